Context: an optimization exercise on an open-source flow, tuned for small area, a short achievable clock period and few clock cycles per item. The choices shown serve that exercise and are no tape-out recipe.
RTL that was checked went through simulation tests only; none was proved equivalent to the original.
Order is by start time. A run may have started before the one above it ended, and the first run may already hold edits.
Some runs may be left out. An edit can pass the tests and still lose a function that they never use.
Only the layout flow was run in runs 2, 7, 11, 16, 22 to 30, 35, 36, 38, 39, 42, 43, 50, 53, 54, 57, 58 and 60; the RTL was not checked for function there.
No driver is modelled on the clock port, so clock power and skew are understated where the tree is cut down; a real chip needs a root buffer or a tree.

`run.sh`:
```
#!/bin/bash
# synth_recipe.tcl (not shown) runs the flow's synth.tcl, then flattens the netlist and writes it again
# the make line also repeats each setting of config.mk as NAME=value (left out here)
make -C /OpenROAD-flow-scripts/flow DESIGN_CONFIG=/design/flow/config.mk WORK_HOME=/design/flow/orfs CLKGATE_MAP_FILE= SYNTH_SCRIPT=/design/flow/synth_recipe.tcl finish
```
`config.mk`:
```
export PLATFORM = sky130hd
export DESIGN_NAME = Reconstructor
export DESIGN_NICKNAME = Reconstructor
export VERILOG_FILES = /design/flow/design.v
export SDC_FILE = /design/flow/constraint.sdc
export NUM_CORES = 4
export LEC_CHECK = 0
export CAP_MARGIN = 20
export CORE_MARGIN = 2
export CORE_UTILIZATION = 40
export PLACE_DENSITY = 0.6
export SLEW_MARGIN = 20
```
`constraint.sdc`:
```
create_clock -name core_clock -period 11.0 [get_ports {CLK}]
set_input_delay 2.2000 -clock core_clock [delete_from_list [all_inputs] [get_ports {CLK}]]
set_output_delay 2.2000 -clock core_clock [all_outputs]
set_load 0.01 [all_outputs]
```
`design.v`:
```
`timescale 1ns / 1ps
module Reconstructor(
    input enable,
    input CLK,
    input reset,
    input [7:0]height,
    input [7:0]width,
    input Vector_sig,
    input [7:0]mv_x,
    input [7:0]addr_x,
    input [7:0]mv_y,
    input [7:0]addr_y,
    output Nxt_block_sig,
	 input [1:0]data_type,
	 output [15:0]Tindex,
	 input [5:0]pdi,
	 output [15:0]index,
	 output we,
	 output [8:0]datax_out,
	 output [8:0]datay_out,
	 output [5:0]pdo
    );
reg [2:0] state;
reg [2:0] next_state;
assign Nxt_block_sig = (state == waiting);
parameter idle = 3'd0;
parameter waiting = 3'd1;
parameter bgen = 3'd2;
parameter ogen = 3'd3;
parameter comset = 3'd4;
reg Blo_fin;
reg OA_fin;
reg Com_fin;
reg Type_fin;
always @(posedge CLK or posedge reset)
	begin
		if (reset)
			state <= idle;
		else
			state <= next_state;
	end
always @(*)
	begin
		case (state)
			idle :
				begin 
					if (enable)
						next_state <= waiting;
					else	
						next_state <= idle;
				end
			waiting :
				if (Vector_sig)
					begin
						next_state <= bgen;
					end
				else
					begin
						next_state <= waiting;
					end
			bgen :
				begin 
					if (Blo_fin)
						next_state <= ogen;
					else	
						next_state <= bgen;
				end
			ogen :
				begin 
					if (OA_fin)
						next_state <= comset;
					else	
						next_state <= ogen;
				end
			comset :
				begin 
					if (Com_fin)
						next_state <= waiting;
					else	if (Com_fin)
						next_state <= idle;
					else
						next_state <= comset;
				end
			default :
				next_state <= idle;
		endcase
	end
reg [7:0]Raddr_x[0:3];
reg [7:0]Raddr_y[0:3];
wire [7:0]lookup;
assign lookup = Raddr_x[0];
reg c0;
always @(posedge CLK)
	begin
		if (state == idle)
			begin
				Blo_fin <= 0;
				c0 <= 1'b0;
				Raddr_x[0] <= 0; Raddr_x[1] <= 0; Raddr_x[2] <= 0; Raddr_x[3] <= 0;
				Raddr_y[0] <= 0; Raddr_y[1] <= 0; Raddr_y[2] <= 0; Raddr_y[3] <= 0;
			end
		else if (state == bgen)
			case (c0)
				1'b0 :
					begin
						c0 <= 1'b1;
						Blo_fin <= 1;
						Raddr_x[0] <= baddr1 (mv_x, addr_x);  
						Raddr_y[0] <= baddr1 (mv_y, addr_y);
						Raddr_x[1] <= baddr4 (mv_x, addr_x);  
						Raddr_y[1] <= baddr1 (mv_y, addr_y);
						Raddr_x[2] <= baddr1 (mv_x, addr_x);  
						Raddr_y[2] <= baddr4 (mv_y, addr_y);
						Raddr_x[3] <= baddr4 (mv_x, addr_x);  
						Raddr_y[3] <= baddr4 (mv_y, addr_y);
					end
				1'b1 :
					begin
						Blo_fin <= 0;
						c0 <= 1'b0;
					end
			endcase
	end
function [7:0] baddr1;
  input [7:0] mv, addr;
  begin
    baddr1 = ((mv + (addr-1)*4 ) >> 2) + 1;
  end
endfunction
function [7:0] baddr2;
  input [7:0] mv, addr;
  begin
    baddr2 = ((mv + 1 + (addr-1)*4 ) >> 2) + 1;
  end
endfunction
function [7:0] baddr3;
  input [7:0] mv, addr;
  begin
    baddr3 = ((mv + 2 + (addr-1)*4 ) >> 2) + 1;
  end
endfunction
function [7:0] baddr4;
  input [7:0] mv, addr;
  begin
    baddr4 = ((mv + addr*4 - 1) >> 2)+ 1;
  end
endfunction
reg c1;
reg [4:0]OAvalue[0:3];
always @(posedge CLK)
	begin
		if (state == idle)
			begin
				c1 <= 0;
				OA_fin <= 1'b0;
			end
		else if (state == ogen)
			case (c1)
				1'b0 :
					begin
						OA_fin <= 1'b1;
						c1 <= 1'b1;
						OAvalue[0] = inBlock(baddr1(mv_x,addr_x),baddr1(mv_y,addr_y),Raddr_x[0],Raddr_y[0])
										+	inBlock(baddr1(mv_x,addr_x),baddr2(mv_y,addr_y),Raddr_x[0],Raddr_y[0])
										+	inBlock(baddr1(mv_x,addr_x),baddr3(mv_y,addr_y),Raddr_x[0],Raddr_y[0])
										+	inBlock(baddr1(mv_x,addr_x),baddr4(mv_y,addr_y),Raddr_x[0],Raddr_y[0])
										+	inBlock(baddr2(mv_x,addr_x),baddr1(mv_y,addr_y),Raddr_x[0],Raddr_y[0])
										+	inBlock(baddr2(mv_x,addr_x),baddr2(mv_y,addr_y),Raddr_x[0],Raddr_y[0])
										+	inBlock(baddr2(mv_x,addr_x),baddr3(mv_y,addr_y),Raddr_x[0],Raddr_y[0])
										+	inBlock(baddr2(mv_x,addr_x),baddr4(mv_y,addr_y),Raddr_x[0],Raddr_y[0])
										+	inBlock(baddr3(mv_x,addr_x),baddr1(mv_y,addr_y),Raddr_x[0],Raddr_y[0])
										+	inBlock(baddr3(mv_x,addr_x),baddr2(mv_y,addr_y),Raddr_x[0],Raddr_y[0])
										+	inBlock(baddr3(mv_x,addr_x),baddr3(mv_y,addr_y),Raddr_x[0],Raddr_y[0])
										+	inBlock(baddr3(mv_x,addr_x),baddr4(mv_y,addr_y),Raddr_x[0],Raddr_y[0])
										+	inBlock(baddr4(mv_x,addr_x),baddr1(mv_y,addr_y),Raddr_x[0],Raddr_y[0])
										+	inBlock(baddr4(mv_x,addr_x),baddr2(mv_y,addr_y),Raddr_x[0],Raddr_y[0])
										+	inBlock(baddr4(mv_x,addr_x),baddr3(mv_y,addr_y),Raddr_x[0],Raddr_y[0])
										+	inBlock(baddr4(mv_x,addr_x),baddr4(mv_y,addr_y),Raddr_x[0],Raddr_y[0]);
						OAvalue[1] = inBlock(baddr1(mv_x,addr_x),baddr1(mv_y,addr_y),Raddr_x[1],Raddr_y[1])
										+	inBlock(baddr1(mv_x,addr_x),baddr2(mv_y,addr_y),Raddr_x[1],Raddr_y[1])
										+	inBlock(baddr1(mv_x,addr_x),baddr3(mv_y,addr_y),Raddr_x[1],Raddr_y[1])
										+	inBlock(baddr1(mv_x,addr_x),baddr4(mv_y,addr_y),Raddr_x[1],Raddr_y[1])
										+	inBlock(baddr2(mv_x,addr_x),baddr1(mv_y,addr_y),Raddr_x[1],Raddr_y[1])
										+	inBlock(baddr2(mv_x,addr_x),baddr2(mv_y,addr_y),Raddr_x[1],Raddr_y[1])
										+	inBlock(baddr2(mv_x,addr_x),baddr3(mv_y,addr_y),Raddr_x[1],Raddr_y[1])
										+	inBlock(baddr2(mv_x,addr_x),baddr4(mv_y,addr_y),Raddr_x[1],Raddr_y[1])
										+	inBlock(baddr3(mv_x,addr_x),baddr1(mv_y,addr_y),Raddr_x[1],Raddr_y[1])
										+	inBlock(baddr3(mv_x,addr_x),baddr2(mv_y,addr_y),Raddr_x[1],Raddr_y[1])
										+	inBlock(baddr3(mv_x,addr_x),baddr3(mv_y,addr_y),Raddr_x[1],Raddr_y[1])
										+	inBlock(baddr3(mv_x,addr_x),baddr4(mv_y,addr_y),Raddr_x[1],Raddr_y[1])
										+	inBlock(baddr4(mv_x,addr_x),baddr1(mv_y,addr_y),Raddr_x[1],Raddr_y[1])
										+	inBlock(baddr4(mv_x,addr_x),baddr2(mv_y,addr_y),Raddr_x[1],Raddr_y[1])
										+	inBlock(baddr4(mv_x,addr_x),baddr3(mv_y,addr_y),Raddr_x[1],Raddr_y[1])
										+	inBlock(baddr4(mv_x,addr_x),baddr4(mv_y,addr_y),Raddr_x[1],Raddr_y[1]);
						OAvalue[2] = inBlock(baddr1(mv_x,addr_x),baddr1(mv_y,addr_y),Raddr_x[2],Raddr_y[2])
										+	inBlock(baddr1(mv_x,addr_x),baddr2(mv_y,addr_y),Raddr_x[2],Raddr_y[2])
										+	inBlock(baddr1(mv_x,addr_x),baddr3(mv_y,addr_y),Raddr_x[2],Raddr_y[2])
										+	inBlock(baddr1(mv_x,addr_x),baddr4(mv_y,addr_y),Raddr_x[2],Raddr_y[2])
										+	inBlock(baddr2(mv_x,addr_x),baddr1(mv_y,addr_y),Raddr_x[2],Raddr_y[2])
										+	inBlock(baddr2(mv_x,addr_x),baddr2(mv_y,addr_y),Raddr_x[2],Raddr_y[2])
										+	inBlock(baddr2(mv_x,addr_x),baddr3(mv_y,addr_y),Raddr_x[2],Raddr_y[2])
										+	inBlock(baddr2(mv_x,addr_x),baddr4(mv_y,addr_y),Raddr_x[2],Raddr_y[2])
										+	inBlock(baddr3(mv_x,addr_x),baddr1(mv_y,addr_y),Raddr_x[2],Raddr_y[2])
										+	inBlock(baddr3(mv_x,addr_x),baddr2(mv_y,addr_y),Raddr_x[2],Raddr_y[2])
										+	inBlock(baddr3(mv_x,addr_x),baddr3(mv_y,addr_y),Raddr_x[2],Raddr_y[2])
										+	inBlock(baddr3(mv_x,addr_x),baddr4(mv_y,addr_y),Raddr_x[2],Raddr_y[2])
										+	inBlock(baddr4(mv_x,addr_x),baddr1(mv_y,addr_y),Raddr_x[2],Raddr_y[2])
										+	inBlock(baddr4(mv_x,addr_x),baddr2(mv_y,addr_y),Raddr_x[2],Raddr_y[2])
										+	inBlock(baddr4(mv_x,addr_x),baddr3(mv_y,addr_y),Raddr_x[2],Raddr_y[2])
										+	inBlock(baddr4(mv_x,addr_x),baddr4(mv_y,addr_y),Raddr_x[2],Raddr_y[2]);
						OAvalue[3] = inBlock(baddr1(mv_x,addr_x),baddr1(mv_y,addr_y),Raddr_x[3],Raddr_y[3])
										+	inBlock(baddr1(mv_x,addr_x),baddr2(mv_y,addr_y),Raddr_x[3],Raddr_y[3])
										+	inBlock(baddr1(mv_x,addr_x),baddr3(mv_y,addr_y),Raddr_x[3],Raddr_y[3])
										+	inBlock(baddr1(mv_x,addr_x),baddr4(mv_y,addr_y),Raddr_x[3],Raddr_y[3])
										+	inBlock(baddr2(mv_x,addr_x),baddr1(mv_y,addr_y),Raddr_x[3],Raddr_y[3])
										+	inBlock(baddr2(mv_x,addr_x),baddr2(mv_y,addr_y),Raddr_x[3],Raddr_y[3])
										+	inBlock(baddr2(mv_x,addr_x),baddr3(mv_y,addr_y),Raddr_x[3],Raddr_y[3])
										+	inBlock(baddr2(mv_x,addr_x),baddr4(mv_y,addr_y),Raddr_x[3],Raddr_y[3])
										+	inBlock(baddr3(mv_x,addr_x),baddr1(mv_y,addr_y),Raddr_x[3],Raddr_y[3])
										+	inBlock(baddr3(mv_x,addr_x),baddr2(mv_y,addr_y),Raddr_x[3],Raddr_y[3])
										+	inBlock(baddr3(mv_x,addr_x),baddr3(mv_y,addr_y),Raddr_x[3],Raddr_y[3])
										+	inBlock(baddr3(mv_x,addr_x),baddr4(mv_y,addr_y),Raddr_x[3],Raddr_y[3])
										+	inBlock(baddr4(mv_x,addr_x),baddr1(mv_y,addr_y),Raddr_x[3],Raddr_y[3])
										+	inBlock(baddr4(mv_x,addr_x),baddr2(mv_y,addr_y),Raddr_x[3],Raddr_y[3])
										+	inBlock(baddr4(mv_x,addr_x),baddr3(mv_y,addr_y),Raddr_x[3],Raddr_y[3])
										+	inBlock(baddr4(mv_x,addr_x),baddr4(mv_y,addr_y),Raddr_x[3],Raddr_y[3]);
					end
				1'b1 :
					begin
						OA_fin <= 1'b0;
						c1 <= 1'b0;
					end
			endcase
	end
function  inBlock;
  input [7:0] addrx, addry, blockx, blocky;
  begin
    inBlock = (addrx == blockx) && (addry == blocky);
  end
endfunction
reg [1:0]ct;
reg [1:0]btype;
assign Tindex = (addr_y-1)*width + addr_x-1;
always @(posedge CLK)
	btype <= data_type;
reg [4:0]c2;
reg [5:0]p_out;
reg wlf;
reg [2:0]reg_index;
assign we = wlf;
assign index = Raddr_x[reg_index]-1 + (Raddr_y[reg_index]-1)*width ;
assign pdo = p_out;
assign datax_out = {1'b0,mv_x};
assign datay_out = {1'b0,mv_y};
always @(posedge CLK)
	begin
		if (state != comset)
			begin
				c2 <= 0;
				Com_fin <= 0;
				reg_index <= 0;
				wlf <= 0;
			end
		else if (state == comset)
			case (c2)
				4'd0	:
					begin
						c2 <= c2+1;
						wlf <= 0; 
						p_out <= OAvalue[reg_index] + btype*4;
						reg_index <= 0;
					end
				4'd1	:
					begin
						if ( p_out > pdi ) begin wlf <= 1; c2 <= c2+1; end
						else begin c2 <= c2+2; reg_index <= 1; end
					end
				4'd2	:
					begin
						c2 <= c2+1;
						wlf <= 0;
						reg_index <= 1;
					end
				4'd3	:
					begin
						c2 <= c2+1;
						wlf <= 0; 
						p_out <= OAvalue[reg_index] + btype*4;
					end
				4'd4	:
					begin
						if ( p_out > pdi ) begin wlf <= 1; c2 <= c2+1; end
						else begin c2 <= c2+2; reg_index <= 2; end
					end
				4'd5	:
					begin
						c2 <= c2+1;
						wlf <= 0;
						reg_index <= 2;
					end
				4'd6	:
					begin
						c2 <= c2+1;
						wlf <= 0; 
						p_out <= OAvalue[reg_index] + btype*4;
					end
				4'd7	:
					begin
						if ( p_out > pdi ) begin wlf <= 1; c2 <= c2+1; end
						else begin c2 <= c2+2; reg_index <= 3; end
					end
				4'd8	:
					begin
						c2 <= c2+1;
						wlf <= 0;
						reg_index <= 3;
					end
				4'd9	:
					begin
						c2 <= c2+1;
						wlf <= 0; 
						p_out <= OAvalue[reg_index] + btype*4;
					end
				4'd10	:
					begin
						if ( p_out > pdi ) begin wlf <= 1; c2 <= c2+1; end
						else begin c2 <= c2+2; reg_index <= 0; end
					end
				4'd11	:
					begin
						c2 <= c2+1;
						wlf <= 0;
						reg_index <= 0;
					end
				4'd12 :
					begin
						c2 <= c2+1;
						Com_fin <= 1;
					end
				4'd13 :
					begin
						c2 <= 0;
						Com_fin <= 0;
					end
			endcase
	end
endmodule
```
==> results by group, run 1 <==
Clock network
  • CTS root buf: clkbuf_16
  • Post-CTS setup buffer count: 0
  • Clock tree buffer depth: 2
  • Worst-skew pair later-pin latency: roughly 0.35 ns
  • Total CTS buffers: 9
  • TritonCTS Sinks: 74
  • CTS tree: yes
  • H-Tree Depth: 3
  • Clk pin slew, worst setup/hold paths: 0.06 ns

Timing
  • Final Cycle Share: 0.974
  • Setup tns final: 0 ns
  • Slew margin rel.: 0.346
  • Clk_skew: 0.0117 ns
  • Fin. max-slew vios: 0
  • RSZ-0062 raised after global routing: no
  • Max Fclk: 93.3 MHz
  • Tightest Pin Transition: 0.981 ns
  • Minimum clock period after layout: ~11 ns
  • Final hold violations: 0
  • Setup Viol. Count Final: 0

Placed design
  • Post-DP HPWL: 35.0 mm
  • Placement Cell Area: 19000 sq um
  • Gpl congestion: ~0.86
  • IO buf count: roughly 110

Drt
  • DRT Pass-1 Iters: 5
  • DR vias: around 14000
  • Routed length per placed instance: 15.6 um
  • Final ANT Viol Nets: 0
  • Drt drc: 0
  • Initial DRC Count: 713
  • Vias per cell: a little over 5
  • Final WL: just over 40 mm

Critical path
  • CP max stage cell: or4_4
  • Worst setup EP type: output pin
  • Worst R2R Start: Raddr_y[2][0]$_SDFFE_PP0P_
  • Critical path data required time: between 8 and 9 ns
  • CP Max Fanout: 5
  • Max incr delay on CP: between 0.5 and 0.6 ns
  • Crit start category: input port
  • Crit path kind: input port to output pin
  • Critical-path cell list: clkdlybuf4s50_1, or4_4, nor2_4, nand3_2, xnor2_2, and2_1, fa_1, fa_1, fa_1, inv_1, fa_1, inv_1, fa_1, ha_1, a21o_1, a31oi_1, o211ai_1, a31o_2, a21oi_1, xnor2_1, clkdlybuf4s50_1
  • CP startpoint: addr_y[0]
  • Critical path data arrival time: 8.52 ns
  • Critical Path Most Common Cell: fa_1

Yosys
  • Post-synth cell types: 89
  • Synth top area share: 0.208
  • Post-synthesis compound-gate area fraction: 0.0935
  • Post-synth ARST share: 0.0405
  • #FFs+latches synth: 74
  • Largest family of logic cells by synthesized area: adder cells
  • Yosys warning count: 4
  • Avg Synthesized Cell Area: 8.66 sq um
  • Simple-gate share of the synthesized area: 0.190
  • Adder-cell area share of the yosys netlist: 0.339
  • Post-synthesis mux area share: 0.0186
  • Xor-xnor portion of the synthesized cell area: 0.171
  • Post-synth EDFFs: 26
  • Top_reg_cell synth: dfxtp_1
  • Synthesized cell area: 17400 sq um
  • Synth area leaders: fa_1 21%, ha_1 13%, xnor2_1 8.9%
  • Sequential area share after synthesis: 0.101
  • Gate Count Post-Synth: 2009
  • Post-synth top area cell: fa_1

Global routing
  • Vias in the first global route: 13500
  • GRT Residual Overflow: 0
  • First-pass GRT wire length: 68.3 mm
  • Initial antenna violation count: 0
  • Tot GR Track Use: 0.189
  • Largest net degree at the start of global routing: 44

Hold path
  • Hold wc startpoint: wlf$_SDFFE_PN0P_
  • Worst hold path class: flip-flop to flip-flop

Layout
  • Share of cells above drive strength 1: 0.0459
  • Area growth from synthesis to layout: 11.3%
  • Nets@finish: between 2000 and 2500
  • Most common cell after layout, fill and taps aside: inv_1
  • Register Area: approximately 1800 sq um
  • Final Cell Area: 19400 sq um
  • Multi-input gate area: 14200 sq um
  • Filler cell count: 4290
  • Ant diodes: 0
  • Commonest cells after routing, fill and taps aside: 291 x inv_1, 199 x nand2_1, 182 x ha_1

Floorplanning
  • Starting Density: 0.405
  • Die X: 213 um
  • Die Y: between 200 and 250 um
  • Core ar.: 43000 sq um
  • Die ar.: 45200 sq um
  • FP Rows: 76
  • I/O Pins: 118

Run
  • Maxcap violations: 0

Status
  • Outcome: timing/DRC/antenna clean
[cell usage after synthesis (all sizes together), types with 4 or more instances]
master and n:
a211oi 27, a21o 25, a21oi 84, a221oi 4, a31oi 7, and2 72
and3 17, and4 12, buf 28, clkbuf 62, dfxtp 45, edfxtp 26
fa 181, ha 182, inv 291, mux2i 20, mux4 5, nand2 199
nand2b 15, nand3 45, nand3b 6, nand4 11, nand4b 5, nor2 96
nor2b 39, nor3 50, nor3b 11, nor4 6, nor4b 5, nor4bb 5
o211ai 4, o21a 15, o21ai 39, o21bai 10, o31ai 6, or2 13
or3 6, xnor2 179, xnor3 22, xor2 90, xor3 4
[through the flow]
step / instances / setup WS [ns] / hold WS (ns) / utilization
final: 2655 / 0.284 / 0.473 / 0.451
after detailed placement: 2639 / 0.123 / 0.474 / 0.442
after global placement: 2639 / 0.214 / 0.461 / 0.442
after global routing: 2655 / 0.0276 / 0.510 / 0.451
after floorplan: 2010 / 1.37 / 0.445 / -
after CTS: 2655 / 0.102 / 0.485 / 0.450
[worst max-delay path: cells and delay by family]
kind | cells | cell delay [ns]
simple gates | 4 | 0.98
fa+ha+maj | 6 | 2.80
buf+inv | 4 | 1.09
xor+xnor | 2 | 0.37
compound gates | 5 | 1.08
[layer usage]
layer / GRT usage / share of wire / vias to the layer above
met4: 0.0449 / 0.020 / 0
met2: 0.326 / 0.48 / 264
met5: 0 / 0 / -
met1: 0.256 / 0.47 / 6674
li1: - / - / 6634
met3: 0.0174 / 0.032 / 50
[cell type report]
type                       instances  area share
sequential                        74      0.0907
timing repair buffer             134      0.0657
clock buffer                      10      0.0118
inverter                         291      0.0564
tap                              585      0.0378
clock inverter                     6     0.00594
multi-input combinational       1555       0.732
[flip-flops by register name, indices dropped and copies added (netlist names)]
register and flops:
reg_index 2, Com_fin 1, OA_fin 1, Blo_fin 1
OAvalue 20, btype 2, state 3, p_out 6
wlf 1, c2 5, Raddr_x 16, Raddr_y 16
[worst paths after layout]
check	slack [ns]	depth (start not counted)	to
worst max-delay path	0.28	21	Tindex[15]
worst min-delay path	0.47	2	wlf$_SDFFE_PN0P_
worst max register to register	5.81	16	OAvalue[2][2]$_DFFE_PP_
worst min register to register	0.47	2	wlf$_SDFFE_PN0P_
max in group asynchronous	8.85	2	state[2]$_DFF_PP0_
min in group asynchronous	2.02	2	state[1]$_DFF_PP0_
[what timing repair did]
action,4_1_cts,5_1_grt
gates resized for setup,0,3
endpoints found under the setup margin,0,2
hold buffers,0,0
[cells by family after synthesis]
logic type               Yosys count
other                              1
XOR/XNOR                         295
AND/OR/NAND/NOR                  621
adder cells (fa/ha/maj)          363
flip-flops                        74
buffers and inverters            381
multiplexers                      26
AO/OA/AOI/OAI                    248
Testbench counts, summed over its fixed seeds: cycles 90,520, vectors 5,350.
Power of run 1 is not shown: default switching activity piles up to over one toggle a cycle in this logic, so the estimate is an artifact.
==> inputs of run 2 (changes only) <==
==> design.v (replaced) <==
module Reconstructor(
    input enable,
    input CLK,
    input reset,
    input [7:0]height,
    input [7:0]width,
    input Vector_sig,
    input [7:0]mv_x,
    input [7:0]addr_x,
    input [7:0]mv_y,
    input [7:0]addr_y,
    output Nxt_block_sig,
    input [1:0]data_type,
    output [15:0]Tindex,
    input [5:0]pdi,
    output [15:0]index,
    output we,
    output [8:0]datax_out,
    output [8:0]datay_out,
    output [5:0]pdo
    );
localparam IDLE = 3'd0, WAIT = 3'd1, S1 = 3'd2, RD0 = 3'd3, CMP = 3'd4, RD = 3'd5;
reg [2:0] state;
reg [15:0] I, N;          
reg jxN, jyN, nval;       
reg [4:0] preg;           
reg [1:0] btype;
wire [1:0] rx = mv_x[1:0], ry = mv_y[1:0];
wire hasx = |rx, hasy = |ry;
function [4:0] oa;
  input jx, jy;
  input [1:0] rx, ry;
  reg [2:0] cx, cy;
  begin
    cx = jx ? {1'b0, rx} : (rx == 2'd0 ? 3'd4 : {1'b0, 2'd0 - rx});
    cy = jy ? {1'b0, ry} : (ry == 2'd0 ? 3'd4 : {1'b0, 2'd0 - ry});
    oa = cx * cy;
  end
endfunction
wire s_cmp = (state == CMP);
wire wr = s_cmp & ({1'b0, preg} > pdi);
wire last = ~nval;
wire bx = (state == RD0) ? 1'b0 : jxN;
wire by = (state == RD0) ? 1'b0 : jyN;
wire nx_v  = (~bx & hasx) | (~by & hasy);
wire nx_x  = ~bx & hasx;
wire nx_y  = (~bx & hasx) ? by : 1'b1;
wire tgt_x = (state == S1) ? 1'b0 : nx_x;
wire tgt_y = (state == S1) ? 1'b0 : nx_y;
wire tmode = (state == IDLE) | (state == WAIT) | (s_cmp & last);
wire [7:0] op = tmode ? addr_y : addr_y + mv_y[7:2] + {7'd0, tgt_y};
wire [7:0] ax = tmode ? addr_x : addr_x + mv_x[7:2] + {7'd0, tgt_x};
wire [15:0] M = op * width + {8'd0, ax} + {8'hFF, ~width};
assign Nxt_block_sig = (state == WAIT) | (s_cmp & last & ~wr);
assign Tindex = I;
assign index = (s_cmp & ~wr) ? N : I;
assign we = wr;
assign pdo = {1'b0, preg};
assign datax_out = {1'b0, mv_x};
assign datay_out = {1'b0, mv_y};
always @(posedge CLK or posedge reset)
  if (reset)
    state <= IDLE;
  else
    case (state)
      IDLE: if (enable) state <= WAIT;
      WAIT: if (Vector_sig) state <= S1;
      S1:   state <= RD0;
      RD0:  state <= CMP;
      CMP:  if (last) state <= (~wr & Vector_sig) ? S1 : WAIT;
            else if (wr) state <= RD;
      RD:   state <= CMP;
      default: state <= IDLE;
    endcase
always @(posedge CLK) begin
  case (state)
    IDLE, WAIT, S1: I <= M;
    RD0: begin
      N <= M; nval <= nx_v; jxN <= nx_x; jyN <= nx_y;
      btype <= data_type;
      preg <= oa(1'b0, 1'b0, rx, ry) + {data_type, 2'b00};
    end
    CMP: if (last) I <= M;
         else begin
           I <= N;
           preg <= oa(jxN, jyN, rx, ry) + {btype, 2'b00};
           N <= M; nval <= nx_v; jxN <= nx_x; jyN <= nx_y;
         end
    default: ;
  endcase
end
endmodule
==> run 2 against run 1 <==
  * Still clean
  * Cell area down 62%
  * Via count down 66%
  * Synthesized cell count down 68%
  * Utilization up 4.3 points
  * Non-clock buffer count down 26
  * Clock skew down 0.0040 ns
  * Sequential cell count down 29
  * Register-to-register slack worse by 2.5 ns
  * Worst setup slack better by 0.88 ns
  * Synthesized area down 65%
  * Wire length down 69%
  * Largest cell class unchanged
==> results by group, run 2 <==
Yosys
  • Synthesized cell area: 6150 sq um (was 17400 sq um)
  • Synth area leaders: edfxtp_1 21%, fa_1 19%, ha_1 15% (was fa_1 21%, ha_1 13%, xnor2_1 8.9%)
  • Post-synth top area cell: edfxtp_1 (was fa_1)
  • Post-synth ARST share: 0.0667 (was 0.0405)
  • Avg Synthesized Cell Area: 9.43 sq um (was 8.66 sq um)
  • Post-synth top cells: 94 x inv_1, 80 x nand2_1, 76 x ha_1 (was 291 x inv_1, 199 x nand2_1, 182 x ha_1)
  • Gate Count Post-Synth: 652 (was 2009)
  • Post-synth EDFFs: 42 (was 26)
  • Synth top area share: 0.205 (was 0.208)

Floorplanning
  • Core ar.: 15100 sq um (was 43000 sq um)
  • Die ar.: 16400 sq um (was 45200 sq um)
  • Die X: 128 um (was 213 um)
  • Starting Density: 0.407 (was 0.405)

Clock network
  • Post-CTS Resized: 0 (unchanged)
  • TritonCTS Sinks: 45 (was 74)
  • Clk pin slew, worst setup/hold paths: 0.06 ns (about the same)
  • CTS root buf: clkbuf_16 (unchanged)
  • Clock tree buffer depth: 2 (unchanged)
  • CTS Hold Bufs: 0 (unchanged)

Global routing
  • Largest net degree at the start of global routing: 24 (was 44)
  • Tot GR Track Use: 0.163 (was 0.189)

Critical path
  • Crit start category: input port (unchanged)
  • Crit path kind: input port to flip-flop (was input port to output pin)
  • R2R Setup Slk: 3.31 ns (was 5.81 ns)
  • Critical path data required time: 11.03 ns (was 8.80 ns)
  • Max incr delay on CP: 0.62 ns (was 0.56 ns)
  • Worst R2R Start: state[1]$_DFFE_PP0P_ (was Raddr_y[2][0]$_SDFFE_PP0P_)
  • CP max stage cell: xor2_1 (was or4_4)
  • Critical path data arrival time: 9.86 ns (was 8.52 ns)
  • Worst R2R End: I[15]$_DFFE_PP_ (was OAvalue[2][2]$_DFFE_PP_)

Hold path
  • Hold Path End: I[2]$_DFFE_PP_ (was wlf$_SDFFE_PN0P_)
  • Hold path cells: 2 (unchanged)

Layout
  • Ant diodes: 0 (unchanged)
  • Filler cell count: 1420 (was 4290)
  • Commonest cells after routing, fill and taps aside: 106 x clkdlybuf4s50_1, 94 x inv_1, 80 x nand2_1 (was 291 x inv_1, 199 x nand2_1, 182 x ha_1)
  • Area growth from synthesis to layout: 21.2% (was 11.3%)
  • Nets@finish: 931 (was 2488)
  • Register Area: 1340 sq um (was 1760 sq um)
  • Most common cell after layout, fill and taps aside: clkdlybuf4s50_1 (was inv_1)

Timing
  • Clk_skew: 0.00766 ns (was 0.0117 ns)
  • Final hold violations: 0 (unchanged)
  • Minimum clock period after layout: 9.83 ns (was 10.72 ns)
  • Tightest Pin Transition: 1.05 ns (was 0.981 ns)
  • Setup tns final: 0 ns (unchanged)
  • Fin. max-slew vios: 0 (unchanged)
  • Final Cycle Share: 0.894 (was 0.974)

Status
  • Outcome: timing/DRC/antenna clean (unchanged)

Placed design
  • Post-DP HPWL: 10.9 mm (was 35.0 mm)

Drt
  • Vias per cell: 4.94 (was 5.13)
[run 2: metrics by stage]
stage / utilization / hold WS [ns] / worst slack [ns] / cell area (sq um) / instances
CTS: 0.494 / 0.556 / 1.15 / 7450 / 926
global placement: 0.481 / 0.538 / 0.940 / 7260 / 918
global route: 0.494 / 0.581 / 0.619 / 7450 / 926
floorplan: - / 0.504 / 2.06 / 6150 / 654
detailed placement: 0.481 / 0.539 / 0.861 / 7260 / 918
finish: 0.494 / 0.553 / 1.17 / 7450 / 926
[run 2: worst max path at each step]
stage | start | endpoint
2_1_floorplan | mv_x[0] | I[15]$_DFFE_PP_
3_3_place_gp | mv_x[0] | I[14]$_DFFE_PP_
3_5_place_dp | mv_x[0] | I[15]$_DFFE_PP_
4_1_cts | mv_x[0] | I[15]$_DFFE_PP_
5_1_grt | mv_x[0] | I[15]$_DFFE_PP_
6_report | mv_x[0] | I[15]$_DFFE_PP_
[run 2: cell families after synthesis]
group	synth area share
AOI/OAI and AO/OA	0.103
xor gates and xnor gates	0.0385
adders and majority gates	0.344
buffers and inverters	0.0920
DFF	0.217
muxes	0.0544
other	0.000610
and+or+nand+nor	0.150
[run 2: worst max-delay path, delay by kind of cell]
kind | cells | cell delay [ns]
adder cells (fa/ha/maj) | 9 | 4.14
AO/OA/AOI/OAI | 7 | 1.13
XOR/XNOR | 2 | 0.76
buffers and inverters | 5 | 0.74
AND/OR/NAND/NOR | 5 | 0.60
multiplexers | 1 | 0.28
[run 2: per-layer routing]
layer	wire length [um]	GRT usage
met1	6340	0.220
met2	5990	0.285
met3	472	0.0179
met4	65	0.0297
met5	0	0
[run 2: area by class of cell]
type | count | share of cell area
clock buffer | 5 | 0.0168
clock inverter | 3 | 0.00924
inverter | 95 | 0.0479
multi-input combinational | 482 | 0.571
sequential | 45 | 0.179
tap | 188 | 0.0316
timing repair buffer | 108 | 0.144
Power of run 2 is left out for the same reason.
==> inputs of run 3 (changes only) <==
--- a/design.v
+++ b/design.v
@@ -27,5 +27,9 @@
 reg [1:0] btype;
 wire [1:0] rx = mv_x[1:0], ry = mv_y[1:0];
-wire hasx = |rx, hasy = |ry;
+reg hasx, hasy;
+always @(posedge CLK) begin
+  hasx <= |rx;
+  hasy <= |ry;
+end
 function [4:0] oa;
   input jx, jy;
@@ -49,6 +53,11 @@
 wire tgt_y = (state == S1) ? 1'b0 : nx_y;
 wire tmode = (state == IDLE) | (state == WAIT) | (s_cmp & last);
-wire [7:0] op = tmode ? addr_y : addr_y + mv_y[7:2] + {7'd0, tgt_y};
-wire [7:0] ax = tmode ? addr_x : addr_x + mv_x[7:2] + {7'd0, tgt_x};
+reg [7:0] ry0, rx0;
+always @(posedge CLK) begin
+  ry0 <= addr_y + mv_y[7:2];
+  rx0 <= addr_x + mv_x[7:2];
+end
+wire [7:0] op = tmode ? addr_y : ry0 + {7'd0, tgt_y};
+wire [7:0] ax = tmode ? addr_x : rx0 + {7'd0, tgt_x};
 wire [15:0] M = op * width + {8'd0, ax} + {8'hFF, ~width};
 assign Nxt_block_sig = (state == WAIT) | (s_cmp & last & ~wr);
--- a/config.mk
+++ b/config.mk
@@ -6,7 +6,9 @@
 export NUM_CORES = 4
 export LEC_CHECK = 0
+export ABC_CLOCK_PERIOD_IN_PS = 6000
 export CAP_MARGIN = 20
 export CORE_MARGIN = 2
 export CORE_UTILIZATION = 40
 export PLACE_DENSITY = 0.6
+export SETUP_SLACK_MARGIN = 4.5
 export SLEW_MARGIN = 20
==> run 3 against run 2 <==
  * Clock skew increased by 0.0038 ns
  * Non-clock buffer count rose by 45
  * Synthesized area rose by 13%
  * Critical path depth is 9 lower
  * Via count is 19% higher
  * Utilization rose by 5.4 points
  * Maximum frequency rose by 50%
  * Global-route usage up 1.9 points
  * Sequential cell count grew 18
  * Still clean
  * Hold slack lost 0.012 ns
==> results by group, run 3 <==
Status
  • Outcome: timing/DRC/antenna clean (unchanged)

Floorplanning
  • Die ar.: 18400 sq um (was 16400 sq um)
  • I/O Pins: 118 (unchanged)
  • Die Y: 136 um (was 128 um)
  • FP Rows: 48 (was 45)
  • Die X: 136 um (was 128 um)

Timing
  • Final hold violations: 0 (unchanged)
  • Minimum clock period after layout: 6.57 ns (was 9.83 ns)
  • Post-route setup slack: 4.43 ns (was 1.17 ns)
  • Max Fclk: 152 MHz (was 102 MHz)
  • Worst Hold Slack: 0.541 ns (was 0.553 ns)
  • Fin. max-slew vios: 0 (unchanged)
  • RSZ-0062 raised after global routing: yes (was no)
  • Tightest Pin Transition: 0.997 ns (was 1.05 ns)
  • Clk_skew: 0.0114 ns (was 0.00766 ns)

Global routing
  • GRT Residual Overflow: 0 (unchanged)
  • Vias in the first global route: 5566 (was 4777)
  • GR Util met3: 0.0343 (was 0.0179)
  • Tot GR Track Use: 0.181 (was 0.163)
  • Largest net degree at the start of global routing: 29 (was 24)
  • GRT met1 Usage: 0.240 (was 0.220)
  • First-pass GRT wire length: 26.7 mm (was 22.0 mm)

Hold path
  • Hold Path End: I[2]$_DFFE_PP_ (unchanged)
  • Hold wc startpoint: N[2]$_DFFE_PP_ (unchanged)
  • Hold path cells: 2 (unchanged)

Drt
  • Initial DRC Count: 292 (was 144)
  • Drt drc: 0 (unchanged)
  • DRT Pass-1 Iters: 4 (unchanged)
  • DR vias: 5459 (was 4579)
  • Final WL: 16.4 mm (was 12.9 mm)

Layout
  • Final Cell Area: 9370 sq um (was 7450 sq um)
  • Fin cells: 1101 (was 926)
  • Most common cell after layout, fill and taps aside: inv_1 (was clkdlybuf4s50_1)
  • Share of cells above drive strength 1: 0.253 (was 0.0501)
  • Filler cell count: 1498 (was 1420)
  • Area growth from synthesis to layout: 34.8% (was 21.2%)
  • Nets@finish: 1069 (was 931)
  • Ant diodes: 0 (unchanged)

Clock network
  • CTS Hold Bufs: 0 (unchanged)
  • CTS tree: yes (unchanged)
  • Worst-skew pair later-pin latency: 0.34 ns (was 0.29 ns)
  • TritonCTS Sinks: 63 (was 45)
  • Total CTS buffers: 9 (was 5)

Yosys
  • Synth top area share: 0.181 (was 0.205)
  • Post-synth top cells: 101 x nand2_1, 97 x inv_1, 82 x ha_1 (was 94 x inv_1, 80 x nand2_1, 76 x ha_1)
  • Gate Count Post-Synth: 737 (was 652)
  • #FFs+latches synth: 63 (was 45)
  • Count leader, synth: nand2_1 (was inv_1)
  • Avg Synthesized Cell Area: 9.43 sq um (about the same)
  • Sequential area share after synthesis: 0.244 (was 0.217)
  • Post-synth top area cell: edfxtp_1 (unchanged)
  • Post-synth EDFFs: 42 (unchanged)
  • Post-synth ARST share: 0.0476 (was 0.0667)
  • Top_reg_cell synth: edfxtp_1 (unchanged)
  • Synthesized cell area: 6950 sq um (was 6150 sq um)
  • Post-synth cell types: 61 (was 57)
  • Yosys warning count: 1 (unchanged)

Critical path
  • Critical path's top delay family: adder cells (unchanged)
  • Max incr delay on CP: 0.54 ns (was 0.62 ns)
  • CP max stage cell: fa_1 (was xor2_1)
  • Crit start category: input port (unchanged)
  • Critical path buffers and inverters: 6 (was 5)
  • Worst setup EP type: flip-flop (unchanged)
  • R2R cell count: 28 (was 26)
  • Worst R2R Start: state[1]$_DFFE_PP0P_ (unchanged)
  • Critical path data arrival time: 6.65 ns (was 9.86 ns)

Run
  • Maxcap violations: 0 (unchanged)

Placed design
  • IO buf count: 106 (unchanged)
  • Gpl congestion: 0.805 (was 0.830)
  • # placed instances: 1038 (was 918)
  • Post-DP HPWL: 12.4 mm (was 10.9 mm)
-- run 3: changes by cell type in the layout (fill, tap and decap cells not counted), sizes merged, moves of 9 or more --
cell           previous run  this run
buf                       2        64
clkdlybuf4s50           106        64
nand2                    81       101
dfxtp                     0        18
clkdlybuf4s15             0        14
clkbuf                    5        15
nand3                     4        14
xnor2                    17        26
-- run 3: worst max path at each step --
stage | to | slack [ns] | startpoint
6_report | N[15]$_DFFE_PP_ | 4.43 | addr_y[4]
4_1_cts | I[13]$_DFFE_PP_ | 4.37 | addr_y[4]
5_1_grt | N[15]$_DFFE_PP_ | 4.25 | addr_y[4]
3_3_place_gp | N[15]$_DFFE_PP_ | 3.55 | addr_y[5]
3_5_place_dp | N[15]$_DFFE_PP_ | 3.53 | addr_y[5]
2_1_floorplan | N[15]$_DFFE_PP_ | 4.35 | addr_y[1]
-- run 3: logic make-up (layout without fill, tap and decap cells) --
| family | Yosys count | count (layout) | share of synthesized area |
|---|---|---|---|
| multiplexers | 31 | 31 | 0.0542 |
| adder cells (fa/ha/maj) | 138 | 138 | 0.309 |
| buffers and inverters | 129 | 266 | 0.0832 |
| XOR/XNOR | 35 | 35 | 0.0441 |
| AO/OA/AOI/OAI | 92 | 92 | 0.0886 |
| flip-flops | 63 | 63 | 0.244 |
| AND/OR/NAND/NOR | 248 | 248 | 0.176 |
| other | 1 | 3 | 0.000540 |
-- run 3: what timing repair did --
item                       CTS  global route
setup endpoints to repair   38            36
resized for setup          191            57
pin swaps                   28            31
setup buffers               29            16
cloned                       1             0
-- run 3: area by class of cell --
class	count	area, sq um	area share
clock buffers	12	246	0.0263
multi-input cells	547	5290	0.564
well taps	225	282	0.0301
repair buffers	153	1440	0.154
inverters	97	364	0.0389
clock inverters	4	45.0	0.00481
flip-flops and latches	63	1700	0.182
-- run 3: metal layers --
| metal | vias to the layer above | part of all wire |
|---|---|---|
| li1 | 2722 | - |
| met1 | 2610 | 0.47 |
| met2 | 116 | 0.47 |
| met3 | 11 | 0.048 |
| met4 | 0 | 0.014 |
| met5 | - | 0 |
Testbench counts for the RTL of run 3, summed over its fixed seeds: cycles 37,029, vectors 5,350.
Power of run 3 is left out for the same reason.
==> inputs of run 4 (changes only) <==
--- a/config.mk
+++ b/config.mk
@@ -6,9 +6,7 @@
 export NUM_CORES = 4
 export LEC_CHECK = 0
-export ABC_CLOCK_PERIOD_IN_PS = 6000
 export CAP_MARGIN = 20
 export CORE_MARGIN = 2
 export CORE_UTILIZATION = 40
 export PLACE_DENSITY = 0.6
-export SETUP_SLACK_MARGIN = 4.5
 export SLEW_MARGIN = 20
==> run 4 against run 3 <==
  * Worst setup slack worse by 1.1 ns
  * Cell count fell by 4.3%
  * Highest routed layer unchanged
  * Critical endpoint unchanged
  * First-iteration DRC count down 21%
  * Critical path type unchanged
==> results by group, run 4 <==
Floorplanning
  • Die Y: 136 um (unchanged)
  • FP Rows: 48 (unchanged)
  • Die X: 136 um (unchanged)
  • Starting Density: 0.406 (unchanged)
  • I/O Pins: 118 (unchanged)

Timing
  • Clk_skew: 0.0109 ns (was 0.0114 ns)
  • Final hold violations: 0 (unchanged)
  • Max Fclk: 131 MHz (was 152 MHz)
  • RSZ-0062 raised after global routing: no (was yes)
  • Minimum clock period after layout: 7.63 ns (was 6.57 ns)
  • Fin. max-slew vios: 0 (unchanged)
  • Slew margin rel.: 0.298 (was 0.334)
  • Setup tns final: 0 ns (unchanged)
  • Tightest Pin Transition: 1.05 ns (was 0.997 ns)

Clock network
  • CTS root buf: clkbuf_16 (unchanged)
  • H-Tree Depth: 3 (unchanged)
  • CTS Hold Bufs: 0 (unchanged)
  • TritonCTS Sinks: 63 (unchanged)
  • Total CTS buffers: 9 (unchanged)
  • Clock tree buffer depth: 2 (unchanged)
  • Post-CTS setup buffer count: 0 (was 29)
  • Worst-skew pair later-pin latency: 0.33 ns (was 0.34 ns)
  • CTS tree: yes (unchanged)

Layout
  • Nets@finish: 1022 (was 1069)
  • Most common cell after layout, fill and taps aside: clkdlybuf4s50_1 (was inv_1)
  • Commonest cells after routing, fill and taps aside: 106 x clkdlybuf4s50_1, 101 x nand2_1, 97 x inv_1 (was 88 x inv_1, 86 x nand2_1, 64 x ha_1, 64 x clkdlybuf4s50_1, 52 x fa_1)
  • Share of cells above drive strength 1: 0.0603 (was 0.253)
  • Filler cell count: 1558 (was 1498)

Yosys
  • Post-synth top cells: 101 x nand2_1, 97 x inv_1, 82 x ha_1 (unchanged)
  • Avg Synthesized Cell Area: 9.43 sq um (unchanged)
  • Yosys warning count: 1 (unchanged)
  • Post-synth cell types: 61 (unchanged)
  • Post-synth ARST share: 0.0476 (unchanged)
  • Sequential area share after synthesis: 0.244 (unchanged)
  • Count leader, synth: nand2_1 (unchanged)
  • Synth area leaders: edfxtp_1 18%, fa_1 16%, ha_1 15% (unchanged)
  • #FFs+latches synth: 63 (unchanged)
  • Top_reg_cell synth: edfxtp_1 (unchanged)
  • Synth top area share: 0.181 (unchanged)
  • Post-synth top area cell: edfxtp_1 (unchanged)
  • Post-synth EDFFs: 42 (unchanged)
  • Synthesized cell area: 6950 sq um (unchanged)

Global routing
  • Vias in the first global route: 5222 (was 5566)
  • First-pass GRT wire length: 24.2 mm (was 26.7 mm)
  • GR Util met3: 0.0268 (was 0.0343)
  • GR met2 Demand/Resource: 0.270 (was 0.308)
  • Global routing's busiest layer: met2 (unchanged)
  • Largest net degree at the start of global routing: 29 (unchanged)
  • Initial antenna violation count: 0 (unchanged)
  • Tot GR Track Use: 0.163 (was 0.181)

Critical path
  • Crit path kind: input port to flip-flop (unchanged)
  • Crit start category: input port (unchanged)
  • R2R cell count: 27 (was 28)
  • Worst setup EP type: flip-flop (unchanged)
  • CP Max Fanout: 8 (was 5)
  • Worst R2R End: N[15]$_DFFE_PP_ (was I[13]$_DFFE_PP_)
  • Critical path data required time: 11.08 ns (about the same)
  • Setup crit end: N[15]$_DFFE_PP_ (unchanged)

Status
  • Outcome: timing/DRC/antenna clean (unchanged)

Drt
  • Initial DRC Count: 232 (was 292)
  • Final WL: 14.1 mm (was 16.4 mm)
  • Final ANT Viol Nets: 0 (unchanged)
  • Vias per cell: 4.90 (was 4.96)
  • DR vias: 5168 (was 5459)
  • Routed length per placed instance: 13.4 um (was 14.9 um)
  • DRT Pass-1 Iters: 4 (unchanged)

Placed design
  • IO buf count: 106 (unchanged)
  • Post-DP HPWL: 11.8 mm (was 12.4 mm)

Hold path
  • Worst hold path class: flip-flop to flip-flop (unchanged)
  • Hold wc startpoint: N[2]$_DFFE_PP_ (unchanged)

Run
  • Maxcap violations: 0 (unchanged)
## run 4: cell counts after synthesis
No cell type changed its count.
## run 4: routing by layer
layer	part of all wire	wire length, um	up-vias
met1	0.48	6740	2409
met3	0.051	713	11
met2	0.46	6460	122
met5	0	0	-
li1	-	-	2626
met4	0.012	169	0
## run 4: cell type report
cell class                 count  area [sq um]  area share
multi-input combinational    547          4680       0.559
sequential                    63          1700       0.202
timing repair buffer         106          1060       0.127
inverter                      97           364      0.0435
tap                          225           282      0.0336
clock buffer                  13           250      0.0299
clock inverter                 3          42.5     0.00508
## run 4: kinds of logic after synthesis
logic type	Yosys count	share of synthesized area
AOI/OAI and AO/OA	92	0.0886
xor gates and xnor gates	35	0.0441
and+or+nand+nor	248	0.176
DFF	63	0.244
buffers and inverters	129	0.0832
adders and majority gates	138	0.309
other	1	0.000540
muxes	31	0.0542
## run 4: worst min-delay path by stage
stage	to	slack, ns	depth (start not counted)
after floorplan	I[0]$_DFFE_PP_	0.50	2
after global placement	I[0]$_DFFE_PP_	0.53	2
after detailed placement	I[2]$_DFFE_PP_	0.54	2
after CTS	I[0]$_DFFE_PP_	0.55	2
after global routing	I[2]$_DFFE_PP_	0.59	2
final	I[2]$_DFFE_PP_	0.55	2
## run 4: through the flow
step / std cells / instance area [sq um] / worst slack, ns / util
after detailed placement: 1038 / 8090 / 2.96 / 0.472
final: 1054 / 8380 / 3.37 / 0.490
after global routing: 1054 / 8380 / 2.89 / 0.490
after global placement: 1038 / 8090 / 3.00 / 0.472
after CTS: 1054 / 8380 / 3.30 / 0.490
after floorplan: 739 / 6960 / 3.90 / -
## run 4: critical path: stages
cell             delay, ns
clkdlybuf4s50_1       0.49
nand2_1               0.05
o21ai_1               0.35
nand2_1               0.16
fa_1                  0.55
inv_1                 0.05
fa_1                  0.51
inv_1                 0.05
fa_1                  0.47
inv_1                 0.05
fa_1                  0.53
inv_1                 0.05
fa_1                  0.52
inv_1                 0.04
ha_1                  0.35
and3_1                0.24
a221oi_4              0.34
o21ai_2               0.17
a2111oi_2             0.30
and4b_1               0.22
Power of run 4 is left out for the same reason.
==> inputs of run 5 (changes only) <==
--- a/config.mk
+++ b/config.mk
@@ -6,7 +6,9 @@
 export NUM_CORES = 4
 export LEC_CHECK = 0
+export ABC_CLOCK_PERIOD_IN_PS = 6000
 export CAP_MARGIN = 20
 export CORE_MARGIN = 2
 export CORE_UTILIZATION = 40
 export PLACE_DENSITY = 0.6
+export SETUP_SLACK_MARGIN = 3.5
 export SLEW_MARGIN = 20
==> run 5 against run 4 <==
  * Global-route usage about the same
  * Cell count grew 0.57%
  * Register-to-register slack better by 0.56 ns
  * Maximum frequency increased by 5.5%
  * Sequential share of layout area decreased by 0.41 points
  * Via count increased by 0.62%
  * Utilization increased by 1.1 points
  * Critical path type unchanged
  * Synthesized area is the same
  * Die area did not move
==> results by group, run 5 <==
Layout
  • Ant diodes: 0 (unchanged)
  • Nets@finish: 1028 (was 1022)
  • Clock network share of area: 0.0342 (was 0.0349)
  • Sequential cells: 63 (unchanged)
  • Seq area share: 0.198 (was 0.202)
  • Multi-In Gates: 547 (unchanged)

Status
  • Outcome: timing/DRC/antenna clean (unchanged)

Critical path
  • Critical path data required time: 11.08 ns (about the same)
  • CP max stage cell: fa_1 (unchanged)
  • Worst R2R Start: state[1]$_DFFE_PP0P_ (unchanged)
  • R2R Setup Slk: 4.02 ns (was 3.46 ns)
  • Critical path data arrival time: 7.32 ns (was 7.72 ns)
  • Worst setup EP type: flip-flop (unchanged)

Yosys
  • Post-synth cell types: 61 (unchanged)
  • Synthesized cell area: 6950 sq um (unchanged)
  • Sequential area share after synthesis: 0.244 (unchanged)
  • Synth area leaders: edfxtp_1 18%, fa_1 16%, ha_1 15% (unchanged)
  • Count leader, synth: nand2_1 (unchanged)
  • Yosys warning count: 1 (unchanged)
  • Avg Synthesized Cell Area: 9.43 sq um (unchanged)

Clock network
  • Clock tree buffer depth: 2 (unchanged)
  • CTS tree: yes (unchanged)
  • H-Tree Depth: 3 (unchanged)
  • CTS root buf: clkbuf_16 (unchanged)

Timing
  • Tightest Pin Transition: 1.04 ns (was 1.05 ns)
  • Max Fclk: 138 MHz (was 131 MHz)
  • Setup tns final: 0 ns (unchanged)
  • Minimum clock period after layout: 7.23 ns (was 7.63 ns)
  • Final hold violations: 0 (unchanged)
  • Post-route setup slack: 3.77 ns (was 3.37 ns)
  • Fin. max-slew vios: 0 (unchanged)
  • Final Cycle Share: 0.657 (was 0.694)
  • Slew margin rel.: 0.303 (was 0.298)
  • RSZ-0062 raised after global routing: yes (was no)

Global routing
  • Tot GR Track Use: 0.163 (about the same)
  • GRT Residual Overflow: 0 (unchanged)
  • Initial antenna violation count: 0 (unchanged)

Hold path
  • Worst hold path class: flip-flop to flip-flop (unchanged)

Placed design
  • Post-DP HPWL: 11.8 mm (unchanged)
  • IO buf count: 106 (unchanged)

Floorplanning
  • I/O Pins: 118 (unchanged)
  • Die ar.: 18400 sq um (unchanged)
  • Starting Density: 0.406 (unchanged)
  • Die X: 136 um (unchanged)

Drt
  • Final ANT Viol Nets: 0 (unchanged)
  • DR WL met2: 6.61 mm (was 6.46 mm)
  • Metal3 WL: 638 um (was 713 um)
  • Final WL: 14.3 mm (was 14.1 mm)

Run
  • Maxcap violations: 0 (unchanged)
run 5: cell counts after synthesis:
Identical to the previous run, type by type.
run 5: repair_timing:
item | in CTS | in global routing
gates resized for setup | 3 | 30
endpoints found under the setup margin | 3 | 15
pin swaps | 1 | 4
setup buffers | 2 | 4
run 5: how the worst min path moves through the flow:
stage / startpoint / to / slack, ns / depth (start not counted)
finish: N[2]$_DFFE_PP_ / I[2]$_DFFE_PP_ / 0.55 / 2
global route: N[2]$_DFFE_PP_ / I[2]$_DFFE_PP_ / 0.59 / 2
CTS: N[0]$_DFFE_PP_ / I[0]$_DFFE_PP_ / 0.55 / 2
detailed placement: N[2]$_DFFE_PP_ / I[2]$_DFFE_PP_ / 0.54 / 2
global placement: N[0]$_DFFE_PP_ / I[0]$_DFFE_PP_ / 0.53 / 2
floorplan: N[0]$_DFFE_PP_ / I[0]$_DFFE_PP_ / 0.50 / 2
run 5: kinds of logic after synthesis:
family,Yosys count,synth area share
AND/OR/NAND/NOR,248,0.176
adder cells (fa/ha/maj),138,0.309
buffers and inverters,129,0.0832
AO/OA/AOI/OAI,92,0.0886
flip-flops,63,0.244
XOR/XNOR,35,0.0441
multiplexers,31,0.0542
other,1,0.000540
run 5: through the flow:
| step | instances | area (sq um) | hold WS [ns] | utilization |
|---|---|---|---|---|
| 6_report | 1060 | 8560 | 0.552 | 0.500 |
| 3_3_place_gp | 1038 | 8090 | 0.532 | 0.472 |
| 5_1_grt | 1060 | 8560 | 0.588 | 0.500 |
| 2_1_floorplan | 739 | 6960 | 0.503 | - |
| 4_1_cts | 1056 | 8400 | 0.551 | 0.491 |
| 3_5_place_dp | 1038 | 8090 | 0.537 | 0.472 |
run 5: metal layers:
metal / vias to the layer above / track usage
met5: - / 0
met4: 0 / 0.0440
met3: 11 / 0.0268
met2: 118 / 0.271
met1: 2429 / 0.221
li1: 2642 / -
run 5: critical path, delay by kind of cell:
kind	cells	cell delay [ns]
and+or+nand+nor	4	0.77
buffers and inverters	5	0.67
adders and majority gates	6	2.72
AOI/OAI and AO/OA	4	0.94
Power of run 5 is left out for the same reason.
==> inputs of run 6 (changes only) <==
--- a/config.mk
+++ b/config.mk
@@ -10,5 +10,7 @@
 export CORE_MARGIN = 2
 export CORE_UTILIZATION = 40
+export CTS_BUF_LIST = sky130_fd_sc_hd__clkbuf_8
+export CTS_CLUSTER_SIZE = 30
 export PLACE_DENSITY = 0.6
-export SETUP_SLACK_MARGIN = 3.5
+export SETUP_SLACK_MARGIN = 4.5
 export SLEW_MARGIN = 20
==> run 6 against run 5 <==
  * Cell count increased by 4.1%
  * Die area is the same
  * Maximum frequency increased by 11%
  * First-iteration DRC count is 9.2% higher
  * Critical path depth stayed put
  * Wire length rose by 15%
  * Synthesized cell count did not move
  * Via count up 6.1%
  * Count of clock-buffer cells in the layout fell by 3
  * Non-clock buffer count rose by 43
  * Critical path type unchanged
  * Critical endpoint unchanged
==> results by group, run 6 <==
Yosys
  • Synthesized cell area: 6950 sq um (unchanged)
  • #FFs+latches synth: 63 (unchanged)
  • Post-synth cell types: 61 (unchanged)
  • Post-synthesis compound-gate area fraction: 0.0886 (unchanged)
  • Post-synth ARST share: 0.0476 (unchanged)
  • Largest family of logic cells by synthesized area: adder cells (unchanged)
  • Top_reg_cell synth: edfxtp_1 (unchanged)
  • Synth top area share: 0.181 (unchanged)
  • Gate Count Post-Synth: 737 (unchanged)
  • Yosys warning count: 1 (unchanged)
  • Sequential area share after synthesis: 0.244 (unchanged)
  • Post-synth top area cell: edfxtp_1 (unchanged)

Clock network
  • H-Tree Depth: 3 (unchanged)
  • Clock tree buffer depth: 2 (unchanged)
  • Clk pin slew, worst setup/hold paths: 0.07 ns (was 0.05 ns)

Critical path
  • Critical path data arrival time: 6.63 ns (was 7.32 ns)
  • R2R cell count: 26 (was 27)
  • Crit start category: input port (unchanged)
  • Worst setup EP type: flip-flop (unchanged)

Hold path
  • Hold Path End: I[2]$_DFFE_PP_ (unchanged)
  • Hold wc startpoint: N[2]$_DFFE_PP_ (unchanged)
  • Worst hold path class: flip-flop to flip-flop (unchanged)

Timing
  • RSZ-0062 raised after global routing: yes (unchanged)
  • Setup Viol. Count Final: 0 (unchanged)
  • Clk_skew: 0.0203 ns (was 0.0130 ns)
  • Slew margin rel.: 0.330 (was 0.303)
  • Setup tns final: 0 ns (unchanged)
  • Final Cycle Share: 0.592 (was 0.657)

Drt
  • Final ANT Viol Nets: 0 (unchanged)
  • Vias per cell: 5.00 (was 4.91)
  • DR vias: 5518 (was 5200)
  • DRT Pass-1 Iters: 5 (was 4)
  • Routed length per placed instance: 14.9 um (was 13.5 um)

Floorplanning
  • Core ar.: 17100 sq um (unchanged)
  • Starting Density: 0.406 (unchanged)
  • Die ar.: 18400 sq um (unchanged)
  • FP Rows: 48 (unchanged)
  • Die X: 136 um (unchanged)
  • I/O Pins: 118 (unchanged)

Layout
  • Commonest cells after routing, fill and taps aside: 89 x inv_1, 87 x nand2_1, 64 x ha_1, 64 x clkdlybuf4s50_1, 53 x fa_1 (was 102 x clkdlybuf4s50_1, 98 x nand2_1, 97 x inv_1)
  • Layout Utilization: 0.544 (was 0.500)
  • Fin cells: 1103 (was 1060)
  • Area growth from synthesis to layout: 33.9% (was 23.2%)

Global routing
  • Largest net degree at the start of global routing: 29 (unchanged)
  • Initial antenna violation count: 0 (unchanged)
  • Tot GR Track Use: 0.183 (was 0.163)

Run
  • Maxcap violations: 0 (unchanged)

Placed design
  • IO buf count: 106 (unchanged)

Status
  • Outcome: timing/DRC/antenna clean (unchanged)
==> run 6: cell counts after synthesis <==
No cell type changed its count.
==> run 6: per-stage QoR <==
step	worst slack [ns]	hold slack, ns	area [sq um]
finish	4.49	0.545	9310
global route	4.28	0.580	9310
CTS	4.40	0.546	8970
detailed placement	3.53	0.528	8240
global placement	3.55	0.514	8240
floorplan	4.35	0.503	7110
==> run 6: cell type report <==
cell class	instances	area (sq um)	share of cell area
clock buffers	10	138	0.0148
repair buffers	155	1480	0.159
flip-flops and latches	63	1700	0.183
multi-input cells	547	5290	0.569
inverters	97	364	0.0391
well taps	225	282	0.0302
clock inverters	6	52.6	0.00565
==> run 6: worst max-delay path: stages <==
cell,delay [ns]
buf_8,0.10
nand2_4,0.05
o21ai_4,0.08
and2_4,0.16
fa_1,0.54
inv_2,0.05
fa_1,0.52
inv_2,0.04
fa_1,0.46
fa_1,0.54
inv_1,0.05
fa_2,0.53
inv_2,0.04
ha_4,0.15
a211o_1,0.28
a21oi_2,0.19
o21ai_4,0.11
a2111oi_4,0.29
and4b_1,0.23
==> run 6: routing by layer <==
layer  global-route usage  share of wire  wire length [um]  up-vias
met5                    0              0                 0        -
met4               0.0475          0.012               194        0
met3               0.0339          0.045               744       15
met2                0.308           0.47              7800      127
met1                0.242           0.47              7680     2655
li1                     -              -                 -     2721
==> run 6: worst max-delay path by stage <==
stage                    startpoint         endpoint  cells past startpoint
6_report                  addr_y[5]  N[15]$_DFFE_PP_                     19
2_1_floorplan             addr_y[1]  N[15]$_DFFE_PP_                     17
4_1_cts                   addr_y[5]  I[13]$_DFFE_PP_                     19
3_3_place_gp              addr_y[5]  N[15]$_DFFE_PP_                     20
5_1_grt        state[1]$_DFFE_PP0P_  N[15]$_DFFE_PP_                     27
3_5_place_dp              addr_y[5]  N[15]$_DFFE_PP_                     20
==> run 6: cells by family after synthesis <==
family,count (synthesis)
adders and majority gates,138
other,1
AOI/OAI and AO/OA,92
and+or+nand+nor,248
xor gates and xnor gates,35
muxes,31
DFF,63
buffers and inverters,129
Power of run 6 is left out for the same reason.
==> inputs of run 7 (changes only) <==
--- a/design.v
+++ b/design.v
@@ -60,5 +60,7 @@
 wire [7:0] op = tmode ? addr_y : ry0 + {7'd0, tgt_y};
 wire [7:0] ax = tmode ? addr_x : rx0 + {7'd0, tgt_x};
-wire [15:0] M = op * width + {8'd0, ax} + {8'hFF, ~width};
+wire [15:0] r0 = {8'hFF, ~(width & {8{~op[0]}})};
+wire [14:0] pr = op[7:1] * width;
+wire [15:0] M = r0 + {pr, 1'b0} + {8'd0, ax};
 assign Nxt_block_sig = (state == WAIT) | (s_cmp & last & ~wr);
 assign Tindex = I;
==> run 7 against run 6 <==
  * Cell area down 4.1%
  * Die area down 4.9%
  * Global-route usage down 1.6 points
  * Count of clock-buffer cells in the layout down 1
  * Synthesized cell count down 5.3%
  * Sequential share of layout area up 0.78 points
  * Sequential cell count unchanged
  * Still clean
  * Utilization up 1.4 points
  * Cell count down 4.4%
  * Clock skew down 0.011 ns
  * Critical path depth up 6
  * Wire length down 11%
==> results by group, run 7 <==
Critical path
  • CP Max Fanout: 4 (unchanged)
  • Critical Path Most Common Cell: fa_1 (unchanged)
  • Max incr delay on CP: 0.55 ns (was 0.54 ns)
  • Critical path data required time: 11.11 ns (was 11.12 ns)
  • CP max stage cell: fa_1 (unchanged)
  • Critical path's top delay family: adder cells (unchanged)
  • Critical path buffers and inverters: 5 (unchanged)
  • Crit path kind: input port to flip-flop (unchanged)
  • Worst setup EP type: flip-flop (unchanged)
  • Crit start category: input port (unchanged)

Run
  • Maxcap violations: 0 (unchanged)

Placed design
  • IO buf count: 106 (unchanged)
  • # placed instances: 996 (was 1038)
  • Post-DP HPWL: 11.3 mm (was 12.4 mm)
  • Placement Cell Area: 7940 sq um (was 8240 sq um)
  • Gpl congestion: 0.794 (was 0.805)
  • Dpl ws: 2.62 ns (was 3.53 ns)

Clock network
  • TritonCTS Sinks: 63 (unchanged)
  • H-Tree Depth: 3 (unchanged)
  • CTS root buf: clkbuf_8 (unchanged)
  • CTS tree: yes (unchanged)
  • CTS Hold Bufs: 0 (unchanged)
  • Clock tree buffer depth: 2 (unchanged)
  • Worst-skew pair later-pin latency: 0.35 ns (was 0.37 ns)

Yosys
  • Post-synth ARST share: 0.0476 (unchanged)
  • #FFs+latches synth: 63 (unchanged)
  • Yosys warning count: 1 (unchanged)
  • Top_reg_cell synth: edfxtp_1 (unchanged)
  • Count leader, synth: inv_1 (was nand2_1)
  • Sequential area share after synthesis: 0.257 (was 0.244)
  • Post-synth top area cell: edfxtp_1 (unchanged)
  • Avg Synthesized Cell Area: 9.45 sq um (was 9.43 sq um)
  • Post-synth EDFFs: 42 (unchanged)
  • Gate Count Post-Synth: 698 (was 737)
  • Post-synth top cells: 86 x inv_1, 76 x ha_1, 66 x nand2_1 (was 101 x nand2_1, 97 x inv_1, 82 x ha_1)
  • Synth area leaders: edfxtp_1 19%, ha_1 14%, fa_1 14% (was edfxtp_1 18%, fa_1 16%, ha_1 15%)
  • Synth top area share: 0.191 (was 0.181)

Layout
  • Area growth from synthesis to layout: 35.3% (was 33.9%)
  • Layout Utilization: 0.558 (was 0.544)
  • Filler cell count: 1426 (was 1510)
  • Nets@finish: 1015 (was 1071)

Drt
  • Final ANT Viol Nets: 0 (unchanged)
  • Initial DRC Count: 184 (was 274)
  • Drt drc: 0 (unchanged)
  • Routed length per placed instance: 13.9 um (was 14.9 um)
  • Vias per cell: 4.84 (was 5.00)

Timing
  • Post-route setup slack: 3.58 ns (was 4.49 ns)
  • Worst Hold Slack: 0.556 ns (was 0.545 ns)
  • RSZ-0062 raised after global routing: yes (unchanged)
  • Final Cycle Share: 0.675 (was 0.592)
  • Fin. max-slew vios: 0 (unchanged)
  • Tightest Pin Transition: 1.02 ns (was 1.00 ns)
  • Final hold violations: 0 (unchanged)
  • Setup Viol. Count Final: 0 (unchanged)
  • Slew margin rel.: 0.319 (was 0.330)
  • Max Fclk: 135 MHz (was 154 MHz)
  • Clk_skew: 0.00948 ns (was 0.0203 ns)

Floorplanning
  • Starting Density: 0.412 (was 0.406)
  • Die Y: 132 um (was 136 um)
  • I/O Pins: 118 (unchanged)
  • Die ar.: 17500 sq um (was 18400 sq um)
  • FP Rows: 46 (was 48)

Global routing
  • Initial antenna violation count: 0 (unchanged)
  • GRT Residual Overflow: 0 (unchanged)
  • GR met2 Demand/Resource: 0.294 (was 0.308)
  • GR Util met3: 0.0280 (was 0.0339)
  • Vias in the first global route: 5294 (was 5589)
  • Largest net degree at the start of global routing: 29 (unchanged)
  • GRT met1 Usage: 0.209 (was 0.242)

Status
  • Outcome: timing/DRC/antenna clean (unchanged)

Hold path
  • Worst hold path class: flip-flop to flip-flop (unchanged)
## run 7: cell type report
cell class | count | area [sq um] | share of cell area
clock buffers | 9 | 124 | 0.0139
clock inverters | 7 | 121 | 0.0136
inverters | 87 | 329 | 0.0369
multi-input cells | 521 | 4930 | 0.552
flip-flops and latches | 63 | 1700 | 0.190
well taps | 216 | 270 | 0.0303
repair buffers | 152 | 1450 | 0.163
## run 7: repair_timing
item	4_1_cts	5_1_grt
resized for setup	118	46
buffers inserted	29	14
pin swaps	41	35
endpoints found under the setup margin	38	37
## run 7: final timing paths
| path | depth (start not counted) | endpoint | start | slack (ns) |
|---|---|---|---|---|
| max | 25 | I[15]$_DFFE_PP_ | addr_y[3] | 3.58 |
| min in group asynchronous | 2 | state[1]$_DFFE_PP0P_ | reset | 2.04 |
| min | 2 | I[4]$_DFFE_PP_ | N[4]$_DFFE_PP_ | 0.56 |
| max reg2reg | 32 | I[15]$_DFFE_PP_ | state[1]$_DFFE_PP0P_ | 3.78 |
| max in group asynchronous | 2 | state[2]$_DFFE_PP0P_ | reset | 8.80 |
| min reg2reg | 2 | I[4]$_DFFE_PP_ | N[4]$_DFFE_PP_ | 0.56 |
## run 7: metal layers
metal / up-vias / routed length (um)
met5: - / 0
met2: 97 / 7190
met4: 0 / 206
met1: 2416 / 6680
li1: 2584 / -
met3: 14 / 578
## run 7: kinds of logic (layout without fill, tap and decap cells)
group | after synthesis | in the layout | share of synthesized area
fa+ha+maj | 122 | 122 | 0.282
compound gates | 101 | 101 | 0.0990
flops | 63 | 63 | 0.257
mux | 32 | 32 | 0.0540
xor+xnor | 55 | 55 | 0.0730
buf+inv | 116 | 255 | 0.0770
other cells | 1 | 3 | 0.000568
simple gates | 208 | 208 | 0.157
## run 7: worst register-to-register path, delay by kind of cell (launching register included)
family	cells	cell delay, ns
compound gates	9	1.65
xor+xnor	2	0.27
fa+ha+maj	9	3.36
buf+inv	3	0.14
flops	1	0.42
mux	1	0.26
simple gates	8	0.90
Power of run 7 is left out for the same reason.
==> inputs of run 8 (changes only) <==
--- a/design.v
+++ b/design.v
@@ -60,7 +60,5 @@
 wire [7:0] op = tmode ? addr_y : ry0 + {7'd0, tgt_y};
 wire [7:0] ax = tmode ? addr_x : rx0 + {7'd0, tgt_x};
-wire [15:0] r0 = {8'hFF, ~(width & {8{~op[0]}})};
-wire [14:0] pr = op[7:1] * width;
-wire [15:0] M = r0 + {pr, 1'b0} + {8'd0, ax};
+wire [15:0] M = op * width + {8'd0, ax} + {8'hFF, ~width};
 assign Nxt_block_sig = (state == WAIT) | (s_cmp & last & ~wr);
 assign Tindex = I;
==> flow/run.sh (new file) <==
#!/bin/bash
# Standard layout, with every port buffered by sky130_fd_sc_hd__buf_2.
set -euo pipefail
export BUFFER_PORTS_ARGS="-buffer_cell sky130_fd_sc_hd__buf_2"
bash standard.sh > standard.log 2>&1
==> standard.sh (new file) <==
#!/bin/bash
# synth_recipe.tcl (not shown) runs the flow's synth.tcl, then flattens the netlist and writes it again
# the make line also repeats each setting of config.mk as NAME=value (left out here)
make -C /OpenROAD-flow-scripts/flow DESIGN_CONFIG=/design/flow/config.mk WORK_HOME=/design/flow/orfs CLKGATE_MAP_FILE= SYNTH_SCRIPT=/design/flow/synth_recipe.tcl "${@:-finish}"
removed: run.sh
==> run 8 against run 7 <==
  * Still clean
  * Non-clock buffer count shrank 17
  * Via count rose by 4.5%
  * Largest cell class unchanged
  * Die area increased by 5.2%
  * Maximum frequency grew 15%
  * Hold slack worse by 0.015 ns
  * Critical path depth fell by 8
==> results by group, run 8 <==
Drt
  • DRT Pass-1 Iters: 4 (unchanged)
  • Vias per cell: 4.93 (was 4.84)
  • Routed length per placed instance: 13.7 um (was 13.9 um)
  • Final WL: 14.8 mm (was 14.7 mm)

Yosys
  • Post-synth EDFFs: 42 (unchanged)
  • Top_reg_cell synth: edfxtp_1 (unchanged)
  • Yosys warning count: 1 (unchanged)
  • Synth area leaders: edfxtp_1 18%, fa_1 16%, ha_1 15% (was edfxtp_1 19%, ha_1 14%, fa_1 14%)
  • Post-synth top area cell: edfxtp_1 (unchanged)
  • Avg Synthesized Cell Area: 9.43 sq um (was 9.45 sq um)
  • Post-synthesis compound-gate area fraction: 0.0886 (was 0.0990)
  • Post-synth top cells: 101 x nand2_1, 97 x inv_1, 82 x ha_1 (was 86 x inv_1, 76 x ha_1, 66 x nand2_1)
  • Gate Count Post-Synth: 737 (was 698)
  • Synthesized cell area: 6950 sq um (was 6600 sq um)
  • Xor-xnor portion of the synthesized cell area: 0.0441 (was 0.0730)
  • Largest family of logic cells by synthesized area: adder cells (unchanged)

Clock network
  • Worst-skew pair later-pin latency: 0.36 ns (was 0.35 ns)
  • TritonCTS Sinks: 63 (unchanged)
  • CTS tree: yes (unchanged)
  • Clock tree buffer depth: 2 (unchanged)
  • Clk pin slew, worst setup/hold paths: 0.08 ns (about the same)
  • Total CTS buffers: 9 (unchanged)

Layout
  • Buffers excl. clock: 135 (was 152)
  • Register Area: 1700 sq um (unchanged)
  • Layout Utilization: 0.497 (was 0.558)
  • Clock network share of area: 0.0222 (was 0.0275)
  • Nets@finish: 1052 (was 1015)
  • Fin cells: 1084 (was 1055)
  • Largest class: multi-input combinational cells (unchanged)
  • Most common cell after layout, fill and taps aside: buf_2 (was clkdlybuf4s50_1)

Global routing
  • Initial antenna violation count: 1 (was 0)
  • GR met2 Demand/Resource: 0.260 (was 0.294)
  • Tot GR Track Use: 0.165 (was 0.167)
  • GRT Residual Overflow: 0 (unchanged)
  • Largest net degree at the start of global routing: 29 (unchanged)
  • First-pass GRT wire length: 24.2 mm (was 24.3 mm)

Timing
  • Setup tns final: 0 ns (unchanged)
  • Setup Viol. Count Final: 0 (unchanged)
  • Max Fclk: 154 MHz (was 135 MHz)
  • RSZ-0062 raised after global routing: yes (unchanged)
  • Final hold violations: 0 (unchanged)

Critical path
  • Critical Path Most Common Cell: fa_1 (unchanged)
  • Max incr delay on CP: 0.55 ns (about the same)
  • CP Max Fanout: 6 (was 4)
  • Critical path data required time: 11.12 ns (was 11.11 ns)

Run
  • Maxcap violations: 0 (unchanged)

Status
  • Outcome: timing/DRC/antenna clean (unchanged)

Hold path
  • Worst hold path class: flip-flop to flip-flop (unchanged)

Floorplanning
  • FP Rows: 48 (was 46)
[run 8: cell types whose count changed in the layout (fill, tap and decap cells not counted), moves of 6 or more]
| cell | change |
|---|---|
| buf_2 | +97 |
| clkdlybuf4s50_1 | -85 |
| nand2_1 | +36 |
| nor2b_1 | -21 |
| inv_1 | +16 |
| mux2_2 | -14 |
| buf_6 | -10 |
| fa_1 | +9 |
| mux2_4 | +8 |
| xnor2_1 | -8 |
| o21a_1 | -7 |
| buf_4 | -6 |
[run 8: metrics by stage]
step	worst slack (ns)	hold slack (ns)	instance area, sq um
floorplan	4.35	0.503	7110
detailed placement	3.58	0.527	7700
CTS	4.46	0.546	8180
finish	4.52	0.540	8510
global placement	3.61	0.517	7700
global route	4.33	0.561	8510
[run 8: cells by family (layout without fill, tap and decap cells)]
group | Yosys count | in the layout
other cells | 1 | 3
compound gates | 92 | 92
buf+inv | 129 | 248
fa+ha+maj | 138 | 138
flops | 63 | 63
mux | 31 | 31
simple gates | 248 | 249
xor+xnor | 35 | 35
[run 8: metal layers]
metal / part of all wire / wire length, um / up-vias
li1: - / - / 2685
met5: 0 / 0 / -
met4: 0.012 / 176 / 0
met3: 0.050 / 742 / 13
met1: 0.49 / 7300 / 2512
met2: 0.45 / 6630 / 130
[run 8: worst paths after layout]
path,end,slack (ns),cells after the start,startpoint
setup / recovery,N[15]$_DFFE_PP_,4.52,17,addr_y[0]
hold / removal,I[1]$_DFFE_PP_,0.54,2,N[1]$_DFFE_PP_
setup reg to reg,N[15]$_DFFE_PP_,4.65,27,state[1]$_DFFE_PP0P_
hold reg to reg,I[1]$_DFFE_PP_,0.54,2,N[1]$_DFFE_PP_
max in group asynchronous,state[1]$_DFFE_PP0P_,9.14,2,reset
min in group asynchronous,state[0]$_DFFE_PP0P_,1.71,2,reset
[run 8: timing repair]
| action | in CTS | in global routing |
|---|---|---|
| setup endpoints to repair | 20 | 17 |
| gates resized for setup | 38 | 50 |
| setup buffers | 17 | 12 |
| cloned | 0 | 1 |
| pin swaps | 16 | 28 |
Testbench counts for the RTL of run 8, summed over its fixed seeds: cycles 37,029, vectors 5,350.
Power of run 8 is left out for the same reason.
==> inputs of run 9 (changes only) <==
==> flow/run.sh (replaced) <==
#!/bin/bash
# Standard layout, with every port buffered by sky130_fd_sc_hd__buf_1.
set -euo pipefail
export BUFFER_PORTS_ARGS="-buffer_cell sky130_fd_sc_hd__buf_1"
bash standard.sh > standard.log 2>&1
==> run 9 against run 8 <==
  * Die area unchanged
  * Clock skew increased by 0.0055 ns
  * Count of clock-buffer cells in the layout did not move
  * Critical endpoint is now I[11]$_DFFE_PP_
  * Sequential cell count is the same
  * Still clean on timing, DRC and antenna
==> results by group, run 9 <==
Layout
  • Clkbuf count: 9 (unchanged)
  • Fin cells: 1086 (was 1084)
  • Multi-input gate share of total cell area: 0.615 (was 0.610)
  • Commonest cells after routing, fill and taps aside: 99 x inv_1, 93 x buf_1, 86 x nand2_1 (was 101 x buf_2, 94 x inv_1, 91 x nand2_1)
  • Ant diodes: 1 (was 0)
  • Area growth from synthesis to layout: 19.0% (was 22.5%)
  • Sequential cells: 63 (unchanged)
  • Non-clock inverters: 97 (unchanged)
  • Buffers excl. clock: 136 (was 135)
  • Multi-input gate area: 5090 sq um (was 5200 sq um)
  • Filler cell count: 1658 (was 1610)
  • Multi-In Gates: 548 (unchanged)
  • Most common cell after layout, fill and taps aside: inv_1 (was buf_2)
  • Register Area: 1700 sq um (unchanged)
  • Seq area share: 0.206 (was 0.200)
  • Final Cell Area: 8270 sq um (was 8510 sq um)

Placed design
  • IO buf count: 106 (unchanged)
  • Dpl ws: 3.57 ns (was 3.58 ns)
  • Post-DP HPWL: 11.7 mm (was 11.5 mm)
  • Placement Cell Area: 7570 sq um (was 7700 sq um)
  • Gpl congestion: 0.775 (was 0.778)

Critical path
  • Critical path data arrival time: 6.67 ns (was 6.60 ns)
  • Worst setup EP type: flip-flop (unchanged)
  • CP Max Fanout: 7 (was 6)
  • Worst R2R Start: state[0]$_DFFE_PP0P_ (was state[1]$_DFFE_PP0P_)
  • Worst R2R End: I[11]$_DFFE_PP_ (was N[15]$_DFFE_PP_)
  • CP startpoint: addr_y[0] (unchanged)

Run
  • Maxcap violations: 0 (unchanged)

Timing
  • Worst Hold Slack: 0.546 ns (was 0.540 ns)
  • Fin. max-slew vios: 0 (unchanged)
  • Max Fclk: 152 MHz (was 154 MHz)
  • Slew margin rel.: 0.313 (was 0.314)
  • Setup Viol. Count Final: 0 (unchanged)
  • Setup tns final: 0 ns (unchanged)
  • Minimum clock period after layout: 6.57 ns (was 6.48 ns)
  • Tightest Pin Transition: 1.03 ns (about the same)
  • Final Cycle Share: 0.597 (was 0.589)

Global routing
  • GRT Residual Overflow: 0 (unchanged)
  • Tot GR Track Use: 0.164 (was 0.165)
  • First-pass GRT wire length: 24.0 mm (was 24.2 mm)
  • Largest net degree at the start of global routing: 29 (unchanged)
  • Vias in the first global route: 4964 (was 5035)
  • Initial antenna violation count: 1 (unchanged)

Drt
  • Final ANT Viol Nets: 0 (unchanged)
  • DRT Pass-1 Iters: 4 (unchanged)
  • Drt drc: 0 (unchanged)
  • Final WL: 14.9 mm (was 14.8 mm)
  • Vias per cell: 4.85 (was 4.93)
  • Routed length per placed instance: 13.7 um (about the same)

Yosys
  • Synth top area share: 0.181 (unchanged)
  • Synth area leaders: edfxtp_1 18%, fa_1 16%, ha_1 15% (unchanged)
  • Post-synth EDFFs: 42 (unchanged)
  • Post-synth ARST share: 0.0476 (unchanged)
  • Avg Synthesized Cell Area: 9.43 sq um (unchanged)
  • Post-synth top cells: 101 x nand2_1, 97 x inv_1, 82 x ha_1 (unchanged)
  • Top_reg_cell synth: edfxtp_1 (unchanged)
  • Post-synth top area cell: edfxtp_1 (unchanged)
  • Gate Count Post-Synth: 737 (unchanged)
  • Yosys warning count: 1 (unchanged)
  • Synthesized cell area: 6950 sq um (unchanged)

Clock network
  • Clock tree buffer depth: 2 (unchanged)
  • Worst-skew pair later-pin latency: 0.36 ns (about the same)
  • H-Tree Depth: 3 (unchanged)
  • Clk pin slew, worst setup/hold paths: 0.07 ns (was 0.08 ns)

Floorplanning
  • Die X: 136 um (unchanged)
  • Die ar.: 18400 sq um (unchanged)
  • FP Rows: 48 (unchanged)
  • Die Y: 136 um (unchanged)
  • Starting Density: 0.406 (unchanged)
  • Tap cells: 225 (unchanged)

Status
  • Outcome: timing/DRC/antenna clean (unchanged)
[run 9: cell families (layout without fill, tap and decap cells)]
group	count (synthesis)	in the layout	share of synthesized area
other	1	4	0.000540
xor gates and xnor gates	35	35	0.0441
DFF	63	63	0.244
AOI/OAI and AO/OA	92	92	0.0886
adders and majority gates	138	138	0.309
and+or+nand+nor	248	249	0.176
buffers and inverters	129	249	0.0832
muxes	31	31	0.0542
[run 9: worst max-delay path: stages]
cell,delay (ns)
buf_8,0.10
mux2i_4,0.25
nand2b_4,0.20
fa_1,0.43
fa_1,0.51
inv_1,0.05
fa_1,0.48
fa_1,0.54
inv_1,0.05
fa_1,0.49
inv_2,0.04
ha_4,0.17
a211o_1,0.31
a21oi_2,0.19
o21ai_4,0.09
buf_4,0.15
xor2_2,0.15
mux2_4,0.26
[run 9: worst min-delay path by stage]
| stage | startpoint | end | slack, ns | cells after the start |
|---|---|---|---|---|
| after floorplan | N[0]$_DFFE_PP_ | I[0]$_DFFE_PP_ | 0.50 | 2 |
| after global placement | N[0]$_DFFE_PP_ | I[0]$_DFFE_PP_ | 0.51 | 2 |
| after detailed placement | N[0]$_DFFE_PP_ | I[0]$_DFFE_PP_ | 0.52 | 2 |
| after CTS | hasy$_DFF_P_ | nval$_DFFE_PP_ | 0.56 | 2 |
| after global routing | N[0]$_DFFE_PP_ | I[0]$_DFFE_PP_ | 0.58 | 2 |
| final | N[4]$_DFFE_PP_ | I[4]$_DFFE_PP_ | 0.55 | 2 |
[run 9: what timing repair did]
item                                    4_1_cts  5_1_grt
gates resized for setup                      38       46
endpoints found under the setup margin       20       24
setup buffers                                16       14
pin swaps                                     8       23
cloned                                        0        1
[run 9: per-layer routing]
layer  track usage  wire length (um)  vias to the layer above
met1         0.230              7340                     2442
met2         0.262              6510                      127
met3        0.0336               831                       12
li1              -                 -                     2688
met4        0.0382               190                        0
met5             0                 0                        -
Power of run 9 is left out for the same reason.
==> inputs of run 10 (changes only) <==
--- a/design.v
+++ b/design.v
@@ -26,9 +26,11 @@
 reg [4:0] preg;           
 reg [1:0] btype;
-wire [1:0] rx = mv_x[1:0], ry = mv_y[1:0];
+reg [7:0] ry0, rx0;
 reg hasx, hasy;
 always @(posedge CLK) begin
-  hasx <= |rx;
-  hasy <= |ry;
+  ry0 <= addr_y + mv_y[7:2];
+  rx0 <= addr_x + mv_x[7:2];
+  hasx <= |mv_x[1:0];
+  hasy <= |mv_y[1:0];
 end
 function [4:0] oa;
@@ -43,25 +45,20 @@
 endfunction
 wire s_cmp = (state == CMP);
+wire s_rd0 = (state == RD0);
 wire wr = s_cmp & ({1'b0, preg} > pdi);
 wire last = ~nval;
-wire bx = (state == RD0) ? 1'b0 : jxN;
-wire by = (state == RD0) ? 1'b0 : jyN;
-wire nx_v  = (~bx & hasx) | (~by & hasy);
-wire nx_x  = ~bx & hasx;
-wire nx_y  = (~bx & hasx) ? by : 1'b1;
-wire tgt_x = (state == S1) ? 1'b0 : nx_x;
-wire tgt_y = (state == S1) ? 1'b0 : nx_y;
+wire adv = s_rd0 | (s_cmp & ~last);    
+wire nx_v = (~jxN & hasx) | (~jyN & hasy);
+wire nx_x = ~jxN & hasx;
+wire nx_y = (~jxN & hasx) ? jyN : 1'b1;
 wire tmode = (state == IDLE) | (state == WAIT) | (s_cmp & last);
-reg [7:0] ry0, rx0;
-always @(posedge CLK) begin
-  ry0 <= addr_y + mv_y[7:2];
-  rx0 <= addr_x + mv_x[7:2];
-end
+wire tgt_x = (state == S1) ? 1'b0 : (state == RD) ? jxN : nx_x;
+wire tgt_y = (state == S1) ? 1'b0 : (state == RD) ? jyN : nx_y;
 wire [7:0] op = tmode ? addr_y : ry0 + {7'd0, tgt_y};
 wire [7:0] ax = tmode ? addr_x : rx0 + {7'd0, tgt_x};
 wire [15:0] M = op * width + {8'd0, ax} + {8'hFF, ~width};
 assign Nxt_block_sig = (state == WAIT) | (s_cmp & last & ~wr);
-assign Tindex = I;
-assign index = (s_cmp & ~wr) ? N : I;
+assign Tindex = N;
+assign index = (s_rd0 | (s_cmp & ~wr)) ? N : I;
 assign we = wr;
 assign pdo = {1'b0, preg};
@@ -83,19 +80,15 @@
     endcase
 always @(posedge CLK) begin
-  case (state)
-    IDLE, WAIT, S1: I <= M;
-    RD0: begin
-      N <= M; nval <= nx_v; jxN <= nx_x; jyN <= nx_y;
-      btype <= data_type;
-      preg <= oa(1'b0, 1'b0, rx, ry) + {data_type, 2'b00};
-    end
-    CMP: if (last) I <= M;
-         else begin
-           I <= N;
-           preg <= oa(jxN, jyN, rx, ry) + {btype, 2'b00};
-           N <= M; nval <= nx_v; jxN <= nx_x; jyN <= nx_y;
-         end
-    default: ;
-  endcase
+  N <= M;
+  if (state == S1) begin
+    jxN <= 1'b0; jyN <= 1'b0; nval <= 1'b1;
+  end
+  if (s_rd0)
+    btype <= data_type;
+  if (adv) begin
+    I <= N;
+    preg <= oa(jxN, jyN, mv_x[1:0], mv_y[1:0]) + {(s_rd0 ? data_type : btype), 2'b00};
+    nval <= nx_v; jxN <= nx_x; jyN <= nx_y;
+  end
 end
 endmodule
==> run 10 against run 9 <==
  * Synthesized cell count down 11%
  * Maximum frequency grew 3.8%
  * Synthesized area down 10%
  * Count of clock-buffer cells in the layout grew 1
  * Largest cell class unchanged
  * Sequential share of layout area grew 0.96 points
  * Non-clock buffer count down 23
  * Critical endpoint is now N[15]$_DFF_P_
  * Still clean on timing, DRC and antenna
  * Clock skew increased by 0.0013 ns
  * Global-route usage fell by 0.82 points
  * Wire length shrank 17%
  * Sequential cell count unchanged
  * Critical path depth down 2
  * Highest routed layer unchanged
  * Via count is 12% lower
==> results by group, run 10 <==
Timing
  • Final Cycle Share: 0.575 (was 0.597)
  • Tightest Pin Transition: 0.891 ns (was 1.03 ns)
  • Minimum clock period after layout: 6.33 ns (was 6.57 ns)
  • Slew margin rel.: 0.404 (was 0.313)

Global routing
  • GR Util met3: 0.0291 (was 0.0336)
  • Global routing's busiest layer: met2 (unchanged)
  • GR met2 Demand/Resource: 0.273 (was 0.262)
  • Initial antenna violation count: 0 (was 1)
  • Tot GR Track Use: 0.156 (was 0.164)
  • GRT met1 Usage: 0.196 (was 0.230)
  • Vias in the first global route: 4741 (was 4964)

Layout
  • Commonest cells after routing, fill and taps aside: 101 x buf_1, 100 x inv_1, 78 x ha_1 (was 99 x inv_1, 93 x buf_1, 86 x nand2_1)
  • Area growth from synthesis to layout: 13.3% (was 19.0%)
  • Filler cell count: 1463 (was 1658)
  • Ant diodes: 0 (was 1)
  • Most common cell after layout, fill and taps aside: buf_1 (was inv_1)
  • Nets@finish: 944 (was 1053)

Placed design
  • Post-DP HPWL: 10.4 mm (was 11.7 mm)
  • Gpl congestion: 0.845 (was 0.775)
  • IO buf count: 106 (unchanged)

Critical path
  • Worst setup EP type: flip-flop (unchanged)
  • Critical path data arrival time: 6.56 ns (was 6.67 ns)
  • Worst R2R End: N[15]$_DFF_P_ (was I[11]$_DFFE_PP_)
  • Critical Path Most Common Cell: fa_1 (unchanged)
  • CP Max Fanout: 9 (was 7)
  • R2R Setup Slk: 4.83 ns (was 4.62 ns)
  • Crit path kind: input port to flip-flop (unchanged)

Yosys
  • Largest family of logic cells by synthesized area: adder cells (unchanged)
  • Post-synth top area cell: fa_1 (was edfxtp_1)
  • Simple-gate share of the synthesized area: 0.142 (was 0.176)
  • Sequential area share after synthesis: 0.243 (was 0.244)
  • Synthesized cell area: 6240 sq um (was 6950 sq um)
  • Top_reg_cell synth: dfxtp_1 (was edfxtp_1)
  • Yosys warning count: 1 (unchanged)
  • Adder-cell area share of the yosys netlist: 0.329 (was 0.309)

Hold path
  • Worst hold path class: flip-flop to flip-flop (unchanged)
  • Hold wc startpoint: N[1]$_DFF_P_ (was N[4]$_DFFE_PP_)

Drt
  • Final WL: 12.3 mm (was 14.9 mm)
  • DR vias: 4643 (was 5269)
  • Metal3 WL: 563 um (was 831 um)
  • Metal-1 WL: 5.78 mm (was 7.34 mm)

Floorplanning
  • Die X: 129 um (was 136 um)
  • Starting Density: 0.410 (was 0.406)
  • Core ar.: 15200 sq um (was 17100 sq um)

Clock network
  • CTS tree: yes (unchanged)
  • TritonCTS Sinks: 63 (unchanged)
  • Post-CTS setup buffer count: 0 (was 16)
  • Post-CTS Resized: 5 (was 38)

Status
  • Outcome: timing/DRC/antenna clean (unchanged)
run 10: cell count changes after synthesis, sizes merged, moves of 4 or more:
cell / previous run / this run
and2: 30 / 23
nor4: 4 / 0
nor3: 10 / 5
or2: 7 / 0
clkbuf: 3 / 7
dfxtp: 18 / 36
mux2i: 8 / 4
or3: 5 / 1
nand2: 101 / 70
o21ai: 25 / 29
edfxtp: 42 / 24
run 10: kinds of logic (layout without fill, tap and decap cells):
group                      after synthesis  count (layout)
AOI/OAI and AO/OA                       87              87
xor gates and xnor gates                36              36
adders and majority gates              132             132
buffers and inverters                  132             228
DFF                                     63              63
muxes                                   25              25
other                                    1               3
and+or+nand+nor                        183             183
run 10: layout make-up:
| cell class | count | area [sq um] | share of cell area |
|---|---|---|---|
| Multi-Input combinational cell | 466 | 4250 | 0.601 |
| Sequential cell | 63 | 1520 | 0.215 |
| Timing Repair Buffer | 113 | 469 | 0.0664 |
| Inverter | 99 | 372 | 0.0526 |
| Tap cell | 188 | 235 | 0.0333 |
| Clock buffer | 10 | 138 | 0.0195 |
| Clock inverter | 6 | 85.1 | 0.0120 |
run 10: worst min-delay path by stage:
| stage | endpoint | slack (ns) | cells past startpoint |
|---|---|---|---|
| after CTS | I[1]$_DFFE_PP_ | 0.47 | 0 |
| final | I[1]$_DFFE_PP_ | 0.46 | 0 |
| after global routing | I[1]$_DFFE_PP_ | 0.48 | 0 |
| after global placement | I[15]$_DFFE_PP_ | 0.44 | 0 |
| after floorplan | btype[0]$_DFF_P_ | 0.47 | 1 |
| after detailed placement | I[1]$_DFFE_PP_ | 0.45 | 0 |
run 10: metrics by stage:
step | utilization | instance area, sq um | setup slack (ns) | std cells | hold WS (ns)
finish | 0.465 | 7070 | 4.67 | 945 | 0.456
global route | 0.465 | 7070 | 4.45 | 945 | 0.480
CTS | 0.457 | 6940 | 4.54 | 939 | 0.466
detailed placement | 0.440 | 6690 | 3.85 | 923 | 0.447
global placement | 0.440 | 6690 | 3.96 | 923 | 0.442
floorplan | - | 6260 | 4.51 | 661 | 0.474
Testbench counts for the RTL of run 10, summed over its fixed seeds: cycles 37,029, vectors 5,350.
Power of run 10 is left out for the same reason.
==> inputs of run 11 (changes only) <==
--- a/design.v
+++ b/design.v
@@ -57,5 +57,5 @@
 wire [7:0] op = tmode ? addr_y : ry0 + {7'd0, tgt_y};
 wire [7:0] ax = tmode ? addr_x : rx0 + {7'd0, tgt_x};
-wire [15:0] M = op * width + {8'd0, ax} + {8'hFF, ~width};
+wire [15:0] M = op[7:1] * {width, 1'b0} + {8'hFF, ~(width & {8{~op[0]}})} + {8'd0, ax};
 assign Nxt_block_sig = (state == WAIT) | (s_cmp & last & ~wr);
 assign Tindex = N;
==> run 11 against run 10 <==
  * Synthesized area down 0.44%
  * Sequential cell count did not move
  * Cell count increased by 4.8%
  * Via count grew 6.3%
  * Register-to-register slack worse by 0.77 ns
  * Sequential share of layout area down 2.0 points
  * Critical path depth is 7 higher
  * Non-clock buffer count grew 40
  * Synthesized cell count is the same
  * Worst setup slack got worse by 0.77 ns
  * Highest routed layer unchanged
==> results by group, run 11 <==
Status
  • Outcome: timing/DRC/antenna clean (unchanged)

Drt
  • DR vias: 4937 (was 4643)
  • Drt drc: 0 (unchanged)
  • Final ANT Viol Nets: 0 (unchanged)
  • DRT Pass-1 Iters: 4 (was 6)
  • Initial DRC Count: 217 (was 202)
  • Final WL: 13.2 mm (was 12.3 mm)

Floorplanning
  • Core ar.: 15200 sq um (unchanged)
  • Die X: 129 um (about the same)
  • FP Rows: 45 (unchanged)
  • Starting Density: 0.409 (was 0.410)
  • Tap cells: 188 (unchanged)
  • Die ar.: 16500 sq um (was 16600 sq um)
  • I/O Pins: 118 (unchanged)
  • Die Y: 129 um (about the same)

Layout
  • Most common cell after layout, fill and taps aside: buf_1 (unchanged)
  • Multi-In Gates: 484 (was 466)
  • Register Area: 1520 sq um (unchanged)
  • Clock network share of area: 0.0233 (was 0.0315)
  • Nets@finish: 973 (was 944)
  • Non-clock inverters: 86 (was 99)
  • Seq area share: 0.195 (was 0.215)
  • Sequential cells: 63 (unchanged)
  • Area growth from synthesis to layout: 25.3% (was 13.3%)
  • Buffering overhead: 0.110 (was 0.0664)
  • Final Cell Area: 7780 sq um (was 7070 sq um)
  • Share of cells above drive strength 1: 0.223 (was 0.0898)
  • Largest class: multi-input combinational cells (unchanged)
  • Buffers excl. clock: 153 (was 113)
  • Commonest cells after routing, fill and taps aside: 93 x buf_1, 86 x inv_1, 60 x ha_1 (was 101 x buf_1, 100 x inv_1, 78 x ha_1)

Hold path
  • Hold Path End: I[13]$_DFFE_PP_ (was I[1]$_DFFE_PP_)
  • Hold wc startpoint: N[13]$_DFF_P_ (was N[1]$_DFF_P_)
  • Hold path cells: 0 (unchanged)
  • Worst hold path class: flip-flop to flip-flop (unchanged)

Timing
  • Final Cycle Share: 0.646 (was 0.575)
  • Final hold violations: 0 (unchanged)
  • Setup Viol. Count Final: 0 (unchanged)
  • Fin. max-slew vios: 0 (unchanged)
  • Setup tns final: 0 ns (unchanged)
  • Max Fclk: 141 MHz (was 158 MHz)
  • Tightest Pin Transition: 0.904 ns (was 0.891 ns)
  • Slew margin rel.: 0.396 (was 0.404)

Yosys
  • Gate Count Post-Synth: 659 (unchanged)
  • Synthesized cell area: 6210 sq um (was 6240 sq um)
  • Post-synth top cells: 86 x inv_1, 74 x ha_1, 53 x nand2_1 (was 99 x inv_1, 79 x ha_1, 70 x nand2_1)
  • Post-synth ARST share: 0.0476 (unchanged)
  • Avg Synthesized Cell Area: 9.42 sq um (was 9.47 sq um)
  • Count leader, synth: inv_1 (unchanged)
  • Synth top area share: 0.149 (was 0.170)
  • Post-synth top area cell: ha_1 (was fa_1)
  • Yosys warning count: 1 (unchanged)

Clock network
  • Total CTS buffers: 9 (unchanged)
  • Post-CTS setup buffer count: 32 (was 0)
  • Clk pin slew, worst setup/hold paths: 0.06 ns (was 0.07 ns)
  • CTS Hold Bufs: 0 (unchanged)
  • CTS tree: yes (unchanged)
  • TritonCTS Sinks: 63 (unchanged)
  • Post-CTS Resized: 62 (was 5)

Placed design
  • Post-DP HPWL: 10.2 mm (was 10.4 mm)
  • Placement Cell Area: 6740 sq um (was 6690 sq um)
  • Gpl congestion: 0.861 (was 0.845)

Critical path
  • R2R cell count: 30 (was 25)
  • Worst R2R End: N[15]$_DFF_P_ (unchanged)
  • Critical path's top delay family: adder cells (unchanged)
  • Max incr delay on CP: 0.51 ns (was 0.55 ns)
  • Crit path kind: input port to flip-flop (unchanged)
  • Critical path data required time: 11.23 ns (about the same)
  • Worst R2R Start: state[1]$_DFFE_PP0P_ (was state[2]$_DFFE_PP0P_)
  • Critical path buffers and inverters: 5 (was 4)
  • CP max stage cell: fa_1 (unchanged)

Global routing
  • First-pass GRT wire length: 22.4 mm (was 20.9 mm)
[run 11: cell types whose count changed in the layout (fill, tap and decap cells not counted), sizes merged, moves of 6 or more]
cell | before | now
a21oi | 24 | 34
nor2b | 10 | 27
o21ai | 29 | 22
nand2 | 70 | 53
inv | 100 | 88
o21bai | 1 | 10
a21o | 7 | 14
fa | 53 | 42
xnor2 | 25 | 31
or2 | 0 | 7
buf | 109 | 151
[run 11: kinds of logic after synthesis]
| family | count (synthesis) | share of synthesized area |
|---|---|---|
| AOI/OAI and AO/OA | 112 | 0.119 |
| xor gates and xnor gates | 45 | 0.0657 |
| adders and majority gates | 116 | 0.284 |
| buffers and inverters | 114 | 0.0868 |
| DFF | 63 | 0.244 |
| muxes | 26 | 0.0520 |
| other | 1 | 0.000604 |
| and+or+nand+nor | 182 | 0.147 |
[run 11: per-stage QoR]
step	hold slack, ns	util	worst slack (ns)	instances
2_1_floorplan	0.474	-	3.76	661
3_3_place_gp	0.453	0.443	3.24	928
3_5_place_dp	0.459	0.443	3.15	928
4_1_cts	0.473	0.489	3.94	976
5_1_grt	0.471	0.512	3.70	990
6_report	0.465	0.512	3.90	990
[run 11: per-layer routing]
metal | track usage | routed length (um) | vias up | share of wire
li1 | - | - | 2468 | -
met1 | 0.203 | 5960 | 2352 | 0.45
met2 | 0.300 | 6560 | 101 | 0.50
met3 | 0.0341 | 477 | 16 | 0.036
met4 | 0.0492 | 212 | 0 | 0.016
met5 | 0 | 0 | - | 0
[run 11: worst max-delay path by stage]
stage	startpoint	to	slack, ns	depth (start not counted)
global route	addr_y[2]	N[15]$_DFF_P_	3.70	27
detailed placement	addr_y[6]	N[13]$_DFF_P_	3.15	23
finish	addr_y[2]	N[15]$_DFF_P_	3.90	23
global placement	addr_y[6]	N[15]$_DFF_P_	3.24	23
CTS	addr_y[4]	N[15]$_DFF_P_	3.94	21
floorplan	addr_y[2]	N[13]$_DFF_P_	3.76	22
Power of run 11 is left out for the same reason.
==> inputs of run 12 (changes only) <==
--- a/design.v
+++ b/design.v
@@ -57,5 +57,5 @@
 wire [7:0] op = tmode ? addr_y : ry0 + {7'd0, tgt_y};
 wire [7:0] ax = tmode ? addr_x : rx0 + {7'd0, tgt_x};
-wire [15:0] M = op[7:1] * {width, 1'b0} + {8'hFF, ~(width & {8{~op[0]}})} + {8'd0, ax};
+wire [15:0] M = op * width + {8'd0, ax} + {8'hFF, ~width};
 assign Nxt_block_sig = (state == WAIT) | (s_cmp & last & ~wr);
 assign Tindex = N;
--- a/config.mk
+++ b/config.mk
@@ -13,4 +13,4 @@
 export CTS_CLUSTER_SIZE = 30
 export PLACE_DENSITY = 0.6
-export SETUP_SLACK_MARGIN = 4.5
+export SETUP_SLACK_MARGIN = 5
 export SLEW_MARGIN = 20
==> run 12 against run 11 <==
  * Still clean
  * Clock skew decreased by 0.0044 ns
  * Via count fell by 0.81%
  * Utilization is 2.1 points higher
  * Sequential cell count stayed put
  * Critical path type is now input port to output pin
  * Largest cell class unchanged
==> results by group, run 12 <==
Floorplanning
  • Die X: 129 um (about the same)
  • Starting Density: 0.410 (was 0.409)
  • Core ar.: 15200 sq um (unchanged)
  • Die ar.: 16600 sq um (was 16500 sq um)
  • FP Rows: 45 (unchanged)

Drt
  • DR vias: 4897 (was 4937)
  • Final ANT Viol Nets: 0 (unchanged)
  • Initial DRC Count: 210 (was 217)
  • Vias per cell: 4.94 (was 4.99)
  • DRT Pass-1 Iters: 4 (unchanged)
  • Routed length per placed instance: 13.9 um (was 13.3 um)
  • Final WL: 13.8 mm (was 13.2 mm)

Timing
  • Fin. max-slew vios: 0 (unchanged)
  • RSZ-0062 raised after global routing: yes (unchanged)
  • Max Fclk: 164 MHz (was 141 MHz)
  • Setup tns final: 0 ns (unchanged)
  • Minimum clock period after layout: 6.08 ns (was 7.10 ns)
  • Worst Hold Slack: 0.463 ns (was 0.465 ns)
  • Post-route setup slack: 4.92 ns (was 3.90 ns)
  • Final hold violations: 0 (unchanged)
  • Slew margin rel.: 0.382 (was 0.396)
  • Final Cycle Share: 0.553 (was 0.646)
  • Clk_skew: 0.0105 ns (was 0.0149 ns)
  • Setup Viol. Count Final: 0 (unchanged)

Layout
  • Commonest cells after routing, fill and taps aside: 95 x inv_1, 73 x buf_1, 61 x ha_1 (was 93 x buf_1, 86 x inv_1, 60 x ha_1)
  • Share of cells above drive strength 1: 0.274 (was 0.223)
  • Fin cells: 991 (was 990)
  • Final Cell Area: 8110 sq um (was 7780 sq um)
  • Area growth from synthesis to layout: 30.0% (was 25.3%)
  • Ant diodes: 0 (unchanged)
  • Filler cell count: 1353 (was 1406)

Yosys
  • #FFs+latches synth: 63 (unchanged)
  • Synthesized cell area: 6240 sq um (was 6210 sq um)
  • Post-synth ARST share: 0.0476 (unchanged)
  • Post-synth cell types: 61 (was 64)
  • Post-synth top area cell: fa_1 (was ha_1)
  • Avg Synthesized Cell Area: 9.47 sq um (was 9.42 sq um)
  • Sequential area share after synthesis: 0.243 (was 0.244)
  • Post-synth EDFFs: 24 (unchanged)
  • Post-synth top cells: 99 x inv_1, 79 x ha_1, 70 x nand2_1 (was 86 x inv_1, 74 x ha_1, 53 x nand2_1)
  • Gate Count Post-Synth: 659 (unchanged)

Critical path
  • Crit path kind: input port to output pin (was input port to flip-flop)
  • Worst setup EP type: output pin (was flip-flop)
  • Critical path data arrival time: 3.88 ns (was 7.33 ns)
  • Critical path data required time: 8.80 ns (was 11.23 ns)

Global routing
  • GR met2 Demand/Resource: 0.291 (was 0.300)
  • Vias in the first global route: 4829 (was 5015)
  • Initial antenna violation count: 0 (unchanged)
  • GRT Residual Overflow: 0 (unchanged)
  • GRT met1 Usage: 0.207 (was 0.203)
  • Global routing's busiest layer: met2 (unchanged)
  • GR Util met3: 0.0328 (was 0.0341)

Placed design
  • Post-DP HPWL: 10.2 mm (about the same)
  • IO buf count: 106 (unchanged)
  • Dpl ws: 4.31 ns (was 3.15 ns)
  • # placed instances: 923 (was 928)
  • Gpl congestion: 0.830 (was 0.861)
  • Placement Cell Area: 6820 sq um (was 6740 sq um)

Clock network
  • Worst-skew pair later-pin latency: 0.36 ns (about the same)
  • CTS tree: yes (unchanged)
  • Clock tree buffer depth: 2 (unchanged)
  • CTS root buf: clkbuf_8 (unchanged)
  • Post-CTS setup buffer count: 27 (was 32)
  • TritonCTS Sinks: 63 (unchanged)
  • Post-CTS Resized: 81 (was 62)
  • CTS Hold Bufs: 0 (unchanged)
  • Total CTS buffers: 9 (unchanged)
  • H-Tree Depth: 3 (unchanged)

Run
  • Maxcap violations: 0 (unchanged)

Status
  • Outcome: timing/DRC/antenna clean (unchanged)

Hold path
  • Worst hold path class: flip-flop to flip-flop (unchanged)
run 12: cell count changes in the layout (fill, tap and decap cells not counted), sizes merged, moves of 7 or more:
cell / change
a21o: -7
a21oi: -10
fa: +11
o21bai: -9
o21ai: +7
or2: -7
nand2: +17
nor2b: -17
inv: +11
run 12: kinds of logic (layout without fill, tap and decap cells):
kind of cell | Yosys count | count (layout) | share of synthesized area
adder cells (fa/ha/maj) | 132 | 132 | 0.329
AND/OR/NAND/NOR | 183 | 183 | 0.142
AO/OA/AOI/OAI | 87 | 87 | 0.0919
flip-flops | 63 | 63 | 0.243
buffers and inverters | 132 | 274 | 0.0935
other | 1 | 3 | 0.000601
multiplexers | 25 | 25 | 0.0503
XOR/XNOR | 36 | 36 | 0.0505
run 12: final cells by class:
class	instances	area (sq um)	share of cell area
repair buffers	159	1030	0.126
inverters	99	372	0.0458
clock buffers	9	124	0.0153
flip-flops and latches	63	1520	0.187
clock inverters	7	97.6	0.0120
multi-input cells	466	4740	0.584
well taps	188	235	0.0290
run 12: metal layers:
metal	share of wire	up-vias
met1	0.45	2344
met2	0.50	108
li1	-	2427
met4	0.015	0
met5	0	-
met3	0.041	18
run 12: worst paths after layout:
kind / end / startpoint / slack [ns] / cells after the start
hold / removal: I[10]$_DFFE_PP_ / N[10]$_DFF_P_ / 0.46 / 0
hold reg to reg: I[10]$_DFFE_PP_ / N[10]$_DFF_P_ / 0.46 / 0
setup reg to reg: N[11]$_DFF_P_ / state[2]$_DFFE_PP0P_ / 5.06 / 25
setup / recovery: index[12] / pdi[4] / 4.92 / 11
min in group asynchronous: state[1]$_DFFE_PP0P_ / reset / 1.67 / 2
max in group asynchronous: state[2]$_DFFE_PP0P_ / reset / 9.19 / 2
run 12: worst max-delay path, stage by stage:
cell,delay [ns]
buf_1,0.09
inv_2,0.05
ha_4,0.21
and3_4,0.19
a31o_4,0.23
a21oi_4,0.15
o21ai_4,0.08
buf_6,0.14
buf_16,0.14
mux2_4,0.30
buf_6,0.12
Testbench counts for the RTL of run 12, summed over its fixed seeds: cycles 37,029, vectors 5,350.
Power of run 12 is left out for the same reason.
==> inputs of run 13 (changes only) <==
--- a/config.mk
+++ b/config.mk
@@ -6,5 +6,5 @@
 export NUM_CORES = 4
 export LEC_CHECK = 0
-export ABC_CLOCK_PERIOD_IN_PS = 6000
+export ABC_CLOCK_PERIOD_IN_PS = 4500
 export CAP_MARGIN = 20
 export CORE_MARGIN = 2
==> run 13 against run 12 <==
  * Die area did not move
  * Count of clock-buffer cells in the layout did not move
  * Cell area did not move
  * First-iteration DRC count did not move
  * Synthesized area did not move
  * Global-route usage did not move
  * Sequential cell count did not move
  * Worst setup slack did not move
  * Hold slack did not move
==> results by group, run 13 <==
Status
  • Outcome: timing/DRC/antenna clean (unchanged)

Yosys
  • Post-synth cell types: 61 (unchanged)
  • Sequential area share after synthesis: 0.243 (unchanged)
  • Avg Synthesized Cell Area: 9.47 sq um (unchanged)
  • Gate Count Post-Synth: 659 (unchanged)
  • Post-synth top cells: 99 x inv_1, 79 x ha_1, 70 x nand2_1 (unchanged)
  • Top_reg_cell synth: dfxtp_1 (unchanged)
  • Yosys warning count: 1 (unchanged)
  • Post-synth ARST share: 0.0476 (unchanged)
  • Synth top area share: 0.170 (unchanged)

Critical path
  • Crit start category: input port (unchanged)
  • Critical path buffers and inverters: 5 (unchanged)
  • Critical path's top delay family: buffers and inverters (unchanged)
  • Critical Path Most Common Cell: buf_6 (unchanged)
  • Max incr delay on CP: 0.30 ns (about the same)
  • Worst setup EP type: output pin (unchanged)
  • Critical-path cell list: buf_1, inv_2, ha_4, and3_4, a31o_4, a21oi_4, o21ai_4, buf_6, buf_16, mux2_4, buf_6 (unchanged)
  • CP max stage cell: mux2_4 (unchanged)
  • Critical path data arrival time: 3.88 ns (about the same)
  • Critical path data required time: 8.80 ns (about the same)
  • Crit path kind: input port to output pin (unchanged)

Drt
  • Routed length per placed instance: 13.9 um (unchanged)
  • Final ANT Viol Nets: 0 (unchanged)
  • DR vias: 4897 (unchanged)
  • Vias per cell: 4.94 (unchanged)
  • Initial DRC Count: 210 (unchanged)
  • Final WL: 13.8 mm (unchanged)
  • Drt drc: 0 (unchanged)
  • DRT Pass-1 Iters: 4 (unchanged)

Global routing
  • Global routing's busiest layer: met2 (unchanged)
  • Tot GR Track Use: 0.166 (unchanged)
  • Vias in the first global route: 4829 (unchanged)
  • GR met2 Demand/Resource: 0.291 (unchanged)
  • GRT Residual Overflow: 0 (unchanged)
  • Largest net degree at the start of global routing: 30 (unchanged)
  • First-pass GRT wire length: 22.2 mm (unchanged)
  • GR Util met3: 0.0328 (unchanged)
  • GRT met1 Usage: 0.207 (unchanged)

Clock network
  • H-Tree Depth: 3 (unchanged)
  • Total CTS buffers: 9 (unchanged)
  • CTS Hold Bufs: 0 (unchanged)
  • TritonCTS Sinks: 63 (unchanged)
  • CTS tree: yes (unchanged)
  • CTS root buf: clkbuf_8 (unchanged)
  • Clock tree buffer depth: 2 (unchanged)
  • Worst-skew pair later-pin latency: 0.36 ns (about the same)

Layout
  • Nets@finish: 990 (unchanged)
  • Ant diodes: 0 (unchanged)
  • Commonest cells after routing, fill and taps aside: 95 x inv_1, 73 x buf_1, 61 x ha_1 (unchanged)
  • Share of cells above drive strength 1: 0.274 (unchanged)
  • Area growth from synthesis to layout: 30.0% (unchanged)
  • Most common cell after layout, fill and taps aside: inv_1 (unchanged)

Hold path
  • Worst hold path class: flip-flop to flip-flop (unchanged)

Placed design
  • IO buf count: 106 (unchanged)
  • Gpl congestion: 0.830 (unchanged)
  • Post-DP HPWL: 10.2 mm (unchanged)

Timing
  • Tightest Pin Transition: 0.924 ns (unchanged)
  • Max Fclk: 164 MHz (unchanged)
  • Setup tns final: 0 ns (unchanged)
  • Setup Viol. Count Final: 0 (unchanged)
  • RSZ-0062 raised after global routing: yes (unchanged)
  • Clk_skew: 0.0105 ns (unchanged)
  • Final hold violations: 0 (unchanged)
  • Minimum clock period after layout: 6.08 ns (unchanged)
  • Fin. max-slew vios: 0 (unchanged)

Floorplanning
  • Die Y: 129 um (unchanged)
  • I/O Pins: 118 (unchanged)
  • Starting Density: 0.410 (unchanged)
  • FP Rows: 45 (unchanged)
  • Die X: 129 um (unchanged)
  • Die ar.: 16600 sq um (unchanged)
run 13: cell counts after synthesis:
No cell type changed its count.
run 13: what timing repair did:
action	4_1_cts	5_1_grt
setup buffers	27	24
cloned	1	0
endpoints found under the setup margin	25	27
resized for setup	81	80
pin swaps	21	39
run 13: layout make-up:
cell class / count / area (sq um)
clock buffers: 9 / 124
clock inverters: 7 / 97.6
fillers: 1353 / 7090
inverters: 99 / 372
multi-input cells: 466 / 4740
flip-flops and latches: 63 / 1520
well taps: 188 / 235
repair buffers: 159 / 1030
run 13: per-layer routing:
layer,share of wire,vias up
li1,-,2427
met1,0.45,2344
met2,0.50,108
met3,0.041,18
met4,0.015,0
met5,0,-
run 13: through the flow:
step	hold slack [ns]	setup WS [ns]	utilization	instance area (sq um)	cells
3_5_place_dp	0.453	4.31	0.449	6820	923
5_1_grt	0.481	4.83	0.534	8110	991
6_report	0.463	4.92	0.534	8110	991
3_3_place_gp	0.445	4.37	0.449	6820	923
2_1_floorplan	0.474	4.87	-	6400	661
4_1_cts	0.470	4.89	0.501	7620	967
run 13: path summary, 6_finish.rpt:
kind	startpoint	endpoint	slack [ns]	cells after the start
max	pdi[4]	index[12]	4.92	11
min	N[10]$_DFF_P_	I[10]$_DFFE_PP_	0.46	0
max reg2reg	state[2]$_DFFE_PP0P_	N[11]$_DFF_P_	5.06	25
min reg2reg	N[10]$_DFF_P_	I[10]$_DFFE_PP_	0.46	0
max in group asynchronous	reset	state[2]$_DFFE_PP0P_	9.19	2
min in group asynchronous	reset	state[1]$_DFFE_PP0P_	1.67	2
run 13: cell families after synthesis:
logic type                 Yosys count  synth area share
DFF                                 63             0.243
and+or+nand+nor                    183             0.142
AOI/OAI and AO/OA                   87            0.0919
xor gates and xnor gates            36            0.0505
adders and majority gates          132             0.329
buffers and inverters              132            0.0935
other                                1          0.000601
muxes                               25            0.0503
Power of run 13 is left out for the same reason.
==> inputs of run 14 (changes only) <==
--- a/config.mk
+++ b/config.mk
@@ -6,5 +6,5 @@
 export NUM_CORES = 4
 export LEC_CHECK = 0
-export ABC_CLOCK_PERIOD_IN_PS = 4500
+export ABC_CLOCK_PERIOD_IN_PS = 6000
 export CAP_MARGIN = 20
 export CORE_MARGIN = 2
@@ -13,4 +13,4 @@
 export CTS_CLUSTER_SIZE = 30
 export PLACE_DENSITY = 0.6
-export SETUP_SLACK_MARGIN = 5
+export SETUP_SLACK_MARGIN = 4
 export SLEW_MARGIN = 20
==> run 14 against run 13 <==
  * Still clean
  * Sequential share of layout area up 3.3 points
  * Synthesized area is the same
  * Synthesized cell count unchanged
  * Cell area fell by 15%
  * Die area unchanged
  * Hold slack better by 0.0028 ns
  * Cell count shrank 5.2%
  * Global-route usage shrank 1.2 points
  * Critical path type is now input port to flip-flop
  * Largest cell class unchanged
==> results by group, run 14 <==
Status
  • Outcome: timing/DRC/antenna clean (unchanged)

Drt
  • DRT Pass-1 Iters: 4 (unchanged)
  • Initial DRC Count: 186 (was 210)
  • DR vias: 4589 (was 4897)
  • Final ANT Viol Nets: 0 (unchanged)
  • Final WL: 12.1 mm (was 13.8 mm)

Layout
  • Share of cells above drive strength 1: 0.0639 (was 0.274)
  • Ant diodes: 0 (unchanged)
  • Commonest cells after routing, fill and taps aside: 106 x buf_1, 99 x inv_1, 79 x ha_1 (was 95 x inv_1, 73 x buf_1, 61 x ha_1)
  • Most common cell after layout, fill and taps aside: buf_1 (was inv_1)
  • Final Cell Area: 6890 sq um (was 8110 sq um)
  • Nets@finish: 938 (was 990)

Clock network
  • TritonCTS Sinks: 63 (unchanged)
  • Total CTS buffers: 9 (unchanged)
  • Worst-skew pair later-pin latency: 0.35 ns (was 0.36 ns)
  • CTS root buf: clkbuf_8 (unchanged)
  • CTS Hold Bufs: 0 (unchanged)
  • H-Tree Depth: 3 (unchanged)
  • Clk pin slew, worst setup/hold paths: 0.08 ns (was 0.07 ns)
  • CTS tree: yes (unchanged)

Timing
  • Final hold violations: 0 (unchanged)
  • RSZ-0062 raised after global routing: no (was yes)
  • Worst Hold Slack: 0.466 ns (was 0.463 ns)
  • Setup Viol. Count Final: 0 (unchanged)
  • Setup tns final: 0 ns (unchanged)
  • Slew margin rel.: 0.388 (was 0.382)
  • Tightest Pin Transition: 0.915 ns (was 0.924 ns)
  • Clk_skew: 0.0110 ns (was 0.0105 ns)
  • Fin. max-slew vios: 0 (unchanged)
  • Final Cycle Share: 0.606 (was 0.553)

Hold path
  • Hold Path End: I[1]$_DFFE_PP_ (was I[10]$_DFFE_PP_)
  • Worst hold path class: flip-flop to flip-flop (unchanged)
  • Hold path cells: 0 (unchanged)
  • Hold wc startpoint: N[1]$_DFF_P_ (was N[10]$_DFF_P_)

Critical path
  • CP startpoint: addr_y[7] (was pdi[4])
  • Worst R2R End: N[15]$_DFF_P_ (was N[11]$_DFF_P_)
  • Worst R2R Start: state[2]$_DFFE_PP0P_ (unchanged)
  • Critical path data required time: 11.23 ns (was 8.80 ns)
  • R2R Setup Slk: 4.50 ns (was 5.06 ns)
  • Worst setup EP type: flip-flop (was output pin)
  • R2R cell count: 25 (unchanged)
  • Setup crit end: N[15]$_DFF_P_ (was index[12])
  • CP Max Fanout: 8 (unchanged)

Floorplanning
  • I/O Pins: 118 (unchanged)
  • Core ar.: 15200 sq um (unchanged)
  • Die Y: 129 um (unchanged)
  • Die ar.: 16600 sq um (unchanged)
  • Starting Density: 0.410 (unchanged)
  • FP Rows: 45 (unchanged)
  • Die X: 129 um (unchanged)

Yosys
  • Post-synth cell types: 61 (unchanged)
  • Sequential area share after synthesis: 0.243 (unchanged)
  • Synth top area share: 0.170 (unchanged)
  • Gate Count Post-Synth: 659 (unchanged)
  • Synth area leaders: fa_1 17%, ha_1 16%, dfxtp_1 12% (unchanged)
  • Count leader, synth: inv_1 (unchanged)
  • Avg Synthesized Cell Area: 9.47 sq um (unchanged)
  • Yosys warning count: 1 (unchanged)
  • Synthesized cell area: 6240 sq um (unchanged)
  • Post-synth top area cell: fa_1 (unchanged)
  • Post-synth ARST share: 0.0476 (unchanged)

Global routing
  • First-pass GRT wire length: 20.8 mm (was 22.2 mm)
  • GRT Residual Overflow: 0 (unchanged)
  • Largest net degree at the start of global routing: 30 (unchanged)
  • Initial antenna violation count: 0 (unchanged)
  • Vias in the first global route: 4609 (was 4829)

Placed design
  • Placement Cell Area: 6680 sq um (was 6820 sq um)
  • IO buf count: 106 (unchanged)
  • Gpl congestion: 0.821 (was 0.830)
  • Post-DP HPWL: 10.3 mm (was 10.2 mm)

Run
  • Maxcap violations: 0 (unchanged)
==> run 14: cell counts after synthesis <==
No cell type changed its count.
==> run 14: metal layers <==
| layer | global-route usage | up-vias | part of all wire |
|---|---|---|---|
| met1 | 0.199 | 2150 | 0.48 |
| li1 | - | 2321 | - |
| met5 | 0 | - | 0 |
| met3 | 0.0274 | 15 | 0.040 |
| met2 | 0.263 | 103 | 0.47 |
| met4 | 0.0448 | 0 | 0.011 |
==> run 14: through the flow <==
| step | instances | util | setup slack [ns] |
|---|---|---|---|
| after floorplan | 661 | - | 4.45 |
| after global placement | 923 | 0.439 | 3.84 |
| after detailed placement | 923 | 0.439 | 3.77 |
| after CTS | 939 | 0.452 | 4.11 |
| after global routing | 939 | 0.453 | 3.99 |
| final | 939 | 0.453 | 4.33 |
==> run 14: area by class of cell <==
cell class,count,area (sq um)
multi-input combinational,466,4160
timing repair buffer,107,405
tap,188,235
fill,1506,8310
sequential,63,1520
inverter,99,372
clock buffer,9,124
clock inverter,7,72.6
==> run 14: logic make-up (layout without fill, tap and decap cells) <==
group | after synthesis | after routing | synth area share
adders and majority gates | 132 | 132 | 0.329
other | 1 | 3 | 0.000601
DFF | 63 | 63 | 0.243
and+or+nand+nor | 183 | 183 | 0.142
xor gates and xnor gates | 36 | 36 | 0.0505
muxes | 25 | 25 | 0.0503
buffers and inverters | 132 | 222 | 0.0935
AOI/OAI and AO/OA | 87 | 87 | 0.0919
==> run 14: repair_timing <==
| action | CTS | global route |
|---|---|---|
| setup buffers | 0 | 0 |
| setup endpoints to repair | 0 | 7 |
| gates resized for setup | 0 | 3 |
==> run 14: worst max-delay path, stage by stage <==
cell     delay [ns]
buf_1          0.19
nand2_1        0.10
o21ai_2        0.18
nand2_1        0.14
fa_1           0.51
inv_1          0.05
fa_1           0.54
fa_1           0.44
fa_1           0.54
inv_1          0.05
fa_1           0.49
inv_1          0.04
ha_1           0.36
a21oi_1        0.27
nand2_1        0.09
a31oi_1        0.38
o21ai_1        0.18
xnor2_1        0.15
Power of run 14 is left out for the same reason.
==> inputs of run 15 (changes only) <==
--- a/config.mk
+++ b/config.mk
@@ -6,5 +6,4 @@
 export NUM_CORES = 4
 export LEC_CHECK = 0
-export ABC_CLOCK_PERIOD_IN_PS = 6000
 export CAP_MARGIN = 20
 export CORE_MARGIN = 2
@@ -13,4 +12,4 @@
 export CTS_CLUSTER_SIZE = 30
 export PLACE_DENSITY = 0.6
-export SETUP_SLACK_MARGIN = 4
+export SETUP_SLACK_MARGIN = 4.5
 export SLEW_MARGIN = 20
==> run 15 against run 14 <==
  * Synthesized cell count stayed put
  * Critical endpoint unchanged
  * Die area stayed put
  * Wire length increased by 1.7%
  * Via count grew 1.2%
  * Non-clock buffer count is 6 higher
  * Global-route usage is 0.22 points higher
  * Hold slack worse by 0.0094 ns
  * Still clean
  * Cell count grew 0.64%
  * Cell area rose by 2.6%
  * Clock skew rose by 0.0050 ns
  * Synthesized area is the same
==> results by group, run 15 <==
Floorplanning
  • Core ar.: 15200 sq um (unchanged)
  • Starting Density: 0.410 (unchanged)
  • Die ar.: 16600 sq um (unchanged)
  • Die X: 129 um (unchanged)
  • Die Y: 129 um (unchanged)

Yosys
  • #FFs+latches synth: 63 (unchanged)
  • Post-synth EDFFs: 24 (unchanged)
  • Synth top area share: 0.170 (unchanged)
  • Yosys warning count: 1 (unchanged)
  • Post-synth ARST share: 0.0476 (unchanged)
  • Sequential area share after synthesis: 0.243 (unchanged)
  • Synth area leaders: fa_1 17%, ha_1 16%, dfxtp_1 12% (unchanged)
  • Synthesized cell area: 6240 sq um (unchanged)
  • Post-synth top cells: 99 x inv_1, 79 x ha_1, 70 x nand2_1 (unchanged)
  • Post-synth cell types: 61 (unchanged)

Critical path
  • CP Max Fanout: 9 (was 8)
  • CP max stage cell: fa_1 (unchanged)
  • Crit start category: input port (unchanged)
  • Critical-path cell list: buf_1, nand2_1, fa_1, fa_1, inv_1, fa_1, fa_1, inv_1, fa_1, inv_1, ha_4, a21oi_2, nand2_1, a31oi_4, o21ai_1, xnor2_1 (was buf_1, nand2_1, o21ai_2, nand2_1, fa_1, inv_1, fa_1, fa_1, fa_1, inv_1, fa_1, inv_1, ha_1, a21oi_1, nand2_1, a31oi_1, o21ai_1, xnor2_1)
  • Critical path data required time: 11.23 ns (about the same)
  • Critical Path Most Common Cell: fa_1 (unchanged)
  • Max incr delay on CP: 0.55 ns (was 0.54 ns)
  • Crit path kind: input port to flip-flop (unchanged)
  • Critical path data arrival time: 6.56 ns (was 6.90 ns)
  • Critical path buffers and inverters: 4 (unchanged)
  • Worst setup EP type: flip-flop (unchanged)

Timing
  • Setup tns final: 0 ns (unchanged)
  • Setup Viol. Count Final: 0 (unchanged)
  • Fin. max-slew vios: 0 (unchanged)
  • Slew margin rel.: 0.404 (was 0.388)
  • Final Cycle Share: 0.575 (was 0.606)
  • Final hold violations: 0 (unchanged)

Layout
  • Nets@finish: 944 (was 938)
  • Most common cell after layout, fill and taps aside: buf_1 (unchanged)

Placed design
  • Gpl congestion: 0.845 (was 0.821)
  • Post-DP HPWL: 10.4 mm (was 10.3 mm)

Drt
  • Drt drc: 0 (unchanged)
  • Initial DRC Count: 202 (was 186)
  • Final ANT Viol Nets: 0 (unchanged)
  • Final WL: 12.3 mm (was 12.1 mm)
  • Routed length per placed instance: 13.0 um (was 12.9 um)

Global routing
  • GRT Residual Overflow: 0 (unchanged)
  • Largest net degree at the start of global routing: 30 (unchanged)
  • Initial antenna violation count: 0 (unchanged)

Clock network
  • Worst-skew pair later-pin latency: 0.35 ns (about the same)
  • CTS root buf: clkbuf_8 (unchanged)
  • Total CTS buffers: 9 (unchanged)

Hold path
  • Worst hold path class: flip-flop to flip-flop (unchanged)

Status
  • Outcome: timing/DRC/antenna clean (unchanged)
-- run 15: final timing paths --
kind | start | to | depth (start not counted)
worst max-delay path | width[5] | N[15]$_DFF_P_ | 16
worst min-delay path | N[1]$_DFF_P_ | I[1]$_DFFE_PP_ | 0
worst max register to register | state[2]$_DFFE_PP0P_ | N[15]$_DFF_P_ | 25
worst min register to register | N[1]$_DFF_P_ | I[1]$_DFFE_PP_ | 0
max in group asynchronous | reset | state[1]$_DFFE_PP0P_ | 2
min in group asynchronous | reset | state[0]$_DFFE_PP0P_ | 2
-- run 15: logic make-up after synthesis --
| logic type | count (synthesis) | share of synthesized area |
|---|---|---|
| xor gates and xnor gates | 36 | 0.0505 |
| AOI/OAI and AO/OA | 87 | 0.0919 |
| DFF | 63 | 0.243 |
| other | 1 | 0.000601 |
| and+or+nand+nor | 183 | 0.142 |
| buffers and inverters | 132 | 0.0935 |
| muxes | 25 | 0.0503 |
| adders and majority gates | 132 | 0.329 |
-- run 15: metrics by stage --
| stage | hold slack, ns | util | instances |
|---|---|---|---|
| floorplan | 0.474 | - | 661 |
| global placement | 0.442 | 0.440 | 923 |
| detailed placement | 0.447 | 0.440 | 923 |
| CTS | 0.466 | 0.457 | 939 |
| global route | 0.480 | 0.465 | 945 |
| finish | 0.456 | 0.465 | 945 |
-- run 15: layout make-up --
class / count / area [sq um]
clock inverters: 6 / 85.1
repair buffers: 113 / 469
clock buffers: 10 / 138
fillers: 1463 / 8140
flip-flops and latches: 63 / 1520
well taps: 188 / 235
multi-input cells: 466 / 4250
inverters: 99 / 372
-- run 15: repair_timing --
| item | 4_1_cts | 5_1_grt |
|---|---|---|
| gates cloned | 0 | 0 |
| pin swaps | 0 | 6 |
| buffers inserted | 0 | 6 |
| resized for setup | 5 | 18 |
| setup endpoints to repair | 8 | 25 |
-- run 15: routing by layer --
metal | GRT usage | routed length (um) | part of all wire
met1 | 0.196 | 5780 | 0.47
met2 | 0.273 | 5800 | 0.47
met3 | 0.0291 | 563 | 0.046
met4 | 0.0480 | 156 | 0.013
met5 | 0 | 0 | 0
Power of run 15 is left out for the same reason.
==> inputs of run 16 (changes only) <==
--- a/design.v
+++ b/design.v
@@ -57,5 +57,22 @@
 wire [7:0] op = tmode ? addr_y : ry0 + {7'd0, tgt_y};
 wire [7:0] ax = tmode ? addr_x : rx0 + {7'd0, tgt_x};
-wire [15:0] M = op * width + {8'd0, ax} + {8'hFF, ~width};
+function [8:0] bpp;              
+  input b2, b1, b0;
+  input [7:0] w;
+  reg one, two;
+  begin
+    one = b1 ^ b0;
+    two = (b2 & ~b1 & ~b0) | (~b2 & b1 & b0);
+    bpp = ({9{one}} & {1'b0, w} | {9{two}} & {w, 1'b0}) ^ {9{b2}};
+  end
+endfunction
+wire [8:0] pp0 = bpp(op[1], op[0], 1'b0, width);
+wire [8:0] pp1 = bpp(op[3], op[2], op[1], width);
+wire [8:0] pp2 = bpp(op[5], op[4], op[3], width);
+wire [8:0] pp3 = bpp(op[7], op[6], op[5], width);
+wire [15:0] ex = {~op[7], 1'b1, ~op[5], 1'b1, ~op[3], 1'b1, ~op[1], 1'b1,
+                  1'b0, op[7], 1'b0, op[5], 1'b0, op[3], 1'b0, op[1]};
+wire [15:0] M = {7'd0, pp0} + {5'd0, pp1, 2'd0} + {3'd0, pp2, 4'd0} + {1'd0, pp3, 6'd0}
+              + {op[7] ? width : 8'd0, 8'd0} + ex + {8'd0, ax} + {8'd0, ~width};
 assign Nxt_block_sig = (state == WAIT) | (s_cmp & last & ~wr);
 assign Tindex = N;
--- a/config.mk
+++ b/config.mk
@@ -6,4 +6,5 @@
 export NUM_CORES = 4
 export LEC_CHECK = 0
+export ABC_CLOCK_PERIOD_IN_PS = 6000
 export CAP_MARGIN = 20
 export CORE_MARGIN = 2
==> run 16 against run 15 <==
  * Still clean on timing, DRC and antenna
  * Critical path depth up 3
  * Hold slack better by 0.027 ns
  * Cell area up 12%
  * Maximum frequency down 2.1%
  * Sequential share of layout area down 2.4 points
  * Synthesized cell count up 16%
  * Critical endpoint is now N[14]$_DFF_P_
  * Largest cell class unchanged
  * Highest routed layer unchanged
==> results by group, run 16 <==
Clock network
  • H-Tree Depth: 3 (unchanged)
  • CTS root buf: clkbuf_8 (unchanged)
  • Total CTS buffers: 9 (unchanged)
  • TritonCTS Sinks: 63 (unchanged)
  • Worst-skew pair later-pin latency: 0.34 ns (was 0.35 ns)
  • Clk pin slew, worst setup/hold paths: 0.07 ns (about the same)

Floorplanning
  • Die ar.: 17700 sq um (was 16600 sq um)
  • Starting Density: 0.405 (was 0.410)
  • FP Rows: 47 (was 45)
  • I/O Pins: 118 (unchanged)

Yosys
  • Synth area leaders: ha_1 13%, fa_1 12%, dfxtp_1 11% (was fa_1 17%, ha_1 16%, dfxtp_1 12%)
  • Count leader, synth: inv_1 (unchanged)
  • Synth top area share: 0.128 (was 0.170)
  • #FFs+latches synth: 63 (unchanged)
  • Post-synth cell types: 69 (was 61)
  • Yosys warning count: 1 (unchanged)
  • Post-synthesis mux area share: 0.0219 (was 0.0503)
  • Top_reg_cell synth: dfxtp_1 (unchanged)
  • Post-synthesis compound-gate area fraction: 0.192 (was 0.0919)
  • Xor-xnor portion of the synthesized cell area: 0.0668 (was 0.0505)
  • Gate Count Post-Synth: 764 (was 659)
  • Post-synth ARST share: 0.0476 (unchanged)

Drt
  • DRT Pass-1 Iters: 5 (was 6)
  • Vias per cell: 5.47 (was 4.91)
  • DR vias: 5965 (was 4643)
  • Initial DRC Count: 484 (was 202)

Global routing
  • Tot GR Track Use: 0.197 (was 0.156)
  • Largest net degree at the start of global routing: 24 (was 30)
  • First-pass GRT wire length: 28.4 mm (was 20.9 mm)

Critical path
  • CP max stage cell: or4_4 (was fa_1)
  • CP Max Fanout: 5 (was 9)
  • Crit start category: input port (unchanged)
  • Max incr delay on CP: 0.53 ns (was 0.55 ns)
  • Critical path data arrival time: 6.69 ns (was 6.56 ns)
  • Crit path kind: input port to flip-flop (unchanged)
  • Critical-path cell list: buf_2, or3_4, o31a_4, and3_4, or4_4, fa_1, inv_1, fa_1, inv_2, fa_1, inv_2, ha_4, ha_4, o21ai_2, a21bo_2, nor2_2, nand2_2, o2111ai_2, or3b_4 (was buf_1, nand2_1, fa_1, fa_1, inv_1, fa_1, fa_1, inv_1, fa_1, inv_1, ha_4, a21oi_2, nand2_1, a31oi_4, o21ai_1, xnor2_1)

Status
  • Outcome: timing/DRC/antenna clean (unchanged)

Placed design
  • Placement Cell Area: 7230 sq um (was 6690 sq um)
  • Post-DP HPWL: 12.5 mm (was 10.4 mm)
  • Gpl congestion: 0.891 (was 0.845)

Timing
  • Setup Viol. Count Final: 0 (unchanged)
  • Fin. max-slew vios: 0 (unchanged)

Layout
  • Share of cells above drive strength 1: 0.163 (was 0.0898)
  • Final Cell Area: 7930 sq um (was 7070 sq um)
  • Most common cell after layout, fill and taps aside: buf_1 (unchanged)
  • Nets@finish: 1033 (was 944)
  • Filler cell count: 1605 (was 1463)
  • Ant diodes: 0 (unchanged)

Hold path
  • Worst hold path class: flip-flop to flip-flop (unchanged)
## run 16: cell types whose count changed after synthesis, sizes merged, moves of 10 or more
cell    previous run  this run
fa                53        40
a22oi              0        17
nand4              2        18
mux2              21         5
nand2             70        35
ha                79        68
a32oi              0        10
a21oi             24        52
xnor2             25        38
and2              23         3
clkbuf             7        31
o211ai             3        17
nand3             14        35
## run 16: repair_timing
| action | CTS | global route |
|---|---|---|
| endpoints found under the hold margin | 0 | 0 |
| pin swaps | 7 | 24 |
| gates resized for setup | 41 | 38 |
| endpoints found under the setup margin | 8 | 6 |
| setup buffers | 21 | 7 |
| gates cloned | 3 | 0 |
## run 16: final timing paths
kind,depth (start not counted),start,endpoint
max,19,addr_y[7],N[14]$_DFF_P_
min,2,btype[1]$_DFF_P_,btype[1]$_DFF_P_
min in group asynchronous,2,reset,state[0]$_DFFE_PP0P_
min reg2reg,2,btype[1]$_DFF_P_,btype[1]$_DFF_P_
max reg2reg,27,state[1]$_DFFE_PP0P_,N[14]$_DFF_P_
max in group asynchronous,2,reset,state[1]$_DFFE_PP0P_
## run 16: layout make-up
cell class,instances,area [sq um],area share
Clock inverter,5,20.0,0.00253
Timing Repair Buffer,140,698,0.0881
Sequential cell,63,1520,0.191
Tap cell,220,275,0.0347
Multi-Input combinational cell,558,4900,0.618
Inverter,93,364,0.0459
Clock buffer,11,151,0.0191
## run 16: routing by layer
| layer | vias up | wire length, um | track usage |
|---|---|---|---|
| met3 | 22 | 918 | 0.0377 |
| met4 | 0 | 301 | 0.0561 |
| met1 | 2858 | 7710 | 0.262 |
| met5 | - | 0 | 0 |
| met2 | 179 | 8100 | 0.330 |
| li1 | 2906 | - | - |
## run 16: per-stage QoR
stage,hold WS (ns),utilization,setup slack [ns],cells
global placement,0.471,0.439,3.61,1043
finish,0.483,0.481,4.53,1090
global route,0.526,0.481,4.41,1090
CTS,0.490,0.470,4.50,1083
detailed placement,0.476,0.439,3.56,1043
floorplan,0.455,-,4.44,766
Power of run 16 is left out for the same reason.
==> inputs of run 17 (changes only) <==
--- a/design.v
+++ b/design.v
@@ -57,22 +57,10 @@
 wire [7:0] op = tmode ? addr_y : ry0 + {7'd0, tgt_y};
 wire [7:0] ax = tmode ? addr_x : rx0 + {7'd0, tgt_x};
-function [8:0] bpp;              
-  input b2, b1, b0;
-  input [7:0] w;
-  reg one, two;
-  begin
-    one = b1 ^ b0;
-    two = (b2 & ~b1 & ~b0) | (~b2 & b1 & b0);
-    bpp = ({9{one}} & {1'b0, w} | {9{two}} & {w, 1'b0}) ^ {9{b2}};
-  end
-endfunction
-wire [8:0] pp0 = bpp(op[1], op[0], 1'b0, width);
-wire [8:0] pp1 = bpp(op[3], op[2], op[1], width);
-wire [8:0] pp2 = bpp(op[5], op[4], op[3], width);
-wire [8:0] pp3 = bpp(op[7], op[6], op[5], width);
-wire [15:0] ex = {~op[7], 1'b1, ~op[5], 1'b1, ~op[3], 1'b1, ~op[1], 1'b1,
-                  1'b0, op[7], 1'b0, op[5], 1'b0, op[3], 1'b0, op[1]};
-wire [15:0] M = {7'd0, pp0} + {5'd0, pp1, 2'd0} + {3'd0, pp2, 4'd0} + {1'd0, pp3, 6'd0}
-              + {op[7] ? width : 8'd0, 8'd0} + ex + {8'd0, ax} + {8'd0, ~width};
+wire [15:0] W16 = {8'd0, width};
+wire [15:0] M = {8'hFF, ~(width & {8{~op[0]}})}
+              + (op[1] ? W16 << 1 : 16'd0) + (op[2] ? W16 << 2 : 16'd0)
+              + (op[3] ? W16 << 3 : 16'd0) + (op[4] ? W16 << 4 : 16'd0)
+              + (op[5] ? W16 << 5 : 16'd0) + (op[6] ? W16 << 6 : 16'd0)
+              + (op[7] ? W16 << 7 : 16'd0) + {8'd0, ax};
 assign Nxt_block_sig = (state == WAIT) | (s_cmp & last & ~wr);
 assign Tindex = N;
==> run 17 against run 16 <==
  * Via count down 30%
  * Synthesized area down 14%
  * Global-route usage down 4.8 points
  * Wire length down 35%
  * Critical endpoint is now index[11]
  * Highest routed layer unchanged
  * Hold slack worse by 0.022 ns
==> results by group, run 17 <==
Critical path
  • Worst setup EP type: output pin (was flip-flop)
  • Critical path data arrival time: 4.14 ns (was 6.69 ns)
  • Critical-path cell list: buf_1, inv_1, ha_1, and3_4, and3_4, a211o_1, a21bo_4, mux2_4, buf_1 (was buf_2, or3_4, o31a_4, and3_4, or4_4, fa_1, inv_1, fa_1, inv_2, fa_1, inv_2, ha_4, ha_4, o21ai_2, a21bo_2, nor2_2, nand2_2, o2111ai_2, or3b_4)
  • Crit path kind: input port to output pin (was input port to flip-flop)
  • Max incr delay on CP: 0.37 ns (was 0.53 ns)
  • Crit start category: input port (unchanged)
  • CP max stage cell: a211o_1 (was or4_4)
  • Critical path buffers and inverters: 3 (was 4)

Drt
  • Routed length per placed instance: 13.0 um (was 15.6 um)
  • Vias per cell: 4.89 (was 5.47)
  • DR vias: 4199 (was 5965)
  • Drt drc: 0 (unchanged)
  • DRT Pass-1 Iters: 7 (was 5)

Layout
  • Share of cells above drive strength 1: 0.0692 (was 0.163)
  • Ant diodes: 0 (unchanged)
  • Most common cell after layout, fill and taps aside: buf_1 (unchanged)
  • Area growth from synthesis to layout: 12.0% (was 18.8%)
  • Nets@finish: 847 (was 1033)

Clock network
  • CTS root buf: clkbuf_8 (unchanged)
  • TritonCTS Sinks: 63 (unchanged)
  • Clk pin slew, worst setup/hold paths: 0.07 ns (about the same)
  • CTS tree: yes (unchanged)
  • H-Tree Depth: 3 (unchanged)
  • CTS Hold Bufs: 0 (unchanged)
  • Worst-skew pair later-pin latency: 0.34 ns (about the same)

Global routing
  • First-pass GRT wire length: 18.0 mm (was 28.4 mm)
  • Initial antenna violation count: 0 (unchanged)

Timing
  • Max Fclk: 158 MHz (was 155 MHz)
  • Final Cycle Share: 0.576 (was 0.588)
  • Clk_skew: 0.0122 ns (was 0.0127 ns)
  • Fin. max-slew vios: 0 (unchanged)
  • Setup Viol. Count Final: 0 (unchanged)
  • Minimum clock period after layout: 6.34 ns (was 6.47 ns)
  • Tightest Pin Transition: 0.877 ns (was 1.00 ns)
  • Final hold violations: 0 (unchanged)
  • RSZ-0062 raised after global routing: no (was yes)
  • Slew margin rel.: 0.414 (was 0.330)

Hold path
  • Worst hold path class: flip-flop to flip-flop (unchanged)

Run
  • Maxcap violations: 0 (unchanged)

Yosys
  • Post-synth top cells: 75 x inv_1, 64 x ha_1, 53 x nand2_1 (was 91 x inv_1, 68 x ha_1, 52 x a21oi_1)
  • Synth area leaders: fa_1 17%, ha_1 14%, dfxtp_1 13% (was ha_1 13%, fa_1 12%, dfxtp_1 11%)
  • Yosys warning count: 1 (unchanged)
  • Adder-cell area share of the yosys netlist: 0.312 (was 0.248)
  • Simple-gate share of the synthesized area: 0.152 (was 0.150)
  • Largest family of logic cells by synthesized area: adder cells (unchanged)

Floorplanning
  • Die X: 123 um (was 133 um)
  • Starting Density: 0.410 (was 0.405)

Status
  • Outcome: timing/DRC/antenna clean (unchanged)

Placed design
  • IO buf count: 106 (unchanged)
## run 17: changes by cell type after synthesis, sizes merged, moves of 14 or more
| cell | delta |
|---|---|
| a22oi | -17 |
| nand2 | +18 |
| nor2 | -16 |
| nor2b | +24 |
| inv | -18 |
| clkbuf | -28 |
| and2 | +14 |
| nand4 | -17 |
| nand3 | -20 |
| xnor2 | -17 |
| a21oi | -34 |
## run 17: cell type report
type,instances,area (sq um)
fillers,1360,7540
multi-input cells,418,3750
flip-flops and latches,63,1520
repair buffers,107,405
inverters,75,282
well taps,180,225
clock buffers,9,124
clock inverters,7,87.6
## run 17: routing by layer
| metal | up-vias | global-route usage | wire length (um) |
|---|---|---|---|
| met1 | 1971 | 0.201 | 5430 |
| met4 | 0 | 0.0433 | 134 |
| met3 | 12 | 0.0295 | 596 |
| met5 | - | 0 | 0 |
| li1 | 2089 | - | - |
| met2 | 127 | 0.244 | 4980 |
## run 17: logic make-up (layout without fill, tap and decap cells)
kind of cell	after synthesis	count (layout)
AO/OA/AOI/OAI	71	71
AND/OR/NAND/NOR	173	173
multiplexers	24	24
adder cells (fa/ha/maj)	113	113
buffers and inverters	103	198
flip-flops	63	63
other	1	3
XOR/XNOR	34	34
## run 17: metrics by stage
step	instances	util	instance area, sq um	hold WS [ns]	setup slack, ns
floorplan	584	-	5720	0.471	4.81
global placement	843	0.441	6140	0.437	4.10
detailed placement	843	0.441	6140	0.449	4.05
CTS	859	0.457	6360	0.465	4.61
global route	859	0.459	6390	0.476	4.52
finish	859	0.459	6390	0.461	4.66
## run 17: final timing paths
kind	depth (start not counted)	endpoint	from	slack, ns
max	9	index[11]	pdi[3]	4.66
min	0	I[15]$_DFFE_PP_	N[15]$_DFF_P_	0.46
max reg2reg	22	N[13]$_DFF_P_	jxN$_SDFFCE_PN0P_	5.08
min reg2reg	0	I[15]$_DFFE_PP_	N[15]$_DFF_P_	0.46
max in group asynchronous	2	state[2]$_DFFE_PP0P_	reset	9.17
min in group asynchronous	2	state[1]$_DFFE_PP0P_	reset	1.69
Testbench counts for the RTL of run 17, summed over its fixed seeds: cycles 37,029, vectors 5,350.
Power of run 17 is left out for the same reason.
==> inputs of run 18 (changes only) <==
==> flow/run.sh (replaced) <==
#!/bin/bash
# Standard layout, with every port buffered by sky130_fd_sc_hd__buf_1 and a
# clock tree of clkbuf_8 without dummy loads.
set -euo pipefail
export BUFFER_PORTS_ARGS="-buffer_cell sky130_fd_sc_hd__buf_1"
export CTS_ARGS="-sink_clustering_enable -repair_clock_nets -dont_use_dummy_load -buf_list sky130_fd_sc_hd__clkbuf_8 -sink_clustering_size 30 -sink_clustering_max_diameter 150"
bash standard.sh > standard.log 2>&1
==> run 18 against run 17 <==
  * Still clean on timing, DRC and antenna
  * Global-route usage down 0.078 points
  * Synthesized cell count unchanged
  * Utilization down 0.63 points
  * Cell count down 0.81%
  * Non-clock buffer count unchanged
  * First-iteration DRC count down 31%
  * Cell area down 1.4%
  * Die area unchanged
  * Critical path type unchanged
==> results by group, run 18 <==
Status
  • Outcome: timing/DRC/antenna clean (unchanged)

Placed design
  • IO buf count: 106 (unchanged)
  • Gpl congestion: 0.792 (unchanged)
  • # placed instances: 843 (unchanged)
  • Placement Cell Area: 6140 sq um (unchanged)

Drt
  • Final ANT Viol Nets: 0 (unchanged)
  • DR vias: 4175 (was 4199)
  • DRT Pass-1 Iters: 5 (was 7)
  • Initial DRC Count: 133 (was 194)
  • Final WL: 11.1 mm (about the same)
  • Drt drc: 0 (unchanged)
  • Routed length per placed instance: 13.0 um (about the same)

Timing
  • Max Fclk: 158 MHz (about the same)
  • Fin. max-slew vios: 0 (unchanged)
  • Clk_skew: 0.0107 ns (was 0.0122 ns)
  • Setup Viol. Count Final: 0 (unchanged)
  • RSZ-0062 raised after global routing: no (unchanged)
  • Slew margin rel.: 0.415 (was 0.414)
  • Final hold violations: 0 (unchanged)
  • Final Cycle Share: 0.576 (about the same)
  • Minimum clock period after layout: 6.34 ns (about the same)
  • Setup tns final: 0 ns (unchanged)
  • Tightest Pin Transition: 0.875 ns (was 0.877 ns)

Yosys
  • Yosys warning count: 1 (unchanged)
  • Post-synth top cells: 75 x inv_1, 64 x ha_1, 53 x nand2_1 (unchanged)
  • Synth top area share: 0.172 (unchanged)
  • Sequential area share after synthesis: 0.266 (unchanged)
  • Gate Count Post-Synth: 582 (unchanged)
  • Synth area leaders: fa_1 17%, ha_1 14%, dfxtp_1 13% (unchanged)
  • Count leader, synth: inv_1 (unchanged)
  • Synthesized cell area: 5710 sq um (unchanged)
  • Avg Synthesized Cell Area: 9.81 sq um (unchanged)
  • Post-synth EDFFs: 24 (unchanged)
  • Top_reg_cell synth: dfxtp_1 (unchanged)
  • Post-synth ARST share: 0.0476 (unchanged)

Critical path
  • CP Max Fanout: 16 (unchanged)
  • Crit path kind: input port to output pin (unchanged)
  • Critical path data arrival time: 4.14 ns (about the same)
  • CP startpoint: pdi[3] (unchanged)
  • Critical-path cell list: buf_1, inv_1, ha_1, and3_4, and3_4, a211o_1, a21bo_4, mux2_4, buf_1 (unchanged)
  • Crit start category: input port (unchanged)
  • Max incr delay on CP: 0.37 ns (about the same)
  • Critical path data required time: 8.80 ns (about the same)
  • Worst R2R Start: jxN$_SDFFCE_PN0P_ (unchanged)
  • CP max stage cell: a211o_1 (unchanged)

Clock network
  • TritonCTS Sinks: 63 (unchanged)
  • Worst-skew pair later-pin latency: 0.33 ns (was 0.34 ns)
  • Clock tree buffer depth: 2 (unchanged)
  • Total CTS buffers: 9 (unchanged)
  • CTS tree: yes (unchanged)
  • Clk pin slew, worst setup/hold paths: 0.06 ns (was 0.07 ns)
  • Post-CTS setup buffer count: 0 (unchanged)
  • CTS root buf: clkbuf_8 (unchanged)

Run
  • Maxcap violations: 0 (unchanged)

Layout
  • Area growth from synthesis to layout: 10.5% (was 12.0%)
  • Final Cell Area: 6310 sq um (was 6390 sq um)
  • Share of cells above drive strength 1: 0.0625 (was 0.0692)
  • Nets@finish: 847 (unchanged)
  • Commonest cells after routing, fill and taps aside: 106 x buf_1, 75 x inv_1, 64 x ha_1 (unchanged)

Hold path
  • Worst hold path class: flip-flop to flip-flop (unchanged)
  • Hold wc startpoint: N[15]$_DFF_P_ (unchanged)

Floorplanning
  • Die X: 123 um (unchanged)
  • Die ar.: 15200 sq um (unchanged)
  • FP Rows: 43 (unchanged)
  • I/O Pins: 118 (unchanged)
  • Core ar.: 13900 sq um (unchanged)
  • Die Y: 123 um (unchanged)

Global routing
  • Initial antenna violation count: 0 (unchanged)
  • First-pass GRT wire length: 17.9 mm (was 18.0 mm)
  • Tot GR Track Use: 0.149 (about the same)
  • Vias in the first global route: 3967 (was 3955)
==> run 18: cell counts after synthesis <==
No cell type changed its count.
==> run 18: final timing paths <==
path,end,slack [ns],depth (start not counted)
setup / recovery,index[11],4.66,9
hold / removal,I[15]$_DFFE_PP_,0.46,0
setup reg to reg,N[13]$_DFF_P_,5.07,22
hold reg to reg,I[15]$_DFFE_PP_,0.46,0
max in group asynchronous,state[2]$_DFFE_PP0P_,9.16,2
min in group asynchronous,state[1]$_DFFE_PP0P_,1.71,2
==> run 18: worst max-delay path, delay by kind of cell <==
family | cells | cell delay [ns]
multiplexers | 1 | 0.32
AND/OR/NAND/NOR | 2 | 0.36
AO/OA/AOI/OAI | 2 | 0.71
adder cells (fa/ha/maj) | 1 | 0.30
buffers and inverters | 3 | 0.23
==> run 18: logic make-up after synthesis <==
kind of cell,after synthesis,synth area share
xor+xnor,34,0.0522
other cells,1,0.000657
simple gates,173,0.152
compound gates,71,0.0794
flops,63,0.266
mux,24,0.0526
buf+inv,103,0.0850
fa+ha+maj,113,0.312
==> run 18: metal layers <==
metal  global-route usage  up-vias  wire length, um
met4               0.0433        0              108
met2                0.243      119             4980
met3               0.0295        8              544
li1                     -     2081                -
met5                    0        -                0
met1                0.199     1967             5460
==> run 18: final cells by class <==
| type | instances | area [sq um] |
|---|---|---|
| Inverter | 75 | 282 |
| Sequential cell | 63 | 1520 |
| Timing Repair Buffer | 107 | 405 |
| Multi-Input combinational cell | 418 | 3750 |
| Fill cell | 1365 | 7630 |
| Tap cell | 180 | 225 |
| Clock buffer | 9 | 124 |
==> run 18: metrics by stage <==
step           hold slack, ns  worst slack, ns  utilization
4_1_cts                 0.464             4.60        0.450
3_5_place_dp            0.449             4.05        0.441
3_3_place_gp            0.437             4.10        0.441
6_report                0.459             4.66        0.453
5_1_grt                 0.474             4.51        0.453
2_1_floorplan           0.471             4.81            -
==> run 18: what timing repair did <==
action	4_1_cts	5_1_grt
gates resized for setup	3	8
setup endpoints to repair	18	3
hold buffers	0	0
Power of run 18 is left out for the same reason.
==> inputs of run 19 (changes only) <==
--- a/design.v
+++ b/design.v
@@ -26,9 +26,6 @@
 reg [4:0] preg;           
 reg [1:0] btype;
-reg [7:0] ry0, rx0;
 reg hasx, hasy;
 always @(posedge CLK) begin
-  ry0 <= addr_y + mv_y[7:2];
-  rx0 <= addr_x + mv_x[7:2];
   hasx <= |mv_x[1:0];
   hasy <= |mv_y[1:0];
@@ -52,9 +49,29 @@
 wire nx_x = ~jxN & hasx;
 wire nx_y = (~jxN & hasx) ? jyN : 1'b1;
+reg [2:0] ns;
+always @(*)
+  case (state)
+    IDLE: ns = enable ? WAIT : IDLE;
+    WAIT: ns = Vector_sig ? S1 : WAIT;
+    S1:   ns = RD0;
+    RD0:  ns = CMP;
+    CMP:  ns = last ? ((~wr & Vector_sig) ? S1 : WAIT) : (wr ? RD : CMP);
+    RD:   ns = CMP;
+    default: ns = IDLE;
+  endcase
+wire kx = (state == S1) ? 1'b0 : adv ? nx_x : jxN;
+wire ky = (state == S1) ? 1'b0 : adv ? nx_y : jyN;
+wire kx_nx = ~kx & hasx;
+wire ky_nx = (~kx & hasx) ? ky : 1'b1;
+wire tx = (ns == S1) ? 1'b0 : (ns == RD) ? kx : kx_nx;
+wire ty = (ns == S1) ? 1'b0 : (ns == RD) ? ky : ky_nx;
+reg [7:0] ryc, rxc;
+always @(posedge CLK) begin
+  ryc <= addr_y + mv_y[7:2] + {7'd0, ty};
+  rxc <= addr_x + mv_x[7:2] + {7'd0, tx};
+end
 wire tmode = (state == IDLE) | (state == WAIT) | (s_cmp & last);
-wire tgt_x = (state == S1) ? 1'b0 : (state == RD) ? jxN : nx_x;
-wire tgt_y = (state == S1) ? 1'b0 : (state == RD) ? jyN : nx_y;
-wire [7:0] op = tmode ? addr_y : ry0 + {7'd0, tgt_y};
-wire [7:0] ax = tmode ? addr_x : rx0 + {7'd0, tgt_x};
+wire [7:0] op = tmode ? addr_y : ryc;
+wire [7:0] ax = tmode ? addr_x : rxc;
 wire [15:0] W16 = {8'd0, width};
 wire [15:0] M = {8'hFF, ~(width & {8{~op[0]}})}
@@ -74,14 +91,5 @@
     state <= IDLE;
   else
-    case (state)
-      IDLE: if (enable) state <= WAIT;
-      WAIT: if (Vector_sig) state <= S1;
-      S1:   state <= RD0;
-      RD0:  state <= CMP;
-      CMP:  if (last) state <= (~wr & Vector_sig) ? S1 : WAIT;
-            else if (wr) state <= RD;
-      RD:   state <= CMP;
-      default: state <= IDLE;
-    endcase
+    state <= ns;
 always @(posedge CLK) begin
   N <= M;
==> flow/run.sh (replaced) <==
#!/bin/bash
# Standard layout, with every port buffered by sky130_fd_sc_hd__buf_1.
set -euo pipefail
export BUFFER_PORTS_ARGS="-buffer_cell sky130_fd_sc_hd__buf_1"
bash standard.sh > standard.log 2>&1
==> run 19 against run 18 <==
  * Clock skew increased by 0.0030 ns
  * Non-clock buffer count up 2
  * Utilization rose by 1.4 points
  * Worst setup slack worse by 0.011 ns
  * Synthesized area decreased by 3.4%
  * Cell area is 1.3% lower
  * First-iteration DRC count up 92%
  * Count of clock-buffer cells in the layout grew 1
  * Global-route usage is 0.77 points higher
  * Cell count decreased by 4.5%
  * Largest cell class unchanged
  * Register-to-register slack better by 0.41 ns
  * Synthesized cell count decreased by 7.9%
==> results by group, run 19 <==
Drt
  • Vias per cell: 4.90 (about the same)
  • Final WL: 10.8 mm (was 11.1 mm)
  • Metal3 WL: 502 um (was 544 um)
  • Final ANT Viol Nets: 0 (unchanged)

Yosys
  • Synthesized cell area: 5510 sq um (was 5710 sq um)
  • Simple-gate share of the synthesized area: 0.128 (was 0.152)
  • Post-synthesis mux area share: 0.0788 (was 0.0526)
  • #FFs+latches synth: 63 (unchanged)
  • Sequential area share after synthesis: 0.275 (was 0.266)
  • Adder-cell area share of the yosys netlist: 0.317 (was 0.312)
  • Post-synth top cells: 71 x inv_1, 58 x ha_1, 51 x fa_1, 51 x nand2_1, 36 x dfxtp_1 (was 75 x inv_1, 64 x ha_1, 53 x nand2_1)
  • Synth area leaders: fa_1 19%, ha_1 13%, dfxtp_1 13% (was fa_1 17%, ha_1 14%, dfxtp_1 13%)
  • Gate Count Post-Synth: 536 (was 582)
  • Post-synth EDFFs: 24 (unchanged)
  • Top_reg_cell synth: dfxtp_1 (unchanged)
  • Xor-xnor portion of the synthesized cell area: 0.0365 (was 0.0522)
  • Largest family of logic cells by synthesized area: adder cells (unchanged)
  • Yosys warning count: 1 (unchanged)

Placed design
  • Gpl congestion: 0.826 (was 0.792)
  • Dpl ws: 3.95 ns (was 4.05 ns)
  • IO buf count: 106 (unchanged)

Floorplanning
  • Die ar.: 14700 sq um (was 15200 sq um)
  • I/O Pins: 118 (unchanged)
  • Die X: 121 um (was 123 um)
  • Core ar.: 13300 sq um (was 13900 sq um)
  • Die Y: 121 um (was 123 um)

Run
  • Maxcap violations: 0 (unchanged)

Timing
  • Minimum clock period after layout: 6.35 ns (was 6.34 ns)
  • Setup tns final: 0 ns (unchanged)
  • Final Cycle Share: 0.577 (was 0.576)
  • Clk_skew: 0.0136 ns (was 0.0107 ns)
  • Slew margin rel.: 0.401 (was 0.415)
  • Tightest Pin Transition: 0.896 ns (was 0.875 ns)

Critical path
  • CP Max Fanout: 16 (unchanged)
  • CP startpoint: pdi[3] (unchanged)
  • Worst setup EP type: output pin (unchanged)
  • Critical path data required time: 8.80 ns (about the same)

Hold path
  • Hold wc startpoint: N[15]$_DFF_P_ (unchanged)
  • Worst hold path class: flip-flop to flip-flop (unchanged)

Layout
  • Share of cells above drive strength 1: 0.0878 (was 0.0625)
  • Fin cells: 814 (was 852)
  • Filler cell count: 1275 (was 1365)
  • Most common cell after layout, fill and taps aside: buf_1 (unchanged)

Clock network
  • Worst-skew pair later-pin latency: 0.35 ns (was 0.33 ns)
  • Total CTS buffers: 9 (unchanged)
  • CTS root buf: clkbuf_8 (unchanged)

Global routing
  • Vias in the first global route: 4071 (was 3967)
  • GRT Residual Overflow: 0 (unchanged)

Status
  • Outcome: timing/DRC/antenna clean (unchanged)
run 19: cell types whose count changed after synthesis, moves of 6 or more:
cell and change:
nor2b_1 -17, ha_1 -6, nand3_1 -9, xor2_1 -6, and2_1 +8, mux2_2 +11
run 19: cell families (layout without fill, tap and decap cells):
| logic type | Yosys count | count (layout) |
|---|---|---|
| and+or+nand+nor | 142 | 142 |
| adders and majority gates | 109 | 109 |
| buffers and inverters | 96 | 196 |
| AOI/OAI and AO/OA | 66 | 66 |
| DFF | 63 | 63 |
| muxes | 36 | 36 |
| xor gates and xnor gates | 23 | 23 |
| other | 1 | 3 |
run 19: critical path, cell delays in order:
cell and delay [ns]:
buf_1 0.07, inv_1 0.04, ha_1 0.30, and3_4 0.18, a31o_1 0.22, a21o_4 0.22, a32o_4 0.42, mux2_4 0.34
buf_1 0.13
run 19: stage by stage:
| step | hold WS (ns) | cell area, sq um |
|---|---|---|
| floorplan | 0.474 | 5520 |
| detailed placement | 0.450 | 5960 |
| global route | 0.487 | 6220 |
| CTS | 0.466 | 6190 |
| global placement | 0.443 | 5960 |
| finish | 0.464 | 6220 |
run 19: final cells by class:
| cell class | count | area (sq um) | area share |
|---|---|---|---|
| Clock buffer | 10 | 138 | 0.0221 |
| Clock inverter | 6 | 77.6 | 0.0125 |
| Inverter | 71 | 267 | 0.0428 |
| Multi-Input combinational cell | 379 | 3580 | 0.576 |
| Sequential cell | 63 | 1520 | 0.244 |
| Tap cell | 176 | 220 | 0.0354 |
| Timing Repair Buffer | 109 | 420 | 0.0676 |
run 19: worst paths after layout:
check | to | cells past startpoint | slack (ns)
max in group asynchronous | state[0]$_DFF_PP0_ | 2 | 9.21
min in group asynchronous | state[1]$_DFF_PP0_ | 2 | 1.67
hold / removal | I[15]$_DFFE_PN_ | 0 | 0.46
setup / recovery | index[12] | 9 | 4.65
setup reg to reg | N[13]$_DFF_P_ | 17 | 5.48
hold reg to reg | I[15]$_DFFE_PN_ | 0 | 0.46
Testbench counts for the RTL of run 19, summed over its fixed seeds: cycles 37,029, vectors 5,350.
Power of run 19 is left out for the same reason.
==> inputs of run 20 (changes only) <==
==> flow/run.sh (replaced) <==
#!/bin/bash
# Standard layout, with every port buffered by sky130_fd_sc_hd__buf_1 and a
# clock tree of clkbuf_8 without dummy loads.
set -euo pipefail
export BUFFER_PORTS_ARGS="-buffer_cell sky130_fd_sc_hd__buf_1"
export CTS_ARGS="-sink_clustering_enable -repair_clock_nets -dont_use_dummy_load -buf_list sky130_fd_sc_hd__clkbuf_8 -sink_clustering_size 30 -sink_clustering_max_diameter 150"
bash standard.sh > standard.log 2>&1
--- a/config.mk
+++ b/config.mk
@@ -6,11 +6,10 @@
 export NUM_CORES = 4
 export LEC_CHECK = 0
-export ABC_CLOCK_PERIOD_IN_PS = 6000
 export CAP_MARGIN = 20
 export CORE_MARGIN = 2
-export CORE_UTILIZATION = 40
+export CORE_UTILIZATION = 60
 export CTS_BUF_LIST = sky130_fd_sc_hd__clkbuf_8
 export CTS_CLUSTER_SIZE = 30
-export PLACE_DENSITY = 0.6
+export PLACE_DENSITY = 0.75
 export SETUP_SLACK_MARGIN = 4.5
 export SLEW_MARGIN = 20
==> run 20 against run 19 <==
  * Wire length shrank 2.6%
  * Synthesized cell count is the same
  * Utilization grew 22 points
  * Hold slack lost 0.038 ns
  * Sequential cell count is the same
  * Count of clock-buffer cells in the layout shrank 1
  * Via count is essentially flat
  * Die area shrank 32%
  * Non-clock buffer count shrank 3
  * First-iteration DRC count shrank 47%
  * Global-route usage grew 7.1 points
==> results by group, run 20 <==
Clock network
  • Clk pin slew, worst setup/hold paths: 0.08 ns (was 0.06 ns)
  • Clock tree buffer depth: 2 (unchanged)
  • CTS tree: yes (unchanged)
  • TritonCTS Sinks: 63 (unchanged)
  • Total CTS buffers: 9 (unchanged)
  • H-Tree Depth: 3 (unchanged)
  • CTS root buf: clkbuf_8 (unchanged)
  • Post-CTS setup buffer count: 0 (unchanged)

Layout
  • Area growth from synthesis to layout: 9.19% (was 12.9%)
  • Share of cells above drive strength 1: 0.0764 (was 0.0878)
  • Commonest cells after routing, fill and taps aside: 106 x buf_1, 71 x inv_1, 57 x ha_1 (was 106 x buf_1, 73 x inv_1, 57 x ha_1)
  • Nets@finish: 799 (was 802)
  • Final Cell Area: 6020 sq um (was 6220 sq um)
  • Ant diodes: 0 (unchanged)
  • Most common cell after layout, fill and taps aside: buf_1 (unchanged)
  • Fin cells: 736 (was 814)

Yosys
  • Post-synth EDFFs: 24 (unchanged)
  • Sequential area share after synthesis: 0.275 (unchanged)
  • Gate Count Post-Synth: 536 (unchanged)
  • Avg Synthesized Cell Area: 10.3 sq um (unchanged)
  • Synth area leaders: fa_1 19%, ha_1 13%, dfxtp_1 13% (unchanged)
  • Post-synth ARST share: 0.0476 (unchanged)
  • Synth top area share: 0.185 (unchanged)
  • Post-synth cell types: 57 (unchanged)
  • Count leader, synth: inv_1 (unchanged)
  • #FFs+latches synth: 63 (unchanged)
  • Top_reg_cell synth: dfxtp_1 (unchanged)
  • Synthesized cell area: 5510 sq um (unchanged)
  • Post-synth top cells: 71 x inv_1, 58 x ha_1, 51 x fa_1, 51 x nand2_1, 36 x dfxtp_1 (unchanged)
  • Yosys warning count: 1 (unchanged)

Drt
  • Drt drc: 0 (unchanged)
  • DRT Pass-1 Iters: 4 (unchanged)
  • Final ANT Viol Nets: 0 (unchanged)
  • DR vias: 3984 (was 3985)
  • Final WL: 10.5 mm (was 10.8 mm)
  • Initial DRC Count: 136 (was 256)

Global routing
  • Initial antenna violation count: 0 (unchanged)
  • Tot GR Track Use: 0.228 (was 0.156)
  • Vias in the first global route: 4006 (was 4071)
  • Largest net degree at the start of global routing: 22 (unchanged)
  • GRT Residual Overflow: 0 (unchanged)
  • First-pass GRT wire length: 18.0 mm (was 18.3 mm)

Critical path
  • Crit start category: input port (unchanged)
  • Worst setup EP type: flip-flop (was output pin)
  • Worst R2R Start: state[2]$_DFF_PP0_ (unchanged)
  • Critical path data required time: 11.29 ns (was 8.80 ns)
  • CP startpoint: addr_y[0] (was pdi[3])
  • Critical path data arrival time: 6.63 ns (was 4.15 ns)
  • CP Max Fanout: 8 (was 16)

Timing
  • Setup tns final: 0 ns (unchanged)
  • Fin. max-slew vios: 0 (unchanged)
  • Clk_skew: 0.0290 ns (was 0.0136 ns)
  • Final Cycle Share: 0.577 (about the same)
  • Setup Viol. Count Final: 0 (unchanged)
  • RSZ-0062 raised after global routing: yes (was no)
  • Max Fclk: 158 MHz (about the same)
  • Worst Hold Slack: 0.426 ns (was 0.464 ns)
  • Minimum clock period after layout: 6.34 ns (was 6.35 ns)

Floorplanning
  • Die Y: 99.8 um (was 121 um)
  • Core ar.: 8810 sq um (was 13300 sq um)
  • Starting Density: 0.626 (was 0.413)
  • Die X: 99.8 um (was 121 um)
  • Die ar.: 9970 sq um (was 14700 sq um)

Status
  • Outcome: timing/DRC/antenna clean (unchanged)

Hold path
  • Worst hold path class: flip-flop to flip-flop (unchanged)
  • Hold path cells: 0 (unchanged)

Run
  • Maxcap violations: 0 (unchanged)

Placed design
  • Post-DP HPWL: 8.67 mm (was 9.00 mm)
  • # placed instances: 727 (was 797)
  • Placement Cell Area: 5860 sq um (was 5960 sq um)
  • IO buf count: 106 (unchanged)
[run 20: repair_timing]
action	in CTS	in global routing
hold buffers	0	0
cloned	0	0
resized for setup	4	4
pin swaps	0	1
endpoints found under the setup margin	17	17
[run 20: final cells by class]
cell class                      count  area (sq um)
Inverter                           71           267
Clock buffer                        9           124
Multi-Input combinational cell    379          3580
Fill cell                         742          2790
Sequential cell                    63          1520
Timing Repair Buffer              106           398
Tap cell                          108           135
[run 20: worst paths after layout]
kind	slack, ns	end
setup / recovery	4.66	N[13]$_DFF_P_
hold / removal	0.43	I[11]$_DFFE_PN_
setup reg to reg	4.99	N[13]$_DFF_P_
hold reg to reg	0.43	I[11]$_DFFE_PN_
max in group asynchronous	9.17	state[1]$_DFF_PP0_
min in group asynchronous	1.70	state[2]$_DFF_PP0_
[run 20: cell families after synthesis]
| group | share of synthesized area |
|---|---|
| AOI/OAI and AO/OA | 0.0813 |
| xor gates and xnor gates | 0.0365 |
| adders and majority gates | 0.317 |
| buffers and inverters | 0.0831 |
| DFF | 0.275 |
| muxes | 0.0788 |
| other | 0.000680 |
| and+or+nand+nor | 0.128 |
[run 20: per-layer routing]
layer  track usage  wire (um)
met5             0          0
met4        0.0738        175
met3        0.0453        552
met2         0.390       4960
met1         0.291       4850
[run 20: through the flow]
stage / worst slack [ns] / utilization
after global placement: 4.07 / 0.666
after detailed placement: 3.97 / 0.666
after floorplan: 4.58 / -
after CTS: 4.57 / 0.681
final: 4.66 / 0.683
after global routing: 4.42 / 0.683
[run 20: critical path, cell delays in order]
cell and delay, ns:
buf_1 0.11, mux2i_2 0.42, and2_1 0.21, fa_1 0.44
fa_1 0.52, inv_1 0.05, fa_1 0.47, inv_1 0.05
fa_1 0.52, inv_1 0.04, ha_2 0.36, o21ai_0 0.12
o21ai_1 0.23, a21boi_0 0.17, or4b_2 0.63, nand3_1 0.08
Power of run 20 is left out for the same reason.
==> inputs of run 21 (changes only) <==
--- a/config.mk
+++ b/config.mk
@@ -6,10 +6,11 @@
 export NUM_CORES = 4
 export LEC_CHECK = 0
+export ABC_CLOCK_PERIOD_IN_PS = 6000
 export CAP_MARGIN = 20
 export CORE_MARGIN = 2
-export CORE_UTILIZATION = 60
+export CORE_UTILIZATION = 40
 export CTS_BUF_LIST = sky130_fd_sc_hd__clkbuf_8
 export CTS_CLUSTER_SIZE = 30
-export PLACE_DENSITY = 0.75
+export PLACE_DENSITY = 0.6
 export SETUP_SLACK_MARGIN = 4.5
 export SLEW_MARGIN = 20
==> run 21 against run 20 <==
  * Hold slack improved by 0.035 ns
  * Cell area rose by 1.9%
  * Wire length rose by 2.7%
  * Synthesized cell count did not move
  * Largest cell class unchanged
==> results by group, run 21 <==
Yosys
  • Yosys warning count: 1 (unchanged)
  • Gate Count Post-Synth: 536 (unchanged)
  • Post-synth top cells: 71 x inv_1, 58 x ha_1, 51 x fa_1, 51 x nand2_1, 36 x dfxtp_1 (unchanged)
  • Post-synth ARST share: 0.0476 (unchanged)
  • Synth area leaders: fa_1 19%, ha_1 13%, dfxtp_1 13% (unchanged)
  • Post-synthesis compound-gate area fraction: 0.0813 (unchanged)
  • Sequential area share after synthesis: 0.275 (unchanged)
  • Adder-cell area share of the yosys netlist: 0.317 (unchanged)
  • Count leader, synth: inv_1 (unchanged)
  • #FFs+latches synth: 63 (unchanged)
  • Largest family of logic cells by synthesized area: adder cells (unchanged)
  • Post-synthesis mux area share: 0.0788 (unchanged)
  • Synthesized cell area: 5510 sq um (unchanged)
  • Avg Synthesized Cell Area: 10.3 sq um (unchanged)
  • Post-synth top area cell: fa_1 (unchanged)
  • Post-synth cell types: 57 (unchanged)

Floorplanning
  • Core ar.: 13300 sq um (was 8810 sq um)
  • Starting Density: 0.413 (was 0.626)
  • I/O Pins: 118 (unchanged)
  • Die ar.: 14700 sq um (was 9970 sq um)
  • Die X: 121 um (was 99.8 um)

Timing
  • Fin. max-slew vios: 0 (unchanged)
  • Clk_skew: 0.0203 ns (was 0.0290 ns)
  • Final hold violations: 0 (unchanged)
  • Post-route setup slack: 4.65 ns (was 4.66 ns)
  • Minimum clock period after layout: 6.35 ns (was 6.34 ns)
  • Slew margin rel.: 0.403 (was 0.320)
  • Max Fclk: 157 MHz (was 158 MHz)
  • Setup Viol. Count Final: 0 (unchanged)
  • RSZ-0062 raised after global routing: no (was yes)
  • Setup tns final: 0 ns (unchanged)
  • Final Cycle Share: 0.577 (about the same)

Layout
  • Commonest cells after routing, fill and taps aside: 106 x buf_1, 71 x inv_1, 57 x ha_1 (unchanged)
  • Final Cell Area: 6130 sq um (was 6020 sq um)
  • Layout Utilization: 0.459 (was 0.683)
  • Share of cells above drive strength 1: 0.0808 (was 0.0764)
  • Area growth from synthesis to layout: 11.2% (was 9.19%)
  • Nets@finish: 802 (was 799)

Placed design
  • Gpl congestion: 0.826 (was 0.852)
  • Placement Cell Area: 5960 sq um (was 5860 sq um)
  • Dpl ws: 3.95 ns (was 3.97 ns)
  • IO buf count: 106 (unchanged)

Critical path
  • Max incr delay on CP: 0.43 ns (was 0.63 ns)
  • Worst R2R End: N[13]$_DFF_P_ (unchanged)
  • Crit start category: input port (unchanged)
  • Critical Path Most Common Cell: buf_1 (was fa_1)
  • Setup crit end: index[12] (was N[13]$_DFF_P_)
  • Critical-path cell list: buf_1, inv_1, ha_1, and3_4, a31o_1, a21o_4, a32o_4, mux2_4, buf_1 (was buf_1, mux2i_2, and2_1, fa_1, fa_1, inv_1, fa_1, inv_1, fa_1, inv_1, ha_2, o21ai_0, o21ai_1, a21boi_0, or4b_2, nand3_1)
  • R2R cell count: 17 (was 16)
  • Critical path data required time: 8.80 ns (was 11.29 ns)
  • R2R Setup Slk: 5.47 ns (was 4.99 ns)
  • Worst R2R Start: state[2]$_DFF_PP0_ (unchanged)
  • CP max stage cell: a32o_4 (was or4b_2)

Drt
  • Initial DRC Count: 257 (was 136)
  • DR vias: 3967 (was 3984)
  • Drt drc: 0 (unchanged)
  • DRT Pass-1 Iters: 4 (unchanged)
  • Vias per cell: 4.92 (was 5.41)
  • Final WL: 10.8 mm (was 10.5 mm)

Global routing
  • GRT Residual Overflow: 0 (unchanged)
  • Vias in the first global route: 4058 (was 4006)
  • First-pass GRT wire length: 18.4 mm (was 18.0 mm)

Clock network
  • Worst-skew pair later-pin latency: 0.35 ns (was 0.34 ns)
  • Total CTS buffers: 9 (unchanged)
  • TritonCTS Sinks: 63 (unchanged)
  • Clk pin slew, worst setup/hold paths: 0.07 ns (was 0.08 ns)
  • CTS root buf: clkbuf_8 (unchanged)
  • H-Tree Depth: 3 (unchanged)
  • CTS Hold Bufs: 0 (unchanged)

Run
  • Maxcap violations: 0 (unchanged)

Status
  • Outcome: timing/DRC/antenna clean (unchanged)
## run 21: cell counts after synthesis
No cell type changed its count.
## run 21: repair_timing
action                     in CTS  in global routing
setup buffers                   0                  1
setup endpoints to repair      17                  1
resized for setup               4                  6
pin swaps                       0                  1
## run 21: worst min-delay path by stage
stage                           startpoint          endpoint  slack (ns)  cells past startpoint
after floorplan           btype[0]$_DFF_P_  btype[0]$_DFF_P_        0.47                      1
after global placement       N[15]$_DFF_P_   I[15]$_DFFE_PN_        0.44                      0
after detailed placement     N[15]$_DFF_P_   I[15]$_DFFE_PN_        0.45                      0
after CTS                    N[15]$_DFF_P_   I[15]$_DFFE_PN_        0.47                      0
after global routing          N[1]$_DFF_P_    I[1]$_DFFE_PN_        0.49                      0
final                         N[2]$_DFF_P_    I[2]$_DFFE_PN_        0.46                      0
## run 21: worst max-delay path: cells and delay by family
kind                       cells  cell delay (ns)
and+or+nand+nor                1             0.18
adders and majority gates      1             0.30
AOI/OAI and AO/OA              3             0.87
muxes                          1             0.34
buffers and inverters          3             0.24
## run 21: per-layer routing
metal | track usage | wire length, um | vias to the layer above
met5 | 0 | 0 | -
met1 | 0.191 | 4860 | 1903
li1 | - | - | 1950
met2 | 0.270 | 5260 | 101
met4 | 0.0496 | 180 | 0
met3 | 0.0456 | 522 | 13
## run 21: final cells by class
cell class | count | area (sq um)
timing repair buffer | 109 | 420
fill | 1282 | 7220
inverter | 71 | 267
sequential | 63 | 1520
clock buffer | 9 | 124
tap | 176 | 220
multi-input combinational | 379 | 3580
## run 21: metrics by stage
stage	cells	hold slack, ns
2_1_floorplan	538	0.474
3_3_place_gp	797	0.443
3_5_place_dp	797	0.450
4_1_cts	806	0.466
5_1_grt	807	0.487
6_report	807	0.461
Power of run 21 is left out for the same reason.
==> inputs of run 22 (changes only) <==
==> design.v (replaced) <==
module Reconstructor(
    input enable,
    input CLK,
    input reset,
    input [7:0]height,
    input [7:0]width,
    input Vector_sig,
    input [7:0]mv_x,
    input [7:0]addr_x,
    input [7:0]mv_y,
    input [7:0]addr_y,
    output Nxt_block_sig,
    input [1:0]data_type,
    output [15:0]Tindex,
    input [5:0]pdi,
    output [15:0]index,
    output we,
    output [8:0]datax_out,
    output [8:0]datay_out,
    output [5:0]pdo
    );
localparam IDLE = 3'd0, WAIT = 3'd1, S1 = 3'd2, RD = 3'd3, TL = 3'd4, WR = 3'd5;
reg [2:0] state;
reg [15:0] N;             
reg [1:0] kN;             
reg [1:0] kP;             
reg pv;                   
reg tv;                   
reg [3:0] f;              
reg [4:0] preg;           
reg [1:0] btype;
reg [7:0] ry0, rx0;
reg [1:0] rx, ry;
reg ser;                  
always @(posedge CLK) begin
  ry0 <= addr_y + mv_y[7:2];
  rx0 <= addr_x + mv_x[7:2];
  rx <= mv_x[1:0];
  ry <= mv_y[1:0];
  ser <= (width == 8'd0) | (width == 8'd1) | (width == 8'd255);
end
wire hasx = |rx, hasy = |ry;
function [4:0] oa;
  input [1:0] k;
  input [1:0] rx, ry;
  reg [2:0] cx, cy;
  begin
    cx = k[0] ? {1'b0, rx} : (rx == 2'd0 ? 3'd4 : {1'b0, 2'd0 - rx});
    cy = k[1] ? {1'b0, ry} : (ry == 2'd0 ? 3'd4 : {1'b0, 2'd0 - ry});
    oa = cx * cy;
  end
endfunction
wire [1:0] tsel = tv ? btype : data_type;
wire [4:0] pN = oa(kN, rx, ry) + {tsel, 2'b00};    
wire s_rd = (state == RD), s_tl = (state == TL), s_wr = (state == WR);
wire gt = {1'b0, preg} > pdi;
wire nv = (~kN[0] & hasx) | (~kN[1] & hasy);
wire [1:0] nxt = (~kN[0] & hasx) ? {kN[1], 1'b1} : 2'b10;
wire [3:0] fr = s_wr ? f & ~(4'b0001 << kN) : f;
wire [1:0] ff = fr[0] ? 2'd0 : fr[1] ? 2'd1 : fr[2] ? 2'd2 : 2'd3;
wire fany = |fr;
reg [1:0] tgt;
reg tmode;
always @(*) begin
  tgt = kN; tmode = 1'b0;
  case (state)
    S1: tgt = 2'd0;
    RD: if (nv & ~ser) tgt = nxt;
    TL: if (fany) tgt = ff;
        else if (ser & nv) tgt = nxt;
        else tmode = 1'b1;
    WR: if (fany) tgt = ff; else tmode = 1'b1;
    default: tmode = 1'b1;
  endcase
end
wire [7:0] op = tmode ? addr_y : ry0 + {7'd0, tgt[1]};
wire [7:0] ax = tmode ? addr_x : rx0 + {7'd0, tgt[0]};
wire [15:0] W16 = {8'd0, width};
wire [15:0] M = {8'hFF, ~(width & {8{~op[0]}})}
              + (op[1] ? W16 << 1 : 16'd0) + (op[2] ? W16 << 2 : 16'd0)
              + (op[3] ? W16 << 3 : 16'd0) + (op[4] ? W16 << 4 : 16'd0)
              + (op[5] ? W16 << 5 : 16'd0) + (op[6] ? W16 << 6 : 16'd0)
              + (op[7] ? W16 << 7 : 16'd0) + {8'd0, ax};
wire tl_done = s_tl & ~fany & ~(ser & nv);    
assign Nxt_block_sig = (state == WAIT) | (tl_done & ~gt);
assign Tindex = N;
assign index = N;
assign we = (s_tl & gt) | s_wr;
assign pdo = {1'b0, pN};
assign datax_out = {1'b0, mv_x};
assign datay_out = {1'b0, mv_y};
always @(posedge CLK or posedge reset)
  if (reset)
    state <= IDLE;
  else
    case (state)
      IDLE: if (enable) state <= WAIT;
      WAIT: if (Vector_sig) state <= S1;
      S1:   state <= RD;
      RD:   if (~nv | ser) state <= TL;
      TL:   if (fany) state <= WR;
            else if (ser & nv) state <= RD;
            else state <= (~gt & Vector_sig) ? S1 : WAIT;
      WR:   if (~fany) state <= WAIT;
      default: state <= IDLE;
    endcase
always @(posedge CLK) begin
  N <= M;
  kN <= tgt;
  case (state)
    S1: begin pv <= 1'b0; tv <= 1'b0; f <= 4'd0; end
    RD: begin
      if (pv) f[kP] <= gt;
      kP <= kN; pv <= 1'b1;
      preg <= pN;
      if (~tv) btype <= data_type;
      tv <= 1'b1;
    end
    TL: pv <= 1'b0;
    WR: f <= fr;
    default: ;
  endcase
end
endmodule
==> run 22 against run 21 <==
  * Still clean on timing, DRC and antenna
  * Critical path depth increased by 15
  * Sequential share of layout area down 6.7 points
  * Via count up 27%
  * Synthesized cell count increased by 30%
  * Synthesized area rose by 16%
  * Critical path type is now flip-flop to flip-flop
  * Largest cell class unchanged
==> results by group, run 22 <==
Timing
  • Setup Viol. Count Final: 0 (unchanged)
  • Max Fclk: 159 MHz (was 157 MHz)
  • RSZ-0062 raised after global routing: yes (was no)
  • Minimum clock period after layout: 6.28 ns (was 6.35 ns)

Layout
  • Commonest cells after routing, fill and taps aside: 106 x buf_1, 94 x inv_1, 64 x ha_1 (was 106 x buf_1, 71 x inv_1, 57 x ha_1)
  • Filler cell count: 1608 (was 1282)
  • Area growth from synthesis to layout: 14.2% (was 11.2%)
  • Nets@finish: 972 (was 802)
  • Max FFs per register: 16
  • Share of cells above drive strength 1: 0.141 (was 0.0808)
  • Most common cell after layout, fill and taps aside: buf_1 (unchanged)

Yosys
  • Post-synth cell types: 77 (was 57)
  • Synth area leaders: fa_1 15%, ha_1 14%, dfxtp_1 12% (was fa_1 19%, ha_1 13%, dfxtp_1 13%)
  • Top_reg_cell synth: dfxtp_1 (unchanged)
  • Synth top area share: 0.154 (was 0.185)
  • Count leader, synth: inv_1 (unchanged)

Global routing
  • Vias in the first global route: 4781 (was 4058)
  • GRT Residual Overflow: 0 (unchanged)
  • Largest net degree at the start of global routing: 18 (was 22)
  • Tot GR Track Use: 0.173 (was 0.158)

Hold path
  • Worst hold path class: flip-flop to flip-flop (unchanged)
  • Hold wc startpoint: kN[1]$_DFF_P_ (was N[2]$_DFF_P_)

Placed design
  • Dpl ws: 2.89 ns (was 3.95 ns)
  • IO buf count: 106 (unchanged)
  • Gpl congestion: 0.795 (was 0.826)
  • Placement Cell Area: 6690 sq um (was 5960 sq um)

Drt
  • Routed length per placed instance: 14.1 um (was 13.4 um)
  • DRT Pass-1 Iters: 4 (unchanged)
  • Vias per cell: 5.01 (was 4.92)
  • Final ANT Viol Nets: 0 (unchanged)
  • Final WL: 14.2 mm (was 10.8 mm)

Clock network
  • CTS root buf: clkbuf_8 (unchanged)
  • Clock tree buffer depth: 2 (unchanged)
  • CTS tree: yes (unchanged)
  • TritonCTS Sinks: 57 (was 63)
  • H-Tree Depth: 3 (unchanged)

Critical path
  • Crit start category: flip-flop (was input port)
  • Worst setup EP type: flip-flop (was output pin)
  • CP max stage cell: fa_2 (was a32o_4)
  • Crit path kind: flip-flop to flip-flop (was input port to output pin)
  • R2R cell count: 24 (was 17)
  • Critical path buffers and inverters: 3 (unchanged)
  • Worst R2R Start: state[0]$_DFFE_PP0P_ (was state[2]$_DFF_PP0_)
  • Critical path data required time: 11.23 ns (was 8.80 ns)
  • Critical path data arrival time: 6.52 ns (was 4.15 ns)

Floorplanning
  • I/O Pins: 118 (unchanged)
  • Core ar.: 15800 sq um (was 13300 sq um)
  • Starting Density: 0.405 (was 0.413)

Status
  • Outcome: timing/DRC/antenna clean (unchanged)
run 22: timing repair:
item                                    in CTS  in global routing
endpoints found under the hold margin        0                  0
pin swaps                                    6                 31
endpoints found under the setup margin      11                  7
resized for setup                           18                 40
buffers inserted                             8                 24
run 22: layer usage:
layer,track usage,share of wire,vias up
met5,0,0,-
met4,0.0488,0.014,0
li1,-,-,2553
met2,0.294,0.50,93
met1,0.225,0.45,2374
met3,0.0334,0.034,16
run 22: worst max path at each step:
stage	slack [ns]	from	end	cells past startpoint
finish	4.72	state[0]$_DFFE_PP0P_	N[14]$_DFF_P_	24
global route	4.47	state[0]$_DFFE_PP0P_	N[14]$_DFF_P_	27
CTS	4.52	kN[0]$_DFF_P_	N[14]$_DFF_P_	24
global placement	2.91	state[2]$_DFFE_PP0P_	N[15]$_DFF_P_	24
detailed placement	2.89	state[2]$_DFFE_PP0P_	N[15]$_DFF_P_	24
floorplan	4.55	addr_y[2]	N[15]$_DFF_P_	16
run 22: cell type report:
class	count	area, sq um	share of cell area
multi-input cells	489	4570	0.627
well taps	216	270	0.0370
inverters	97	373	0.0511
clock buffers	9	124	0.0170
flip-flops and latches	57	1320	0.181
repair buffers	138	636	0.0871
run 22: cells by family (layout without fill, tap and decap cells):
| family | count (synthesis) | after routing | synth area share |
|---|---|---|---|
| compound gates | 111 | 111 | 0.126 |
| xor+xnor | 30 | 30 | 0.0411 |
| fa+ha+maj | 120 | 120 | 0.293 |
| buf+inv | 155 | 244 | 0.115 |
| flops | 57 | 57 | 0.204 |
| mux | 13 | 13 | 0.0213 |
| other cells | 1 | 3 | 0.000587 |
| simple gates | 212 | 212 | 0.199 |
run 22: tightest hold or removal path, cell delays in order (launching register included):
cell     delay [ns]
dfxtp_4        0.37
a21oi_1        0.11
a31oi_1        0.06
run 22: through the flow:
stage           util  hold WS [ns]
2_1_floorplan      -         0.445
3_3_place_gp   0.424         0.583
3_5_place_dp   0.424         0.595
4_1_cts        0.440         0.574
5_1_grt        0.463         0.620
6_report       0.463         0.591
Power of run 22 is left out for the same reason.
==> inputs of run 23 (changes only) <==
--- a/design.v
+++ b/design.v
@@ -30,10 +30,7 @@
 reg [4:0] preg;           
 reg [1:0] btype;
-reg [7:0] ry0, rx0;
 reg [1:0] rx, ry;
 reg ser;                  
 always @(posedge CLK) begin
-  ry0 <= addr_y + mv_y[7:2];
-  rx0 <= addr_x + mv_x[7:2];
   rx <= mv_x[1:0];
   ry <= mv_y[1:0];
@@ -51,29 +48,79 @@
   end
 endfunction
-wire [1:0] tsel = tv ? btype : data_type;
-wire [4:0] pN = oa(kN, rx, ry) + {tsel, 2'b00};    
+wire [4:0] oaN = oa(kN, rx, ry);
+wire [4:0] pN = oaN + {btype, 2'b00};                           
+wire [4:0] pN0 = oaN + {(tv ? btype : data_type), 2'b00};      
 wire s_rd = (state == RD), s_tl = (state == TL), s_wr = (state == WR);
 wire gt = {1'b0, preg} > pdi;
-wire nv = (~kN[0] & hasx) | (~kN[1] & hasy);
-wire [1:0] nxt = (~kN[0] & hasx) ? {kN[1], 1'b1} : 2'b10;
-wire [3:0] fr = s_wr ? f & ~(4'b0001 << kN) : f;
-wire [1:0] ff = fr[0] ? 2'd0 : fr[1] ? 2'd1 : fr[2] ? 2'd2 : 2'd3;
+function [2:0] nextk;             
+  input [1:0] k;
+  input hx, hy;
+  begin
+    nextk[2] = (~k[0] & hx) | (~k[1] & hy);
+    nextk[1:0] = (~k[0] & hx) ? {k[1], 1'b1} : 2'b10;
+  end
+endfunction
+function [1:0] first;
+  input [3:0] fl;
+  first = fl[0] ? 2'd0 : fl[1] ? 2'd1 : fl[2] ? 2'd2 : 2'd3;
+endfunction
+function [2:0] target;
+  input [2:0] st;
+  input [1:0] k;
+  input [3:0] fl;
+  input sr, hx, hy;
+  reg [2:0] n;
+  begin
+    n = nextk(k, hx, hy);
+    target = {1'b0, k};
+    case (st)
+      S1: target = 3'd0;
+      RD: if (n[2] & ~sr) target = {1'b0, n[1:0]};
+      TL: if (|fl) target = {1'b0, first(fl)};
+          else if (sr & n[2]) target = {1'b0, n[1:0]};
+          else target = 3'b100;
+      WR: if (|fl) target = {1'b0, first(fl)}; else target = 3'b100;
+      default: target = 3'b100;
+    endcase
+  end
+endfunction
+wire [2:0] nk = nextk(kN, hasx, hasy);
+wire nv = nk[2];
+wire [3:0] fr = s_wr ? f & ~(4'b0001 << kN) : f;    
 wire fany = |fr;
+reg [2:0] ns;
+always @(*)
+  case (state)
+    IDLE: ns = enable ? WAIT : IDLE;
+    WAIT: ns = Vector_sig ? S1 : WAIT;
+    S1:   ns = RD;
+    RD:   ns = (~nv | ser) ? TL : RD;
+    TL:   ns = fany ? WR : (ser & nv) ? RD : (~gt & Vector_sig) ? S1 : WAIT;
+    WR:   ns = fany ? WR : WAIT;
+    default: ns = IDLE;
+  endcase
+reg [3:0] fn;
+always @(*) begin
+  fn = f;
+  case (state)
+    S1: fn = 4'd0;
+    RD: if (pv) fn[kP] = gt;
+    WR: fn = fr;
+    default: ;
+  endcase
+end
 reg [1:0] tgt;
 reg tmode;
-always @(*) begin
-  tgt = kN; tmode = 1'b0;
-  case (state)
-    S1: tgt = 2'd0;
-    RD: if (nv & ~ser) tgt = nxt;
-    TL: if (fany) tgt = ff;
-        else if (ser & nv) tgt = nxt;
-        else tmode = 1'b1;
-    WR: if (fany) tgt = ff; else tmode = 1'b1;
-    default: tmode = 1'b1;
-  endcase
+wire [3:0] fnr = (ns == WR) ? fn & ~(4'b0001 << tgt) : fn;
+wire [2:0] tn = target(ns, tgt, fnr, ser, hasx, hasy);
+reg [7:0] ryc, rxc;
+always @(posedge CLK) begin
+  tgt <= tn[1:0];
+  tmode <= tn[2];
+  ryc <= addr_y + mv_y[7:2] + {7'd0, tn[1]};
+  rxc <= addr_x + mv_x[7:2] + {7'd0, tn[0]};
 end
-wire [7:0] op = tmode ? addr_y : ry0 + {7'd0, tgt[1]};
-wire [7:0] ax = tmode ? addr_x : rx0 + {7'd0, tgt[0]};
+wire [7:0] op = tmode ? addr_y : ryc;
+wire [7:0] ax = tmode ? addr_x : rxc;
 wire [15:0] W16 = {8'd0, width};
 wire [15:0] M = {8'hFF, ~(width & {8{~op[0]}})}
@@ -94,29 +141,18 @@
     state <= IDLE;
   else
-    case (state)
-      IDLE: if (enable) state <= WAIT;
-      WAIT: if (Vector_sig) state <= S1;
-      S1:   state <= RD;
-      RD:   if (~nv | ser) state <= TL;
-      TL:   if (fany) state <= WR;
-            else if (ser & nv) state <= RD;
-            else state <= (~gt & Vector_sig) ? S1 : WAIT;
-      WR:   if (~fany) state <= WAIT;
-      default: state <= IDLE;
-    endcase
+    state <= ns;
 always @(posedge CLK) begin
   N <= M;
   kN <= tgt;
+  f <= fn;
   case (state)
-    S1: begin pv <= 1'b0; tv <= 1'b0; f <= 4'd0; end
+    S1: begin pv <= 1'b0; tv <= 1'b0; end
     RD: begin
-      if (pv) f[kP] <= gt;
       kP <= kN; pv <= 1'b1;
-      preg <= pN;
+      preg <= pN0;
       if (~tv) btype <= data_type;
       tv <= 1'b1;
     end
     TL: pv <= 1'b0;
-    WR: f <= fr;
     default: ;
   endcase
==> run 23 against run 22 <==
  * Still clean on timing, DRC and antenna
  * Wire length is 16% lower
  * Sequential cell count is 3 higher
  * Sequential share of layout area is 3.7 points higher
  * Register-to-register slack better by 0.85 ns
  * Clock skew is 0.0012 ns higher
  * Synthesized area is 12% lower
  * Largest cell class unchanged
==> results by group, run 23 <==
Yosys
  • Yosys warning count: 1 (unchanged)
  • Post-synth cell types: 60 (was 77)
  • Avg Synthesized Cell Area: 9.45 sq um (was 9.14 sq um)
  • Sequential area share after synthesis: 0.237 (was 0.204)
  • Synthesized cell area: 5590 sq um (was 6390 sq um)
  • Gate Count Post-Synth: 592 (was 699)

Floorplanning
  • Starting Density: 0.406 (was 0.405)
  • FP Rows: 43 (was 46)
  • I/O Pins: 118 (unchanged)
  • Core ar.: 13800 sq um (was 15800 sq um)
  • Die X: 122 um (was 130 um)
  • Die Y: 122 um (was 130 um)
  • Die ar.: 14900 sq um (was 17000 sq um)

Clock network
  • H-Tree Depth: 3 (unchanged)
  • Clk pin slew, worst setup/hold paths: 0.07 ns (about the same)

Global routing
  • First-pass GRT wire length: 19.9 mm (was 23.0 mm)
  • GRT Residual Overflow: 0 (unchanged)
  • Largest net degree at the start of global routing: 17 (was 18)
  • Vias in the first global route: 4297 (was 4781)
  • Initial antenna violation count: 0 (unchanged)

Hold path
  • Worst hold path class: flip-flop to flip-flop (unchanged)
  • Hold path cells: 0 (was 2)

Critical path
  • Worst setup EP type: flip-flop (unchanged)
  • Crit path kind: input port to flip-flop (was flip-flop to flip-flop)
  • CP max stage cell: fa_1 (was fa_2)
  • Critical-path cell list: buf_1, mux2_4, and2_1, fa_1, fa_1, fa_1, ha_1, ha_1, fa_1, a21o_1, a21oi_2, o21bai_1, a21oi_2, o21ai_1, a21o_1, a21oi_1, xnor2_1 (was or3b_4, a21oi_4, a31o_2, a21oi_1, a31oi_1, ha_2, ha_4, xor2_2, nor2_2, a221oi_4, buf_4, nand4_1, fa_2, fa_1, fa_1, inv_1, fa_1, ha_4, nor2b_2, o31a_1, o211ai_1, buf_4, a211o_1, nand4_1)
  • R2R cell count: 15 (was 24)
  • Critical Path Most Common Cell: fa_1 (unchanged)

Layout
  • Filler cell count: 1388 (was 1608)
  • Fin cells: 843 (was 1006)
  • Area growth from synthesis to layout: 8.72% (was 14.2%)
  • Commonest cells after routing, fill and taps aside: 105 x buf_1, 74 x inv_1, 73 x nand2_1 (was 106 x buf_1, 94 x inv_1, 64 x ha_1)

Timing
  • Setup tns final: 0 ns (unchanged)
  • Worst Hold Slack: 0.488 ns (was 0.591 ns)
  • Slew margin rel.: 0.327 (was 0.390)
  • Max Fclk: 160 MHz (was 159 MHz)
  • Setup Viol. Count Final: 0 (unchanged)
  • Minimum clock period after layout: 6.26 ns (was 6.28 ns)

Placed design
  • IO buf count: 106 (unchanged)
  • Post-DP HPWL: 9.71 mm (was 10.8 mm)

Status
  • Outcome: timing/DRC/antenna clean (unchanged)

Drt
  • Final WL: 11.8 mm (was 14.2 mm)
  • Metal3 WL: 687 um (was 483 um)
  • Final ANT Viol Nets: 0 (unchanged)
  • DR WL met2: 6.19 mm (was 7.04 mm)
  • Highest metal layer with signal wires: met4 (unchanged)
  • Drt drc: 0 (unchanged)
  • Vias per cell: 4.93 (was 5.01)

Run
  • Maxcap violations: 0 (unchanged)
-- run 23: changes by cell type after synthesis, sizes merged, moves of 8 or more --
cell / previous run / this run
or3b: 13 / 0
nor3b: 27 / 1
nor2b: 16 / 6
nand3: 25 / 2
and2: 0 / 17
inv: 96 / 76
mux2: 5 / 14
a31oi: 8 / 0
nand2: 36 / 74
-- run 23: final timing paths --
check	start	end	slack, ns
min in group asynchronous	reset	state[1]$_DFF_PP0_	1.67
min	tgt[1]$_DFF_P_	kN[1]$_DFF_P_	0.49
max	addr_y[4]	N[14]$_DFF_P_	4.74
max in group asynchronous	reset	state[0]$_DFF_PP0_	9.20
max reg2reg	tmode$_DFF_P_	N[14]$_DFF_P_	5.57
min reg2reg	tgt[1]$_DFF_P_	kN[1]$_DFF_P_	0.49
-- run 23: layer usage --
metal,up-vias,global-route usage
met2,99,0.312
met5,-,0
li1,2046,-
met1,1999,0.195
met3,12,0.0534
met4,0,0.0489
-- run 23: critical path, delay by kind of cell --
family	cells	cell delay [ns]
compound gates	7	1.13
xor+xnor	1	0.13
fa+ha+maj	6	2.45
buf+inv	1	0.10
mux	1	0.30
simple gates	1	0.19
-- run 23: kinds of logic (layout without fill, tap and decap cells) --
family,count (synthesis),count (layout),synth area share
flops,60,60,0.237
simple gates,162,162,0.141
mux,22,22,0.0432
fa+ha+maj,116,116,0.329
compound gates,77,77,0.0960
buf+inv,128,196,0.112
other cells,1,4,0.000670
xor+xnor,26,26,0.0407
-- run 23: timing repair --
action / 4_1_cts / 5_1_grt
hold buffers: 0 / 0
gates resized for setup: 5 / 4
endpoints found under the setup margin: 1 / 1
buffers inserted: 0 / 5
pin swaps: 0 / 1
-- run 23: final cells by class --
type                            count  area [sq um]  area share
Multi-Input combinational cell    406          3680       0.605
Tap cell                          180           225      0.0370
Clock buffer                        9           124      0.0204
Antenna cell                        1          2.50    0.000412
Inverter                           76           285      0.0469
Timing Repair Buffer              111           437      0.0718
Sequential cell                    60          1330       0.218
Power of run 23 is left out for the same reason.
==> inputs of run 24 (changes only) <==
--- a/design.v
+++ b/design.v
@@ -28,5 +28,4 @@
 reg tv;                   
 reg [3:0] f;              
-reg [4:0] preg;           
 reg [1:0] btype;
 reg [1:0] rx, ry;
@@ -48,9 +47,8 @@
   end
 endfunction
-wire [4:0] oaN = oa(kN, rx, ry);
-wire [4:0] pN = oaN + {btype, 2'b00};                           
-wire [4:0] pN0 = oaN + {(tv ? btype : data_type), 2'b00};      
+wire [1:0] kQ = (state == RD) ? kP : kN;
+wire [4:0] pQ = oa(kQ, rx, ry) + {btype, 2'b00};
 wire s_rd = (state == RD), s_tl = (state == TL), s_wr = (state == WR);
-wire gt = {1'b0, preg} > pdi;
+wire gt = {1'b0, pQ} > pdi;
 function [2:0] nextk;             
   input [1:0] k;
@@ -134,5 +132,5 @@
 assign index = N;
 assign we = (s_tl & gt) | s_wr;
-assign pdo = {1'b0, pN};
+assign pdo = {1'b0, pQ};
 assign datax_out = {1'b0, mv_x};
 assign datay_out = {1'b0, mv_y};
@@ -150,5 +148,4 @@
     RD: begin
       kP <= kN; pv <= 1'b1;
-      preg <= pN0;
       if (~tv) btype <= data_type;
       tv <= 1'b1;
==> run 24 against run 23 <==
  * Still clean on timing, DRC and antenna
  * Clock skew is 0.0021 ns lower
  * Hold slack better by 0.025 ns
  * Cell count is 1.9% higher
  * Sequential cell count is 5 lower
  * Utilization is 2.5 points higher
  * Register-to-register slack worse by 0.94 ns
  * Worst setup slack worse by 0.33 ns
==> results by group, run 24 <==
Yosys
  • Post-synth top cells: 78 x inv_1, 73 x nand2_1, 62 x ha_1 (was 74 x inv_1, 73 x nand2_1, 64 x ha_1)
  • Post-synth ARST share: 0.0545 (was 0.0500)
  • Count leader, synth: inv_1 (unchanged)
  • Post-synth cell types: 67 (was 60)
  • Synth area leaders: fa_1 19%, dfxtp_1 17%, ha_1 14% (was fa_1 19%, dfxtp_1 16%, ha_1 14%)
  • Top_reg_cell synth: dfxtp_1 (unchanged)
  • Gate Count Post-Synth: 602 (was 592)
  • Post-synth top area cell: fa_1 (unchanged)
  • Post-synth EDFFs: 6 (was 11)
  • #FFs+latches synth: 55 (was 60)
  • Sequential area share after synthesis: 0.215 (was 0.237)

Drt
  • DR vias: 4264 (was 4156)
  • Metal3 WL: 609 um (was 687 um)
  • DR WL met2: 6.08 mm (was 6.19 mm)
  • DRT Pass-1 Iters: 4 (unchanged)
  • Vias per cell: 4.96 (was 4.93)
  • Metal-1 WL: 5.25 mm (was 4.84 mm)
  • Initial DRC Count: 165 (was 209)
  • Drt drc: 0 (unchanged)
  • Final WL: 12.1 mm (was 11.8 mm)

Timing
  • RSZ-0062 raised after global routing: yes (was no)
  • Minimum clock period after layout: 6.58 ns (was 6.26 ns)
  • Tightest Pin Transition: 0.921 ns (was 1.01 ns)
  • Final hold violations: 0 (unchanged)
  • Max Fclk: 152 MHz (was 160 MHz)

Global routing
  • Vias in the first global route: 4299 (was 4297)
  • GRT Residual Overflow: 0 (unchanged)

Clock network
  • Post-CTS setup buffer count: 15 (was 0)
  • Worst-skew pair later-pin latency: 0.33 ns (was 0.35 ns)
  • Total CTS buffers: 5 (was 9)
  • CTS tree: yes (unchanged)
  • CTS Hold Bufs: 0 (unchanged)

Hold path
  • Hold Path End: kN[0]$_DFF_P_ (was kN[1]$_DFF_P_)
  • Hold path cells: 0 (unchanged)
  • Worst hold path class: flip-flop to flip-flop (unchanged)

Floorplanning
  • Die ar.: 14600 sq um (was 14900 sq um)
  • I/O Pins: 118 (unchanged)
  • Die Y: 121 um (was 122 um)

Critical path
  • Worst setup EP type: output pin (was flip-flop)
  • Crit path kind: flip-flop to output pin (was input port to flip-flop)
  • CP max stage cell: dfrtp_2 (was fa_1)
  • R2R cell count: 35 (was 15)

Run
  • Maxcap violations: 0 (unchanged)

Layout
  • Most common cell after layout, fill and taps aside: buf_1 (unchanged)
  • Max FFs per register: 16 (unchanged)
  • Commonest cells after routing, fill and taps aside: 104 x buf_1, 77 x inv_1, 71 x nand2_1 (was 105 x buf_1, 74 x inv_1, 73 x nand2_1)

Placed design
  • Post-DP HPWL: 9.37 mm (was 9.71 mm)
  • Dpl ws: 3.78 ns (was 3.95 ns)

Status
  • Outcome: timing/DRC/antenna clean (unchanged)
run 24: through the flow:
step,util,instance area [sq um],cells
2_1_floorplan,-,5480,604
3_3_place_gp,0.432,5740,833
3_5_place_dp,0.432,5740,833
4_1_cts,0.457,6070,853
5_1_grt,0.466,6200,859
6_report,0.466,6200,859
run 24: worst max-delay path by stage:
| stage | cells after the start | to | slack [ns] | from |
|---|---|---|---|---|
| 5_1_grt | 23 | Nxt_block_sig | 4.22 | state[2]$_DFF_PP0_ |
| 3_5_place_dp | 22 | Nxt_block_sig | 3.78 | state[2]$_DFF_PP0_ |
| 6_report | 23 | Nxt_block_sig | 4.42 | state[2]$_DFF_PP0_ |
| 3_3_place_gp | 22 | Nxt_block_sig | 3.86 | state[2]$_DFF_PP0_ |
| 2_1_floorplan | 23 | Nxt_block_sig | 4.50 | state[1]$_DFF_PP0_ |
| 4_1_cts | 23 | Nxt_block_sig | 4.39 | state[2]$_DFF_PP0_ |
run 24: cell families (layout without fill, tap and decap cells):
kind of cell,Yosys count,after routing,synth area share
muxes,17,17,0.0339
buffers and inverters,133,212,0.121
adders and majority gates,113,113,0.328
and+or+nand+nor,175,175,0.159
AOI/OAI and AO/OA,83,83,0.102
DFF,55,55,0.215
xor gates and xnor gates,25,25,0.0400
other,1,3,0.000686
run 24: final cells by class:
| class | count | area [sq um] |
|---|---|---|
| clock buffer | 5 | 68.8 |
| fill | 1277 | 7100 |
| inverter | 80 | 310 |
| multi-input combinational | 416 | 3850 |
| sequential | 55 | 1180 |
| tap | 176 | 220 |
| timing repair buffer | 127 | 571 |
run 24: worst max-delay path, delay by kind of cell, from the launching register on:
family,cells,cell delay (ns)
AOI/OAI and AO/OA,4,0.41
xor gates and xnor gates,2,0.32
adders and majority gates,4,1.24
buffers and inverters,4,0.36
DFF,1,0.42
and+or+nand+nor,9,1.29
run 24: per-layer routing:
layer	track usage	vias to the layer above
met5	0	-
met4	0.0443	0
met1	0.225	2040
met2	0.304	122
met3	0.0343	10
li1	-	2092
Power of run 24 is left out for the same reason.
==> inputs of run 25 (changes only) <==
--- a/design.v
+++ b/design.v
@@ -22,5 +22,5 @@
 localparam IDLE = 3'd0, WAIT = 3'd1, S1 = 3'd2, RD = 3'd3, TL = 3'd4, WR = 3'd5;
 reg [2:0] state;
-reg [15:0] N;             
+reg [15:0] NS, NC;        
 reg [1:0] kN;             
 reg [1:0] kP;             
@@ -121,12 +121,31 @@
 wire [7:0] op = tmode ? addr_y : ryc;
 wire [7:0] ax = tmode ? addr_x : rxc;
+function [31:0] csa;               
+  input [15:0] a, b, c;
+  begin
+    csa[15:0] = a ^ b ^ c;
+    csa[31:16] = {(a[14:0] & b[14:0]) | (a[14:0] & c[14:0]) | (b[14:0] & c[14:0]), 1'b0};
+  end
+endfunction
 wire [15:0] W16 = {8'd0, width};
-wire [15:0] M = {8'hFF, ~(width & {8{~op[0]}})}
-              + (op[1] ? W16 << 1 : 16'd0) + (op[2] ? W16 << 2 : 16'd0)
-              + (op[3] ? W16 << 3 : 16'd0) + (op[4] ? W16 << 4 : 16'd0)
-              + (op[5] ? W16 << 5 : 16'd0) + (op[6] ? W16 << 6 : 16'd0)
-              + (op[7] ? W16 << 7 : 16'd0) + {8'd0, ax};
+wire [15:0] r0 = {8'hFF, ~(width & {8{~op[0]}})};
+wire [15:0] r1 = op[1] ? W16 << 1 : 16'd0;
+wire [15:0] r2 = op[2] ? W16 << 2 : 16'd0;
+wire [15:0] r3 = op[3] ? W16 << 3 : 16'd0;
+wire [15:0] r4 = op[4] ? W16 << 4 : 16'd0;
+wire [15:0] r5 = op[5] ? W16 << 5 : 16'd0;
+wire [15:0] r6 = op[6] ? W16 << 6 : 16'd0;
+wire [15:0] r7 = op[7] ? W16 << 7 : 16'd0;
+wire [15:0] r8 = {8'd0, ax};
+wire [31:0] a1 = csa(r0, r1, r2);
+wire [31:0] a2 = csa(r3, r4, r5);
+wire [31:0] a3 = csa(r6, r7, r8);
+wire [31:0] b1 = csa(a1[15:0], a1[31:16], a2[15:0]);
+wire [31:0] b2 = csa(a2[31:16], a3[15:0], a3[31:16]);
+wire [31:0] c1 = csa(b1[15:0], b1[31:16], b2[15:0]);
+wire [31:0] d1 = csa(c1[15:0], c1[31:16], b2[31:16]);
 wire tl_done = s_tl & ~fany & ~(ser & nv);    
 assign Nxt_block_sig = (state == WAIT) | (tl_done & ~gt);
+wire [15:0] N = NS + NC;
 assign Tindex = N;
 assign index = N;
@@ -141,5 +160,6 @@
     state <= ns;
 always @(posedge CLK) begin
-  N <= M;
+  NS <= d1[15:0];
+  NC <= d1[31:16];
   kN <= tgt;
   f <= fn;
==> run 25 against run 24 <==
  * Cell area rose by 9.7%
  * Non-clock buffer count fell by 7
  * Global-route usage fell by 0.84 points
  * Utilization fell by 1.6 points
  * Register-to-register slack improved by 0.27 ns
  * Hold slack got worse by 0.016 ns
  * Count of clock-buffer cells in the layout rose by 4
  * Sequential share of layout area rose by 2.5 points
  * Synthesized cell count rose by 8.0%
  * Critical path type unchanged
==> results by group, run 25 <==
Critical path
  • Worst setup EP type: output pin (unchanged)
  • Critical path data arrival time: 4.56 ns (was 4.38 ns)
  • CP Max Fanout: 5 (unchanged)
  • CP max stage cell: fa_1 (was dfrtp_2)
  • Max incr delay on CP: 0.42 ns (about the same)

Timing
  • Slew margin rel.: 0.408 (was 0.385)
  • RSZ-0062 raised after global routing: yes (unchanged)
  • Post-route setup slack: 4.24 ns (was 4.42 ns)
  • Tightest Pin Transition: 0.887 ns (was 0.921 ns)
  • Setup Viol. Count Final: 0 (unchanged)
  • Worst Hold Slack: 0.498 ns (was 0.513 ns)
  • Setup tns final: 0 ns (unchanged)
  • Minimum clock period after layout: 6.76 ns (was 6.58 ns)
  • Clk_skew: 0.0283 ns (was 0.0138 ns)

Drt
  • Drt drc: 0 (unchanged)
  • DR vias: 4595 (was 4264)
  • Metal-1 WL: 5.79 mm (was 5.25 mm)
  • Vias per cell: 5.02 (was 4.96)
  • DRT Pass-1 Iters: 4 (unchanged)

Yosys
  • Simple-gate share of the synthesized area: 0.165 (was 0.159)
  • Xor-xnor portion of the synthesized cell area: 0.0356 (was 0.0400)
  • Post-synthesis compound-gate area fraction: 0.112 (was 0.102)
  • Adder-cell area share of the yosys netlist: 0.301 (was 0.328)
  • Count leader, synth: inv_1 (unchanged)
  • Largest family of logic cells by synthesized area: adder cells (unchanged)
  • Post-synth top cells: 87 x inv_1, 63 x ha_1, 60 x dfxtp_1 (was 78 x inv_1, 73 x nand2_1, 62 x ha_1)
  • Post-synth top area cell: dfxtp_1 (was fa_1)

Global routing
  • Largest net degree at the start of global routing: 17 (unchanged)
  • Initial antenna violation count: 0 (unchanged)
  • GRT Residual Overflow: 0 (unchanged)

Layout
  • Multi-input gate area: 4140 sq um (was 3850 sq um)
  • Fin cells: 915 (was 859)
  • Ant diodes: 0 (unchanged)
  • Commonest cells after routing, fill and taps aside: 104 x buf_1, 85 x inv_1, 62 x ha_1 (was 104 x buf_1, 77 x inv_1, 71 x nand2_1)
  • Filler cell count: 1452 (was 1277)
  • Layout Utilization: 0.450 (was 0.466)

Hold path
  • Worst hold path class: flip-flop to flip-flop (unchanged)
  • Hold path cells: 0 (unchanged)

Placed design
  • Dpl ws: 3.81 ns (was 3.78 ns)
  • # placed instances: 892 (was 833)
  • Post-DP HPWL: 9.95 mm (was 9.37 mm)
  • Gpl congestion: 0.817 (was 0.847)

Status
  • Outcome: timing/DRC/antenna clean (unchanged)

Clock network
  • Total CTS buffers: 9 (was 5)
  • CTS root buf: clkbuf_8 (unchanged)
  • TritonCTS Sinks: 69 (was 55)

Run
  • Maxcap violations: 0 (unchanged)

Floorplanning
  • I/O Pins: 118 (unchanged)
  • Core ar.: 15100 sq um (was 13300 sq um)
run 25: cell types whose count changed after synthesis, sizes merged, moves of 4 or more:
cell / change
a21oi: +5
and2: -13
dfxtp: +14
inv: +8
mux2i: +4
nand2: -30
nor2: +7
nor2b: +35
o211ai: +7
run 25: cell type report:
cell class / count / area share
Clock buffer: 9 / 0.0182
Tap cell: 188 / 0.0346
Sequential cell: 69 / 0.215
Multi-Input combinational cell: 441 / 0.608
Inverter: 88 / 0.0486
Timing Repair Buffer: 120 / 0.0749
run 25: what timing repair did:
action | CTS | global route
resized for setup | 15 | 11
pin swaps | 15 | 8
hold buffers | 0 | 0
setup endpoints to repair | 7 | 6
buffers inserted | 12 | 2
run 25: final timing paths:
kind / startpoint / endpoint / slack (ns)
worst max-delay path: state[2]$_DFF_PP0_ / Nxt_block_sig / 4.24
worst min-delay path: tgt[1]$_DFF_P_ / kN[1]$_DFF_P_ / 0.50
worst max register to register: state[2]$_DFF_PP0_ / ryc[6]$_DFF_P_ / 4.90
worst min register to register: tgt[1]$_DFF_P_ / kN[1]$_DFF_P_ / 0.50
max in group asynchronous: reset / state[0]$_DFF_PP0_ / 9.18
min in group asynchronous: reset / state[0]$_DFF_PP0_ / 1.68
run 25: logic make-up (layout without fill, tap and decap cells):
| logic type | Yosys count | after routing |
|---|---|---|
| and+or+nand+nor | 183 | 183 |
| buffers and inverters | 142 | 217 |
| adders and majority gates | 116 | 116 |
| AOI/OAI and AO/OA | 94 | 94 |
| DFF | 69 | 69 |
| xor gates and xnor gates | 25 | 25 |
| muxes | 20 | 20 |
| other | 1 | 3 |
run 25: critical path, delay by kind of cell (launching register included):
kind / cells / cell delay (ns)
adder cells (fa/ha/maj): 4 / 1.25
AND/OR/NAND/NOR: 7 / 1.22
multiplexers: 2 / 0.46
AO/OA/AOI/OAI: 3 / 0.42
flip-flops: 1 / 0.41
XOR/XNOR: 2 / 0.29
buffers and inverters: 2 / 0.17
Power of run 25 is not shown: the default activity estimate is doubtful for this run.
==> inputs of run 26 (changes only) <==
--- a/design.v
+++ b/design.v
@@ -28,4 +28,5 @@
 reg tv;                   
 reg [3:0] f;              
+reg [4:0] preg;           
 reg [1:0] btype;
 reg [1:0] rx, ry;
@@ -47,8 +48,9 @@
   end
 endfunction
-wire [1:0] kQ = (state == RD) ? kP : kN;
-wire [4:0] pQ = oa(kQ, rx, ry) + {btype, 2'b00};
+wire [4:0] oaN = oa(kN, rx, ry);
+wire [4:0] pN = oaN + {btype, 2'b00};                           
+wire [4:0] pN0 = oaN + {(tv ? btype : data_type), 2'b00};      
 wire s_rd = (state == RD), s_tl = (state == TL), s_wr = (state == WR);
-wire gt = {1'b0, pQ} > pdi;
+wire gt = {1'b0, preg} > pdi;
 function [2:0] nextk;             
   input [1:0] k;
@@ -151,5 +153,5 @@
 assign index = N;
 assign we = (s_tl & gt) | s_wr;
-assign pdo = {1'b0, pQ};
+assign pdo = {1'b0, pN};
 assign datax_out = {1'b0, mv_x};
 assign datay_out = {1'b0, mv_y};
@@ -168,4 +170,5 @@
     RD: begin
       kP <= kN; pv <= 1'b1;
+      preg <= pN0;
       if (~tv) btype <= data_type;
       tv <= 1'b1;
==> run 26 against run 25 <==
  * Cell count grew 2.0%
  * Via count shrank 0.11%
  * Count of clock-buffer cells in the layout is the same
  * Maximum frequency grew 13%
  * Worst setup slack gained 0.80 ns
  * Sequential share of layout area grew 2.5 points
  * Sequential cell count grew 5
==> results by group, run 26 <==
Run
  • Maxcap violations: 0 (unchanged)

Floorplanning
  • Core ar.: 15300 sq um (was 15100 sq um)
  • Die Y: 129 um (was 128 um)
  • Die ar.: 16700 sq um (was 16400 sq um)
  • FP Rows: 45 (unchanged)
  • Starting Density: 0.410 (was 0.408)

Critical path
  • Critical path buffers and inverters: 3 (was 2)
  • Critical Path Most Common Cell: a21oi_1
  • Max incr delay on CP: 0.34 ns (was 0.42 ns)
  • Worst setup EP type: output pin (unchanged)
  • Critical path data arrival time: 3.76 ns (was 4.56 ns)
  • Critical path data required time: 8.80 ns (about the same)
  • Critical path depth in cells: 9 (was 20)
  • Crit start category: input port (was flip-flop)

Clock network
  • CTS tree: yes (unchanged)
  • Clock tree buffer depth: 2 (unchanged)

Layout
  • Most common cell after layout, fill and taps aside: buf_1 (unchanged)
  • Area growth from synthesis to layout: 7.02% (was 10.5%)

Drt
  • DR WL met2: 5.92 mm (was 6.03 mm)
  • Initial DRC Count: 202 (was 140)
  • Vias per cell: 4.92 (was 5.02)
  • Metal3 WL: 543 um (was 521 um)
  • Metal-1 WL: 5.69 mm (was 5.79 mm)
  • Final ANT Viol Nets: 0 (unchanged)
  • Highest metal layer with signal wires: met4 (unchanged)
  • Final WL: 12.3 mm (was 12.5 mm)
  • DR vias: 4590 (was 4595)

Timing
  • Minimum clock period after layout: 5.96 ns (was 6.76 ns)
  • Clk_skew: 0.0282 ns (was 0.0283 ns)
  • Final hold violations: 0 (unchanged)
  • RSZ-0062 raised after global routing: no (was yes)

Global routing
  • Initial antenna violation count: 0 (unchanged)
  • GR met2 Demand/Resource: 0.274 (was 0.284)
  • GRT met1 Usage: 0.198 (was 0.213)
  • First-pass GRT wire length: 20.8 mm (was 21.8 mm)
  • Global routing's busiest layer: met2 (unchanged)

Yosys
  • Synth area leaders: dfxtp_1 19%, fa_1 17%, ha_1 13% (was dfxtp_1 20%, fa_1 17%, ha_1 13%)
  • Count leader, synth: inv_1 (unchanged)
  • Simple-gate share of the synthesized area: 0.161 (was 0.165)
  • Sequential area share after synthesis: 0.257 (was 0.237)
  • Post-synthesis compound-gate area fraction: 0.103 (was 0.112)
  • Avg Synthesized Cell Area: 9.52 sq um (was 9.47 sq um)
  • Post-synthesis mux area share: 0.0342 (was 0.0348)
  • Post-synth top cells: 85 x inv_1, 65 x ha_1, 60 x dfxtp_1 (was 87 x inv_1, 63 x ha_1, 60 x dfxtp_1)

Placed design
  • IO buf count: 106 (unchanged)
  • Post-DP HPWL: 10.4 mm (was 9.95 mm)

Hold path
  • Worst hold path class: flip-flop to flip-flop (unchanged)
  • Hold path cells: 0 (unchanged)

Status
  • Outcome: timing/DRC/antenna clean (unchanged)
run 26: cell types whose count changed after synthesis, sizes merged, moves of 3 or more:
cell    previous run  this run
edfxtp             6        11
o211ai             9         6
o21bai             3         0
nor2              35        41
run 26: stage by stage:
step | cells | instance area [sq um] | hold WS [ns] | util | setup slack [ns]
CTS | 933 | 6700 | 0.462 | 0.439 | 5.03
detailed placement | 924 | 6570 | 0.463 | 0.431 | 4.80
floorplan | 659 | 6260 | 0.329 | - | 5.38
global placement | 924 | 6570 | 0.460 | 0.431 | 4.96
finish | 933 | 6700 | 0.462 | 0.439 | 5.04
global route | 933 | 6700 | 0.477 | 0.439 | 4.80
run 26: cell type report:
cell class                      count  area [sq um]
Fill cell                        1521          8560
Multi-Input combinational cell    445          3970
Sequential cell                    74          1610
Timing Repair Buffer              106           398
Inverter                           88           330
Tap cell                          211           264
Clock buffer                        9           124
run 26: path summary, 6_finish.rpt:
check | startpoint | endpoint | slack (ns)
max | pdi[2] | Nxt_block_sig | 5.04
min | tgt[0]$_DFF_P_ | kN[0]$_DFF_P_ | 0.46
max reg2reg | state[0]$_DFF_PP0_ | rxc[7]$_DFF_P_ | 6.76
min reg2reg | tgt[0]$_DFF_P_ | kN[0]$_DFF_P_ | 0.46
max in group asynchronous | reset | state[2]$_DFF_PP0_ | 9.20
min in group asynchronous | reset | state[0]$_DFF_PP0_ | 1.68
run 26: logic make-up (layout without fill, tap and decap cells):
family,count (synthesis),count (layout)
buffers and inverters,140,203
AO/OA/AOI/OAI,91,91
XOR/XNOR,23,23
other,1,3
adder cells (fa/ha/maj),119,119
flip-flops,74,74
AND/OR/NAND/NOR,189,189
multiplexers,20,20
run 26: worst register-to-register path: cells and delay by family, from the launching register on:
family	cells	cell delay (ns)
adders and majority gates	1	0.43
AOI/OAI and AO/OA	10	2.37
xor gates and xnor gates	1	0.14
DFF	1	0.63
and+or+nand+nor	3	0.56
Power of run 26 is not shown: the default activity estimate is doubtful for this run.
==> inputs of run 27 (changes only) <==
--- a/design.v
+++ b/design.v
@@ -22,5 +22,5 @@
 localparam IDLE = 3'd0, WAIT = 3'd1, S1 = 3'd2, RD = 3'd3, TL = 3'd4, WR = 3'd5;
 reg [2:0] state;
-reg [15:0] NS, NC;        
+reg [15:0] N;             
 reg [1:0] kN;             
 reg [1:0] kP;             
@@ -123,31 +123,12 @@
 wire [7:0] op = tmode ? addr_y : ryc;
 wire [7:0] ax = tmode ? addr_x : rxc;
-function [31:0] csa;               
-  input [15:0] a, b, c;
-  begin
-    csa[15:0] = a ^ b ^ c;
-    csa[31:16] = {(a[14:0] & b[14:0]) | (a[14:0] & c[14:0]) | (b[14:0] & c[14:0]), 1'b0};
-  end
-endfunction
 wire [15:0] W16 = {8'd0, width};
-wire [15:0] r0 = {8'hFF, ~(width & {8{~op[0]}})};
-wire [15:0] r1 = op[1] ? W16 << 1 : 16'd0;
-wire [15:0] r2 = op[2] ? W16 << 2 : 16'd0;
-wire [15:0] r3 = op[3] ? W16 << 3 : 16'd0;
-wire [15:0] r4 = op[4] ? W16 << 4 : 16'd0;
-wire [15:0] r5 = op[5] ? W16 << 5 : 16'd0;
-wire [15:0] r6 = op[6] ? W16 << 6 : 16'd0;
-wire [15:0] r7 = op[7] ? W16 << 7 : 16'd0;
-wire [15:0] r8 = {8'd0, ax};
-wire [31:0] a1 = csa(r0, r1, r2);
-wire [31:0] a2 = csa(r3, r4, r5);
-wire [31:0] a3 = csa(r6, r7, r8);
-wire [31:0] b1 = csa(a1[15:0], a1[31:16], a2[15:0]);
-wire [31:0] b2 = csa(a2[31:16], a3[15:0], a3[31:16]);
-wire [31:0] c1 = csa(b1[15:0], b1[31:16], b2[15:0]);
-wire [31:0] d1 = csa(c1[15:0], c1[31:16], b2[31:16]);
+wire [15:0] M = {8'hFF, ~(width & {8{~op[0]}})}
+              + (op[1] ? W16 << 1 : 16'd0) + (op[2] ? W16 << 2 : 16'd0)
+              + (op[3] ? W16 << 3 : 16'd0) + (op[4] ? W16 << 4 : 16'd0)
+              + (op[5] ? W16 << 5 : 16'd0) + (op[6] ? W16 << 6 : 16'd0)
+              + (op[7] ? W16 << 7 : 16'd0) + {8'd0, ax};
 wire tl_done = s_tl & ~fany & ~(ser & nv);    
 assign Nxt_block_sig = (state == WAIT) | (tl_done & ~gt);
-wire [15:0] N = NS + NC;
 assign Tindex = N;
 assign index = N;
@@ -162,6 +143,5 @@
     state <= ns;
 always @(posedge CLK) begin
-  NS <= d1[15:0];
-  NC <= d1[31:16];
+  N <= M;
   kN <= tgt;
   f <= fn;
==> flow/run.sh (replaced) <==
#!/bin/bash
# Standard layout, with every port buffered by sky130_fd_sc_hd__buf_1 and a
# clock tree of clkbuf_8 without dummy loads.
set -euo pipefail
export BUFFER_PORTS_ARGS="-buffer_cell sky130_fd_sc_hd__buf_1"
export CTS_ARGS="-sink_clustering_enable -repair_clock_nets -dont_use_dummy_load -buf_list sky130_fd_sc_hd__clkbuf_16 -sink_clustering_size 64 -sink_clustering_max_diameter 500 -distance_between_buffers 200"
bash standard.sh > standard.log 2>&1
==> run 27 against run 26 <==
  * Die area fell by 10%
  * Cell count fell by 9.6%
  * Wire length fell by 3.9%
  * First-iteration DRC count rose by 5.4%
  * Critical path depth rose by 8
  * Synthesized cell count fell by 9.9%
  * Cell area fell by 7.6%
==> results by group, run 27 <==
Clock network
  • CTS Hold Bufs: 0 (unchanged)
  • CTS root buf: clkbuf_16 (was clkbuf_8)
  • Total CTS buffers: 9 (unchanged)
  • TritonCTS Sinks: 60 (was 74)
  • Worst-skew pair later-pin latency: 0.33 ns (was 0.37 ns)

Global routing
  • Largest net degree at the start of global routing: 17 (unchanged)
  • Initial antenna violation count: 0 (unchanged)
  • Vias in the first global route: 4284 (was 4628)
  • First-pass GRT wire length: 19.9 mm (was 20.8 mm)

Timing
  • Tightest Pin Transition: 1.02 ns (was 0.895 ns)
  • Minimum clock period after layout: 6.28 ns (was 5.96 ns)
  • Clk_skew: 0.0122 ns (was 0.0282 ns)
  • Setup tns final: 0 ns (unchanged)
  • Slew margin rel.: 0.317 (was 0.403)
  • Final Cycle Share: 0.571 (was 0.542)

Placed design
  • Post-DP HPWL: 9.71 mm (was 10.4 mm)
  • Placement Cell Area: 5880 sq um (was 6570 sq um)
  • IO buf count: 106 (unchanged)

Layout
  • Filler cell count: 1376 (was 1521)
  • Nets@finish: 840 (was 903)
  • Commonest cells after routing, fill and taps aside: 103 x buf_1, 74 x inv_1, 73 x nand2_1 (was 106 x buf_1, 85 x inv_1, 65 x ha_1)
  • Max FFs per register: 16 (unchanged)
  • Register Area: 1330 sq um (was 1610 sq um)
  • Share of cells above drive strength 1: 0.0740 (was 0.0499)

Floorplanning
  • Die ar.: 14900 sq um (was 16700 sq um)
  • FP Rows: 43 (was 45)
  • Die Y: 122 um (was 129 um)

Critical path
  • Critical path data arrival time: 6.53 ns (was 3.76 ns)
  • CP max stage cell: fa_1 (was o21ai_1)
  • Worst setup EP type: flip-flop (was output pin)
  • Crit start category: input port (unchanged)
  • Critical path's top delay family: adder cells (was compound AO/OA/AOI/OAI gates)
  • CP Max Fanout: 5 (was 6)
  • Critical path data required time: 11.25 ns (was 8.80 ns)

Drt
  • Final WL: 11.9 mm (was 12.3 mm)
  • DR vias: 4166 (was 4590)
  • Drt drc: 0 (unchanged)
  • DR WL met2: 6.21 mm (was 5.92 mm)
  • Metal3 WL: 662 um (was 543 um)
  • Initial DRC Count: 213 (was 202)
  • DRT Pass-1 Iters: 4 (unchanged)

Yosys
  • #FFs+latches synth: 60 (was 74)
  • Gate Count Post-Synth: 592 (was 657)
  • Yosys warning count: 1 (unchanged)
  • Post-synth EDFFs: 11 (unchanged)
  • Avg Synthesized Cell Area: 9.45 sq um (was 9.52 sq um)
  • Post-synth top area cell: fa_1 (was dfxtp_1)

Status
  • Outcome: timing/DRC/antenna clean (unchanged)

Hold path
  • Worst hold path class: flip-flop to flip-flop (unchanged)
[run 27: cell types whose count changed after synthesis, sizes merged, moves of 5 or more]
cell    previous run  this run
and2               9        17
clkbuf             5        10
or3                0         5
dfxtp             60        46
nand3              7         2
nand2             45        74
nor2              41        25
o21a               5         0
buf               47        42
inv               88        76
nor2b             42         6
[run 27: cells by family (layout without fill, tap and decap cells)]
| logic type | count (synthesis) | count (layout) | share of synthesized area |
|---|---|---|---|
| and+or+nand+nor | 162 | 162 | 0.141 |
| buffers and inverters | 128 | 196 | 0.112 |
| adders and majority gates | 116 | 116 | 0.329 |
| AOI/OAI and AO/OA | 77 | 77 | 0.0960 |
| DFF | 60 | 60 | 0.237 |
| xor gates and xnor gates | 26 | 26 | 0.0407 |
| muxes | 22 | 22 | 0.0432 |
| other | 1 | 4 | 0.000670 |
[run 27: per-layer routing]
| layer | GRT usage | vias up |
|---|---|---|
| li1 | - | 2045 |
| met1 | 0.195 | 2017 |
| met2 | 0.311 | 93 |
| met3 | 0.0525 | 11 |
| met4 | 0.0553 | 0 |
| met5 | 0 | - |
[run 27: worst paths after layout]
kind	slack, ns	end	from	cells past startpoint
min reg2reg	0.48	kN[1]$_DFF_P_	tgt[1]$_DFF_P_	0
min in group asynchronous	1.70	state[1]$_DFF_PP0_	reset	2
max in group asynchronous	9.17	state[0]$_DFF_PP0_	reset	2
max reg2reg	5.58	N[14]$_DFF_P_	tmode$_DFF_P_	15
max	4.72	N[14]$_DFF_P_	addr_y[4]	17
min	0.48	kN[1]$_DFF_P_	tgt[1]$_DFF_P_	0
[run 27: timing repair]
action,4_1_cts,5_1_grt
cloned,0,0
pin swaps,0,1
endpoints found under the setup margin,1,1
setup buffers,0,5
gates resized for setup,5,6
[run 27: area by class of cell]
cell class,count,share of cell area
antenna,1,0.000405
multi-input combinational,406,0.595
sequential,60,0.214
tap,180,0.0364
timing repair buffer,111,0.0710
clock buffer,9,0.0364
inverter,76,0.0461
Power of run 27 is not shown: default switching activity piles up to over one toggle a cycle in this logic, so the estimate is an artifact.
==> inputs of run 28 (changes only) <==
==> flow/run.sh (replaced) <==
#!/bin/bash
# Standard layout, with every port buffered by sky130_fd_sc_hd__buf_1 and a
# clock tree of clkbuf_8 without dummy loads.
set -euo pipefail
export BUFFER_PORTS_ARGS="-buffer_cell sky130_fd_sc_hd__buf_1"
export CTS_ARGS="-sink_clustering_enable -repair_clock_nets -dont_use_dummy_load -buf_list sky130_fd_sc_hd__clkbuf_8 -sink_clustering_size 64 -sink_clustering_max_diameter 500"
bash standard.sh > standard.log 2>&1
==> run 28 against run 27 <==
  * Cell area is 1.7% lower
  * Cell count stayed put
  * Via count is 0.24% lower
  * Synthesized area stayed put
  * Die area stayed put
  * First-iteration DRC count is 1.9% lower
  * Utilization is 0.75 points lower
  * Sequential cell count stayed put
  * Wire length hardly changed
  * Highest routed layer unchanged
  * Non-clock buffer count stayed put
  * Sequential share of layout area is 0.37 points higher
==> results by group, run 28 <==
Clock network
  • CTS root buf: clkbuf_8 (was clkbuf_16)
  • CTS Hold Bufs: 0 (unchanged)
  • TritonCTS Sinks: 60 (unchanged)
  • Worst-skew pair later-pin latency: 0.35 ns (was 0.33 ns)

Floorplanning
  • Starting Density: 0.406 (unchanged)
  • Core ar.: 13800 sq um (unchanged)
  • Die ar.: 14900 sq um (unchanged)
  • FP Rows: 43 (unchanged)

Placed design
  • Placement Cell Area: 5880 sq um (unchanged)
  • # placed instances: 828 (unchanged)
  • Gpl congestion: 0.846 (unchanged)
  • IO buf count: 106 (unchanged)

Yosys
  • Top_reg_cell synth: dfxtp_1 (unchanged)
  • Post-synth top area cell: fa_1 (unchanged)
  • Count leader, synth: inv_1 (unchanged)
  • Post-synth cell types: 60 (unchanged)
  • Avg Synthesized Cell Area: 9.45 sq um (unchanged)
  • Yosys warning count: 1 (unchanged)
  • Post-synth ARST share: 0.0500 (unchanged)
  • Post-synth EDFFs: 11 (unchanged)
  • Gate Count Post-Synth: 592 (unchanged)

Drt
  • Final WL: 11.8 mm (was 11.9 mm)
  • DR vias: 4156 (was 4166)
  • Highest metal layer with signal wires: met4 (unchanged)
  • Metal-1 WL: 4.84 mm (unchanged)
  • Drt drc: 0 (unchanged)

Status
  • Outcome: timing/DRC/antenna clean (unchanged)

Timing
  • Final Cycle Share: 0.569 (was 0.571)
  • Minimum clock period after layout: 6.26 ns (was 6.28 ns)
  • Fin. max-slew vios: 0 (unchanged)
  • Clk_skew: 0.0159 ns (was 0.0122 ns)
  • Setup tns final: 0 ns (unchanged)
  • Worst Hold Slack: 0.488 ns (was 0.480 ns)

Run
  • Maxcap violations: 0 (unchanged)

Layout
  • Fin cells: 843 (unchanged)
  • Share of cells above drive strength 1: 0.0710 (was 0.0740)
  • Nets@finish: 840 (unchanged)
  • Area growth from synthesis to layout: 8.72% (was 10.6%)
  • Final Cell Area: 6080 sq um (was 6180 sq um)
  • Max FFs per register: 16 (unchanged)
  • Commonest cells after routing, fill and taps aside: 105 x buf_1, 74 x inv_1, 73 x nand2_1 (was 103 x buf_1, 74 x inv_1, 73 x nand2_1)

Critical path
  • CP max stage cell: fa_1 (unchanged)
  • Worst setup EP type: flip-flop (unchanged)
  • CP Max Fanout: 5 (unchanged)
  • Critical path data arrival time: 6.52 ns (was 6.53 ns)

Global routing
  • Global routing's busiest layer: met2 (unchanged)
  • GRT Residual Overflow: 0 (unchanged)
  • First-pass GRT wire length: 19.9 mm (about the same)
  • GRT met1 Usage: 0.195 (about the same)
run 28: cell counts after synthesis:
Identical to the previous run, type by type.
run 28: repair_timing:
action	CTS	global route
pin swaps	0	1
cloned	0	0
resized for setup	5	4
hold endpoints to repair	0	0
setup buffers	0	5
endpoints found under the setup margin	1	1
run 28: path summary, 6_finish.rpt:
path,startpoint,end,slack [ns]
setup / recovery,addr_y[4],N[14]$_DFF_P_,4.74
hold / removal,tgt[1]$_DFF_P_,kN[1]$_DFF_P_,0.49
setup reg to reg,tmode$_DFF_P_,N[14]$_DFF_P_,5.57
hold reg to reg,tgt[1]$_DFF_P_,kN[1]$_DFF_P_,0.49
max in group asynchronous,reset,state[0]$_DFF_PP0_,9.20
min in group asynchronous,reset,state[1]$_DFF_PP0_,1.67
run 28: final cells by class:
cell class              count  area (sq um)
repair buffers            111           437
flip-flops and latches     60          1330
multi-input cells         406          3680
fillers                  1388          7690
well taps                 180           225
inverters                  76           285
clock buffers               9           124
diodes                      1          2.50
run 28: kinds of logic (layout without fill, tap and decap cells):
kind of cell | count (synthesis) | after routing | share of synthesized area
other | 1 | 4 | 0.000670
AND/OR/NAND/NOR | 162 | 162 | 0.141
multiplexers | 22 | 22 | 0.0432
XOR/XNOR | 26 | 26 | 0.0407
adder cells (fa/ha/maj) | 116 | 116 | 0.329
flip-flops | 60 | 60 | 0.237
AO/OA/AOI/OAI | 77 | 77 | 0.0960
buffers and inverters | 128 | 196 | 0.112
run 28: per-stage QoR:
| stage | setup WS, ns | utilization |
|---|---|---|
| 2_1_floorplan | 4.65 | - |
| 3_3_place_gp | 4.03 | 0.427 |
| 3_5_place_dp | 3.95 | 0.427 |
| 4_1_cts | 4.54 | 0.437 |
| 5_1_grt | 4.50 | 0.441 |
| 6_report | 4.74 | 0.441 |
run 28: worst max-delay path, delay by kind of cell:
kind,cells,cell delay [ns]
AND/OR/NAND/NOR,1,0.19
XOR/XNOR,1,0.13
buffers and inverters,1,0.10
multiplexers,1,0.30
AO/OA/AOI/OAI,7,1.13
adder cells (fa/ha/maj),6,2.45
Power of run 28 is left out for the same reason.
--- run 29: outline of the changes from run 28 ---
design.v: 160 -> 283 lines; modules unchanged: 0
  Reconstructor: edited, 160 -> 283 lines, not shown
==> flow/run.sh (replaced) <==
#!/bin/bash
# Standard layout, with every port buffered by sky130_fd_sc_hd__buf_1 and a
# clock tree of clkbuf_8 without dummy loads.
set -euo pipefail
export BUFFER_PORTS_ARGS="-buffer_cell sky130_fd_sc_hd__buf_1"
export CTS_ARGS="-sink_clustering_enable -repair_clock_nets -dont_use_dummy_load -buf_list sky130_fd_sc_hd__clkbuf_8 -sink_clustering_size 30 -sink_clustering_max_diameter 150"
bash standard.sh > standard.log 2>&1
==> run 29 against run 28 <==
  * Still clean
  * First-iteration DRC count down 22%
  * Maximum frequency down 0.17%
  * Cell count up 1.2%
  * Sequential share of layout area down 0.098 points
  * Count of clock-buffer cells in the layout unchanged
  * Critical path depth down 2
  * Cell area up 0.45%
  * Synthesized cell count up 2.5%
  * Critical endpoint is now N[15]$_DFF_P_
  * Largest cell class unchanged
==> results by group, run 29 <==
Drt
  • Drt drc: 0 (unchanged)
  • Vias per cell: 5.01 (was 4.93)
  • DR vias: 4272 (was 4156)
  • Final ANT Viol Nets: 0 (unchanged)
  • Routed length per placed instance: 13.8 um (was 14.1 um)

Critical path
  • Critical Path Most Common Cell: fa_1 (unchanged)
  • Crit start category: input port (unchanged)
  • Worst setup EP type: flip-flop (unchanged)
  • CP max stage cell: fa_1 (unchanged)
  • Critical path buffers and inverters: 1 (unchanged)
  • Crit path kind: input port to flip-flop (unchanged)
  • CP Max Fanout: 8 (was 5)
  • Critical path data required time: 11.24 ns (was 11.27 ns)

Yosys
  • Yosys warning count: 1 (unchanged)
  • Synth area leaders: fa_1 17%, dfxtp_1 16%, ha_1 12% (was fa_1 19%, dfxtp_1 16%, ha_1 14%)
  • Post-synth top area cell: fa_1 (unchanged)
  • Post-synth ARST share: 0.0500 (unchanged)
  • Post-synth EDFFs: 11 (unchanged)
  • Count leader, synth: inv_1 (unchanged)
  • Post-synth cell types: 71 (was 60)
  • Gate Count Post-Synth: 607 (was 592)
  • Sequential area share after synthesis: 0.233 (was 0.237)
  • #FFs+latches synth: 60 (unchanged)

Global routing
  • Largest net degree at the start of global routing: 17 (unchanged)
  • First-pass GRT wire length: 19.9 mm (about the same)
  • GRT Residual Overflow: 0 (unchanged)
  • Vias in the first global route: 4383 (was 4297)

Timing
  • Tightest Pin Transition: 0.923 ns (was 1.01 ns)
  • Setup tns final: 0 ns (unchanged)
  • Fin. max-slew vios: 0 (unchanged)
  • Slew margin rel.: 0.384 (was 0.327)
  • Final Cycle Share: 0.570 (was 0.569)
  • Minimum clock period after layout: 6.27 ns (was 6.26 ns)

Layout
  • Share of cells above drive strength 1: 0.0594 (was 0.0710)
  • Max FFs per register: 16 (unchanged)
  • Final Cell Area: 6110 sq um (was 6080 sq um)
  • Nets@finish: 838 (was 840)

Floorplanning
  • Die Y: 123 um (was 122 um)
  • Core ar.: 13900 sq um (was 13800 sq um)
  • Die ar.: 15200 sq um (was 14900 sq um)
  • I/O Pins: 118 (unchanged)

Clock network
  • CTS Hold Bufs: 0 (unchanged)
  • H-Tree Depth: 3 (unchanged)
  • Total CTS buffers: 9 (unchanged)
  • Clk pin slew, worst setup/hold paths: 0.07 ns (about the same)
  • CTS root buf: clkbuf_8 (unchanged)

Status
  • Outcome: timing/DRC/antenna clean (unchanged)

Placed design
  • Post-DP HPWL: 9.62 mm (was 9.71 mm)
  • Placement Cell Area: 5980 sq um (was 5880 sq um)
==> run 29: cell count changes after synthesis, sizes merged, moves of 5 or more <==
cell	previous run	this run
nor2b	6	33
a211oi	3	8
nor2	25	31
nand2b	7	12
nand2	74	47
ha	64	55
==> run 29: repair_timing <==
| action | in CTS | in global routing |
|---|---|---|
| buffers inserted | 0 | 0 |
| setup endpoints to repair | 0 | 2 |
| resized for setup | 0 | 2 |
==> run 29: worst paths after layout <==
check,depth (start not counted),slack [ns],endpoint,from
setup / recovery,15,4.73,N[15]$_DFF_P_,addr_y[0]
hold / removal,0,0.54,kN[1]$_DFF_P_,tgt[1]$_DFF_P_
setup reg to reg,14,5.63,N[15]$_DFF_P_,tmode$_DFF_P_
hold reg to reg,0,0.54,kN[1]$_DFF_P_,tgt[1]$_DFF_P_
max in group asynchronous,2,9.19,state[1]$_DFF_PP0_,reset
min in group asynchronous,2,1.68,state[0]$_DFF_PP0_,reset
==> run 29: final cells by class <==
cell class,instances,area (sq um)
well taps,180,225
fillers,1393,7770
multi-input cells,420,3740
flip-flops and latches,60,1330
repair buffers,106,398
clock buffers,9,124
inverters,78,295
==> run 29: logic make-up after synthesis <==
family          after synthesis  share of synthesized area
compound gates               99                      0.125
xor+xnor                     25                     0.0385
fa+ha+maj                   103                      0.290
buf+inv                     129                      0.113
flops                        60                      0.233
mux                          23                     0.0431
other cells                   1                   0.000659
simple gates                167                      0.158
==> run 29: per-stage QoR <==
stage,utilization,hold WS (ns),setup slack [ns],cells
2_1_floorplan,-,0.329,4.76,609
3_3_place_gp,0.431,0.516,4.23,844
3_5_place_dp,0.431,0.528,4.22,844
4_1_cts,0.440,0.539,4.59,853
5_1_grt,0.440,0.576,4.52,853
6_report,0.440,0.544,4.73,853
==> run 29: routing by layer <==
metal / global-route usage / vias up / part of all wire
met5: 0 / - / 0
met3: 0.0411 / 14 / 0.050
met4: 0.0632 / 0 / 0.015
li1: - / 2101 / -
met2: 0.282 / 103 / 0.46
met1: 0.213 / 2054 / 0.47
Power of run 29 is left out for the same reason.
==> inputs of run 30 (changes only) <==
--- a/design.v
+++ b/design.v
@@ -20,22 +20,15 @@
     output [5:0]pdo
     );
-localparam IDLE = 3'd0, WAIT = 3'd1, S1 = 3'd2, RD = 3'd3, TL = 3'd4, WR = 3'd5;
+localparam IDLE = 3'd0, WAIT = 3'd1, S1 = 3'd2, RD0 = 3'd3, CMP = 3'd4, RD = 3'd5;
 reg [2:0] state;
-reg [15:0] N;             
-reg [1:0] kN;             
-reg [1:0] kP;             
-reg pv;                   
-reg tv;                   
-reg [3:0] f;              
+reg [15:0] I, N;          
+reg jxN, jyN, nval;       
 reg [4:0] preg;           
 reg [1:0] btype;
-reg [1:0] rx, ry;
-reg ser;                  
+reg hasx, hasy;
 always @(posedge CLK) begin
-  rx <= mv_x[1:0];
-  ry <= mv_y[1:0];
-  ser <= (width == 8'd0) | (width == 8'd1) | (width == 8'd255);
+  hasx <= |mv_x[1:0];
+  hasy <= |mv_y[1:0];
 end
-wire hasx = |rx, hasy = |ry;
 function [4:0] oa;
   input [1:0] k;
@@ -61,45 +54,12 @@
   end
 endfunction
-wire [4:0] oaN = oa(kN, rx, ry);
-wire [4:0] pN = oaN + {btype, 2'b00};                           
-wire [4:0] pN0 = oaN + {(tv ? btype : data_type), 2'b00};      
-wire s_rd = (state == RD), s_tl = (state == TL), s_wr = (state == WR);
-wire gt = {1'b0, preg} > pdi;
-function [2:0] nextk;             
-  input [1:0] k;
-  input hx, hy;
-  begin
-    nextk[2] = (~k[0] & hx) | (~k[1] & hy);
-    nextk[1:0] = (~k[0] & hx) ? {k[1], 1'b1} : 2'b10;
-  end
-endfunction
-function [1:0] first;
-  input [3:0] fl;
-  first = fl[0] ? 2'd0 : fl[1] ? 2'd1 : fl[2] ? 2'd2 : 2'd3;
-endfunction
-function [2:0] target;
-  input [2:0] st;
-  input [1:0] k;
-  input [3:0] fl;
-  input sr, hx, hy;
-  reg [2:0] n;
-  begin
-    n = nextk(k, hx, hy);
-    target = {1'b0, k};
-    case (st)
-      S1: target = 3'd0;
-      RD: if (n[2] & ~sr) target = {1'b0, n[1:0]};
-      TL: if (|fl) target = {1'b0, first(fl)};
-          else if (sr & n[2]) target = {1'b0, n[1:0]};
-          else target = 3'b100;
-      WR: if (|fl) target = {1'b0, first(fl)}; else target = 3'b100;
-      default: target = 3'b100;
-    endcase
-  end
-endfunction
-wire [2:0] nk = nextk(kN, hasx, hasy);
-wire nv = nk[2];
-wire [3:0] fr = s_wr ? f & ~(4'b0001 << kN) : f;    
-wire fany = |fr;
+wire s_cmp = (state == CMP);
+wire s_rd0 = (state == RD0);
+wire wr = s_cmp & ({1'b0, preg} > pdi);
+wire last = ~nval;
+wire adv = s_rd0 | (s_cmp & ~last);    
+wire nx_v = (~jxN & hasx) | (~jyN & hasy);
+wire nx_x = ~jxN & hasx;
+wire nx_y = (~jxN & hasx) ? jyN : 1'b1;
 reg [2:0] ns;
 always @(*)
@@ -107,31 +67,22 @@
     IDLE: ns = enable ? WAIT : IDLE;
     WAIT: ns = Vector_sig ? S1 : WAIT;
-    S1:   ns = RD;
-    RD:   ns = (~nv | ser) ? TL : RD;
-    TL:   ns = fany ? WR : (ser & nv) ? RD : (~gt & Vector_sig) ? S1 : WAIT;
-    WR:   ns = fany ? WR : WAIT;
+    S1:   ns = RD0;
+    RD0:  ns = CMP;
+    CMP:  ns = last ? ((~wr & Vector_sig) ? S1 : WAIT) : (wr ? RD : CMP);
+    RD:   ns = CMP;
     default: ns = IDLE;
   endcase
-reg [3:0] fn;
-always @(*) begin
-  fn = f;
-  case (state)
-    S1: fn = 4'd0;
-    RD: if (pv) fn[kP] = gt;
-    WR: fn = fr;
-    default: ;
-  endcase
-end
-reg [1:0] tgt;
-reg tmode;
-wire [3:0] fnr = (ns == WR) ? fn & ~(4'b0001 << tgt) : fn;
-wire [2:0] tn = target(ns, tgt, fnr, ser, hasx, hasy);
+wire kx = (state == S1) ? 1'b0 : adv ? nx_x : jxN;
+wire ky = (state == S1) ? 1'b0 : adv ? nx_y : jyN;
+wire kx_nx = ~kx & hasx;
+wire ky_nx = (~kx & hasx) ? ky : 1'b1;
+wire tx = (ns == S1) ? 1'b0 : (ns == RD) ? kx : kx_nx;
+wire ty = (ns == S1) ? 1'b0 : (ns == RD) ? ky : ky_nx;
 reg [7:0] ryc, rxc;
 always @(posedge CLK) begin
-  tgt <= tn[1:0];
-  tmode <= tn[2];
-  ryc <= addr_y + mv_y[7:2] + {7'd0, tn[1]};
-  rxc <= addr_x + mv_x[7:2] + {7'd0, tn[0]};
+  ryc <= addr_y + mv_y[7:2] + {7'd0, ty};
+  rxc <= addr_x + mv_x[7:2] + {7'd0, tx};
 end
+wire tmode = (state == IDLE) | (state == WAIT) | (s_cmp & last);
 wire [7:0] op = tmode ? addr_y : ryc;
 wire [7:0] ax = tmode ? addr_x : rxc;
@@ -252,10 +203,9 @@
 wire [15:0] tb = {1'b1, s111, s109, s107, s105, s103, s101, s99, s97, s95, s93, s91, s89, s87, ax[1], ax[0]};
 wire [15:0] M = ta + tb;
-wire tl_done = s_tl & ~fany & ~(ser & nv);    
-assign Nxt_block_sig = (state == WAIT) | (tl_done & ~gt);
+assign Nxt_block_sig = (state == WAIT) | (s_cmp & last & ~wr);
 assign Tindex = N;
-assign index = N;
-assign we = (s_tl & gt) | s_wr;
-assign pdo = {1'b0, pN};
+assign index = (s_rd0 | (s_cmp & ~wr)) ? N : I;
+assign we = wr;
+assign pdo = {1'b0, preg};
 assign datax_out = {1'b0, mv_x};
 assign datay_out = {1'b0, mv_y};
@@ -267,17 +217,14 @@
 always @(posedge CLK) begin
   N <= M;
-  kN <= tgt;
-  f <= fn;
-  case (state)
-    S1: begin pv <= 1'b0; tv <= 1'b0; end
-    RD: begin
-      kP <= kN; pv <= 1'b1;
-      preg <= pN0;
-      if (~tv) btype <= data_type;
-      tv <= 1'b1;
-    end
-    TL: pv <= 1'b0;
-    default: ;
-  endcase
+  if (state == S1) begin
+    jxN <= 1'b0; jyN <= 1'b0; nval <= 1'b1;
+  end
+  if (s_rd0)
+    btype <= data_type;
+  if (adv) begin
+    I <= N;
+    preg <= oa({jyN, jxN}, mv_x[1:0], mv_y[1:0]) + {(s_rd0 ? data_type : btype), 2'b00};
+    nval <= nx_v; jxN <= nx_x; jyN <= nx_y;
+  end
 end
 endmodule
==> run 30 against run 29 <==
  * Still clean
  * Sequential cell count up 3
  * Hold slack worse by 0.097 ns
  * Critical endpoint is now index[4]
  * Synthesized area down 2.1%
  * Synthesized cell count down 7.7%
==> results by group, run 30 <==
Floorplanning
  • Starting Density: 0.406 (was 0.410)
  • Die Y: 122 um (was 123 um)
  • Die ar.: 14900 sq um (was 15200 sq um)
  • I/O Pins: 118 (unchanged)

Run
  • Maxcap violations: 0 (unchanged)

Clock network
  • H-Tree Depth: 3 (unchanged)
  • CTS tree: yes (unchanged)
  • Total CTS buffers: 9 (unchanged)
  • TritonCTS Sinks: 63 (was 60)
  • Clock tree buffer depth: 2 (unchanged)

Global routing
  • First-pass GRT wire length: 19.3 mm (was 19.9 mm)
  • GR met2 Demand/Resource: 0.287 (was 0.282)
  • Tot GR Track Use: 0.164 (was 0.170)
  • GRT met1 Usage: 0.199 (was 0.213)

Yosys
  • #FFs+latches synth: 63 (was 60)
  • Avg Synthesized Cell Area: 9.95 sq um (was 9.38 sq um)
  • Post-synth cell types: 51 (was 71)
  • Adder-cell area share of the yosys netlist: 0.281 (was 0.290)
  • Count leader, synth: inv_1 (unchanged)
  • Simple-gate share of the synthesized area: 0.137 (was 0.158)

Placed design
  • Gpl congestion: 0.826 (was 0.829)
  • Post-DP HPWL: 9.32 mm (was 9.62 mm)
  • IO buf count: 106 (unchanged)

Drt
  • Final WL: 11.5 mm (was 11.7 mm)
  • Routed length per placed instance: 13.7 um (was 13.8 um)
  • Initial DRC Count: 152 (was 162)

Timing
  • Setup Viol. Count Final: 0 (unchanged)
  • Clk_skew: 0.0167 ns (was 0.0123 ns)
  • RSZ-0062 raised after global routing: no (unchanged)
  • Final hold violations: 0 (unchanged)
  • Tightest Pin Transition: 0.960 ns (was 0.923 ns)
  • Fin. max-slew vios: 0 (unchanged)
  • Minimum clock period after layout: 6.30 ns (was 6.27 ns)
  • Max Fclk: 159 MHz (was 160 MHz)

Critical path
  • Critical path data arrival time: 4.10 ns (was 6.51 ns)
  • R2R Setup Slk: 5.43 ns (was 5.63 ns)
  • Worst setup EP type: output pin (was flip-flop)
  • CP max stage cell: mux2_2 (was fa_1)
  • Max incr delay on CP: 0.35 ns (was 0.56 ns)
  • Worst R2R Start: state[0]$_DFF_PP0_ (was tmode$_DFF_P_)
  • Crit start category: input port (unchanged)
  • Critical path data required time: 8.80 ns (was 11.24 ns)
  • Crit path kind: input port to output pin (was input port to flip-flop)

Layout
  • Most common cell after layout, fill and taps aside: buf_1 (unchanged)
  • Commonest cells after routing, fill and taps aside: 106 x buf_1, 86 x inv_1, 50 x ha_1 (was 106 x buf_1, 76 x inv_1, 55 x ha_1)
  • Ant diodes: 0 (unchanged)

Hold path
  • Hold path cells: 0 (unchanged)
  • Hold Path End: I[0]$_DFFE_PN_ (was kN[1]$_DFF_P_)

Status
  • Outcome: timing/DRC/antenna clean (unchanged)
## run 30: timing repair
action,CTS,global route
pin swaps,1,0
endpoints found under the setup margin,16,4
setup buffers,1,0
gates resized for setup,0,3
hold endpoints to repair,0,0
## run 30: area by class of cell
type                       count  area [sq um]
clock buffer                   9           124
fill                        1347          7550
inverter                      86           323
multi-input combinational    389          3560
sequential                    63          1520
tap                          180           225
timing repair buffer         107           418
## run 30: metrics by stage
stage	worst slack [ns]	instances	hold WS [ns]	utilization	cell area, sq um
6_report	4.70	834	0.447	0.450	6170
5_1_grt	4.55	834	0.474	0.450	6170
4_1_cts	4.61	834	0.453	0.449	6160
3_5_place_dp	4.27	824	0.446	0.438	6020
3_3_place_gp	4.23	824	0.437	0.438	6020
2_1_floorplan	4.87	562	0.454	-	5580
## run 30: how the worst max path moves through the flow
| stage | cells after the start | slack, ns | to | from |
|---|---|---|---|---|
| 6_report | 10 | 4.70 | index[4] | pdi[3] |
| 5_1_grt | 15 | 4.55 | N[15]$_DFF_P_ | addr_y[3] |
| 4_1_cts | 15 | 4.61 | N[15]$_DFF_P_ | addr_y[3] |
| 3_5_place_dp | 15 | 4.27 | N[15]$_DFF_P_ | addr_y[3] |
| 3_3_place_gp | 15 | 4.23 | N[15]$_DFF_P_ | addr_y[3] |
| 2_1_floorplan | 14 | 4.87 | N[15]$_DFF_P_ | addr_y[3] |
## run 30: routing by layer
layer  up-vias  wire length [um]  share of wire
li1       2015                 -              -
met1      1988              5150           0.45
met2       115              5510           0.48
met3        20               573          0.050
met4         0               235          0.021
met5         -                 0              0
## run 30: critical path: cells and delay by family
kind                       cells  cell delay [ns]
AOI/OAI and AO/OA              3             0.64
adders and majority gates      1             0.30
buffers and inverters          4             0.43
muxes                          1             0.35
and+or+nand+nor                1             0.18
Power of run 30 is left out for the same reason.
==> inputs of run 31 (changes only) <==
--- a/design.v
+++ b/design.v
@@ -20,15 +20,22 @@
     output [5:0]pdo
     );
-localparam IDLE = 3'd0, WAIT = 3'd1, S1 = 3'd2, RD0 = 3'd3, CMP = 3'd4, RD = 3'd5;
+localparam IDLE = 3'd0, WAIT = 3'd1, S1 = 3'd2, RD = 3'd3, TL = 3'd4, WR = 3'd5;
 reg [2:0] state;
-reg [15:0] I, N;          
-reg jxN, jyN, nval;       
+reg [15:0] N;             
+reg [1:0] kN;             
+reg [1:0] kP;             
+reg pv;                   
+reg tv;                   
+reg [3:0] f;              
 reg [4:0] preg;           
 reg [1:0] btype;
-reg hasx, hasy;
+reg [1:0] rx, ry;
+reg ser;                  
 always @(posedge CLK) begin
-  hasx <= |mv_x[1:0];
-  hasy <= |mv_y[1:0];
-end
+  rx <= mv_x[1:0];
+  ry <= mv_y[1:0];
+  ser <= (width == 8'd0) | (width == 8'd1) | (width == 8'd255);
+end
+wire hasx = |rx, hasy = |ry;
 function [4:0] oa;
   input [1:0] k;
@@ -38,28 +45,48 @@
     cx = k[0] ? {1'b0, rx} : (rx == 2'd0 ? 3'd4 : {1'b0, 2'd0 - rx});
     cy = k[1] ? {1'b0, ry} : (ry == 2'd0 ? 3'd4 : {1'b0, 2'd0 - ry});
-    case ({cx[2], cy[2]})
-      2'b11: oa = 5'd16;
-      2'b10: oa = {1'b0, cy[1:0], 2'b00};
-      2'b01: oa = {1'b0, cx[1:0], 2'b00};
-      default: case ({cx[1:0], cy[1:0]})
-        4'b0101: oa = 5'd1;
-        4'b0110, 4'b1001: oa = 5'd2;
-        4'b0111, 4'b1101: oa = 5'd3;
-        4'b1010: oa = 5'd4;
-        4'b1011, 4'b1110: oa = 5'd6;
-        4'b1111: oa = 5'd9;
-        default: oa = 5'd0;
-      endcase
+    oa = cx * cy;
+  end
+endfunction
+wire [4:0] oaN = oa(kN, rx, ry);
+wire [4:0] pN = oaN + {btype, 2'b00};                           
+wire [4:0] pN0 = oaN + {(tv ? btype : data_type), 2'b00};      
+wire s_rd = (state == RD), s_tl = (state == TL), s_wr = (state == WR);
+wire gt = {1'b0, preg} > pdi;
+function [2:0] nextk;             
+  input [1:0] k;
+  input hx, hy;
+  begin
+    nextk[2] = (~k[0] & hx) | (~k[1] & hy);
+    nextk[1:0] = (~k[0] & hx) ? {k[1], 1'b1} : 2'b10;
+  end
+endfunction
+function [1:0] first;
+  input [3:0] fl;
+  first = fl[0] ? 2'd0 : fl[1] ? 2'd1 : fl[2] ? 2'd2 : 2'd3;
+endfunction
+function [2:0] target;
+  input [2:0] st;
+  input [1:0] k;
+  input [3:0] fl;
+  input sr, hx, hy;
+  reg [2:0] n;
+  begin
+    n = nextk(k, hx, hy);
+    target = {1'b0, k};
+    case (st)
+      S1: target = 3'd0;
+      RD: if (n[2] & ~sr) target = {1'b0, n[1:0]};
+      TL: if (|fl) target = {1'b0, first(fl)};
+          else if (sr & n[2]) target = {1'b0, n[1:0]};
+          else target = 3'b100;
+      WR: if (|fl) target = {1'b0, first(fl)}; else target = 3'b100;
+      default: target = 3'b100;
     endcase
   end
 endfunction
-wire s_cmp = (state == CMP);
-wire s_rd0 = (state == RD0);
-wire wr = s_cmp & ({1'b0, preg} > pdi);
-wire last = ~nval;
-wire adv = s_rd0 | (s_cmp & ~last);    
-wire nx_v = (~jxN & hasx) | (~jyN & hasy);
-wire nx_x = ~jxN & hasx;
-wire nx_y = (~jxN & hasx) ? jyN : 1'b1;
+wire [2:0] nk = nextk(kN, hasx, hasy);
+wire nv = nk[2];
+wire [3:0] fr = s_wr ? f & ~(4'b0001 << kN) : f;    
+wire fany = |fr;
 reg [2:0] ns;
 always @(*)
@@ -67,22 +94,31 @@
     IDLE: ns = enable ? WAIT : IDLE;
     WAIT: ns = Vector_sig ? S1 : WAIT;
-    S1:   ns = RD0;
-    RD0:  ns = CMP;
-    CMP:  ns = last ? ((~wr & Vector_sig) ? S1 : WAIT) : (wr ? RD : CMP);
-    RD:   ns = CMP;
+    S1:   ns = RD;
+    RD:   ns = (~nv | ser) ? TL : RD;
+    TL:   ns = fany ? WR : (ser & nv) ? RD : (~gt & Vector_sig) ? S1 : WAIT;
+    WR:   ns = fany ? WR : WAIT;
     default: ns = IDLE;
   endcase
-wire kx = (state == S1) ? 1'b0 : adv ? nx_x : jxN;
-wire ky = (state == S1) ? 1'b0 : adv ? nx_y : jyN;
-wire kx_nx = ~kx & hasx;
-wire ky_nx = (~kx & hasx) ? ky : 1'b1;
-wire tx = (ns == S1) ? 1'b0 : (ns == RD) ? kx : kx_nx;
-wire ty = (ns == S1) ? 1'b0 : (ns == RD) ? ky : ky_nx;
+reg [3:0] fn;
+always @(*) begin
+  fn = f;
+  case (state)
+    S1: fn = 4'd0;
+    RD: if (pv) fn[kP] = gt;
+    WR: fn = fr;
+    default: ;
+  endcase
+end
+reg [1:0] tgt;
+reg tmode;
+wire [3:0] fnr = (ns == WR) ? fn & ~(4'b0001 << tgt) : fn;
+wire [2:0] tn = target(ns, tgt, fnr, ser, hasx, hasy);
 reg [7:0] ryc, rxc;
 always @(posedge CLK) begin
-  ryc <= addr_y + mv_y[7:2] + {7'd0, ty};
-  rxc <= addr_x + mv_x[7:2] + {7'd0, tx};
-end
-wire tmode = (state == IDLE) | (state == WAIT) | (s_cmp & last);
+  tgt <= tn[1:0];
+  tmode <= tn[2];
+  ryc <= addr_y + mv_y[7:2] + {7'd0, tn[1]};
+  rxc <= addr_x + mv_x[7:2] + {7'd0, tn[0]};
+end
 wire [7:0] op = tmode ? addr_y : ryc;
 wire [7:0] ax = tmode ? addr_x : rxc;
@@ -203,9 +239,10 @@
 wire [15:0] tb = {1'b1, s111, s109, s107, s105, s103, s101, s99, s97, s95, s93, s91, s89, s87, ax[1], ax[0]};
 wire [15:0] M = ta + tb;
-assign Nxt_block_sig = (state == WAIT) | (s_cmp & last & ~wr);
+wire tl_done = s_tl & ~fany & ~(ser & nv);    
+assign Nxt_block_sig = (state == WAIT) | (tl_done & ~gt);
 assign Tindex = N;
-assign index = (s_rd0 | (s_cmp & ~wr)) ? N : I;
-assign we = wr;
-assign pdo = {1'b0, preg};
+assign index = N;
+assign we = (s_tl & gt) | s_wr;
+assign pdo = {1'b0, pN};
 assign datax_out = {1'b0, mv_x};
 assign datay_out = {1'b0, mv_y};
@@ -217,14 +254,17 @@
 always @(posedge CLK) begin
   N <= M;
-  if (state == S1) begin
-    jxN <= 1'b0; jyN <= 1'b0; nval <= 1'b1;
-  end
-  if (s_rd0)
-    btype <= data_type;
-  if (adv) begin
-    I <= N;
-    preg <= oa({jyN, jxN}, mv_x[1:0], mv_y[1:0]) + {(s_rd0 ? data_type : btype), 2'b00};
-    nval <= nx_v; jxN <= nx_x; jyN <= nx_y;
-  end
+  kN <= tgt;
+  f <= fn;
+  case (state)
+    S1: begin pv <= 1'b0; tv <= 1'b0; end
+    RD: begin
+      kP <= kN; pv <= 1'b1;
+      preg <= pN0;
+      if (~tv) btype <= data_type;
+      tv <= 1'b1;
+    end
+    TL: pv <= 1'b0;
+    default: ;
+  endcase
 end
 endmodule
==> run 31 against run 30 <==
  * Hold slack gained 0.051 ns
  * Global-route usage shrank 0.38 points
  * Cell area shrank 1.5%
  * Critical path type is now input port to flip-flop
  * Sequential share of layout area shrank 2.8 points
  * Via count grew 0.19%
  * Critical path depth grew 8
  * Critical endpoint is now N[14]$_DFF_P_
  * Maximum frequency grew 2.2%
  * Worst setup slack gained 0.13 ns
  * Clock skew grew 0.0086 ns
==> results by group, run 31 <==
Clock network
  • Post-CTS setup buffer count: 0 (was 1)
  • TritonCTS Sinks: 60 (was 63)
  • CTS Hold Bufs: 0 (unchanged)
  • CTS root buf: clkbuf_8 (unchanged)
  • Clock tree buffer depth: 2 (unchanged)
  • Post-CTS Resized: 1 (was 0)
  • Clk pin slew, worst setup/hold paths: 0.06 ns (about the same)
  • CTS tree: yes (unchanged)

Yosys
  • #FFs+latches synth: 60 (was 63)
  • Synth top area share: 0.178 (was 0.169)
  • Top_reg_cell synth: dfxtp_1 (unchanged)
  • Post-synthesis compound-gate area fraction: 0.124 (was 0.0934)
  • Avg Synthesized Cell Area: 9.58 sq um (was 9.95 sq um)
  • Post-synth EDFFs: 11 (was 24)
  • Simple-gate share of the synthesized area: 0.135 (was 0.137)
  • Sequential area share after synthesis: 0.235 (was 0.272)
  • Post-synth top cells: 82 x inv_1, 56 x ha_1, 50 x fa_1 (was 86 x inv_1, 50 x ha_1, 47 x fa_1)
  • Synthesized cell area: 5640 sq um (was 5570 sq um)

Placed design
  • Dpl ws: 4.11 ns (was 4.27 ns)
  • Post-DP HPWL: 9.13 mm (was 9.32 mm)

Global routing
  • GRT met1 Usage: 0.211 (was 0.199)
  • Initial antenna violation count: 0 (unchanged)
  • Global routing's busiest layer: met2 (unchanged)

Timing
  • Clk_skew: 0.0253 ns (was 0.0167 ns)
  • RSZ-0062 raised after global routing: yes (was no)
  • Worst Hold Slack: 0.498 ns (was 0.447 ns)
  • Minimum clock period after layout: 6.17 ns (was 6.30 ns)
  • Setup tns final: 0 ns (unchanged)

Layout
  • Most common cell after layout, fill and taps aside: buf_1 (unchanged)
  • Max FFs per register: 16
  • Ant diodes: 0 (unchanged)

Critical path
  • CP max stage cell: fa_1 (was mux2_2)
  • Critical path data arrival time: 6.44 ns (was 4.10 ns)
  • Crit start category: input port (unchanged)
  • Worst setup EP type: flip-flop (was output pin)
  • Crit path kind: input port to flip-flop (was input port to output pin)
  • Critical path buffers and inverters: 4 (unchanged)

Floorplanning
  • Die Y: 123 um (was 122 um)
  • Core ar.: 13800 sq um (was 13700 sq um)
  • FP Rows: 43 (unchanged)

Drt
  • DR vias: 4146 (was 4138)
  • Metal-1 WL: 5.17 mm (was 5.15 mm)
  • Drt drc: 0 (unchanged)
  • Vias per cell: 4.97 (was 4.96)
  • Routed length per placed instance: 13.3 um (was 13.7 um)
  • Final ANT Viol Nets: 0 (unchanged)
  • Initial DRC Count: 212 (was 152)

Hold path
  • Hold path cells: 0 (unchanged)

Status
  • Outcome: timing/DRC/antenna clean (unchanged)
-- run 31: changes by cell type in the layout (fill, tap and decap cells not counted), moves of 6 or more --
cell / change
o21ai_0: -8
edfxtp_1: -13
nor2_1: -9
ha_1: +6
dfxtp_1: +10
xnor2_1: +7
mux2_4: -10
-- run 31: cell type report --
| cell class | instances | area, sq um | share of cell area |
|---|---|---|---|
| multi-input cells | 396 | 3690 | 0.608 |
| flip-flops and latches | 60 | 1330 | 0.218 |
| repair buffers | 106 | 399 | 0.0656 |
| inverters | 83 | 312 | 0.0512 |
| well taps | 180 | 225 | 0.0370 |
| clock buffers | 9 | 124 | 0.0204 |
-- run 31: cells by family after synthesis --
group,Yosys count
DFF,60
buffers and inverters,134
adders and majority gates,106
AOI/OAI and AO/OA,91
other,1
and+or+nand+nor,145
muxes,21
xor gates and xnor gates,30
-- run 31: stage by stage --
stage | utilization | area (sq um)
4_1_cts | 0.438 | 6050
3_5_place_dp | 0.429 | 5930
6_report | 0.440 | 6080
5_1_grt | 0.440 | 6080
2_1_floorplan | - | 5640
3_3_place_gp | 0.429 | 5930
-- run 31: how the worst max path moves through the flow --
stage              start            end  slack, ns  depth (start not counted)
4_1_cts        addr_y[0]  N[15]$_DFF_P_       4.50                         19
5_1_grt        addr_y[0]  N[14]$_DFF_P_       4.49                         18
3_3_place_gp   addr_y[1]  N[14]$_DFF_P_       4.15                         18
6_report       addr_y[0]  N[14]$_DFF_P_       4.83                         18
3_5_place_dp   addr_y[1]  N[15]$_DFF_P_       4.11                         19
2_1_floorplan  addr_y[0]  N[14]$_DFF_P_       4.86                         17
-- run 31: worst register-to-register path, stage by stage, from the launching register on --
cell and delay [ns]:
dfxtp_1 0.93, mux2i_4 0.50, and2_1 0.21, fa_1 0.42
fa_1 0.52, inv_1 0.05, fa_1 0.47, inv_1 0.05
fa_1 0.49, inv_1 0.04, ha_1 0.21, nor3_1 0.24
o21ai_1 0.15, a31oi_1 0.29, a21oi_1 0.15, a21o_1 0.20
a21oi_1 0.17, xnor2_1 0.14
Testbench counts for the RTL of run 31, summed over its fixed seeds: cycles 37,693, vectors 5,350.
Power of run 31 is left out for the same reason.
==> inputs of run 32 (changes only) <==
--- a/config.mk
+++ b/config.mk
@@ -13,4 +13,4 @@
 export CTS_CLUSTER_SIZE = 30
 export PLACE_DENSITY = 0.6
-export SETUP_SLACK_MARGIN = 4.5
+export SETUP_SLACK_MARGIN = 4.8
 export SLEW_MARGIN = 20
==> run 32 against run 31 <==
  * Global-route usage about the same
  * First-iteration DRC count rose by 6.6%
  * Non-clock buffer count grew 4
  * Die area unchanged
  * Worst setup slack improved by 0.18 ns
  * Highest routed layer unchanged
==> results by group, run 32 <==
Status
  • Outcome: timing/DRC/antenna clean (unchanged)

Critical path
  • Critical path buffers and inverters: 3 (was 4)
  • Critical-path cell list: buf_1, mux2_2, and2_1, fa_1, inv_1, fa_1, inv_1, fa_1, fa_1, ha_1, and3_1, a31oi_2, a21oi_1, a21o_1, a21oi_1, xnor2_1 (was buf_1, mux2i_4, and2_1, fa_1, fa_1, inv_1, fa_1, inv_1, fa_1, inv_1, ha_1, nor3_1, o21ai_1, a31oi_1, a21oi_1, a21o_1, a21oi_1, xnor2_1)
  • Critical path data arrival time: 6.26 ns (was 6.44 ns)

Timing
  • Post-route setup slack: 5.01 ns (was 4.83 ns)
  • Final Cycle Share: 0.545 (was 0.561)
  • Minimum clock period after layout: 5.99 ns (was 6.17 ns)
  • Final hold violations: 0 (unchanged)
  • Worst Hold Slack: 0.499 ns (was 0.498 ns)
  • Max Fclk: 167 MHz (was 162 MHz)
  • Slew margin rel.: 0.352 (was 0.374)
  • Tightest Pin Transition: 0.970 ns (was 0.938 ns)
  • Fin. max-slew vios: 0 (unchanged)

Global routing
  • GR met2 Demand/Resource: 0.261 (about the same)
  • GR Util met3: 0.0232 (unchanged)
  • Largest net degree at the start of global routing: 17 (unchanged)
  • GRT met1 Usage: 0.210 (was 0.211)
  • Vias in the first global route: 4149 (was 4155)
  • Tot GR Track Use: 0.160 (about the same)
  • GRT Residual Overflow: 0 (unchanged)

Clock network
  • TritonCTS Sinks: 60 (unchanged)
  • Clk pin slew, worst setup/hold paths: 0.06 ns (about the same)
  • CTS Hold Bufs: 0 (unchanged)
  • Worst-skew pair later-pin latency: 0.36 ns (about the same)
  • Clock tree buffer depth: 2 (unchanged)

Drt
  • Metal3 WL: 542 um (was 522 um)
  • Initial DRC Count: 226 (was 212)
  • Routed length per placed instance: 13.3 um (about the same)
  • Highest metal layer with signal wires: met4 (unchanged)
  • DR vias: 4163 (was 4146)
  • Metal-1 WL: 5.22 mm (was 5.17 mm)

Yosys
  • Synth area leaders: fa_1 18%, dfxtp_1 16%, ha_1 12% (unchanged)
  • Sequential area share after synthesis: 0.235 (unchanged)
  • #FFs+latches synth: 60 (unchanged)
  • Post-synth EDFFs: 11 (unchanged)
  • Post-synth cell types: 65 (unchanged)
  • Top_reg_cell synth: dfxtp_1 (unchanged)
  • Synth top area share: 0.178 (unchanged)
  • Count leader, synth: inv_1 (unchanged)
  • Avg Synthesized Cell Area: 9.58 sq um (unchanged)

Placed design
  • Dpl ws: 4.11 ns (unchanged)
  • Placement Cell Area: 5930 sq um (unchanged)

Layout
  • Share of cells above drive strength 1: 0.0881 (was 0.0673)
  • Most common cell after layout, fill and taps aside: buf_1 (unchanged)
  • Area growth from synthesis to layout: 9.08% (was 7.90%)
  • Max FFs per register: 16 (unchanged)
  • Ant diodes: 0 (unchanged)

Floorplanning
  • Die Y: 123 um (unchanged)
  • Starting Density: 0.408 (unchanged)
==> run 32: cell count changes in the layout (fill, tap and decap cells not counted), sizes merged <==
| cell | delta |
|---|---|
| buf | +2 |
| clkbuf | +2 |
==> run 32: area by class of cell <==
type	instances	area (sq um)	area share
flip-flops and latches	60	1330	0.216
repair buffers	110	433	0.0704
well taps	180	225	0.0366
multi-input cells	396	3730	0.606
clock buffers	9	124	0.0202
inverters	83	312	0.0507
==> run 32: repair_timing <==
| item | 4_1_cts | 5_1_grt |
|---|---|---|
| pin swaps | 1 | 3 |
| setup buffers | 0 | 4 |
| setup endpoints to repair | 7 | 6 |
| gates resized for setup | 7 | 12 |
==> run 32: logic make-up after synthesis <==
kind of cell,count (synthesis),share of synthesized area
other cells,1,0.000665
compound gates,91,0.124
mux,21,0.0402
simple gates,145,0.135
buf+inv,134,0.115
flops,60,0.235
fa+ha+maj,106,0.302
xor+xnor,30,0.0466
==> run 32: worst paths after layout <==
kind,startpoint,end,slack [ns],depth (start not counted)
max in group asynchronous,reset,state[2]$_DFF_PP0_,9.17,2
min,tgt[1]$_DFF_P_,kN[1]$_DFF_P_,0.50,0
max,addr_y[3],N[14]$_DFF_P_,5.01,16
max reg2reg,tmode$_DFF_P_,N[14]$_DFF_P_,5.85,15
min reg2reg,tgt[1]$_DFF_P_,kN[1]$_DFF_P_,0.50,0
min in group asynchronous,reset,state[0]$_DFF_PP0_,1.70,2
==> run 32: worst register-to-register path, cell delays in order (launching register included) <==
cell	delay (ns)
dfxtp_1	0.96
mux2_2	0.51
and2_1	0.21
fa_1	0.54
inv_1	0.05
fa_1	0.38
inv_1	0.08
fa_1	0.44
fa_1	0.47
ha_1	0.36
and3_1	0.24
a31oi_2	0.22
a21oi_1	0.13
a21o_1	0.20
a21oi_1	0.17
xnor2_1	0.14
==> run 32: per-stage QoR <==
step,instances,util
after floorplan,590,-
after global placement,825,0.429
after detailed placement,825,0.429
after CTS,834,0.440
after global routing,838,0.445
final,838,0.445
Power of run 32 is left out for the same reason.
==> inputs of run 33 (changes only) <==
--- a/config.mk
+++ b/config.mk
@@ -13,4 +13,4 @@
 export CTS_CLUSTER_SIZE = 30
 export PLACE_DENSITY = 0.6
-export SETUP_SLACK_MARGIN = 4.8
+export SETUP_SLACK_MARGIN = 5
 export SLEW_MARGIN = 20
==> run 33 against run 32 <==
  * Highest routed layer unchanged
  * Sequential share of layout area is 0.70 points lower
  * Synthesized cell count stayed put
  * Sequential cell count stayed put
  * Critical path type unchanged
  * Synthesized area stayed put
  * Critical path depth is 3 higher
  * Count of clock-buffer cells in the layout stayed put
  * Cell count is 0.60% higher
==> results by group, run 33 <==
Layout
  • Register Area: 1330 sq um (unchanged)
  • Area growth from synthesis to layout: 12.7% (was 9.08%)
  • Most common cell after layout, fill and taps aside: buf_1 (unchanged)
  • Commonest cells after routing, fill and taps aside: 101 x buf_1, 82 x inv_1, 49 x fa_1, 49 x ha_1, 46 x dfxtp_1 (was 102 x buf_1, 82 x inv_1, 56 x ha_1)
  • Ant diodes: 0 (unchanged)
  • Nets@finish: 831 (was 826)
  • Share of cells above drive strength 1: 0.127 (was 0.0881)

Critical path
  • CP max stage cell: fa_1 (unchanged)
  • Critical path's top delay family: adder cells (unchanged)
  • Critical path buffers and inverters: 4 (was 3)
  • Critical-path cell list: buf_2, mux2i_4, nand2b_4, fa_1, fa_1, inv_1, fa_1, inv_1, fa_1, inv_1, ha_4, nor3_2, o2111ai_1, and2_4, a21oi_4, a21oi_2, nand2_1, o21ai_2, xor2_1 (was buf_1, mux2_2, and2_1, fa_1, inv_1, fa_1, inv_1, fa_1, fa_1, ha_1, and3_1, a31oi_2, a21oi_1, a21o_1, a21oi_1, xnor2_1)
  • Critical path data required time: 11.23 ns (was 11.27 ns)
  • Worst R2R End: N[15]$_DFF_P_ (was N[14]$_DFF_P_)
  • Critical path depth in cells: 19 (was 16)
  • Critical Path Most Common Cell: fa_1 (unchanged)
  • Setup crit end: N[15]$_DFF_P_ (was N[14]$_DFF_P_)

Yosys
  • Avg Synthesized Cell Area: 9.58 sq um (unchanged)
  • Synthesized cell area: 5640 sq um (unchanged)
  • Synth area leaders: fa_1 18%, dfxtp_1 16%, ha_1 12% (unchanged)
  • Post-synth top cells: 82 x inv_1, 56 x ha_1, 50 x fa_1 (unchanged)
  • Yosys warning count: 1 (unchanged)
  • Post-synth ARST share: 0.0500 (unchanged)
  • Synth top area share: 0.178 (unchanged)

Hold path
  • Worst hold path class: flip-flop to flip-flop (unchanged)

Drt
  • DRT Pass-1 Iters: 4 (unchanged)
  • Vias per cell: 4.96 (was 4.97)
  • DR vias: 4180 (was 4163)
  • Final WL: 11.9 mm (was 11.2 mm)
  • Final ANT Viol Nets: 0 (unchanged)

Placed design
  • Post-DP HPWL: 9.32 mm (was 9.13 mm)
  • Gpl congestion: 0.795 (was 0.809)
  • Dpl ws: 4.32 ns (was 4.11 ns)
  • IO buf count: 106 (unchanged)

Timing
  • Setup Viol. Count Final: 0 (unchanged)
  • Tightest Pin Transition: 1.10 ns (was 0.970 ns)
  • Post-route setup slack: 5.09 ns (was 5.01 ns)
  • Clk_skew: 0.0171 ns (was 0.0241 ns)

Clock network
  • H-Tree Depth: 3 (unchanged)
  • CTS tree: yes (unchanged)
  • TritonCTS Sinks: 60 (unchanged)

Status
  • Outcome: timing/DRC/antenna clean (unchanged)

Floorplanning
  • Die Y: 123 um (unchanged)
  • Starting Density: 0.408 (unchanged)
  • FP Rows: 43 (unchanged)
  • Die X: 123 um (unchanged)
  • I/O Pins: 118 (unchanged)

Run
  • Maxcap violations: 0 (unchanged)

Global routing
  • Largest net degree at the start of global routing: 17 (unchanged)
  • Tot GR Track Use: 0.164 (was 0.160)
[run 33: cell counts after synthesis]
No cell type changed its count.
[run 33: per-stage QoR]
| stage | instances | cell area (sq um) | hold slack, ns |
|---|---|---|---|
| 2_1_floorplan | 590 | 5670 | 0.326 |
| 4_1_cts | 840 | 6150 | 0.463 |
| 6_report | 843 | 6350 | 0.475 |
| 3_5_place_dp | 825 | 5950 | 0.470 |
| 3_3_place_gp | 825 | 5950 | 0.466 |
| 5_1_grt | 843 | 6350 | 0.477 |
[run 33: final cells by class]
type	count	area share
multi-input combinational	396	0.612
tap	180	0.0355
clock buffer	9	0.0195
timing repair buffer	115	0.0748
sequential	60	0.209
inverter	83	0.0490
[run 33: cells by family after synthesis]
group / share of synthesized area
buf+inv: 0.115
simple gates: 0.135
fa+ha+maj: 0.302
compound gates: 0.124
flops: 0.235
xor+xnor: 0.0466
other cells: 0.000665
mux: 0.0402
[run 33: routing by layer]
layer / wire (um) / part of all wire / global-route usage
met1: 5290 / 0.45 / 0.210
met5: 0 / 0 / 0
met4: 123 / 0.010 / 0.0740
met3: 609 / 0.051 / 0.0330
met2: 5850 / 0.49 / 0.267
[run 33: worst min-delay path by stage]
stage,endpoint,cells past startpoint,startpoint,slack [ns]
2_1_floorplan,kN[0]$_DFF_P_,0,tgt[0]$_DFF_P_,0.33
3_3_place_gp,kN[1]$_DFF_P_,0,tgt[1]$_DFF_P_,0.47
3_5_place_dp,kN[1]$_DFF_P_,0,tgt[1]$_DFF_P_,0.47
4_1_cts,kN[1]$_DFF_P_,0,tgt[1]$_DFF_P_,0.46
5_1_grt,kN[1]$_DFF_P_,0,tgt[1]$_DFF_P_,0.48
6_report,kN[1]$_DFF_P_,0,tgt[1]$_DFF_P_,0.48
[run 33: worst reg2reg max path, delay by kind of cell, from the launching register on]
kind / cells / cell delay [ns]
compound gates: 4 / 0.47
xor+xnor: 1 / 0.16
fa+ha+maj: 5 / 2.09
buf+inv: 3 / 0.17
flops: 1 / 1.04
mux: 1 / 0.43
simple gates: 4 / 0.70
Power of run 33 is left out for the same reason.
==> inputs of run 34 (changes only) <==
--- a/config.mk
+++ b/config.mk
@@ -13,4 +13,4 @@
 export CTS_CLUSTER_SIZE = 30
 export PLACE_DENSITY = 0.6
-export SETUP_SLACK_MARGIN = 5
+export SETUP_SLACK_MARGIN = 4.7
 export SLEW_MARGIN = 20
==> run 34 against run 33 <==
  * Hold slack gained 0.025 ns
  * Synthesized cell count is the same
  * Register-to-register slack gained 0.02 ns
  * Synthesized area is the same
  * Maximum frequency shrank 2.2%
  * Via count shrank 0.74%
  * Critical path depth shrank 9
  * Critical path type is now input port to output pin
  * Critical endpoint is now Nxt_block_sig
==> results by group, run 34 <==
Layout
  • Filler cell count: 1323 (was 1351)
  • Area growth from synthesis to layout: 8.61% (was 12.7%)
  • Most common cell after layout, fill and taps aside: buf_1 (unchanged)
  • Commonest cells after routing, fill and taps aside: 102 x buf_1, 82 x inv_1, 56 x ha_1 (was 101 x buf_1, 82 x inv_1, 49 x fa_1, 49 x ha_1, 46 x dfxtp_1)
  • Nets@finish: 824 (was 831)
  • Ant diodes: 0 (unchanged)

Yosys
  • Gate Count Post-Synth: 588 (unchanged)
  • Synthesized cell area: 5640 sq um (unchanged)
  • #FFs+latches synth: 60 (unchanged)
  • Post-synth top cells: 82 x inv_1, 56 x ha_1, 50 x fa_1 (unchanged)
  • Avg Synthesized Cell Area: 9.58 sq um (unchanged)
  • Top_reg_cell synth: dfxtp_1 (unchanged)
  • Synth top area share: 0.178 (unchanged)

Drt
  • DR vias: 4149 (was 4180)
  • Drt drc: 0 (unchanged)
  • Routed length per placed instance: 13.3 um (was 14.1 um)
  • Vias per cell: 4.96 (about the same)

Placed design
  • IO buf count: 106 (unchanged)

Hold path
  • Worst hold path class: flip-flop to flip-flop (unchanged)
  • Hold path cells: 0 (unchanged)

Global routing
  • First-pass GRT wire length: 18.8 mm (was 19.1 mm)
  • GRT Residual Overflow: 0 (unchanged)
  • Tot GR Track Use: 0.160 (was 0.164)
  • Largest net degree at the start of global routing: 17 (unchanged)
  • Vias in the first global route: 4152 (was 4168)

Timing
  • Fin. max-slew vios: 0 (unchanged)
  • Max Fclk: 166 MHz (was 169 MHz)
  • Post-route setup slack: 4.96 ns (was 5.09 ns)
  • Slew margin rel.: 0.352 (was 0.267)
  • Final Cycle Share: 0.549 (was 0.537)
  • Final hold violations: 0 (unchanged)
  • Minimum clock period after layout: 6.04 ns (was 5.91 ns)
  • Clk_skew: 0.0212 ns (was 0.0171 ns)
  • RSZ-0062 raised after global routing: no (was yes)
  • Setup Viol. Count Final: 0 (unchanged)

Floorplanning
  • Die ar.: 15100 sq um (unchanged)
  • Die Y: 123 um (unchanged)
  • I/O Pins: 118 (unchanged)
  • Die X: 123 um (unchanged)
  • FP Rows: 43 (unchanged)

Status
  • Outcome: timing/DRC/antenna clean (unchanged)

Critical path
  • Worst setup EP type: output pin (was flip-flop)
  • Max incr delay on CP: 0.40 ns (was 0.51 ns)
  • Critical path data required time: 8.80 ns (was 11.23 ns)
  • Crit start category: input port (unchanged)

Clock network
  • CTS tree: yes (unchanged)
  • TritonCTS Sinks: 60 (unchanged)
  • CTS root buf: clkbuf_8 (unchanged)
  • Clk pin slew, worst setup/hold paths: 0.06 ns (was 0.07 ns)
run 34: cell counts after synthesis:
No cell type changed its count.
run 34: layout make-up:
class	instances	area, sq um	share of cell area
Multi-Input combinational cell	396	3720	0.607
Inverter	83	312	0.0509
Tap cell	180	225	0.0368
Timing Repair Buffer	108	418	0.0683
Sequential cell	60	1330	0.217
Clock buffer	9	124	0.0202
run 34: worst paths after layout:
path	from	to	slack, ns
min in group asynchronous	reset	state[0]$_DFF_PP0_	1.70
min	tgt[1]$_DFF_P_	kN[1]$_DFF_P_	0.50
max	pdi[1]	Nxt_block_sig	4.96
min reg2reg	tgt[1]$_DFF_P_	kN[1]$_DFF_P_	0.50
max in group asynchronous	reset	state[2]$_DFF_PP0_	9.17
max reg2reg	tmode$_DFF_P_	N[14]$_DFF_P_	5.84
run 34: cells by family (layout without fill, tap and decap cells):
kind of cell	count (synthesis)	after routing	synth area share
flops	60	60	0.235
buf+inv	134	200	0.115
compound gates	91	91	0.124
other cells	1	3	0.000665
xor+xnor	30	30	0.0466
simple gates	145	145	0.135
mux	21	21	0.0402
fa+ha+maj	106	106	0.302
run 34: metrics by stage:
| stage | instances | area (sq um) | utilization |
|---|---|---|---|
| 6_report | 836 | 6120 | 0.443 |
| 5_1_grt | 836 | 6120 | 0.443 |
| 4_1_cts | 834 | 6080 | 0.439 |
| 3_5_place_dp | 825 | 5930 | 0.429 |
| 3_3_place_gp | 825 | 5930 | 0.429 |
| 2_1_floorplan | 590 | 5640 | - |
run 34: critical path: cells and delay by family:
kind                       cells  cell delay [ns]
adders and majority gates      1             0.31
buffers and inverters          3             0.25
and+or+nand+nor                2             0.25
AOI/OAI and AO/OA              4             0.84
run 34: repair_timing:
action | in CTS | in global routing
endpoints found under the setup margin | 4 | 5
pin swaps | 0 | 1
buffers inserted | 0 | 2
resized for setup | 4 | 12
run 34: per-layer routing:
layer  routed length, um  global-route usage
met1                5170               0.210
met2                5120               0.261
met3                 521              0.0232
met4                 293              0.0704
met5                   0                   0
Power of run 34 is left out for the same reason.
==> inputs of run 35 (changes only) <==
--- a/design.v
+++ b/design.v
@@ -45,12 +45,33 @@
     cx = k[0] ? {1'b0, rx} : (rx == 2'd0 ? 3'd4 : {1'b0, 2'd0 - rx});
     cy = k[1] ? {1'b0, ry} : (ry == 2'd0 ? 3'd4 : {1'b0, 2'd0 - ry});
-    oa = cx * cy;
+    case ({cx[2], cy[2]})
+      2'b11: oa = 5'd16;
+      2'b10: oa = {1'b0, cy[1:0], 2'b00};
+      2'b01: oa = {1'b0, cx[1:0], 2'b00};
+      default: case ({cx[1:0], cy[1:0]})
+        4'b0101: oa = 5'd1;
+        4'b0110, 4'b1001: oa = 5'd2;
+        4'b0111, 4'b1101: oa = 5'd3;
+        4'b1010: oa = 5'd4;
+        4'b1011, 4'b1110: oa = 5'd6;
+        4'b1111: oa = 5'd9;
+        default: oa = 5'd0;
+      endcase
+    endcase
   end
 endfunction
+function [4:0] pri;
+  input [4:0] o;
+  input [1:0] t;
+  pri = {o[4:2] + {1'b0, t}, o[1:0]};
+endfunction
 wire [4:0] oaN = oa(kN, rx, ry);
-wire [4:0] pN = oaN + {btype, 2'b00};                           
-wire [4:0] pN0 = oaN + {(tv ? btype : data_type), 2'b00};      
+wire [4:0] pN = pri(oaN, btype);                          
+wire [4:0] pN0 = pri(oaN, tv ? btype : data_type);       
 wire s_rd = (state == RD), s_tl = (state == TL), s_wr = (state == WR);
-wire gt = {1'b0, preg} > pdi;
+wire [5:0] cp = {1'b0, preg};
+wire [5:0] cg = cp & ~pdi, cl = ~cp & pdi;
+wire [5:0] ce = ~(cg | cl);
+wire gt = cg[5] | ce[5] & (cg[4] | ce[4] & (cg[3] | ce[3] & (cg[2] | ce[2] & (cg[1] | ce[1] & cg[0]))));
 function [2:0] nextk;             
   input [1:0] k;
@@ -81,5 +102,5 @@
           else target = 3'b100;
       WR: if (|fl) target = {1'b0, first(fl)}; else target = 3'b100;
-      default: target = 3'b100;
+      default: target = 3'd0;     
     endcase
   end
@@ -100,18 +121,35 @@
     default: ns = IDLE;
   endcase
-reg [3:0] fn;
-always @(*) begin
-  fn = f;
+function [3:0] flags;
+  input [2:0] st;
+  input [3:0] f, fr;
+  input pv, g;
+  input [1:0] kP;
+  begin
+    flags = f;
+    case (st)
+      S1: flags = 4'd0;
+      RD: if (pv) flags[kP] = g;
+      WR: flags = fr;
+      default: ;
+    endcase
+  end
+endfunction
+wire [3:0] fn0 = flags(state, f, fr, pv, 1'b0, kP);
+wire [3:0] fn1 = flags(state, f, fr, pv, 1'b1, kP);
+wire [3:0] fn = gt ? fn1 : fn0;
+reg [2:0] nst;
+always @(*)
   case (state)
-    S1: fn = 4'd0;
-    RD: if (pv) fn[kP] = gt;
-    WR: fn = fr;
-    default: ;
+    TL:   nst = fany ? WR : (ser & nv) ? RD : S1;
+    default: nst = ns;
   endcase
-end
 reg [1:0] tgt;
 reg tmode;
-wire [3:0] fnr = (ns == WR) ? fn & ~(4'b0001 << tgt) : fn;
-wire [2:0] tn = target(ns, tgt, fnr, ser, hasx, hasy);
+wire [3:0] fnr0 = (nst == WR) ? fn0 & ~(4'b0001 << tgt) : fn0;
+wire [3:0] fnr1 = (nst == WR) ? fn1 & ~(4'b0001 << tgt) : fn1;
+wire [2:0] tn0 = target(nst, tgt, fnr0, ser, hasx, hasy);
+wire [2:0] tn1 = target(nst, tgt, fnr1, ser, hasx, hasy);
+wire [2:0] tn = gt ? tn1 : tn0;
 reg [7:0] ryc, rxc;
 always @(posedge CLK) begin
@@ -121,6 +159,7 @@
   rxc <= addr_x + mv_x[7:2] + {7'd0, tn[0]};
 end
-wire [7:0] op = tmode ? addr_y : ryc;
-wire [7:0] ax = tmode ? addr_x : rxc;
+wire tm = tmode | (state == WAIT) | (state == IDLE);
+wire [7:0] op = tm ? addr_y : ryc;
+wire [7:0] ax = tm ? addr_x : rxc;
 wire [15:0] r0 = {8'hFF, ~(width & {8{~op[0]}})};
 wire s1 = r0[5] ^ (op[1] & width[4]);
--- a/config.mk
+++ b/config.mk
@@ -13,4 +13,4 @@
 export CTS_CLUSTER_SIZE = 30
 export PLACE_DENSITY = 0.6
-export SETUP_SLACK_MARGIN = 4.7
+export SETUP_SLACK_MARGIN = 4.5
 export SLEW_MARGIN = 20
==> run 35 against run 34 <==
  * Utilization shrank 0.30 points
  * Still clean
  * Critical path type is now input port to flip-flop
  * Cell count grew 7.2%
  * Critical path depth grew 7
  * Cell area grew 4.0%
  * First-iteration DRC count grew 11%
  * Hold slack lost 0.034 ns
  * Sequential cell count is the same
  * Non-clock buffer count shrank 1
  * Largest cell class unchanged
  * Via count grew 13%
  * Maximum frequency shrank 5.1%
  * Synthesized cell count grew 10%
==> results by group, run 35 <==
Drt
  • DRT Pass-1 Iters: 5 (was 4)
  • DR WL met2: 5.87 mm (was 5.12 mm)
  • Vias per cell: 5.23 (was 4.96)
  • Highest metal layer with signal wires: met4 (unchanged)
  • Final ANT Viol Nets: 0 (unchanged)
  • Drt drc: 0 (unchanged)
  • Routed length per placed instance: 14.4 um (was 13.3 um)
  • Metal-1 WL: 6.00 mm (was 5.17 mm)
  • Initial DRC Count: 240 (was 217)

Clock network
  • CTS tree: yes (unchanged)
  • Clk pin slew, worst setup/hold paths: 0.07 ns (was 0.06 ns)
  • Worst-skew pair later-pin latency: 0.37 ns (was 0.36 ns)
  • Clock tree buffer depth: 2 (unchanged)
  • TritonCTS Sinks: 60 (unchanged)
  • CTS root buf: clkbuf_8 (unchanged)
  • CTS Hold Bufs: 0 (unchanged)

Yosys
  • Post-synth ARST share: 0.0500 (unchanged)
  • Yosys warning count: 1 (unchanged)
  • Sequential area share after synthesis: 0.224 (was 0.235)
  • Post-synth top area cell: fa_1 (unchanged)
  • Count leader, synth: inv_1 (unchanged)
  • Synthesized cell area: 5920 sq um (was 5640 sq um)
  • Top_reg_cell synth: dfxtp_1 (unchanged)
  • Synth top area share: 0.162 (was 0.178)
  • Gate Count Post-Synth: 648 (was 588)
  • #FFs+latches synth: 60 (unchanged)

Placed design
  • Dpl ws: 4.10 ns (was 4.11 ns)
  • Post-DP HPWL: 10.2 mm (was 9.13 mm)
  • Placement Cell Area: 6190 sq um (was 5930 sq um)
  • # placed instances: 886 (was 825)
  • Gpl congestion: 0.937 (was 0.809)

Global routing
  • Initial antenna violation count: 0 (unchanged)
  • Vias in the first global route: 4622 (was 4152)
  • Largest net degree at the start of global routing: 17 (unchanged)
  • GRT Residual Overflow: 0 (unchanged)

Timing
  • Minimum clock period after layout: 6.37 ns (was 6.04 ns)
  • Final Cycle Share: 0.579 (was 0.549)
  • Tightest Pin Transition: 0.743 ns (was 0.970 ns)
  • Setup Viol. Count Final: 0 (unchanged)
  • RSZ-0062 raised after global routing: yes (was no)
  • Final hold violations: 0 (unchanged)
  • Max Fclk: 157 MHz (was 166 MHz)
  • Post-route setup slack: 4.63 ns (was 4.96 ns)
  • Slew margin rel.: 0.491 (was 0.352)

Hold path
  • Hold path cells: 0 (unchanged)
  • Worst hold path class: flip-flop to flip-flop (unchanged)
  • Hold wc startpoint: tgt[1]$_DFF_P_ (unchanged)
  • Hold Path End: kN[1]$_DFF_P_ (unchanged)

Layout
  • Nets@finish: 872 (was 824)
  • Most common cell after layout, fill and taps aside: buf_1 (unchanged)
  • Share of cells above drive strength 1: 0.0730 (was 0.0808)
  • Max FFs per register: 16 (unchanged)
  • Final Cell Area: 6370 sq um (was 6120 sq um)
  • Layout Utilization: 0.440 (was 0.443)
  • Register Area: 1330 sq um (unchanged)
  • Fin cells: 896 (was 836)

Floorplanning
  • Die Y: 126 um (was 123 um)
  • Core ar.: 14500 sq um (was 13800 sq um)
  • I/O Pins: 118 (unchanged)
  • Starting Density: 0.409 (was 0.408)
  • Die X: 126 um (was 123 um)
  • Die ar.: 15800 sq um (was 15100 sq um)

Status
  • Outcome: timing/DRC/antenna clean (unchanged)

Critical path
  • Crit path kind: input port to flip-flop (was input port to output pin)
  • Critical path data arrival time: 6.65 ns (was 3.84 ns)
  • Critical path data required time: 11.28 ns (was 8.80 ns)
  • Worst R2R Start: state[1]$_DFF_PP0_ (was tmode$_DFF_P_)
  • Worst R2R End: N[15]$_DFF_P_ (was N[14]$_DFF_P_)
  • CP Max Fanout: 8 (unchanged)
  • R2R cell count: 17 (was 15)

Run
  • Maxcap violations: 0 (unchanged)
run 35: worst max-delay path by stage:
| stage | start | endpoint | slack, ns |
|---|---|---|---|
| 4_1_cts | addr_y[0] | N[15]$_DFF_P_ | 4.63 |
| 6_report | addr_y[2] | N[15]$_DFF_P_ | 4.63 |
| 2_1_floorplan | addr_y[0] | N[15]$_DFF_P_ | 4.77 |
| 3_5_place_dp | addr_y[0] | N[15]$_DFF_P_ | 4.10 |
| 5_1_grt | addr_y[2] | N[15]$_DFF_P_ | 4.40 |
| 3_3_place_gp | addr_y[0] | N[15]$_DFF_P_ | 4.11 |
run 35: what timing repair did:
action                     in CTS  in global routing
resized for setup               1                  7
buffers inserted                0                  1
setup endpoints to repair       1                  5
cloned                          0                  0
pin swaps                       0                  2
run 35: cell families after synthesis:
kind of cell	Yosys count	share of synthesized area
buffers and inverters	129	0.109
adders and majority gates	98	0.268
AOI/OAI and AO/OA	130	0.157
muxes	27	0.0490
xor gates and xnor gates	23	0.0340
and+or+nand+nor	180	0.158
other	1	0.000633
DFF	60	0.224
run 35: area by class of cell:
class	instances	area share
inverters	75	0.0444
clock buffers	9	0.0195
well taps	184	0.0362
repair buffers	107	0.0637
flip-flops and latches	60	0.208
multi-input cells	461	0.628
run 35: per-layer routing:
metal  vias up  global-route usage
met1      2231               0.232
met4         0              0.0765
li1       2277                   -
met2       157               0.265
met3        22              0.0331
met5         -                   0
run 35: critical path, cell delays in order:
cell and delay (ns):
buf_1 0.11, mux2_2 0.36, and2_1 0.20, fa_1 0.48, inv_1 0.05, fa_1 0.47
inv_1 0.05, fa_1 0.46, fa_1 0.53, ha_2 0.30, and3_1 0.17, a21oi_1 0.16
o31ai_2 0.13, o41ai_2 0.45, o21ai_2 0.12, o41ai_2 0.25, xnor2_1 0.16
Power of run 35 is left out for the same reason.
==> inputs of run 36 (changes only) <==
--- a/config.mk
+++ b/config.mk
@@ -13,4 +13,4 @@
 export CTS_CLUSTER_SIZE = 30
 export PLACE_DENSITY = 0.6
-export SETUP_SLACK_MARGIN = 4.5
+export SETUP_SLACK_MARGIN = 4.8
 export SLEW_MARGIN = 20
==> run 36 against run 35 <==
  * Die area unchanged
  * Via count rose by 0.34%
  * Synthesized area is the same
  * Critical path depth is the same
  * Non-clock buffer count rose by 7
  * Wire length increased by 2.7%
  * Count of clock-buffer cells in the layout unchanged
  * Maximum frequency grew 3.0%
  * Highest routed layer unchanged
  * Sequential cell count unchanged
==> results by group, run 36 <==
Floorplanning
  • Die Y: 126 um (unchanged)
  • Die ar.: 15800 sq um (unchanged)
  • I/O Pins: 118 (unchanged)
  • Die X: 126 um (unchanged)
  • Core ar.: 14500 sq um (unchanged)

Critical path
  • Critical Path Most Common Cell: fa_1 (unchanged)
  • R2R Setup Slk: 5.40 ns (was 5.15 ns)
  • Worst setup EP type: flip-flop (unchanged)
  • Critical path data required time: 11.23 ns (was 11.28 ns)
  • R2R cell count: 17 (unchanged)
  • Max incr delay on CP: 0.54 ns (was 0.53 ns)
  • Crit start category: input port (unchanged)
  • Critical path buffers and inverters: 3 (unchanged)
  • CP Max Fanout: 3 (was 8)
  • Worst R2R Start: state[1]$_DFF_PP0_ (unchanged)
  • Critical path's top delay family: adder cells (unchanged)
  • CP max stage cell: fa_1 (unchanged)

Drt
  • Final WL: 13.2 mm (was 12.9 mm)
  • Routed length per placed instance: 14.7 um (was 14.4 um)
  • DRT Pass-1 Iters: 4 (was 5)
  • DR vias: 4703 (was 4687)
  • Drt drc: 0 (unchanged)
  • Final ANT Viol Nets: 0 (unchanged)

Placed design
  • IO buf count: 106 (unchanged)
  • Dpl ws: 4.26 ns (was 4.10 ns)
  • Post-DP HPWL: 10.4 mm (was 10.2 mm)

Layout
  • Max FFs per register: 16 (unchanged)
  • Ant diodes: 0 (unchanged)
  • Commonest cells after routing, fill and taps aside: 101 x buf_1, 71 x inv_1, 48 x fa_1, 48 x ha_1, 47 x nor2_1 (was 106 x buf_1, 73 x inv_1, 49 x ha_1)
  • Share of cells above drive strength 1: 0.102 (was 0.0730)
  • Nets@finish: 879 (was 872)
  • Area growth from synthesis to layout: 10.0% (was 7.52%)
  • Layout Utilization: 0.450 (was 0.440)

Clock network
  • CTS tree: yes (unchanged)
  • H-Tree Depth: 3 (unchanged)
  • Clock tree buffer depth: 2 (unchanged)
  • Clk pin slew, worst setup/hold paths: 0.06 ns (was 0.07 ns)
  • Total CTS buffers: 9 (unchanged)
  • CTS root buf: clkbuf_8 (unchanged)
  • TritonCTS Sinks: 60 (unchanged)

Hold path
  • Worst hold path class: flip-flop to flip-flop (unchanged)
  • Hold path cells: 0 (unchanged)

Yosys
  • Synth top area share: 0.162 (unchanged)
  • Post-synth top cells: 73 x inv_1, 50 x ha_1, 48 x fa_1 (unchanged)
  • #FFs+latches synth: 60 (unchanged)
  • Post-synth ARST share: 0.0500 (unchanged)
  • Largest family of logic cells by synthesized area: adder cells (unchanged)
  • Synth area leaders: fa_1 16%, dfxtp_1 16%, ha_1 11% (unchanged)
  • Top_reg_cell synth: dfxtp_1 (unchanged)
  • Synthesized cell area: 5920 sq um (unchanged)
  • Post-synth cell types: 73 (unchanged)
  • Sequential area share after synthesis: 0.224 (unchanged)
  • Post-synthesis mux area share: 0.0490 (unchanged)
  • Gate Count Post-Synth: 648 (unchanged)
  • Post-synth EDFFs: 11 (unchanged)
  • Post-synth top area cell: fa_1 (unchanged)

Status
  • Outcome: timing/DRC/antenna clean (unchanged)

Timing
  • Minimum clock period after layout: 6.19 ns (was 6.37 ns)
  • Slew margin rel.: 0.487 (was 0.491)
  • Setup tns final: 0 ns (unchanged)
  • Final Cycle Share: 0.562 (was 0.579)
  • Tightest Pin Transition: 0.747 ns (was 0.743 ns)
  • Fin. max-slew vios: 0 (unchanged)
  • Clk_skew: 0.0187 ns (was 0.0169 ns)
  • Worst Hold Slack: 0.468 ns (was 0.467 ns)
  • Final hold violations: 0 (unchanged)
  • Post-route setup slack: 4.81 ns (was 4.63 ns)

Global routing
  • GRT Residual Overflow: 0 (unchanged)
  • Largest net degree at the start of global routing: 17 (unchanged)
  • First-pass GRT wire length: 22.4 mm (was 21.7 mm)
  • Tot GR Track Use: 0.175 (was 0.171)
-- run 36: cell types whose count changed in the layout (fill, tap and decap cells not counted), moves of 2 or more --
| cell | change |
|---|---|
| inv_1 | -2 |
| buf_2 | +2 |
| and2_4 | +3 |
| buf_1 | -5 |
| inv_2 | +2 |
| and2_1 | -3 |
| ha_4 | +2 |
| buf_4 | +7 |
| buf_6 | +2 |
-- run 36: area by class of cell --
class | count | area, sq um | share of cell area
Clock buffer | 9 | 124 | 0.0190
Inverter | 75 | 283 | 0.0434
Multi-Input combinational cell | 461 | 4070 | 0.625
Sequential cell | 60 | 1330 | 0.204
Tap cell | 184 | 230 | 0.0354
Timing Repair Buffer | 114 | 477 | 0.0732
-- run 36: stage by stage --
stage               cells  area (sq um)
floorplan             650          5930
global placement      886          6200
detailed placement    886          6200
CTS                   903          6490
global route          903          6510
finish                903          6510
-- run 36: worst max-delay path by stage --
| stage | start | depth (start not counted) | endpoint | slack (ns) |
|---|---|---|---|---|
| after floorplan | addr_y[1] | 16 | N[15]$_DFF_P_ | 4.81 |
| after global placement | addr_y[0] | 17 | N[15]$_DFF_P_ | 4.28 |
| after detailed placement | addr_y[0] | 17 | N[15]$_DFF_P_ | 4.26 |
| after CTS | addr_y[2] | 17 | N[15]$_DFF_P_ | 4.72 |
| after global routing | addr_y[2] | 17 | N[15]$_DFF_P_ | 4.66 |
| final | addr_y[2] | 17 | N[15]$_DFF_P_ | 4.81 |
-- run 36: routing by layer --
layer / vias up / GRT usage / share of wire
li1: 2304 / - / -
met1: 2248 / 0.231 / 0.46
met2: 136 / 0.291 / 0.47
met3: 15 / 0.0302 / 0.050
met4: 0 / 0.0614 / 0.016
met5: - / 0 / 0
-- run 36: what timing repair did --
item | CTS | global route
resized for setup | 25 | 3
endpoints found under the setup margin | 4 | 6
hold buffers | 0 | 0
pin swaps | 11 | 1
setup buffers | 8 | 0
Power of run 36 is left out for the same reason.
==> inputs of run 37 (changes only) <==
==> design.v: back to that of run 31 <==
--- a/config.mk
+++ b/config.mk
@@ -13,4 +13,4 @@
 export CTS_CLUSTER_SIZE = 30
 export PLACE_DENSITY = 0.6
-export SETUP_SLACK_MARGIN = 4.8
+export SETUP_SLACK_MARGIN = 4.9
 export SLEW_MARGIN = 20
==> run 37 against run 36 <==
  * Non-clock buffer count down 4
  * Wire length shrank 14%
  * Clock skew grew 0.0014 ns
  * Via count fell by 12%
  * Worst setup slack better by 0.25 ns
  * Sequential cell count unchanged
  * Global-route usage fell by 1.1 points
  * Synthesized cell count down 9.3%
  * Count of clock-buffer cells in the layout stayed put
  * Register-to-register slack better by 0.45 ns
  * Hold slack better by 0.024 ns
  * Critical endpoint is now N[14]$_DFF_P_
  * Highest routed layer unchanged
==> results by group, run 37 <==
Drt
  • Final WL: 11.4 mm (was 13.2 mm)
  • Drt drc: 0 (unchanged)
  • Final ANT Viol Nets: 0 (unchanged)
  • Routed length per placed instance: 13.5 um (was 14.7 um)

Critical path
  • Crit path kind: input port to flip-flop (unchanged)
  • R2R Setup Slk: 5.85 ns (was 5.40 ns)
  • Critical-path cell list: buf_1, mux2_4, and2_1, fa_1, inv_1, fa_1, inv_1, fa_1, fa_1, ha_1, and3_1, a31oi_2, a21oi_1, a21o_1, a21oi_1, xnor2_1 (was buf_6, mux2_4, and2_4, fa_1, inv_2, fa_1, inv_2, fa_1, fa_1, ha_4, and3_4, a21oi_4, o31ai_4, o41ai_4, o21ai_1, o41ai_2, xnor2_1)
  • Max incr delay on CP: 0.49 ns (was 0.54 ns)
  • Critical path depth in cells: 16 (was 17)

Clock network
  • Clock tree buffer depth: 2 (unchanged)
  • Worst-skew pair later-pin latency: 0.36 ns (about the same)
  • CTS tree: yes (unchanged)
  • CTS Hold Bufs: 0 (unchanged)
  • H-Tree Depth: 3 (unchanged)
  • Total CTS buffers: 9 (unchanged)

Timing
  • Minimum clock period after layout: 5.94 ns (was 6.19 ns)
  • Setup Viol. Count Final: 0 (unchanged)
  • Clk_skew: 0.0201 ns (was 0.0187 ns)
  • Slew margin rel.: 0.275 (was 0.487)
  • Fin. max-slew vios: 0 (unchanged)
  • Tightest Pin Transition: 1.09 ns (was 0.747 ns)
  • Max Fclk: 168 MHz (was 162 MHz)
  • Post-route setup slack: 5.06 ns (was 4.81 ns)
  • Setup tns final: 0 ns (unchanged)
  • RSZ-0062 raised after global routing: yes (unchanged)
  • Final Cycle Share: 0.540 (was 0.562)

Global routing
  • Global routing's busiest layer: met2 (unchanged)
  • Tot GR Track Use: 0.164 (was 0.175)
  • GRT Residual Overflow: 0 (unchanged)

Yosys
  • Post-synth cell types: 65 (was 73)
  • Post-synth top area cell: fa_1 (unchanged)
  • Post-synth EDFFs: 11 (unchanged)
  • Avg Synthesized Cell Area: 9.58 sq um (was 9.14 sq um)
  • Count leader, synth: inv_1 (unchanged)
  • Yosys warning count: 1 (unchanged)
  • Top_reg_cell synth: dfxtp_1 (unchanged)
  • #FFs+latches synth: 60 (unchanged)
  • Gate Count Post-Synth: 588 (was 648)
  • Post-synth ARST share: 0.0500 (unchanged)
  • Synth top area share: 0.178 (was 0.162)
  • Post-synth top cells: 82 x inv_1, 56 x ha_1, 50 x fa_1 (was 73 x inv_1, 50 x ha_1, 48 x fa_1)

Floorplanning
  • Die ar.: 15100 sq um (was 15800 sq um)
  • Die Y: 123 um (was 126 um)
  • I/O Pins: 118 (unchanged)
  • Core ar.: 13800 sq um (was 14500 sq um)

Status
  • Outcome: timing/DRC/antenna clean (unchanged)

Hold path
  • Worst hold path class: flip-flop to flip-flop (unchanged)

Placed design
  • Post-DP HPWL: 9.17 mm (was 10.4 mm)
  • IO buf count: 106 (unchanged)
run 37: worst paths after layout:
check | from | end
setup / recovery | addr_y[2] | N[14]$_DFF_P_
hold / removal | tgt[1]$_DFF_P_ | kN[1]$_DFF_P_
setup reg to reg | tmode$_DFF_P_ | N[14]$_DFF_P_
hold reg to reg | tgt[1]$_DFF_P_ | kN[1]$_DFF_P_
max in group asynchronous | reset | state[0]$_DFF_PP0_
min in group asynchronous | reset | state[2]$_DFF_PP0_
run 37: through the flow:
step	std cells	cell area, sq um
4_1_cts	835	6090
3_3_place_gp	825	5930
2_1_floorplan	590	5650
6_report	838	6170
3_5_place_dp	825	5930
5_1_grt	838	6170
run 37: worst register-to-register path, delay by kind of cell, from the launching register on:
| family | cells | cell delay [ns] |
|---|---|---|
| AO/OA/AOI/OAI | 5 | 0.85 |
| XOR/XNOR | 1 | 0.13 |
| adder cells (fa/ha/maj) | 5 | 2.18 |
| buffers and inverters | 3 | 0.14 |
| flip-flops | 1 | 1.03 |
| multiplexers | 1 | 0.42 |
| AND/OR/NAND/NOR | 2 | 0.35 |
run 37: repair_timing:
action / 4_1_cts / 5_1_grt
pin swaps: 1 / 3
setup buffers: 1 / 3
gates resized for setup: 5 / 17
setup endpoints to repair: 4 / 7
endpoints found under the hold margin: 0 / 0
run 37: cell type report:
type | count | area, sq um | share of cell area
multi-input cells | 396 | 3750 | 0.608
inverters | 83 | 312 | 0.0505
flip-flops and latches | 60 | 1330 | 0.215
repair buffers | 110 | 433 | 0.0702
well taps | 180 | 225 | 0.0365
clock buffers | 9 | 124 | 0.0201
run 37: metal layers:
layer,up-vias,wire (um)
met5,-,0
met4,0,176
met3,12,510
met2,92,5370
met1,1996,5300
li1,2048,-
run 37: cell families after synthesis:
family	after synthesis	synth area share
buffers and inverters	134	0.115
AO/OA/AOI/OAI	91	0.124
adder cells (fa/ha/maj)	106	0.302
other	1	0.000665
flip-flops	60	0.235
XOR/XNOR	30	0.0466
multiplexers	21	0.0402
AND/OR/NAND/NOR	145	0.135
Testbench counts for the RTL of run 37, summed over its fixed seeds: cycles 37,693, vectors 5,350.
Power of run 37 is left out for the same reason.
==> inputs of run 38 (changes only) <==
==> design.v: back to that of run 30 <==
--- a/config.mk
+++ b/config.mk
@@ -13,4 +13,4 @@
 export CTS_CLUSTER_SIZE = 30
 export PLACE_DENSITY = 0.6
-export SETUP_SLACK_MARGIN = 4.9
+export SETUP_SLACK_MARGIN = 4.8
 export SLEW_MARGIN = 20
==> run 38 against run 37 <==
  * Still clean on timing, DRC and antenna
  * Non-clock buffer count fell by 1
  * Synthesized area fell by 1.1%
  * Synthesized cell count fell by 4.8%
  * Die area fell by 1.1%
  * First-iteration DRC count fell by 24%
  * Critical path depth fell by 6
  * Count of clock-buffer cells in the layout did not move
  * Via count rose by 0.24%
  * Sequential share of layout area rose by 2.2 points
  * Register-to-register slack got worse by 0.31 ns
  * Clock skew fell by 0.0031 ns
  * Critical endpoint is now index[5]
  * Largest cell class unchanged
==> results by group, run 38 <==
Status
  • Outcome: timing/DRC/antenna clean (unchanged)

Clock network
  • CTS tree: yes (unchanged)
  • Post-CTS setup buffer count: 2 (was 1)
  • Total CTS buffers: 9 (unchanged)
  • Post-CTS Resized: 5 (unchanged)
  • Worst-skew pair later-pin latency: 0.35 ns (was 0.36 ns)
  • Clk pin slew, worst setup/hold paths: 0.06 ns (about the same)

Placed design
  • Post-DP HPWL: 9.32 mm (was 9.17 mm)
  • Gpl congestion: 0.826 (was 0.809)
  • IO buf count: 106 (unchanged)

Timing
  • Slew margin rel.: 0.354 (was 0.275)
  • RSZ-0062 raised after global routing: yes (unchanged)
  • Worst Hold Slack: 0.447 ns (was 0.492 ns)
  • Max Fclk: 162 MHz (was 168 MHz)
  • Clk_skew: 0.0170 ns (was 0.0201 ns)
  • Tightest Pin Transition: 0.967 ns (was 1.09 ns)
  • Fin. max-slew vios: 0 (unchanged)
  • Setup tns final: 0 ns (unchanged)

Yosys
  • Post-synth EDFFs: 24 (was 11)
  • Adder-cell area share of the yosys netlist: 0.281 (was 0.302)
  • Avg Synthesized Cell Area: 9.95 sq um (was 9.58 sq um)
  • Post-synth top area cell: fa_1 (unchanged)
  • Largest family of logic cells by synthesized area: adder cells (unchanged)
  • Synth area leaders: fa_1 17%, dfxtp_1 13%, edfxtp_1 13% (was fa_1 18%, dfxtp_1 16%, ha_1 12%)
  • Gate Count Post-Synth: 560 (was 588)
  • Top_reg_cell synth: dfxtp_1 (unchanged)
  • Synthesized cell area: 5570 sq um (was 5640 sq um)
  • Count leader, synth: inv_1 (unchanged)
  • Post-synth cell types: 51 (was 65)

Critical path
  • Critical path data arrival time: 3.99 ns (was 6.22 ns)
  • Max incr delay on CP: 0.34 ns (was 0.49 ns)
  • Worst setup EP type: output pin (was flip-flop)
  • CP max stage cell: o31ai_4 (was fa_1)

Drt
  • DRT Pass-1 Iters: 4 (unchanged)
  • Routed length per placed instance: 14.1 um (was 13.5 um)
  • DR vias: 4158 (was 4148)

Global routing
  • Initial antenna violation count: 0 (unchanged)
  • Largest net degree at the start of global routing: 24 (was 17)
  • GRT Residual Overflow: 0 (unchanged)
  • First-pass GRT wire length: 19.4 mm (was 19.1 mm)

Layout
  • Multi-input gate area: 3670 sq um (was 3750 sq um)
  • Ant diodes: 0 (unchanged)
  • Area growth from synthesis to layout: 15.0% (was 9.46%)
  • Register Area: 1520 sq um (was 1330 sq um)

Floorplanning
  • Die X: 122 um (was 123 um)
  • I/O Pins: 118 (unchanged)
  • Die Y: 122 um (was 123 um)

Hold path
  • Worst hold path class: flip-flop to flip-flop (unchanged)

Run
  • Maxcap violations: 0 (unchanged)
-- run 38: cell count changes after synthesis, sizes merged, moves of 7 or more --
cell,previous run,this run
buf,44,24
edfxtp,11,24
clkbuf,7,0
mux2,13,28
xnor2,20,13
dfxtp,46,36
nor2,13,23
-- run 38: layout make-up --
class,count,share of cell area
Multi-Input combinational cell,389,0.573
Sequential cell,63,0.237
Timing Repair Buffer,109,0.0855
Inverter,86,0.0504
Tap cell,180,0.0351
Clock buffer,9,0.0193
-- run 38: stage by stage --
stage	utilization	setup WS, ns
after floorplan	-	4.87
after global placement	0.438	4.23
after detailed placement	0.438	4.27
after CTS	0.451	4.77
after global routing	0.467	4.74
final	0.467	4.81
-- run 38: layer usage --
metal	GRT usage	vias to the layer above	share of wire
li1	-	2022	-
met4	0.0611	0	0.020
met3	0.0323	21	0.046
met1	0.200	2007	0.44
met2	0.288	108	0.49
met5	0	-	0
-- run 38: kinds of logic after synthesis --
family	count (synthesis)
AOI/OAI and AO/OA	76
xor gates and xnor gates	24
adders and majority gates	97
buffers and inverters	110
DFF	63
muxes	41
other	1
and+or+nand+nor	148
-- run 38: final timing paths --
check	start	end	cells past startpoint
max	pdi[1]	index[5]	10
min	N[0]$_DFF_P_	I[0]$_DFFE_PN_	0
max reg2reg	state[0]$_DFF_PP0_	N[14]$_DFF_P_	17
min reg2reg	N[0]$_DFF_P_	I[0]$_DFFE_PN_	0
max in group asynchronous	reset	state[2]$_DFF_PP0_	2
min in group asynchronous	reset	state[0]$_DFF_PP0_	2
-- run 38: worst max-delay path, delay by kind of cell --
| kind | cells | cell delay [ns] |
|---|---|---|
| buffers and inverters | 4 | 0.46 |
| adders and majority gates | 1 | 0.20 |
| AOI/OAI and AO/OA | 3 | 0.69 |
| and+or+nand+nor | 1 | 0.13 |
| muxes | 1 | 0.30 |
Power of run 38 is left out for the same reason.
==> inputs of run 39 (changes only) <==
==> design.v (replaced) <==
module Reconstructor(
    input enable,
    input CLK,
    input reset,
    input [7:0]height,
    input [7:0]width,
    input Vector_sig,
    input [7:0]mv_x,
    input [7:0]addr_x,
    input [7:0]mv_y,
    input [7:0]addr_y,
    output Nxt_block_sig,
    input [1:0]data_type,
    output [15:0]Tindex,
    input [5:0]pdi,
    output [15:0]index,
    output we,
    output [8:0]datax_out,
    output [8:0]datay_out,
    output [5:0]pdo
    );
localparam IDLE = 3'd0, WAIT = 3'd1, S1 = 3'd2, RD = 3'd3, TL = 3'd4, WR = 3'd5;
reg [2:0] state;
reg [15:0] N;             
reg [1:0] kN;             
reg [1:0] kP;             
reg pv;                   
reg tv;                   
reg [3:0] f;              
reg [4:0] preg;           
reg [1:0] btype;
reg [1:0] rx, ry;
reg ser;                  
always @(posedge CLK) begin
  rx <= mv_x[1:0];
  ry <= mv_y[1:0];
  ser <= (width == 8'd0) | (width == 8'd1) | (width == 8'd255);
end
wire hasx = |rx, hasy = |ry;
function [4:0] oa;
  input [1:0] k;
  input [1:0] rx, ry;
  reg [2:0] cx, cy;
  begin
    cx = k[0] ? {1'b0, rx} : (rx == 2'd0 ? 3'd4 : {1'b0, 2'd0 - rx});
    cy = k[1] ? {1'b0, ry} : (ry == 2'd0 ? 3'd4 : {1'b0, 2'd0 - ry});
    oa = cx * cy;
  end
endfunction
wire [4:0] oaN = oa(kN, rx, ry);
wire [4:0] pN = oaN + {btype, 2'b00};                           
wire [4:0] pN0 = oaN + {(tv ? btype : data_type), 2'b00};      
wire s_rd = (state == RD), s_tl = (state == TL), s_wr = (state == WR);
wire gt = {1'b0, preg} > pdi;
function [2:0] nextk;             
  input [1:0] k;
  input hx, hy;
  begin
    nextk[2] = (~k[0] & hx) | (~k[1] & hy);
    nextk[1:0] = (~k[0] & hx) ? {k[1], 1'b1} : 2'b10;
  end
endfunction
function [1:0] first;
  input [3:0] fl;
  first = fl[0] ? 2'd0 : fl[1] ? 2'd1 : fl[2] ? 2'd2 : 2'd3;
endfunction
function [2:0] target;
  input [2:0] st;
  input [1:0] k;
  input [3:0] fl;
  input sr, hx, hy;
  reg [2:0] n;
  begin
    n = nextk(k, hx, hy);
    target = {1'b0, k};
    case (st)
      S1: target = 3'd0;
      RD: if (n[2] & ~sr) target = {1'b0, n[1:0]};
      TL: if (|fl) target = {1'b0, first(fl)};
          else if (sr & n[2]) target = {1'b0, n[1:0]};
          else target = 3'b100;
      WR: if (|fl) target = {1'b0, first(fl)}; else target = 3'b100;
      default: target = 3'b100;
    endcase
  end
endfunction
wire [2:0] nk = nextk(kN, hasx, hasy);
wire nv = nk[2];
wire [3:0] fr = s_wr ? f & ~(4'b0001 << kN) : f;    
wire fany = |fr;
reg [2:0] ns;
always @(*)
  case (state)
    IDLE: ns = enable ? WAIT : IDLE;
    WAIT: ns = Vector_sig ? S1 : WAIT;
    S1:   ns = RD;
    RD:   ns = (~nv | ser) ? TL : RD;
    TL:   ns = fany ? WR : (ser & nv) ? RD : (~gt & Vector_sig) ? S1 : WAIT;
    WR:   ns = fany ? WR : WAIT;
    default: ns = IDLE;
  endcase
reg [3:0] fn;
always @(*) begin
  fn = f;
  case (state)
    S1: fn = 4'd0;
    RD: if (pv) fn[kP] = gt;
    WR: fn = fr;
    default: ;
  endcase
end
reg [1:0] tgt;
reg tmode;
wire [3:0] fnr = (ns == WR) ? fn & ~(4'b0001 << tgt) : fn;
wire [2:0] tn = target(ns, tgt, fnr, ser, hasx, hasy);
reg [7:0] ryc, rxc;
always @(posedge CLK) begin
  tgt <= tn[1:0];
  tmode <= tn[2];
  ryc <= addr_y + mv_y[7:2] + {7'd0, tn[1]};
  rxc <= addr_x + mv_x[7:2] + {7'd0, tn[0]};
end
wire [7:0] op = tmode ? addr_y : ryc;
wire [7:0] ax = tmode ? addr_x : rxc;
wire [15:0] r0 = {8'hFF, ~(width & {8{~op[0]}})};
wire s1, c2;
assign {c2, s1} = r0[5] + (op[1] & width[4]);
wire s3, c4;
assign {c4, s3} = r0[6] + (op[1] & width[5]) + (op[2] & width[4]);
wire s5, c6;
assign {c6, s5} = (op[3] & width[3]) + (op[4] & width[2]);
wire s7, c8;
assign {c8, s7} = r0[7] + (op[1] & width[6]) + (op[2] & width[5]);
wire s9, c10;
assign {c10, s9} = (op[3] & width[4]) + (op[4] & width[3]) + (op[5] & width[2]);
wire s11, c12;
assign {c12, s11} = (op[6] & width[1]) + (op[7] & width[0]);
wire s13, c14;
assign {c14, s13} = 1'b1 + (op[1] & width[7]) + (op[2] & width[6]);
wire s15, c16;
assign {c16, s15} = (op[3] & width[5]) + (op[4] & width[4]) + (op[5] & width[3]);
wire s17, c18;
assign {c18, s17} = (op[6] & width[2]) + (op[7] & width[1]);
wire s19, c20;
assign {c20, s19} = 1'b1 + (op[2] & width[7]) + (op[3] & width[6]);
wire s21, c22;
assign {c22, s21} = (op[4] & width[5]) + (op[5] & width[4]) + (op[6] & width[3]);
wire s23, c24;
assign {c24, s23} = 1'b1 + (op[3] & width[7]) + (op[4] & width[6]);
wire s25, c26;
assign {c26, s25} = r0[3] + (op[1] & width[2]);
wire s27, c28;
assign {c28, s27} = r0[4] + (op[1] & width[3]) + (op[2] & width[2]);
wire s29, c30;
assign {c30, s29} = (op[3] & width[1]) + (op[4] & width[0]);
wire s31, c32;
assign {c32, s31} = s1 + (op[2] & width[3]) + (op[3] & width[2]);
wire s33, c34;
assign {c34, s33} = (op[4] & width[1]) + (op[5] & width[0]) + ax[5];
wire s35, c36;
assign {c36, s35} = c2 + s3 + s5;
wire s37, c38;
assign {c38, s37} = (op[5] & width[1]) + (op[6] & width[0]) + ax[6];
wire s39, c40;
assign {c40, s39} = c4 + c6 + s7;
wire s41, c42;
assign {c42, s41} = s9 + s11 + ax[7];
wire s43, c44;
assign {c44, s43} = c8 + c10 + c12;
wire s45, c46;
assign {c46, s45} = s13 + s15 + s17;
wire s47, c48;
assign {c48, s47} = c14 + c16 + c18;
wire s49, c50;
assign {c50, s49} = s19 + s21 + (op[7] & width[2]);
wire s51, c52;
assign {c52, s51} = c20 + c22 + s23;
wire s53, c54;
assign {c54, s53} = (op[5] & width[5]) + (op[6] & width[4]) + (op[7] & width[3]);
wire s55, c56;
assign {c56, s55} = c24 + 1'b1 + (op[4] & width[7]);
wire s57, c58;
assign {c58, s57} = (op[5] & width[6]) + (op[6] & width[5]) + (op[7] & width[4]);
wire s59, c60;
assign {c60, s59} = 1'b1 + (op[5] & width[7]) + (op[6] & width[6]);
wire s61, c62;
assign {c62, s61} = r0[2] + (op[1] & width[1]);
wire s63, c64;
assign {c64, s63} = s25 + (op[2] & width[1]) + (op[3] & width[0]);
wire s65, c66;
assign {c66, s65} = c26 + s27 + s29;
wire s67, c68;
assign {c68, s67} = c28 + c30 + s31;
wire s69, c70;
assign {c70, s69} = c32 + c34 + s35;
wire s71, c72;
assign {c72, s71} = c36 + c38 + s39;
wire s73, c74;
assign {c74, s73} = c40 + c42 + s43;
wire s75, c76;
assign {c76, s75} = c44 + c46 + s47;
wire s77, c78;
assign {c78, s77} = c48 + c50 + s51;
wire s79, c80;
assign {c80, s79} = c52 + c54 + s55;
wire s81, c82;
assign {c82, s81} = c56 + c58 + s59;
wire s83, c84;
assign {c84, s83} = c60 + 1'b1 + (op[6] & width[7]);
wire s85, c86;
assign {c86, s85} = r0[1] + (op[1] & width[0]);
wire s87, c88;
assign {c88, s87} = s61 + (op[2] & width[0]) + ax[2];
wire s89, c90;
assign {c90, s89} = c62 + s63 + ax[3];
wire s91, c92;
assign {c92, s91} = c64 + s65 + ax[4];
wire s93, c94;
assign {c94, s93} = c66 + s67 + s33;
wire s95, c96;
assign {c96, s95} = c68 + s69 + s37;
wire s97, c98;
assign {c98, s97} = c70 + s71 + s41;
wire s99, c100;
assign {c100, s99} = c72 + s73 + s45;
wire s101, c102;
assign {c102, s101} = c74 + s75 + s49;
wire s103, c104;
assign {c104, s103} = c76 + s77 + s53;
wire s105, c106;
assign {c106, s105} = c78 + s79 + s57;
wire s107, c108;
assign {c108, s107} = c80 + s81 + (op[7] & width[5]);
wire s109, c110;
assign {c110, s109} = c82 + s83 + (op[7] & width[6]);
wire s111, c112;
assign {c112, s111} = c84 + 1'b1 + (op[7] & width[7]);
wire [15:0] ta = {c112, c110, c108, c106, c104, c102, c100, c98, c96, c94, c92, c90, c88, c86, s85, r0[0]};
wire [15:0] tb = {1'b1, s111, s109, s107, s105, s103, s101, s99, s97, s95, s93, s91, s89, s87, ax[1], ax[0]};
wire [15:0] M = ta + tb;
wire tl_done = s_tl & ~fany & ~(ser & nv);    
assign Nxt_block_sig = (state == WAIT) | (tl_done & ~gt);
assign Tindex = N;
assign index = N;
assign we = (s_tl & gt) | s_wr;
assign pdo = {1'b0, pN};
assign datax_out = {1'b0, mv_x};
assign datay_out = {1'b0, mv_y};
always @(posedge CLK or posedge reset)
  if (reset)
    state <= IDLE;
  else
    state <= ns;
always @(posedge CLK) begin
  N <= M;
  kN <= tgt;
  f <= fn;
  case (state)
    S1: begin pv <= 1'b0; tv <= 1'b0; end
    RD: begin
      kP <= kN; pv <= 1'b1;
      preg <= pN0;
      if (~tv) btype <= data_type;
      tv <= 1'b1;
    end
    TL: pv <= 1'b0;
    default: ;
  endcase
end
endmodule
--- a/config.mk
+++ b/config.mk
@@ -13,4 +13,4 @@
 export CTS_CLUSTER_SIZE = 30
 export PLACE_DENSITY = 0.6
-export SETUP_SLACK_MARGIN = 4.8
+export SETUP_SLACK_MARGIN = 4.9
 export SLEW_MARGIN = 20
==> run 39 against run 38 <==
  * Register-to-register slack improved by 0.24 ns
  * Still clean
  * Cell count rose by 7.9%
  * Count of clock-buffer cells in the layout unchanged
  * Largest cell class unchanged
==> results by group, run 39 <==
Floorplanning
  • I/O Pins: 118 (unchanged)
  • Die ar.: 15400 sq um (was 14900 sq um)
  • FP Rows: 43 (unchanged)
  • Die Y: 124 um (was 122 um)
  • Core ar.: 14000 sq um (was 13700 sq um)
  • Die X: 124 um (was 122 um)

Layout
  • Layout Utilization: 0.462 (was 0.467)
  • Nets@finish: 889 (was 815)
  • Area growth from synthesis to layout: 12.1% (was 15.0%)
  • Share of cells above drive strength 1: 0.0971 (was 0.122)
  • Final Cell Area: 6460 sq um (was 6410 sq um)
  • Max FFs per register: 16
  • Commonest cells after routing, fill and taps aside: 108 x inv_1, 100 x buf_1, 51 x ha_1 (was 88 x buf_1, 83 x inv_1, 47 x fa_1)

Timing
  • Minimum clock period after layout: 6.02 ns (was 6.19 ns)
  • Setup Viol. Count Final: 0 (unchanged)
  • Final Cycle Share: 0.547 (was 0.563)
  • Setup tns final: 0 ns (unchanged)
  • Fin. max-slew vios: 0 (unchanged)
  • Final hold violations: 0 (unchanged)
  • Clk_skew: 0.0159 ns (was 0.0170 ns)
  • Worst Hold Slack: 0.477 ns (was 0.447 ns)
  • Slew margin rel.: 0.261 (was 0.354)
  • Tightest Pin Transition: 1.11 ns (was 0.967 ns)
  • Max Fclk: 166 MHz (was 162 MHz)

Yosys
  • Yosys warning count: 1 (unchanged)
  • Post-synth EDFFs: 11 (was 24)
  • Top_reg_cell synth: dfxtp_1 (unchanged)
  • Synthesized cell area: 5770 sq um (was 5570 sq um)
  • Synth top area share: 0.174 (was 0.169)
  • Synth area leaders: fa_1 17%, dfxtp_1 16%, ha_1 12% (was fa_1 17%, dfxtp_1 13%, edfxtp_1 13%)
  • Post-synth ARST share: 0.0500 (was 0.0476)
  • #FFs+latches synth: 60 (was 63)

Critical path
  • Critical path data required time: 8.80 ns (about the same)
  • CP max stage cell: a211oi_4 (was o31ai_4)
  • Critical path data arrival time: 3.82 ns (was 3.99 ns)
  • Worst R2R Start: tmode$_DFF_P_ (was state[0]$_DFF_PP0_)
  • Max incr delay on CP: 0.39 ns (was 0.34 ns)
  • CP startpoint: pdi[1] (unchanged)
  • R2R Setup Slk: 5.78 ns (was 5.54 ns)
  • Crit start category: input port (unchanged)
  • Worst setup EP type: output pin (unchanged)
  • Crit path kind: input port to output pin (unchanged)

Global routing
  • First-pass GRT wire length: 20.2 mm (was 19.4 mm)
  • Initial antenna violation count: 1 (was 0)
  • Vias in the first global route: 4602 (was 4264)
  • GRT Residual Overflow: 0 (unchanged)
  • GR Util met3: 0.0325 (was 0.0323)
  • Largest net degree at the start of global routing: 17 (was 24)

Status
  • Outcome: timing/DRC/antenna clean (unchanged)

Run
  • Maxcap violations: 0 (unchanged)

Clock network
  • H-Tree Depth: 3 (unchanged)
  • Clk pin slew, worst setup/hold paths: 0.06 ns (about the same)
  • CTS tree: yes (unchanged)
  • Worst-skew pair later-pin latency: 0.36 ns (was 0.35 ns)
  • Clock tree buffer depth: 2 (unchanged)
  • TritonCTS Sinks: 60 (was 63)
  • CTS root buf: clkbuf_8 (unchanged)
  • Total CTS buffers: 9 (unchanged)

Drt
  • Initial DRC Count: 263 (was 137)
  • Routed length per placed instance: 12.9 um (was 14.1 um)
  • Final ANT Viol Nets: 0 (unchanged)
  • Vias per cell: 4.92 (was 4.97)
  • DR vias: 4437 (was 4158)
  • Drt drc: 0 (unchanged)
  • Final WL: 11.7 mm (was 11.8 mm)

Placed design
  • Gpl congestion: 0.827 (was 0.826)
  • IO buf count: 106 (unchanged)
  • Post-DP HPWL: 9.61 mm (was 9.32 mm)
  • Placement Cell Area: 6120 sq um (was 6020 sq um)

Hold path
  • Worst hold path class: flip-flop to flip-flop (unchanged)
  • Hold path cells: 0 (unchanged)
-- run 39: layout make-up --
cell class,instances,area [sq um]
flip-flops and latches,60,1330
fillers,1370,7520
multi-input cells,425,3890
clock buffers,9,124
diodes,1,2.50
inverters,112,420
repair buffers,115,473
well taps,180,225
-- run 39: cell families after synthesis --
| family | synth area share |
|---|---|
| other | 0.000650 |
| flip-flops | 0.230 |
| XOR/XNOR | 0.0380 |
| AO/OA/AOI/OAI | 0.112 |
| adder cells (fa/ha/maj) | 0.295 |
| AND/OR/NAND/NOR | 0.157 |
| multiplexers | 0.0388 |
| buffers and inverters | 0.129 |
-- run 39: worst paths after layout --
check,end
max,Nxt_block_sig
min,kN[0]$_DFF_P_
max reg2reg,N[14]$_DFF_P_
min reg2reg,kN[0]$_DFF_P_
max in group asynchronous,state[2]$_DFF_PP0_
min in group asynchronous,state[0]$_DFF_PP0_
-- run 39: repair_timing --
item | in CTS | in global routing
setup endpoints to repair | 5 | 6
gates resized for setup | 7 | 28
pin swaps | 1 | 8
hold buffers | 0 | 0
buffers inserted | 1 | 8
-- run 39: through the flow --
step | setup WS, ns | std cells
global route | 4.87 | 901
detailed placement | 4.35 | 883
CTS | 4.90 | 893
finish | 4.98 | 902
global placement | 4.37 | 883
floorplan | 4.90 | 646
-- run 39: worst max-delay path: cells and delay by family --
kind	cells	cell delay (ns)
buffers and inverters	3	0.24
adder cells (fa/ha/maj)	1	0.29
AO/OA/AOI/OAI	3	0.72
AND/OR/NAND/NOR	3	0.35
-- run 39: metal layers --
metal | routed length, um | vias up
li1 | - | 2210
met1 | 5440 | 2108
met2 | 5400 | 105
met3 | 636 | 14
met4 | 190 | 0
met5 | 0 | -
Power of run 39 is left out for the same reason.
==> inputs of run 40 (changes only) <==
==> design.v: back to that of run 31 <==
==> flow/run.sh (replaced) <==
#!/bin/bash
# Standard layout, with every port buffered by sky130_fd_sc_hd__buf_1 and the
# clock tree options below.
set -euo pipefail
export BUFFER_PORTS_ARGS="-buffer_cell sky130_fd_sc_hd__buf_1"
export CTS_ARGS="-sink_clustering_enable -repair_clock_nets -dont_use_dummy_load -buf_list sky130_fd_sc_hd__clkbuf_8 -sink_clustering_size 64 -sink_clustering_max_diameter 1000 -sink_clustering_levels 1"
bash standard.sh > standard.log 2>&1
==> run 40 against run 39 <==
  * Still clean
  * Clock skew rose by 0.0043 ns
  * Sequential cell count did not move
  * Cell count fell by 7.1%
  * Synthesized area fell by 2.3%
  * Critical path depth rose by 6
  * First-iteration DRC count fell by 31%
  * Critical path type is now input port to flip-flop
  * Largest cell class unchanged
  * Highest routed layer unchanged
==> results by group, run 40 <==
Timing
  • Setup Viol. Count Final: 0 (unchanged)
  • Final hold violations: 0 (unchanged)
  • Slew margin rel.: 0.275 (was 0.261)
  • Fin. max-slew vios: 0 (unchanged)
  • Setup tns final: 0 ns (unchanged)
  • RSZ-0062 raised after global routing: yes (was no)
  • Clk_skew: 0.0201 ns (was 0.0159 ns)
  • Minimum clock period after layout: 5.94 ns (was 6.02 ns)
  • Max Fclk: 168 MHz (was 166 MHz)
  • Tightest Pin Transition: 1.09 ns (was 1.11 ns)
  • Final Cycle Share: 0.540 (was 0.547)

Critical path
  • Max incr delay on CP: 0.49 ns (was 0.39 ns)
  • Crit start category: input port (unchanged)
  • Critical Path Most Common Cell: fa_1 (was buf_1)
  • CP max stage cell: fa_1 (was a211oi_4)
  • Critical path data required time: 11.28 ns (was 8.80 ns)
  • Crit path kind: input port to flip-flop (was input port to output pin)

Global routing
  • GRT Residual Overflow: 0 (unchanged)
  • First-pass GRT wire length: 19.1 mm (was 20.2 mm)
  • Largest net degree at the start of global routing: 17 (unchanged)
  • Vias in the first global route: 4139 (was 4602)
  • Tot GR Track Use: 0.164 (was 0.168)

Drt
  • Drt drc: 0 (unchanged)
  • DR vias: 4148 (was 4437)
  • Routed length per placed instance: 13.5 um (was 12.9 um)
  • DRT Pass-1 Iters: 4 (unchanged)
  • Final ANT Viol Nets: 0 (unchanged)
  • Final WL: 11.4 mm (was 11.7 mm)
  • Vias per cell: 4.95 (was 4.92)

Yosys
  • Synth top area share: 0.178 (was 0.174)
  • Post-synth top area cell: fa_1 (unchanged)
  • Top_reg_cell synth: dfxtp_1 (unchanged)
  • Post-synth top cells: 82 x inv_1, 56 x ha_1, 50 x fa_1 (was 111 x inv_1, 56 x ha_1, 50 x fa_1)
  • Simple-gate share of the synthesized area: 0.135 (was 0.157)
  • #FFs+latches synth: 60 (unchanged)
  • Avg Synthesized Cell Area: 9.58 sq um (was 8.95 sq um)
  • Largest family of logic cells by synthesized area: adder cells (unchanged)
  • Adder-cell area share of the yosys netlist: 0.302 (was 0.295)
  • Post-synthesis compound-gate area fraction: 0.124 (was 0.112)
  • Post-synthesis mux area share: 0.0402 (was 0.0388)
  • Post-synth EDFFs: 11 (unchanged)
  • Yosys warning count: 1 (unchanged)
  • Count leader, synth: inv_1 (unchanged)
  • Sequential area share after synthesis: 0.235 (was 0.230)

Floorplanning
  • Die X: 123 um (was 124 um)
  • Die ar.: 15100 sq um (was 15400 sq um)
  • Core ar.: 13800 sq um (was 14000 sq um)
  • I/O Pins: 118 (unchanged)
  • Die Y: 123 um (was 124 um)
  • FP Rows: 43 (unchanged)

Clock network
  • CTS tree: yes (unchanged)
  • Worst-skew pair later-pin latency: 0.36 ns (about the same)
  • H-Tree Depth: 3 (unchanged)
  • Clk pin slew, worst setup/hold paths: 0.06 ns (about the same)
  • CTS root buf: clkbuf_8 (unchanged)
  • TritonCTS Sinks: 60 (unchanged)
  • Clock tree buffer depth: 2 (unchanged)
  • Total CTS buffers: 9 (unchanged)

Hold path
  • Worst hold path class: flip-flop to flip-flop (unchanged)

Layout
  • Filler cell count: 1312 (was 1370)
  • Ant diodes: 0 (was 1)
  • Final Cell Area: 6170 sq um (was 6460 sq um)
  • Layout Utilization: 0.446 (was 0.462)
  • Max FFs per register: 16 (unchanged)
  • Area growth from synthesis to layout: 9.46% (was 12.1%)
  • Multi-input gate area: 3750 sq um (was 3890 sq um)

Placed design
  • Post-DP HPWL: 9.17 mm (was 9.61 mm)
  • Dpl ws: 4.26 ns (was 4.35 ns)
  • Gpl congestion: 0.809 (was 0.827)

Run
  • Maxcap violations: 0 (unchanged)

Status
  • Outcome: timing/DRC/antenna clean (unchanged)
## run 40: cell types whose count changed after synthesis, sizes merged, moves of 4 or more
cell / delta
o21ai: -11
inv: -29
o22ai: +4
a21o: +10
nor2: -22
o32ai: -4
nor2b: -15
and2: +12
## run 40: final timing paths
path | from | cells past startpoint | to | slack [ns]
worst max-delay path | addr_y[2] | 16 | N[14]$_DFF_P_ | 5.06
worst min-delay path | tgt[1]$_DFF_P_ | 0 | kN[1]$_DFF_P_ | 0.49
worst max register to register | tmode$_DFF_P_ | 17 | N[14]$_DFF_P_ | 5.85
worst min register to register | tgt[1]$_DFF_P_ | 0 | kN[1]$_DFF_P_ | 0.49
max in group asynchronous | reset | 2 | state[0]$_DFF_PP0_ | 9.17
min in group asynchronous | reset | 2 | state[2]$_DFF_PP0_ | 1.70
## run 40: area by class of cell
type,instances,share of cell area
Multi-Input combinational cell,396,0.608
Sequential cell,60,0.215
Timing Repair Buffer,110,0.0702
Inverter,83,0.0505
Tap cell,180,0.0365
Clock buffer,9,0.0201
## run 40: metrics by stage
| stage | hold WS [ns] | cells |
|---|---|---|
| final | 0.492 | 838 |
| after detailed placement | 0.473 | 825 |
| after global routing | 0.529 | 838 |
| after global placement | 0.466 | 825 |
| after floorplan | 0.326 | 590 |
| after CTS | 0.492 | 835 |
## run 40: layer usage
| layer | global-route usage | part of all wire |
|---|---|---|
| met2 | 0.269 | 0.47 |
| met4 | 0.0668 | 0.016 |
| met5 | 0 | 0 |
| met3 | 0.0325 | 0.045 |
| met1 | 0.212 | 0.47 |
## run 40: worst max-delay path, delay by kind of cell
family / cells / cell delay, ns
AOI/OAI and AO/OA: 4 / 0.70
muxes: 1 / 0.31
xor gates and xnor gates: 1 / 0.13
buffers and inverters: 3 / 0.20
adders and majority gates: 5 / 2.27
and+or+nand+nor: 2 / 0.40
## run 40: repair_timing
action,4_1_cts,5_1_grt
gates resized for setup,5,17
hold buffers,0,0
endpoints found under the hold margin,0,0
setup buffers,1,3
endpoints found under the setup margin,4,7
pin swaps,1,3
Testbench counts for the RTL of run 40, summed over its fixed seeds: cycles 37,693, vectors 5,350.
Power of run 40 is left out for the same reason.
==> inputs of run 41 (changes only) <==
==> flow/run.sh (replaced) <==
#!/bin/bash
# Standard layout, with every port buffered by sky130_fd_sc_hd__buf_1 and the
# clock tree options below.
set -euo pipefail
export BUFFER_PORTS_ARGS="-buffer_cell sky130_fd_sc_hd__buf_1"
export CTS_ARGS="-repair_clock_nets -dont_use_dummy_load -root_buf sky130_fd_sc_hd__clkbuf_16 -buf_list sky130_fd_sc_hd__clkbuf_16 -distance_between_buffers 1000"
bash standard.sh > standard.log 2>&1
==> run 41 against run 40 <==
  * Still clean on timing, DRC and antenna
  * Worst setup slack hardly changed
  * Register-to-register slack got worse by 0.04 ns
  * Cell count fell by 0.12%
  * First-iteration DRC count grew 21%
  * Die area stayed put
  * Via count about the same
  * Non-clock buffer count fell by 1
  * Sequential cell count did not move
  * Utilization up 0.90 points
  * Sequential share of layout area down 0.42 points
  * Global-route usage is 0.069 points higher
  * Wire length is 0.70% higher
  * Highest routed layer unchanged
==> results by group, run 41 <==
Drt
  • Routed length per placed instance: 13.7 um (was 13.5 um)
  • Final ANT Viol Nets: 0 (unchanged)
  • Final WL: 11.4 mm (about the same)
  • Initial DRC Count: 219 (was 181)

Hold path
  • Worst hold path class: flip-flop to flip-flop (unchanged)
  • Hold path cells: 0 (unchanged)

Layout
  • Commonest cells after routing, fill and taps aside: 100 x buf_1, 82 x inv_1, 54 x ha_1 (was 102 x buf_1, 82 x inv_1, 55 x ha_1)
  • Share of cells above drive strength 1: 0.0989 (was 0.0927)
  • Layout Utilization: 0.455 (was 0.446)
  • Ant diodes: 0 (unchanged)
  • Max FFs per register: 16 (unchanged)
  • Fin cells: 837 (was 838)

Placed design
  • IO buf count: 106 (unchanged)
  • Post-DP HPWL: 9.17 mm (unchanged)
  • Dpl ws: 4.26 ns (unchanged)

Clock network
  • CTS root buf: clkbuf_16 (was clkbuf_8)
  • Clk pin slew, worst setup/hold paths: 0.05 ns (was 0.06 ns)
  • Total CTS buffers: 9 (unchanged)
  • H-Tree Depth: 3 (unchanged)
  • CTS tree: yes (unchanged)
  • TritonCTS Sinks: 60 (unchanged)

Timing
  • Final Cycle Share: 0.540 (about the same)
  • Slew margin rel.: 0.270 (was 0.275)
  • RSZ-0062 raised after global routing: yes (unchanged)
  • Final hold violations: 0 (unchanged)
  • Max Fclk: 168 MHz (about the same)
  • Setup tns final: 0 ns (unchanged)
  • Tightest Pin Transition: 1.09 ns (about the same)
  • Fin. max-slew vios: 0 (unchanged)
  • Setup Viol. Count Final: 0 (unchanged)
  • Post-route setup slack: 5.06 ns (about the same)

Floorplanning
  • I/O Pins: 118 (unchanged)
  • Die ar.: 15100 sq um (unchanged)

Status
  • Outcome: timing/DRC/antenna clean (unchanged)

Global routing
  • GRT Residual Overflow: 0 (unchanged)
  • Initial antenna violation count: 0 (unchanged)

Critical path
  • Crit start category: input port (unchanged)
  • CP max stage cell: fa_1 (unchanged)
  • Critical-path cell list: buf_2, mux2i_4, nand2b_4, fa_1, fa_1, inv_1, fa_1, inv_1, fa_1, inv_1, ha_1, nor3_2, o21ai_2, a31oi_2, a21oi_2, a21o_1, a21oi_1, xnor2_1 (was buf_1, mux2_4, and2_1, fa_1, inv_1, fa_1, inv_1, fa_1, fa_1, ha_1, and3_1, a31oi_2, a21oi_1, a21o_1, a21oi_1, xnor2_1)
  • Critical path's top delay family: adder cells (unchanged)
  • Worst R2R Start: tmode$_DFF_P_ (unchanged)
  • Critical path data arrival time: 6.20 ns (was 6.22 ns)
  • R2R Setup Slk: 5.81 ns (was 5.85 ns)

Yosys
  • Count leader, synth: inv_1 (unchanged)
  • Post-synth ARST share: 0.0500 (unchanged)
  • Post-synth top cells: 82 x inv_1, 56 x ha_1, 50 x fa_1 (unchanged)
  • Sequential area share after synthesis: 0.235 (unchanged)
  • Post-synth top area cell: fa_1 (unchanged)

Run
  • Maxcap violations: 0 (unchanged)
==> run 41: cell counts after synthesis <==
Identical to the previous run, type by type.
==> run 41: cells by family (layout without fill, tap and decap cells) <==
kind of cell,count (synthesis),count (layout),synth area share
AOI/OAI and AO/OA,91,91,0.124
muxes,21,21,0.0402
xor gates and xnor gates,30,30,0.0466
other,1,3,0.000665
adders and majority gates,106,106,0.302
DFF,60,60,0.235
buffers and inverters,134,201,0.115
and+or+nand+nor,145,145,0.135
==> run 41: through the flow <==
stage / hold WS [ns] / cell area (sq um)
2_1_floorplan: 0.326 / 5650
3_3_place_gp: 0.466 / 5930
3_5_place_dp: 0.473 / 5930
4_1_cts: 0.486 / 6210
5_1_grt: 0.523 / 6290
6_report: 0.489 / 6290
==> run 41: cell type report <==
type,count,area [sq um]
inverter,83,312
tap,180,225
multi-input combinational,396,3780
fill,1294,7530
clock buffer,9,225
sequential,60,1330
timing repair buffer,109,428
==> run 41: how the worst max path moves through the flow <==
stage	start	endpoint	slack, ns	cells after the start
after global placement	addr_y[1]	N[14]$_DFF_P_	4.32	18
after floorplan	addr_y[0]	N[14]$_DFF_P_	4.95	17
after detailed placement	addr_y[1]	N[14]$_DFF_P_	4.26	18
after CTS	addr_y[0]	N[15]$_DFF_P_	4.90	19
final	addr_y[1]	N[14]$_DFF_P_	5.06	18
after global routing	addr_y[1]	N[14]$_DFF_P_	4.86	18
==> run 41: routing by layer <==
layer | GRT usage | vias to the layer above | part of all wire
li1 | - | 2052 | -
met1 | 0.213 | 1979 | 0.46
met2 | 0.271 | 106 | 0.48
met3 | 0.0395 | 9 | 0.048
met4 | 0.0539 | 0 | 0.011
met5 | 0 | - | 0
==> run 41: timing repair <==
item / CTS / global route
pin swaps: 1 / 2
gates resized for setup: 10 / 17
setup buffers: 1 / 2
endpoints found under the setup margin: 6 / 6
Power of run 41 is left out for the same reason.
==> inputs of run 42 (changes only) <==
--- a/design.v
+++ b/design.v
@@ -48,7 +48,5 @@
   end
 endfunction
-wire [4:0] oaN = oa(kN, rx, ry);
-wire [4:0] pN = oaN + {btype, 2'b00};                           
-wire [4:0] pN0 = oaN + {(tv ? btype : data_type), 2'b00};      
+wire [4:0] pN = oa(kN, rx, ry) + {(tv ? btype : data_type), 2'b00};
 wire s_rd = (state == RD), s_tl = (state == TL), s_wr = (state == WR);
 wire gt = {1'b0, preg} > pdi;
@@ -260,5 +258,5 @@
     RD: begin
       kP <= kN; pv <= 1'b1;
-      preg <= pN0;
+      preg <= pN;
       if (~tv) btype <= data_type;
       tv <= 1'b1;
==> flow/run.sh (replaced) <==
#!/bin/bash
# Standard layout, with every port buffered by sky130_fd_sc_hd__buf_1 and a
# clock tree of clkbuf_8 without dummy loads.
set -euo pipefail
export BUFFER_PORTS_ARGS="-buffer_cell sky130_fd_sc_hd__buf_1"
export CTS_ARGS="-sink_clustering_enable -repair_clock_nets -dont_use_dummy_load -buf_list sky130_fd_sc_hd__clkbuf_8 -sink_clustering_size 30 -sink_clustering_max_diameter 150"
bash standard.sh > standard.log 2>&1
==> run 42 against run 41 <==
  * First-iteration DRC count fell by 5.5%
  * Critical path depth fell by 10
  * Synthesized cell count rose by 3.1%
  * Wire length fell by 0.10%
  * Sequential share of layout area rose by 0.45 points
==> results by group, run 42 <==
Status
  • Outcome: timing/DRC/antenna clean (unchanged)

Drt
  • Drt drc: 0 (unchanged)
  • DR vias: 4320 (was 4146)
  • DRT Pass-1 Iters: 5 (unchanged)
  • Final WL: 11.4 mm (about the same)
  • Vias per cell: 5.05 (was 4.95)
  • Routed length per placed instance: 13.3 um (was 13.7 um)

Run
  • Maxcap violations: 0 (unchanged)

Floorplanning
  • Starting Density: 0.407 (was 0.408)
  • Die ar.: 15000 sq um (was 15100 sq um)
  • FP Rows: 43 (unchanged)
  • Die X: 122 um (was 123 um)
  • Die Y: 122 um (was 123 um)

Timing
  • Tightest Pin Transition: 1.10 ns (was 1.09 ns)
  • Final hold violations: 0 (unchanged)
  • Worst Hold Slack: 0.538 ns (was 0.489 ns)
  • Setup Viol. Count Final: 0 (unchanged)
  • RSZ-0062 raised after global routing: yes (unchanged)
  • Slew margin rel.: 0.268 (was 0.270)
  • Setup tns final: 0 ns (unchanged)
  • Fin. max-slew vios: 0 (unchanged)
  • Max Fclk: 165 MHz (was 168 MHz)

Layout
  • Layout Utilization: 0.447 (was 0.455)
  • Most common cell after layout, fill and taps aside: buf_1 (unchanged)
  • Nets@finish: 841 (was 825)
  • Final Cell Area: 6160 sq um (was 6290 sq um)
  • Fin cells: 856 (was 837)
  • Filler cell count: 1384 (was 1294)
  • Ant diodes: 0 (unchanged)
  • Commonest cells after routing, fill and taps aside: 105 x buf_1, 79 x inv_1, 51 x ha_1 (was 100 x buf_1, 82 x inv_1, 54 x ha_1)
  • Register Area: 1330 sq um (unchanged)
  • Multi-input gate area: 3770 sq um (was 3780 sq um)
  • Share of cells above drive strength 1: 0.0695 (was 0.0989)

Yosys
  • Synth top area share: 0.175 (was 0.178)
  • Avg Synthesized Cell Area: 9.25 sq um (was 9.58 sq um)
  • Yosys warning count: 1 (unchanged)
  • Post-synth EDFFs: 11 (unchanged)
  • Post-synth ARST share: 0.0500 (unchanged)
  • Top_reg_cell synth: dfxtp_1 (unchanged)
  • Post-synth top cells: 79 x inv_1, 54 x ha_1, 49 x fa_1 (was 82 x inv_1, 56 x ha_1, 50 x fa_1)
  • Gate Count Post-Synth: 606 (was 588)
  • Synthesized cell area: 5600 sq um (was 5640 sq um)
  • Sequential area share after synthesis: 0.237 (was 0.235)

Clock network
  • CTS root buf: clkbuf_8 (was clkbuf_16)
  • CTS Hold Bufs: 0 (unchanged)
  • Worst-skew pair later-pin latency: 0.36 ns (was 0.34 ns)
  • Clk pin slew, worst setup/hold paths: 0.08 ns (was 0.05 ns)
  • Total CTS buffers: 9 (unchanged)
  • TritonCTS Sinks: 60 (unchanged)
  • CTS tree: yes (unchanged)

Critical path
  • Worst setup EP type: output pin (was flip-flop)
  • Critical path buffers and inverters: 2 (was 4)
  • Crit path kind: input port to output pin (was input port to flip-flop)
  • CP startpoint: data_type[1] (was addr_y[1])
  • CP Max Fanout: 2 (was 4)
  • Critical-path cell list: buf_1, mux2_4, fa_1, ha_2, xor2_1, xnor2_1, xnor2_1, buf_2 (was buf_2, mux2i_4, nand2b_4, fa_1, fa_1, inv_1, fa_1, inv_1, fa_1, inv_1, ha_1, nor3_2, o21ai_2, a31oi_2, a21oi_2, a21o_1, a21oi_1, xnor2_1)
  • Max incr delay on CP: 0.50 ns (was 0.52 ns)
  • Worst R2R Start: tmode$_DFF_P_ (unchanged)
  • Critical Path Most Common Cell: xnor2_1 (was fa_1)
  • Crit start category: input port (unchanged)
  • CP max stage cell: fa_1 (unchanged)
  • Critical path data arrival time: 3.88 ns (was 6.20 ns)

Hold path
  • Worst hold path class: flip-flop to flip-flop (unchanged)

Placed design
  • Gpl congestion: 0.824 (was 0.809)
  • Dpl ws: 4.27 ns (was 4.26 ns)
  • Placement Cell Area: 5910 sq um (was 5930 sq um)
  • Post-DP HPWL: 9.23 mm (was 9.17 mm)
  • # placed instances: 845 (was 825)

Global routing
  • First-pass GRT wire length: 19.3 mm (was 19.2 mm)
  • Tot GR Track Use: 0.163 (was 0.165)
  • Largest net degree at the start of global routing: 17 (unchanged)
run 42: changes by cell type after synthesis, sizes merged, moves of 4 or more:
cell / delta
a211oi: +5
a21o: -4
a21oi: +5
and2: -12
nand3: +4
nor2: +9
nor2b: +14
o21ai: +6
xor2: -4
run 42: final timing paths:
kind / to / slack [ns] / cells past startpoint
min reg2reg: kN[0]$_DFF_P_ / 0.54 / 0
max in group asynchronous: state[1]$_DFF_PP0_ / 9.19 / 2
max reg2reg: N[14]$_DFF_P_ / 5.84 / 14
min: kN[0]$_DFF_P_ / 0.54 / 0
max: pdo[4] / 4.92 / 8
min in group asynchronous: state[0]$_DFF_PP0_ / 1.68 / 2
run 42: routing by layer:
| metal | up-vias | share of wire | track usage |
|---|---|---|---|
| met1 | 2030 | 0.47 | 0.221 |
| met2 | 160 | 0.45 | 0.258 |
| met3 | 16 | 0.066 | 0.0311 |
| met5 | - | 0 | 0 |
| met4 | 0 | 0.017 | 0.0654 |
| li1 | 2114 | - | - |
run 42: repair_timing:
| action | CTS | global route |
|---|---|---|
| buffers inserted | 0 | 2 |
| pin swaps | 2 | 3 |
| endpoints found under the setup margin | 6 | 5 |
| gates resized for setup | 10 | 12 |
run 42: kinds of logic after synthesis:
logic type               Yosys count  share of synthesized area
adder cells (fa/ha/maj)          103                      0.296
AND/OR/NAND/NOR                  172                      0.165
XOR/XNOR                          26                     0.0406
flip-flops                        60                      0.237
buffers and inverters            129                      0.111
AO/OA/AOI/OAI                     95                      0.112
multiplexers                      20                     0.0380
other                              1                   0.000669
run 42: final cells by class:
cell class | instances | area share
inverters | 80 | 0.0487
well taps | 180 | 0.0366
flip-flops and latches | 60 | 0.215
clock buffers | 9 | 0.0201
repair buffers | 108 | 0.0672
multi-input cells | 419 | 0.612
Power of run 42 is left out for the same reason.
==> inputs of run 43 (changes only) <==
--- a/design.v
+++ b/design.v
@@ -48,5 +48,7 @@
   end
 endfunction
-wire [4:0] pN = oa(kN, rx, ry) + {(tv ? btype : data_type), 2'b00};
+wire [4:0] oaN = oa(kN, rx, ry);
+wire [4:0] pN = oaN + {btype, 2'b00};                           
+wire [4:0] pN0 = oaN + {(tv ? btype : data_type), 2'b00};      
 wire s_rd = (state == RD), s_tl = (state == TL), s_wr = (state == WR);
 wire gt = {1'b0, preg} > pdi;
@@ -67,13 +69,18 @@
   input [1:0] k;
   input [3:0] fl;
+  input [1:0] last;
   input sr, hx, hy;
   reg [2:0] n;
+  reg [3:0] rem;
   begin
     n = nextk(k, hx, hy);
+    rem = fl & ~(4'b0001 << k);
     target = {1'b0, k};
     case (st)
       S1: target = 3'd0;
       RD: if (n[2] & ~sr) target = {1'b0, n[1:0]};
-      TL: if (|fl) target = {1'b0, first(fl)};
+          else if (|fl) target = {1'b0, first(fl)};
+      TL: if (k != last) target = {1'b0, (|rem) ? first(rem) : last};
+          else if (|fl) target = {1'b0, first(fl)};
           else if (sr & n[2]) target = {1'b0, n[1:0]};
           else target = 3'b100;
@@ -87,4 +94,6 @@
 wire [3:0] fr = s_wr ? f & ~(4'b0001 << kN) : f;    
 wire fany = |fr;
+wire tlb = s_tl & (kN != kP);        
+wire wr_done = s_wr & ~f[kN] & ~fany;   
 reg [2:0] ns;
 always @(*)
@@ -94,6 +103,6 @@
     S1:   ns = RD;
     RD:   ns = (~nv | ser) ? TL : RD;
-    TL:   ns = fany ? WR : (ser & nv) ? RD : (~gt & Vector_sig) ? S1 : WAIT;
-    WR:   ns = fany ? WR : WAIT;
+    TL:   ns = (tlb | fany) ? WR : (ser & nv) ? RD : (~gt & Vector_sig) ? S1 : WAIT;
+    WR:   ns = fany ? WR : (wr_done & Vector_sig) ? S1 : WAIT;
     default: ns = IDLE;
   endcase
@@ -104,4 +113,5 @@
     S1: fn = 4'd0;
     RD: if (pv) fn[kP] = gt;
+    TL: if (tlb) fn = (f & ~(4'b0001 << kN)) | ({3'b000, gt} << kP);
     WR: fn = fr;
     default: ;
@@ -111,5 +121,5 @@
 reg tmode;
 wire [3:0] fnr = (ns == WR) ? fn & ~(4'b0001 << tgt) : fn;
-wire [2:0] tn = target(ns, tgt, fnr, ser, hasx, hasy);
+wire [2:0] tn = target(ns, tgt, fnr, kN, ser, hasx, hasy);
 reg [7:0] ryc, rxc;
 always @(posedge CLK) begin
@@ -237,9 +247,9 @@
 wire [15:0] tb = {1'b1, s111, s109, s107, s105, s103, s101, s99, s97, s95, s93, s91, s89, s87, ax[1], ax[0]};
 wire [15:0] M = ta + tb;
-wire tl_done = s_tl & ~fany & ~(ser & nv);    
-assign Nxt_block_sig = (state == WAIT) | (tl_done & ~gt);
+wire tl_done = s_tl & ~tlb & ~fany & ~(ser & nv);    
+assign Nxt_block_sig = (state == WAIT) | (tl_done & ~gt) | wr_done;
 assign Tindex = N;
 assign index = N;
-assign we = (s_tl & gt) | s_wr;
+assign we = (s_tl & (gt | tlb)) | (s_wr & f[kN]);
 assign pdo = {1'b0, pN};
 assign datax_out = {1'b0, mv_x};
@@ -258,5 +268,5 @@
     RD: begin
       kP <= kN; pv <= 1'b1;
-      preg <= pN;
+      preg <= pN0;
       if (~tv) btype <= data_type;
       tv <= 1'b1;
==> run 43 against run 42 <==
  * Non-clock buffer count increased by 2
  * Via count increased by 7.2%
  * Worst setup slack improved by 0.048 ns
  * Hold slack improved by 0.032 ns
  * Highest routed layer unchanged
  * Cell count increased by 5.0%
  * Synthesized cell count increased by 7.6%
  * Count of clock-buffer cells in the layout unchanged
  * Sequential share of layout area decreased by 1.3 points
  * Critical path depth increased by 1
  * Still clean on timing, DRC and antenna
  * Global-route usage increased by 0.32 points
  * Cell area increased by 6.6%
  * Die area increased by 7.3%
==> results by group, run 43 <==
Status
  • Outcome: timing/DRC/antenna clean (unchanged)

Yosys
  • Post-synth top cells: 77 x inv_1, 56 x ha_1, 50 x fa_1 (was 79 x inv_1, 54 x ha_1, 49 x fa_1)
  • Top_reg_cell synth: dfxtp_1 (unchanged)
  • #FFs+latches synth: 60 (unchanged)
  • Count leader, synth: inv_1 (unchanged)
  • Avg Synthesized Cell Area: 9.24 sq um (was 9.25 sq um)
  • Synthesized cell area: 6020 sq um (was 5600 sq um)
  • Post-synth cell types: 71 (was 67)

Critical path
  • Critical-path cell list: buf_1, inv_1, ha_4, a211oi_2, or3_4, a32oi_4, nor2_1, nor3_1, clkbuf_2 (was buf_1, mux2_4, fa_1, ha_2, xor2_1, xnor2_1, xnor2_1, buf_2)
  • Critical path buffers and inverters: 3 (was 2)
  • Worst R2R End: N[13]$_DFF_P_ (was N[14]$_DFF_P_)
  • R2R cell count: 15 (was 14)
  • R2R Setup Slk: 5.87 ns (was 5.84 ns)
  • Crit path kind: input port to output pin (unchanged)
  • Crit start category: input port (unchanged)
  • Critical path depth in cells: 9 (was 8)
  • CP startpoint: pdi[3] (was data_type[1])
  • Critical path data arrival time: 3.83 ns (was 3.88 ns)

Layout
  • Most common cell after layout, fill and taps aside: buf_1 (unchanged)
  • Fin cells: 899 (was 856)
  • Ant diodes: 0 (unchanged)

Drt
  • Final WL: 13.0 mm (was 11.4 mm)
  • Initial DRC Count: 230 (was 207)
  • Vias per cell: 5.15 (was 5.05)
  • DR vias: 4633 (was 4320)
  • Final ANT Viol Nets: 0 (unchanged)

Timing
  • Setup Viol. Count Final: 0 (unchanged)
  • Minimum clock period after layout: 6.03 ns (was 6.08 ns)
  • Final hold violations: 0 (unchanged)
  • Clk_skew: 0.0250 ns (was 0.0260 ns)
  • Setup tns final: 0 ns (unchanged)
  • Max Fclk: 166 MHz (was 165 MHz)
  • RSZ-0062 raised after global routing: yes (unchanged)

Clock network
  • TritonCTS Sinks: 60 (unchanged)
  • Clock tree buffer depth: 2 (unchanged)
  • Clk pin slew, worst setup/hold paths: 0.07 ns (was 0.08 ns)
  • CTS root buf: clkbuf_8 (unchanged)
  • CTS Hold Bufs: 0 (unchanged)
  • H-Tree Depth: 3 (unchanged)
  • CTS tree: yes (unchanged)

Floorplanning
  • Die X: 127 um (was 122 um)
  • FP Rows: 44 (was 43)
  • Starting Density: 0.411 (was 0.407)
  • Core ar.: 14600 sq um (was 13800 sq um)

Run
  • Maxcap violations: 0 (unchanged)

Global routing
  • GRT Residual Overflow: 0 (unchanged)
  • Vias in the first global route: 4581 (was 4284)

Hold path
  • Worst hold path class: flip-flop to flip-flop (unchanged)

Placed design
  • Placement Cell Area: 6270 sq um (was 5910 sq um)
[run 43: cell types whose count changed after synthesis, moves of 5 or more]
| cell | delta |
|---|---|
| clkbuf_1 | +5 |
| xnor2_1 | +6 |
| nand2_1 | -8 |
| o21ai_1 | -7 |
| nor3_1 | +5 |
| a21oi_1 | -6 |
| buf_1 | -5 |
| a21o_1 | +6 |
| nor2_1 | +13 |
| o21ai_0 | +9 |
[run 43: layout make-up]
| class | count | area, sq um |
|---|---|---|
| clock buffers | 9 | 124 |
| fillers | 1439 | 8080 |
| inverters | 78 | 293 |
| multi-input cells | 458 | 4160 |
| flip-flops and latches | 60 | 1330 |
| well taps | 184 | 230 |
| repair buffers | 110 | 433 |
[run 43: routing by layer]
metal  wire (um)  share of wire  track usage  vias to the layer above
met3         690          0.053       0.0321                       15
met4         193          0.015       0.0705                        0
li1            -              -            -                     2278
met1        6080           0.47        0.221                     2222
met5           0              0            0                        -
met2        6050           0.47        0.266                      118
[run 43: timing repair]
item | in CTS | in global routing
endpoints found under the setup margin | 6 | 10
pin swaps | 0 | 4
gates resized for setup | 7 | 22
cloned | 0 | 0
buffers inserted | 0 | 3
[run 43: kinds of logic (layout without fill, tap and decap cells)]
logic type	count (synthesis)	in the layout	share of synthesized area
flops	60	60	0.220
fa+ha+maj	106	106	0.282
simple gates	179	179	0.158
other cells	1	3	0.000622
xor+xnor	34	34	0.0494
buf+inv	136	197	0.114
mux	24	24	0.0444
compound gates	112	112	0.131
[run 43: worst min path at each step]
stage	startpoint	to	slack (ns)	depth (start not counted)
finish	tgt[0]$_DFF_P_	kN[0]$_DFF_P_	0.57	0
global route	tgt[0]$_DFF_P_	kN[0]$_DFF_P_	0.58	0
CTS	tgt[0]$_DFF_P_	kN[0]$_DFF_P_	0.56	0
detailed placement	tgt[0]$_DFF_P_	kN[0]$_DFF_P_	0.55	0
global placement	tgt[0]$_DFF_P_	kN[0]$_DFF_P_	0.54	0
floorplan	tgt[1]$_DFF_P_	kN[1]$_DFF_P_	0.33	0
Power of run 43 is left out for the same reason.
==> inputs of run 44 (changes only) <==
--- a/design.v
+++ b/design.v
@@ -69,18 +69,13 @@
   input [1:0] k;
   input [3:0] fl;
-  input [1:0] last;
   input sr, hx, hy;
   reg [2:0] n;
-  reg [3:0] rem;
   begin
     n = nextk(k, hx, hy);
-    rem = fl & ~(4'b0001 << k);
     target = {1'b0, k};
     case (st)
       S1: target = 3'd0;
       RD: if (n[2] & ~sr) target = {1'b0, n[1:0]};
-          else if (|fl) target = {1'b0, first(fl)};
-      TL: if (k != last) target = {1'b0, (|rem) ? first(rem) : last};
-          else if (|fl) target = {1'b0, first(fl)};
+      TL: if (|fl) target = {1'b0, first(fl)};
           else if (sr & n[2]) target = {1'b0, n[1:0]};
           else target = 3'b100;
@@ -94,6 +89,4 @@
 wire [3:0] fr = s_wr ? f & ~(4'b0001 << kN) : f;    
 wire fany = |fr;
-wire tlb = s_tl & (kN != kP);        
-wire wr_done = s_wr & ~f[kN] & ~fany;   
 reg [2:0] ns;
 always @(*)
@@ -103,6 +96,6 @@
     S1:   ns = RD;
     RD:   ns = (~nv | ser) ? TL : RD;
-    TL:   ns = (tlb | fany) ? WR : (ser & nv) ? RD : (~gt & Vector_sig) ? S1 : WAIT;
-    WR:   ns = fany ? WR : (wr_done & Vector_sig) ? S1 : WAIT;
+    TL:   ns = fany ? WR : (ser & nv) ? RD : (~gt & Vector_sig) ? S1 : WAIT;
+    WR:   ns = fany ? WR : WAIT;
     default: ns = IDLE;
   endcase
@@ -113,5 +106,4 @@
     S1: fn = 4'd0;
     RD: if (pv) fn[kP] = gt;
-    TL: if (tlb) fn = (f & ~(4'b0001 << kN)) | ({3'b000, gt} << kP);
     WR: fn = fr;
     default: ;
@@ -121,5 +113,5 @@
 reg tmode;
 wire [3:0] fnr = (ns == WR) ? fn & ~(4'b0001 << tgt) : fn;
-wire [2:0] tn = target(ns, tgt, fnr, kN, ser, hasx, hasy);
+wire [2:0] tn = target(ns, tgt, fnr, ser, hasx, hasy);
 reg [7:0] ryc, rxc;
 always @(posedge CLK) begin
@@ -247,9 +239,9 @@
 wire [15:0] tb = {1'b1, s111, s109, s107, s105, s103, s101, s99, s97, s95, s93, s91, s89, s87, ax[1], ax[0]};
 wire [15:0] M = ta + tb;
-wire tl_done = s_tl & ~tlb & ~fany & ~(ser & nv);    
-assign Nxt_block_sig = (state == WAIT) | (tl_done & ~gt) | wr_done;
+wire tl_done = s_tl & ~fany & ~(ser & nv);    
+assign Nxt_block_sig = (state == WAIT) | (tl_done & ~gt);
 assign Tindex = N;
 assign index = N;
-assign we = (s_tl & (gt | tlb)) | (s_wr & f[kN]);
+assign we = (s_tl & gt) | s_wr;
 assign pdo = {1'b0, pN};
 assign datax_out = {1'b0, mv_x};
--- a/config.mk
+++ b/config.mk
@@ -6,5 +6,5 @@
 export NUM_CORES = 4
 export LEC_CHECK = 0
-export ABC_CLOCK_PERIOD_IN_PS = 6000
+export ABC_AREA = 1
 export CAP_MARGIN = 20
 export CORE_MARGIN = 2
@@ -13,4 +13,4 @@
 export CTS_CLUSTER_SIZE = 30
 export PLACE_DENSITY = 0.6
-export SETUP_SLACK_MARGIN = 4.9
+export SETUP_SLACK_MARGIN = 4.5
 export SLEW_MARGIN = 20
==> run 44 against run 43 <==
  * Via count fell by 6.5%
  * Cell area fell by 7.4%
  * Synthesized area decreased by 7.0%
  * Still clean
  * Count of clock-buffer cells in the layout stayed put
  * Wire length is 11% lower
  * Sequential cell count did not move
  * Synthesized cell count rose by 3.5%
==> results by group, run 44 <==
Layout
  • Max FFs per register: 16 (unchanged)
  • Commonest cells after routing, fill and taps aside: 124 x inv_1, 114 x nand2_1, 106 x buf_1 (was 102 x buf_1, 77 x inv_1, 53 x ha_1)
  • Final Cell Area: 6080 sq um (was 6570 sq um)
  • Share of cells above drive strength 1: 0.0652 (was 0.0881)
  • Layout Utilization: 0.441 (was 0.448)
  • Fin cells: 932 (was 899)
  • Ant diodes: 0 (unchanged)
  • Most common cell after layout, fill and taps aside: inv_1 (was buf_1)

Timing
  • Final hold violations: 0 (unchanged)
  • Post-route setup slack: 4.77 ns (was 4.97 ns)
  • Slew margin rel.: 0.469 (was 0.325)
  • Tightest Pin Transition: 0.788 ns (was 1.01 ns)
  • Clk_skew: 0.0207 ns (was 0.0250 ns)
  • Setup Viol. Count Final: 0 (unchanged)
  • Minimum clock period after layout: 6.23 ns (was 6.03 ns)
  • Setup tns final: 0 ns (unchanged)
  • Fin. max-slew vios: 0 (unchanged)
  • Final Cycle Share: 0.567 (was 0.548)
  • Max Fclk: 160 MHz (was 166 MHz)

Yosys
  • Avg Synthesized Cell Area: 8.30 sq um (was 9.24 sq um)
  • Synth area leaders: fa_1 18%, dfxtp_1 16%, ha_1 13% (was fa_1 17%, dfxtp_1 15%, ha_1 12%)
  • Count leader, synth: inv_1 (unchanged)
  • Post-synthesis compound-gate area fraction: 0.0895 (was 0.131)
  • Gate Count Post-Synth: 675 (was 652)
  • Synth top area share: 0.179 (was 0.166)
  • Largest family of logic cells by synthesized area: adder cells (unchanged)
  • #FFs+latches synth: 60 (unchanged)
  • Post-synthesis mux area share: 0.00938 (was 0.0444)
  • Top_reg_cell synth: dfxtp_1 (unchanged)
  • Post-synth EDFFs: 11 (unchanged)
  • Synthesized cell area: 5600 sq um (was 6020 sq um)
  • Adder-cell area share of the yosys netlist: 0.304 (was 0.282)

Critical path
  • CP Max Fanout: 7 (was 6)
  • Critical path data required time: 11.24 ns (was 8.80 ns)
  • Critical path data arrival time: 6.47 ns (was 3.83 ns)
  • R2R cell count: 22 (was 15)
  • Worst R2R Start: tmode$_DFF_P_ (unchanged)
  • Crit start category: input port (unchanged)
  • Crit path kind: input port to flip-flop (was input port to output pin)
  • Worst setup EP type: flip-flop (was output pin)

Clock network
  • Clk pin slew, worst setup/hold paths: 0.07 ns (about the same)
  • TritonCTS Sinks: 60 (unchanged)
  • Post-CTS Resized: 0 (was 7)
  • CTS root buf: clkbuf_8 (unchanged)
  • Total CTS buffers: 9 (unchanged)
  • CTS tree: yes (unchanged)
  • Worst-skew pair later-pin latency: 0.36 ns (about the same)

Drt
  • Initial DRC Count: 188 (was 230)
  • Routed length per placed instance: 12.4 um (was 14.5 um)
  • Final WL: 11.6 mm (was 13.0 mm)
  • DR vias: 4334 (was 4633)
  • Drt drc: 0 (unchanged)
  • Vias per cell: 4.65 (was 5.15)

Floorplanning
  • Die X: 122 um (was 127 um)
  • FP Rows: 43 (was 44)
  • Core ar.: 13800 sq um (was 14600 sq um)
  • Die Y: 122 um (was 127 um)
  • I/O Pins: 118 (unchanged)

Hold path
  • Hold wc startpoint: tgt[1]$_DFF_P_ (was tgt[0]$_DFF_P_)
  • Hold Path End: kN[1]$_DFF_P_ (was kN[0]$_DFF_P_)
  • Hold path cells: 0 (unchanged)

Global routing
  • Initial antenna violation count: 0 (unchanged)
  • First-pass GRT wire length: 19.4 mm (was 21.4 mm)
  • Largest net degree at the start of global routing: 19 (was 18)

Placed design
  • IO buf count: 106 (unchanged)
  • Post-DP HPWL: 9.71 mm (was 10.4 mm)
  • # placed instances: 922 (was 887)
  • Gpl congestion: 0.897 (was 0.900)
  • Dpl ws: 4.07 ns (was 4.28 ns)
  • Placement Cell Area: 5940 sq um (was 6270 sq um)

Status
  • Outcome: timing/DRC/antenna clean (unchanged)
-- run 44: cell count changes in the layout (fill, tap and decap cells not counted), sizes merged, moves of 12 or more --
| cell | change |
|---|---|
| inv | +50 |
| xnor2 | -21 |
| nand2 | +79 |
| nor2b | -29 |
| nor2 | +26 |
| and2 | -17 |
| a21o | -13 |
| a21oi | +13 |
| nand2b | -12 |
| xor2 | +17 |
-- run 44: logic make-up after synthesis --
group,count (synthesis)
flip-flops,60
AND/OR/NAND/NOR,221
adder cells (fa/ha/maj),106
multiplexers,5
buffers and inverters,169
XOR/XNOR,30
other,1
AO/OA/AOI/OAI,83
-- run 44: worst max-delay path by stage --
stage                          from       endpoint  slack, ns
after floorplan           addr_y[1]  N[14]$_DFF_P_       4.68
after global routing      addr_y[1]  N[13]$_DFF_P_       4.44
final                     addr_y[1]  N[13]$_DFF_P_       4.77
after detailed placement  addr_y[2]  N[14]$_DFF_P_       4.07
after CTS                 addr_y[1]  N[14]$_DFF_P_       4.50
after global placement    addr_y[2]  N[14]$_DFF_P_       4.09
-- run 44: area by class of cell --
class | instances | area, sq um
clock buffers | 9 | 124
fillers | 1433 | 7690
inverters | 128 | 480
multi-input cells | 448 | 3520
flip-flops and latches | 60 | 1330
well taps | 180 | 225
repair buffers | 107 | 405
-- run 44: critical path, stage by stage --
cell and delay [ns]:
buf_1 0.11, or2_2 0.31, o21ai_2 0.16, inv_1 0.10
nand2_1 0.10, fa_1 0.46, fa_1 0.52, inv_1 0.05
fa_1 0.47, inv_1 0.05, fa_1 0.49, inv_1 0.04
ha_1 0.34, nand2_1 0.10, inv_1 0.04, nand4_1 0.07
o211ai_1 0.18, nand3_1 0.12, nand2_1 0.08, a31oi_1 0.23
o21ai_1 0.10, xor2_1 0.14
-- run 44: routing by layer --
layer	global-route usage	share of wire
met1	0.206	0.45
met5	0	0
met4	0.0819	0.033
met3	0.0316	0.046
met2	0.285	0.48
Testbench counts for the RTL of run 44, summed over its fixed seeds: cycles 37,693, vectors 5,350.
Power of run 44 is left out for the same reason.
==> inputs of run 45 (changes only) <==
--- a/config.mk
+++ b/config.mk
@@ -13,4 +13,4 @@
 export CTS_CLUSTER_SIZE = 30
 export PLACE_DENSITY = 0.6
-export SETUP_SLACK_MARGIN = 4.5
+export SETUP_SLACK_MARGIN = 4.9
 export SLEW_MARGIN = 20
==> run 45 against run 44 <==
  * Maximum frequency is 5.3% higher
  * Critical path depth is 2 lower
  * Sequential cell count stayed put
  * Worst setup slack better by 0.31 ns
  * Cell count is 0.64% higher
  * Cell area is 2.2% higher
  * Die area stayed put
  * Wire length is 1.0% higher
  * Global-route usage is 0.54 points higher
  * Sequential share of layout area is 0.46 points lower
  * Register-to-register slack better by 0.07 ns
  * Count of clock-buffer cells in the layout stayed put
  * Critical endpoint is now N[14]$_DFF_P_
==> results by group, run 45 <==
Yosys
  • Post-synth ARST share: 0.0500 (unchanged)
  • Post-synth EDFFs: 11 (unchanged)
  • Post-synth top cells: 124 x inv_1, 114 x nand2_1, 57 x nor2_1 (unchanged)
  • Avg Synthesized Cell Area: 8.30 sq um (unchanged)
  • Simple-gate share of the synthesized area: 0.175 (unchanged)
  • Post-synthesis compound-gate area fraction: 0.0895 (unchanged)
  • Synthesized cell area: 5600 sq um (unchanged)
  • Post-synthesis mux area share: 0.00938 (unchanged)
  • #FFs+latches synth: 60 (unchanged)
  • Count leader, synth: inv_1 (unchanged)

Critical path
  • Critical path data required time: 11.29 ns (was 11.24 ns)
  • R2R cell count: 20 (was 22)
  • Worst R2R End: N[14]$_DFF_P_ (was N[13]$_DFF_P_)
  • Critical Path Most Common Cell: fa_1 (was inv_1)
  • R2R Setup Slk: 5.60 ns (was 5.53 ns)
  • Critical path data arrival time: 6.21 ns (was 6.47 ns)
  • Worst R2R Start: tmode$_DFF_P_ (unchanged)
  • CP max stage cell: fa_1 (unchanged)
  • Critical-path cell list: buf_1, or2_4, o21ai_4, nor2_1, fa_1, inv_1, fa_1, inv_1, fa_1, fa_1, ha_2, a21oi_2, o21a_1, nand2_1, a21boi_2, o21ai_2, a21oi_1, nor2_1, nor2_1, xor2_1 (was buf_1, or2_2, o21ai_2, inv_1, nand2_1, fa_1, fa_1, inv_1, fa_1, inv_1, fa_1, inv_1, ha_1, nand2_1, inv_1, nand4_1, o211ai_1, nand3_1, nand2_1, a31oi_1, o21ai_1, xor2_1)
  • Worst setup EP type: flip-flop (unchanged)

Layout
  • Ant diodes: 0 (unchanged)
  • Max FFs per register: 16 (unchanged)
  • Share of cells above drive strength 1: 0.0963 (was 0.0652)
  • Nets@finish: 926 (was 920)
  • Final Cell Area: 6210 sq um (was 6080 sq um)

Timing
  • Fin. max-slew vios: 0 (unchanged)
  • Tightest Pin Transition: 0.864 ns (was 0.788 ns)
  • Clk_skew: 0.0265 ns (was 0.0207 ns)
  • Final hold violations: 0 (unchanged)
  • Final Cycle Share: 0.538 (was 0.567)
  • Max Fclk: 169 MHz (was 160 MHz)

Clock network
  • Worst-skew pair later-pin latency: 0.37 ns (was 0.36 ns)
  • H-Tree Depth: 3 (unchanged)

Floorplanning
  • I/O Pins: 118 (unchanged)
  • Core ar.: 13800 sq um (unchanged)
  • Die X: 122 um (unchanged)
  • FP Rows: 43 (unchanged)

Drt
  • Final ANT Viol Nets: 0 (unchanged)
  • Drt drc: 0 (unchanged)
  • Vias per cell: 4.65 (about the same)
  • Initial DRC Count: 225 (was 188)
  • Routed length per placed instance: 12.5 um (was 12.4 um)
  • DRT Pass-1 Iters: 4 (unchanged)

Global routing
  • Largest net degree at the start of global routing: 19 (unchanged)
  • Tot GR Track Use: 0.174 (was 0.168)

Hold path
  • Hold path cells: 0 (unchanged)

Status
  • Outcome: timing/DRC/antenna clean (unchanged)

Placed design
  • Placement Cell Area: 5970 sq um (was 5940 sq um)
  • Post-DP HPWL: 9.70 mm (was 9.71 mm)
==> run 45: cell counts after synthesis <==
No cell type changed its count.
==> run 45: worst max path at each step <==
| stage | startpoint | to | slack (ns) | cells after the start |
|---|---|---|---|---|
| 5_1_grt | addr_y[1] | N[13]$_DFF_P_ | 4.89 | 22 |
| 3_3_place_gp | addr_y[2] | N[14]$_DFF_P_ | 4.41 | 20 |
| 3_5_place_dp | addr_y[2] | N[14]$_DFF_P_ | 4.44 | 22 |
| 4_1_cts | addr_y[1] | N[14]$_DFF_P_ | 4.90 | 20 |
| 6_report | addr_y[1] | N[14]$_DFF_P_ | 5.08 | 20 |
| 2_1_floorplan | addr_y[1] | N[14]$_DFF_P_ | 4.91 | 21 |
==> run 45: layout make-up <==
type	count	area share
multi-input combinational	448	0.580
inverter	128	0.0774
tap	180	0.0363
sequential	60	0.214
timing repair buffer	113	0.0729
clock buffer	9	0.0199
==> run 45: kinds of logic (layout without fill, tap and decap cells) <==
| kind of cell | count (synthesis) | in the layout |
|---|---|---|
| and+or+nand+nor | 221 | 221 |
| buffers and inverters | 169 | 250 |
| adders and majority gates | 106 | 106 |
| AOI/OAI and AO/OA | 83 | 83 |
| DFF | 60 | 60 |
| xor gates and xnor gates | 30 | 30 |
| muxes | 5 | 5 |
| other | 1 | 3 |
==> run 45: repair_timing <==
item / in CTS / in global routing
gates resized for setup: 3 / 20
setup endpoints to repair: 2 / 4
setup buffers: 1 / 6
pin swaps: 1 / 9
==> run 45: through the flow <==
step	setup slack (ns)	cells	utilization	hold slack [ns]
2_1_floorplan	4.91	677	-	0.375
3_3_place_gp	4.41	922	0.434	0.393
3_5_place_dp	4.44	922	0.434	0.393
4_1_cts	4.90	932	0.444	0.388
5_1_grt	4.89	938	0.451	0.405
6_report	5.08	938	0.451	0.388
==> run 45: metal layers <==
layer  up-vias  GRT usage  wire length (um)
met5         -          0                 0
met4         0     0.0682               328
met3        25     0.0520               615
met2       101      0.295              5570
met1      2000      0.206              5190
li1       2235          -                 -
Power of run 45 is left out for the same reason.
==> inputs of run 46 (changes only) <==
--- a/config.mk
+++ b/config.mk
@@ -6,5 +6,5 @@
 export NUM_CORES = 4
 export LEC_CHECK = 0
-export ABC_AREA = 1
+export ABC_CLOCK_PERIOD_IN_PS = 6000
 export CAP_MARGIN = 20
 export CORE_MARGIN = 2
@@ -15,2 +15,3 @@
 export SETUP_SLACK_MARGIN = 4.9
 export SLEW_MARGIN = 20
+export TNS_END_PERCENT = 5
==> run 46 against run 45 <==
  * Still clean
  * Sequential share of layout area increased by 0.20 points
  * Synthesized area increased by 0.56%
  * Non-clock buffer count down 5
  * Worst setup slack got worse by 0.058 ns
  * Hold slack better by 0.11 ns
  * Sequential cell count unchanged
  * Clock skew down 0.0066 ns
  * Largest cell class unchanged
==> results by group, run 46 <==
Yosys
  • Post-synth cell types: 65 (was 46)
  • Post-synth EDFFs: 11 (unchanged)
  • Top_reg_cell synth: dfxtp_1 (unchanged)
  • Post-synth top area cell: fa_1 (unchanged)
  • Gate Count Post-Synth: 588 (was 675)
  • Sequential area share after synthesis: 0.235 (was 0.237)
  • Post-synth top cells: 82 x inv_1, 56 x ha_1, 50 x fa_1 (was 124 x inv_1, 114 x nand2_1, 57 x nor2_1)
  • #FFs+latches synth: 60 (unchanged)
  • Yosys warning count: 1 (unchanged)
  • Synth area leaders: fa_1 18%, dfxtp_1 16%, ha_1 12% (was fa_1 18%, dfxtp_1 16%, ha_1 13%)
  • Synthesized cell area: 5640 sq um (was 5600 sq um)

Timing
  • Fin. max-slew vios: 0 (unchanged)
  • Final hold violations: 0 (unchanged)
  • Clk_skew: 0.0199 ns (was 0.0265 ns)
  • Setup tns final: 0 ns (unchanged)
  • Max Fclk: 167 MHz (was 169 MHz)
  • RSZ-0062 raised after global routing: yes (was no)
  • Tightest Pin Transition: 1.09 ns (was 0.864 ns)
  • Setup Viol. Count Final: 0 (unchanged)
  • Minimum clock period after layout: 5.98 ns (was 5.92 ns)

Layout
  • Share of cells above drive strength 1: 0.0899 (was 0.0963)
  • Ant diodes: 0 (unchanged)
  • Nets@finish: 824 (was 926)
  • Area growth from synthesis to layout: 9.19% (was 10.8%)
  • Fin cells: 836 (was 938)
  • Most common cell after layout, fill and taps aside: buf_1 (was inv_1)

Placed design
  • IO buf count: 106 (unchanged)
  • Post-DP HPWL: 9.17 mm (was 9.70 mm)
  • Gpl congestion: 0.809 (was 0.917)
  • # placed instances: 825 (was 922)

Critical path
  • Critical path's top delay family: compound AO/OA/AOI/OAI gates (was adder cells)
  • R2R cell count: 18 (was 20)
  • Critical path depth in cells: 10 (was 20)
  • Max incr delay on CP: 0.40 ns (was 0.52 ns)
  • Worst setup EP type: output pin (was flip-flop)
  • Setup crit end: Nxt_block_sig (was N[14]$_DFF_P_)
  • CP Max Fanout: 8 (was 5)
  • Worst R2R End: N[15]$_DFF_P_ (was N[14]$_DFF_P_)
  • Crit start category: input port (unchanged)
  • Critical path data arrival time: 3.78 ns (was 6.21 ns)
  • Crit path kind: input port to output pin (was input port to flip-flop)
  • CP startpoint: pdi[1] (was addr_y[1])
  • CP max stage cell: a21boi_4 (was fa_1)

Clock network
  • CTS tree: yes (unchanged)
  • Total CTS buffers: 9 (unchanged)
  • Clock tree buffer depth: 2 (unchanged)
  • TritonCTS Sinks: 60 (unchanged)
  • H-Tree Depth: 3 (unchanged)
  • Clk pin slew, worst setup/hold paths: 0.05 ns (was 0.07 ns)
  • Worst-skew pair later-pin latency: 0.36 ns (was 0.37 ns)
  • CTS root buf: clkbuf_8 (unchanged)

Drt
  • Metal-1 WL: 5.21 mm (was 5.19 mm)
  • Drt drc: 0 (unchanged)
  • Initial DRC Count: 175 (was 225)
  • Routed length per placed instance: 13.6 um (was 12.5 um)
  • DR WL met2: 5.41 mm (was 5.57 mm)
  • Metal3 WL: 588 um (was 615 um)
  • Highest metal layer with signal wires: met4 (unchanged)
  • Final WL: 11.4 mm (was 11.7 mm)

Global routing
  • Tot GR Track Use: 0.164 (was 0.174)
  • Largest net degree at the start of global routing: 17 (was 19)
  • GRT Residual Overflow: 0 (unchanged)
  • Vias in the first global route: 4139 (was 4396)
  • First-pass GRT wire length: 19.1 mm (was 20.1 mm)

Floorplanning
  • Starting Density: 0.408 (was 0.407)
  • FP Rows: 43 (unchanged)
  • Die Y: 123 um (was 122 um)
  • Core ar.: 13800 sq um (about the same)
  • I/O Pins: 118 (unchanged)

Status
  • Outcome: timing/DRC/antenna clean (unchanged)

Hold path
  • Worst hold path class: flip-flop to flip-flop (unchanged)
[run 46: changes by cell type after synthesis, sizes merged, moves of 12 or more]
cell,change
nor2,-48
nand2,-73
o21ai,-15
inv,-45
nor2b,+16
and2,+26
xor2,-15
xnor2,+15
a21oi,-12
[run 46: what timing repair did]
action                                  in CTS  in global routing
resized for setup                            5                 16
buffers inserted                             1                  1
endpoints found under the setup margin       4                  7
pin swaps                                    1                  3
[run 46: cell families after synthesis]
family / synth area share
other: 0.000665
multiplexers: 0.0402
AO/OA/AOI/OAI: 0.124
AND/OR/NAND/NOR: 0.135
buffers and inverters: 0.115
XOR/XNOR: 0.0466
adder cells (fa/ha/maj): 0.302
flip-flops: 0.235
[run 46: how the worst min path moves through the flow]
stage / from / end / slack [ns] / cells past startpoint
after floorplan: tgt[0]$_DFF_P_ / kN[0]$_DFF_P_ / 0.33 / 0
after global placement: tgt[1]$_DFF_P_ / kN[1]$_DFF_P_ / 0.47 / 0
after detailed placement: tgt[1]$_DFF_P_ / kN[1]$_DFF_P_ / 0.47 / 0
after CTS: tgt[1]$_DFF_P_ / kN[1]$_DFF_P_ / 0.49 / 0
after global routing: tgt[1]$_DFF_P_ / kN[1]$_DFF_P_ / 0.53 / 0
final: tgt[1]$_DFF_P_ / kN[1]$_DFF_P_ / 0.50 / 0
[run 46: layer usage]
layer | global-route usage | vias to the layer above
li1 | - | 2037
met1 | 0.212 | 1986
met2 | 0.269 | 110
met3 | 0.0325 | 12
met4 | 0.0668 | 0
met5 | 0 | -
[run 46: cell type report]
class,instances,area (sq um),area share
multi-input cells,396,3750,0.609
flip-flops and latches,60,1330,0.216
repair buffers,108,418,0.0679
inverters,83,312,0.0506
well taps,180,225,0.0366
clock buffers,9,124,0.0201
[run 46: metrics by stage]
step	utilization	cell area, sq um	setup WS, ns
2_1_floorplan	-	5650	4.95
3_3_place_gp	0.429	5930	4.32
3_5_place_dp	0.429	5930	4.26
4_1_cts	0.440	6090	4.86
5_1_grt	0.445	6150	4.83
6_report	0.445	6150	5.02
Power of run 46 is left out for the same reason.
==> inputs of run 47 (changes only) <==
--- a/config.mk
+++ b/config.mk
@@ -7,5 +7,5 @@
 export LEC_CHECK = 0
 export ABC_CLOCK_PERIOD_IN_PS = 6000
-export CAP_MARGIN = 20
+export CAP_MARGIN = 0
 export CORE_MARGIN = 2
 export CORE_UTILIZATION = 40
@@ -14,4 +14,3 @@
 export PLACE_DENSITY = 0.6
 export SETUP_SLACK_MARGIN = 4.9
-export SLEW_MARGIN = 20
-export TNS_END_PERCENT = 5
+export SLEW_MARGIN = 0
==> run 47 against run 46 <==
  * Non-clock buffer count is 2 higher
  * Highest routed layer unchanged
  * Global-route usage did not move
  * Hold slack got worse by 0.0065 ns
  * Maximum frequency increased by 0.63%
  * Register-to-register slack gained 0.03 ns
==> results by group, run 47 <==
Placed design
  • Post-DP HPWL: 9.17 mm (unchanged)
  • Gpl congestion: 0.809 (unchanged)
  • # placed instances: 825 (unchanged)
  • IO buf count: 106 (unchanged)
  • Dpl ws: 4.26 ns (unchanged)

Drt
  • Vias per cell: 4.95 (was 4.96)
  • Initial DRC Count: 181 (was 175)
  • Final WL: 11.4 mm (about the same)
  • Routed length per placed instance: 13.5 um (was 13.6 um)
  • Final ANT Viol Nets: 0 (unchanged)
  • DRT Pass-1 Iters: 4 (unchanged)
  • DR vias: 4148 (was 4145)

Global routing
  • Initial antenna violation count: 0 (unchanged)
  • Largest net degree at the start of global routing: 17 (unchanged)
  • Tot GR Track Use: 0.164 (unchanged)
  • Vias in the first global route: 4139 (unchanged)
  • First-pass GRT wire length: 19.1 mm (unchanged)

Timing
  • Setup tns final: 0 ns (unchanged)
  • Fin. max-slew vios: 0 (unchanged)
  • Final hold violations: 0 (unchanged)
  • Setup Viol. Count Final: 0 (unchanged)
  • Minimum clock period after layout: 5.94 ns (was 5.98 ns)
  • Slew margin rel.: 0.275 (was 0.274)
  • Max Fclk: 168 MHz (was 167 MHz)
  • RSZ-0062 raised after global routing: yes (unchanged)
  • Tightest Pin Transition: 1.09 ns (about the same)

Yosys
  • Top_reg_cell synth: dfxtp_1 (unchanged)
  • Post-synth cell types: 65 (unchanged)
  • Post-synth EDFFs: 11 (unchanged)
  • Avg Synthesized Cell Area: 9.58 sq um (unchanged)
  • Synth area leaders: fa_1 18%, dfxtp_1 16%, ha_1 12% (unchanged)
  • Gate Count Post-Synth: 588 (unchanged)
  • Synth top area share: 0.178 (unchanged)
  • Synthesized cell area: 5640 sq um (unchanged)
  • Sequential area share after synthesis: 0.235 (unchanged)
  • Post-synth top area cell: fa_1 (unchanged)
  • Yosys warning count: 1 (unchanged)
  • Post-synth top cells: 82 x inv_1, 56 x ha_1, 50 x fa_1 (unchanged)

Floorplanning
  • Core ar.: 13800 sq um (unchanged)
  • Die Y: 123 um (unchanged)
  • FP Rows: 43 (unchanged)
  • Die ar.: 15100 sq um (unchanged)
  • Die X: 123 um (unchanged)
  • I/O Pins: 118 (unchanged)
  • Starting Density: 0.408 (unchanged)

Critical path
  • Max incr delay on CP: 0.49 ns (was 0.40 ns)
  • Critical-path cell list: buf_1, mux2_4, and2_1, fa_1, inv_1, fa_1, inv_1, fa_1, fa_1, ha_1, and3_1, a31oi_2, a21oi_1, a21o_1, a21oi_1, xnor2_1 (was buf_1, inv_1, ha_1, and3_1, a31oi_1, a21boi_4, a2111oi_2, a21oi_1, nor2_1, clkbuf_2)
  • Crit start category: input port (unchanged)
  • Critical path data arrival time: 6.22 ns (was 3.78 ns)
  • Worst setup EP type: flip-flop (was output pin)
  • Critical Path Most Common Cell: fa_1
  • Crit path kind: input port to flip-flop (was input port to output pin)
  • CP Max Fanout: 8 (unchanged)
  • Critical path data required time: 11.28 ns (was 8.80 ns)

Layout
  • Area growth from synthesis to layout: 9.46% (was 9.19%)
  • Nets@finish: 826 (was 824)
  • Commonest cells after routing, fill and taps aside: 102 x buf_1, 82 x inv_1, 55 x ha_1 (unchanged)
  • Fin cells: 838 (was 836)
  • Most common cell after layout, fill and taps aside: buf_1 (unchanged)
  • Max FFs per register: 16 (unchanged)
  • Share of cells above drive strength 1: 0.0927 (was 0.0899)

Clock network
  • TritonCTS Sinks: 60 (unchanged)
  • CTS Hold Bufs: 0 (unchanged)
  • CTS tree: yes (unchanged)
  • CTS root buf: clkbuf_8 (unchanged)
  • Total CTS buffers: 9 (unchanged)
  • Clock tree buffer depth: 2 (unchanged)
  • H-Tree Depth: 3 (unchanged)

Status
  • Outcome: timing/DRC/antenna clean (unchanged)

Run
  • Maxcap violations: 0 (unchanged)

Hold path
  • Worst hold path class: flip-flop to flip-flop (unchanged)
[run 47: cell type report]
cell class                 count  area (sq um)
fill                        1312          7660
timing repair buffer         110           433
clock buffer                   9           124
inverter                      83           312
tap                          180           225
sequential                    60          1330
multi-input combinational    396          3750
[run 47: worst max-delay path: cells and delay by family]
kind                       cells  cell delay [ns]
adders and majority gates      5             2.27
AOI/OAI and AO/OA              4             0.70
buffers and inverters          3             0.20
muxes                          1             0.31
xor gates and xnor gates       1             0.13
and+or+nand+nor                2             0.40
[run 47: path summary, 6_finish.rpt]
| path | start | endpoint | slack (ns) | cells past startpoint |
|---|---|---|---|---|
| max in group asynchronous | reset | state[0]$_DFF_PP0_ | 9.17 | 2 |
| worst max-delay path | addr_y[2] | N[14]$_DFF_P_ | 5.06 | 16 |
| worst min-delay path | tgt[1]$_DFF_P_ | kN[1]$_DFF_P_ | 0.49 | 0 |
| worst min register to register | tgt[1]$_DFF_P_ | kN[1]$_DFF_P_ | 0.49 | 0 |
| min in group asynchronous | reset | state[2]$_DFF_PP0_ | 1.70 | 2 |
| worst max register to register | tmode$_DFF_P_ | N[14]$_DFF_P_ | 5.85 | 17 |
[run 47: logic make-up after synthesis]
group / synth area share
other cells: 0.000665
xor+xnor: 0.0466
mux: 0.0402
flops: 0.235
fa+ha+maj: 0.302
buf+inv: 0.115
compound gates: 0.124
simple gates: 0.135
[run 47: per-layer routing]
layer,track usage,up-vias,share of wire
li1,-,2048,-
met5,0,-,0
met2,0.269,92,0.47
met4,0.0668,0,0.016
met1,0.212,1996,0.47
met3,0.0325,12,0.045
[run 47: what timing repair did]
action | CTS | global route
buffers inserted | 1 | 3
resized for setup | 5 | 17
endpoints found under the hold margin | 0 | 0
cloned | 0 | 0
endpoints found under the setup margin | 4 | 7
pin swaps | 1 | 3
[run 47: per-stage QoR]
step                hold slack, ns  cell area (sq um)  utilization
finish                       0.492               6170        0.446
floorplan                    0.326               5650            -
global route                 0.529               6170        0.446
detailed placement           0.473               5930        0.429
global placement             0.466               5930        0.429
CTS                          0.492               6090        0.440
Power of run 47 is left out for the same reason.
==> inputs of run 48 (changes only) <==
--- a/design.v
+++ b/design.v
@@ -45,12 +45,33 @@
     cx = k[0] ? {1'b0, rx} : (rx == 2'd0 ? 3'd4 : {1'b0, 2'd0 - rx});
     cy = k[1] ? {1'b0, ry} : (ry == 2'd0 ? 3'd4 : {1'b0, 2'd0 - ry});
-    oa = cx * cy;
+    case ({cx[2], cy[2]})
+      2'b11: oa = 5'd16;
+      2'b10: oa = {1'b0, cy[1:0], 2'b00};
+      2'b01: oa = {1'b0, cx[1:0], 2'b00};
+      default: case ({cx[1:0], cy[1:0]})
+        4'b0101: oa = 5'd1;
+        4'b0110, 4'b1001: oa = 5'd2;
+        4'b0111, 4'b1101: oa = 5'd3;
+        4'b1010: oa = 5'd4;
+        4'b1011, 4'b1110: oa = 5'd6;
+        4'b1111: oa = 5'd9;
+        default: oa = 5'd0;
+      endcase
+    endcase
   end
 endfunction
+function [4:0] pri;
+  input [4:0] o;
+  input [1:0] t;
+  pri = {o[4:2] + {1'b0, t}, o[1:0]};
+endfunction
 wire [4:0] oaN = oa(kN, rx, ry);
-wire [4:0] pN = oaN + {btype, 2'b00};                           
-wire [4:0] pN0 = oaN + {(tv ? btype : data_type), 2'b00};      
+wire [4:0] pN = pri(oaN, btype);                          
+wire [4:0] pN0 = pri(oaN, tv ? btype : data_type);       
 wire s_rd = (state == RD), s_tl = (state == TL), s_wr = (state == WR);
-wire gt = {1'b0, preg} > pdi;
+wire [5:0] cp = {1'b0, preg};
+wire [5:0] cg = cp & ~pdi, cl = ~cp & pdi;
+wire [5:0] ce = ~(cg | cl);
+wire gt = cg[5] | ce[5] & (cg[4] | ce[4] & (cg[3] | ce[3] & (cg[2] | ce[2] & (cg[1] | ce[1] & cg[0]))));
 function [2:0] nextk;             
   input [1:0] k;
--- a/config.mk
+++ b/config.mk
@@ -7,5 +7,5 @@
 export LEC_CHECK = 0
 export ABC_CLOCK_PERIOD_IN_PS = 6000
-export CAP_MARGIN = 0
+export CAP_MARGIN = 20
 export CORE_MARGIN = 2
 export CORE_UTILIZATION = 40
@@ -14,3 +14,3 @@
 export PLACE_DENSITY = 0.6
 export SETUP_SLACK_MARGIN = 4.9
-export SLEW_MARGIN = 0
+export SLEW_MARGIN = 20
==> run 48 against run 47 <==
  * Global-route usage grew 0.69 points
  * Clock skew about the same
  * Count of clock-buffer cells in the layout is the same
  * Register-to-register slack improved by 0.08 ns
  * Critical path type unchanged
  * Via count grew 4.9%
  * First-iteration DRC count up 44%
  * Sequential share of layout area up 0.11 points
  * Hold slack worse by 0.047 ns
  * Worst setup slack better by 0.019 ns
  * Still clean
  * Synthesized area increased by 0.84%
==> results by group, run 48 <==
Hold path
  • Hold path cells: 0 (unchanged)
  • Hold wc startpoint: tgt[1]$_DFF_P_ (unchanged)

Critical path
  • Worst R2R End: N[15]$_DFF_P_ (was N[14]$_DFF_P_)
  • CP Max Fanout: 8 (unchanged)
  • Crit start category: input port (unchanged)
  • Worst setup EP type: flip-flop (unchanged)
  • R2R Setup Slk: 5.93 ns (was 5.85 ns)

Timing
  • Final hold violations: 0 (unchanged)
  • Slew margin rel.: 0.364 (was 0.275)
  • Max Fclk: 169 MHz (was 168 MHz)
  • Minimum clock period after layout: 5.92 ns (was 5.94 ns)
  • Tightest Pin Transition: 0.953 ns (was 1.09 ns)
  • RSZ-0062 raised after global routing: no (was yes)
  • Setup tns final: 0 ns (unchanged)
  • Fin. max-slew vios: 0 (unchanged)

Clock network
  • Total CTS buffers: 9 (unchanged)
  • CTS tree: yes (unchanged)
  • H-Tree Depth: 3 (unchanged)
  • Clock tree buffer depth: 2 (unchanged)
  • Clk pin slew, worst setup/hold paths: 0.07 ns (was 0.06 ns)
  • Worst-skew pair later-pin latency: 0.36 ns (about the same)

Global routing
  • GR met2 Demand/Resource: 0.277 (was 0.269)
  • First-pass GRT wire length: 20.3 mm (was 19.1 mm)
  • Initial antenna violation count: 0 (unchanged)
  • Tot GR Track Use: 0.171 (was 0.164)
  • Vias in the first global route: 4445 (was 4139)
  • Global routing's busiest layer: met2 (unchanged)

Yosys
  • Synth top area share: 0.169 (was 0.178)
  • Post-synth ARST share: 0.0500 (unchanged)
  • Synthesized cell area: 5680 sq um (was 5640 sq um)
  • Sequential area share after synthesis: 0.233 (was 0.235)
  • Yosys warning count: 1 (unchanged)
  • Synth area leaders: fa_1 17%, dfxtp_1 16%, ha_1 12% (was fa_1 18%, dfxtp_1 16%, ha_1 12%)
  • Avg Synthesized Cell Area: 9.27 sq um (was 9.58 sq um)

Floorplanning
  • Die ar.: 15200 sq um (was 15100 sq um)
  • Die X: 123 um (about the same)
  • Starting Density: 0.409 (was 0.408)
  • Die Y: 123 um (about the same)

Drt
  • Final WL: 11.7 mm (was 11.4 mm)
  • Metal3 WL: 653 um (was 510 um)
  • DR vias: 4353 (was 4148)
  • DRT Pass-1 Iters: 4 (unchanged)
  • Highest metal layer with signal wires: met4 (unchanged)
  • Drt drc: 0 (unchanged)

Placed design
  • Gpl congestion: 0.845 (was 0.809)
  • IO buf count: 106 (unchanged)

Layout
  • Most common cell after layout, fill and taps aside: buf_1 (unchanged)
  • Area growth from synthesis to layout: 7.97% (was 9.46%)

Status
  • Outcome: timing/DRC/antenna clean (unchanged)
run 48: cell type report:
class | instances | area (sq um) | area share
Sequential cell | 60 | 1330 | 0.216
Timing Repair Buffer | 107 | 405 | 0.0661
Tap cell | 180 | 225 | 0.0367
Multi-Input combinational cell | 433 | 3780 | 0.617
Clock buffer | 9 | 124 | 0.0202
Inverter | 72 | 270 | 0.0440
run 48: what timing repair did:
item,4_1_cts,5_1_grt
gates resized for setup,4,6
gates cloned,0,0
setup endpoints to repair,2,5
buffers inserted,0,0
run 48: cell families (layout without fill, tap and decap cells):
family | Yosys count | count (layout) | share of synthesized area
compound gates | 106 | 106 | 0.129
xor+xnor | 23 | 23 | 0.0354
fa+ha+maj | 102 | 102 | 0.288
buf+inv | 122 | 188 | 0.109
flops | 60 | 60 | 0.233
mux | 20 | 20 | 0.0379
other cells | 1 | 3 | 0.000660
simple gates | 179 | 179 | 0.167
run 48: stage by stage:
stage	instances	util	hold slack, ns	worst slack, ns
after floorplan	615	-	0.399	5.01
after global placement	852	0.430	0.427	4.38
after detailed placement	852	0.430	0.430	4.34
after CTS	861	0.441	0.440	4.94
after global routing	861	0.442	0.456	4.91
final	861	0.442	0.445	5.08
run 48: how the worst max path moves through the flow:
stage	from	end	slack (ns)	cells after the start
2_1_floorplan	addr_y[0]	N[15]$_DFF_P_	5.01	15
3_3_place_gp	addr_y[0]	N[15]$_DFF_P_	4.38	16
3_5_place_dp	addr_y[0]	N[15]$_DFF_P_	4.34	16
4_1_cts	addr_y[1]	N[15]$_DFF_P_	4.94	16
5_1_grt	addr_y[1]	N[15]$_DFF_P_	4.91	16
6_report	addr_y[1]	N[15]$_DFF_P_	5.08	16
run 48: critical path, stage by stage:
cell and delay, ns:
buf_1 0.12, mux2_4 0.32, and2_1 0.19, fa_1 0.50, inv_1 0.05, fa_1 0.48, inv_1 0.05, fa_1 0.46
fa_1 0.47, ha_1 0.38, and3_1 0.21, o311ai_1 0.11, nand3_1 0.16, o311ai_2 0.16, o21ai_1 0.15, xor2_1 0.15
Testbench counts for the RTL of run 48, summed over its fixed seeds: cycles 37,693, vectors 5,350.
Power of run 48 is left out for the same reason.
==> inputs of run 49 (changes only) <==
--- a/config.mk
+++ b/config.mk
@@ -13,4 +13,4 @@
 export CTS_CLUSTER_SIZE = 30
 export PLACE_DENSITY = 0.6
-export SETUP_SLACK_MARGIN = 4.9
+export SETUP_SLACK_MARGIN = 4.7
 export SLEW_MARGIN = 20
==> run 49 against run 48 <==
  * Utilization shrank 0.13 points
  * Worst setup slack worse by 0.16 ns
  * Still clean on timing, DRC and antenna
  * Cell count unchanged
  * Maximum frequency shrank 2.6%
  * Clock skew rose by 0.00073 ns
  * Synthesized area stayed put
  * Critical path depth stayed put
  * Sequential share of layout area increased by 0.062 points
  * Wire length is 0.26% higher
  * Register-to-register slack worse by 0.08 ns
==> results by group, run 49 <==
Status
  • Outcome: timing/DRC/antenna clean (unchanged)

Timing
  • Setup tns final: 0 ns (unchanged)
  • RSZ-0062 raised after global routing: no (unchanged)
  • Setup Viol. Count Final: 0 (unchanged)
  • Final hold violations: 0 (unchanged)
  • Max Fclk: 165 MHz (was 169 MHz)

Critical path
  • Critical path data required time: 11.24 ns (was 11.25 ns)
  • Worst R2R Start: tmode$_DFF_P_ (unchanged)
  • Crit path kind: input port to flip-flop (unchanged)
  • CP startpoint: addr_y[1] (unchanged)
  • Critical path data arrival time: 6.32 ns (was 6.17 ns)
  • Worst setup EP type: flip-flop (unchanged)
  • R2R cell count: 15 (unchanged)
  • CP Max Fanout: 8 (unchanged)
  • R2R Setup Slk: 5.85 ns (was 5.93 ns)

Clock network
  • CTS root buf: clkbuf_8 (unchanged)
  • Total CTS buffers: 9 (unchanged)
  • CTS tree: yes (unchanged)
  • H-Tree Depth: 3 (unchanged)
  • Worst-skew pair later-pin latency: 0.36 ns (about the same)
  • TritonCTS Sinks: 60 (unchanged)
  • Post-CTS setup buffer count: 0 (unchanged)
  • Clock tree buffer depth: 2 (unchanged)

Drt
  • Routed length per placed instance: 13.6 um (was 13.5 um)
  • DR vias: 4335 (was 4353)
  • DRT Pass-1 Iters: 4 (unchanged)
  • Final ANT Viol Nets: 0 (unchanged)
  • Final WL: 11.7 mm (about the same)
  • Drt drc: 0 (unchanged)

Global routing
  • First-pass GRT wire length: 20.3 mm (about the same)
  • Tot GR Track Use: 0.171 (about the same)
  • Vias in the first global route: 4457 (was 4445)
  • Largest net degree at the start of global routing: 18 (unchanged)
  • Initial antenna violation count: 0 (unchanged)

Floorplanning
  • Starting Density: 0.409 (unchanged)
  • Core ar.: 13900 sq um (unchanged)
  • I/O Pins: 118 (unchanged)
  • Die X: 123 um (unchanged)
  • Die Y: 123 um (unchanged)
  • FP Rows: 43 (unchanged)
  • Die ar.: 15200 sq um (unchanged)

Yosys
  • Post-synth ARST share: 0.0500 (unchanged)
  • Avg Synthesized Cell Area: 9.27 sq um (unchanged)
  • Post-synthesis mux area share: 0.0379 (unchanged)
  • Post-synth top cells: 71 x inv_1, 54 x ha_1, 48 x fa_1 (unchanged)
  • Simple-gate share of the synthesized area: 0.167 (unchanged)
  • Synth top area share: 0.169 (unchanged)
  • Post-synth cell types: 68 (unchanged)
  • Sequential area share after synthesis: 0.233 (unchanged)
  • Xor-xnor portion of the synthesized cell area: 0.0354 (unchanged)
  • #FFs+latches synth: 60 (unchanged)
  • Synth area leaders: fa_1 17%, dfxtp_1 16%, ha_1 12% (unchanged)
  • Largest family of logic cells by synthesized area: adder cells (unchanged)
  • Post-synth EDFFs: 11 (unchanged)
  • Post-synth top area cell: fa_1 (unchanged)
  • Yosys warning count: 1 (unchanged)
  • Adder-cell area share of the yosys netlist: 0.288 (unchanged)

Layout
  • Layout Utilization: 0.441 (was 0.442)
  • Ant diodes: 0 (unchanged)
  • Commonest cells after routing, fill and taps aside: 106 x buf_1, 71 x inv_1, 54 x ha_1 (unchanged)
  • Filler cell count: 1390 (was 1385)
  • Register Area: 1330 sq um (unchanged)
  • Share of cells above drive strength 1: 0.0661 (was 0.0705)
  • Nets@finish: 845 (unchanged)
  • Area growth from synthesis to layout: 7.66% (was 7.97%)
  • Most common cell after layout, fill and taps aside: buf_1 (unchanged)

Placed design
  • Post-DP HPWL: 9.59 mm (unchanged)
  • IO buf count: 106 (unchanged)

Run
  • Maxcap violations: 0 (unchanged)

Hold path
  • Hold path cells: 0 (unchanged)
  • Worst hold path class: flip-flop to flip-flop (unchanged)
run 49: metrics by stage:
| stage | instance area, sq um | worst slack (ns) | std cells |
|---|---|---|---|
| 2_1_floorplan | 5690 | 5.01 | 615 |
| 3_3_place_gp | 5970 | 4.38 | 852 |
| 3_5_place_dp | 5970 | 4.34 | 852 |
| 4_1_cts | 6100 | 4.71 | 861 |
| 5_1_grt | 6120 | 4.72 | 861 |
| 6_report | 6120 | 4.92 | 861 |
run 49: final cells by class:
cell class,count,area share
multi-input combinational,433,0.616
inverter,72,0.0442
tap,180,0.0368
sequential,60,0.217
timing repair buffer,107,0.0663
clock buffer,9,0.0202
run 49: worst max-delay path by stage:
stage / cells past startpoint / endpoint
floorplan: 15 / N[15]$_DFF_P_
global placement: 16 / N[15]$_DFF_P_
detailed placement: 16 / N[15]$_DFF_P_
CTS: 16 / N[15]$_DFF_P_
global route: 16 / N[15]$_DFF_P_
finish: 16 / N[15]$_DFF_P_
run 49: kinds of logic after synthesis:
| family | after synthesis |
|---|---|
| other cells | 1 |
| fa+ha+maj | 102 |
| flops | 60 |
| compound gates | 106 |
| simple gates | 179 |
| mux | 20 |
| buf+inv | 122 |
| xor+xnor | 23 |
run 49: timing repair:
action	in CTS	in global routing
setup endpoints to repair	0	5
hold buffers	0	0
resized for setup	0	4
run 49: worst max-delay path, stage by stage:
cell and delay (ns):
buf_1 0.12, mux2_2 0.37, and2_1 0.20, fa_1 0.50
inv_1 0.05, fa_1 0.48, inv_1 0.05, fa_1 0.46
fa_1 0.47, ha_1 0.38, and3_1 0.21, o311ai_1 0.11
nand3_1 0.14, o311ai_1 0.20, o21ai_0 0.21, xor2_1 0.17
run 49: layer usage:
metal / global-route usage / vias to the layer above / share of wire
met5: 0 / - / 0
met4: 0.0682 / 0 / 0.017
met3: 0.0341 / 14 / 0.055
met2: 0.277 / 112 / 0.46
met1: 0.224 / 2058 / 0.47
li1: - / 2151 / -
Power of run 49 is left out for the same reason.
==> inputs of run 50 (changes only) <==
--- a/design.v
+++ b/design.v
@@ -259,5 +259,10 @@
 wire [15:0] ta = {c112, c110, c108, c106, c104, c102, c100, c98, c96, c94, c92, c90, c88, c86, s85, r0[0]};
 wire [15:0] tb = {1'b1, s111, s109, s107, s105, s103, s101, s99, s97, s95, s93, s91, s89, s87, ax[1], ax[0]};
-wire [15:0] M = ta + tb;
+wire [15:0] ag = ta & tb, ap = ta | tb;
+wire [15:0] g1 = ag | (ap & {ag[14:0], 1'b0}), p1 = ap & {ap[14:0], 1'b0};
+wire [15:0] g2 = g1 | (p1 & {g1[13:0], 2'b0}), p2 = p1 & {p1[13:0], 2'b0};
+wire [15:0] g4 = g2 | (p2 & {g2[11:0], 4'b0}), p4 = p2 & {p2[11:0], 4'b0};
+wire [15:0] g8 = g4 | (p4 & {g4[7:0], 8'b0});
+wire [15:0] M = ta ^ tb ^ {g8[14:0], 1'b0};
 wire tl_done = s_tl & ~fany & ~(ser & nv);    
 assign Nxt_block_sig = (state == WAIT) | (tl_done & ~gt);
--- a/config.mk
+++ b/config.mk
@@ -13,4 +13,4 @@
 export CTS_CLUSTER_SIZE = 30
 export PLACE_DENSITY = 0.6
-export SETUP_SLACK_MARGIN = 4.7
+export SETUP_SLACK_MARGIN = 5
 export SLEW_MARGIN = 20
==> run 50 against run 49 <==
  * Hold slack improved by 0.097 ns
  * Critical path type unchanged
  * Die area rose by 7.0%
  * Cell area rose by 10%
  * Worst setup slack improved by 0.10 ns
  * Via count rose by 7.5%
  * Critical path depth did not move
  * Maximum frequency rose by 1.7%
  * Highest routed layer unchanged
  * Synthesized area rose by 7.3%
  * Cell count rose by 10%
  * Sequential share of layout area fell by 2.0 points
==> results by group, run 50 <==
Placed design
  • Gpl congestion: 0.833 (was 0.845)
  • # placed instances: 932 (was 852)
  • IO buf count: 106 (unchanged)
  • Placement Cell Area: 6430 sq um (was 5970 sq um)

Hold path
  • Hold path cells: 0 (unchanged)
  • Hold Path End: kN[1]$_DFF_P_ (unchanged)

Yosys
  • Post-synth cell types: 68 (unchanged)
  • #FFs+latches synth: 60 (unchanged)
  • Avg Synthesized Cell Area: 8.85 sq um (was 9.27 sq um)
  • Post-synth EDFFs: 11 (unchanged)
  • Gate Count Post-Synth: 689 (was 613)
  • Post-synth top area cell: fa_1 (unchanged)
  • Synthesized cell area: 6100 sq um (was 5680 sq um)

Clock network
  • H-Tree Depth: 3 (unchanged)
  • CTS Hold Bufs: 0 (unchanged)
  • TritonCTS Sinks: 60 (unchanged)
  • Post-CTS Resized: 17 (was 0)

Drt
  • Drt drc: 0 (unchanged)
  • DR WL met2: 5.34 mm (was 5.36 mm)
  • Highest metal layer with signal wires: met4 (unchanged)
  • Initial DRC Count: 225 (was 249)
  • Metal-1 WL: 5.84 mm (was 5.49 mm)
  • Final WL: 12.1 mm (was 11.7 mm)
  • Metal3 WL: 679 um (was 641 um)

Timing
  • Max Fclk: 167 MHz (was 165 MHz)
  • Fin. max-slew vios: 0 (unchanged)
  • RSZ-0062 raised after global routing: yes (was no)
  • Clk_skew: 0.0220 ns (was 0.0211 ns)
  • Setup tns final: 0 ns (unchanged)

Global routing
  • First-pass GRT wire length: 20.8 mm (was 20.3 mm)
  • Vias in the first global route: 4502 (was 4457)
  • Largest net degree at the start of global routing: 17 (was 18)

Critical path
  • R2R Setup Slk: 5.76 ns (was 5.85 ns)
  • Worst R2R End: N[13]$_DFF_P_ (was N[15]$_DFF_P_)
  • Critical path's top delay family: adder cells (unchanged)
  • Critical Path Most Common Cell: fa_1 (unchanged)
  • CP Max Fanout: 5 (was 8)
  • Critical path depth in cells: 16 (unchanged)
  • Worst setup EP type: flip-flop (unchanged)
  • Critical path data required time: 11.24 ns (about the same)

Floorplanning
  • FP Rows: 45 (was 43)

Layout
  • Filler cell count: 1508 (was 1390)
  • Share of cells above drive strength 1: 0.0804 (was 0.0661)
  • Commonest cells after routing, fill and taps aside: 115 x inv_1, 99 x buf_1, 65 x ha_1 (was 106 x buf_1, 71 x inv_1, 54 x ha_1)
  • Max FFs per register: 16 (unchanged)
  • Fin cells: 947 (was 861)
  • Area growth from synthesis to layout: 10.4% (was 7.66%)

Run
  • Maxcap violations: 0 (unchanged)

Status
  • Outcome: timing/DRC/antenna clean (unchanged)
-- run 50: cell count changes after synthesis, moves of 5 or more --
cell	delta
and2_1	-5
clkbuf_1	+6
ha_1	+14
inv_1	+45
nand2_1	-7
nor2_1	+18
nor2b_1	+5
nor3_1	+6
o21ai_2	-5
-- run 50: logic make-up (layout without fill, tap and decap cells) --
group | count (synthesis) | in the layout | synth area share
AOI/OAI and AO/OA | 100 | 100 | 0.118
xor gates and xnor gates | 22 | 22 | 0.0316
adders and majority gates | 116 | 116 | 0.297
buffers and inverters | 170 | 238 | 0.130
DFF | 60 | 60 | 0.218
muxes | 20 | 20 | 0.0347
other | 1 | 3 | 0.000615
and+or+nand+nor | 200 | 200 | 0.171
-- run 50: worst reg2reg max path, stage by stage, from the launching register on --
cell	delay, ns
dfxtp_1	1.09
mux2_4	0.40
and2_4	0.18
ha_4	0.23
fa_1	0.52
inv_2	0.04
fa_1	0.46
fa_1	0.53
inv_1	0.05
ha_2	0.16
or3_1	0.31
o211a_1	0.26
o41ai_4	0.32
o31ai_4	0.11
a211o_1	0.31
xor2_1	0.15
-- run 50: final cells by class --
class / count / area, sq um / area share
clock buffer: 9 / 124 / 0.0184
inverter: 117 / 439 / 0.0653
multi-input combinational: 461 / 4140 / 0.616
sequential: 60 / 1330 / 0.197
tap: 188 / 235 / 0.0350
timing repair buffer: 112 / 462 / 0.0686
-- run 50: layer usage --
layer  vias up  track usage
met4         0       0.0685
met1      2169        0.218
met3        16       0.0260
met2       126        0.254
met5         -            0
li1       2347            -
-- run 50: worst max-delay path by stage --
stage,start,end,slack (ns)
after detailed placement,addr_y[0],N[15]$_DFF_P_,4.28
after global routing,addr_y[1],N[15]$_DFF_P_,4.85
after CTS,addr_y[1],N[13]$_DFF_P_,5.00
after floorplan,addr_y[1],N[15]$_DFF_P_,4.82
final,addr_y[1],N[13]$_DFF_P_,5.02
after global placement,addr_y[0],N[15]$_DFF_P_,4.29
Power of run 50 is left out for the same reason.
==> inputs of run 51 (changes only) <==
--- a/design.v
+++ b/design.v
@@ -259,10 +259,5 @@
 wire [15:0] ta = {c112, c110, c108, c106, c104, c102, c100, c98, c96, c94, c92, c90, c88, c86, s85, r0[0]};
 wire [15:0] tb = {1'b1, s111, s109, s107, s105, s103, s101, s99, s97, s95, s93, s91, s89, s87, ax[1], ax[0]};
-wire [15:0] ag = ta & tb, ap = ta | tb;
-wire [15:0] g1 = ag | (ap & {ag[14:0], 1'b0}), p1 = ap & {ap[14:0], 1'b0};
-wire [15:0] g2 = g1 | (p1 & {g1[13:0], 2'b0}), p2 = p1 & {p1[13:0], 2'b0};
-wire [15:0] g4 = g2 | (p2 & {g2[11:0], 4'b0}), p4 = p2 & {p2[11:0], 4'b0};
-wire [15:0] g8 = g4 | (p4 & {g4[7:0], 8'b0});
-wire [15:0] M = ta ^ tb ^ {g8[14:0], 1'b0};
+wire [15:0] M = ta + tb;
 wire tl_done = s_tl & ~fany & ~(ser & nv);    
 assign Nxt_block_sig = (state == WAIT) | (tl_done & ~gt);
==> run 51 against run 50 <==
  * Via count decreased by 6.5%
  * Sequential cell count unchanged
  * Register-to-register slack improved by 0.26 ns
  * Worst setup slack gained 0.16 ns
  * First-iteration DRC count is 20% higher
  * Wire length decreased by 4.0%
  * Synthesized cell count shrank 11%
  * Hold slack worse by 0.097 ns
  * Cell area decreased by 8.2%
  * Utilization is 0.28 points lower
  * Global-route usage rose by 1.1 points
  * Critical path type is now input port to output pin
  * Highest routed layer unchanged
==> results by group, run 51 <==
Timing
  • Max Fclk: 172 MHz (was 167 MHz)
  • Final hold violations: 0 (unchanged)
  • Fin. max-slew vios: 0 (unchanged)
  • Final Cycle Share: 0.529 (was 0.543)
  • Setup tns final: 0 ns (unchanged)
  • Setup Viol. Count Final: 0 (unchanged)
  • Minimum clock period after layout: 5.82 ns (was 5.98 ns)
  • RSZ-0062 raised after global routing: no (was yes)
  • Tightest Pin Transition: 0.992 ns (was 1.17 ns)

Layout
  • Most common cell after layout, fill and taps aside: buf_1 (was inv_1)
  • Max FFs per register: 16 (unchanged)
  • Layout Utilization: 0.445 (was 0.448)
  • Share of cells above drive strength 1: 0.0764 (was 0.0804)
  • Ant diodes: 0 (unchanged)

Floorplanning
  • Die Y: 123 um (was 127 um)
  • FP Rows: 43 (was 45)
  • Core ar.: 13900 sq um (was 15000 sq um)

Global routing
  • Largest net degree at the start of global routing: 18 (was 17)
  • First-pass GRT wire length: 20.3 mm (was 20.8 mm)
  • GRT Residual Overflow: 0 (unchanged)
  • Tot GR Track Use: 0.171 (was 0.161)
  • Initial antenna violation count: 0 (unchanged)

Run
  • Maxcap violations: 0 (unchanged)

Critical path
  • Critical path buffers and inverters: 3 (unchanged)
  • Max incr delay on CP: 0.29 ns (was 0.53 ns)
  • Critical path data arrival time: 3.62 ns (was 6.21 ns)
  • CP max stage cell: ha_1 (was fa_1)
  • Crit path kind: input port to output pin (was input port to flip-flop)
  • Critical-path cell list: buf_1, inv_1, ha_1, a21oi_1, a21oi_2, nor2_2, a41oi_1, nor2_1, buf_1 (was buf_8, mux2_4, and2_4, ha_4, fa_1, inv_2, fa_1, fa_1, inv_1, ha_2, or3_1, o211a_1, o41ai_4, o31ai_4, a211o_1, xor2_1)
  • Critical path data required time: 8.80 ns (was 11.24 ns)
  • CP Max Fanout: 6 (was 5)
  • Crit start category: input port (unchanged)

Clock network
  • Post-CTS setup buffer count: 0 (was 6)
  • CTS tree: yes (unchanged)
  • CTS Hold Bufs: 0 (unchanged)
  • Clock tree buffer depth: 2 (unchanged)

Drt
  • DR vias: 4355 (was 4658)
  • Final WL: 11.6 mm (was 12.1 mm)
  • Drt drc: 0 (unchanged)
  • Routed length per placed instance: 13.5 um (was 12.8 um)
  • DRT Pass-1 Iters: 4 (unchanged)

Yosys
  • Count leader, synth: inv_1 (unchanged)
  • Post-synth cell types: 68 (unchanged)
  • Yosys warning count: 1 (unchanged)
  • Post-synth top cells: 71 x inv_1, 54 x ha_1, 48 x fa_1 (was 116 x inv_1, 68 x ha_1, 48 x fa_1)
  • Post-synth EDFFs: 11 (unchanged)

Placed design
  • IO buf count: 106 (unchanged)
  • Placement Cell Area: 5970 sq um (was 6430 sq um)

Status
  • Outcome: timing/DRC/antenna clean (unchanged)
## run 51: cell types whose count changed after synthesis, moves of 5 or more
cell	before	now
nor3_1	13	7
o21ai_2	0	5
nor2b_1	41	36
nand2_1	40	47
nor2_1	47	29
inv_1	116	71
ha_1	68	54
clkbuf_1	10	4
and2_1	11	16
## run 51: kinds of logic after synthesis
logic type / Yosys count / share of synthesized area
simple gates: 179 / 0.167
buf+inv: 122 / 0.109
compound gates: 106 / 0.129
fa+ha+maj: 102 / 0.288
flops: 60 / 0.233
xor+xnor: 23 / 0.0354
mux: 20 / 0.0379
other cells: 1 / 0.000660
## run 51: worst paths after layout
path / start / to / slack, ns / cells past startpoint
min in group asynchronous: reset / state[0]$_DFF_PP0_ / 1.67 / 2
setup / recovery: pdi[2] / Nxt_block_sig / 5.18 / 9
max in group asynchronous: reset / state[2]$_DFF_PP0_ / 9.19 / 2
hold / removal: tgt[1]$_DFF_P_ / kN[1]$_DFF_P_ / 0.44 / 0
setup reg to reg: tmode$_DFF_P_ / N[13]$_DFF_P_ / 6.02 / 15
hold reg to reg: tgt[1]$_DFF_P_ / kN[1]$_DFF_P_ / 0.44 / 0
## run 51: routing by layer
metal	part of all wire	routed length, um	global-route usage	vias to the layer above
met2	0.46	5370	0.277	109
met4	0.016	184	0.0682	0
li1	-	-	-	2151
met5	0	0	0	-
met1	0.46	5400	0.224	2082
met3	0.059	690	0.0341	13
## run 51: per-stage QoR
| stage | hold slack, ns | instances | worst slack (ns) |
|---|---|---|---|
| 6_report | 0.444 | 861 | 5.18 |
| 5_1_grt | 0.456 | 861 | 5.00 |
| 4_1_cts | 0.440 | 861 | 5.01 |
| 3_5_place_dp | 0.430 | 852 | 4.34 |
| 3_3_place_gp | 0.427 | 852 | 4.38 |
| 2_1_floorplan | 0.399 | 615 | 5.01 |
## run 51: final cells by class
cell class,instances,area [sq um]
fill,1383,7700
timing repair buffer,107,405
multi-input combinational,433,3820
sequential,60,1330
tap,180,225
inverter,72,270
clock buffer,9,124
Testbench counts for the RTL of run 51, summed over its fixed seeds: cycles 37,693, vectors 5,350.
Power of run 51 is left out for the same reason.
==> inputs of run 52 (changes only) <==
==> flow/run.sh (replaced) <==
#!/bin/bash
# Standard layout, with every port buffered by sky130_fd_sc_hd__buf_1, a
# clock tree of clkbuf_8 without dummy loads, and timing repair aiming at
# 5.3 ns of setup slack.
set -euo pipefail
export BUFFER_PORTS_ARGS="-buffer_cell sky130_fd_sc_hd__buf_1"
export CTS_ARGS="-sink_clustering_enable -repair_clock_nets -dont_use_dummy_load -buf_list sky130_fd_sc_hd__clkbuf_8 -sink_clustering_size 30 -sink_clustering_max_diameter 150"
export SETUP_SLACK_MARGIN=5.3
bash standard.sh > standard.log 2>&1
--- a/config.mk
+++ b/config.mk
@@ -13,4 +13,3 @@
 export CTS_CLUSTER_SIZE = 30
 export PLACE_DENSITY = 0.6
-export SETUP_SLACK_MARGIN = 5
 export SLEW_MARGIN = 20
==> run 52 against run 51 <==
  * Hold slack got worse by 0.0018 ns
  * Count of clock-buffer cells in the layout did not move
  * Clock skew rose by 0.013 ns
  * Sequential cell count did not move
  * Register-to-register slack improved by 0.42 ns
  * Synthesized cell count did not move
  * Non-clock buffer count rose by 18
  * Worst setup slack improved by 0.16 ns
  * Largest cell class unchanged
==> results by group, run 52 <==
Yosys
  • Synth area leaders: fa_1 17%, dfxtp_1 16%, ha_1 12% (unchanged)
  • Post-synth top cells: 71 x inv_1, 54 x ha_1, 48 x fa_1 (unchanged)
  • Post-synth EDFFs: 11 (unchanged)
  • Xor-xnor portion of the synthesized cell area: 0.0354 (unchanged)
  • Sequential area share after synthesis: 0.233 (unchanged)
  • Top_reg_cell synth: dfxtp_1 (unchanged)
  • Count leader, synth: inv_1 (unchanged)
  • Post-synth cell types: 68 (unchanged)
  • Post-synthesis compound-gate area fraction: 0.129 (unchanged)
  • Post-synthesis mux area share: 0.0379 (unchanged)
  • Post-synth ARST share: 0.0500 (unchanged)
  • Largest family of logic cells by synthesized area: adder cells (unchanged)
  • Synth top area share: 0.169 (unchanged)

Floorplanning
  • I/O Pins: 118 (unchanged)
  • FP Rows: 43 (unchanged)
  • Die Y: 123 um (unchanged)

Layout
  • Ant diodes: 0 (unchanged)
  • Share of cells above drive strength 1: 0.153 (was 0.0764)
  • Area growth from synthesis to layout: 15.3% (was 8.67%)
  • Register Area: 1330 sq um (about the same)
  • Commonest cells after routing, fill and taps aside: 96 x buf_1, 70 x inv_1, 48 x fa_1, 48 x ha_1, 47 x nand2_1 (was 106 x buf_1, 71 x inv_1, 51 x ha_1)
  • Nets@finish: 863 (was 845)

Global routing
  • Initial antenna violation count: 0 (unchanged)
  • GRT Residual Overflow: 0 (unchanged)
  • Tot GR Track Use: 0.173 (was 0.171)
  • Vias in the first global route: 4459 (was 4445)

Clock network
  • Total CTS buffers: 9 (unchanged)
  • Clk pin slew, worst setup/hold paths: 0.06 ns (was 0.07 ns)
  • CTS root buf: clkbuf_8 (unchanged)
  • CTS tree: yes (unchanged)
  • Clock tree buffer depth: 2 (unchanged)
  • Worst-skew pair later-pin latency: 0.37 ns (was 0.36 ns)
  • H-Tree Depth: 3 (unchanged)

Drt
  • Final WL: 12.0 mm (was 11.6 mm)
  • Metal3 WL: 718 um (was 690 um)
  • Vias per cell: 5.05 (was 5.06)

Critical path
  • Critical path data arrival time: 3.46 ns (was 3.62 ns)
  • Worst setup EP type: output pin (unchanged)
  • Max incr delay on CP: 0.28 ns (was 0.29 ns)
  • Crit start category: input port (unchanged)

Status
  • Outcome: timing/DRC/antenna clean (unchanged)

Hold path
  • Worst hold path class: flip-flop to flip-flop (unchanged)

Placed design
  • Dpl ws: 4.70 ns (was 4.34 ns)
  • Gpl congestion: 0.833 (was 0.845)

Timing
  • Final hold violations: 0 (unchanged)
  • Post-route setup slack: 5.34 ns (was 5.18 ns)
  • Slew margin rel.: 0.534 (was 0.338)
  • Setup Viol. Count Final: 0 (unchanged)

Run
  • Maxcap violations: 0 (unchanged)
[run 52: final cells by class]
type / count / share of cell area
inverter: 72 / 0.0412
tap: 180 / 0.0344
sequential: 60 / 0.203
multi-input combinational: 433 / 0.617
clock buffer: 9 / 0.0189
timing repair buffer: 125 / 0.0863
[run 52: worst paths after layout]
kind	start	to	slack, ns	depth (start not counted)
max reg2reg	tmode$_DFF_P_	N[14]$_DFF_P_	6.44	13
min in group asynchronous	reset	state[0]$_DFF_PP0_	1.66	2
min	tgt[1]$_DFF_P_	kN[1]$_DFF_P_	0.44	0
min reg2reg	tgt[1]$_DFF_P_	kN[1]$_DFF_P_	0.44	0
max in group asynchronous	reset	state[2]$_DFF_PP0_	9.20	2
max	pdi[2]	Nxt_block_sig	5.34	9
[run 52: critical path, delay by kind of cell]
family / cells / cell delay (ns)
simple gates: 3 / 0.30
fa+ha+maj: 1 / 0.28
buf+inv: 3 / 0.28
compound gates: 2 / 0.40
[run 52: cell families (layout without fill, tap and decap cells)]
| family | Yosys count | in the layout |
|---|---|---|
| multiplexers | 20 | 20 |
| AO/OA/AOI/OAI | 106 | 106 |
| flip-flops | 60 | 60 |
| buffers and inverters | 122 | 206 |
| AND/OR/NAND/NOR | 179 | 179 |
| XOR/XNOR | 23 | 23 |
| adder cells (fa/ha/maj) | 102 | 102 |
| other | 1 | 3 |
[run 52: layer usage]
layer | vias to the layer above | track usage
li1 | 2189 | -
met1 | 2121 | 0.227
met2 | 121 | 0.279
met3 | 12 | 0.0369
met4 | 0 | 0.0696
met5 | - | 0
[run 52: what timing repair did]
item	4_1_cts	5_1_grt
setup buffers	9	10
pin swaps	12	23
resized for setup	26	29
endpoints found under the hold margin	0	0
endpoints found under the setup margin	7	12
[run 52: per-stage QoR]
stage | instances | cell area (sq um) | util
6_report | 879 | 6560 | 0.472
2_1_floorplan | 615 | 5770 | -
5_1_grt | 879 | 6560 | 0.472
4_1_cts | 869 | 6370 | 0.459
3_3_place_gp | 851 | 6040 | 0.435
3_5_place_dp | 851 | 6040 | 0.435
Power of run 52 is left out for the same reason.
--- run 53: outline of the changes from run 52 ---
design.v: 291 -> 292 lines; modules unchanged: 0
  Reconstructor: edited, 291 -> 292 lines, shown in part
==> module Reconstructor as of run 53, first 41 of 292 lines <==
module Reconstructor(
    input enable,
    input CLK,
    input reset,
    input [7:0]height,
    input [7:0]width,
    input Vector_sig,
    input [7:0]mv_x,
    input [7:0]addr_x,
    input [7:0]mv_y,
    input [7:0]addr_y,
    output Nxt_block_sig,
    input [1:0]data_type,
    output [15:0]Tindex,
    input [5:0]pdi,
    output [15:0]index,
    output we,
    output [8:0]datax_out,
    output [8:0]datay_out,
    output [5:0]pdo
    );
localparam IDLE = 3'd0, WAIT = 3'd1, S1 = 3'd2, RD = 3'd3, TL = 3'd4, WR = 3'd5;
reg [2:0] state;
reg [15:0] N;             
reg [1:0] kN;             
reg [1:0] kP;             
reg pv;                   
reg tv;                   
reg [3:0] f;              
reg [4:0] preg;           
reg [1:0] btype;
reg [1:0] rx, ry;
reg ser;                  
always @(posedge CLK) begin
  rx <= mv_x[1:0];
  ry <= mv_y[1:0];
  ser <= (width == 8'd0) | (width == 8'd1) | (width == 8'd255);
end
wire hasx = |rx, hasy = |ry;
function [4:0] oa;
  input [1:0] k;
==> flow/run.sh (replaced) <==
#!/bin/bash
# Standard layout, with every port buffered by sky130_fd_sc_hd__buf_1 and a
# clock tree of clkbuf_8 without dummy loads.
set -euo pipefail
export BUFFER_PORTS_ARGS="-buffer_cell sky130_fd_sc_hd__buf_1"
export CTS_ARGS="-sink_clustering_enable -repair_clock_nets -dont_use_dummy_load -buf_list sky130_fd_sc_hd__clkbuf_8 -sink_clustering_size 30 -sink_clustering_max_diameter 150"
bash standard.sh > standard.log 2>&1
--- a/config.mk
+++ b/config.mk
@@ -13,3 +13,4 @@
 export CTS_CLUSTER_SIZE = 30
 export PLACE_DENSITY = 0.6
+export SETUP_SLACK_MARGIN = 5
 export SLEW_MARGIN = 20
==> run 53 against run 52 <==
  * Still clean
  * Synthesized cell count up 2.8%
  * Cell area down 2.3%
  * First-iteration DRC count down 4.0%
  * Register-to-register slack worse by 0.80 ns
  * Clock skew down 0.0049 ns
  * Maximum frequency down 8.8%
  * Non-clock buffer count down 7
  * Via count up 1.7%
  * Worst setup slack worse by 0.54 ns
  * Critical path type is now input port to flip-flop
==> results by group, run 53 <==
Clock network
  • CTS root buf: clkbuf_8 (unchanged)
  • Clock tree buffer depth: 2 (unchanged)
  • CTS tree: yes (unchanged)
  • Clk pin slew, worst setup/hold paths: 0.06 ns (about the same)
  • H-Tree Depth: 3 (unchanged)
  • Worst-skew pair later-pin latency: 0.37 ns (about the same)

Yosys
  • Largest family of logic cells by synthesized area: adder cells (unchanged)
  • Avg Synthesized Cell Area: 9.05 sq um (was 9.27 sq um)
  • Top_reg_cell synth: dfxtp_1 (unchanged)
  • Post-synth top area cell: fa_1 (unchanged)
  • Simple-gate share of the synthesized area: 0.155 (was 0.167)
  • Post-synth top cells: 90 x inv_1, 55 x nand2_1, 54 x ha_1 (was 71 x inv_1, 54 x ha_1, 48 x fa_1)
  • Synth area leaders: fa_1 17%, dfxtp_1 16%, ha_1 12% (unchanged)
  • Post-synth EDFFs: 11 (unchanged)
  • Post-synth ARST share: 0.0500 (unchanged)
  • Synth top area share: 0.169 (about the same)
  • Count leader, synth: inv_1 (unchanged)
  • Adder-cell area share of the yosys netlist: 0.287 (was 0.288)
  • Post-synth cell types: 68 (unchanged)
  • Synthesized cell area: 5700 sq um (was 5680 sq um)

Layout
  • Share of cells above drive strength 1: 0.100 (was 0.153)
  • Fin cells: 887 (was 879)
  • Area growth from synthesis to layout: 12.3% (was 15.3%)
  • Nets@finish: 871 (was 863)
  • Ant diodes: 0 (unchanged)
  • Most common cell after layout, fill and taps aside: buf_1 (unchanged)
  • Max FFs per register: 16 (unchanged)

Timing
  • Final Cycle Share: 0.564 (was 0.514)
  • Final hold violations: 0 (unchanged)
  • Setup Viol. Count Final: 0 (unchanged)
  • Max Fclk: 161 MHz (was 177 MHz)
  • Minimum clock period after layout: 6.20 ns (was 5.66 ns)
  • Setup tns final: 0 ns (unchanged)
  • Fin. max-slew vios: 0 (unchanged)
  • RSZ-0062 raised after global routing: yes (unchanged)
  • Slew margin rel.: 0.356 (was 0.534)

Drt
  • DRT Pass-1 Iters: 5 (was 4)
  • Drt drc: 0 (unchanged)
  • Routed length per placed instance: 13.7 um (was 13.6 um)

Critical path
  • Critical path data arrival time: 6.47 ns (was 3.46 ns)
  • Critical-path cell list: buf_6, mux2_4, and2_4, fa_1, inv_2, fa_1, inv_2, fa_1, fa_1, ha_4, and3_4, a21oi_4, o31ai_4, or4_4, a31o_1, o41ai_2, xnor2_1 (was buf_1, inv_1, ha_4, nand4b_1, a21oi_4, nor2_4, a41oi_2, nor2_1, buf_2)
  • CP Max Fanout: 2 (was 6)

Status
  • Outcome: timing/DRC/antenna clean (unchanged)

Global routing
  • Largest net degree at the start of global routing: 17 (was 18)
  • Vias in the first global route: 4628 (was 4459)

Floorplanning
  • Core ar.: 13900 sq um (unchanged)
  • Starting Density: 0.411 (was 0.409)

Hold path
  • Worst hold path class: flip-flop to flip-flop (unchanged)

Placed design
  • Post-DP HPWL: 9.63 mm (was 9.61 mm)
run 53: cell count changes in the layout (fill, tap and decap cells not counted), sizes merged, moves of 8 or more:
cell   delta
o21ai     -9
nand2     +8
nor2b    -27
inv      +18
and2     +12
run 53: per-stage QoR:
step	setup slack (ns)	instance area [sq um]
floorplan	4.71	5760
global placement	4.23	6050
detailed placement	4.23	6050
CTS	4.80	6320
global route	4.69	6400
finish	4.80	6400
run 53: worst max-delay path, delay by kind of cell:
family | cells | cell delay (ns)
adder cells (fa/ha/maj) | 5 | 2.20
AND/OR/NAND/NOR | 3 | 0.77
AO/OA/AOI/OAI | 4 | 0.70
multiplexers | 1 | 0.27
buffers and inverters | 3 | 0.17
XOR/XNOR | 1 | 0.16
run 53: area by class of cell:
cell class	instances	area (sq um)	share of cell area
Multi-Input combinational cell	430	3880	0.605
Sequential cell	60	1330	0.207
Timing Repair Buffer	118	513	0.0801
Inverter	90	338	0.0528
Tap cell	180	225	0.0352
Clock buffer	9	124	0.0193
run 53: final timing paths:
path                                 from                 end  depth (start not counted)
min reg2reg                tgt[0]$_DFF_P_       kN[0]$_DFF_P_                          0
max in group asynchronous           reset  state[1]$_DFF_PP0_                          2
min                        tgt[0]$_DFF_P_       kN[0]$_DFF_P_                          0
min in group asynchronous           reset  state[2]$_DFF_PP0_                          2
max                             addr_y[2]       N[15]$_DFF_P_                         17
max reg2reg                 tmode$_DFF_P_       N[15]$_DFF_P_                         16
run 53: per-layer routing:
| layer | share of wire | global-route usage | wire, um |
|---|---|---|---|
| met4 | 0.015 | 0.0575 | 187 |
| met3 | 0.061 | 0.0397 | 736 |
| met1 | 0.47 | 0.227 | 5700 |
| met2 | 0.45 | 0.281 | 5500 |
| met5 | 0 | 0 | 0 |
run 53: timing repair:
action	CTS	global route
resized for setup	16	13
setup buffers	10	2
endpoints found under the setup margin	6	6
pin swaps	5	9
Power of run 53 is left out for the same reason.
==> run 54: too many edits to list; what changed since run 53 <==
design.v: 292 -> 288 lines; modules unchanged: 0
  Reconstructor: edited, 292 -> 288 lines, shown in part
==> module Reconstructor, changes in run 54, first 37 of 184 lines <==
@@ -30,11 +30,6 @@
 reg [4:0] preg;           
 reg [1:0] btype;
-reg [1:0] rx, ry;
-reg ser;                  
-always @(posedge CLK) begin
-  rx <= mv_x[1:0];
-  ry <= mv_y[1:0];
-  ser <= (width == 8'd0) | (width == 8'd1) | (width == 8'd255);
-end
+wire [1:0] rx = mv_x[1:0], ry = mv_y[1:0];
+wire ser = (width == 8'd0) | (width == 8'd1) | (width == 8'd255);    
 wire hasx = |rx, hasy = |ry;
 function [4:0] oa;
@@ -108,4 +103,6 @@
 wire [2:0] nk = nextk(kN, hasx, hasy);
 wire nv = nk[2];
+reg sercont;
+always @(posedge CLK) sercont <= ser & nv;
 wire [3:0] fr = s_wr ? f & ~(4'b0001 << kN) : f;    
 wire fany = |fr;
@@ -117,5 +114,5 @@
     S1:   ns = RD;
     RD:   ns = (~nv | ser) ? TL : RD;
-    TL:   ns = fany ? WR : (ser & nv) ? RD : (~gt & Vector_sig) ? S1 : WAIT;
+    TL:   ns = fany ? WR : sercont ? RD : (~gt & Vector_sig) ? S1 : WAIT;
     WR:   ns = fany ? WR : WAIT;
     default: ns = IDLE;
@@ -143,45 +140,44 @@
 end
 wire [7:0] op = tmode ? addr_y : ryc;
-wire [7:0] tW = width & {8{tmode}}, aW = width & {8{~tmode}};
 wire [7:0] ax = tmode ? addr_x : rxc;
 wire [15:0] r0 = {8'hFF, ~(width & {8{~op[0]}})};
-wire s1 = r0[5] ^ ((addr_y[1] & tW[4]) | (ryc[1] & aW[4]));
-wire c2 = r0[5] & ((addr_y[1] & tW[4]) | (ryc[1] & aW[4]));
-wire s3 = r0[6] ^ ((addr_y[1] & tW[5]) | (ryc[1] & aW[5])) ^ ((addr_y[2] & tW[4]) | (ryc[2] & aW[4]));
==> run 54 against run 53 <==
  * Sequential share of layout area down 1.4 points
  * Non-clock buffer count grew 10
  * Critical endpoint is now pdo[4]
  * Count of clock-buffer cells in the layout shrank 4
  * Clock skew shrank 0.011 ns
  * Hold slack improved by 0.020 ns
  * Sequential cell count shrank 4
  * Highest routed layer unchanged
  * Register-to-register slack better by 0.45 ns
  * Global-route usage fell by 0.12 points
  * Utilization is 2.3 points higher
  * Critical path depth is 5 lower
  * Synthesized area fell by 3.4%
==> results by group, run 54 <==
Drt
  • Final ANT Viol Nets: 0 (unchanged)
  • DR vias: 4321 (was 4519)
  • Drt drc: 0 (unchanged)
  • Initial DRC Count: 175 (was 288)

Layout
  • Filler cell count: 1303 (was 1342)
  • Nets@finish: 845 (was 871)
  • Most common cell after layout, fill and taps aside: buf_1 (unchanged)
  • Max FFs per register: 16 (unchanged)
  • Layout Utilization: 0.484 (was 0.461)
  • Commonest cells after routing, fill and taps aside: 94 x buf_1, 72 x inv_1, 45 x fa_1 (was 100 x buf_1, 88 x inv_1, 55 x nand2_1)

Yosys
  • Count leader, synth: inv_1 (unchanged)
  • Post-synth top area cell: fa_1 (unchanged)
  • Post-synth EDFFs: 11 (unchanged)
  • Top_reg_cell synth: dfxtp_1 (unchanged)
  • Synth top area share: 0.175 (was 0.169)
  • Sequential area share after synthesis: 0.226 (was 0.233)
  • Post-synth top cells: 75 x inv_1, 54 x ha_1, 48 x fa_1 (was 90 x inv_1, 55 x nand2_1, 54 x ha_1)
  • Gate Count Post-Synth: 596 (was 630)
  • Post-synth cell types: 60 (was 68)

Hold path
  • Worst hold path class: flip-flop to flip-flop (unchanged)

Status
  • Outcome: timing/DRC/antenna clean (unchanged)

Global routing
  • GRT met1 Usage: 0.233 (was 0.227)
  • GR met2 Demand/Resource: 0.284 (was 0.281)
  • Vias in the first global route: 4357 (was 4628)
  • First-pass GRT wire length: 20.2 mm (was 20.8 mm)
  • Initial antenna violation count: 0 (unchanged)
  • GRT Residual Overflow: 0 (unchanged)

Placed design
  • IO buf count: 106 (unchanged)

Clock network
  • CTS root buf: clkbuf_8 (unchanged)
  • Total CTS buffers: 5 (was 9)
  • H-Tree Depth: 2 (was 3)
  • Clock tree buffer depth: 2 (unchanged)
  • TritonCTS Sinks: 56 (was 60)

Timing
  • Final hold violations: 0 (unchanged)
  • Clk_skew: 0.0175 ns (was 0.0289 ns)
  • Tightest Pin Transition: 0.658 ns (was 0.964 ns)
  • Fin. max-slew vios: 0 (unchanged)
  • RSZ-0062 raised after global routing: yes (unchanged)
  • Max Fclk: 161 MHz (about the same)
  • Minimum clock period after layout: 6.21 ns (was 6.20 ns)

Critical path
  • Worst setup EP type: output pin (was flip-flop)
  • CP Max Fanout: 3 (was 2)
  • Crit path kind: input port to output pin (was input port to flip-flop)
  • Critical path data required time: 8.80 ns (was 11.27 ns)

Floorplanning
  • I/O Pins: 118 (unchanged)
  • Die ar.: 14700 sq um (was 15200 sq um)
  • Die Y: 121 um (was 123 um)
  • FP Rows: 42 (was 43)

Run
  • Maxcap violations: 0 (unchanged)
run 54: stage by stage:
stage	area (sq um)	setup slack [ns]	cells	hold WS (ns)
2_1_floorplan	5600	4.97	598	0.329
3_3_place_gp	5890	4.38	830	0.488
3_5_place_dp	5890	4.34	830	0.490
4_1_cts	6200	4.73	851	0.509
5_1_grt	6460	4.70	857	0.547
6_report	6460	4.79	857	0.513
run 54: path summary, 6_finish.rpt:
kind,from,end,depth (start not counted)
max in group asynchronous,reset,state[2]$_DFF_PP0_,2
worst min register to register,tgt[1]$_DFF_P_,kN[1]$_DFF_P_,0
worst max-delay path,mv_y[0],pdo[4],12
worst max register to register,tmode$_DFF_P_,N[13]$_DFF_P_,17
min in group asynchronous,reset,state[0]$_DFF_PP0_,2
worst min-delay path,tgt[1]$_DFF_P_,kN[1]$_DFF_P_,0
run 54: layout make-up:
class	instances	area (sq um)	area share
Multi-Input combinational cell	416	4010	0.620
Tap cell	176	220	0.0341
Sequential cell	56	1250	0.193
Timing Repair Buffer	128	616	0.0953
Inverter	76	300	0.0465
Clock buffer	5	68.8	0.0107
run 54: cells by family after synthesis:
| group | synth area share |
|---|---|
| adder cells (fa/ha/maj) | 0.297 |
| flip-flops | 0.226 |
| other | 0.000681 |
| buffers and inverters | 0.111 |
| AO/OA/AOI/OAI | 0.116 |
| AND/OR/NAND/NOR | 0.166 |
| XOR/XNOR | 0.0414 |
| multiplexers | 0.0407 |
run 54: timing repair:
item	in CTS	in global routing
gates resized for setup	30	45
pin swaps	15	18
setup buffers	16	6
hold buffers	0	0
setup endpoints to repair	7	14
run 54: worst max-delay path, cell delays in order:
cell,delay (ns)
buf_8,0.10
inv_4,0.05
ha_4,0.20
mux2i_4,0.15
inv_2,0.08
ha_4,0.15
mux2i_1,0.16
o21ai_2,0.08
ha_2,0.19
fa_2,0.35
xor2_2,0.15
buf_2,0.14
run 54: per-layer routing:
layer  vias to the layer above  routed length, um
met1                      2078               5600
met3                         8                608
met4                         0                114
met2                       118               5650
met5                         -                  0
li1                       2117                  -
Power of run 54 is left out for the same reason.
==> inputs of run 55 (changes only) <==
--- a/design.v
+++ b/design.v
@@ -30,6 +30,11 @@
 reg [4:0] preg;           
 reg [1:0] btype;
-wire [1:0] rx = mv_x[1:0], ry = mv_y[1:0];
-wire ser = (width == 8'd0) | (width == 8'd1) | (width == 8'd255);    
+reg [1:0] rx, ry;
+reg ser;                  
+always @(posedge CLK) begin
+  rx <= mv_x[1:0];
+  ry <= mv_y[1:0];
+  ser <= (width == 8'd0) | (width == 8'd1) | (width == 8'd255);
+end
 wire hasx = |rx, hasy = |ry;
 function [4:0] oa;
@@ -103,6 +108,4 @@
 wire [2:0] nk = nextk(kN, hasx, hasy);
 wire nv = nk[2];
-reg sercont;
-always @(posedge CLK) sercont <= ser & nv;
 wire [3:0] fr = s_wr ? f & ~(4'b0001 << kN) : f;    
 wire fany = |fr;
@@ -114,5 +117,5 @@
     S1:   ns = RD;
     RD:   ns = (~nv | ser) ? TL : RD;
-    TL:   ns = fany ? WR : sercont ? RD : (~gt & Vector_sig) ? S1 : WAIT;
+    TL:   ns = fany ? WR : (ser & nv) ? RD : (~gt & Vector_sig) ? S1 : WAIT;
     WR:   ns = fany ? WR : WAIT;
     default: ns = IDLE;
@@ -257,5 +260,5 @@
 wire [15:0] tb = {1'b1, s111, s109, s107, s105, s103, s101, s99, s97, s95, s93, s91, s89, s87, ax[1], ax[0]};
 wire [15:0] M = ta + tb;
-wire tl_done = s_tl & ~fany & ~sercont;    
+wire tl_done = s_tl & ~fany & ~(ser & nv);    
 assign Nxt_block_sig = (state == WAIT) | (tl_done & ~gt);
 assign Tindex = N;
--- a/config.mk
+++ b/config.mk
@@ -12,4 +12,5 @@
 export CTS_BUF_LIST = sky130_fd_sc_hd__clkbuf_8
 export CTS_CLUSTER_SIZE = 30
+export GPL_TIMING_DRIVEN = 1
 export PLACE_DENSITY = 0.6
 export SETUP_SLACK_MARGIN = 5
==> run 55 against run 54 <==
  * Global-route usage fell by 0.060 points
  * Synthesized area rose by 3.2%
  * Maximum frequency rose by 6.7%
  * Sequential share of layout area rose by 2.2 points
  * Non-clock buffer count fell by 21
  * Count of clock-buffer cells in the layout rose by 4
  * Clock skew rose by 0.0033 ns
  * Sequential cell count rose by 4
  * Synthesized cell count rose by 2.9%
  * Worst setup slack improved by 0.39 ns
  * Critical path type unchanged
  * Critical endpoint is now Nxt_block_sig
==> results by group, run 55 <==
Status
  • Outcome: timing/DRC/antenna clean (unchanged)

Yosys
  • Post-synth top area cell: fa_1 (unchanged)
  • Top_reg_cell synth: dfxtp_1 (unchanged)
  • Post-synth cell types: 68 (was 60)
  • Avg Synthesized Cell Area: 9.27 sq um (was 9.24 sq um)
  • #FFs+latches synth: 60 (was 56)
  • Count leader, synth: inv_1 (unchanged)
  • Post-synthesis mux area share: 0.0379 (was 0.0407)
  • Post-synth top cells: 71 x inv_1, 54 x ha_1, 48 x fa_1 (was 75 x inv_1, 54 x ha_1, 48 x fa_1)
  • Simple-gate share of the synthesized area: 0.167 (was 0.166)
  • Sequential area share after synthesis: 0.233 (was 0.226)
  • Synth top area share: 0.169 (was 0.175)
  • Post-synth ARST share: 0.0500 (was 0.0536)
  • Yosys warning count: 1 (unchanged)
  • Adder-cell area share of the yosys netlist: 0.288 (was 0.297)
  • Gate Count Post-Synth: 613 (was 596)

Layout
  • Max FFs per register: 16 (unchanged)
  • Layout Utilization: 0.445 (was 0.484)
  • Multi-input gate area: 3820 sq um (was 4010 sq um)
  • Share of cells above drive strength 1: 0.0764 (was 0.163)
  • Fin cells: 861 (was 857)
  • Register Area: 1330 sq um (was 1250 sq um)
  • Final Cell Area: 6180 sq um (was 6460 sq um)
  • Commonest cells after routing, fill and taps aside: 106 x buf_1, 71 x inv_1, 51 x ha_1 (was 94 x buf_1, 72 x inv_1, 45 x fa_1)
  • Nets@finish: 845 (unchanged)
  • Ant diodes: 0 (unchanged)
  • Area growth from synthesis to layout: 8.67% (was 17.3%)
  • Filler cell count: 1383 (was 1303)

Clock network
  • Total CTS buffers: 9 (was 5)
  • Worst-skew pair later-pin latency: 0.36 ns (was 0.33 ns)
  • TritonCTS Sinks: 60 (was 56)
  • CTS tree: yes (unchanged)
  • Clock tree buffer depth: 2 (unchanged)
  • Clk pin slew, worst setup/hold paths: 0.07 ns (was 0.10 ns)
  • CTS root buf: clkbuf_8 (unchanged)

Drt
  • DR WL met2: 5.37 mm (was 5.65 mm)
  • Vias per cell: 5.06 (was 5.04)
  • Routed length per placed instance: 13.5 um (was 14.0 um)
  • Metal3 WL: 690 um (was 608 um)
  • Final ANT Viol Nets: 0 (unchanged)
  • DR vias: 4355 (was 4321)
  • Initial DRC Count: 270 (was 175)
  • Metal-1 WL: 5.40 mm (was 5.60 mm)

Placed design
  • Placement Cell Area: 5970 sq um (was 5890 sq um)
  • Gpl congestion: 0.845 (was 0.828)
  • Dpl ws: 4.34 ns (about the same)
  • IO buf count: 106 (unchanged)
  • # placed instances: 852 (was 830)

Timing
  • Worst Hold Slack: 0.444 ns (was 0.513 ns)
  • Minimum clock period after layout: 5.82 ns (was 6.21 ns)
  • Setup tns final: 0 ns (unchanged)
  • Setup Viol. Count Final: 0 (unchanged)
  • Final hold violations: 0 (unchanged)
  • Clk_skew: 0.0209 ns (was 0.0175 ns)
  • Slew margin rel.: 0.338 (was 0.561)
  • Max Fclk: 172 MHz (was 161 MHz)
  • Final Cycle Share: 0.529 (was 0.565)
  • RSZ-0062 raised after global routing: no (was yes)

Critical path
  • Critical path data arrival time: 3.62 ns (was 4.01 ns)
  • Crit start category: input port (unchanged)
  • CP Max Fanout: 6 (was 3)

Global routing
  • Initial antenna violation count: 0 (unchanged)
  • GRT Residual Overflow: 0 (unchanged)
  • Largest net degree at the start of global routing: 18 (was 17)
  • First-pass GRT wire length: 20.3 mm (was 20.2 mm)

Floorplanning
  • FP Rows: 43 (was 42)
  • Starting Density: 0.409 (was 0.413)
  • Die ar.: 15200 sq um (was 14700 sq um)
  • Die Y: 123 um (was 121 um)
  • I/O Pins: 118 (unchanged)

Hold path
  • Worst hold path class: flip-flop to flip-flop (unchanged)
==> run 55: final cells by class <==
| class | count | area share |
|---|---|---|
| clock buffers | 9 | 0.0201 |
| repair buffers | 107 | 0.0656 |
| well taps | 180 | 0.0365 |
| flip-flops and latches | 60 | 0.215 |
| multi-input cells | 433 | 0.619 |
| inverters | 72 | 0.0438 |
==> run 55: worst paths after layout <==
| path | startpoint | end | slack, ns | cells after the start |
|---|---|---|---|---|
| min in group asynchronous | reset | state[0]$_DFF_PP0_ | 1.67 | 2 |
| setup / recovery | pdi[2] | Nxt_block_sig | 5.18 | 9 |
| hold reg to reg | tgt[1]$_DFF_P_ | kN[1]$_DFF_P_ | 0.44 | 0 |
| hold / removal | tgt[1]$_DFF_P_ | kN[1]$_DFF_P_ | 0.44 | 0 |
| setup reg to reg | tmode$_DFF_P_ | N[13]$_DFF_P_ | 6.02 | 15 |
| max in group asynchronous | reset | state[2]$_DFF_PP0_ | 9.19 | 2 |
==> run 55: layer usage <==
metal | track usage | vias up
li1 | - | 2151
met1 | 0.224 | 2082
met2 | 0.277 | 109
met3 | 0.0341 | 13
met4 | 0.0682 | 0
met5 | 0 | -
==> run 55: cell families after synthesis <==
logic type / Yosys count
muxes: 20
xor gates and xnor gates: 23
other: 1
AOI/OAI and AO/OA: 106
and+or+nand+nor: 179
buffers and inverters: 122
DFF: 60
adders and majority gates: 102
==> run 55: repair_timing <==
| item | CTS | global route |
|---|---|---|
| setup endpoints to repair | 6 | 7 |
| pin swaps | 0 | 2 |
| hold buffers | 0 | 0 |
| resized for setup | 7 | 8 |
| buffers inserted | 0 | 0 |
| endpoints found under the hold margin | 0 | 0 |
==> run 55: critical path: stages <==
cell,delay [ns]
buf_1,0.06
inv_1,0.04
ha_1,0.29
a21oi_1,0.18
a21oi_2,0.14
nor2_2,0.28
a41oi_1,0.16
nor2_1,0.11
buf_1,0.16
Testbench counts for the RTL of run 55, summed over its fixed seeds: cycles 37,693, vectors 5,350.
Power of run 55 is left out for the same reason.
==> inputs of run 56 (changes only) <==
--- a/config.mk
+++ b/config.mk
@@ -9,9 +9,8 @@
 export CAP_MARGIN = 20
 export CORE_MARGIN = 2
-export CORE_UTILIZATION = 40
+export CORE_UTILIZATION = 55
 export CTS_BUF_LIST = sky130_fd_sc_hd__clkbuf_8
 export CTS_CLUSTER_SIZE = 30
-export GPL_TIMING_DRIVEN = 1
-export PLACE_DENSITY = 0.6
+export PLACE_DENSITY = 0.75
 export SETUP_SLACK_MARGIN = 5
 export SLEW_MARGIN = 20
==> run 56 against run 55 <==
  * Count of clock-buffer cells in the layout unchanged
  * Cell count down 5.1%
  * Maximum frequency down 0.46%
  * Non-clock buffer count unchanged
  * Critical path depth up 7
  * Critical path type is now input port to flip-flop
  * Highest routed layer unchanged
==> results by group, run 56 <==
Status
  • Outcome: timing/DRC/antenna clean (unchanged)

Critical path
  • Critical path buffers and inverters: 3 (unchanged)
  • CP Max Fanout: 7 (was 6)
  • Critical path data required time: 11.27 ns (was 8.80 ns)
  • Worst setup EP type: flip-flop (was output pin)
  • Critical path's top delay family: adder cells (was compound AO/OA/AOI/OAI gates)
  • Critical-path cell list: buf_1, mux2_4, and2_1, fa_1, inv_1, fa_1, inv_1, fa_1, fa_1, ha_4, and3_1, o311ai_2, nand3_1, o311ai_4, o21ai_1, xor2_1 (was buf_1, inv_1, ha_1, a21oi_1, a21oi_2, nor2_2, a41oi_1, nor2_1, buf_1)
  • CP max stage cell: fa_1 (was ha_1)
  • Critical path data arrival time: 6.11 ns (was 3.62 ns)

Yosys
  • Post-synth top area cell: fa_1 (unchanged)
  • Post-synth EDFFs: 11 (unchanged)
  • Post-synth top cells: 71 x inv_1, 54 x ha_1, 48 x fa_1 (unchanged)
  • Post-synth cell types: 68 (unchanged)
  • Yosys warning count: 1 (unchanged)
  • Gate Count Post-Synth: 613 (unchanged)
  • Synth top area share: 0.169 (unchanged)
  • Post-synth ARST share: 0.0500 (unchanged)
  • Avg Synthesized Cell Area: 9.27 sq um (unchanged)
  • Count leader, synth: inv_1 (unchanged)
  • #FFs+latches synth: 60 (unchanged)
  • Top_reg_cell synth: dfxtp_1 (unchanged)
  • Synthesized cell area: 5680 sq um (unchanged)

Clock network
  • Total CTS buffers: 9 (unchanged)
  • Worst-skew pair later-pin latency: 0.35 ns (was 0.36 ns)
  • Clk pin slew, worst setup/hold paths: 0.06 ns (was 0.07 ns)
  • CTS root buf: clkbuf_8 (unchanged)
  • Clock tree buffer depth: 2 (unchanged)
  • CTS tree: yes (unchanged)
  • TritonCTS Sinks: 60 (unchanged)
  • CTS Hold Bufs: 0 (unchanged)
  • H-Tree Depth: 3 (unchanged)

Drt
  • Vias per cell: 5.35 (was 5.06)
  • Routed length per placed instance: 14.2 um (was 13.5 um)
  • Drt drc: 0 (unchanged)
  • Final WL: 11.6 mm (about the same)
  • Final ANT Viol Nets: 0 (unchanged)
  • Initial DRC Count: 155 (was 270)
  • DRT Pass-1 Iters: 4 (unchanged)

Layout
  • Layout Utilization: 0.603 (was 0.445)
  • Nets@finish: 845 (unchanged)
  • Commonest cells after routing, fill and taps aside: 106 x buf_1, 71 x inv_1, 52 x ha_1 (was 106 x buf_1, 71 x inv_1, 51 x ha_1)
  • Ant diodes: 0 (unchanged)
  • Max FFs per register: 16 (unchanged)
  • Most common cell after layout, fill and taps aside: buf_1 (unchanged)

Timing
  • Clk_skew: 0.0178 ns (was 0.0209 ns)
  • Minimum clock period after layout: 5.85 ns (was 5.82 ns)
  • Final Cycle Share: 0.531 (was 0.529)
  • Max Fclk: 171 MHz (was 172 MHz)
  • Setup Viol. Count Final: 0 (unchanged)
  • Post-route setup slack: 5.15 ns (was 5.18 ns)
  • Worst Hold Slack: 0.468 ns (was 0.444 ns)
  • Fin. max-slew vios: 0 (unchanged)
  • Tightest Pin Transition: 0.996 ns (was 0.992 ns)
  • RSZ-0062 raised after global routing: yes (was no)
  • Slew margin rel.: 0.335 (was 0.338)

Placed design
  • IO buf count: 106 (unchanged)
  • Dpl ws: 4.40 ns (was 4.34 ns)
  • Gpl congestion: 0.862 (was 0.845)

Floorplanning
  • Die ar.: 11200 sq um (was 15200 sq um)
  • I/O Pins: 118 (unchanged)
  • FP Rows: 37 (was 43)
  • Die X: 106 um (was 123 um)
  • Starting Density: 0.558 (was 0.409)
  • Die Y: 106 um (was 123 um)

Global routing
  • GRT Residual Overflow: 0 (unchanged)
  • Largest net degree at the start of global routing: 18 (unchanged)
  • Tot GR Track Use: 0.222 (was 0.171)
  • Vias in the first global route: 4485 (was 4445)
  • Initial antenna violation count: 0 (unchanged)

Hold path
  • Worst hold path class: flip-flop to flip-flop (unchanged)

Run
  • Maxcap violations: 0 (unchanged)
## run 56: cell counts after synthesis
Identical to the previous run, type by type.
## run 56: metrics by stage
step	instance area (sq um)	std cells
3_3_place_gp	5910	807
4_1_cts	6060	816
3_5_place_dp	5910	807
6_report	6140	817
5_1_grt	6140	817
2_1_floorplan	5690	615
## run 56: cell families (layout without fill, tap and decap cells)
kind of cell / after synthesis / in the layout / share of synthesized area
DFF: 60 / 60 / 0.233
xor gates and xnor gates: 23 / 23 / 0.0354
AOI/OAI and AO/OA: 106 / 106 / 0.129
and+or+nand+nor: 179 / 179 / 0.167
other: 1 / 3 / 0.000660
buffers and inverters: 122 / 188 / 0.109
adders and majority gates: 102 / 102 / 0.288
muxes: 20 / 20 / 0.0379
## run 56: path summary, 6_finish.rpt
kind	from	endpoint	slack (ns)	cells past startpoint
min in group asynchronous	reset	state[0]$_DFF_PP0_	1.68	2
hold reg to reg	tgt[1]$_DFF_P_	kN[1]$_DFF_P_	0.47	0
setup reg to reg	tmode$_DFF_P_	N[15]$_DFF_P_	5.98	15
hold / removal	tgt[1]$_DFF_P_	kN[1]$_DFF_P_	0.47	0
max in group asynchronous	reset	state[1]$_DFF_PP0_	9.20	2
setup / recovery	addr_y[1]	N[15]$_DFF_P_	5.15	16
## run 56: routing by layer
layer	wire length, um	vias up	part of all wire	global-route usage
met5	0	-	0	0
met4	169	0	0.015	0.0771
met3	642	12	0.055	0.0433
met2	5640	118	0.49	0.390
met1	5140	2091	0.44	0.272
li1	-	2147	-	-
## run 56: cell type report
cell class | instances | area (sq um)
fillers | 904 | 4040
multi-input cells | 433 | 3850
flip-flops and latches | 60 | 1330
repair buffers | 107 | 405
inverters | 72 | 270
well taps | 136 | 170
clock buffers | 9 | 124
## run 56: what timing repair did
item,4_1_cts,5_1_grt
setup buffers,0,1
resized for setup,6,12
pin swaps,0,3
endpoints found under the setup margin,6,9
Power of run 56 is left out for the same reason.
==> inputs of run 57 (changes only) <==
--- a/design.v
+++ b/design.v
@@ -20,22 +20,15 @@
     output [5:0]pdo
     );
-localparam IDLE = 3'd0, WAIT = 3'd1, S1 = 3'd2, RD = 3'd3, TL = 3'd4, WR = 3'd5;
+localparam IDLE = 3'd0, WAIT = 3'd1, S1 = 3'd2, RD0 = 3'd3, CMP = 3'd4, RD = 3'd5;
 reg [2:0] state;
-reg [15:0] N;             
-reg [1:0] kN;             
-reg [1:0] kP;             
-reg pv;                   
-reg tv;                   
-reg [3:0] f;              
+reg [15:0] I, N;          
+reg jxN, jyN, nval;       
 reg [4:0] preg;           
 reg [1:0] btype;
-reg [1:0] rx, ry;
-reg ser;                  
+reg hasx, hasy;
 always @(posedge CLK) begin
-  rx <= mv_x[1:0];
-  ry <= mv_y[1:0];
-  ser <= (width == 8'd0) | (width == 8'd1) | (width == 8'd255);
+  hasx <= |mv_x[1:0];
+  hasy <= |mv_y[1:0];
 end
-wire hasx = |rx, hasy = |ry;
 function [4:0] oa;
   input [1:0] k;
@@ -66,48 +59,16 @@
   pri = {o[4:2] + {1'b0, t}, o[1:0]};
 endfunction
-wire [4:0] oaN = oa(kN, rx, ry);
-wire [4:0] pN = pri(oaN, btype);                          
-wire [4:0] pN0 = pri(oaN, tv ? btype : data_type);       
-wire s_rd = (state == RD), s_tl = (state == TL), s_wr = (state == WR);
+wire s_cmp = (state == CMP);
+wire s_rd0 = (state == RD0);
 wire [5:0] cp = {1'b0, preg};
 wire [5:0] cg = cp & ~pdi, cl = ~cp & pdi;
 wire [5:0] ce = ~(cg | cl);
 wire gt = cg[5] | ce[5] & (cg[4] | ce[4] & (cg[3] | ce[3] & (cg[2] | ce[2] & (cg[1] | ce[1] & cg[0]))));
-function [2:0] nextk;             
-  input [1:0] k;
-  input hx, hy;
-  begin
-    nextk[2] = (~k[0] & hx) | (~k[1] & hy);
-    nextk[1:0] = (~k[0] & hx) ? {k[1], 1'b1} : 2'b10;
-  end
-endfunction
-function [1:0] first;
-  input [3:0] fl;
-  first = fl[0] ? 2'd0 : fl[1] ? 2'd1 : fl[2] ? 2'd2 : 2'd3;
-endfunction
-function [2:0] target;
-  input [2:0] st;
-  input [1:0] k;
-  input [3:0] fl;
-  input sr, hx, hy;
-  reg [2:0] n;
-  begin
-    n = nextk(k, hx, hy);
-    target = {1'b0, k};
-    case (st)
-      S1: target = 3'd0;
-      RD: if (n[2] & ~sr) target = {1'b0, n[1:0]};
-      TL: if (|fl) target = {1'b0, first(fl)};
-          else if (sr & n[2]) target = {1'b0, n[1:0]};
-          else target = 3'b100;
-      WR: if (|fl) target = {1'b0, first(fl)}; else target = 3'b100;
-      default: target = 3'b100;
-    endcase
-  end
-endfunction
-wire [2:0] nk = nextk(kN, hasx, hasy);
-wire nv = nk[2];
-wire [3:0] fr = s_wr ? f & ~(4'b0001 << kN) : f;    
-wire fany = |fr;
+wire wr = s_cmp & gt;
+wire last = ~nval;
+wire adv = s_rd0 | (s_cmp & ~last);    
+wire nx_v = (~jxN & hasx) | (~jyN & hasy);
+wire nx_x = ~jxN & hasx;
+wire nx_y = (~jxN & hasx) ? jyN : 1'b1;
 reg [2:0] ns;
 always @(*)
@@ -115,31 +76,22 @@
     IDLE: ns = enable ? WAIT : IDLE;
     WAIT: ns = Vector_sig ? S1 : WAIT;
-    S1:   ns = RD;
-    RD:   ns = (~nv | ser) ? TL : RD;
-    TL:   ns = fany ? WR : (ser & nv) ? RD : (~gt & Vector_sig) ? S1 : WAIT;
-    WR:   ns = fany ? WR : WAIT;
+    S1:   ns = RD0;
+    RD0:  ns = CMP;
+    CMP:  ns = last ? ((~wr & Vector_sig) ? S1 : WAIT) : (wr ? RD : CMP);
+    RD:   ns = CMP;
     default: ns = IDLE;
   endcase
-reg [3:0] fn;
-always @(*) begin
-  fn = f;
-  case (state)
-    S1: fn = 4'd0;
-    RD: if (pv) fn[kP] = gt;
-    WR: fn = fr;
-    default: ;
-  endcase
-end
-reg [1:0] tgt;
-reg tmode;
-wire [3:0] fnr = (ns == WR) ? fn & ~(4'b0001 << tgt) : fn;
-wire [2:0] tn = target(ns, tgt, fnr, ser, hasx, hasy);
+wire kx = (state == S1) ? 1'b0 : adv ? nx_x : jxN;
+wire ky = (state == S1) ? 1'b0 : adv ? nx_y : jyN;
+wire kx_nx = ~kx & hasx;
+wire ky_nx = (~kx & hasx) ? ky : 1'b1;
+wire tx = (ns == S1) ? 1'b0 : (ns == RD) ? kx : kx_nx;
+wire ty = (ns == S1) ? 1'b0 : (ns == RD) ? ky : ky_nx;
 reg [7:0] ryc, rxc;
 always @(posedge CLK) begin
-  tgt <= tn[1:0];
-  tmode <= tn[2];
-  ryc <= addr_y + mv_y[7:2] + {7'd0, tn[1]};
-  rxc <= addr_x + mv_x[7:2] + {7'd0, tn[0]};
+  ryc <= addr_y + mv_y[7:2] + {7'd0, ty};
+  rxc <= addr_x + mv_x[7:2] + {7'd0, tx};
 end
+wire tmode = (state == IDLE) | (state == WAIT) | (s_cmp & last);
 wire [7:0] op = tmode ? addr_y : ryc;
 wire [7:0] ax = tmode ? addr_x : rxc;
@@ -260,10 +212,9 @@
 wire [15:0] tb = {1'b1, s111, s109, s107, s105, s103, s101, s99, s97, s95, s93, s91, s89, s87, ax[1], ax[0]};
 wire [15:0] M = ta + tb;
-wire tl_done = s_tl & ~fany & ~(ser & nv);    
-assign Nxt_block_sig = (state == WAIT) | (tl_done & ~gt);
+assign Nxt_block_sig = (state == WAIT) | (s_cmp & last & ~wr);
 assign Tindex = N;
-assign index = N;
-assign we = (s_tl & gt) | s_wr;
-assign pdo = {1'b0, pN};
+assign index = (s_rd0 | (s_cmp & ~wr)) ? N : I;
+assign we = wr;
+assign pdo = {1'b0, preg};
 assign datax_out = {1'b0, mv_x};
 assign datay_out = {1'b0, mv_y};
@@ -275,17 +226,14 @@
 always @(posedge CLK) begin
   N <= M;
-  kN <= tgt;
-  f <= fn;
-  case (state)
-    S1: begin pv <= 1'b0; tv <= 1'b0; end
-    RD: begin
-      kP <= kN; pv <= 1'b1;
-      preg <= pN0;
-      if (~tv) btype <= data_type;
-      tv <= 1'b1;
-    end
-    TL: pv <= 1'b0;
-    default: ;
-  endcase
+  if (state == S1) begin
+    jxN <= 1'b0; jyN <= 1'b0; nval <= 1'b1;
+  end
+  if (s_rd0)
+    btype <= data_type;
+  if (adv) begin
+    I <= N;
+    preg <= pri(oa({jyN, jxN}, mv_x[1:0], mv_y[1:0]), s_rd0 ? data_type : btype);
+    nval <= nx_v; jxN <= nx_x; jyN <= nx_y;
+  end
 end
 endmodule
--- a/config.mk
+++ b/config.mk
@@ -9,8 +9,8 @@
 export CAP_MARGIN = 20
 export CORE_MARGIN = 2
-export CORE_UTILIZATION = 55
+export CORE_UTILIZATION = 40
 export CTS_BUF_LIST = sky130_fd_sc_hd__clkbuf_8
 export CTS_CLUSTER_SIZE = 30
-export PLACE_DENSITY = 0.75
+export PLACE_DENSITY = 0.6
 export SETUP_SLACK_MARGIN = 5
 export SLEW_MARGIN = 20
==> run 57 against run 56 <==
  * First-iteration DRC count rose by 44%
  * Cell count rose by 4.2%
  * Die area rose by 33%
  * Hold slack got worse by 0.019 ns
  * Maximum frequency fell by 5.6%
  * Global-route usage fell by 6.6 points
  * Utilization fell by 14 points
  * Cell area rose by 2.5%
  * Sequential cell count rose by 3
  * Worst setup slack got worse by 0.35 ns
  * Via count fell by 4.9%
  * Synthesized cell count fell by 7.2%
==> results by group, run 57 <==
Status
  • Outcome: timing/DRC/antenna clean (unchanged)

Placed design
  • Gpl congestion: 0.831 (was 0.862)
  • IO buf count: 106 (unchanged)
  • Post-DP HPWL: 9.10 mm (was 9.39 mm)

Floorplanning
  • Die Y: 122 um (was 106 um)
  • Die ar.: 14900 sq um (was 11200 sq um)
  • Die X: 122 um (was 106 um)
  • Core ar.: 13700 sq um (was 10200 sq um)
  • Starting Density: 0.406 (was 0.558)

Yosys
  • Avg Synthesized Cell Area: 9.79 sq um (was 9.27 sq um)
  • Gate Count Post-Synth: 569 (was 613)
  • Post-synth EDFFs: 24 (was 11)
  • Sequential area share after synthesis: 0.272 (was 0.233)
  • Post-synth top area cell: fa_1 (unchanged)
  • Synth top area share: 0.169 (about the same)
  • Synth area leaders: fa_1 17%, dfxtp_1 13%, edfxtp_1 13% (was fa_1 17%, dfxtp_1 16%, ha_1 12%)
  • Top_reg_cell synth: dfxtp_1 (unchanged)

Drt
  • Vias per cell: 4.88 (was 5.35)
  • DR vias: 4152 (was 4368)
  • Final ANT Viol Nets: 0 (unchanged)
  • Initial DRC Count: 223 (was 155)
  • DRT Pass-1 Iters: 4 (unchanged)

Global routing
  • GRT Residual Overflow: 0 (unchanged)
  • Vias in the first global route: 4209 (was 4485)
  • First-pass GRT wire length: 18.7 mm (was 19.8 mm)
  • Initial antenna violation count: 0 (unchanged)

Critical path
  • Critical path data arrival time: 3.99 ns (was 6.11 ns)
  • Crit path kind: input port to output pin (was input port to flip-flop)
  • CP startpoint: pdi[1] (was addr_y[1])
  • R2R Setup Slk: 5.79 ns (was 5.98 ns)
  • CP Max Fanout: 16 (was 7)
  • Worst R2R Start: state[0]$_DFF_PP0_ (was tmode$_DFF_P_)
  • Crit start category: input port (unchanged)
  • Max incr delay on CP: 0.35 ns (was 0.50 ns)
  • Worst setup EP type: output pin (was flip-flop)
  • Critical-path cell list: buf_1, inv_1, ha_1, nand4b_1, a211oi_2, or2_4, o31ai_4, buf_12, mux2_2, buf_1 (was buf_1, mux2_4, and2_1, fa_1, inv_1, fa_1, inv_1, fa_1, fa_1, ha_4, and3_1, o311ai_2, nand3_1, o311ai_4, o21ai_1, xor2_1)
  • R2R cell count: 18 (was 15)

Timing
  • Fin. max-slew vios: 0 (unchanged)
  • Final Cycle Share: 0.563 (was 0.531)
  • Minimum clock period after layout: 6.19 ns (was 5.85 ns)
  • Slew margin rel.: 0.445 (was 0.335)

Hold path
  • Hold Path End: I[14]$_DFFE_PN_ (was kN[1]$_DFF_P_)

Clock network
  • Clock tree buffer depth: 2 (unchanged)
  • Clk pin slew, worst setup/hold paths: 0.06 ns (about the same)
  • Post-CTS Resized: 2 (was 6)

Layout
  • Most common cell after layout, fill and taps aside: buf_1 (unchanged)
  • Commonest cells after routing, fill and taps aside: 105 x buf_1, 89 x inv_1, 49 x nand2_1 (was 106 x buf_1, 71 x inv_1, 52 x ha_1)
  • Ant diodes: 0 (unchanged)

Run
  • Maxcap violations: 0 (unchanged)
==> run 57: changes by cell type after synthesis, sizes merged, moves of 4 or more <==
cell and change:
nor2b -17, and2 +6, buf -22, a211oi +5, a21oi -6, inv +18, edfxtp +13, or3 -4
nand4 -7, mux2 +16, ha -5, o21a -4, o21ai -10, dfxtp -10
==> run 57: per-stage QoR <==
step | utilization | hold WS, ns | cells | worst slack [ns] | cell area, sq um
after floorplan | - | 0.454 | 571 | 5.01 | 5630
after global placement | 0.442 | 0.442 | 833 | 4.41 | 6060
after detailed placement | 0.442 | 0.454 | 833 | 4.38 | 6060
after CTS | 0.454 | 0.453 | 843 | 4.80 | 6230
after global routing | 0.459 | 0.468 | 851 | 4.72 | 6300
final | 0.459 | 0.449 | 851 | 4.81 | 6300
==> run 57: area by class of cell <==
class	count	area, sq um
clock buffer	9	124
tap	180	225
multi-input combinational	393	3610
inverter	90	338
fill	1354	7420
timing repair buffer	116	487
sequential	63	1520
==> run 57: cells by family (layout without fill, tap and decap cells) <==
| group | count (synthesis) | count (layout) | share of synthesized area |
|---|---|---|---|
| AO/OA/AOI/OAI | 80 | 80 | 0.0977 |
| XOR/XNOR | 22 | 22 | 0.0346 |
| adder cells (fa/ha/maj) | 96 | 96 | 0.279 |
| buffers and inverters | 115 | 215 | 0.0964 |
| flip-flops | 63 | 63 | 0.272 |
| multiplexers | 37 | 37 | 0.0795 |
| other | 1 | 3 | 0.000673 |
| AND/OR/NAND/NOR | 155 | 155 | 0.140 |
==> run 57: critical path, delay by kind of cell <==
kind | cells | cell delay, ns
buf+inv | 4 | 0.43
fa+ha+maj | 1 | 0.27
compound gates | 2 | 0.36
simple gates | 2 | 0.39
mux | 1 | 0.35
==> run 57: per-layer routing <==
layer / global-route usage / vias to the layer above / wire, um
li1: - / 2058 / -
met3: 0.0328 / 18 / 608
met4: 0.0582 / 0 / 211
met1: 0.199 / 1958 / 5100
met5: 0 / - / 0
met2: 0.260 / 118 / 5130
Power of run 57 is left out for the same reason.
==> inputs of run 58 (changes only) <==
--- a/design.v
+++ b/design.v
@@ -20,15 +20,22 @@
     output [5:0]pdo
     );
-localparam IDLE = 3'd0, WAIT = 3'd1, S1 = 3'd2, RD0 = 3'd3, CMP = 3'd4, RD = 3'd5;
+localparam IDLE = 3'd0, WAIT = 3'd1, S1 = 3'd2, RD = 3'd3, TL = 3'd4, WR = 3'd5;
 reg [2:0] state;
-reg [15:0] I, N;          
-reg jxN, jyN, nval;       
+reg [15:0] N;             
+reg [1:0] kN;             
+reg [1:0] kP;             
+reg pv;                   
+reg tv;                   
+reg [3:0] f;              
 reg [4:0] preg;           
 reg [1:0] btype;
-reg hasx, hasy;
+reg [1:0] rx, ry;
+reg ser;                  
 always @(posedge CLK) begin
-  hasx <= |mv_x[1:0];
-  hasy <= |mv_y[1:0];
-end
+  rx <= mv_x[1:0];
+  ry <= mv_y[1:0];
+  ser <= (width == 8'd0) | (width == 8'd1) | (width == 8'd255);
+end
+wire hasx = |rx, hasy = |ry;
 function [4:0] oa;
   input [1:0] k;
@@ -59,16 +66,55 @@
   pri = {o[4:2] + {1'b0, t}, o[1:0]};
 endfunction
-wire s_cmp = (state == CMP);
-wire s_rd0 = (state == RD0);
+wire [4:0] oaN = oa(kN, rx, ry);
+wire [4:0] pN = pri(oaN, btype);                          
+wire [4:0] pN0 = pri(oaN, tv ? btype : data_type);       
+wire s_rd = (state == RD), s_tl = (state == TL), s_wr = (state == WR);
 wire [5:0] cp = {1'b0, preg};
 wire [5:0] cg = cp & ~pdi, cl = ~cp & pdi;
 wire [5:0] ce = ~(cg | cl);
 wire gt = cg[5] | ce[5] & (cg[4] | ce[4] & (cg[3] | ce[3] & (cg[2] | ce[2] & (cg[1] | ce[1] & cg[0]))));
-wire wr = s_cmp & gt;
-wire last = ~nval;
-wire adv = s_rd0 | (s_cmp & ~last);    
-wire nx_v = (~jxN & hasx) | (~jyN & hasy);
-wire nx_x = ~jxN & hasx;
-wire nx_y = (~jxN & hasx) ? jyN : 1'b1;
+function [2:0] nextk;             
+  input [1:0] k;
+  input hx, hy;
+  begin
+    nextk[2] = (~k[0] & hx) | (~k[1] & hy);
+    nextk[1:0] = (~k[0] & hx) ? {k[1], 1'b1} : 2'b10;
+  end
+endfunction
+function [1:0] first;
+  input [3:0] fl;
+  first = fl[0] ? 2'd0 : fl[1] ? 2'd1 : fl[2] ? 2'd2 : 2'd3;
+endfunction
+function [2:0] target;
+  input [2:0] st;
+  input [1:0] k;
+  input [3:0] fl;
+  input [1:0] last;
+  input sr, hx, hy;
+  reg [2:0] n;
+  reg [3:0] rem;
+  begin
+    n = nextk(k, hx, hy);
+    rem = fl & ~(4'b0001 << k);
+    target = {1'b0, k};
+    case (st)
+      S1: target = 3'd0;
+      RD: if (n[2] & ~sr) target = {1'b0, n[1:0]};
+          else if (|fl) target = {1'b0, first(fl)};
+      TL: if (k != last) target = {1'b0, (|rem) ? first(rem) : last};
+          else if (|fl) target = {1'b0, first(fl)};
+          else if (sr & n[2]) target = {1'b0, n[1:0]};
+          else target = 3'b100;
+      WR: if (|fl) target = {1'b0, first(fl)}; else target = 3'b100;
+      default: target = 3'b100;
+    endcase
+  end
+endfunction
+wire [2:0] nk = nextk(kN, hasx, hasy);
+wire nv = nk[2];
+wire [3:0] fr = s_wr ? f & ~(4'b0001 << kN) : f;    
+wire fany = |fr;
+wire tlb = s_tl & (kN != kP);        
+wire wr_done = s_wr & ~f[kN] & ~fany;   
 reg [2:0] ns;
 always @(*)
@@ -76,22 +122,32 @@
     IDLE: ns = enable ? WAIT : IDLE;
     WAIT: ns = Vector_sig ? S1 : WAIT;
-    S1:   ns = RD0;
-    RD0:  ns = CMP;
-    CMP:  ns = last ? ((~wr & Vector_sig) ? S1 : WAIT) : (wr ? RD : CMP);
-    RD:   ns = CMP;
+    S1:   ns = RD;
+    RD:   ns = (~nv | ser) ? TL : RD;
+    TL:   ns = (tlb | fany) ? WR : (ser & nv) ? RD : (~gt & Vector_sig) ? S1 : WAIT;
+    WR:   ns = fany ? WR : (wr_done & Vector_sig) ? S1 : WAIT;
     default: ns = IDLE;
   endcase
-wire kx = (state == S1) ? 1'b0 : adv ? nx_x : jxN;
-wire ky = (state == S1) ? 1'b0 : adv ? nx_y : jyN;
-wire kx_nx = ~kx & hasx;
-wire ky_nx = (~kx & hasx) ? ky : 1'b1;
-wire tx = (ns == S1) ? 1'b0 : (ns == RD) ? kx : kx_nx;
-wire ty = (ns == S1) ? 1'b0 : (ns == RD) ? ky : ky_nx;
+reg [3:0] fn;
+always @(*) begin
+  fn = f;
+  case (state)
+    S1: fn = 4'd0;
+    RD: if (pv) fn[kP] = gt;
+    TL: if (tlb) fn = (f & ~(4'b0001 << kN)) | ({3'b000, gt} << kP);
+    WR: fn = fr;
+    default: ;
+  endcase
+end
+reg [1:0] tgt;
+reg tmode;
+wire [3:0] fnr = (ns == WR) ? fn & ~(4'b0001 << tgt) : fn;
+wire [2:0] tn = target(ns, tgt, fnr, kN, ser, hasx, hasy);
 reg [7:0] ryc, rxc;
 always @(posedge CLK) begin
-  ryc <= addr_y + mv_y[7:2] + {7'd0, ty};
-  rxc <= addr_x + mv_x[7:2] + {7'd0, tx};
-end
-wire tmode = (state == IDLE) | (state == WAIT) | (s_cmp & last);
+  tgt <= tn[1:0];
+  tmode <= tn[2];
+  ryc <= addr_y + mv_y[7:2] + {7'd0, tn[1]};
+  rxc <= addr_x + mv_x[7:2] + {7'd0, tn[0]};
+end
 wire [7:0] op = tmode ? addr_y : ryc;
 wire [7:0] ax = tmode ? addr_x : rxc;
@@ -212,9 +268,10 @@
 wire [15:0] tb = {1'b1, s111, s109, s107, s105, s103, s101, s99, s97, s95, s93, s91, s89, s87, ax[1], ax[0]};
 wire [15:0] M = ta + tb;
-assign Nxt_block_sig = (state == WAIT) | (s_cmp & last & ~wr);
+wire tl_done = s_tl & ~tlb & ~fany & ~(ser & nv);    
+assign Nxt_block_sig = (state == WAIT) | (tl_done & ~gt) | wr_done;
 assign Tindex = N;
-assign index = (s_rd0 | (s_cmp & ~wr)) ? N : I;
-assign we = wr;
-assign pdo = {1'b0, preg};
+assign index = N;
+assign we = (s_tl & (gt | tlb)) | (s_wr & f[kN]);
+assign pdo = {1'b0, pN};
 assign datax_out = {1'b0, mv_x};
 assign datay_out = {1'b0, mv_y};
@@ -226,14 +283,17 @@
 always @(posedge CLK) begin
   N <= M;
-  if (state == S1) begin
-    jxN <= 1'b0; jyN <= 1'b0; nval <= 1'b1;
-  end
-  if (s_rd0)
-    btype <= data_type;
-  if (adv) begin
-    I <= N;
-    preg <= pri(oa({jyN, jxN}, mv_x[1:0], mv_y[1:0]), s_rd0 ? data_type : btype);
-    nval <= nx_v; jxN <= nx_x; jyN <= nx_y;
-  end
+  kN <= tgt;
+  f <= fn;
+  case (state)
+    S1: begin pv <= 1'b0; tv <= 1'b0; end
+    RD: begin
+      kP <= kN; pv <= 1'b1;
+      preg <= pN0;
+      if (~tv) btype <= data_type;
+      tv <= 1'b1;
+    end
+    TL: pv <= 1'b0;
+    default: ;
+  endcase
 end
 endmodule
==> run 58 against run 57 <==
  * Maximum frequency increased by 3.9%
  * Global-route usage increased by 1.7 points
  * Count of clock-buffer cells in the layout unchanged
  * Sequential share of layout area decreased by 4.5 points
  * Still clean on timing, DRC and antenna
  * Die area increased by 8.1%
  * Synthesized cell count increased by 18%
  * Register-to-register slack improved by 0.04 ns
  * Wire length increased by 22%
==> results by group, run 58 <==
Clock network
  • TritonCTS Sinks: 60 (was 63)
  • CTS tree: yes (unchanged)
  • CTS root buf: clkbuf_8 (unchanged)
  • Worst-skew pair later-pin latency: 0.36 ns (was 0.33 ns)

Yosys
  • Post-synth EDFFs: 11 (was 24)
  • Top_reg_cell synth: dfxtp_1 (unchanged)
  • Avg Synthesized Cell Area: 8.97 sq um (was 9.79 sq um)
  • Simple-gate share of the synthesized area: 0.175 (was 0.140)
  • Post-synth cell types: 74 (was 58)
  • Yosys warning count: 1 (unchanged)
  • Post-synthesis compound-gate area fraction: 0.133 (was 0.0977)
  • Synth area leaders: fa_1 16%, dfxtp_1 15%, ha_1 11% (was fa_1 17%, dfxtp_1 13%, edfxtp_1 13%)

Timing
  • Fin. max-slew vios: 0 (unchanged)
  • Clk_skew: 0.0225 ns (was 0.0142 ns)
  • Tightest Pin Transition: 1.21 ns (was 0.832 ns)
  • Setup Viol. Count Final: 0 (unchanged)
  • Slew margin rel.: 0.189 (was 0.445)
  • Minimum clock period after layout: 5.96 ns (was 6.19 ns)

Critical path
  • Critical path data required time: 8.80 ns (about the same)
  • Critical path data arrival time: 3.76 ns (was 3.99 ns)
  • Crit path kind: input port to output pin (unchanged)
  • Crit start category: input port (unchanged)
  • Critical path's top delay family: simple AND/OR/NAND/NOR gates (was buffers and inverters)
  • Critical path buffers and inverters: 3 (was 4)
  • Critical-path cell list: buf_6, inv_2, ha_4, a21oi_2, a21oi_2, or2_4, nor3_4, and3_4, a21oi_4, nor2_1, buf_2 (was buf_1, inv_1, ha_1, nand4b_1, a211oi_2, or2_4, o31ai_4, buf_12, mux2_2, buf_1)
  • Worst setup EP type: output pin (unchanged)
  • Max incr delay on CP: 0.28 ns (was 0.35 ns)

Placed design
  • Dpl ws: 4.40 ns (was 4.38 ns)
  • # placed instances: 909 (was 833)
  • IO buf count: 106 (unchanged)

Global routing
  • Tot GR Track Use: 0.173 (was 0.156)
  • GRT Residual Overflow: 0 (unchanged)
  • Initial antenna violation count: 0 (unchanged)
  • First-pass GRT wire length: 22.6 mm (was 18.7 mm)

Run
  • Maxcap violations: 0 (unchanged)

Layout
  • Share of cells above drive strength 1: 0.0951 (was 0.0939)
  • Most common cell after layout, fill and taps aside: buf_1 (unchanged)
  • Max FFs per register: 16
  • Final Cell Area: 6760 sq um (was 6300 sq um)

Drt
  • Drt drc: 0 (unchanged)
  • Final WL: 13.4 mm (was 11.1 mm)
  • Initial DRC Count: 334 (was 223)
  • Vias per cell: 5.28 (was 4.88)

Floorplanning
  • Die Y: 127 um (was 122 um)
  • Die ar.: 16100 sq um (was 14900 sq um)
  • Starting Density: 0.412 (was 0.406)
  • I/O Pins: 118 (unchanged)

Status
  • Outcome: timing/DRC/antenna clean (unchanged)

Hold path
  • Hold wc startpoint: tgt[0]$_DFF_P_ (was N[14]$_DFF_P_)
## run 58: cell families (layout without fill, tap and decap cells)
logic type | after synthesis | after routing
other | 1 | 4
xor gates and xnor gates | 31 | 31
and+or+nand+nor | 198 | 198
buffers and inverters | 141 | 202
muxes | 23 | 23
DFF | 60 | 60
adders and majority gates | 102 | 102
AOI/OAI and AO/OA | 117 | 117
## run 58: final timing paths
path | end | slack (ns) | cells past startpoint
hold reg to reg | kN[0]$_DFF_P_ | 0.57 | 0
hold / removal | kN[0]$_DFF_P_ | 0.57 | 0
setup reg to reg | N[13]$_DFF_P_ | 5.83 | 15
max in group asynchronous | state[1]$_DFF_PP0_ | 9.19 | 2
setup / recovery | Nxt_block_sig | 5.04 | 11
min in group asynchronous | state[0]$_DFF_PP0_ | 1.69 | 2
## run 58: layer usage
| metal | GRT usage | part of all wire | up-vias |
|---|---|---|---|
| met5 | 0 | 0 | - |
| met3 | 0.0489 | 0.060 | 11 |
| li1 | - | - | 2361 |
| met4 | 0.0420 | 0.0096 | 0 |
| met2 | 0.275 | 0.45 | 158 |
| met1 | 0.235 | 0.48 | 2335 |
## run 58: layout make-up
type / instances / area, sq um / area share
inverter: 85 / 319 / 0.0472
sequential: 60 / 1330 / 0.196
multi-input combinational: 474 / 4330 / 0.640
timing repair buffer: 108 / 429 / 0.0635
antenna: 1 / 2.50 / 0.000370
tap: 184 / 230 / 0.0341
clock buffer: 9 / 124 / 0.0183
## run 58: timing repair
action / in CTS / in global routing
gates resized for setup: 11 / 44
hold buffers: 0 / 0
pin swaps: 0 / 17
endpoints found under the setup margin: 7 / 11
setup buffers: 1 / 1
## run 58: worst reg2reg max path: stages, from the launching register on
cell and delay [ns]:
dfxtp_1 1.13, mux2i_4 0.43, buf_6 0.17, nand2_1 0.07, ha_1 0.35, fa_1 0.57
fa_1 0.44, fa_1 0.47, ha_1 0.27, nor3_1 0.18, o21ai_1 0.11, nand2_1 0.15
o2111ai_4 0.18, a31o_2 0.27, a21oi_1 0.17, xnor2_1 0.14
Power of run 58 is left out for the same reason.
==> inputs of run 59 (changes only) <==
--- a/design.v
+++ b/design.v
@@ -90,18 +90,13 @@
   input [1:0] k;
   input [3:0] fl;
-  input [1:0] last;
   input sr, hx, hy;
   reg [2:0] n;
-  reg [3:0] rem;
   begin
     n = nextk(k, hx, hy);
-    rem = fl & ~(4'b0001 << k);
     target = {1'b0, k};
     case (st)
       S1: target = 3'd0;
       RD: if (n[2] & ~sr) target = {1'b0, n[1:0]};
-          else if (|fl) target = {1'b0, first(fl)};
-      TL: if (k != last) target = {1'b0, (|rem) ? first(rem) : last};
-          else if (|fl) target = {1'b0, first(fl)};
+      TL: if (|fl) target = {1'b0, first(fl)};
           else if (sr & n[2]) target = {1'b0, n[1:0]};
           else target = 3'b100;
@@ -115,6 +110,4 @@
 wire [3:0] fr = s_wr ? f & ~(4'b0001 << kN) : f;    
 wire fany = |fr;
-wire tlb = s_tl & (kN != kP);        
-wire wr_done = s_wr & ~f[kN] & ~fany;   
 reg [2:0] ns;
 always @(*)
@@ -124,6 +117,6 @@
     S1:   ns = RD;
     RD:   ns = (~nv | ser) ? TL : RD;
-    TL:   ns = (tlb | fany) ? WR : (ser & nv) ? RD : (~gt & Vector_sig) ? S1 : WAIT;
-    WR:   ns = fany ? WR : (wr_done & Vector_sig) ? S1 : WAIT;
+    TL:   ns = fany ? WR : (ser & nv) ? RD : (~gt & Vector_sig) ? S1 : WAIT;
+    WR:   ns = fany ? WR : WAIT;
     default: ns = IDLE;
   endcase
@@ -134,5 +127,4 @@
     S1: fn = 4'd0;
     RD: if (pv) fn[kP] = gt;
-    TL: if (tlb) fn = (f & ~(4'b0001 << kN)) | ({3'b000, gt} << kP);
     WR: fn = fr;
     default: ;
@@ -142,5 +134,5 @@
 reg tmode;
 wire [3:0] fnr = (ns == WR) ? fn & ~(4'b0001 << tgt) : fn;
-wire [2:0] tn = target(ns, tgt, fnr, kN, ser, hasx, hasy);
+wire [2:0] tn = target(ns, tgt, fnr, ser, hasx, hasy);
 reg [7:0] ryc, rxc;
 always @(posedge CLK) begin
@@ -268,9 +260,9 @@
 wire [15:0] tb = {1'b1, s111, s109, s107, s105, s103, s101, s99, s97, s95, s93, s91, s89, s87, ax[1], ax[0]};
 wire [15:0] M = ta + tb;
-wire tl_done = s_tl & ~tlb & ~fany & ~(ser & nv);    
-assign Nxt_block_sig = (state == WAIT) | (tl_done & ~gt) | wr_done;
+wire tl_done = s_tl & ~fany & ~(ser & nv);    
+assign Nxt_block_sig = (state == WAIT) | (tl_done & ~gt);
 assign Tindex = N;
 assign index = N;
-assign we = (s_tl & (gt | tlb)) | (s_wr & f[kN]);
+assign we = (s_tl & gt) | s_wr;
 assign pdo = {1'b0, pN};
 assign datax_out = {1'b0, mv_x};
==> flow/run.sh (replaced) <==
#!/bin/bash
# Standard layout, with every port buffered by sky130_fd_sc_hd__buf_1 and a
# clock tree of clkbuf_8 without dummy loads, whose leaf buffers are then
# merged in pairs (flow/halve.tcl).
set -euo pipefail
export BUFFER_PORTS_ARGS="-buffer_cell sky130_fd_sc_hd__buf_1"
export CTS_ARGS="-sink_clustering_enable -repair_clock_nets -dont_use_dummy_load -buf_list sky130_fd_sc_hd__clkbuf_8 -sink_clustering_size 30 -sink_clustering_max_diameter 150"
export POST_CTS_TCL="$(pwd)/flow/halve.tcl"
bash standard.sh > standard.log 2>&1
==> flow/halve.tcl (new file) <==
# After CTS: merge the clock tree's leaf buffers in pairs (each pair's sinks
# move to its first buffer, the second is removed).
set block [ord::get_db_block]
set leaves {}
foreach inst [$block getInsts] {
  set name [$inst getName]
  if {[string match "clkbuf_*_CLK" $name] && $name ne "clkbuf_0_CLK"} { lappend leaves $name }
}
set leaves [lsort $leaves]
foreach {a b} $leaves {
  if {$b eq ""} { continue }
  set ia [$block findInst $a]
  set ib [$block findInst $b]
  set na [[$ia findITerm X] getNet]
  set nb [[$ib findITerm X] getNet]
  foreach it [$nb getITerms] {
    if {[[$it getInst] getName] ne $b} {
      $it disconnect
      $it connect $na
    }
  }
  odb::dbInst_destroy $ib
  odb::dbNet_destroy $nb
}
detailed_placement
check_placement -verbose
estimate_parasitics -placement
report_clock_skew
report_worst_slack -max
report_worst_slack -min
==> run 59 against run 58 <==
  * Global-route usage decreased by 0.47 points
  * Hold slack lost 0.12 ns
  * Sequential share of layout area is 2.0 points higher
  * Clock skew is 0.013 ns higher
  * Maximum frequency up 2.4%
  * Sequential cell count unchanged
  * Die area shrank 5.7%
==> results by group, run 59 <==
Placed design
  • IO buf count: 106 (unchanged)
  • Gpl congestion: 0.845 (was 0.934)
  • Post-DP HPWL: 9.59 mm (was 10.7 mm)

Global routing
  • GR met2 Demand/Resource: 0.283 (was 0.275)
  • Initial antenna violation count: 0 (unchanged)
  • Tot GR Track Use: 0.169 (was 0.173)
  • Largest net degree at the start of global routing: 19 (was 23)
  • First-pass GRT wire length: 20.3 mm (was 22.6 mm)
  • Global routing's busiest layer: met2 (unchanged)

Layout
  • Commonest cells after routing, fill and taps aside: 106 x buf_1, 71 x inv_1, 51 x ha_1 (was 101 x buf_1, 81 x inv_1, 51 x nand2_1)
  • Nets@finish: 841 (was 900)
  • Filler cell count: 1386 (was 1404)
  • Area growth from synthesis to layout: 7.71% (was 12.0%)
  • Max FFs per register: 16 (unchanged)

Critical path
  • Critical Path Most Common Cell: buf_1 (was a21oi_2)
  • Max incr delay on CP: 0.29 ns (was 0.28 ns)
  • CP max stage cell: ha_1 (was or2_4)
  • Critical path's top delay family: compound AO/OA/AOI/OAI gates (was simple AND/OR/NAND/NOR gates)

Floorplanning
  • Core ar.: 13900 sq um (was 14600 sq um)
  • Die ar.: 15200 sq um (was 16100 sq um)
  • FP Rows: 43 (was 44)
  • I/O Pins: 118 (unchanged)
  • Starting Density: 0.409 (was 0.412)

Timing
  • Final Cycle Share: 0.529 (was 0.542)
  • Setup Viol. Count Final: 0 (unchanged)
  • RSZ-0062 raised after global routing: no (was yes)
  • Tightest Pin Transition: 0.983 ns (was 1.21 ns)
  • Setup tns final: 0 ns (unchanged)
  • Max Fclk: 172 MHz (was 168 MHz)
  • Slew margin rel.: 0.344 (was 0.189)

Yosys
  • Avg Synthesized Cell Area: 9.27 sq um (was 8.97 sq um)
  • Count leader, synth: inv_1 (unchanged)
  • #FFs+latches synth: 60 (unchanged)
  • Post-synth top cells: 71 x inv_1, 54 x ha_1, 48 x fa_1 (was 84 x inv_1, 54 x ha_1, 51 x nand2_1)
  • Sequential area share after synthesis: 0.233 (was 0.220)
  • Synth top area share: 0.169 (was 0.159)
  • Synth area leaders: fa_1 17%, dfxtp_1 16%, ha_1 12% (was fa_1 16%, dfxtp_1 15%, ha_1 11%)
  • Post-synth ARST share: 0.0500 (unchanged)
  • Post-synth cell types: 68 (was 74)

Drt
  • DR WL met2: 5.38 mm (was 6.12 mm)
  • Highest metal layer with signal wires: met4 (unchanged)
  • Routed length per placed instance: 13.5 um (was 14.6 um)
  • DRT Pass-1 Iters: 4 (was 5)
  • DR vias: 4327 (was 4865)
  • Initial DRC Count: 265 (was 334)

Status
  • Outcome: timing/DRC/antenna clean (unchanged)

Run
  • Maxcap violations: 0 (unchanged)

Clock network
  • TritonCTS Sinks: 60 (unchanged)
  • Worst-skew pair later-pin latency: 0.35 ns (was 0.36 ns)
-- run 59: cell types whose count changed after synthesis, moves of 4 or more --
cell / delta
a31oi_1: -4
and2_1: +5
buf_2: -5
clkbuf_1: -5
inv_1: -13
nand2_1: -4
nor3_1: -7
o21a_1: +5
o21ai_0: -6
o21ai_2: +5
o21bai_1: -5
o22ai_1: -4
xnor2_1: -4
xor2_1: -4
-- run 59: path summary, 6_finish.rpt --
path                           startpoint                  to  slack [ns]  depth (start not counted)
setup / recovery                   pdi[2]       Nxt_block_sig        5.18                          9
hold reg to reg            tgt[1]$_DFF_P_       kN[1]$_DFF_P_        0.45                          0
hold / removal             tgt[1]$_DFF_P_       kN[1]$_DFF_P_        0.45                          0
setup reg to reg            tmode$_DFF_P_       N[15]$_DFF_P_        6.01                         15
max in group asynchronous           reset  state[2]$_DFF_PP0_        9.19                          2
min in group asynchronous           reset  state[0]$_DFF_PP0_        1.68                          2
-- run 59: cell families (layout without fill, tap and decap cells) --
logic type,Yosys count,after routing,synth area share
and+or+nand+nor,179,179,0.167
buffers and inverters,122,184,0.109
AOI/OAI and AO/OA,106,106,0.129
adders and majority gates,102,102,0.288
DFF,60,60,0.233
xor gates and xnor gates,23,23,0.0354
muxes,20,20,0.0379
other,1,3,0.000660
-- run 59: layout make-up --
type / count / area (sq um) / share of cell area
clock buffer: 5 / 68.8 / 0.0112
sequential: 60 / 1330 / 0.217
tap: 180 / 225 / 0.0368
inverter: 72 / 270 / 0.0442
multi-input combinational: 433 / 3820 / 0.625
timing repair buffer: 107 / 405 / 0.0662
-- run 59: metrics by stage --
| step | std cells | hold slack, ns | setup slack, ns | area, sq um | utilization |
|---|---|---|---|---|---|
| 2_1_floorplan | 615 | 0.399 | 5.01 | 5690 | - |
| 3_3_place_gp | 852 | 0.427 | 4.38 | 5970 | 0.430 |
| 3_5_place_dp | 852 | 0.430 | 4.34 | 5970 | 0.430 |
| 5_1_grt | 857 | 0.463 | 5.00 | 6120 | 0.441 |
| 6_report | 857 | 0.452 | 5.18 | 6120 | 0.441 |
Testbench counts for the RTL of run 59, summed over its fixed seeds: cycles 37,693, vectors 5,350.
Power of run 59 is left out for the same reason.
==> inputs of run 60 (changes only) <==
--- a/design.v
+++ b/design.v
@@ -24,7 +24,4 @@
 reg [15:0] N;             
 reg [1:0] kN;             
-reg [1:0] kP;             
-reg pv;                   
-reg tv;                   
 reg [3:0] f;              
 reg [4:0] preg;           
@@ -38,4 +35,7 @@
 end
 wire hasx = |rx, hasy = |ry;
+wire [1:0] kP = {kN[1] & kN[0], kN[1] & ~kN[0] & hasx};
+wire pv = (kN != 2'd0) & ~ser;
+wire tv = ~((state == RD) & (kN == 2'd0));    
 function [4:0] oa;
   input [1:0] k;
@@ -278,12 +278,8 @@
   f <= fn;
   case (state)
-    S1: begin pv <= 1'b0; tv <= 1'b0; end
     RD: begin
-      kP <= kN; pv <= 1'b1;
       preg <= pN0;
       if (~tv) btype <= data_type;
-      tv <= 1'b1;
     end
-    TL: pv <= 1'b0;
     default: ;
   endcase
==> flow/run.sh (replaced) <==
#!/bin/bash
# Standard layout, with every port buffered by sky130_fd_sc_hd__buf_1 and a
# clock tree of clkbuf_8 without dummy loads.
set -euo pipefail
export BUFFER_PORTS_ARGS="-buffer_cell sky130_fd_sc_hd__buf_1"
export CTS_ARGS="-sink_clustering_enable -repair_clock_nets -dont_use_dummy_load -buf_list sky130_fd_sc_hd__clkbuf_8 -sink_clustering_size 30 -sink_clustering_max_diameter 150"
bash standard.sh > standard.log 2>&1
removed: flow/halve.tcl
==> run 60 against run 59 <==
  * Synthesized area down 2.3%
  * Cell count down 0.82%
  * Count of clock-buffer cells in the layout unchanged
  * Non-clock buffer count up 11
  * Global-route usage down 0.77 points
  * Utilization up 0.89 points
  * Critical path type is now input port to flip-flop
  * Highest routed layer unchanged
==> results by group, run 60 <==
Timing
  • Fin. max-slew vios: 0 (unchanged)
  • Final Cycle Share: 0.549 (was 0.529)
  • Final hold violations: 0 (unchanged)
  • Post-route setup slack: 4.96 ns (was 5.18 ns)
  • Slew margin rel.: 0.577 (was 0.344)
  • Setup tns final: 0 ns (unchanged)

Floorplanning
  • FP Rows: 43 (unchanged)
  • I/O Pins: 118 (unchanged)
  • Die Y: 122 um (was 123 um)
  • Die X: 122 um (was 123 um)

Critical path
  • Worst setup EP type: flip-flop (was output pin)
  • Critical path data arrival time: 6.31 ns (was 3.62 ns)
  • Max incr delay on CP: 0.53 ns (was 0.29 ns)
  • Critical path data required time: 11.26 ns (was 8.80 ns)
  • Critical Path Most Common Cell: fa_1 (was buf_1)
  • Critical path buffers and inverters: 4 (was 3)
  • Critical path's top delay family: adder cells (was compound AO/OA/AOI/OAI gates)
  • Crit start category: input port (unchanged)

Yosys
  • #FFs+latches synth: 56 (was 60)
  • Post-synth cell types: 68 (unchanged)
  • Post-synth EDFFs: 7 (was 11)
  • Count leader, synth: inv_1 (unchanged)

Layout
  • Fin cells: 850 (was 857)
  • Ant diodes: 0 (unchanged)
  • Share of cells above drive strength 1: 0.115 (was 0.0709)
  • Final Cell Area: 6170 sq um (was 6120 sq um)
  • Max FFs per register: 16 (unchanged)
  • Area growth from synthesis to layout: 11.1% (was 7.71%)
  • Commonest cells after routing, fill and taps aside: 103 x buf_1, 77 x inv_1, 50 x ha_1 (was 106 x buf_1, 71 x inv_1, 51 x ha_1)

Drt
  • Final WL: 11.2 mm (was 11.6 mm)
  • Drt drc: 0 (unchanged)
  • Vias per cell: 5.01 (was 5.05)
  • Initial DRC Count: 148 (was 265)
  • DRT Pass-1 Iters: 4 (unchanged)
  • Final ANT Viol Nets: 0 (unchanged)
  • DR vias: 4255 (was 4327)

Hold path
  • Worst hold path class: flip-flop to flip-flop (unchanged)

Global routing
  • Tot GR Track Use: 0.161 (was 0.169)
  • Initial antenna violation count: 0 (unchanged)
  • Largest net degree at the start of global routing: 17 (was 19)

Clock network
  • Clock tree buffer depth: 2
  • CTS tree: yes
  • CTS root buf: clkbuf_8
  • CTS Hold Bufs: 0
  • Total CTS buffers: 5

Run
  • Maxcap violations: 0 (unchanged)

Placed design
  • # placed instances: 833 (was 852)
  • Dpl ws: 4.40 ns (was 4.34 ns)

Status
  • Outcome: timing/DRC/antenna clean (unchanged)
## run 60: what timing repair did
action / in CTS / in global routing
pin swaps: 3 / 18
resized for setup: 5 / 29
endpoints found under the setup margin: 6 / 6
buffers inserted: 5 / 7
## run 60: layout make-up
cell class	instances	area [sq um]
Clock buffer	5	68.8
Timing Repair Buffer	118	517
Fill cell	1370	7550
Sequential cell	56	1210
Inverter	79	297
Tap cell	180	225
Multi-Input combinational cell	412	3860
## run 60: cell families (layout without fill, tap and decap cells)
kind of cell	after synthesis	in the layout	synth area share
AOI/OAI and AO/OA	94	94	0.126
other	1	3	0.000675
adders and majority gates	101	101	0.292
xor gates and xnor gates	24	24	0.0378
and+or+nand+nor	167	167	0.159
DFF	56	56	0.217
muxes	23	23	0.0446
buffers and inverters	134	202	0.121
## run 60: worst paths after layout
kind | start | to | slack [ns] | cells after the start
worst max-delay path | addr_y[2] | N[15]$_DFF_P_ | 4.96 | 18
worst min-delay path | tgt[1]$_DFF_P_ | kN[1]$_DFF_P_ | 0.48 | 0
worst max register to register | tmode$_DFF_P_ | N[15]$_DFF_P_ | 6.05 | 17
worst min register to register | tgt[1]$_DFF_P_ | kN[1]$_DFF_P_ | 0.48 | 0
max in group asynchronous | reset | state[2]$_DFF_PP0_ | 9.18 | 2
min in group asynchronous | reset | state[0]$_DFF_PP0_ | 1.69 | 2
## run 60: metal layers
layer | routed length (um) | vias to the layer above | part of all wire | global-route usage
met5 | 0 | - | 0 | 0
met4 | 145 | 0 | 0.013 | 0.0445
met3 | 543 | 10 | 0.048 | 0.0318
met2 | 5380 | 111 | 0.48 | 0.280
met1 | 5130 | 2051 | 0.46 | 0.203
li1 | - | 2083 | - | -
## run 60: worst register-to-register path: cells and delay by family, from the launching register on
kind	cells	cell delay (ns)
AO/OA/AOI/OAI	5	0.81
multiplexers	1	0.39
XOR/XNOR	1	0.12
flip-flops	1	0.75
buffers and inverters	3	0.26
adder cells (fa/ha/maj)	5	2.25
AND/OR/NAND/NOR	2	0.27
Power of run 60 is left out for the same reason.

==> separate check: timing with driven ports <==
Ports are ideal in the flow. The routed layouts listed here were re-timed in OpenROAD. Step 1 sets driving cells, clkbuf_16 on the clock port and buf_2 on the other inputs (assumed; they add their load-dependent delay and slew). Step 2 adds t to the input delays and takes it off the output delays; t is the mean of the earliest and latest rising clock arrival at the registers after step 1. Input paths then give back, and output paths get back, about the clock's delay inside the block. a / b / c = ideal ports / drivers / drivers and shift; a / b = the first two.
run | t, ns | setup slack, ns | hold slack, ns | worst setup path after step 2 | clock arrival spread, ns
run 1 | 0.380 | 0.284 / 0.262 / 0.262 | 0.473 / 0.473 / 0.473 | input to output | 0.012 / 0.012
run 2 | 0.318 | 1.168 / 1.179 / 0.862 | 0.553 / 0.553 / 0.553 | input to register | 0.007 / 0.007
run 3 | 0.373 | 4.427 / 4.421 / 4.048 | 0.541 / 0.541 / 0.541 | input to register | 0.011 / 0.011
run 4 | 0.367 | 3.367 / 3.377 / 3.010 | 0.553 / 0.553 / 0.553 | input to register | 0.011 / 0.010
run 5 | 0.368 | 3.768 / 3.785 / 3.417 | 0.552 / 0.552 / 0.552 | input to register | 0.013 / 0.013
run 6 | 0.404 | 4.487 / 4.477 / 4.073 | 0.545 / 0.545 / 0.545 | input to register | 0.022 / 0.021
run 7 | 0.387 | 3.577 / 3.576 / 3.190 | 0.556 / 0.556 / 0.556 | input to register | 0.009 / 0.009
run 8 | 0.393 | 4.520 / 4.518 / 4.125 | 0.540 / 0.540 / 0.540 | input to register | 0.010 / 0.010
run 9 | 0.388 | 4.432 / 4.432 / 4.045 | 0.546 / 0.546 / 0.546 | input to register | 0.015 / 0.015
run 10 | 0.373 | 4.670 / 4.668 / 4.295 | 0.456 / 0.456 / 0.456 | input to register | 0.016 / 0.016
run 11 | 0.387 | 3.897 / 3.891 / 3.504 | 0.465 / 0.465 / 0.465 | input to register | 0.015 / 0.015
run 12 | 0.389 | 4.916 / 4.892 / 4.567 | 0.463 / 0.463 / 0.463 | input to register | 0.011 / 0.011
run 13 | 0.389 | 4.916 / 4.892 / 4.567 | 0.463 / 0.463 / 0.463 | input to register | 0.011 / 0.011
run 14 | 0.375 | 4.331 / 4.336 / 3.961 | 0.466 / 0.466 / 0.466 | input to register | 0.011 / 0.012
run 15 | 0.373 | 4.670 / 4.668 / 4.295 | 0.456 / 0.456 / 0.456 | input to register | 0.016 / 0.016
run 16 | 0.374 | 4.533 / 4.537 / 4.163 | 0.483 / 0.483 / 0.483 | input to register | 0.013 / 0.013
run 17 | 0.369 | 4.664 / 4.640 / 4.416 | 0.461 / 0.461 / 0.461 | input to register | 0.014 / 0.013
run 18 | 0.359 | 4.663 / 4.639 / 4.424 | 0.459 / 0.459 / 0.459 | input to register | 0.011 / 0.011
run 19 | 0.380 | 4.651 / 4.626 / 4.342 | 0.464 / 0.464 / 0.464 | input to register | 0.013 / 0.014
run 20 | 0.361 | 4.656 / 4.664 / 4.308 | 0.426 / 0.426 / 0.426 | input to register | 0.029 / 0.029
run 21 | 0.374 | 4.649 / 4.624 / 4.342 | 0.461 / 0.461 / 0.461 | input to register | 0.021 / 0.020
run 22 | 0.390 | 4.716 / 4.716 / 4.375 | 0.591 / 0.591 / 0.591 | input to register | 0.016 / 0.016
run 23 | 0.379 | 4.744 / 4.710 / 4.331 | 0.488 / 0.488 / 0.488 | input to register | 0.017 / 0.017
run 24 | 0.359 | 4.418 / 4.381 / 4.320 | 0.513 / 0.513 / 0.513 | input to register | 0.014 / 0.014
run 25 | 0.387 | 4.241 / 4.205 / 4.592 | 0.498 / 0.498 / 0.498 | register to output | 0.028 / 0.028
run 26 | 0.389 | 5.038 / 5.016 / 4.852 | 0.462 / 0.462 / 0.462 | input to register | 0.029 / 0.028
run 27 | 0.366 | 4.722 / 4.740 / 4.373 | 0.480 / 0.480 / 0.480 | input to register | 0.015 / 0.015
run 28 | 0.379 | 4.744 / 4.710 / 4.331 | 0.488 / 0.488 / 0.488 | input to register | 0.017 / 0.017
run 29 | 0.391 | 4.734 / 4.751 / 4.360 | 0.544 / 0.544 / 0.544 | input to register | 0.012 / 0.012
run 30 | 0.380 | 4.697 / 4.672 / 4.404 | 0.447 / 0.447 / 0.447 | input to register | 0.017 / 0.017
run 31 | 0.384 | 4.830 / 4.841 / 4.457 | 0.498 / 0.498 / 0.498 | input to register | 0.025 / 0.026
run 32 | 0.383 | 5.007 / 5.006 / 4.637 | 0.499 / 0.499 / 0.499 | input to register | 0.025 / 0.024
run 33 | 0.387 | 5.092 / 5.089 / 4.725 | 0.475 / 0.475 / 0.475 | input to register | 0.022 / 0.021
run 34 | 0.382 | 4.959 / 4.934 / 4.631 | 0.500 / 0.500 / 0.500 | input to register | 0.021 / 0.022
run 35 | 0.396 | 4.631 / 4.644 / 4.248 | 0.467 / 0.467 / 0.467 | input to register | 0.017 / 0.017
run 36 | 0.392 | 4.814 / 4.818 / 4.426 | 0.468 / 0.468 / 0.468 | input to register | 0.019 / 0.018
run 37 | 0.388 | 5.060 / 5.045 / 4.689 | 0.492 / 0.492 / 0.492 | input to register | 0.020 / 0.020
run 38 | 0.381 | 4.810 / 4.779 / 4.605 | 0.447 / 0.447 / 0.447 | input to register | 0.017 / 0.017
run 39 | 0.390 | 4.984 / 4.960 / 4.664 | 0.477 / 0.477 / 0.477 | input to register | 0.021 / 0.020
run 40 | 0.388 | 5.060 / 5.045 / 4.689 | 0.492 / 0.492 / 0.492 | input to register | 0.020 / 0.020
run 41 | 0.371 | 5.061 / 5.040 / 4.710 | 0.489 / 0.489 / 0.489 | input to register | 0.012 / 0.013
run 42 | 0.387 | 4.923 / 4.901 / 4.654 | 0.538 / 0.538 / 0.538 | input to register | 0.026 / 0.026
run 43 | 0.384 | 4.970 / 4.945 / 4.700 | 0.570 / 0.570 / 0.570 | input to register | 0.025 / 0.025
run 44 | 0.385 | 4.767 / 4.776 / 4.391 | 0.395 / 0.395 / 0.395 | input to register | 0.023 / 0.022
run 45 | 0.388 | 5.080 / 5.086 / 4.699 | 0.388 / 0.388 / 0.388 | input to register | 0.027 / 0.027
run 46 | 0.389 | 5.023 / 5.000 / 4.678 | 0.498 / 0.498 / 0.498 | input to register | 0.020 / 0.020
run 47 | 0.388 | 5.060 / 5.045 / 4.689 | 0.492 / 0.492 / 0.492 | input to register | 0.020 / 0.020
run 48 | 0.388 | 5.080 / 5.094 / 4.707 | 0.445 / 0.445 / 0.445 | input to register | 0.022 / 0.023
run 49 | 0.388 | 4.922 / 4.937 / 4.549 | 0.443 / 0.443 / 0.443 | input to register | 0.024 / 0.024
run 50 | 0.386 | 5.025 / 5.022 / 4.636 | 0.541 / 0.541 / 0.541 | input to register | 0.022 / 0.022
run 51 | 0.383 | 5.181 / 5.154 / 4.823 | 0.444 / 0.444 / 0.444 | input to register | 0.023 / 0.022
run 52 | 0.392 | 5.344 / 5.320 / 4.958 | 0.442 / 0.442 / 0.442 | input to register | 0.034 / 0.033
run 53 | 0.390 | 4.800 / 4.800 / 4.410 | 0.493 / 0.493 / 0.493 | input to register | 0.029 / 0.029
run 54 | 0.355 | 4.790 / 4.745 / 4.714 | 0.513 / 0.513 / 0.513 | input to register | 0.018 / 0.018
run 55 | 0.383 | 5.181 / 5.154 / 4.823 | 0.444 / 0.444 / 0.444 | input to register | 0.023 / 0.022
run 56 | 0.381 | 5.154 / 5.169 / 4.788 | 0.468 / 0.468 / 0.468 | input to register | 0.018 / 0.018
run 57 | 0.362 | 4.805 / 4.783 / 4.783 | 0.449 / 0.449 / 0.449 | input to output | 0.014 / 0.014
run 58 | 0.388 | 5.039 / 5.007 / 4.777 | 0.567 / 0.567 / 0.567 | input to register | 0.022 / 0.023
run 59 | 0.368 | 5.176 / 5.148 / 4.830 | 0.452 / 0.452 / 0.452 | input to register | 0.035 / 0.035
run 60 | 0.355 | 4.956 / 4.953 / 4.598 | 0.483 / 0.483 / 0.483 | input to register | 0.022 / 0.023
After both steps setup and hold are still met in every run listed. The setup slack of run 6, which loses most, moves by -0.010 ns with the drivers and by -0.414 ns with both steps.
